This design comes from an exercise in tuning for small area, a short achievable clock period and few clock cycles per item on the open sky130 flow, not from production work. At most, simulation tests tie the RTL to the original design; equivalence was not proved. Order is by start time. A run may have started before the one above it ended, and the first run may already hold edits. The series may have gaps, and a smaller design here may also do less where the tests do not look. The RTL of runs 5, 6, 9, 10 and 22 to 25 was laid out without a check of its function.

`design/flow/run.sh`:
```
#!/bin/bash
# synth_recipe.tcl (not shown) runs the flow's synth.tcl, then flattens the netlist and writes it again
# the make line also repeats each setting of config.mk as NAME=value (left out here)
make -C /OpenROAD-flow-scripts/flow DESIGN_CONFIG=/design/flow/config.mk WORK_HOME=/design/flow/orfs CLKGATE_MAP_FILE= SYNTH_SCRIPT=/design/flow/synth_recipe.tcl finish
```
`design/flow/config.mk`:
```
export PLATFORM = sky130hd
export DESIGN_NAME = arctan_top
export DESIGN_NICKNAME = arctan_top
export VERILOG_FILES = /design/flow/design.v
export SDC_FILE = /design/flow/constraint.sdc
export NUM_CORES = 4
export LEC_CHECK = 0
export CAP_MARGIN = 20
export CORE_MARGIN = 2
export CORE_UTILIZATION = 40
export SLEW_MARGIN = 20
```
`design/flow/constraint.sdc`:
```
create_clock -name core_clock -period 200.0 [get_ports {clk}]
set_input_delay 40.0000 -clock core_clock [delete_from_list [all_inputs] [get_ports {clk}]]
set_output_delay 40.0000 -clock core_clock [all_outputs]
set_load 0.01 [all_outputs]
```
`design/flow/design.v`:
```
module arctan_step #(parameter K = 0) (
	input  [33:0] x,
	input  [32:0] u,
	input         n,
	output [33:0] xo,
	output [32:0] uo,
	output        no
);
wire [33:0] xs;
wire [33:0] us;
wire [33:0] ua = {1'b0, u};
wire [33:0] xb = ~xs;
wire [34:0] cy;
wire [34:0] cx;
wire [33:0] w;
assign cy[0] = 1'b1;
assign cx[0] = n;
genvar i;
generate for (i = 0; i < 34; i = i + 1) begin : b
	if (i + K < 34) begin : in
		assign xs[i] = x[i+K];
		assign us[i] = ua[i+K];
	end else begin : ext
		assign xs[i] = x[33];
		assign us[i] = 1'b0;
	end
	assign w[i]    = ua[i] ^ xb[i] ^ cy[i];
	assign cy[i+1] = (ua[i] & xb[i]) | (cy[i] & (ua[i] ^ xb[i]));
	assign xo[i]   = x[i] ^ us[i] ^ cx[i];
	assign cx[i+1] = (x[i] & us[i]) | (cx[i] & (x[i] ^ us[i]));
end endgenerate
assign uo = w[32:0] ^ {33{w[33]}};
assign no = n ^ w[33];
endmodule
module arctan(
	input             clk,
	input      [31:0] inx,
	input      [31:0] iny,
	output     [31:0] out
);
wire [33:0] x_0 = {{2{inx[31]}}, inx};
wire        n_0 = iny[31];
wire [32:0] u_0 = {2'b0, iny[30:0] ^ {31{iny[31]}}};
wire [37:0] d_0 = {37'b0, n_0};
wire [33:0] x_1; wire [32:0] u_1; wire n_1;
arctan_step #(.K(0)) s0(.x(x_0), .u(u_0), .n(n_0), .xo(x_1), .uo(u_1), .no(n_1));
wire [33:0] x_2; wire [32:0] u_2; wire n_2;
arctan_step #(.K(1)) s1(.x(x_1), .u(u_1), .n(n_1), .xo(x_2), .uo(u_2), .no(n_2));
wire [33:0] x_3; wire [32:0] u_3; wire n_3;
arctan_step #(.K(2)) s2(.x(x_2), .u(u_2), .n(n_2), .xo(x_3), .uo(u_3), .no(n_3));
wire [37:0] dc_0;
assign dc_0[0:0] = d_0[0:0];
assign dc_0[1] = n_1;
assign dc_0[2] = n_2;
assign dc_0[3] = n_3;
assign dc_0[37:4] = 0;
reg [33:0] rx_0; reg [32:0] ru_0; reg rn_0; reg [3:0] rd_0;
always @(posedge clk) begin rx_0 <= x_3; ru_0 <= u_3; rn_0 <= n_3; rd_0 <= dc_0[3:0]; end
wire [37:0] rdx_0 = {34'b0, rd_0};
wire [33:0] x_4; wire [32:0] u_4; wire n_4;
arctan_step #(.K(3)) s3(.x(rx_0), .u(ru_0), .n(rn_0), .xo(x_4), .uo(u_4), .no(n_4));
wire [33:0] x_5; wire [32:0] u_5; wire n_5;
arctan_step #(.K(4)) s4(.x(x_4), .u(u_4), .n(n_4), .xo(x_5), .uo(u_5), .no(n_5));
wire [33:0] x_6; wire [32:0] u_6; wire n_6;
arctan_step #(.K(5)) s5(.x(x_5), .u(u_5), .n(n_5), .xo(x_6), .uo(u_6), .no(n_6));
wire [37:0] dc_1;
assign dc_1[3:0] = rdx_0[3:0];
assign dc_1[4] = n_4;
assign dc_1[5] = n_5;
assign dc_1[6] = n_6;
assign dc_1[37:7] = 0;
reg [33:0] rx_1; reg [32:0] ru_1; reg rn_1; reg [6:0] rd_1;
always @(posedge clk) begin rx_1 <= x_6; ru_1 <= u_6; rn_1 <= n_6; rd_1 <= dc_1[6:0]; end
wire [37:0] rdx_1 = {31'b0, rd_1};
wire [33:0] x_7; wire [32:0] u_7; wire n_7;
arctan_step #(.K(6)) s6(.x(rx_1), .u(ru_1), .n(rn_1), .xo(x_7), .uo(u_7), .no(n_7));
wire [33:0] x_8; wire [32:0] u_8; wire n_8;
arctan_step #(.K(7)) s7(.x(x_7), .u(u_7), .n(n_7), .xo(x_8), .uo(u_8), .no(n_8));
wire [33:0] x_9; wire [32:0] u_9; wire n_9;
arctan_step #(.K(8)) s8(.x(x_8), .u(u_8), .n(n_8), .xo(x_9), .uo(u_9), .no(n_9));
wire [37:0] dc_2;
assign dc_2[6:0] = rdx_1[6:0];
assign dc_2[7] = n_7;
assign dc_2[8] = n_8;
assign dc_2[9] = n_9;
assign dc_2[37:10] = 0;
reg [33:0] rx_2; reg [32:0] ru_2; reg rn_2; reg [9:0] rd_2;
always @(posedge clk) begin rx_2 <= x_9; ru_2 <= u_9; rn_2 <= n_9; rd_2 <= dc_2[9:0]; end
wire [37:0] rdx_2 = {28'b0, rd_2};
wire [33:0] x_10; wire [32:0] u_10; wire n_10;
arctan_step #(.K(9)) s9(.x(rx_2), .u(ru_2), .n(rn_2), .xo(x_10), .uo(u_10), .no(n_10));
wire [33:0] x_11; wire [32:0] u_11; wire n_11;
arctan_step #(.K(10)) s10(.x(x_10), .u(u_10), .n(n_10), .xo(x_11), .uo(u_11), .no(n_11));
wire [33:0] x_12; wire [32:0] u_12; wire n_12;
arctan_step #(.K(11)) s11(.x(x_11), .u(u_11), .n(n_11), .xo(x_12), .uo(u_12), .no(n_12));
wire [37:0] dc_3;
assign dc_3[9:0] = rdx_2[9:0];
assign dc_3[10] = n_10;
assign dc_3[11] = n_11;
assign dc_3[12] = n_12;
assign dc_3[37:13] = 0;
reg [33:0] rx_3; reg [32:0] ru_3; reg rn_3; reg [12:0] rd_3;
always @(posedge clk) begin rx_3 <= x_12; ru_3 <= u_12; rn_3 <= n_12; rd_3 <= dc_3[12:0]; end
wire [37:0] rdx_3 = {25'b0, rd_3};
wire [33:0] x_13; wire [32:0] u_13; wire n_13;
arctan_step #(.K(12)) s12(.x(rx_3), .u(ru_3), .n(rn_3), .xo(x_13), .uo(u_13), .no(n_13));
wire [33:0] x_14; wire [32:0] u_14; wire n_14;
arctan_step #(.K(13)) s13(.x(x_13), .u(u_13), .n(n_13), .xo(x_14), .uo(u_14), .no(n_14));
wire [33:0] x_15; wire [32:0] u_15; wire n_15;
arctan_step #(.K(14)) s14(.x(x_14), .u(u_14), .n(n_14), .xo(x_15), .uo(u_15), .no(n_15));
wire [37:0] dc_4;
assign dc_4[12:0] = rdx_3[12:0];
assign dc_4[13] = n_13;
assign dc_4[14] = n_14;
assign dc_4[15] = n_15;
assign dc_4[37:16] = 0;
reg [33:0] rx_4; reg [32:0] ru_4; reg rn_4; reg [15:0] rd_4;
always @(posedge clk) begin rx_4 <= x_15; ru_4 <= u_15; rn_4 <= n_15; rd_4 <= dc_4[15:0]; end
wire [37:0] rdx_4 = {22'b0, rd_4};
wire [33:0] x_16; wire [32:0] u_16; wire n_16;
arctan_step #(.K(15)) s15(.x(rx_4), .u(ru_4), .n(rn_4), .xo(x_16), .uo(u_16), .no(n_16));
wire [33:0] x_17; wire [32:0] u_17; wire n_17;
arctan_step #(.K(16)) s16(.x(x_16), .u(u_16), .n(n_16), .xo(x_17), .uo(u_17), .no(n_17));
wire [33:0] x_18; wire [32:0] u_18; wire n_18;
arctan_step #(.K(17)) s17(.x(x_17), .u(u_17), .n(n_17), .xo(x_18), .uo(u_18), .no(n_18));
wire [37:0] dc_5;
assign dc_5[15:0] = rdx_4[15:0];
assign dc_5[16] = n_16;
assign dc_5[17] = n_17;
assign dc_5[18] = n_18;
assign dc_5[37:19] = 0;
reg [33:0] rx_5; reg [32:0] ru_5; reg rn_5; reg [18:0] rd_5;
always @(posedge clk) begin rx_5 <= x_18; ru_5 <= u_18; rn_5 <= n_18; rd_5 <= dc_5[18:0]; end
wire [37:0] rdx_5 = {19'b0, rd_5};
wire [33:0] x_19; wire [32:0] u_19; wire n_19;
arctan_step #(.K(18)) s18(.x(rx_5), .u(ru_5), .n(rn_5), .xo(x_19), .uo(u_19), .no(n_19));
wire [33:0] x_20; wire [32:0] u_20; wire n_20;
arctan_step #(.K(19)) s19(.x(x_19), .u(u_19), .n(n_19), .xo(x_20), .uo(u_20), .no(n_20));
wire [33:0] x_21; wire [32:0] u_21; wire n_21;
arctan_step #(.K(20)) s20(.x(x_20), .u(u_20), .n(n_20), .xo(x_21), .uo(u_21), .no(n_21));
wire [37:0] dc_6;
assign dc_6[18:0] = rdx_5[18:0];
assign dc_6[19] = n_19;
assign dc_6[20] = n_20;
assign dc_6[21] = n_21;
assign dc_6[37:22] = 0;
reg [33:0] rx_6; reg [32:0] ru_6; reg rn_6; reg [21:0] rd_6;
always @(posedge clk) begin rx_6 <= x_21; ru_6 <= u_21; rn_6 <= n_21; rd_6 <= dc_6[21:0]; end
wire [37:0] rdx_6 = {16'b0, rd_6};
wire [33:0] x_22; wire [32:0] u_22; wire n_22;
arctan_step #(.K(21)) s21(.x(rx_6), .u(ru_6), .n(rn_6), .xo(x_22), .uo(u_22), .no(n_22));
wire [33:0] x_23; wire [32:0] u_23; wire n_23;
arctan_step #(.K(22)) s22(.x(x_22), .u(u_22), .n(n_22), .xo(x_23), .uo(u_23), .no(n_23));
wire [33:0] x_24; wire [32:0] u_24; wire n_24;
arctan_step #(.K(23)) s23(.x(x_23), .u(u_23), .n(n_23), .xo(x_24), .uo(u_24), .no(n_24));
wire [37:0] dc_7;
assign dc_7[21:0] = rdx_6[21:0];
assign dc_7[22] = n_22;
assign dc_7[23] = n_23;
assign dc_7[24] = n_24;
assign dc_7[37:25] = 0;
reg [33:0] rx_7; reg [32:0] ru_7; reg rn_7; reg [24:0] rd_7;
always @(posedge clk) begin rx_7 <= x_24; ru_7 <= u_24; rn_7 <= n_24; rd_7 <= dc_7[24:0]; end
wire [37:0] rdx_7 = {13'b0, rd_7};
wire [33:0] x_25; wire [32:0] u_25; wire n_25;
arctan_step #(.K(24)) s24(.x(rx_7), .u(ru_7), .n(rn_7), .xo(x_25), .uo(u_25), .no(n_25));
wire [33:0] x_26; wire [32:0] u_26; wire n_26;
arctan_step #(.K(25)) s25(.x(x_25), .u(u_25), .n(n_25), .xo(x_26), .uo(u_26), .no(n_26));
wire [33:0] x_27; wire [32:0] u_27; wire n_27;
arctan_step #(.K(26)) s26(.x(x_26), .u(u_26), .n(n_26), .xo(x_27), .uo(u_27), .no(n_27));
wire [37:0] dc_8;
assign dc_8[24:0] = rdx_7[24:0];
assign dc_8[25] = n_25;
assign dc_8[26] = n_26;
assign dc_8[27] = n_27;
assign dc_8[37:28] = 0;
reg [33:0] rx_8; reg [32:0] ru_8; reg rn_8; reg [27:0] rd_8;
always @(posedge clk) begin rx_8 <= x_27; ru_8 <= u_27; rn_8 <= n_27; rd_8 <= dc_8[27:0]; end
wire [37:0] rdx_8 = {10'b0, rd_8};
wire [33:0] x_28; wire [32:0] u_28; wire n_28;
arctan_step #(.K(27)) s27(.x(rx_8), .u(ru_8), .n(rn_8), .xo(x_28), .uo(u_28), .no(n_28));
wire [33:0] x_29; wire [32:0] u_29; wire n_29;
arctan_step #(.K(28)) s28(.x(x_28), .u(u_28), .n(n_28), .xo(x_29), .uo(u_29), .no(n_29));
wire [33:0] x_30; wire [32:0] u_30; wire n_30;
arctan_step #(.K(29)) s29(.x(x_29), .u(u_29), .n(n_29), .xo(x_30), .uo(u_30), .no(n_30));
wire [37:0] dc_9;
assign dc_9[27:0] = rdx_8[27:0];
assign dc_9[28] = n_28;
assign dc_9[29] = n_29;
assign dc_9[30] = n_30;
assign dc_9[37:31] = 0;
reg [33:0] rx_9; reg [32:0] ru_9; reg rn_9; reg [30:0] rd_9;
always @(posedge clk) begin rx_9 <= x_30; ru_9 <= u_30; rn_9 <= n_30; rd_9 <= dc_9[30:0]; end
wire [37:0] rdx_9 = {7'b0, rd_9};
wire [33:0] x_31; wire [32:0] u_31; wire n_31;
arctan_step #(.K(30)) s30(.x(rx_9), .u(ru_9), .n(rn_9), .xo(x_31), .uo(u_31), .no(n_31));
wire [33:0] x_32; wire [32:0] u_32; wire n_32;
arctan_step #(.K(31)) s31(.x(x_31), .u(u_31), .n(n_31), .xo(x_32), .uo(u_32), .no(n_32));
wire [33:0] x_33; wire [32:0] u_33; wire n_33;
arctan_step #(.K(32)) s32(.x(x_32), .u(u_32), .n(n_32), .xo(x_33), .uo(u_33), .no(n_33));
wire [37:0] dc_10;
assign dc_10[30:0] = rdx_9[30:0];
assign dc_10[31] = n_31;
assign dc_10[32] = n_32;
assign dc_10[33] = n_33;
assign dc_10[37:34] = 0;
reg [33:0] rx_10; reg [32:0] ru_10; reg rn_10; reg [33:0] rd_10;
always @(posedge clk) begin rx_10 <= x_33; ru_10 <= u_33; rn_10 <= n_33; rd_10 <= dc_10[33:0]; end
wire [37:0] rdx_10 = {4'b0, rd_10};
wire [33:0] x_34; wire [32:0] u_34; wire n_34;
arctan_step #(.K(33)) s33(.x(rx_10), .u(ru_10), .n(rn_10), .xo(x_34), .uo(u_34), .no(n_34));
wire [33:0] x_35; wire [32:0] u_35; wire n_35;
arctan_step #(.K(34)) s34(.x(x_34), .u(u_34), .n(n_34), .xo(x_35), .uo(u_35), .no(n_35));
wire [33:0] x_36; wire [32:0] u_36; wire n_36;
arctan_step #(.K(35)) s35(.x(x_35), .u(u_35), .n(n_35), .xo(x_36), .uo(u_36), .no(n_36));
wire [37:0] dc_11;
assign dc_11[33:0] = rdx_10[33:0];
assign dc_11[34] = n_34;
assign dc_11[35] = n_35;
assign dc_11[36] = n_36;
assign dc_11[37:37] = 0;
reg [33:0] rx_11; reg [32:0] ru_11; reg rn_11; reg [36:0] rd_11;
always @(posedge clk) begin rx_11 <= x_36; ru_11 <= u_36; rn_11 <= n_36; rd_11 <= dc_11[36:0]; end
wire [37:0] rdx_11 = {1'b0, rd_11};
wire [33:0] x_37; wire [32:0] u_37; wire n_37;
arctan_step #(.K(36)) s36(.x(rx_11), .u(ru_11), .n(rn_11), .xo(x_37), .uo(u_37), .no(n_37));
wire [37:0] dc_12;
assign dc_12[36:0] = rdx_11[36:0];
assign dc_12[37] = n_37;
wire [37:0] nfin = dc_12;
wire zt1;
wire zt2;
assign zt1 = ~nfin[2] ^ ~nfin[3] ^ ~nfin[5];
assign zt2 = (~nfin[2] & ~nfin[3]) | (~nfin[5] & (~nfin[2] ^ ~nfin[3]));
wire zt3;
wire zt4;
assign zt3 = ~nfin[6] ^ ~nfin[7] ^ nfin[8];
assign zt4 = (~nfin[6] & ~nfin[7]) | (nfin[8] & (~nfin[6] ^ ~nfin[7]));
wire zt5;
wire zt6;
assign zt5 = nfin[9] ^ ~nfin[11] ^ ~nfin[13];
assign zt6 = (nfin[9] & ~nfin[11]) | (~nfin[13] & (nfin[9] ^ ~nfin[11]));
wire zt7;
wire zt8;
assign zt7 = nfin[19] ^ nfin[20] ^ ~nfin[21];
assign zt8 = (nfin[19] & nfin[20]) | (~nfin[21] & (nfin[19] ^ nfin[20]));
wire zt9;
wire zt10;
assign zt9 = nfin[23] ^ nfin[24] ^ ~nfin[25];
assign zt10 = (nfin[23] & nfin[24]) | (~nfin[25] & (nfin[23] ^ nfin[24]));
wire zt11;
wire zt12;
assign zt11 = ~nfin[27] ^ ~nfin[30] ^ ~nfin[32];
assign zt12 = (~nfin[27] & ~nfin[30]) | (~nfin[32] & (~nfin[27] ^ ~nfin[30]));
wire zt13;
wire zt14;
assign zt13 = nfin[35] ^ nfin[36] ^ ~nfin[37];
assign zt14 = (nfin[35] & nfin[36]) | (~nfin[37] & (nfin[35] ^ nfin[36]));
wire zt15;
wire zt16;
assign zt15 = nfin[1] ^ ~nfin[12] ^ nfin[18];
assign zt16 = (nfin[1] & ~nfin[12]) | (nfin[18] & (nfin[1] ^ ~nfin[12]));
wire zt17;
wire zt18;
assign zt17 = nfin[22] ^ ~nfin[26] ^ ~nfin[29];
assign zt18 = (nfin[22] & ~nfin[26]) | (~nfin[29] & (nfin[22] ^ ~nfin[26]));
wire zt19;
wire zt20;
assign zt19 = nfin[2] ^ nfin[4] ^ ~nfin[5];
assign zt20 = (nfin[2] & nfin[4]) | (~nfin[5] & (nfin[2] ^ nfin[4]));
wire zt21;
wire zt22;
assign zt21 = nfin[8] ^ nfin[11] ^ nfin[17];
assign zt22 = (nfin[8] & nfin[11]) | (nfin[17] & (nfin[8] ^ nfin[11]));
wire zt23;
wire zt24;
assign zt23 = nfin[20] ^ nfin[21] ^ nfin[24];
assign zt24 = (nfin[20] & nfin[21]) | (nfin[24] & (nfin[20] ^ nfin[21]));
wire zt25;
wire zt26;
assign zt25 = ~nfin[25] ^ ~nfin[28] ^ ~nfin[30];
assign zt26 = (~nfin[25] & ~nfin[28]) | (~nfin[30] & (~nfin[25] ^ ~nfin[28]));
wire zt27;
wire zt28;
assign zt27 = ~nfin[1] ^ ~nfin[3] ^ nfin[9];
assign zt28 = (~nfin[1] & ~nfin[3]) | (nfin[9] & (~nfin[1] ^ ~nfin[3]));
wire zt29;
wire zt30;
assign zt29 = nfin[16] ^ nfin[19] ^ nfin[23];
assign zt30 = (nfin[16] & nfin[19]) | (nfin[23] & (nfin[16] ^ nfin[19]));
wire zt31;
wire zt32;
assign zt31 = ~nfin[27] ^ ~nfin[29] ^ nfin[32];
assign zt32 = (~nfin[27] & ~nfin[29]) | (nfin[32] & (~nfin[27] ^ ~nfin[29]));
wire zt33;
wire zt34;
assign zt33 = ~nfin[4] ^ nfin[6] ^ nfin[15];
assign zt34 = (~nfin[4] & nfin[6]) | (nfin[15] & (~nfin[4] ^ nfin[6]));
wire zt35;
wire zt36;
assign zt35 = nfin[18] ^ nfin[22] ^ ~nfin[24];
assign zt36 = (nfin[18] & nfin[22]) | (~nfin[24] & (nfin[18] ^ nfin[22]));
wire zt37;
wire zt38;
assign zt37 = ~nfin[26] ^ ~nfin[28] ^ nfin[31];
assign zt38 = (~nfin[26] & ~nfin[28]) | (nfin[31] & (~nfin[26] ^ ~nfin[28]));
wire zt39;
wire zt40;
assign zt39 = ~nfin[1] ^ nfin[5] ^ ~nfin[7];
assign zt40 = (~nfin[1] & nfin[5]) | (~nfin[7] & (~nfin[1] ^ nfin[5]));
wire zt41;
wire zt42;
assign zt41 = ~nfin[8] ^ nfin[14] ^ nfin[17];
assign zt42 = (~nfin[8] & nfin[14]) | (nfin[17] & (~nfin[8] ^ nfin[14]));
wire zt43;
wire zt44;
assign zt43 = nfin[21] ^ ~nfin[23] ^ ~nfin[25];
assign zt44 = (nfin[21] & ~nfin[23]) | (~nfin[25] & (nfin[21] ^ ~nfin[23]));
wire zt45;
wire zt46;
assign zt45 = ~nfin[27] ^ nfin[30] ^ ~nfin[33];
assign zt46 = (~nfin[27] & nfin[30]) | (~nfin[33] & (~nfin[27] ^ nfin[30]));
wire zt47;
wire zt48;
assign zt47 = ~nfin[3] ^ ~nfin[4] ^ nfin[6];
assign zt48 = (~nfin[3] & ~nfin[4]) | (nfin[6] & (~nfin[3] ^ ~nfin[4]));
wire zt49;
wire zt50;
assign zt49 = nfin[9] ^ nfin[10] ^ nfin[13];
assign zt50 = (nfin[9] & nfin[10]) | (nfin[13] & (nfin[9] ^ nfin[10]));
wire zt51;
wire zt52;
assign zt51 = nfin[16] ^ nfin[20] ^ ~nfin[22];
assign zt52 = (nfin[16] & nfin[20]) | (~nfin[22] & (nfin[16] ^ nfin[20]));
wire zt53;
wire zt54;
assign zt53 = ~nfin[24] ^ ~nfin[26] ^ nfin[29];
assign zt54 = (~nfin[24] & ~nfin[26]) | (nfin[29] & (~nfin[24] ^ ~nfin[26]));
wire zt55;
wire zt56;
assign zt55 = nfin[1] ^ ~nfin[2] ^ nfin[7];
assign zt56 = (nfin[1] & ~nfin[2]) | (nfin[7] & (nfin[1] ^ ~nfin[2]));
wire zt57;
wire zt58;
assign zt57 = nfin[12] ^ nfin[15] ^ nfin[19];
assign zt58 = (nfin[12] & nfin[15]) | (nfin[19] & (nfin[12] ^ nfin[15]));
wire zt59;
wire zt60;
assign zt59 = ~nfin[21] ^ ~nfin[23] ^ ~nfin[25];
assign zt60 = (~nfin[21] & ~nfin[23]) | (~nfin[25] & (~nfin[21] ^ ~nfin[23]));
wire zt61;
wire zt62;
assign zt61 = nfin[28] ^ ~nfin[31] ^ 1'b1;
assign zt62 = (nfin[28] & ~nfin[31]) | (1'b1 & (nfin[28] ^ ~nfin[31]));
wire zt63;
wire zt64;
assign zt63 = ~nfin[5] ^ nfin[6] ^ ~nfin[8];
assign zt64 = (~nfin[5] & nfin[6]) | (~nfin[8] & (~nfin[5] ^ nfin[6]));
wire zt65;
wire zt66;
assign zt65 = nfin[11] ^ nfin[14] ^ nfin[18];
assign zt66 = (nfin[11] & nfin[14]) | (nfin[18] & (nfin[11] ^ nfin[14]));
wire zt67;
wire zt68;
assign zt67 = ~nfin[20] ^ ~nfin[22] ^ ~nfin[24];
assign zt68 = (~nfin[20] & ~nfin[22]) | (~nfin[24] & (~nfin[20] ^ ~nfin[22]));
wire zt69;
wire zt70;
assign zt69 = ~nfin[1] ^ ~nfin[3] ^ nfin[4];
assign zt70 = (~nfin[1] & ~nfin[3]) | (nfin[4] & (~nfin[1] ^ ~nfin[3]));
wire zt71;
wire zt72;
assign zt71 = ~nfin[9] ^ nfin[10] ^ nfin[13];
assign zt72 = (~nfin[9] & nfin[10]) | (nfin[13] & (~nfin[9] ^ nfin[10]));
wire zt73;
wire zt74;
assign zt73 = nfin[17] ^ ~nfin[19] ^ ~nfin[21];
assign zt74 = (nfin[17] & ~nfin[19]) | (~nfin[21] & (nfin[17] ^ ~nfin[19]));
wire zt75;
wire zt76;
assign zt75 = ~nfin[23] ^ nfin[26] ^ ~nfin[29];
assign zt76 = (~nfin[23] & nfin[26]) | (~nfin[29] & (~nfin[23] ^ nfin[26]));
wire zt77;
wire zt78;
assign zt77 = ~nfin[5] ^ nfin[6] ^ ~nfin[8];
assign zt78 = (~nfin[5] & nfin[6]) | (~nfin[8] & (~nfin[5] ^ nfin[6]));
wire zt79;
wire zt80;
assign zt79 = nfin[12] ^ nfin[16] ^ ~nfin[18];
assign zt80 = (nfin[12] & nfin[16]) | (~nfin[18] & (nfin[12] ^ nfin[16]));
wire zt81;
wire zt82;
assign zt81 = ~nfin[20] ^ ~nfin[22] ^ nfin[25];
assign zt82 = (~nfin[20] & ~nfin[22]) | (nfin[25] & (~nfin[20] ^ ~nfin[22]));
wire zt83;
wire zt84;
assign zt83 = ~nfin[4] ^ nfin[7] ^ nfin[9];
assign zt84 = (~nfin[4] & nfin[7]) | (nfin[9] & (~nfin[4] ^ nfin[7]));
wire zt85;
wire zt86;
assign zt85 = nfin[11] ^ nfin[15] ^ ~nfin[17];
assign zt86 = (nfin[11] & nfin[15]) | (~nfin[17] & (nfin[11] ^ nfin[15]));
wire zt87;
wire zt88;
assign zt87 = ~nfin[19] ^ ~nfin[21] ^ nfin[24];
assign zt88 = (~nfin[19] & ~nfin[21]) | (nfin[24] & (~nfin[19] ^ ~nfin[21]));
wire zt89;
wire zt90;
assign zt89 = nfin[1] ^ ~nfin[3] ^ ~nfin[5];
assign zt90 = (nfin[1] & ~nfin[3]) | (~nfin[5] & (nfin[1] ^ ~nfin[3]));
wire zt91;
wire zt92;
assign zt91 = nfin[10] ^ nfin[14] ^ ~nfin[16];
assign zt92 = (nfin[10] & nfin[14]) | (~nfin[16] & (nfin[10] ^ nfin[14]));
wire zt93;
wire zt94;
assign zt93 = ~nfin[18] ^ ~nfin[20] ^ nfin[23];
assign zt94 = (~nfin[18] & ~nfin[20]) | (nfin[23] & (~nfin[18] ^ ~nfin[20]));
wire zt95;
wire zt96;
assign zt95 = ~nfin[4] ^ ~nfin[6] ^ nfin[7];
assign zt96 = (~nfin[4] & ~nfin[6]) | (nfin[7] & (~nfin[4] ^ ~nfin[6]));
wire zt97;
wire zt98;
assign zt97 = ~nfin[8] ^ nfin[9] ^ nfin[13];
assign zt98 = (~nfin[8] & nfin[9]) | (nfin[13] & (~nfin[8] ^ nfin[9]));
wire zt99;
wire zt100;
assign zt99 = ~nfin[15] ^ ~nfin[17] ^ ~nfin[19];
assign zt100 = (~nfin[15] & ~nfin[17]) | (~nfin[19] & (~nfin[15] ^ ~nfin[17]));
wire zt101;
wire zt102;
assign zt101 = nfin[22] ^ ~nfin[25] ^ 1'b1;
assign zt102 = (nfin[22] & ~nfin[25]) | (1'b1 & (nfin[22] ^ ~nfin[25]));
wire zt103;
wire zt104;
assign zt103 = ~nfin[1] ^ ~nfin[2] ^ nfin[12];
assign zt104 = (~nfin[1] & ~nfin[2]) | (nfin[12] & (~nfin[1] ^ ~nfin[2]));
wire zt105;
wire zt106;
assign zt105 = ~nfin[14] ^ ~nfin[16] ^ ~nfin[18];
assign zt106 = (~nfin[14] & ~nfin[16]) | (~nfin[18] & (~nfin[14] ^ ~nfin[16]));
wire zt107;
wire zt108;
assign zt107 = nfin[21] ^ ~nfin[24] ^ 1'b1;
assign zt108 = (nfin[21] & ~nfin[24]) | (1'b1 & (nfin[21] ^ ~nfin[24]));
wire zt109;
wire zt110;
assign zt109 = ~nfin[4] ^ nfin[5] ^ nfin[8];
assign zt110 = (~nfin[4] & nfin[5]) | (nfin[8] & (~nfin[4] ^ nfin[5]));
wire zt111;
wire zt112;
assign zt111 = nfin[11] ^ ~nfin[13] ^ ~nfin[15];
assign zt112 = (nfin[11] & ~nfin[13]) | (~nfin[15] & (nfin[11] ^ ~nfin[13]));
wire zt113;
wire zt114;
assign zt113 = ~nfin[17] ^ nfin[20] ^ ~nfin[23];
assign zt114 = (~nfin[17] & nfin[20]) | (~nfin[23] & (~nfin[17] ^ nfin[20]));
wire zt115;
wire zt116;
assign zt115 = nfin[1] ^ nfin[2] ^ ~nfin[3];
assign zt116 = (nfin[1] & nfin[2]) | (~nfin[3] & (nfin[1] ^ nfin[2]));
wire zt117;
wire zt118;
assign zt117 = nfin[7] ^ nfin[10] ^ ~nfin[12];
assign zt118 = (nfin[7] & nfin[10]) | (~nfin[12] & (nfin[7] ^ nfin[10]));
wire zt119;
wire zt120;
assign zt119 = ~nfin[14] ^ ~nfin[16] ^ nfin[19];
assign zt120 = (~nfin[14] & ~nfin[16]) | (nfin[19] & (~nfin[14] ^ ~nfin[16]));
wire zt121;
wire zt122;
assign zt121 = ~nfin[4] ^ ~nfin[6] ^ nfin[9];
assign zt122 = (~nfin[4] & ~nfin[6]) | (nfin[9] & (~nfin[4] ^ ~nfin[6]));
wire zt123;
wire zt124;
assign zt123 = ~nfin[11] ^ ~nfin[13] ^ ~nfin[15];
assign zt124 = (~nfin[11] & ~nfin[13]) | (~nfin[15] & (~nfin[11] ^ ~nfin[13]));
wire zt125;
wire zt126;
assign zt125 = nfin[18] ^ ~nfin[21] ^ 1'b1;
assign zt126 = (nfin[18] & ~nfin[21]) | (1'b1 & (nfin[18] ^ ~nfin[21]));
wire zt127;
wire zt128;
assign zt127 = nfin[8] ^ ~nfin[10] ^ ~nfin[12];
assign zt128 = (nfin[8] & ~nfin[10]) | (~nfin[12] & (nfin[8] ^ ~nfin[10]));
wire zt129;
wire zt130;
assign zt129 = ~nfin[14] ^ nfin[17] ^ ~nfin[20];
assign zt130 = (~nfin[14] & nfin[17]) | (~nfin[20] & (~nfin[14] ^ nfin[17]));
wire zt131;
wire zt132;
assign zt131 = ~nfin[1] ^ ~nfin[2] ^ ~nfin[4];
assign zt132 = (~nfin[1] & ~nfin[2]) | (~nfin[4] & (~nfin[1] ^ ~nfin[2]));
wire zt133;
wire zt134;
assign zt133 = nfin[5] ^ ~nfin[6] ^ nfin[7];
assign zt134 = (nfin[5] & ~nfin[6]) | (nfin[7] & (nfin[5] ^ ~nfin[6]));
wire zt135;
wire zt136;
assign zt135 = ~nfin[9] ^ ~nfin[11] ^ ~nfin[13];
assign zt136 = (~nfin[9] & ~nfin[11]) | (~nfin[13] & (~nfin[9] ^ ~nfin[11]));
wire zt137;
wire zt138;
assign zt137 = nfin[16] ^ ~nfin[19] ^ 1'b1;
assign zt138 = (nfin[16] & ~nfin[19]) | (1'b1 & (nfin[16] ^ ~nfin[19]));
wire zt139;
wire zt140;
assign zt139 = ~nfin[8] ^ ~nfin[10] ^ ~nfin[12];
assign zt140 = (~nfin[8] & ~nfin[10]) | (~nfin[12] & (~nfin[8] ^ ~nfin[10]));
wire zt141;
wire zt142;
assign zt141 = nfin[15] ^ ~nfin[18] ^ 1'b1;
assign zt142 = (nfin[15] & ~nfin[18]) | (1'b1 & (nfin[15] ^ ~nfin[18]));
wire zt143;
wire zt144;
assign zt143 = ~nfin[1] ^ ~nfin[6] ^ ~nfin[7];
assign zt144 = (~nfin[1] & ~nfin[6]) | (~nfin[7] & (~nfin[1] ^ ~nfin[6]));
wire zt145;
wire zt146;
assign zt145 = ~nfin[9] ^ ~nfin[11] ^ nfin[14];
assign zt146 = (~nfin[9] & ~nfin[11]) | (nfin[14] & (~nfin[9] ^ ~nfin[11]));
wire zt147;
wire zt148;
assign zt147 = ~nfin[2] ^ ~nfin[5] ^ ~nfin[8];
assign zt148 = (~nfin[2] & ~nfin[5]) | (~nfin[8] & (~nfin[2] ^ ~nfin[5]));
wire zt149;
wire zt150;
assign zt149 = ~nfin[10] ^ nfin[13] ^ ~nfin[16];
assign zt150 = (~nfin[10] & nfin[13]) | (~nfin[16] & (~nfin[10] ^ nfin[13]));
wire zt151;
wire zt152;
assign zt151 = ~nfin[1] ^ nfin[4] ^ ~nfin[7];
assign zt152 = (~nfin[1] & nfin[4]) | (~nfin[7] & (~nfin[1] ^ nfin[4]));
wire zt153;
wire zt154;
assign zt153 = ~nfin[9] ^ nfin[12] ^ ~nfin[15];
assign zt154 = (~nfin[9] & nfin[12]) | (~nfin[15] & (~nfin[9] ^ nfin[12]));
wire zt155;
wire zt156;
assign zt155 = ~nfin[2] ^ ~nfin[6] ^ ~nfin[8];
assign zt156 = (~nfin[2] & ~nfin[6]) | (~nfin[8] & (~nfin[2] ^ ~nfin[6]));
wire zt157;
wire zt158;
assign zt157 = ~nfin[5] ^ ~nfin[7] ^ nfin[10];
assign zt158 = (~nfin[5] & ~nfin[7]) | (nfin[10] & (~nfin[5] ^ ~nfin[7]));
wire zt159;
wire zt160;
assign zt159 = ~nfin[4] ^ ~nfin[6] ^ nfin[9];
assign zt160 = (~nfin[4] & ~nfin[6]) | (nfin[9] & (~nfin[4] ^ ~nfin[6]));
wire zt161;
wire zt162;
assign zt161 = ~nfin[2] ^ ~nfin[5] ^ nfin[8];
assign zt162 = (~nfin[2] & ~nfin[5]) | (nfin[8] & (~nfin[2] ^ ~nfin[5]));
wire zt163;
wire zt164;
assign zt163 = ~nfin[1] ^ ~nfin[4] ^ nfin[7];
assign zt164 = (~nfin[1] & ~nfin[4]) | (nfin[7] & (~nfin[1] ^ ~nfin[4]));
wire zt165;
wire zt166;
assign zt165 = ~nfin[3] ^ nfin[6] ^ ~nfin[9];
assign zt166 = (~nfin[3] & nfin[6]) | (~nfin[9] & (~nfin[3] ^ nfin[6]));
wire zt167;
wire zt168;
assign zt167 = ~nfin[1] ^ nfin[4] ^ ~nfin[7];
assign zt168 = (~nfin[1] & nfin[4]) | (~nfin[7] & (~nfin[1] ^ nfin[4]));
wire zt169;
wire zt170;
assign zt169 = ~nfin[0] ^ nfin[3] ^ ~nfin[6];
assign zt170 = (~nfin[0] & nfin[3]) | (~nfin[6] & (~nfin[0] ^ nfin[3]));
wire zt171;
wire zt172;
assign zt171 = ~nfin[1] ^ nfin[2] ^ ~nfin[5];
assign zt172 = (~nfin[1] & nfin[2]) | (~nfin[5] & (~nfin[1] ^ nfin[2]));
wire zt173;
wire zt174;
assign zt173 = nfin[0] ^ ~nfin[4] ^ 1'b1;
assign zt174 = (nfin[0] & ~nfin[4]) | (1'b1 & (nfin[0] ^ ~nfin[4]));
wire zt175;
wire zt176;
assign zt175 = nfin[1] ^ ~nfin[3] ^ 1'b1;
assign zt176 = (nfin[1] & ~nfin[3]) | (1'b1 & (nfin[1] ^ ~nfin[3]));
wire zt177;
wire zt178;
assign zt177 = zt1 ^ zt3 ^ zt5;
assign zt178 = (zt1 & zt3) | (zt5 & (zt1 ^ zt3));
wire zt179;
wire zt180;
assign zt179 = zt7 ^ zt9 ^ zt11;
assign zt180 = (zt7 & zt9) | (zt11 & (zt7 ^ zt9));
wire zt181;
wire zt182;
assign zt181 = zt2 ^ zt4 ^ zt6;
assign zt182 = (zt2 & zt4) | (zt6 & (zt2 ^ zt4));
wire zt183;
wire zt184;
assign zt183 = zt8 ^ zt10 ^ zt12;
assign zt184 = (zt8 & zt10) | (zt12 & (zt8 ^ zt10));
wire zt185;
wire zt186;
assign zt185 = zt14 ^ zt15 ^ zt17;
assign zt186 = (zt14 & zt15) | (zt17 & (zt14 ^ zt15));
wire zt187;
wire zt188;
assign zt187 = zt16 ^ zt18 ^ zt19;
assign zt188 = (zt16 & zt18) | (zt19 & (zt16 ^ zt18));
wire zt189;
wire zt190;
assign zt189 = zt21 ^ zt23 ^ zt25;
assign zt190 = (zt21 & zt23) | (zt25 & (zt21 ^ zt23));
wire zt191;
wire zt192;
assign zt191 = zt20 ^ zt22 ^ zt24;
assign zt192 = (zt20 & zt22) | (zt24 & (zt20 ^ zt22));
wire zt193;
wire zt194;
assign zt193 = zt26 ^ zt27 ^ zt29;
assign zt194 = (zt26 & zt27) | (zt29 & (zt26 ^ zt27));
wire zt195;
wire zt196;
assign zt195 = zt31 ^ ~nfin[35] ^ 1'b1;
assign zt196 = (zt31 & ~nfin[35]) | (1'b1 & (zt31 ^ ~nfin[35]));
wire zt197;
wire zt198;
assign zt197 = zt28 ^ zt30 ^ zt32;
assign zt198 = (zt28 & zt30) | (zt32 & (zt28 ^ zt30));
wire zt199;
wire zt200;
assign zt199 = zt33 ^ zt35 ^ zt37;
assign zt200 = (zt33 & zt35) | (zt37 & (zt33 ^ zt35));
wire zt201;
wire zt202;
assign zt201 = zt34 ^ zt36 ^ zt38;
assign zt202 = (zt34 & zt36) | (zt38 & (zt34 ^ zt36));
wire zt203;
wire zt204;
assign zt203 = zt39 ^ zt41 ^ zt43;
assign zt204 = (zt39 & zt41) | (zt43 & (zt39 ^ zt41));
wire zt205;
wire zt206;
assign zt205 = zt40 ^ zt42 ^ zt44;
assign zt206 = (zt40 & zt42) | (zt44 & (zt40 ^ zt42));
wire zt207;
wire zt208;
assign zt207 = zt46 ^ zt47 ^ zt49;
assign zt208 = (zt46 & zt47) | (zt49 & (zt46 ^ zt47));
wire zt209;
wire zt210;
assign zt209 = zt51 ^ zt53 ^ ~nfin[32];
assign zt210 = (zt51 & zt53) | (~nfin[32] & (zt51 ^ zt53));
wire zt211;
wire zt212;
assign zt211 = zt48 ^ zt50 ^ zt52;
assign zt212 = (zt48 & zt50) | (zt52 & (zt48 ^ zt50));
wire zt213;
wire zt214;
assign zt213 = zt54 ^ zt55 ^ zt57;
assign zt214 = (zt54 & zt55) | (zt57 & (zt54 ^ zt55));
wire zt215;
wire zt216;
assign zt215 = zt56 ^ zt58 ^ zt60;
assign zt216 = (zt56 & zt58) | (zt60 & (zt56 ^ zt58));
wire zt217;
wire zt218;
assign zt217 = zt62 ^ zt63 ^ zt65;
assign zt218 = (zt62 & zt63) | (zt65 & (zt62 ^ zt63));
wire zt219;
wire zt220;
assign zt219 = zt67 ^ nfin[27] ^ ~nfin[30];
assign zt220 = (zt67 & nfin[27]) | (~nfin[30] & (zt67 ^ nfin[27]));
wire zt221;
wire zt222;
assign zt221 = zt64 ^ zt66 ^ zt68;
assign zt222 = (zt64 & zt66) | (zt68 & (zt64 ^ zt66));
wire zt223;
wire zt224;
assign zt223 = zt69 ^ zt71 ^ zt73;
assign zt224 = (zt69 & zt71) | (zt73 & (zt69 ^ zt71));
wire zt225;
wire zt226;
assign zt225 = zt70 ^ zt72 ^ zt74;
assign zt226 = (zt70 & zt72) | (zt74 & (zt70 ^ zt72));
wire zt227;
wire zt228;
assign zt227 = zt76 ^ zt77 ^ zt79;
assign zt228 = (zt76 & zt77) | (zt79 & (zt76 ^ zt77));
wire zt229;
wire zt230;
assign zt229 = zt81 ^ ~nfin[28] ^ 1'b1;
assign zt230 = (zt81 & ~nfin[28]) | (1'b1 & (zt81 ^ ~nfin[28]));
wire zt231;
wire zt232;
assign zt231 = zt78 ^ zt80 ^ zt82;
assign zt232 = (zt78 & zt80) | (zt82 & (zt78 ^ zt80));
wire zt233;
wire zt234;
assign zt233 = zt83 ^ zt85 ^ zt87;
assign zt234 = (zt83 & zt85) | (zt87 & (zt83 ^ zt85));
wire zt235;
wire zt236;
assign zt235 = zt84 ^ zt86 ^ zt88;
assign zt236 = (zt84 & zt86) | (zt88 & (zt84 ^ zt86));
wire zt237;
wire zt238;
assign zt237 = zt89 ^ zt91 ^ zt93;
assign zt238 = (zt89 & zt91) | (zt93 & (zt89 ^ zt91));
wire zt239;
wire zt240;
assign zt239 = zt90 ^ zt92 ^ zt94;
assign zt240 = (zt90 & zt92) | (zt94 & (zt90 ^ zt92));
wire zt241;
wire zt242;
assign zt241 = zt95 ^ zt97 ^ zt99;
assign zt242 = (zt95 & zt97) | (zt99 & (zt95 ^ zt97));
wire zt243;
wire zt244;
assign zt243 = zt96 ^ zt98 ^ zt100;
assign zt244 = (zt96 & zt98) | (zt100 & (zt96 ^ zt98));
wire zt245;
wire zt246;
assign zt245 = zt102 ^ zt103 ^ zt105;
assign zt246 = (zt102 & zt103) | (zt105 & (zt102 ^ zt103));
wire zt247;
wire zt248;
assign zt247 = zt104 ^ zt106 ^ zt108;
assign zt248 = (zt104 & zt106) | (zt108 & (zt104 ^ zt106));
wire zt249;
wire zt250;
assign zt249 = zt109 ^ zt111 ^ zt113;
assign zt250 = (zt109 & zt111) | (zt113 & (zt109 ^ zt111));
wire zt251;
wire zt252;
assign zt251 = zt110 ^ zt112 ^ zt114;
assign zt252 = (zt110 & zt112) | (zt114 & (zt110 ^ zt112));
wire zt253;
wire zt254;
assign zt253 = zt115 ^ zt117 ^ zt119;
assign zt254 = (zt115 & zt117) | (zt119 & (zt115 ^ zt117));
wire zt255;
wire zt256;
assign zt255 = zt116 ^ zt118 ^ zt120;
assign zt256 = (zt116 & zt118) | (zt120 & (zt116 ^ zt118));
wire zt257;
wire zt258;
assign zt257 = zt121 ^ zt123 ^ zt125;
assign zt258 = (zt121 & zt123) | (zt125 & (zt121 ^ zt123));
wire zt259;
wire zt260;
assign zt259 = zt122 ^ zt124 ^ zt126;
assign zt260 = (zt122 & zt124) | (zt126 & (zt122 ^ zt124));
wire zt261;
wire zt262;
assign zt261 = zt127 ^ zt129 ^ 1'b1;
assign zt262 = (zt127 & zt129) | (1'b1 & (zt127 ^ zt129));
wire zt263;
wire zt264;
assign zt263 = zt128 ^ zt130 ^ zt131;
assign zt264 = (zt128 & zt130) | (zt131 & (zt128 ^ zt130));
wire zt265;
wire zt266;
assign zt265 = zt133 ^ zt135 ^ zt137;
assign zt266 = (zt133 & zt135) | (zt137 & (zt133 ^ zt135));
wire zt267;
wire zt268;
assign zt267 = zt132 ^ zt134 ^ zt136;
assign zt268 = (zt132 & zt134) | (zt136 & (zt132 ^ zt134));
wire zt269;
wire zt270;
assign zt269 = zt138 ^ zt139 ^ zt141;
assign zt270 = (zt138 & zt139) | (zt141 & (zt138 ^ zt139));
wire zt271;
wire zt272;
assign zt271 = zt140 ^ zt142 ^ zt143;
assign zt272 = (zt140 & zt142) | (zt143 & (zt140 ^ zt142));
wire zt273;
wire zt274;
assign zt273 = zt144 ^ zt146 ^ zt147;
assign zt274 = (zt144 & zt146) | (zt147 & (zt144 ^ zt146));
wire zt275;
wire zt276;
assign zt275 = zt148 ^ zt150 ^ zt151;
assign zt276 = (zt148 & zt150) | (zt151 & (zt148 ^ zt150));
wire zt277;
wire zt278;
assign zt277 = zt152 ^ zt154 ^ zt155;
assign zt278 = (zt152 & zt154) | (zt155 & (zt152 ^ zt154));
wire zt279;
wire zt280;
assign zt279 = zt156 ^ zt157 ^ ~nfin[13];
assign zt280 = (zt156 & zt157) | (~nfin[13] & (zt156 ^ zt157));
wire zt281;
wire zt282;
assign zt281 = zt158 ^ zt159 ^ ~nfin[12];
assign zt282 = (zt158 & zt159) | (~nfin[12] & (zt158 ^ zt159));
wire zt283;
wire zt284;
assign zt283 = zt160 ^ zt161 ^ ~nfin[11];
assign zt284 = (zt160 & zt161) | (~nfin[11] & (zt160 ^ zt161));
wire zt285;
wire zt286;
assign zt285 = zt162 ^ zt163 ^ ~nfin[10];
assign zt286 = (zt162 & zt163) | (~nfin[10] & (zt162 ^ zt163));
wire zt287;
wire zt288;
assign zt287 = zt166 ^ nfin[5] ^ ~nfin[8];
assign zt288 = (zt166 & nfin[5]) | (~nfin[8] & (zt166 ^ nfin[5]));
wire zt289;
wire zt290;
assign zt289 = zt170 ^ zt171 ^ 1'b1;
assign zt290 = (zt170 & zt171) | (1'b1 & (zt170 ^ zt171));
wire zt291;
wire zt292;
assign zt291 = zt176 ^ nfin[0] ^ ~nfin[2];
assign zt292 = (zt176 & nfin[0]) | (~nfin[2] & (zt176 ^ nfin[0]));
wire zt293;
wire zt294;
assign zt293 = zt177 ^ zt179 ^ zt13;
assign zt294 = (zt177 & zt179) | (zt13 & (zt177 ^ zt179));
wire zt295;
wire zt296;
assign zt295 = zt178 ^ zt180 ^ zt181;
assign zt296 = (zt178 & zt180) | (zt181 & (zt178 ^ zt180));
wire zt297;
wire zt298;
assign zt297 = zt183 ^ zt185 ^ ~nfin[31];
assign zt298 = (zt183 & zt185) | (~nfin[31] & (zt183 ^ zt185));
wire zt299;
wire zt300;
assign zt299 = zt182 ^ zt184 ^ zt186;
assign zt300 = (zt182 & zt184) | (zt186 & (zt182 ^ zt184));
wire zt301;
wire zt302;
assign zt301 = zt187 ^ zt189 ^ nfin[33];
assign zt302 = (zt187 & zt189) | (nfin[33] & (zt187 ^ zt189));
wire zt303;
wire zt304;
assign zt303 = zt188 ^ zt190 ^ zt191;
assign zt304 = (zt188 & zt190) | (zt191 & (zt188 ^ zt190));
wire zt305;
wire zt306;
assign zt305 = zt192 ^ zt194 ^ zt196;
assign zt306 = (zt192 & zt194) | (zt196 & (zt192 ^ zt194));
wire zt307;
wire zt308;
assign zt307 = zt197 ^ zt199 ^ ~nfin[34];
assign zt308 = (zt197 & zt199) | (~nfin[34] & (zt197 ^ zt199));
wire zt309;
wire zt310;
assign zt309 = zt198 ^ zt200 ^ zt201;
assign zt310 = (zt198 & zt200) | (zt201 & (zt198 ^ zt200));
wire zt311;
wire zt312;
assign zt311 = zt203 ^ zt45 ^ 1'b1;
assign zt312 = (zt203 & zt45) | (1'b1 & (zt203 ^ zt45));
wire zt313;
wire zt314;
assign zt313 = zt202 ^ zt204 ^ zt205;
assign zt314 = (zt202 & zt204) | (zt205 & (zt202 ^ zt204));
wire zt315;
wire zt316;
assign zt315 = zt206 ^ zt208 ^ zt210;
assign zt316 = (zt206 & zt208) | (zt210 & (zt206 ^ zt208));
wire zt317;
wire zt318;
assign zt317 = zt211 ^ zt213 ^ zt59;
assign zt318 = (zt211 & zt213) | (zt59 & (zt211 ^ zt213));
wire zt319;
wire zt320;
assign zt319 = zt212 ^ zt214 ^ zt215;
assign zt320 = (zt212 & zt214) | (zt215 & (zt212 ^ zt214));
wire zt321;
wire zt322;
assign zt321 = zt216 ^ zt218 ^ zt220;
assign zt322 = (zt216 & zt218) | (zt220 & (zt216 ^ zt218));
wire zt323;
wire zt324;
assign zt323 = zt221 ^ zt223 ^ zt75;
assign zt324 = (zt221 & zt223) | (zt75 & (zt221 ^ zt223));
wire zt325;
wire zt326;
assign zt325 = zt222 ^ zt224 ^ zt225;
assign zt326 = (zt222 & zt224) | (zt225 & (zt222 ^ zt224));
wire zt327;
wire zt328;
assign zt327 = zt226 ^ zt228 ^ zt230;
assign zt328 = (zt226 & zt228) | (zt230 & (zt226 ^ zt228));
wire zt329;
wire zt330;
assign zt329 = zt231 ^ zt233 ^ ~nfin[27];
assign zt330 = (zt231 & zt233) | (~nfin[27] & (zt231 ^ zt233));
wire zt331;
wire zt332;
assign zt331 = zt232 ^ zt234 ^ zt235;
assign zt332 = (zt232 & zt234) | (zt235 & (zt232 ^ zt234));
wire zt333;
wire zt334;
assign zt333 = zt236 ^ zt238 ^ zt239;
assign zt334 = (zt236 & zt238) | (zt239 & (zt236 ^ zt238));
wire zt335;
wire zt336;
assign zt335 = zt240 ^ zt242 ^ zt243;
assign zt336 = (zt240 & zt242) | (zt243 & (zt240 ^ zt242));
wire zt337;
wire zt338;
assign zt337 = zt244 ^ zt246 ^ zt247;
assign zt338 = (zt244 & zt246) | (zt247 & (zt244 ^ zt246));
wire zt339;
wire zt340;
assign zt339 = zt248 ^ zt250 ^ zt251;
assign zt340 = (zt248 & zt250) | (zt251 & (zt248 ^ zt250));
wire zt341;
wire zt342;
assign zt341 = zt252 ^ zt254 ^ zt255;
assign zt342 = (zt252 & zt254) | (zt255 & (zt252 ^ zt254));
wire zt343;
wire zt344;
assign zt343 = zt256 ^ zt258 ^ zt259;
assign zt344 = (zt256 & zt258) | (zt259 & (zt256 ^ zt258));
wire zt345;
wire zt346;
assign zt345 = zt260 ^ zt262 ^ zt263;
assign zt346 = (zt260 & zt262) | (zt263 & (zt260 ^ zt262));
wire zt347;
wire zt348;
assign zt347 = zt264 ^ zt266 ^ zt267;
assign zt348 = (zt264 & zt266) | (zt267 & (zt264 ^ zt266));
wire zt349;
wire zt350;
assign zt349 = zt268 ^ zt270 ^ zt271;
assign zt350 = (zt268 & zt270) | (zt271 & (zt268 ^ zt270));
wire zt351;
wire zt352;
assign zt351 = zt272 ^ zt273 ^ zt149;
assign zt352 = (zt272 & zt273) | (zt149 & (zt272 ^ zt273));
wire zt353;
wire zt354;
assign zt353 = zt274 ^ zt275 ^ zt153;
assign zt354 = (zt274 & zt275) | (zt153 & (zt274 ^ zt275));
wire zt355;
wire zt356;
assign zt355 = zt276 ^ zt277 ^ nfin[11];
assign zt356 = (zt276 & zt277) | (nfin[11] & (zt276 ^ zt277));
wire zt357;
wire zt358;
assign zt357 = zt278 ^ zt279 ^ 1'b1;
assign zt358 = (zt278 & zt279) | (1'b1 & (zt278 ^ zt279));
wire zt359;
wire zt360;
assign zt359 = zt280 ^ zt281 ^ 1'b1;
assign zt360 = (zt280 & zt281) | (1'b1 & (zt280 ^ zt281));
wire zt361;
wire zt362;
assign zt361 = zt282 ^ zt283 ^ 1'b1;
assign zt362 = (zt282 & zt283) | (1'b1 & (zt282 ^ zt283));
wire zt363;
wire zt364;
assign zt363 = zt286 ^ zt164 ^ zt165;
assign zt364 = (zt286 & zt164) | (zt165 & (zt286 ^ zt164));
wire zt365;
wire zt366;
assign zt365 = zt290 ^ zt172 ^ zt173;
assign zt366 = (zt290 & zt172) | (zt173 & (zt290 ^ zt172));
wire zt367;
wire zt368;
assign zt367 = zt292 ^ ~nfin[1] ^ 1'b1;
assign zt368 = (zt292 & ~nfin[1]) | (1'b1 & (zt292 ^ ~nfin[1]));
wire zt369;
wire zt370;
assign zt369 = zt294 ^ zt295 ^ zt297;
assign zt370 = (zt294 & zt295) | (zt297 & (zt294 ^ zt295));
wire zt371;
wire zt372;
assign zt371 = zt296 ^ zt298 ^ zt299;
assign zt372 = (zt296 & zt298) | (zt299 & (zt296 ^ zt298));
wire zt373;
wire zt374;
assign zt373 = zt300 ^ zt302 ^ zt303;
assign zt374 = (zt300 & zt302) | (zt303 & (zt300 ^ zt302));
wire zt375;
wire zt376;
assign zt375 = zt304 ^ zt305 ^ zt307;
assign zt376 = (zt304 & zt305) | (zt307 & (zt304 ^ zt305));
wire zt377;
wire zt378;
assign zt377 = zt306 ^ zt308 ^ zt309;
assign zt378 = (zt306 & zt308) | (zt309 & (zt306 ^ zt308));
wire zt379;
wire zt380;
assign zt379 = zt310 ^ zt312 ^ zt313;
assign zt380 = (zt310 & zt312) | (zt313 & (zt310 ^ zt312));
wire zt381;
wire zt382;
assign zt381 = zt314 ^ zt315 ^ zt317;
assign zt382 = (zt314 & zt315) | (zt317 & (zt314 ^ zt315));
wire zt383;
wire zt384;
assign zt383 = zt316 ^ zt318 ^ zt319;
assign zt384 = (zt316 & zt318) | (zt319 & (zt316 ^ zt318));
wire zt385;
wire zt386;
assign zt385 = zt320 ^ zt321 ^ zt323;
assign zt386 = (zt320 & zt321) | (zt323 & (zt320 ^ zt321));
wire zt387;
wire zt388;
assign zt387 = zt322 ^ zt324 ^ zt325;
assign zt388 = (zt322 & zt324) | (zt325 & (zt322 ^ zt324));
wire zt389;
wire zt390;
assign zt389 = zt326 ^ zt327 ^ zt329;
assign zt390 = (zt326 & zt327) | (zt329 & (zt326 ^ zt327));
wire zt391;
wire zt392;
assign zt391 = zt328 ^ zt330 ^ zt331;
assign zt392 = (zt328 & zt330) | (zt331 & (zt328 ^ zt330));
wire zt393;
wire zt394;
assign zt393 = zt332 ^ zt333 ^ zt241;
assign zt394 = (zt332 & zt333) | (zt241 & (zt332 ^ zt333));
wire zt395;
wire zt396;
assign zt395 = zt334 ^ zt335 ^ zt245;
assign zt396 = (zt334 & zt335) | (zt245 & (zt334 ^ zt335));
wire zt397;
wire zt398;
assign zt397 = zt336 ^ zt337 ^ zt249;
assign zt398 = (zt336 & zt337) | (zt249 & (zt336 ^ zt337));
wire zt399;
wire zt400;
assign zt399 = zt338 ^ zt339 ^ zt253;
assign zt400 = (zt338 & zt339) | (zt253 & (zt338 ^ zt339));
wire zt401;
wire zt402;
assign zt401 = zt340 ^ zt341 ^ zt257;
assign zt402 = (zt340 & zt341) | (zt257 & (zt340 ^ zt341));
wire zt403;
wire zt404;
assign zt403 = zt342 ^ zt343 ^ zt261;
assign zt404 = (zt342 & zt343) | (zt261 & (zt342 ^ zt343));
wire zt405;
wire zt406;
assign zt405 = zt344 ^ zt345 ^ zt265;
assign zt406 = (zt344 & zt345) | (zt265 & (zt344 ^ zt345));
wire zt407;
wire zt408;
assign zt407 = zt346 ^ zt347 ^ zt269;
assign zt408 = (zt346 & zt347) | (zt269 & (zt346 ^ zt347));
wire zt409;
wire zt410;
assign zt409 = zt348 ^ zt349 ^ zt145;
assign zt410 = (zt348 & zt349) | (zt145 & (zt348 ^ zt349));
wire zt411;
wire zt412;
assign zt411 = zt350 ^ zt351 ^ 1'b1;
assign zt412 = (zt350 & zt351) | (1'b1 & (zt350 ^ zt351));
wire zt413;
wire zt414;
assign zt413 = zt354 ^ zt355 ^ ~nfin[14];
assign zt414 = (zt354 & zt355) | (~nfin[14] & (zt354 ^ zt355));
wire zt415;
wire zt416;
assign zt415 = zt362 ^ zt284 ^ zt285;
assign zt416 = (zt362 & zt284) | (zt285 & (zt362 ^ zt284));
wire zt417;
wire zt418;
assign zt417 = zt366 ^ zt174 ^ zt175;
assign zt418 = (zt366 & zt174) | (zt175 & (zt366 ^ zt174));
wire zt419;
wire zt420;
assign zt419 = zt370 ^ zt371 ^ zt301;
assign zt420 = (zt370 & zt371) | (zt301 & (zt370 ^ zt371));
wire zt421;
wire zt422;
assign zt421 = zt372 ^ zt373 ^ zt193;
assign zt422 = (zt372 & zt373) | (zt193 & (zt372 ^ zt373));
wire zt423;
wire zt424;
assign zt423 = zt374 ^ zt375 ^ 1'b1;
assign zt424 = (zt374 & zt375) | (1'b1 & (zt374 ^ zt375));
wire zt425;
wire zt426;
assign zt425 = zt376 ^ zt377 ^ zt311;
assign zt426 = (zt376 & zt377) | (zt311 & (zt376 ^ zt377));
wire zt427;
wire zt428;
assign zt427 = zt378 ^ zt379 ^ zt207;
assign zt428 = (zt378 & zt379) | (zt207 & (zt378 ^ zt379));
wire zt429;
wire zt430;
assign zt429 = zt380 ^ zt381 ^ zt61;
assign zt430 = (zt380 & zt381) | (zt61 & (zt380 ^ zt381));
wire zt431;
wire zt432;
assign zt431 = zt382 ^ zt383 ^ zt217;
assign zt432 = (zt382 & zt383) | (zt217 & (zt382 ^ zt383));
wire zt433;
wire zt434;
assign zt433 = zt386 ^ zt387 ^ zt227;
assign zt434 = (zt386 & zt387) | (zt227 & (zt386 ^ zt387));
wire zt435;
wire zt436;
assign zt435 = zt388 ^ zt389 ^ 1'b1;
assign zt436 = (zt388 & zt389) | (1'b1 & (zt388 ^ zt389));
wire zt437;
wire zt438;
assign zt437 = zt390 ^ zt391 ^ zt237;
assign zt438 = (zt390 & zt391) | (zt237 & (zt390 ^ zt391));
wire zt439;
wire zt440;
assign zt439 = zt392 ^ zt393 ^ zt101;
assign zt440 = (zt392 & zt393) | (zt101 & (zt392 ^ zt393));
wire zt441;
wire zt442;
assign zt441 = zt394 ^ zt395 ^ zt107;
assign zt442 = (zt394 & zt395) | (zt107 & (zt394 ^ zt395));
wire zt443;
wire zt444;
assign zt443 = zt398 ^ zt399 ^ ~nfin[22];
assign zt444 = (zt398 & zt399) | (~nfin[22] & (zt398 ^ zt399));
wire zt445;
wire zt446;
assign zt445 = zt408 ^ zt409 ^ ~nfin[17];
assign zt446 = (zt408 & zt409) | (~nfin[17] & (zt408 ^ zt409));
wire zt447;
wire zt448;
assign zt447 = zt412 ^ zt352 ^ zt353;
assign zt448 = (zt412 & zt352) | (zt353 & (zt412 ^ zt352));
wire zt449;
wire zt450;
assign zt449 = zt414 ^ zt356 ^ zt357;
assign zt450 = (zt414 & zt356) | (zt357 & (zt414 ^ zt356));
wire zt451;
wire zt452;
assign zt451 = zt420 ^ zt421 ^ zt195;
assign zt452 = (zt420 & zt421) | (zt195 & (zt420 ^ zt421));
wire zt453;
wire zt454;
assign zt453 = zt426 ^ zt427 ^ zt209;
assign zt454 = (zt426 & zt427) | (zt209 & (zt426 ^ zt427));
wire zt455;
wire zt456;
assign zt455 = zt430 ^ zt431 ^ zt219;
assign zt456 = (zt430 & zt431) | (zt219 & (zt430 ^ zt431));
wire zt457;
wire zt458;
assign zt457 = zt432 ^ zt384 ^ zt385;
assign zt458 = (zt432 & zt384) | (zt385 & (zt432 ^ zt384));
wire zt459;
wire zt460;
assign zt459 = zt436 ^ zt437 ^ ~nfin[26];
assign zt460 = (zt436 & zt437) | (~nfin[26] & (zt436 ^ zt437));
wire zt461;
wire zt462;
assign zt461 = zt442 ^ zt396 ^ zt397;
assign zt462 = (zt442 & zt396) | (zt397 & (zt442 ^ zt396));
wire zt463;
wire zt464;
assign zt463 = zt444 ^ zt400 ^ zt401;
assign zt464 = (zt444 & zt400) | (zt401 & (zt444 ^ zt400));
wire zt465;
wire zt466;
assign zt465 = zt446 ^ zt410 ^ zt411;
assign zt466 = (zt446 & zt410) | (zt411 & (zt446 ^ zt410));
wire zt467;
wire zt468;
assign zt467 = zt450 ^ zt358 ^ zt359;
assign zt468 = (zt450 & zt358) | (zt359 & (zt450 ^ zt358));
wire zt469;
wire zt470;
assign zt469 = zt452 ^ zt422 ^ zt423;
assign zt470 = (zt452 & zt422) | (zt423 & (zt452 ^ zt422));
wire zt471;
wire zt472;
assign zt471 = zt454 ^ zt428 ^ zt429;
assign zt472 = (zt454 & zt428) | (zt429 & (zt454 ^ zt428));
wire zt473;
wire zt474;
assign zt473 = zt458 ^ zt433 ^ zt229;
assign zt474 = (zt458 & zt433) | (zt229 & (zt458 ^ zt433));
wire zt475;
wire zt476;
assign zt475 = zt460 ^ zt438 ^ zt439;
assign zt476 = (zt460 & zt438) | (zt439 & (zt460 ^ zt438));
wire zt477;
wire zt478;
assign zt477 = zt464 ^ zt402 ^ zt403;
assign zt478 = (zt464 & zt402) | (zt403 & (zt464 ^ zt402));
wire zt479;
wire zt480;
assign zt479 = zt468 ^ zt360 ^ zt361;
assign zt480 = (zt468 & zt360) | (zt361 & (zt468 ^ zt360));
wire zt481;
wire zt482;
assign zt481 = zt470 ^ zt424 ^ zt425;
assign zt482 = (zt470 & zt424) | (zt425 & (zt470 ^ zt424));
wire zt483;
wire zt484;
assign zt483 = zt474 ^ zt434 ^ zt435;
assign zt484 = (zt474 & zt434) | (zt435 & (zt474 ^ zt434));
wire zt485;
wire zt486;
assign zt485 = zt476 ^ zt440 ^ zt441;
assign zt486 = (zt476 & zt440) | (zt441 & (zt476 ^ zt440));
wire zt487;
wire zt488;
assign zt487 = zt478 ^ zt404 ^ zt405;
assign zt488 = (zt478 & zt404) | (zt405 & (zt478 ^ zt404));
wire zt489;
wire zt490;
assign zt489 = zt488 ^ zt406 ^ zt407;
assign zt490 = (zt488 & zt406) | (zt407 & (zt488 ^ zt406));
wire [39:0] zsum;
assign zsum[0] = 1'b1 ^ 1'b0 ^ 1'b0;
wire zt491;
assign zt491 = (1'b1 & 1'b0) | (1'b0 & (1'b1 ^ 1'b0));
assign zsum[1] = zt293 ^ 1'b1 ^ zt491;
wire zt492;
assign zt492 = (zt293 & 1'b1) | (zt491 & (zt293 ^ 1'b1));
assign zsum[2] = zt369 ^ nfin[34] ^ zt492;
wire zt493;
assign zt493 = (zt369 & nfin[34]) | (zt492 & (zt369 ^ nfin[34]));
assign zsum[3] = zt419 ^ ~nfin[36] ^ zt493;
wire zt494;
assign zt494 = (zt419 & ~nfin[36]) | (zt493 & (zt419 ^ ~nfin[36]));
assign zsum[4] = zt451 ^ 1'b0 ^ zt494;
wire zt495;
assign zt495 = (zt451 & 1'b0) | (zt494 & (zt451 ^ 1'b0));
assign zsum[5] = zt469 ^ 1'b0 ^ zt495;
wire zt496;
assign zt496 = (zt469 & 1'b0) | (zt495 & (zt469 ^ 1'b0));
assign zsum[6] = zt481 ^ 1'b0 ^ zt496;
wire zt497;
assign zt497 = (zt481 & 1'b0) | (zt496 & (zt481 ^ 1'b0));
assign zsum[7] = zt482 ^ zt453 ^ zt497;
wire zt498;
assign zt498 = (zt482 & zt453) | (zt497 & (zt482 ^ zt453));
assign zsum[8] = zt471 ^ 1'b0 ^ zt498;
wire zt499;
assign zt499 = (zt471 & 1'b0) | (zt498 & (zt471 ^ 1'b0));
assign zsum[9] = zt472 ^ zt455 ^ zt499;
wire zt500;
assign zt500 = (zt472 & zt455) | (zt499 & (zt472 ^ zt455));
assign zsum[10] = zt456 ^ zt457 ^ zt500;
wire zt501;
assign zt501 = (zt456 & zt457) | (zt500 & (zt456 ^ zt457));
assign zsum[11] = zt473 ^ 1'b0 ^ zt501;
wire zt502;
assign zt502 = (zt473 & 1'b0) | (zt501 & (zt473 ^ 1'b0));
assign zsum[12] = zt483 ^ 1'b0 ^ zt502;
wire zt503;
assign zt503 = (zt483 & 1'b0) | (zt502 & (zt483 ^ 1'b0));
assign zsum[13] = zt484 ^ zt459 ^ zt503;
wire zt504;
assign zt504 = (zt484 & zt459) | (zt503 & (zt484 ^ zt459));
assign zsum[14] = zt475 ^ 1'b0 ^ zt504;
wire zt505;
assign zt505 = (zt475 & 1'b0) | (zt504 & (zt475 ^ 1'b0));
assign zsum[15] = zt485 ^ 1'b0 ^ zt505;
wire zt506;
assign zt506 = (zt485 & 1'b0) | (zt505 & (zt485 ^ 1'b0));
assign zsum[16] = zt486 ^ zt461 ^ zt506;
wire zt507;
assign zt507 = (zt486 & zt461) | (zt506 & (zt486 ^ zt461));
assign zsum[17] = zt462 ^ zt443 ^ zt507;
wire zt508;
assign zt508 = (zt462 & zt443) | (zt507 & (zt462 ^ zt443));
assign zsum[18] = zt463 ^ 1'b0 ^ zt508;
wire zt509;
assign zt509 = (zt463 & 1'b0) | (zt508 & (zt463 ^ 1'b0));
assign zsum[19] = zt477 ^ 1'b0 ^ zt509;
wire zt510;
assign zt510 = (zt477 & 1'b0) | (zt509 & (zt477 ^ 1'b0));
assign zsum[20] = zt487 ^ 1'b0 ^ zt510;
wire zt511;
assign zt511 = (zt487 & 1'b0) | (zt510 & (zt487 ^ 1'b0));
assign zsum[21] = zt489 ^ 1'b0 ^ zt511;
wire zt512;
assign zt512 = (zt489 & 1'b0) | (zt511 & (zt489 ^ 1'b0));
assign zsum[22] = zt490 ^ zt445 ^ zt512;
wire zt513;
assign zt513 = (zt490 & zt445) | (zt512 & (zt490 ^ zt445));
assign zsum[23] = zt465 ^ 1'b0 ^ zt513;
wire zt514;
assign zt514 = (zt465 & 1'b0) | (zt513 & (zt465 ^ 1'b0));
assign zsum[24] = zt466 ^ zt447 ^ zt514;
wire zt515;
assign zt515 = (zt466 & zt447) | (zt514 & (zt466 ^ zt447));
assign zsum[25] = zt448 ^ zt413 ^ zt515;
wire zt516;
assign zt516 = (zt448 & zt413) | (zt515 & (zt448 ^ zt413));
assign zsum[26] = zt449 ^ 1'b0 ^ zt516;
wire zt517;
assign zt517 = (zt449 & 1'b0) | (zt516 & (zt449 ^ 1'b0));
assign zsum[27] = zt467 ^ 1'b0 ^ zt517;
wire zt518;
assign zt518 = (zt467 & 1'b0) | (zt517 & (zt467 ^ 1'b0));
assign zsum[28] = zt479 ^ 1'b0 ^ zt518;
wire zt519;
assign zt519 = (zt479 & 1'b0) | (zt518 & (zt479 ^ 1'b0));
assign zsum[29] = zt480 ^ zt415 ^ zt519;
wire zt520;
assign zt520 = (zt480 & zt415) | (zt519 & (zt480 ^ zt415));
assign zsum[30] = zt416 ^ zt363 ^ zt520;
wire zt521;
assign zt521 = (zt416 & zt363) | (zt520 & (zt416 ^ zt363));
assign zsum[31] = zt364 ^ zt287 ^ zt521;
wire zt522;
assign zt522 = (zt364 & zt287) | (zt521 & (zt364 ^ zt287));
assign zsum[32] = zt288 ^ zt167 ^ zt522;
wire zt523;
assign zt523 = (zt288 & zt167) | (zt522 & (zt288 ^ zt167));
assign zsum[33] = zt168 ^ zt169 ^ zt523;
wire zt524;
assign zt524 = (zt168 & zt169) | (zt523 & (zt168 ^ zt169));
assign zsum[34] = zt289 ^ 1'b0 ^ zt524;
wire zt525;
assign zt525 = (zt289 & 1'b0) | (zt524 & (zt289 ^ 1'b0));
assign zsum[35] = zt365 ^ 1'b0 ^ zt525;
wire zt526;
assign zt526 = (zt365 & 1'b0) | (zt525 & (zt365 ^ 1'b0));
assign zsum[36] = zt417 ^ 1'b0 ^ zt526;
wire zt527;
assign zt527 = (zt417 & 1'b0) | (zt526 & (zt417 ^ 1'b0));
assign zsum[37] = zt418 ^ zt291 ^ zt527;
wire zt528;
assign zt528 = (zt418 & zt291) | (zt527 & (zt418 ^ zt291));
assign zsum[38] = zt367 ^ 1'b0 ^ zt528;
wire zt529;
assign zt529 = (zt367 & 1'b0) | (zt528 & (zt367 ^ 1'b0));
assign zsum[39] = zt368 ^ ~nfin[0] ^ zt529;
assign out = zsum[39:8];
endmodule
module arctan_top(
	input             clk,
	input             rst,
	input             in_valid,
	output            in_ready,
	input      [31:0] inx,
	input      [31:0] iny,
	output reg        out_valid,
	output reg [31:0] out
);
reg [31:0] x_r, y_r;
reg [12:0] v_r;
wire [31:0] z;
arctan u_arctan(.clk(clk), .inx(x_r), .iny(y_r), .out(z));
assign in_ready = 1'b1;
always @(posedge clk) begin
	if (rst) begin
		v_r       <= 0;
		out_valid <= 1'b0;
	end
	else begin
		v_r       <= {v_r[11:0], in_valid};
		out_valid <= v_r[12];
	end
	x_r <= inx;
	y_r <= iny;
	out <= z;
end
endmodule
```
==> impl_metrics.yaml, run 1 <==
placed_design:
  gp_congestion: 0.800
  port_buffers: 99
  place_ws_ns: 155.26
  hpwl_microns: 131000
yosys:
  synth-seq-area-share_pct: 25.3
  async_reset_ff_share_pct: 0
  synth_edf_count: 0
  avgSynthCellArea_sq_um: 13.2
  synthFlopType: "dfxtp_1"
  synth_seq_cells: 1127
  syn_area_sq_um: 89100
  synth.distinct_cells: 36
  ys_warn_count: 2
  syn_inst: 6729
routing:
  drt_wl_total_microns: 150000
  drtAntennaViolNets: 0
  vias: 42700
  drtIter0Drc: 1002
  firstDrtPassIters: 4
  drc: 0
  wl_per_cell_microns: 15.0
  via_per_inst: 4.27
cells_and_area:
  drive_gt1_share_pct: 4.97
  finalNetCount: 9663
  final_common_cell: "fa_1"
  area_growth_pct: 10.8
  mostFrequentLayoutCells: "1979 x fa_1, 1434 x inv_1, 1126 x dfxtp_1"
global_routing:
  gr-total-overflow: 0
  grt_pass1_wl_microns: 260000
  antenna_found_initial: 5
  track_usage_pct: 14.4
  grt_pass1_vias: 51300
  grt_max_degree: 36
sta:
  max-slew-margin-rel_pct: 30.1
  fin_ws_ns: 155.52
  period_share_pct: 22.2
  setup_viol: 0
  setup_tns_ns: 0
  worst_pin_slew_ns: 1.04
  finClkSkew_ns: 0.0432
  fmax_mhz: 22.5
  rsz0062_at_grt: "no"
  final_hold_viol_count: 0
  post-route-min-period_ns: 44.48
  finalMaxSlewViolations: 0
clock_network:
  clk_pin_slew_worst_paths_ns: 0.07
  hold_buffers: 0
  clock_latency_ns: 0.79
  ctsLongestPathBuffers: 3
  cts-resized-gates: 0
  numCtsBuffers: 133
  cts_num_sinks: 1127
  htreeDepth: 4
  post_cts_buffers: 0
  root_buffer: "clkbuf_16"
  cts_tree: "yes"
worst_setup_path:
  cp_max_fo: 33
  worstSetupPathType: "register to register"
  crit_arrival_ns: 45.12
  cp-start-kind: "register"
  path_common_cell: "fa_1"
  slowest_stage: "dfxtp_1"
  cp_num_buf_inv: 14
  required_ns: 200.64
  slowest_delay_ns: 0.69
  crit_family: "adder cells"
  end_kind: "register"
floorplan:
  ios: 101
  start_util_pct: 40.2
  die_w_microns: 476
  rows: 173
  dieArea_sq_um: 227000
  coreArea_sq_um: 222000
  die_h_microns: 476
run_status:
  outcome: "complete, no violations"
min_path:
  hold_path.class: "register to register"
flow_run:
  cap_violations: 0
==> per-stage QoR <==
step / area (sq um) / hold WS [ns] / std cells / utilization [%]
global placement: 94100 / 0.310 / 9752 / 42.4
detailed placement: 94100 / 0.312 / 9752 / 42.4
global route: 98700 / 0.319 / 9997 / 44.5
finish: 98700 / 0.318 / 9999 / 44.5
CTS: 98700 / 0.319 / 9995 / 44.5
floorplan: 89100 / 0.310 / 6731 / -
==> state kept, by name (all words and copies together), names as in the netlist, 34 cells and up <==
register and cells:
u_arctan.rx_0 34, u_arctan.rx_7 34, u_arctan.rx_1 34, u_arctan.rx_9 34, u_arctan.rx_6 34, u_arctan.rx_3 34
u_arctan.rx_4 34, u_arctan.rx_10 34, u_arctan.rx_5 34, u_arctan.rx_2 34, u_arctan.rx_8 34, u_arctan.rd_11 36
==> synthesized netlist by cell type (9+ instances only) <==
cell	instances	area (sq um)
nand4_1	9	56.3
buf_4	34	255
inv_1	1438	5400
xor2_1	124	1090
xnor2_1	1132	9910
dfxtp_1	1127	22600
clkbuf_1	10	37.5
fa_1	1979	39600
xor2_2	21	342
buf_2	67	335
nor2b_1	14	87.6
xnor2_2	14	228
ha_1	705	8820
==> worst paths after layout <==
kind / start / end / slack (ns) / cells after the start
worst min-delay path: u_arctan.rd_9[4] / u_arctan.rd_10[4] / 0.32 / 0
worst max-delay path: u_arctan.rx_10[33] / u_arctan.ru_11[5] / 155.52 / 118
worst max register to register: u_arctan.rx_10[33] / u_arctan.ru_11[5] / 155.52 / 118
worst min register to register: u_arctan.rd_9[4] / u_arctan.rd_10[4] / 0.32 / 0
==> cell type report <==
class / count / area, sq um
Multi-Input combinational cell: 4052 / 60900
Clock buffer: 169 / 3680
Fill cell: 20200 / 123000
Tap cell: 2975 / 3720
Clock inverter: 74 / 981
Sequential cell: 1127 / 22600
Inverter: 1438 / 5400
Timing Repair Buffer: 160 / 1450
Antenna cell: 4 / 10.0
==> worst register-to-register path: cells and delay by family, from the launching register on <==
kind / cells / cell delay (ns)
xor+xnor: 6 / 0.97
fa+ha+maj: 98 / 40.22
buf+inv: 14 / 2.46
flops: 1 / 0.69
==> logic make-up (layout without fill, tap and decap cells) <==
kind of cell	Yosys count	after routing	share of synthesized area, %
adders and majority gates	2684	2684	54.3
buffers and inverters	1552	1841	6.77
xor gates and xnor gates	1292	1292	13.0
AOI/OAI and AO/OA	35	35	0.286
and+or+nand+nor	35	35	0.230
DFF	1127	1127	25.3
other	2	8	0.00843
muxes	2	2	0.0239
==> per-layer routing <==
layer  GRT usage [%]  wire length, microns  share of wire (%)  up-vias
met2            25.7                 78800                 52      303
li1                -                     -                  -    19900
met1            18.1                 63900                 43    22300
met5               0                     0                  0        -
met3            2.19                  4060                2.7      187
met4            3.64                  3470                2.3        0
Testbench counts, summed over its fixed seeds: cycles 3,312, items 3,200.
Power of run 1 is left out: the tool's default activity adds up to more than one toggle a clock period on the data nets, which glitch-free logic cannot reach.
## Run 2: large edit since run 1, in outline
design/flow/design.v: 1360 -> 1253 lines; modules unchanged: 1
  arctan: edited, 1297 -> 1190 lines, not shown
  arctan_top: edited, 29 -> 29 lines
==> module arctan_top as of run 2 <==
module arctan_top(
	input             clk,
	input             rst,
	input             in_valid,
	output            in_ready,
	input      [31:0] inx,
	input      [31:0] iny,
	output reg        out_valid,
	output reg [31:0] out
);
reg [31:0] x_r, y_r;
reg [11:0] v_r;
wire [31:0] z;
arctan u_arctan(.clk(clk), .inx(x_r), .iny(y_r), .out(z));
assign in_ready = 1'b1;
always @(posedge clk) begin
	if (rst) begin
		v_r       <= 0;
		out_valid <= 1'b0;
	end
	else begin
		v_r       <= {v_r[10:0], in_valid};
		out_valid <= v_r[11];
	end
	x_r <= inx;
	y_r <= iny;
	out <= z;
end
endmodule
==> run 2 against run 1 <==
Against the previous run: clock-buffer cell count down 35; design area down 10%; routed wire length down 5.4%; synthesized cell count down 8.8%; area after synthesis down 10%; highest routed layer unchanged; die area down 9.9%; critical path depth down 3; first-iteration DRC count up 3.2%; flip-flop and latch count down 139; final cell count down 9.6%; hold slack better by 0.0057 ns.
==> impl_metrics.yaml, run 2 <==
sta:
  finalMaxSlewViolations: 0
  worst_pin_slew_ns: 1.05
  setup_tns_ns: 0
  fmax_mhz: 23.6
  post-route-min-period_ns: 42.36
  finClkSkew_ns: 0.0593
  period_share_pct: 21.2
  rsz0062_at_grt: "no"
  final_hold_viol_count: 0
  max-slew-margin-rel_pct: 28.5
  setup_viol: 0
clock_network:
  cts_num_sinks: 988
  numCtsBuffers: 105
  post_cts_buffers: 0
  clock_latency_ns: 0.73
  htreeDepth: 3
  hold_buffers: 0
  cts-resized-gates: 0
  cts_tree: "yes"
  clk_pin_slew_worst_paths_ns: 0.06
  root_buffer: "clkbuf_16"
  ctsLongestPathBuffers: 3
yosys:
  synthTopCellsByCount: "1839 x fa_1, 1405 x inv_1, 1007 x xnor2_1"
  syn_area_sq_um: 80200
  syn_inst: 6137
  avgSynthCellArea_sq_um: 13.1
  yosys.area.top_type: "fa_1"
  synthFlopType: "dfxtp_1"
  synth_area_leaders: "fa_1 46%, dfxtp_1 25%, xnor2_1 11%, ha_1 9.0%, inv_1 6.6%"
  synth_top_area_share_pct: 45.9
  async_reset_ff_share_pct: 0
  synth-seq-area-share_pct: 24.7
  yosysMostFrequentCell: "fa_1"
  ys_warn_count: 2
  synth_seq_cells: 988
  synth_edf_count: 0
  synth.distinct_cells: 39
worst_setup_path:
  slowest_delay_ns: 0.53
  crit_arrival_ns: 42.94
  path_common_cell: "fa_1"
  cp_max_fo: 33
  crit_family: "adder cells"
  cp-start-kind: "register"
  required_ns: 200.58
  cp_num_buf_inv: 10
  r2r-start: "u_arctan.ru_3[0]"
  worstSetupPathType: "register to register"
  slowest_stage: "fa_1"
  end_kind: "register"
  critical_path.startpoint: "u_arctan.ru_3[0]"
cells_and_area:
  final_common_cell: "fa_1"
  area_growth_pct: 10.6
  stdcell_count: 9038
  final_area_sq_um: 88700
  fin_util_pct: 44.5
  n_antenna_cell: 0
  finalNetCount: 8776
  mostFrequentLayoutCells: "1839 x fa_1, 1402 x inv_1, 987 x dfxtp_1"
  drive_gt1_share_pct: 4.37
global_routing:
  antenna_found_initial: 1
  grt_pass1_vias: 46700
  grt_max_degree: 36
  grt_pass1_wl_microns: 244000
  gr-total-overflow: 0
  track_usage_pct: 15.0
placed_design:
  hpwl_microns: 126000
  gp_congestion: 0.865
  place_inst: 8841
  port_buffers: 99
  post_dp_cell_area_sq_um: 84900
routing:
  via_per_inst: 4.25
  firstDrtPassIters: 5
  drt-met1-wl_microns: 59900
  drtAntennaViolNets: 0
  wl_per_cell_microns: 15.7
  top_layer: "met4"
  wl_met2_microns: 75300
  drtIter0Drc: 1034
  vias: 38400
  drt_wl_total_microns: 142000
  wl_met3_microns: 3440
  drc: 0
floorplan:
  dieArea_sq_um: 204000
  ios: 101
  rows: 164
  start_util_pct: 40.2
  coreArea_sq_um: 199000
  die_h_microns: 452
  die_w_microns: 452
min_path:
  min_from: "u_arctan.rd_9[0]"
  hold_path.class: "register to register"
run_status:
  outcome: "complete, no violations"
flow_run:
  cap_violations: 0
run 2: cell families after synthesis:
logic type / after synthesis / share of synthesized area [%]
muxes: 1 / 0.0140
buffers and inverters: 1508 / 7.15
AOI/OAI and AO/OA: 34 / 0.312
adders and majority gates: 2415 / 54.9
other: 2 / 0.00937
xor gates and xnor gates: 1152 / 12.7
and+or+nand+nor: 37 / 0.267
DFF: 988 / 24.7
run 2: final timing paths:
kind,depth (start not counted),end,slack [ns]
max,115,u_arctan.ru_4[4],157.64
min,0,u_arctan.rd_10[0],0.32
max reg2reg,115,u_arctan.ru_4[4],157.64
min reg2reg,0,u_arctan.rd_10[0],0.32
run 2: cell type report:
type	instances	area, sq um
fill	18400	111000
multi-input combinational	3643	55100
sequential	988	19800
inverter	1405	5270
tap	2656	3320
clock buffer	134	2910
timing repair buffer	151	1450
clock inverter	61	852
run 2: per-layer routing:
metal / up-vias / global-route usage, %
li1: 18000 / -
met1: 20000 / 19.2
met2: 287 / 27.1
met3: 172 / 1.87
met4: 0 / 3.38
met5: - / 0
run 2: worst register-to-register path, delay by kind of cell, from the launching register on:
| kind | cells | cell delay (ns) |
|---|---|---|
| XOR/XNOR | 6 | 1.00 |
| adder cells (fa/ha/maj) | 99 | 39.04 |
| buffers and inverters | 10 | 1.88 |
| flip-flops | 1 | 0.30 |
run 2: through the flow:
step | setup slack [ns] | hold WS [ns]
finish | 157.64 | 0.323
global route | 156.10 | 0.326
CTS | 157.54 | 0.323
detailed placement | 157.61 | 0.312
global placement | 157.82 | 0.310
floorplan | 159.54 | 0.310
Testbench counts for the RTL of run 2, summed over its fixed seeds: cycles 3,304, items 3,200.
Power of run 2 is left out for the same reason.
==> inputs of run 3 (changes only) <==
--- a/design/flow/config.mk
+++ b/design/flow/config.mk
@@ -7,5 +7,6 @@
 export LEC_CHECK = 0
 export CAP_MARGIN = 20
 export CORE_MARGIN = 2
-export CORE_UTILIZATION = 40
+export CORE_UTILIZATION = 60
+export CTS_BUF_LIST = sky130_fd_sc_hd__clkbuf_8
 export SLEW_MARGIN = 20
==> run 3 against run 2 <==
Against the previous run: via count rose by 2.1%; largest cell class unchanged; area after synthesis did not move; still clean on timing, DRC and antenna; clock skew rose by 0.0080 ns; critical endpoint is now u_arctan.rd_4[15]; flip-flop and latch count did not move; sequential share of layout area rose by 0.32 points; global-route usage rose by 7.8 points; final cell count fell by 8.5%; routed wire length fell by 1.3%; clock-buffer cell count rose by 74; register-to-register slack improved by 0.12 ns; fmax rose by 0.30%.
==> impl_metrics.yaml, run 3 <==
run_status:
  outcome: "complete, no violations"
sta:
  finClkSkew_ns: 0.0673
  period_share_pct: 21.1
  setup_viol: 0
  post-route-min-period_ns: 42.24
  setup_tns_ns: 0
  final_hold_viol_count: 0
  worst_pin_slew_ns: 1.01
  rsz0062_at_grt: "no"
  finalMaxSlewViolations: 0
  fmax_mhz: 23.7
  max-slew-margin-rel_pct: 32.2
routing:
  via_per_inst: 4.74
  firstDrtPassIters: 5
  drtAntennaViolNets: 0
  drt_wl_total_microns: 140000
  drt-met1-wl_microns: 61600
  top_layer: "met4"
  drtIter0Drc: 1307
  wl_met2_microns: 70200
  vias: 39200
  wl_per_cell_microns: 16.9
  drc: 0
  wl_met3_microns: 5850
yosys:
  synth_seq_cells: 988
  synth_top_area_share_pct: 45.9
  synthFlopType: "dfxtp_1"
  async_reset_ff_share_pct: 0
  avgSynthCellArea_sq_um: 13.1
  yosysMostFrequentCell: "fa_1"
  yosys.area.top_type: "fa_1"
  synthTopCellsByCount: "1839 x fa_1, 1405 x inv_1, 1007 x xnor2_1"
  ys_warn_count: 2
  synth-seq-area-share_pct: 24.7
  synth_edf_count: 0
  synth_area_leaders: "fa_1 46%, dfxtp_1 25%, xnor2_1 11%, ha_1 9.0%, inv_1 6.6%"
  synth.distinct_cells: 39
  syn_inst: 6137
  syn_area_sq_um: 80200
clock_network:
  cts_num_sinks: 988
  cts-resized-gates: 0
  post_cts_buffers: 0
  hold_buffers: 0
  clk_pin_slew_worst_paths_ns: 0.06
  numCtsBuffers: 170
  cts_tree: "yes"
  root_buffer: "clkbuf_8"
  htreeDepth: 4
  ctsLongestPathBuffers: 3
  clock_latency_ns: 0.92
worst_setup_path:
  worstSetupPathType: "register to register"
  r2r_cells: 114
  required_ns: 200.75
  slowest_delay_ns: 0.54
  crit_arrival_ns: 42.99
  end_kind: "register"
  slowest_stage: "fa_1"
  path_common_cell: "fa_1"
  cp_max_fo: 33
  cp-start-kind: "register"
placed_design:
  hpwl_microns: 123000
  port_buffers: 99
  gp_congestion: 0.886
global_routing:
  grt_pass1_wl_microns: 242000
  antenna_found_initial: 2
  track_usage_pct: 22.8
  gr-total-overflow: 0
  grt_max_degree: 36
  grt_pass1_vias: 47000
floorplan:
  coreArea_sq_um: 133000
  rows: 134
  ios: 101
  die_h_microns: 370
  dieArea_sq_um: 137000
  die_w_microns: 370
  start_util_pct: 60.2
cells_and_area:
  drive_gt1_share_pct: 5.60
  final_common_cell: "fa_1"
  mostFrequentLayoutCells: "1839 x fa_1, 1451 x inv_1, 987 x dfxtp_1"
  finalNetCount: 8848
  fillers: 10400
  area_growth_pct: 9.03
min_path:
  min_path_cells: 0
  hold_path.class: "register to register"
flow_run:
  cap_violations: 0
==> run 3: worst max-delay path: cells and delay by family, from the launching register on <==
kind	cells	cell delay (ns)
buffers and inverters	9	1.79
xor gates and xnor gates	6	0.87
DFF	1	0.34
adders and majority gates	99	38.98
==> run 3: per-stage QoR <==
step / hold slack, ns / cell area [sq um] / setup WS, ns / instances / utilization [%]
floorplan: 0.310 / 80200 / 159.54 / 6139 / -
global placement: 0.310 / 83800 / 157.83 / 7962 / 62.9
detailed placement: 0.312 / 83800 / 157.35 / 7962 / 62.9
CTS: 0.300 / 87400 / 157.44 / 8270 / 65.7
global route: 0.310 / 87400 / 155.86 / 8272 / 65.7
finish: 0.293 / 87400 / 157.76 / 8272 / 65.7
==> run 3: final timing paths <==
check               startpoint            endpoint  slack (ns)
max reg2reg  u_arctan.rx_3[12]   u_arctan.rd_4[15]      157.76
min reg2reg  u_arctan.rd_9[20]  u_arctan.rd_10[20]        0.29
max          u_arctan.rx_3[12]   u_arctan.rd_4[15]      157.76
min          u_arctan.rd_9[20]  u_arctan.rd_10[20]        0.29
==> run 3: layout make-up <==
cell class | count | area, sq um | share of cell area (%)
Antenna cell | 2 | 5.00 | 0.00572
Clock buffer | 208 | 2860 | 3.27
Clock inverter | 100 | 762 | 0.872
Inverter | 1405 | 5270 | 6.03
Multi-Input combinational cell | 3643 | 55100 | 63.0
Sequential cell | 988 | 19800 | 22.6
Tap cell | 1768 | 2210 | 2.53
Timing Repair Buffer | 158 | 1430 | 1.64
==> run 3: cells by family after synthesis <==
| logic type | count (synthesis) | synth area share (%) |
|---|---|---|
| XOR/XNOR | 1152 | 12.7 |
| multiplexers | 1 | 0.0140 |
| flip-flops | 988 | 24.7 |
| AND/OR/NAND/NOR | 37 | 0.267 |
| buffers and inverters | 1508 | 7.15 |
| AO/OA/AOI/OAI | 34 | 0.312 |
| adder cells (fa/ha/maj) | 2415 | 54.9 |
| other | 2 | 0.00937 |
==> run 3: routing by layer <==
metal,up-vias,GRT usage [%]
met4,0,5.08
met5,-,0
met2,445,38.1
met3,162,4.24
li1,18100,-
met1,20500,31.4
Power of run 3 is left out for the same reason.
==> inputs of run 4 (changes only) <==
--- a/design/flow/config.mk
+++ b/design/flow/config.mk
@@ -7,6 +7,6 @@
 export LEC_CHECK = 0
 export CAP_MARGIN = 20
 export CORE_MARGIN = 2
-export CORE_UTILIZATION = 60
-export CTS_BUF_LIST = sky130_fd_sc_hd__clkbuf_8
+export CORE_UTILIZATION = 40
+export CTS_BUF_LIST = sky130_fd_sc_hd__clkbuf_4
 export SLEW_MARGIN = 20
==> run 4 against run 3 <==
Against the previous run: final cell count increased by 13%; sequential share of layout area decreased by 0.20 points; synthesized cell count unchanged; clock-buffer cell count increased by 155; area after synthesis unchanged; utilization decreased by 21 points; clock skew increased by 0.039 ns; hold slack got worse by 0.049 ns.
==> impl_metrics.yaml, run 4 <==
global_routing:
  grt_pass1_wl_microns: 247000
  grt_max_degree: 36
  antenna_found_initial: 4
  grt_pass1_vias: 48400
  track_usage_pct: 15.3
  gr-total-overflow: 0
sta:
  rsz0062_at_grt: "no"
  post-route-min-period_ns: 42.40
  worst_pin_slew_ns: 1.06
  max-slew-margin-rel_pct: 27.7
  fmax_mhz: 23.6
  setup_viol: 0
  finalMaxSlewViolations: 0
  fin_ws_ns: 157.60
  final_hold_viol_count: 0
  period_share_pct: 21.2
  finClkSkew_ns: 0.107
  setup_tns_ns: 0
worst_setup_path:
  end_kind: "primary output"
  crit_family: "buffers and inverters"
  worstSetupPathType: "register to primary output"
  required_ns: 160.00
  slowest_delay_ns: 0.61
  slowest_stage: "clkdlybuf4s50_1"
  cp-start-kind: "register"
  crit_arrival_ns: 2.40
  cp_max_fo: 1
  worstPathCellList: "clkdlybuf4s50_1"
  cp_num_buf_inv: 1
clock_network:
  numCtsBuffers: 279
  hold_buffers: 0
  cts-resized-gates: 0
  clock_latency_ns: 1.25
  cts_num_sinks: 988
  root_buffer: "clkbuf_4"
  post_cts_buffers: 0
  cts_tree: "yes"
  clk_pin_slew_worst_paths_ns: 0.06
  ctsLongestPathBuffers: 4
  htreeDepth: 5
cells_and_area:
  finalNetCount: 8950
  mostFrequentLayoutCells: "1839 x fa_1, 1402 x inv_1, 987 x dfxtp_1"
  drive_gt1_share_pct: 7.51
  area_growth_pct: 9.98
  final_common_cell: "fa_1"
routing:
  wl_per_cell_microns: 15.4
  via_per_inst: 4.24
  firstDrtPassIters: 5
  drtIter0Drc: 1057
  drt_wl_total_microns: 144000
  drc: 0
  drtAntennaViolNets: 0
  vias: 39500
floorplan:
  start_util_pct: 40.2
  coreArea_sq_um: 199000
  dieArea_sq_um: 204000
  rows: 164
  die_w_microns: 452
  ios: 101
  die_h_microns: 452
placed_design:
  hpwl_microns: 126000
  place_ws_ns: 157.61
  gp_congestion: 0.865
  port_buffers: 99
flow_run:
  cap_violations: 0
yosys:
  synth_top_area_share_pct: 45.9
  synth-seq-area-share_pct: 24.7
  synth_seq_cells: 988
  avgSynthCellArea_sq_um: 13.1
  syn_area_sq_um: 80200
  async_reset_ff_share_pct: 0
  synthFlopType: "dfxtp_1"
  yosys.area.top_type: "fa_1"
  ys_warn_count: 2
  synth.distinct_cells: 39
  synth_edf_count: 0
  synth_area_leaders: "fa_1 46%, dfxtp_1 25%, xnor2_1 11%, ha_1 9.0%, inv_1 6.6%"
  yosysMostFrequentCell: "fa_1"
  syn_inst: 6137
  synthTopCellsByCount: "1839 x fa_1, 1405 x inv_1, 1007 x xnor2_1"
min_path:
  hold_path.class: "register to register"
run_status:
  outcome: "complete, no violations"
## run 4: cell type report
type	count	area (sq um)
antenna	17	42.5
clock buffer	363	2730
clock inverter	84	509
fill	18600	111000
inverter	1405	5270
multi-input combinational	3643	55100
sequential	988	19800
tap	2656	3320
timing repair buffer	151	1450
## run 4: final timing paths
kind | slack [ns] | to | cells after the start | from
setup / recovery | 157.60 | out[31] | 1 | out[31]
setup reg to reg | 157.64 | u_arctan.ru_4[11] | 115 | u_arctan.ru_3[0]
hold reg to reg | 0.24 | u_arctan.rd_9[19] | 0 | u_arctan.rd_8[19]
hold / removal | 0.24 | u_arctan.rd_9[19] | 0 | u_arctan.rd_8[19]
## run 4: through the flow
step	cells	area [sq um]	util, %	hold slack [ns]
final	9307	88200	44.2	0.244
after global routing	9307	88200	44.2	0.267
after CTS	9288	88100	44.2	0.238
after detailed placement	8841	84900	42.5	0.312
after global placement	8839	84800	42.5	0.310
after floorplan	6139	80200	-	0.310
## run 4: logic make-up after synthesis
family / synth area share [%]
adders and majority gates: 54.9
buffers and inverters: 7.15
xor gates and xnor gates: 12.7
DFF: 24.7
and+or+nand+nor: 0.267
AOI/OAI and AO/OA: 0.312
other: 0.00937
muxes: 0.0140
## run 4: worst reg2reg max path: cells and delay by family (launching register included)
family                     cells  cell delay (ns)
xor gates and xnor gates       6             0.97
buffers and inverters         10             1.88
adders and majority gates     99            39.06
DFF                            1             0.30
## run 4: metal layers
metal  global-route usage (%)  routed length, microns  vias to the layer above
li1                         -                       -                    18500
met1                     19.0                   59900                    20400
met2                     27.2                   76100                      441
met3                     2.40                    4130                      226
met4                     4.60                    3660                        0
met5                        0                       0                        -
Power of run 4 is left out for the same reason.
==> run 5: too many edits to list; what changed since run 4 <==
design/flow/design.v: 1253 -> 4873 lines; modules unchanged: 0
  arctan: edited, 1190 -> 4844 lines, not shown
  arctan_top: edited, 29 -> 29 lines
  removed: arctan_step
==> module arctan_top as of run 5 <==
module arctan_top(
	input             clk,
	input             rst,
	input             in_valid,
	output            in_ready,
	input      [31:0] inx,
	input      [31:0] iny,
	output reg        out_valid,
	output reg [31:0] out
);
reg [31:0] x_r, y_r;
reg [6:0] v_r;
wire [31:0] z;
arctan u_arctan(.clk(clk), .inx(x_r), .iny(y_r), .out(z));
assign in_ready = 1'b1;
always @(posedge clk) begin
	if (rst) begin
		v_r       <= 0;
		out_valid <= 1'b0;
	end
	else begin
		v_r       <= {v_r[5:0], in_valid};
		out_valid <= v_r[6];
	end
	x_r <= inx;
	y_r <= iny;
	out <= z;
end
endmodule
--- a/design/flow/config.mk
+++ b/design/flow/config.mk
@@ -8,5 +8,4 @@
 export CAP_MARGIN = 20
 export CORE_MARGIN = 2
 export CORE_UTILIZATION = 40
-export CTS_BUF_LIST = sky130_fd_sc_hd__clkbuf_4
 export SLEW_MARGIN = 20
==> run 5 against run 4 <==
Against the previous run: fmax is 0.48% higher; hold slack better by 0.075 ns; synthesized cell count is 36% lower; clock skew is 0.060 ns lower; final cell count is 39% lower; routed wire length is 36% lower; design area is 40% lower; critical path type is now register to register; largest cell class unchanged.
==> impl_metrics.yaml, run 5 <==
run_status:
  outcome: "complete, no violations"
yosys:
  syn_area_sq_um: 48200
  yosysMostFrequentCell: "fa_1"
  synth_edf_count: 0
  synth.distinct_cells: 63
  avgSynthCellArea_sq_um: 12.3
  synth-seq-area-share_pct: 20.6
  ys_warn_count: 2
  synth_top_area_share_pct: 45.9
  synthFlopType: "dfxtp_1"
  yosys.area.top_type: "fa_1"
  async_reset_ff_share_pct: 0
  synth_seq_cells: 495
  synthTopCellsByCount: "1105 x fa_1, 987 x inv_1, 495 x dfxtp_1"
  syn_inst: 3925
  synth_area_leaders: "fa_1 46%, dfxtp_1 21%, ha_1 10%, xor2_1 8.4%, inv_1 7.7%"
cells_and_area:
  area_growth_pct: 10.4
  finalNetCount: 5606
  fin_util_pct: 44.5
  mostFrequentLayoutCells: "1105 x fa_1, 987 x inv_1, 494 x dfxtp_1"
  final_common_cell: "fa_1"
  n_antenna_cell: 0
  final_area_sq_um: 53200
  drive_gt1_share_pct: 3.93
clock_network:
  clock_latency_ns: 0.68
  cts_num_sinks: 495
  clk_pin_slew_worst_paths_ns: 0.06
  ctsLongestPathBuffers: 3
  htreeDepth: 2
  hold_buffers: 0
  cts-resized-gates: 0
  cts_tree: "yes"
  numCtsBuffers: 57
  root_buffer: "clkbuf_16"
  post_cts_buffers: 0
sta:
  rsz0062_at_grt: "no"
  setup_viol: 0
  finClkSkew_ns: 0.0471
  final_hold_viol_count: 0
  setup_tns_ns: 0
  fmax_mhz: 23.7
  period_share_pct: 21.1
  post-route-min-period_ns: 42.20
  worst_pin_slew_ns: 1.13
  finalMaxSlewViolations: 0
  max-slew-margin-rel_pct: 24.0
  fin_ws_ns: 157.80
worst_setup_path:
  crit_arrival_ns: 42.69
  slowest_stage: "fa_1"
  required_ns: 200.49
  r2r_cells: 119
  cp_max_fo: 16
  cp-start-kind: "register"
  path_common_cell: "fa_1"
  end_kind: "register"
  critical_path.startpoint: "u_arctan.rl_4[5]"
  r2r-start: "u_arctan.rl_4[5]"
  slowest_delay_ns: 0.46
  worstSetupPathType: "register to register"
routing:
  drtIter0Drc: 734
  vias: 24800
  wl_per_cell_microns: 16.1
  drc: 0
  via_per_inst: 4.35
  firstDrtPassIters: 4
  drt_wl_total_microns: 91700
  drtAntennaViolNets: 0
global_routing:
  gr-total-overflow: 0
  grt_max_degree: 36
  antenna_found_initial: 3
  grt_pass1_vias: 29700
  track_usage_pct: 16.2
  grt_pass1_wl_microns: 155000
floorplan:
  ios: 101
  start_util_pct: 40.3
  die_h_microns: 351
  die_w_microns: 351
  dieArea_sq_um: 123000
  coreArea_sq_um: 120000
  rows: 127
placed_design:
  gp_congestion: 0.867
  port_buffers: 99
  post_dp_cell_area_sq_um: 51100
  hpwl_microns: 82000
  place_ws_ns: 157.35
flow_run:
  cap_violations: 0
min_path:
  hold_path.class: "register to register"
  min_path_cells: 0
  min_from: "u_arctan.rd_2[8]"
## run 5: cell types whose count changed in the layout (fill, tap and decap cells not counted), sizes merged, moves of 14 or more
cell    previous run  this run
nor3               2        16
dfxtp            988       495
nand2              3        29
inv             1407       997
clkinv            75        12
xnor2           1016       209
ha               576       389
buf               52        22
nor2               3        36
fa              1839      1105
diode             17         0
xor2             135       464
clkbuf           363        76
## run 5: worst max-delay path: cells and delay by family, from the launching register on
family	cells	cell delay, ns
flip-flops	1	0.38
AND/OR/NAND/NOR	8	1.09
buffers and inverters	13	1.69
XOR/XNOR	7	1.25
adder cells (fa/ha/maj)	91	37.55
## run 5: layout make-up
class                           instances  area [sq um]
Clock buffer                           76          1600
Clock inverter                         32           499
Fill cell                           11100         66400
Inverter                              991          3720
Multi-Input combinational cell       2379         34300
Sequential cell                       495          9910
Tap cell                             1612          2020
Timing Repair Buffer                  121          1160
## run 5: cells by family after synthesis
family | Yosys count | share of synthesized area (%)
fa+ha+maj | 1494 | 56.0
buf+inv | 1053 | 8.37
xor+xnor | 674 | 12.4
flops | 495 | 20.6
simple gates | 145 | 1.58
compound gates | 49 | 0.779
mux | 13 | 0.278
other cells | 2 | 0.0156
## run 5: layer usage
layer	GRT usage (%)	up-vias	routed length [microns]	share of wire (%)
li1	-	11600	-	-
met1	20.4	12900	39100	43
met2	29.6	258	48100	53
met3	1.95	91	2630	2.9
met4	3.67	0	1850	2.0
met5	0	-	0	0
## run 5: stage by stage
step / std cells / hold slack [ns]
global placement: 5598 / 0.310
floorplan: 3927 / 0.310
detailed placement: 5598 / 0.312
finish: 5706 / 0.319
global route: 5706 / 0.314
CTS: 5706 / 0.308
## run 5: path summary, 6_finish.rpt
check,endpoint,slack [ns]
hold / removal,u_arctan.rd_3[8],0.32
hold reg to reg,u_arctan.rd_3[8],0.32
setup / recovery,u_arctan.ru_5[8],157.80
setup reg to reg,u_arctan.ru_5[8],157.80
Power of run 5 is left out for the same reason.
--- run 6: outline of the changes from run 5 ---
design/flow/design.v: 4873 -> 4881 lines; modules unchanged: 0
  arctan: edited, 4844 -> 4852 lines, shown in part
  arctan_top: edited, 29 -> 29 lines
==> module arctan, changes in run 6, first 11 of 4230 lines <==
@@ -362,77 +362,85 @@
 assign x_2_c[33] = (x_1[32] & 1'b0) | (x_2_c[32] & (x_1[32] ^ 1'b0));
 assign x_2[33] = x_1[33] ^ 1'b0 ^ x_2_c[33];
 assign x_2_c[34] = (x_1[33] & 1'b0) | (x_2_c[33] & (x_1[33] ^ 1'b0));
+reg [2:0] rd_0;
+always @(posedge clk) rd_0 <= {n_2, n_1, iny[31]};
+reg rf_0;
+always @(posedge clk) rf_0 <= f_2;
+reg [31:0] ru_0;
+always @(posedge clk) ru_0 <= {un_1[31], un_1[30], un_1[29], un_1[28], un_1[27], un_1[26], un_1[25], un_1[24], un_1[23], un_1[22], un_1[21], un_1[20], un_1[19], un_1[18], un_1[17], un_1[16], un_1[15], un_1[14], un_1[13], un_1[12], un_1[11], un_1[10], un_1[9], un_1[8], un_1[7], un_1[6], un_1[5], un_1[4], un_1[3], un_1[2], un_1[1], un_1[0]};
+reg [33:0] rx_0;
==> module arctan_top as of run 6 <==
module arctan_top(
	input             clk,
	input             rst,
	input             in_valid,
	output            in_ready,
	input      [31:0] inx,
	input      [31:0] iny,
	output reg        out_valid,
	output reg [31:0] out
);
reg [31:0] x_r, y_r;
reg [7:0] v_r;
wire [31:0] z;
arctan u_arctan(.clk(clk), .inx(x_r), .iny(y_r), .out(z));
assign in_ready = 1'b1;
always @(posedge clk) begin
	if (rst) begin
		v_r       <= 0;
		out_valid <= 1'b0;
	end
	else begin
		v_r       <= {v_r[6:0], in_valid};
		out_valid <= v_r[7];
	end
	x_r <= inx;
	y_r <= iny;
	out <= z;
end
endmodule
==> run 6 against run 5 <==
Against the previous run: fmax grew 0.60%; synthesized cell count rose by 2.0%; critical path depth decreased by 10; non-clock buffer count shrank 1; routed wire length decreased by 1.2%; critical path type unchanged; via count is 0.82% higher; area after synthesis rose by 2.8%; final cell count is 2.1% higher; clock-buffer cell count increased by 18; hold slack better by 0.0060 ns; largest cell class unchanged; flip-flop and latch count grew 67; register-to-register slack gained 0.25 ns.
==> impl_metrics.yaml, run 6 <==
run_status:
  outcome: "complete, no violations"
worst_setup_path:
  end_kind: "register"
  path_common_cell: "fa_1"
  slowest_stage: "fa_1"
  r2r-end: "u_arctan.rx_1[33]"
  worstSetupPathType: "register to register"
  required_ns: 200.52
  cp_max_fo: 33
  r2r-start: "u_arctan.rx_0[2]"
  crit_arrival_ns: 42.47
  slowest_delay_ns: 0.47
  ff2ff_setup_slack_ns: 158.05
  r2r_cells: 109
  cp-start-kind: "register"
min_path:
  min_from: "u_arctan.rd_4[11]"
  min_path_cells: 0
  hold_end: "u_arctan.rd_5[11]"
  hold_path.class: "register to register"
yosys:
  avgSynthCellArea_sq_um: 12.4
  yosys.area.top_type: "fa_1"
  synth_area_leaders: "fa_1 45%, dfxtp_1 23%, ha_1 9.8%, inv_1 7.5%, xor2_1 7.1%"
  synth_top_area_share_pct: 44.7
  synth_edf_count: 0
  async_reset_ff_share_pct: 0
  synthTopCellsByCount: "1106 x fa_1, 993 x inv_1, 562 x dfxtp_1"
  ys_warn_count: 2
  synth-seq-area-share_pct: 22.7
  synth.distinct_cells: 60
  syn_area_sq_um: 49500
  synth_seq_cells: 562
  syn_inst: 4004
  yosysMostFrequentCell: "fa_1"
  synthFlopType: "dfxtp_1"
clock_network:
  post_cts_buffers: 0
  htreeDepth: 3
  clk_pin_slew_worst_paths_ns: 0.06
  ctsLongestPathBuffers: 3
  numCtsBuffers: 69
  clock_latency_ns: 0.65
  hold_buffers: 0
  cts_tree: "yes"
  cts_num_sinks: 562
  root_buffer: "clkbuf_16"
  cts-resized-gates: 0
flow_run:
  cap_violations: 0
cells_and_area:
  finalNetCount: 5696
  fin_util_pct: 44.5
  drive_gt1_share_pct: 4.18
  mostFrequentLayoutCells: "1106 x fa_1, 993 x inv_1, 561 x dfxtp_1"
  final_common_cell: "fa_1"
  area_growth_pct: 10.8
placed_design:
  hpwl_microns: 80600
  place_ws_ns: 157.87
  port_buffers: 99
  gp_congestion: 0.866
sta:
  setup_viol: 0
  rsz0062_at_grt: "no"
  hold_ws_ns: 0.325
  setup_tns_ns: 0
  period_share_pct: 21.0
  fmax_mhz: 23.8
  post-route-min-period_ns: 41.95
  max-slew-margin-rel_pct: 28.1
  worst_pin_slew_ns: 1.08
  finClkSkew_ns: 0.0237
  finalMaxSlewViolations: 0
  final_hold_viol_count: 0
  fin_ws_ns: 158.05
routing:
  wl_per_cell_microns: 15.5
  firstDrtPassIters: 4
  drc: 0
  drt_wl_total_microns: 90600
  drtAntennaViolNets: 0
  drtIter0Drc: 717
  via_per_inst: 4.30
  vias: 25100
global_routing:
  gr-total-overflow: 0
  antenna_found_initial: 0
  grt_pass1_wl_microns: 152000
  track_usage_pct: 15.5
  grt_pass1_vias: 30100
  grt_max_degree: 36
floorplan:
  rows: 129
  dieArea_sq_um: 127000
  die_h_microns: 356
  ios: 101
  start_util_pct: 40.2
  coreArea_sq_um: 123000
  die_w_microns: 356
-- run 6: cells by family after synthesis --
group           after synthesis  synth area share, %
fa+ha+maj                  1495                 54.5
compound gates               50                0.725
buf+inv                    1058                 8.18
simple gates                161                 1.77
xor+xnor                    665                 11.8
other cells                   2               0.0152
flops                       562                 22.7
mux                          11                0.237
-- run 6: worst max-delay path by stage --
stage | depth (start not counted) | startpoint | to
after floorplan | 109 | u_arctan.rx_0[2] | u_arctan.rx_1[33]
after CTS | 109 | u_arctan.rx_0[2] | u_arctan.rx_1[33]
after global placement | 110 | u_arctan.ru_0[0] | u_arctan.rx_1[33]
after detailed placement | 110 | u_arctan.ru_0[0] | u_arctan.rx_1[33]
after global routing | 109 | u_arctan.rx_0[2] | u_arctan.rx_1[33]
final | 109 | u_arctan.rx_0[2] | u_arctan.rx_1[33]
-- run 6: critical path: cells and delay by family (launching register included) --
kind | cells | cell delay, ns
buffers and inverters | 7 | 1.04
XOR/XNOR | 3 | 0.45
adder cells (fa/ha/maj) | 96 | 39.40
AND/OR/NAND/NOR | 3 | 0.55
flip-flops | 1 | 0.33
-- run 6: routing by layer --
metal / global-route usage, % / part of all wire, % / vias up
li1: - / - / 11800
met1: 16.4 / 37 / 12700
met2: 29.9 / 56 / 306
met3: 2.35 / 2.7 / 152
met4: 6.58 / 4.5 / 0
met5: 0 / 0 / -
-- run 6: metrics by stage --
step | instances | instance area, sq um
after floorplan | 4006 | 49500
after global placement | 5700 | 52500
after detailed placement | 5700 | 52500
after CTS | 5824 | 54900
after global routing | 5824 | 54900
final | 5825 | 54900
-- run 6: layout make-up --
type / count / area [sq um]
sequential: 562 / 11300
fill: 11400 / 68400
multi-input combinational: 2386 / 34300
timing repair buffer: 120 / 1150
clock inverter: 30 / 370
antenna: 1 / 2.50
tap: 1637 / 2050
inverter: 995 / 3730
clock buffer: 94 / 2040
Power of run 6 is left out for the same reason.
==> run 7: too many edits to list; what changed since run 6 <==
design/flow/design.v: 4881 -> 4873 lines; modules unchanged: 0
  arctan: edited, 4852 -> 4844 lines, not shown
  arctan_top: edited, 29 -> 29 lines
==> module arctan_top as of run 7 <==
module arctan_top(
	input             clk,
	input             rst,
	input             in_valid,
	output            in_ready,
	input      [31:0] inx,
	input      [31:0] iny,
	output reg        out_valid,
	output reg [31:0] out
);
reg [31:0] x_r, y_r;
reg [6:0] v_r;
wire [31:0] z;
arctan u_arctan(.clk(clk), .inx(x_r), .iny(y_r), .out(z));
assign in_ready = 1'b1;
always @(posedge clk) begin
	if (rst) begin
		v_r       <= 0;
		out_valid <= 1'b0;
	end
	else begin
		v_r       <= {v_r[5:0], in_valid};
		out_valid <= v_r[6];
	end
	x_r <= inx;
	y_r <= iny;
	out <= z;
end
endmodule
--- a/design/flow/config.mk
+++ b/design/flow/config.mk
@@ -8,4 +8,5 @@
 export CAP_MARGIN = 20
 export CORE_MARGIN = 2
 export CORE_UTILIZATION = 40
+export CTS_BUF_LIST = sky130_fd_sc_hd__clkbuf_4
 export SLEW_MARGIN = 20
==> run 7 against run 6 <==
Against the previous run: utilization decreased by 0.059 points; synthesized cell count decreased by 3.1%; area after synthesis decreased by 3.5%; clock skew increased by 0.035 ns; register-to-register slack got worse by 0.52 ns; worst setup slack got worse by 0.52 ns; hold slack got worse by 0.031 ns; design area decreased by 4.1%; non-clock buffer count decreased by 1; fmax decreased by 1.2%.
==> impl_metrics.yaml, run 7 <==
floorplan:
  die_w_microns: 350
  start_util_pct: 40.4
  ios: 101
  dieArea_sq_um: 122000
  coreArea_sq_um: 118000
  rows: 126
  die_h_microns: 350
clock_network:
  cts_num_sinks: 496
  post_cts_buffers: 0
  numCtsBuffers: 135
  clk_pin_slew_worst_paths_ns: 0.07
  ctsLongestPathBuffers: 3
  root_buffer: "clkbuf_4"
  cts_tree: "yes"
  htreeDepth: 4
  clock_latency_ns: 1.07
  cts-resized-gates: 0
  hold_buffers: 0
cells_and_area:
  finalNetCount: 5640
  mostFrequentLayoutCells: "1103 x fa_1, 923 x inv_1, 495 x dfxtp_1"
  fillers: 11100
  ff_latch_area_sq_um: 9930
  multiInputGateArea_sq_um: 34200
  final_common_cell: "fa_1"
  drive_gt1_share_pct: 6.13
  area_growth_pct: 10.1
global_routing:
  gr-total-overflow: 0
  grt_pass1_wl_microns: 151000
  grt_pass1_vias: 30000
  track_usage_pct: 15.9
  grt_max_degree: 36
  antenna_found_initial: 2
flow_run:
  cap_violations: 0
placed_design:
  hpwl_microns: 79000
  gp_congestion: 0.848
  port_buffers: 99
yosys:
  ys_warn_count: 2
  synth-seq-area-share_pct: 20.8
  avgSynthCellArea_sq_um: 12.3
  yosys.area.top_type: "fa_1"
  async_reset_ff_share_pct: 0
  syn_inst: 3880
  syn_area_sq_um: 47800
  synth.distinct_cells: 52
  synth_seq_cells: 496
  yosysMostFrequentCell: "fa_1"
  synth_area_leaders: "fa_1 46%, dfxtp_1 21%, ha_1 10%, inv_1 7.2%, xnor2_1 6.2%"
  synthFlopType: "dfxtp_1"
  synth_top_area_share_pct: 46.2
  synthTopCellsByCount: "1103 x fa_1, 923 x inv_1, 496 x dfxtp_1"
  synth_edf_count: 0
worst_setup_path:
  cp_num_buf_inv: 8
  slowest_stage: "dfxtp_2"
  r2r_cells: 110
  r2r-start: "y_r[31]"
  critPathCapture: "u_arctan.rx_0[33]"
  crit_arrival_ns: 43.42
  crit_family: "adder cells"
  r2r-end: "u_arctan.rx_0[33]"
  slowest_delay_ns: 0.95
  worstSetupPathType: "register to register"
  end_kind: "register"
  ff2ff_setup_slack_ns: 157.54
  cp_max_fo: 35
  critical_path.startpoint: "y_r[31]"
  required_ns: 200.95
  cp.depth: 110
  path_common_cell: "fa_1"
  cp-start-kind: "register"
sta:
  rsz0062_at_grt: "no"
  fmax_mhz: 23.5
  hold_ws_ns: 0.294
  finClkSkew_ns: 0.0582
  setup_viol: 0
  setup_tns_ns: 0
  period_share_pct: 21.2
  finalMaxSlewViolations: 0
  max-slew-margin-rel_pct: 31.0
  final_hold_viol_count: 0
  worst_pin_slew_ns: 1.03
  post-route-min-period_ns: 42.47
routing:
  vias: 25100
  drtAntennaViolNets: 0
  via_per_inst: 4.34
  drt_wl_total_microns: 88700
  drc: 0
  wl_per_cell_microns: 15.3
  drtIter0Drc: 711
  firstDrtPassIters: 6
min_path:
  hold_path.class: "register to register"
run_status:
  outcome: "complete, no violations"
==> run 7: per-stage QoR <==
stage	instances	setup WS (ns)	utilization [%]	area [sq um]
final	5782	157.54	44.4	52600
after floorplan	3882	158.58	-	47800
after detailed placement	5541	157.17	42.9	50800
after CTS	5774	157.16	44.4	52600
after global placement	5541	157.89	42.9	50800
after global routing	5782	155.63	44.4	52600
==> run 7: worst register-to-register path: cells and delay by family, from the launching register on <==
kind                       cells  cell delay, ns
DFF                            1            0.95
and+or+nand+nor                1            0.05
adders and majority gates     96           39.07
xor gates and xnor gates       5            1.02
buffers and inverters          8            1.22
==> run 7: layout make-up <==
class / instances / area share [%]
well taps: 1600 / 3.80
repair buffers: 119 / 2.19
clock buffers: 180 / 2.57
diodes: 7 / 0.0333
flip-flops and latches: 496 / 18.9
multi-input cells: 2403 / 65.1
clock inverters: 53 / 0.875
inverters: 924 / 6.59
==> run 7: worst min path at each step <==
stage	slack, ns	end	cells past startpoint	startpoint
final	0.29	u_arctan.rd_5[16]	0	u_arctan.rd_4[16]
after CTS	0.28	u_arctan.rd_5[16]	0	u_arctan.rd_4[16]
after detailed placement	0.31	u_arctan.rd_2[4]	0	u_arctan.rd_1[4]
after global placement	0.31	u_arctan.rd_2[5]	0	u_arctan.rd_1[5]
after floorplan	0.31	u_arctan.rd_1[0]	0	u_arctan.rd_0[0]
after global routing	0.30	u_arctan.rd_1[0]	0	u_arctan.rd_0[0]
==> run 7: kinds of logic (layout without fill, tap and decap cells) <==
logic type | Yosys count | after routing | share of synthesized area (%)
buffers and inverters | 983 | 1276 | 7.75
flip-flops | 496 | 496 | 20.8
AO/OA/AOI/OAI | 50 | 50 | 0.722
other | 2 | 11 | 0.0157
multiplexers | 5 | 5 | 0.113
XOR/XNOR | 668 | 668 | 12.3
adder cells (fa/ha/maj) | 1494 | 1494 | 56.4
AND/OR/NAND/NOR | 182 | 182 | 1.95
==> run 7: layer usage <==
| metal | part of all wire, % | GRT usage (%) | vias to the layer above |
|---|---|---|---|
| met5 | 0 | 0 | - |
| met4 | 2.3 | 5.52 | 0 |
| met3 | 3.7 | 2.76 | 122 |
| met2 | 53 | 28.7 | 325 |
| met1 | 41 | 19.1 | 12900 |
| li1 | - | - | 11800 |
Testbench counts for the RTL of run 7, summed over its fixed seeds: cycles 3,264, items 3,200.
Power of run 7 is left out for the same reason.
==> inputs of run 8 (changes only) <==
--- a/design/flow/config.mk
+++ b/design/flow/config.mk
@@ -8,5 +8,4 @@
 export CAP_MARGIN = 20
 export CORE_MARGIN = 2
 export CORE_UTILIZATION = 40
-export CTS_BUF_LIST = sky130_fd_sc_hd__clkbuf_4
 export SLEW_MARGIN = 20
==> run 8 against run 7 <==
Against the previous run: still clean on timing, DRC and antenna; via count decreased by 2.3%; synthesized cell count unchanged; non-clock buffer count down 1; design area rose by 0.34%; clock skew down 0.010 ns; utilization is 0.15 points higher; worst setup slack unchanged; clock-buffer cell count fell by 110; flip-flop and latch count is the same; register-to-register slack about the same; critical endpoint unchanged.
==> impl_metrics.yaml, run 8 <==
yosys:
  synth_top_area_share_pct: 46.2
  synth_area_leaders: "fa_1 46%, dfxtp_1 21%, ha_1 10%, inv_1 7.2%, xnor2_1 6.2%"
  synth_edf_count: 0
  ys_warn_count: 2
  synth-seq-area-share_pct: 20.8
  syn_inst: 3880
  avgSynthCellArea_sq_um: 12.3
  yosys.area.top_type: "fa_1"
  yosysMostFrequentCell: "fa_1"
  synth_seq_cells: 496
  synthTopCellsByCount: "1103 x fa_1, 923 x inv_1, 496 x dfxtp_1"
  syn_area_sq_um: 47800
  synth.distinct_cells: 52
  synthFlopType: "dfxtp_1"
  async_reset_ff_share_pct: 0
floorplan:
  die_w_microns: 350
  rows: 126
  coreArea_sq_um: 118000
  dieArea_sq_um: 122000
  ios: 101
  start_util_pct: 40.4
  die_h_microns: 350
sta:
  post-route-min-period_ns: 42.47
  setup_viol: 0
  hold_ws_ns: 0.321
  finalMaxSlewViolations: 0
  period_share_pct: 21.2
  rsz0062_at_grt: "no"
  max-slew-margin-rel_pct: 30.3
  finClkSkew_ns: 0.0480
  worst_pin_slew_ns: 1.04
  final_hold_viol_count: 0
  fmax_mhz: 23.5
  setup_tns_ns: 0
global_routing:
  track_usage_pct: 15.7
  grt_pass1_vias: 29200
  grt_max_degree: 36
  grt_pass1_wl_microns: 150000
  gr-total-overflow: 0
  antenna_found_initial: 1
clock_network:
  clk_pin_slew_worst_paths_ns: 0.06
  post_cts_buffers: 0
  ctsLongestPathBuffers: 3
  cts_tree: "yes"
  clock_latency_ns: 0.67
  root_buffer: "clkbuf_16"
  htreeDepth: 2
  cts_num_sinks: 496
  hold_buffers: 0
  cts-resized-gates: 0
  numCtsBuffers: 56
routing:
  drtIter0Drc: 773
  wl_per_cell_microns: 15.6
  firstDrtPassIters: 7
  via_per_inst: 4.34
  drc: 0
  drtAntennaViolNets: 0
  drt_wl_total_microns: 88100
  vias: 24500
worst_setup_path:
  end_kind: "register"
  slowest_delay_ns: 0.95
  slowest_stage: "dfxtp_2"
  worstSetupPathType: "register to register"
  path_common_cell: "fa_1"
  crit_arrival_ns: 43.02
  required_ns: 200.55
  cp_max_fo: 35
  cp-start-kind: "register"
  ff2ff_setup_slack_ns: 157.54
placed_design:
  port_buffers: 99
  place_inst: 5541
  hpwl_microns: 79000
  gp_congestion: 0.848
cells_and_area:
  fillers: 11000
  drive_gt1_share_pct: 3.76
  stdcell_count: 5648
  final_common_cell: "fa_1"
  area_growth_pct: 10.4
  finalNetCount: 5560
  ff_latch_area_sq_um: 9930
  mostFrequentLayoutCells: "1103 x fa_1, 923 x inv_1, 495 x dfxtp_1"
  multiInputGateArea_sq_um: 34200
run_status:
  outcome: "complete, no violations"
flow_run:
  cap_violations: 0
min_path:
  hold_path.class: "register to register"
==> run 8: changes by cell type in the layout (fill, tap and decap cells not counted), moves of 2 or more <==
cell / previous run / this run
clkbuf_4: 180 / 0
clkbuf_16: 0 / 56
clkinv_1: 28 / 1
clkbuf_8: 0 / 11
diode_2: 7 / 1
clkbuf_1: 0 / 3
clkinvlp_4: 4 / 6
inv_6: 2 / 4
inv_8: 0 / 2
==> run 8: path summary, 6_finish.rpt <==
check,from,to,cells after the start
min reg2reg,u_arctan.rd_0[0],u_arctan.rd_1[0],0
max,y_r[31],u_arctan.rx_0[33],110
min,u_arctan.rd_0[0],u_arctan.rd_1[0],0
max reg2reg,y_r[31],u_arctan.rx_0[33],110
==> run 8: metal layers <==
metal / GRT usage, % / vias to the layer above / share of wire (%)
li1: - / 11500 / -
met1: 19.3 / 12600 / 42
met2: 29.0 / 247 / 53
met3: 2.04 / 93 / 3.1
met4: 3.69 / 0 / 2.1
met5: 0 / - / 0
==> run 8: layout make-up <==
class,instances,area share [%]
multi-input combinational,2403,64.8
sequential,496,18.8
inverter,924,6.57
tap,1600,3.79
clock buffer,70,2.96
timing repair buffer,118,2.15
clock inverter,36,0.879
antenna,1,0.00474
==> run 8: stage by stage <==
stage | area [sq um] | worst slack [ns] | utilization (%)
2_1_floorplan | 47800 | 158.58 | -
3_3_place_gp | 50800 | 157.89 | 42.9
3_5_place_dp | 50800 | 157.17 | 42.9
4_1_cts | 52800 | 157.14 | 44.6
5_1_grt | 52800 | 155.61 | 44.6
6_report | 52800 | 157.54 | 44.6
==> run 8: kinds of logic after synthesis <==
logic type,after synthesis,synth area share (%)
muxes,5,0.113
and+or+nand+nor,182,1.95
DFF,496,20.8
xor gates and xnor gates,668,12.3
adders and majority gates,1494,56.4
AOI/OAI and AO/OA,50,0.722
other,2,0.0157
buffers and inverters,983,7.75
==> run 8: critical path: cells and delay by family, from the launching register on <==
kind                       cells  cell delay, ns
xor gates and xnor gates       5            0.95
adders and majority gates     96           39.05
buffers and inverters          8            1.21
DFF                            1            0.95
and+or+nand+nor                1            0.05
Power of run 8 is left out for the same reason.
==> run 9: too many edits to list; what changed since run 8 <==
design/flow/design.v: 4873 -> 4797 lines; modules unchanged: 1
  arctan: edited, 4844 -> 4768 lines, not shown
==> run 9 against run 8 <==
Against the previous run: first-iteration DRC count rose by 18%; register-to-register slack improved by 2.1 ns; utilization fell by 0.075 points; critical path type is now register to primary output; critical endpoint is now out[20].
==> impl_metrics.yaml, run 9 <==
run_status:
  outcome: "complete, no violations"
yosys:
  synth_seq_cells: 496
  syn_inst: 3972
  syn_area_sq_um: 48900
  yosys.area.top_type: "fa_1"
  ys_warn_count: 2
  synthFlopType: "dfxtp_1"
  yosysMostFrequentCell: "fa_1"
  synth_area_leaders: "fa_1 46%, dfxtp_1 20%, ha_1 10%, xnor2_1 9.7%, inv_1 7.4%"
  synth_edf_count: 0
  async_reset_ff_share_pct: 0
  synth.distinct_cells: 66
  synthTopCellsByCount: "1131 x fa_1, 959 x inv_1, 539 x xnor2_1"
  avgSynthCellArea_sq_um: 12.3
  synth-seq-area-share_pct: 20.3
  synth_top_area_share_pct: 46.3
sta:
  period_share_pct: 20.7
  fmax_mhz: 24.1
  setup_tns_ns: 0
  setup_viol: 0
  finalMaxSlewViolations: 0
  max-slew-margin-rel_pct: 42.9
  rsz0062_at_grt: "no"
  fin_ws_ns: 158.52
  post-route-min-period_ns: 41.48
  finClkSkew_ns: 0.0302
  worst_pin_slew_ns: 0.855
  final_hold_viol_count: 0
worst_setup_path:
  required_ns: 160.00
  cp.depth: 1
  slowest_stage: "clkdlybuf4s50_1"
  r2r-start: "y_r[31]"
  end_kind: "primary output"
  slowest_delay_ns: 0.54
  r2r-end: "u_arctan.rf_0"
  cp_max_fo: 1
  r2r_cells: 114
  ff2ff_setup_slack_ns: 159.62
  crit_family: "buffers and inverters"
  cp_num_buf_inv: 1
  cp-start-kind: "register"
  crit_arrival_ns: 1.48
  worstSetupPathType: "register to primary output"
  worstPathCellList: "clkdlybuf4s50_1"
clock_network:
  ctsLongestPathBuffers: 3
  numCtsBuffers: 55
  cts-resized-gates: 0
  root_buffer: "clkbuf_16"
  clock_latency_ns: 0.63
  cts_tree: "yes"
  hold_buffers: 0
  post_cts_buffers: 0
  cts_num_sinks: 496
  clk_pin_slew_worst_paths_ns: 0.07
  htreeDepth: 2
global_routing:
  antenna_found_initial: 14
  grt_pass1_vias: 29400
  grt_max_degree: 36
  track_usage_pct: 15.5
  grt_pass1_wl_microns: 154000
  gr-total-overflow: 0
cells_and_area:
  finalNetCount: 5685
  fin_util_pct: 44.5
  final_common_cell: "fa_1"
  mostFrequentLayoutCells: "1131 x fa_1, 959 x inv_1, 529 x xnor2_1"
  drive_gt1_share_pct: 4.05
  n_antenna_cell: 0
  area_growth_pct: 10.7
routing:
  drtAntennaViolNets: 0
  drtIter0Drc: 911
  vias: 25100
  drc: 0
  wl_per_cell_microns: 15.8
  firstDrtPassIters: 6
  via_per_inst: 4.36
  drt_wl_total_microns: 91100
floorplan:
  coreArea_sq_um: 122000
  rows: 128
  dieArea_sq_um: 125000
  start_util_pct: 40.2
  ios: 101
  die_w_microns: 354
  die_h_microns: 354
min_path:
  min_from: "u_arctan.rd_3[11]"
  hold_path.class: "register to register"
  min_path_cells: 0
  hold_end: "u_arctan.rd_4[11]"
placed_design:
  place_ws_ns: 159.17
  port_buffers: 99
  gp_congestion: 0.888
  hpwl_microns: 81400
flow_run:
  cap_violations: 0
## run 9: cell count changes after synthesis, sizes merged, moves of 8 or more
cell	before	now
xnor2	339	547
xor2	329	127
inv	923	960
fa	1103	1131
a21oi	9	23
o21ai	15	26
nor2	44	34
nand2	38	30
nor3	22	14
## run 9: how the worst max path moves through the flow
stage	end	start	slack [ns]
floorplan	out[0]	out[0]	159.67
CTS	out[21]	out[21]	158.46
finish	out[20]	out[20]	158.52
global route	u_arctan.rf_0	y_r[31]	157.73
global placement	out[26]	out[26]	159.18
detailed placement	out[9]	out[9]	159.17
## run 9: final cells by class
| type | count | area [sq um] |
|---|---|---|
| repair buffers | 127 | 1220 |
| clock inverters | 39 | 622 |
| multi-input cells | 2458 | 35300 |
| inverters | 960 | 3600 |
| fillers | 11200 | 67400 |
| flip-flops and latches | 496 | 9930 |
| clock buffers | 65 | 1460 |
| well taps | 1625 | 2030 |
## run 9: kinds of logic after synthesis
group	after synthesis	share of synthesized area, %
muxes	6	0.136
AOI/OAI and AO/OA	98	1.34
buffers and inverters	1020	7.92
DFF	496	20.3
adders and majority gates	1520	56.3
and+or+nand+nor	154	1.65
other	2	0.0154
xor gates and xnor gates	676	12.4
## run 9: metrics by stage
stage                     instances  area [sq um]  hold slack (ns)
after floorplan                3974         48900            0.310
after global placement         5665         52000            0.311
after detailed placement       5665         52000            0.312
after CTS                      5769         54100            0.324
after global routing           5770         54100            0.329
final                          5770         54100            0.321
## run 9: worst reg2reg max path: cells and delay by family (launching register included)
kind,cells,cell delay [ns]
DFF,1,0.31
xor gates and xnor gates,6,1.20
adders and majority gates,95,36.44
and+or+nand+nor,2,0.69
AOI/OAI and AO/OA,1,0.18
buffers and inverters,10,1.46
## run 9: layer usage
layer,part of all wire [%],global-route usage [%],wire length (microns)
met5,0,0,0
met4,2.0,3.32,1810
met3,2.9,1.72,2660
met2,52,27.8,46900
met1,44,20.1,39700
Power of run 9 is left out for the same reason.
==> run 10: too many edits to list; what changed since run 9 <==
design/flow/design.v: 4797 -> 4797 lines; modules unchanged: 1
  arctan: edited, 4768 -> 4768 lines, not shown
==> run 10 against run 9 <==
Against the previous run: critical path depth is 109 higher; flip-flop and latch count stayed put; area after synthesis is 0.92% lower; final cell count is 2.4% lower; routed wire length is 0.88% lower; register-to-register slack worse by 2.7 ns; clock skew hardly changed; via count is 3.1% lower; die area is 0.91% lower; clock-buffer cell count is 8 higher; largest cell class unchanged; still clean; fmax is 3.6% lower; non-clock buffer count is 4 higher.
==> impl_metrics.yaml, run 10 <==
routing:
  drtIter0Drc: 741
  drtAntennaViolNets: 0
  vias: 24400
  drt_wl_total_microns: 90300
  wl_met2_microns: 45000
  via_per_inst: 4.32
  drc: 0
  wl_met3_microns: 2910
  top_layer: "met5"
  wl_per_cell_microns: 16.0
  drt-met1-wl_microns: 39500
  firstDrtPassIters: 5
clock_network:
  cts_num_sinks: 496
  clock_latency_ns: 0.64
  root_buffer: "clkbuf_16"
  ctsLongestPathBuffers: 3
  numCtsBuffers: 55
  clk_pin_slew_worst_paths_ns: 0.07
  cts-resized-gates: 0
  hold_buffers: 0
  cts_tree: "yes"
  htreeDepth: 2
  post_cts_buffers: 0
global_routing:
  grt_pass1_wl_microns: 156000
  grt_pass1_vias: 29400
  track_usage_pct: 15.7
  gr-total-overflow: 0
  antenna_found_initial: 2
  grt_max_degree: 34
min_path:
  hold_end: "u_arctan.rd_5[6]"
  min_path_cells: 0
  min_from: "u_arctan.rd_4[6]"
  hold_path.class: "register to register"
worst_setup_path:
  slowest_delay_ns: 0.51
  worstSetupPathType: "register to register"
  cp_max_fo: 33
  ff2ff_setup_slack_ns: 156.96
  slowest_stage: "fa_1"
  r2r-start: "y_r[31]"
  cp-start-kind: "register"
  r2r_cells: 110
  r2r-end: "u_arctan.rf_0"
  crit_arrival_ns: 43.56
  path_common_cell: "fa_1"
  end_kind: "register"
  required_ns: 200.52
sta:
  finClkSkew_ns: 0.0297
  post-route-min-period_ns: 43.04
  setup_viol: 0
  final_hold_viol_count: 0
  period_share_pct: 21.5
  worst_pin_slew_ns: 0.970
  max-slew-margin-rel_pct: 35.3
  fmax_mhz: 23.2
  rsz0062_at_grt: "no"
  finalMaxSlewViolations: 0
  fin_ws_ns: 156.96
  setup_tns_ns: 0
cells_and_area:
  final_common_cell: "fa_1"
  n_antenna_cell: 0
  finalNetCount: 5565
  mostFrequentLayoutCells: "1131 x fa_1, 848 x inv_1, 495 x dfxtp_1"
  drive_gt1_share_pct: 4.25
  area_growth_pct: 10.7
yosys:
  avgSynthCellArea_sq_um: 12.6
  synthTopCellsByCount: "1131 x fa_1, 848 x inv_1, 496 x dfxtp_1"
  yosys.area.top_type: "fa_1"
  yosysMostFrequentCell: "fa_1"
  synth_edf_count: 0
  synth-seq-area-share_pct: 20.5
  synth_seq_cells: 496
  synth_top_area_share_pct: 46.7
  syn_inst: 3845
  synth_area_leaders: "fa_1 47%, dfxtp_1 20%, ha_1 10%, xnor2_1 7.8%, inv_1 6.6%"
  synth.distinct_cells: 67
  ys_warn_count: 2
  synthFlopType: "dfxtp_1"
  syn_area_sq_um: 48400
  async_reset_ff_share_pct: 0
floorplan:
  start_util_pct: 40.4
  die_w_microns: 352
  coreArea_sq_um: 120000
  die_h_microns: 352
  ios: 101
  rows: 127
  dieArea_sq_um: 124000
placed_design:
  place_ws_ns: 156.62
  port_buffers: 99
  hpwl_microns: 79900
  gp_congestion: 0.861
flow_run:
  cap_violations: 0
run_status:
  outcome: "complete, no violations"
[run 10: logic make-up after synthesis]
group | count (synthesis) | share of synthesized area (%)
AOI/OAI and AO/OA | 107 | 1.47
xor gates and xnor gates | 674 | 12.4
buffers and inverters | 908 | 7.09
and+or+nand+nor | 131 | 1.53
adders and majority gates | 1521 | 56.8
muxes | 6 | 0.137
DFF | 496 | 20.5
other | 2 | 0.0155
[run 10: cell type report]
class	count	area [sq um]
fillers	11100	66300
multi-input cells	2443	35300
flip-flops and latches	496	9930
inverters	850	3190
well taps	1612	2020
clock buffers	73	1580
repair buffers	131	1250
clock inverters	29	370
[run 10: worst max path at each step]
stage | startpoint | to | slack (ns) | cells after the start
5_1_grt | y_r[31] | u_arctan.rf_0 | 155.14 | 110
4_1_cts | y_r[31] | u_arctan.rf_0 | 156.62 | 110
3_5_place_dp | y_r[31] | u_arctan.rf_0 | 156.62 | 110
3_3_place_gp | y_r[31] | u_arctan.rf_0 | 156.81 | 110
2_1_floorplan | y_r[31] | u_arctan.ru_0[0] | 156.84 | 111
6_report | y_r[31] | u_arctan.rf_0 | 156.96 | 110
[run 10: worst max-delay path: cells and delay by family (launching register included)]
kind            cells  cell delay (ns)
flops               1             0.34
simple gates        2             0.26
fa+ha+maj          96            39.88
buf+inv             5             1.41
compound gates      1             0.09
xor+xnor            6             0.91
[run 10: routing by layer]
layer / global-route usage, % / vias to the layer above
met3: 2.03 / 136
met1: 20.6 / 12400
met2: 27.2 / 321
li1: - / 11500
met4: 4.52 / 2
met5: 0 / -
[run 10: metrics by stage]
stage               area (sq um)  cells  hold WS, ns  utilization, %
finish                     53600   5634        0.321            44.7
global route               53600   5634        0.327            44.7
CTS                        53600   5633        0.316            44.7
detailed placement         51600   5531        0.312            43.0
global placement           51600   5531        0.310            43.0
floorplan                  48500   3847        0.310               -
Power of run 10 is left out for the same reason.
## Run 11: large edit since run 10, in outline
design/flow/design.v: 4797 -> 3284 lines; modules unchanged: 1
  arctan: edited, 4768 -> 3247 lines, not shown
  arctan_fa: new, 4 lines
  arctan_ha: new, 4 lines
==> module arctan_fa as of run 11 <==
module arctan_fa(input a, input b, input c, output s, output co);
assign s  = a ^ b ^ c;
assign co = (a & b) | (c & (a ^ b));
endmodule
==> module arctan_ha as of run 11 <==
module arctan_ha(input a, input b, output s, output co);
assign s  = a ^ b;
assign co = a & b;
endmodule
--- a/design/flow/config.mk
+++ b/design/flow/config.mk
@@ -8,4 +8,7 @@
 export CAP_MARGIN = 20
 export CORE_MARGIN = 2
 export CORE_UTILIZATION = 40
+export CTS_BUF_LIST = sky130_fd_sc_hd__clkbuf_4
 export SLEW_MARGIN = 20
+export SYNTH_HIERARCHICAL = 1
+export SYNTH_MINIMUM_KEEP_SIZE = 0
==> run 11 against run 10 <==
Against the previous run: still clean; worst setup slack improved by 1.1 ns; clock skew grew 0.049 ns; design area fell by 4.3%; area after synthesis fell by 3.5%; routed wire length is 4.0% lower; flip-flop and latch count did not move; largest cell class unchanged.
==> impl_metrics.yaml, run 11 <==
run_status:
  outcome: "complete, no violations"
global_routing:
  grt_use_met3_pct: 2.78
  grt_max_degree: 36
  use_met1_pct: 20.0
  grt_pass1_vias: 28600
  grt_busiest_layer: "met2"
  grt_pass1_wl_microns: 149000
  antenna_found_initial: 4
  gr-total-overflow: 0
  met2_usage_pct: 27.7
  track_usage_pct: 15.8
cells_and_area:
  finalNetCount: 5183
  area_growth_pct: 9.79
  mostFrequentLayoutCells: "1132 x fa_1, 495 x dfxtp_1, 397 x xnor2_1"
  fillers: 10800
  final_common_cell: "fa_1"
  drive_gt1_share_pct: 7.30
  final_area_sq_um: 51300
  ff_latch_area_sq_um: 9930
  multiInputGateArea_sq_um: 35100
clock_network:
  root_buffer: "clkbuf_4"
  htreeDepth: 4
  clock_latency_ns: 1.07
  cts_num_sinks: 496
  ctsLongestPathBuffers: 3
  hold_buffers: 0
  post_cts_buffers: 0
  cts_tree: "yes"
  numCtsBuffers: 134
  cts-resized-gates: 0
  clk_pin_slew_worst_paths_ns: 0.06
worst_setup_path:
  cp-start-kind: "register"
  required_ns: 160.00
  r2r-end: "u_arctan.rf_0"
  worstPathCellList: "clkdlybuf4s50_1"
  cp_num_buf_inv: 1
  r2r-start: "y_r[31]"
  r2r_cells: 109
  worstSetupPathType: "register to primary output"
  end_kind: "primary output"
  ff2ff_setup_slack_ns: 158.22
  slowest_stage: "clkdlybuf4s50_1"
  crit_family: "buffers and inverters"
  cp_max_fo: 1
  slowest_delay_ns: 0.53
  crit_arrival_ns: 1.92
floorplan:
  die_w_microns: 346
  dieArea_sq_um: 120000
  coreArea_sq_um: 116000
  start_util_pct: 40.3
  ios: 101
  die_h_microns: 346
  rows: 125
placed_design:
  gp_congestion: 0.845
  hpwl_microns: 76900
  port_buffers: 99
  post_dp_cell_area_sq_um: 49600
min_path:
  hold_end: "u_arctan.rd_4[8]"
  min_path_cells: 0
  hold_path.class: "register to register"
  min_from: "u_arctan.rd_3[8]"
sta:
  finalMaxSlewViolations: 0
  setup_tns_ns: 0
  post-route-min-period_ns: 41.92
  fmax_mhz: 23.9
  finClkSkew_ns: 0.0788
  rsz0062_at_grt: "no"
  max-slew-margin-rel_pct: 34.0
  final_hold_viol_count: 0
  setup_viol: 0
  worst_pin_slew_ns: 0.979
  period_share_pct: 21.0
routing:
  drtIter0Drc: 636
  drtAntennaViolNets: 0
  vias: 23600
  drt_wl_total_microns: 86700
  wl_per_cell_microns: 16.6
  via_per_inst: 4.51
  firstDrtPassIters: 4
  drc: 0
yosys:
  async_reset_ff_share_pct: 0
  ys_warn_count: 8
  yosys.area.top_type: "fa_1"
  synthFlopType: "dfxtp_1"
  synth_area_leaders: "fa_1 48%, dfxtp_1 21%, ha_1 10%, xnor2_1 7.8%, xor2_1 4.6%"
  synth.distinct_cells: 63
  yosysMostFrequentCell: "fa_1"
  syn_inst: 3414
  avgSynthCellArea_sq_um: 13.7
  syn_area_sq_um: 46700
  synth_top_area_share_pct: 48.5
  synth-seq-area-share_pct: 21.2
  synth_seq_cells: 496
  synth_edf_count: 0
  synthTopCellsByCount: "1132 x fa_1, 496 x dfxtp_1, 415 x xnor2_1"
flow_run:
  cap_violations: 0
[run 11: cell type report]
cell class              instances  area share [%]
diodes                         15          0.0731
clock buffers                 177            2.59
clock inverters                52           0.714
inverters                     391            2.86
multi-input cells            2454            68.4
flip-flops and latches        496            19.4
well taps                    1524            3.72
repair buffers                127            2.34
[run 11: worst register-to-register path, delay by kind of cell (launching register included)]
family          cells  cell delay, ns
xor+xnor            5            1.06
simple gates        3            0.26
flops               1            0.97
fa+ha+maj          96           37.80
buf+inv             4            1.41
compound gates      1            0.15
[run 11: worst max-delay path by stage]
stage,from,endpoint,slack (ns),depth (start not counted)
finish,out[10],out[10],158.08,1
detailed placement,y_r[31],u_arctan.rf_0,158.06,109
floorplan,u_arctan.ru_3[0],u_arctan.ru_4[0],156.94,112
CTS,out[28],out[28],157.91,1
global placement,y_r[31],u_arctan.rf_0,158.50,109
global route,y_r[31],u_arctan.rf_0,156.36,109
[run 11: cells by family after synthesis]
| group | Yosys count | share of synthesized area (%) |
|---|---|---|
| compound gates | 87 | 1.22 |
| xor+xnor | 671 | 12.8 |
| fa+ha+maj | 1512 | 58.7 |
| buf+inv | 482 | 4.17 |
| flops | 496 | 21.2 |
| mux | 2 | 0.0428 |
| other cells | 3 | 0.0241 |
| simple gates | 161 | 1.84 |
[run 11: through the flow]
stage                     setup slack, ns  hold slack [ns]  util [%]  instances
final                              158.08            0.299      44.2       5236
after global routing               156.36            0.297      44.2       5233
after CTS                          157.91            0.290      44.2       5221
after detailed placement           158.06            0.312      42.7       4992
after global placement             158.50            0.310      42.7       4992
after floorplan                    156.94            0.310         -       3432
[run 11: layer usage]
layer	vias to the layer above	share of wire [%]
met1	12300	43
li1	10900	-
met3	126	3.4
met4	2	2.1
met2	328	52
met5	-	0.015
[run 11: modules after synthesis (local to each module, per instance)]
module      times used  cell area [sq um]  cells inside
arctan_fa         1132               20.0             1
arctan               1              17400          1804
arctan_top           1               2140           114
arctan_ha          364               12.5             1
Testbench counts for the RTL of run 11, summed over its fixed seeds: cycles 3,264, items 3,200.
Power of run 11 is left out for the same reason.
==> run 12: too many edits to list; what changed since run 11 <==
design/flow/design.v: 3284 -> 3245 lines; modules unchanged: 3
  arctan: edited, 3247 -> 3208 lines, not shown
==> run 12 against run 11 <==
Against the previous run: clock skew is 0.0089 ns higher; routed wire length grew 0.13%; sequential share of layout area increased by 0.52 points; global-route usage increased by 0.30 points; critical path depth did not move; still clean on timing, DRC and antenna; largest cell class unchanged; fmax is 0.19% higher; utilization hardly changed; highest routed layer unchanged; final cell count down 1.2%; critical endpoint is now out_valid; clock-buffer cell count up 7.
==> impl_metrics.yaml, run 12 <==
yosys:
  yosys.area.top_type: "fa_1"
  synth_area_leaders: "fa_1 50%, dfxtp_1 22%, xnor2_1 8.0%, ha_1 7.7%, xor2_1 4.6%"
  synthTopCellsByCount: "1132 x fa_1, 500 x dfxtp_1, 416 x xnor2_1"
  synth_seq_cells: 500
  yosysMostFrequentCell: "fa_1"
  synth-seq-area-share_pct: 21.9
  synth.distinct_cells: 58
  syn_area_sq_um: 45800
  synth_top_area_share_pct: 49.5
  avgSynthCellArea_sq_um: 13.6
  synthFlopType: "dfxtp_1"
  synth_edf_count: 0
  syn_inst: 3367
  async_reset_ff_share_pct: 0
  ys_warn_count: 8
routing:
  top_layer: "met5"
  drc: 0
  firstDrtPassIters: 5
  vias: 23200
  wl_met3_microns: 2920
  wl_met2_microns: 45500
  drt_wl_total_microns: 86800
  via_per_inst: 4.48
  drtIter0Drc: 773
  wl_per_cell_microns: 16.8
  drt-met1-wl_microns: 36000
  drtAntennaViolNets: 0
global_routing:
  antenna_found_initial: 6
  gr-total-overflow: 0
  track_usage_pct: 16.1
  grt_max_degree: 36
  grt_pass1_vias: 28000
  grt_pass1_wl_microns: 146000
placed_design:
  gp_congestion: 0.850
  port_buffers: 99
  place_inst: 4929
  post_dp_cell_area_sq_um: 48600
  hpwl_microns: 76500
worst_setup_path:
  worstSetupPathType: "register to primary output"
  worstPathCellList: "clkdlybuf4s50_1"
  cp_max_fo: 1
  slowest_stage: "clkdlybuf4s50_1"
  crit_arrival_ns: 1.84
  end_kind: "primary output"
  crit_family: "buffers and inverters"
  slowest_delay_ns: 0.54
  cp_num_buf_inv: 1
  required_ns: 160.00
  cp-start-kind: "register"
min_path:
  hold_path.class: "register to register"
clock_network:
  cts_num_sinks: 500
  post_cts_buffers: 0
  root_buffer: "clkbuf_4"
  cts-resized-gates: 0
  cts_tree: "yes"
  hold_buffers: 0
  numCtsBuffers: 137
  ctsLongestPathBuffers: 3
  htreeDepth: 4
  clk_pin_slew_worst_paths_ns: 0.06
  clock_latency_ns: 1.01
floorplan:
  rows: 124
  die_h_microns: 342
  die_w_microns: 342
  dieArea_sq_um: 117000
  ios: 101
  start_util_pct: 40.2
  coreArea_sq_um: 114000
cells_and_area:
  drive_gt1_share_pct: 7.58
  final_common_cell: "fa_1"
  final_area_sq_um: 50400
  mostFrequentLayoutCells: "1132 x fa_1, 499 x dfxtp_1, 396 x xnor2_1"
  stdcell_count: 5171
  fillers: 10600
  finalNetCount: 5038
  area_growth_pct: 10.1
sta:
  fmax_mhz: 23.9
  worst_pin_slew_ns: 1.06
  final_hold_viol_count: 0
  max-slew-margin-rel_pct: 28.3
  rsz0062_at_grt: "no"
  setup_tns_ns: 0
  finClkSkew_ns: 0.0877
  setup_viol: 0
  finalMaxSlewViolations: 0
  post-route-min-period_ns: 41.84
  period_share_pct: 20.9
run_status:
  outcome: "complete, no violations"
flow_run:
  cap_violations: 0
run 12: final timing paths:
path                                     endpoint              start  cells past startpoint  slack (ns)
worst min-delay path            u_arctan.rd_5[17]  u_arctan.rd_4[17]                      0        0.30
worst max-delay path                    out_valid          out_valid                      1      158.16
worst min register to register  u_arctan.rd_5[17]  u_arctan.rd_4[17]                      0        0.30
worst max register to register      u_arctan.rf_0            y_r[31]                    108      158.49
run 12: routing by layer:
layer | GRT usage, % | up-vias
li1 | - | 10600
met1 | 19.8 | 12000
met2 | 28.7 | 333
met3 | 2.74 | 157
met4 | 5.48 | 4
met5 | 0 | -
run 12: cell type report:
class	instances	area, sq um	share of cell area (%)
Inverter	392	1470	2.92
Multi-Input combinational cell	2396	34000	67.5
Sequential cell	500	10000	19.9
Tap cell	1512	1890	3.76
Antenna cell	4	10.0	0.0199
Timing Repair Buffer	129	1220	2.42
Clock inverter	54	372	0.738
Clock buffer	184	1380	2.74
run 12: kinds of logic after synthesis:
family,after synthesis,share of synthesized area [%]
AO/OA/AOI/OAI,100,1.43
adder cells (fa/ha/maj),1415,57.2
flip-flops,500,21.9
AND/OR/NAND/NOR,193,2.12
multiplexers,4,0.0929
XOR/XNOR,667,13.0
buffers and inverters,485,4.26
other,3,0.0246
run 12: Yosys stat by module (local to each module, per instance):
module      copies in the design  cell area [sq um]  cells inside
arctan_fa                   1132               20.0             1
arctan_top                     1               2140           114
arctan                         1              17600          1854
arctan_ha                    267               12.5             1
run 12: stage by stage:
| stage | hold WS (ns) | utilization (%) | worst slack (ns) |
|---|---|---|---|
| 4_1_cts | 0.286 | 44.2 | 157.92 |
| 3_5_place_dp | 0.312 | 42.7 | 158.30 |
| 5_1_grt | 0.294 | 44.2 | 156.63 |
| 2_1_floorplan | 0.310 | - | 157.01 |
| 6_report | 0.303 | 44.2 | 158.16 |
| 3_3_place_gp | 0.310 | 42.7 | 158.69 |
Testbench counts for the RTL of run 12, summed over its fixed seeds: cycles 3,264, items 3,200.
Power of run 12 is left out for the same reason.
==> inputs of run 13 (changes only) <==
--- a/design/flow/config.mk
+++ b/design/flow/config.mk
@@ -8,7 +8,7 @@
 export CAP_MARGIN = 20
 export CORE_MARGIN = 2
 export CORE_UTILIZATION = 40
-export CTS_BUF_LIST = sky130_fd_sc_hd__clkbuf_4
+export CTS_BUF_LIST = sky130_fd_sc_hd__clkbuf_8
 export SLEW_MARGIN = 20
 export SYNTH_HIERARCHICAL = 1
 export SYNTH_MINIMUM_KEEP_SIZE = 0
==> run 13 against run 12 <==
Against the previous run: routed wire length rose by 0.11%; synthesized cell count unchanged; highest routed layer unchanged; design area rose by 0.49%; global-route usage is 0.091 points lower; worst setup slack better by 0.25 ns; sequential share of layout area fell by 0.096 points; final cell count fell by 1.5%; critical endpoint unchanged; hold slack improved by 0.017 ns.
==> impl_metrics.yaml, run 13 <==
run_status:
  outcome: "complete, no violations"
clock_network:
  hold_buffers: 0
  clock_latency_ns: 0.73
  clk_pin_slew_worst_paths_ns: 0.06
  cts-resized-gates: 0
  cts_tree: "yes"
  root_buffer: "clkbuf_8"
  numCtsBuffers: 90
  post_cts_buffers: 0
  htreeDepth: 3
  cts_num_sinks: 500
  ctsLongestPathBuffers: 3
worst_setup_path:
  r2r-start: "y_r[31]"
  r2r-end: "u_arctan.rf_0"
  critPathCapture: "out_valid"
  cp-start-kind: "register"
  required_ns: 160.00
  crit_arrival_ns: 1.59
  worstSetupPathType: "register to primary output"
  slowest_stage: "clkdlybuf4s50_1"
  end_kind: "primary output"
  slowest_delay_ns: 0.54
  ff2ff_setup_slack_ns: 158.52
  cp_num_buf_inv: 1
  critical_path.startpoint: "out_valid"
  crit_family: "buffers and inverters"
  cp.depth: 1
  r2r_cells: 108
  worstPathCellList: "clkdlybuf4s50_1"
  cp_max_fo: 1
sta:
  finClkSkew_ns: 0.0437
  rsz0062_at_grt: "no"
  worst_pin_slew_ns: 1.00
  setup_viol: 0
  finalMaxSlewViolations: 0
  setup_tns_ns: 0
  post-route-min-period_ns: 41.59
  final_hold_viol_count: 0
  period_share_pct: 20.8
  max-slew-margin-rel_pct: 32.4
  fmax_mhz: 24.0
yosys:
  avgSynthCellArea_sq_um: 13.6
  synthTopCellsByCount: "1132 x fa_1, 500 x dfxtp_1, 416 x xnor2_1"
  synthFlopType: "dfxtp_1"
  synth.distinct_cells: 58
  yosysMostFrequentCell: "fa_1"
  synth_area_leaders: "fa_1 50%, dfxtp_1 22%, xnor2_1 8.0%, ha_1 7.7%, xor2_1 4.6%"
  synth_seq_cells: 500
  synth_top_area_share_pct: 49.5
  ys_warn_count: 8
  synth-seq-area-share_pct: 21.9
  async_reset_ff_share_pct: 0
  syn_area_sq_um: 45800
  yosys.area.top_type: "fa_1"
  synth_edf_count: 0
  syn_inst: 3367
cells_and_area:
  drive_gt1_share_pct: 5.70
  final_common_cell: "fa_1"
  mostFrequentLayoutCells: "1132 x fa_1, 499 x dfxtp_1, 412 x inv_1"
  fillers: 10500
  area_growth_pct: 10.6
  finalNetCount: 4991
floorplan:
  die_w_microns: 342
  dieArea_sq_um: 117000
  ios: 101
  start_util_pct: 40.2
  coreArea_sq_um: 114000
  die_h_microns: 342
  rows: 124
routing:
  drt-met1-wl_microns: 36300
  top_layer: "met5"
  vias: 22900
  wl_met3_microns: 2740
  wl_per_cell_microns: 17.1
  drt_wl_total_microns: 86900
  drc: 0
  drtAntennaViolNets: 0
  firstDrtPassIters: 5
  drtIter0Drc: 803
  via_per_inst: 4.49
  wl_met2_microns: 45500
min_path:
  hold_path.class: "register to register"
global_routing:
  grt_max_degree: 36
  gr-total-overflow: 0
  track_usage_pct: 16.0
  grt_pass1_wl_microns: 146000
  grt_pass1_vias: 27700
  antenna_found_initial: 4
placed_design:
  port_buffers: 99
  gp_congestion: 0.850
  hpwl_microns: 76500
flow_run:
  cap_violations: 0
-- run 13: changes by cell type in the layout (fill, tap and decap cells not counted), sizes merged --
cell,delta
clkinv,-25
bufinv,+5
clkbuf,-79
inv,+17
diode,-1
clkinvlp,+5
-- run 13: layer usage --
metal / up-vias / track usage (%)
li1: 10500 / -
met1: 11900 / 19.9
met2: 327 / 28.7
met3: 137 / 2.43
met4: 2 / 4.98
met5: - / 0
-- run 13: layout make-up --
| type | instances | area [sq um] | share of cell area [%] |
|---|---|---|---|
| clock inverters | 56 | 556 | 1.10 |
| diodes | 3 | 7.51 | 0.0148 |
| repair buffers | 129 | 1220 | 2.41 |
| flip-flops and latches | 500 | 10000 | 19.8 |
| multi-input cells | 2396 | 34000 | 67.2 |
| clock buffers | 105 | 1450 | 2.85 |
| inverters | 392 | 1470 | 2.91 |
| well taps | 1512 | 1890 | 3.74 |
-- run 13: kinds of logic (layout without fill, tap and decap cells) --
group	count (synthesis)	count (layout)	share of synthesized area, %
adder cells (fa/ha/maj)	1415	1415	57.2
XOR/XNOR	667	667	13.0
flip-flops	500	500	21.9
buffers and inverters	485	682	4.26
AND/OR/NAND/NOR	193	193	2.12
AO/OA/AOI/OAI	100	100	1.43
multiplexers	4	4	0.0929
other	3	20	0.0246
-- run 13: worst min-delay path by stage --
stage | startpoint | slack, ns | cells after the start | endpoint
after floorplan | u_arctan.rd_0[0] | 0.31 | 0 | u_arctan.rd_1[0]
after detailed placement | u_arctan.rd_1[3] | 0.31 | 0 | u_arctan.rd_2[3]
final | u_arctan.rd_4[3] | 0.32 | 0 | u_arctan.rd_5[3]
after CTS | u_arctan.rd_4[3] | 0.32 | 0 | u_arctan.rd_5[3]
after global placement | u_arctan.rd_0[2] | 0.31 | 0 | u_arctan.rd_1[2]
after global routing | u_arctan.rd_2[5] | 0.33 | 0 | u_arctan.rd_3[5]
-- run 13: through the flow --
stage	util (%)	cell area [sq um]	setup slack, ns	hold WS, ns	cells
2_1_floorplan	-	45800	157.01	0.310	3381
3_3_place_gp	42.7	48600	158.69	0.310	4928
3_5_place_dp	42.7	48600	158.30	0.312	4929
4_1_cts	44.4	50600	158.27	0.323	5090
5_1_grt	44.4	50600	156.67	0.326	5091
6_report	44.5	50600	158.41	0.320	5093
-- run 13: modules after synthesis (local to each module, per instance) --
module	area (sq um)	cells	flops+latches	copies in the design
arctan_ha	12.5	1	0	267
arctan_top	2140	114	104	1
arctan	17600	1854	396	1
arctan_fa	20.0	1	0	1132
Power of run 13 is left out for the same reason.
==> inputs of run 14 (changes only) <==
--- a/design/flow/config.mk
+++ b/design/flow/config.mk
@@ -8,7 +8,7 @@
 export CAP_MARGIN = 20
 export CORE_MARGIN = 2
 export CORE_UTILIZATION = 40
-export CTS_BUF_LIST = sky130_fd_sc_hd__clkbuf_8
+export CTS_BUF_LIST = sky130_fd_sc_hd__clkbuf_2
 export SLEW_MARGIN = 20
 export SYNTH_HIERARCHICAL = 1
 export SYNTH_MINIMUM_KEEP_SIZE = 0
==> run 14 against run 13 <==
Against the previous run: fmax down 1.4%; area after synthesis is the same; highest routed layer unchanged; worst setup slack got worse by 0.60 ns; critical path type unchanged; synthesized cell count unchanged; first-iteration DRC count fell by 5.1%.
==> impl_metrics.yaml, run 14 <==
sta:
  final_hold_viol_count: 0
  finClkSkew_ns: 0.142
  period_share_pct: 21.1
  finalMaxSlewViolations: 0
  fmax_mhz: 23.7
  max-slew-margin-rel_pct: 31.1
  rsz0062_at_grt: "no"
  worst_pin_slew_ns: 1.03
  post-route-min-period_ns: 42.20
  setup_tns_ns: 0
  setup_viol: 0
global_routing:
  grt_pass1_wl_microns: 146000
  antenna_found_initial: 6
  track_usage_pct: 16.1
  grt_max_degree: 36
  grt_pass1_vias: 28000
  gr-total-overflow: 0
cells_and_area:
  area_growth_pct: 8.97
  mostFrequentLayoutCells: "1132 x fa_1, 499 x dfxtp_1, 396 x xnor2_1"
  final_common_cell: "fa_1"
  drive_gt1_share_pct: 7.43
  finalNetCount: 5036
worst_setup_path:
  slowest_delay_ns: 0.54
  worstSetupPathType: "register to primary output"
  cp_max_fo: 1
  required_ns: 160.00
  cp-start-kind: "register"
  slowest_stage: "clkdlybuf4s50_1"
  cp_num_buf_inv: 1
  crit_arrival_ns: 2.20
  worstPathCellList: "clkdlybuf4s50_1"
  crit_family: "buffers and inverters"
  end_kind: "primary output"
yosys:
  synthTopCellsByCount: "1132 x fa_1, 500 x dfxtp_1, 416 x xnor2_1"
  syn_inst: 3367
  synth_seq_cells: 500
  synthFlopType: "dfxtp_1"
  syn_area_sq_um: 45800
  avgSynthCellArea_sq_um: 13.6
  synth_edf_count: 0
  synth_area_leaders: "fa_1 50%, dfxtp_1 22%, xnor2_1 8.0%, ha_1 7.7%, xor2_1 4.6%"
  synth_top_area_share_pct: 49.5
  async_reset_ff_share_pct: 0
  synth-seq-area-share_pct: 21.9
  ys_warn_count: 8
  yosysMostFrequentCell: "fa_1"
  synth.distinct_cells: 58
  yosys.area.top_type: "fa_1"
routing:
  drt_wl_total_microns: 87000
  vias: 23100
  firstDrtPassIters: 5
  drc: 0
  via_per_inst: 4.48
  drtIter0Drc: 762
  wl_per_cell_microns: 16.8
  drtAntennaViolNets: 0
clock_network:
  hold_buffers: 0
  ctsLongestPathBuffers: 3
  clock_latency_ns: 1.40
  cts-resized-gates: 0
  cts_num_sinks: 500
  clk_pin_slew_worst_paths_ns: 0.09
  post_cts_buffers: 0
  root_buffer: "clkbuf_2"
  numCtsBuffers: 135
  htreeDepth: 4
  cts_tree: "yes"
floorplan:
  die_h_microns: 342
  coreArea_sq_um: 114000
  die_w_microns: 342
  ios: 101
  dieArea_sq_um: 117000
  rows: 124
  start_util_pct: 40.2
run_status:
  outcome: "complete, no violations"
placed_design:
  port_buffers: 99
  hpwl_microns: 76500
  gp_congestion: 0.850
min_path:
  hold_path.class: "register to register"
flow_run:
  cap_violations: 0
==> run 14: cell counts after synthesis <==
No cell type changed its count.
==> run 14: worst paths after layout <==
check / from / to / slack [ns] / depth (start not counted)
worst max-delay path: out_valid / out_valid / 157.80 / 1
worst max register to register: y_r[31] / u_arctan.rf_0 / 158.53 / 108
worst min-delay path: u_arctan.rd_4[2] / u_arctan.rd_5[2] / 0.27 / 0
worst min register to register: u_arctan.rd_4[2] / u_arctan.rd_5[2] / 0.27 / 0
==> run 14: metrics by stage <==
stage	area, sq um	cells	setup WS (ns)	util (%)	hold slack (ns)
after global placement	48600	4928	158.69	42.7	0.310
after global routing	49900	5160	156.65	43.8	0.259
after detailed placement	48600	4929	158.30	42.7	0.312
final	49900	5161	157.80	43.8	0.273
after CTS	49900	5158	157.49	43.8	0.252
after floorplan	45800	3381	157.01	-	0.310
==> run 14: cell type report <==
| cell class | instances | area (sq um) |
|---|---|---|
| Multi-Input combinational cell | 2396 | 34000 |
| Tap cell | 1512 | 1890 |
| Antenna cell | 3 | 7.51 |
| Fill cell | 10700 | 64000 |
| Inverter | 392 | 1470 |
| Clock buffer | 179 | 896 |
| Timing Repair Buffer | 129 | 1220 |
| Clock inverter | 50 | 360 |
| Sequential cell | 500 | 10000 |
==> run 14: cell families after synthesis <==
group | count (synthesis) | share of synthesized area [%]
AO/OA/AOI/OAI | 100 | 1.43
XOR/XNOR | 667 | 13.0
adder cells (fa/ha/maj) | 1415 | 57.2
buffers and inverters | 485 | 4.26
flip-flops | 500 | 21.9
multiplexers | 4 | 0.0929
other | 3 | 0.0246
AND/OR/NAND/NOR | 193 | 2.12
==> run 14: metal layers <==
metal,global-route usage (%),up-vias,part of all wire (%)
met2,28.7,357,52
li1,-,10600,-
met4,5.64,4,2.7
met1,19.6,12000,41
met5,0,-,0.031
met3,2.96,134,3.6
==> run 14: per-module statistics from Yosys (local to each module, per instance) <==
module	flops+latches	cell area (sq um)	copies in the design
arctan	396	17600	1
arctan_ha	0	12.5	267
arctan_fa	0	20.0	1132
arctan_top	104	2140	1
Power of run 14 is left out for the same reason.
==> inputs of run 15 (changes only) <==
--- a/design/flow/config.mk
+++ b/design/flow/config.mk
@@ -7,8 +7,8 @@
 export LEC_CHECK = 0
 export CAP_MARGIN = 20
 export CORE_MARGIN = 2
-export CORE_UTILIZATION = 40
-export CTS_BUF_LIST = sky130_fd_sc_hd__clkbuf_2
+export CORE_UTILIZATION = 65
+export CTS_BUF_LIST = sky130_fd_sc_hd__clkbuf_4
 export SLEW_MARGIN = 20
 export SYNTH_HIERARCHICAL = 1
 export SYNTH_MINIMUM_KEEP_SIZE = 0
==> run 15 against run 14 <==
Against the previous run: still clean on timing, DRC and antenna; first-iteration DRC count increased by 19%; synthesized cell count did not move; clock skew decreased by 0.056 ns; sequential share of layout area is 0.080 points higher; critical path depth unchanged; non-clock buffer count shrank 1; design area shrank 0.40%; flip-flop and latch count is the same; die area shrank 38%; critical endpoint unchanged.
==> impl_metrics.yaml, run 15 <==
cells_and_area:
  ff_latch_area_sq_um: 10000
  drive_gt1_share_pct: 7.35
  area_growth_pct: 8.53
  finalNetCount: 5034
  mostFrequentLayoutCells: "1132 x fa_1, 499 x dfxtp_1, 397 x xnor2_1"
  multiInputGateArea_sq_um: 34000
  fillers: 4955
  final_common_cell: "fa_1"
  final_area_sq_um: 49700
yosys:
  yosys.area.top_type: "fa_1"
  synthFlopType: "dfxtp_1"
  synth_area_leaders: "fa_1 50%, dfxtp_1 22%, xnor2_1 8.0%, ha_1 7.7%, xor2_1 4.6%"
  synth_top_area_share_pct: 49.5
  synth.distinct_cells: 58
  avgSynthCellArea_sq_um: 13.6
  yosysMostFrequentCell: "fa_1"
  synth_edf_count: 0
  synthTopCellsByCount: "1132 x fa_1, 500 x dfxtp_1, 416 x xnor2_1"
  syn_inst: 3367
  async_reset_ff_share_pct: 0
  synth_seq_cells: 500
  ys_warn_count: 8
  syn_area_sq_um: 45800
  synth-seq-area-share_pct: 21.9
sta:
  worst_pin_slew_ns: 0.997
  fin_ws_ns: 158.19
  finalMaxSlewViolations: 0
  rsz0062_at_grt: "no"
  finClkSkew_ns: 0.0857
  final_hold_viol_count: 0
  setup_tns_ns: 0
  fmax_mhz: 23.9
  max-slew-margin-rel_pct: 33.3
  post-route-min-period_ns: 41.81
  setup_viol: 0
  period_share_pct: 20.9
global_routing:
  track_usage_pct: 26.7
  gr-total-overflow: 0
  grt_pass1_vias: 28700
  antenna_found_initial: 2
  grt_max_degree: 36
  grt_pass1_wl_microns: 150000
routing:
  drtIter0Drc: 903
  drt_wl_total_microns: 87800
  drc: 0
  firstDrtPassIters: 4
  via_per_inst: 5.16
  wl_per_cell_microns: 19.1
  drtAntennaViolNets: 0
  vias: 23700
min_path:
  hold_path.class: "register to register"
  hold_end: "u_arctan.rd_5[17]"
  min_path_cells: 0
  min_from: "u_arctan.rd_4[17]"
placed_design:
  place_ws_ns: 157.98
  hpwl_microns: 76700
  gp_congestion: 0.927
  post_dp_cell_area_sq_um: 47900
  port_buffers: 99
worst_setup_path:
  crit_arrival_ns: 1.81
  ff2ff_setup_slack_ns: 158.24
  cp_num_buf_inv: 1
  r2r_cells: 112
  cp-start-kind: "register"
  slowest_delay_ns: 0.53
  slowest_stage: "clkdlybuf4s50_1"
  end_kind: "primary output"
  r2r-start: "u_arctan.rx_3[13]"
  cp_max_fo: 1
  required_ns: 160.00
  worstSetupPathType: "register to primary output"
  worstPathCellList: "clkdlybuf4s50_1"
  crit_family: "buffers and inverters"
  r2r-end: "u_arctan.rf_4"
clock_network:
  post_cts_buffers: 0
  numCtsBuffers: 134
  htreeDepth: 4
  hold_buffers: 0
  cts_num_sinks: 500
  cts-resized-gates: 0
  ctsLongestPathBuffers: 3
  root_buffer: "clkbuf_4"
  cts_tree: "yes"
  clk_pin_slew_worst_paths_ns: 0.06
  clock_latency_ns: 0.98
floorplan:
  die_h_microns: 269
  start_util_pct: 65.5
  dieArea_sq_um: 72600
  die_w_microns: 269
  coreArea_sq_um: 69900
  rows: 97
  ios: 101
flow_run:
  cap_violations: 0
run_status:
  outcome: "complete, no violations"
[run 15: how the worst max path moves through the flow]
| stage | startpoint | cells past startpoint | slack, ns | end |
|---|---|---|---|---|
| after detailed placement | u_arctan.rx_3[13] | 112 | 157.98 | u_arctan.rf_4 |
| after global routing | u_arctan.rx_3[13] | 112 | 156.59 | u_arctan.rf_4 |
| final | out_valid | 1 | 158.19 | out_valid |
| after CTS | u_arctan.rx_3[13] | 112 | 157.96 | u_arctan.rf_4 |
| after global placement | u_arctan.ru_3[0] | 112 | 158.47 | u_arctan.rf_4 |
| after floorplan | u_arctan.ru_3[0] | 112 | 157.01 | u_arctan.ru_4[0] |
[run 15: through the flow]
step	hold slack, ns	instances	util (%)
3_3_place_gp	0.310	4356	68.5
3_5_place_dp	0.312	4356	68.5
4_1_cts	0.270	4586	71.0
6_report	0.278	4589	71.1
2_1_floorplan	0.310	3381	-
5_1_grt	0.304	4589	71.1
[run 15: cells by family (layout without fill, tap and decap cells)]
logic type	Yosys count	after routing	share of synthesized area (%)
AO/OA/AOI/OAI	100	100	1.43
buffers and inverters	485	750	4.26
multiplexers	4	4	0.0929
XOR/XNOR	667	667	13.0
adder cells (fa/ha/maj)	1415	1415	57.2
AND/OR/NAND/NOR	193	193	2.12
flip-flops	500	500	21.9
other	3	20	0.0246
[run 15: routing by layer]
layer | track usage (%) | share of wire (%) | vias to the layer above
li1 | - | - | 10600
met5 | 0 | 0 | -
met2 | 46.4 | 53 | 412
met1 | 33.7 | 40 | 12500
met4 | 9.40 | 2.8 | 0
met3 | 5.24 | 4.2 | 145
[run 15: final cells by class]
| cell class | count | share of cell area, % |
|---|---|---|
| clock buffer | 181 | 2.74 |
| inverter | 392 | 2.96 |
| antenna | 3 | 0.0151 |
| sequential | 500 | 20.2 |
| clock inverter | 49 | 0.849 |
| tap | 940 | 2.37 |
| timing repair buffer | 128 | 2.43 |
| multi-input combinational | 2396 | 68.5 |
[run 15: modules after synthesis, one instance, submodules excluded]
module      copies in the design  flops+latches  area (sq um)  cells inside
arctan_top                     1            104          2140           114
arctan_ha                    267              0          12.5             1
arctan                         1            396         17600          1854
arctan_fa                   1132              0          20.0             1
Power of run 15 is left out for the same reason.
==> inputs of run 16 (changes only) <==
--- a/design/flow/config.mk
+++ b/design/flow/config.mk
@@ -7,8 +7,8 @@
 export LEC_CHECK = 0
 export CAP_MARGIN = 20
 export CORE_MARGIN = 2
-export CORE_UTILIZATION = 65
-export CTS_BUF_LIST = sky130_fd_sc_hd__clkbuf_4
+export CORE_UTILIZATION = 40
+export CTS_BUF_LIST = sky130_fd_sc_hd__clkbuf_2 sky130_fd_sc_hd__clkbuf_4
 export SLEW_MARGIN = 20
 export SYNTH_HIERARCHICAL = 1
 export SYNTH_MINIMUM_KEEP_SIZE = 0
==> run 16 against run 15 <==
Against the previous run: die area rose by 61%; utilization down 27 points; design area rose by 1.4%; non-clock buffer count grew 1; synthesized cell count stayed put; fmax hardly changed; final cell count rose by 13%; clock skew grew 0.0020 ns; area after synthesis unchanged; flip-flop and latch count is the same; register-to-register slack better by 0.25 ns; critical endpoint unchanged; via count down 2.3%.
==> impl_metrics.yaml, run 16 <==
routing:
  drtIter0Drc: 773
  drt_wl_total_microns: 86800
  wl_per_cell_microns: 16.8
  wl_met2_microns: 45500
  via_per_inst: 4.48
  drt-met1-wl_microns: 36000
  drc: 0
  wl_met3_microns: 2920
  top_layer: "met5"
  drtAntennaViolNets: 0
  firstDrtPassIters: 5
  vias: 23200
yosys:
  synthFlopType: "dfxtp_1"
  yosysMostFrequentCell: "fa_1"
  synth_area_leaders: "fa_1 50%, dfxtp_1 22%, xnor2_1 8.0%, ha_1 7.7%, xor2_1 4.6%"
  synth_seq_cells: 500
  yosys.area.top_type: "fa_1"
  synth_top_area_share_pct: 49.5
  ys_warn_count: 8
  async_reset_ff_share_pct: 0
  avgSynthCellArea_sq_um: 13.6
  synthTopCellsByCount: "1132 x fa_1, 500 x dfxtp_1, 416 x xnor2_1"
  synth_edf_count: 0
  synth-seq-area-share_pct: 21.9
  synth.distinct_cells: 58
  syn_area_sq_um: 45800
  syn_inst: 3367
sta:
  period_share_pct: 20.9
  max-slew-margin-rel_pct: 28.3
  final_hold_viol_count: 0
  rsz0062_at_grt: "no"
  setup_tns_ns: 0
  finalMaxSlewViolations: 0
  post-route-min-period_ns: 41.84
  finClkSkew_ns: 0.0877
  fmax_mhz: 23.9
  worst_pin_slew_ns: 1.06
  setup_viol: 0
worst_setup_path:
  cp_num_buf_inv: 1
  slowest_stage: "clkdlybuf4s50_1"
  required_ns: 160.00
  cp-start-kind: "register"
  r2r_cells: 108
  r2r-start: "y_r[31]"
  worstPathCellList: "clkdlybuf4s50_1"
  end_kind: "primary output"
  crit_arrival_ns: 1.84
  cp_max_fo: 1
  slowest_delay_ns: 0.54
  ff2ff_setup_slack_ns: 158.49
  r2r-end: "u_arctan.rf_0"
  worstSetupPathType: "register to primary output"
  crit_family: "buffers and inverters"
  cp.depth: 1
  critical_path.startpoint: "out_valid"
cells_and_area:
  fin_util_pct: 44.2
  final_common_cell: "fa_1"
  finalNetCount: 5038
  area_growth_pct: 10.1
  mostFrequentLayoutCells: "1132 x fa_1, 499 x dfxtp_1, 396 x xnor2_1"
  fillers: 10600
  drive_gt1_share_pct: 7.58
placed_design:
  port_buffers: 99
  hpwl_microns: 76500
  gp_congestion: 0.850
clock_network:
  post_cts_buffers: 0
  htreeDepth: 4
  cts_num_sinks: 500
  cts-resized-gates: 0
  cts_tree: "yes"
  numCtsBuffers: 137
  clock_latency_ns: 1.01
  ctsLongestPathBuffers: 3
  root_buffer: "clkbuf_4"
  clk_pin_slew_worst_paths_ns: 0.06
  hold_buffers: 0
floorplan:
  start_util_pct: 40.2
  dieArea_sq_um: 117000
  die_h_microns: 342
  die_w_microns: 342
  rows: 124
  coreArea_sq_um: 114000
  ios: 101
run_status:
  outcome: "complete, no violations"
global_routing:
  antenna_found_initial: 6
  grt_pass1_wl_microns: 146000
  grt_max_degree: 36
  gr-total-overflow: 0
  track_usage_pct: 16.1
  grt_pass1_vias: 28000
flow_run:
  cap_violations: 0
min_path:
  hold_path.class: "register to register"
  min_path_cells: 0
  hold_end: "u_arctan.rd_5[17]"
  min_from: "u_arctan.rd_4[17]"
==> run 16: final cells by class <==
cell class	count	area, sq um	share of cell area [%]
repair buffers	129	1220	2.42
well taps	1512	1890	3.76
inverters	392	1470	2.92
flip-flops and latches	500	10000	19.9
multi-input cells	2396	34000	67.5
diodes	4	10.0	0.0199
clock inverters	54	372	0.738
clock buffers	184	1380	2.74
==> run 16: per-stage QoR <==
stage	hold slack [ns]	instances	area, sq um	setup slack, ns
2_1_floorplan	0.310	3381	45800	157.01
3_3_place_gp	0.310	4928	48600	158.69
3_5_place_dp	0.312	4929	48600	158.30
4_1_cts	0.286	5167	50400	157.92
5_1_grt	0.294	5170	50400	156.63
6_report	0.303	5171	50400	158.16
==> run 16: logic make-up after synthesis <==
kind of cell / Yosys count / share of synthesized area, %
other: 3 / 0.0246
XOR/XNOR: 667 / 13.0
buffers and inverters: 485 / 4.26
adder cells (fa/ha/maj): 1415 / 57.2
multiplexers: 4 / 0.0929
AND/OR/NAND/NOR: 193 / 2.12
AO/OA/AOI/OAI: 100 / 1.43
flip-flops: 500 / 21.9
==> run 16: layer usage <==
metal	GRT usage (%)	up-vias
met3	2.74	157
met2	28.7	333
met4	5.48	4
met1	19.8	12000
li1	-	10600
met5	0	-
==> run 16: worst max-delay path by stage <==
stage                        to
2_1_floorplan  u_arctan.ru_4[0]
3_3_place_gp      u_arctan.rf_0
3_5_place_dp      u_arctan.rf_0
4_1_cts               out_valid
5_1_grt           u_arctan.rf_0
6_report              out_valid
==> run 16: per-module statistics from Yosys (local to each module, per instance) <==
module / copies in the design / flip-flops and latches / cell area [sq um]
arctan_top: 1 / 104 / 2140
arctan_fa: 1132 / 0 / 20.0
arctan_ha: 267 / 0 / 12.5
arctan: 1 / 396 / 17600
Power of run 16 is left out for the same reason.
==> inputs of run 17 (changes only) <==
==> design/flow/flow/run.sh (new file) <==
#!/bin/bash
# The standard layout (standard.sh), with plain buf_2 cells as the port
# buffers instead of the delay buffer the resizer picks by default.
# make's full output goes to flow_make.log; ORFS keeps each step's log under orfs/logs/.
set -euo pipefail
BUFFER_PORTS_ARGS="-buffer_cell sky130_fd_sc_hd__buf_2" bash standard.sh finish > flow_make.log 2>&1
==> design/flow/standard.sh (new file) <==
#!/bin/bash
# synth_recipe.tcl (not shown) runs the flow's synth.tcl, then flattens the netlist and writes it again
# the make line also repeats each setting of config.mk as NAME=value (left out here)
make -C /OpenROAD-flow-scripts/flow DESIGN_CONFIG=/design/flow/config.mk WORK_HOME=/design/flow/orfs CLKGATE_MAP_FILE= SYNTH_SCRIPT=/design/flow/synth_recipe.tcl "${@:-finish}"
--- a/design/flow/config.mk
+++ b/design/flow/config.mk
@@ -8,7 +8,7 @@
 export CAP_MARGIN = 20
 export CORE_MARGIN = 2
 export CORE_UTILIZATION = 40
-export CTS_BUF_LIST = sky130_fd_sc_hd__clkbuf_2 sky130_fd_sc_hd__clkbuf_4
+export CTS_BUF_LIST = sky130_fd_sc_hd__clkbuf_4
 export SLEW_MARGIN = 20
 export SYNTH_HIERARCHICAL = 1
 export SYNTH_MINIMUM_KEEP_SIZE = 0
removed: design/flow/run.sh
==> run 17 against run 16 <==
Against the previous run: die area stayed put; first-iteration DRC count is 5.0% lower; hold slack better by 0.0030 ns; global-route usage is 0.17 points lower; highest routed layer unchanged.
==> impl_metrics.yaml, run 17 <==
flow_run:
  cap_violations: 0
yosys:
  async_reset_ff_share_pct: 0
  synthFlopType: "dfxtp_1"
  synth_seq_cells: 500
  syn_inst: 3367
  synth-seq-area-share_pct: 21.9
  yosys.area.top_type: "fa_1"
  synthTopCellsByCount: "1132 x fa_1, 500 x dfxtp_1, 416 x xnor2_1"
  ys_warn_count: 8
  synth.distinct_cells: 58
  yosysMostFrequentCell: "fa_1"
  avgSynthCellArea_sq_um: 13.6
  synth_top_area_share_pct: 49.5
  syn_area_sq_um: 45800
  synth_area_leaders: "fa_1 50%, dfxtp_1 22%, xnor2_1 8.0%, ha_1 7.7%, xor2_1 4.6%"
  synth_edf_count: 0
cells_and_area:
  finalNetCount: 5042
  final_area_sq_um: 49900
  area_growth_pct: 8.95
  drive_gt1_share_pct: 10.3
  mostFrequentLayoutCells: "1132 x fa_1, 499 x dfxtp_1, 396 x xnor2_1"
  final_common_cell: "fa_1"
clock_network:
  cts-resized-gates: 0
  post_cts_buffers: 0
  cts_num_sinks: 500
  clk_pin_slew_worst_paths_ns: 0.06
  hold_buffers: 0
  clock_latency_ns: 1.03
  htreeDepth: 4
  cts_tree: "yes"
  root_buffer: "clkbuf_4"
  numCtsBuffers: 141
  ctsLongestPathBuffers: 3
worst_setup_path:
  r2r-start: "y_r[31]"
  required_ns: 200.82
  cp_max_fo: 35
  crit_arrival_ns: 42.26
  end_kind: "register"
  ff2ff_setup_slack_ns: 158.56
  slowest_stage: "dfxtp_2"
  worstSetupPathType: "register to register"
  path_common_cell: "fa_1"
  cp-start-kind: "register"
  slowest_delay_ns: 0.97
  r2r-end: "u_arctan.rf_0"
  r2r_cells: 108
sta:
  rsz0062_at_grt: "no"
  fmax_mhz: 24.1
  setup_tns_ns: 0
  worst_pin_slew_ns: 1.03
  setup_viol: 0
  period_share_pct: 20.7
  final_hold_viol_count: 0
  post-route-min-period_ns: 41.44
  finClkSkew_ns: 0.0808
  max-slew-margin-rel_pct: 30.7
  finalMaxSlewViolations: 0
floorplan:
  dieArea_sq_um: 117000
  die_w_microns: 342
  start_util_pct: 40.2
  die_h_microns: 342
  ios: 101
  coreArea_sq_um: 114000
  rows: 124
global_routing:
  grt_pass1_vias: 27700
  antenna_found_initial: 7
  grt_pass1_wl_microns: 145000
  met2_usage_pct: 28.4
  grt_max_degree: 36
  grt_use_met3_pct: 2.75
  grt_busiest_layer: "met2"
  gr-total-overflow: 0
  use_met1_pct: 19.7
  track_usage_pct: 16.0
min_path:
  hold_end: "u_arctan.rd_5[15]"
  min_from: "u_arctan.rd_4[15]"
  min_path_cells: 0
  hold_path.class: "register to register"
routing:
  firstDrtPassIters: 4
  drtIter0Drc: 734
  via_per_inst: 4.47
  drc: 0
  drtAntennaViolNets: 0
  wl_per_cell_microns: 16.7
  drt_wl_total_microns: 86300
  vias: 23100
placed_design:
  port_buffers: 99
  hpwl_microns: 76500
  gp_congestion: 0.855
  post_dp_cell_area_sq_um: 48100
run_status:
  outcome: "complete, no violations"
## run 17: cell counts after synthesis
No cell type changed its count.
## run 17: modules after synthesis (local to each module, per instance)
module	cells inside	flip-flops and latches	cell area, sq um	times used
arctan	1854	396	17600	1
arctan_top	114	104	2140	1
arctan_fa	1	0	20.0	1132
arctan_ha	1	0	12.5	267
## run 17: cell families (layout without fill, tap and decap cells)
group	Yosys count	count (layout)	synth area share, %
adders and majority gates	1415	1415	57.2
xor gates and xnor gates	667	667	13.0
DFF	500	500	21.9
buffers and inverters	485	765	4.26
and+or+nand+nor	193	193	2.12
AOI/OAI and AO/OA	100	100	1.43
muxes	4	4	0.0929
other	3	21	0.0246
## run 17: worst max-delay path, delay by kind of cell (launching register included)
family / cells / cell delay (ns)
AO/OA/AOI/OAI: 1 / 0.15
AND/OR/NAND/NOR: 3 / 0.42
buffers and inverters: 3 / 1.00
flip-flops: 1 / 0.97
adder cells (fa/ha/maj): 96 / 37.74
XOR/XNOR: 5 / 0.93
## run 17: routing by layer
metal / vias to the layer above / share of wire, %
met3: 129 / 3.1
li1: 10600 / -
met5: - / 0.031
met4: 4 / 2.1
met1: 12000 / 42
met2: 300 / 53
## run 17: cell type report
| type | instances | area [sq um] |
|---|---|---|
| fill | 10700 | 64000 |
| inverter | 392 | 1470 |
| clock buffer | 189 | 1420 |
| antenna | 4 | 10.0 |
| timing repair buffer | 129 | 724 |
| sequential | 500 | 10000 |
| clock inverter | 55 | 324 |
| tap | 1512 | 1890 |
| multi-input combinational | 2396 | 34000 |
## run 17: through the flow
| stage | util [%] | std cells | hold slack, ns | worst slack [ns] |
|---|---|---|---|---|
| after detailed placement | 42.3 | 4929 | 0.312 | 158.37 |
| after global routing | 43.8 | 5177 | 0.331 | 156.99 |
| after CTS | 43.8 | 5173 | 0.305 | 158.31 |
| final | 43.8 | 5177 | 0.306 | 158.56 |
| after floorplan | - | 3381 | 0.310 | 157.01 |
| after global placement | 42.2 | 4928 | 0.310 | 158.72 |
## run 17: worst max-delay path by stage
stage	startpoint	end	slack (ns)	cells after the start
finish	y_r[31]	u_arctan.rf_0	158.56	108
global route	y_r[31]	u_arctan.rf_0	156.99	108
CTS	y_r[31]	u_arctan.rf_0	158.31	108
detailed placement	y_r[31]	u_arctan.rf_0	158.37	108
global placement	y_r[31]	u_arctan.rf_0	158.72	108
floorplan	u_arctan.ru_3[0]	u_arctan.ru_4[0]	157.01	112
Power of run 17 is left out for the same reason.
==> inputs of run 18 (changes only) <==
==> design/flow/run.sh (new file) <==
#!/bin/bash
# synth_recipe.tcl (not shown) runs the flow's synth.tcl, then flattens the netlist and writes it again
# the make line also repeats each setting of config.mk as NAME=value (left out here)
make -C /OpenROAD-flow-scripts/flow DESIGN_CONFIG=/design/flow/config.mk WORK_HOME=/design/flow/orfs CLKGATE_MAP_FILE= SYNTH_SCRIPT=/design/flow/synth_recipe.tcl finish
--- a/design/flow/config.mk
+++ b/design/flow/config.mk
@@ -8,7 +8,9 @@
 export CAP_MARGIN = 20
 export CORE_MARGIN = 2
 export CORE_UTILIZATION = 40
-export CTS_BUF_LIST = sky130_fd_sc_hd__clkbuf_4
+export CTS_BUF_LIST = sky130_fd_sc_hd__clkbuf_8
+export CTS_CLUSTER_DIAMETER = 84
+export CTS_CLUSTER_SIZE = 14
 export SLEW_MARGIN = 20
 export SYNTH_HIERARCHICAL = 1
 export SYNTH_MINIMUM_KEEP_SIZE = 0
removed: design/flow/flow/run.sh
removed: design/flow/standard.sh
==> run 18 against run 17 <==
Against the previous run: routed wire length is 0.51% lower; fmax fell by 0.23%; largest cell class unchanged; sequential share of layout area increased by 0.19 points; non-clock buffer count stayed put; synthesized cell count did not move; via count down 2.6%; worst setup slack got worse by 0.097 ns; critical path type is now register to primary output.
==> impl_metrics.yaml, run 18 <==
run_status:
  outcome: "complete, no violations"
yosys:
  syn_area_sq_um: 45800
  yosysMostFrequentCell: "fa_1"
  synth-seq-area-share_pct: 21.9
  avgSynthCellArea_sq_um: 13.6
  async_reset_ff_share_pct: 0
  synth.distinct_cells: 58
  yosys.area.top_type: "fa_1"
  synth_edf_count: 0
  synthTopCellsByCount: "1132 x fa_1, 500 x dfxtp_1, 416 x xnor2_1"
  ys_warn_count: 8
  synth_top_area_share_pct: 49.5
  synthFlopType: "dfxtp_1"
  synth_seq_cells: 500
  syn_inst: 3367
  synth_area_leaders: "fa_1 50%, dfxtp_1 22%, xnor2_1 8.0%, ha_1 7.7%, xor2_1 4.6%"
sta:
  rsz0062_at_grt: "no"
  finalMaxSlewViolations: 0
  period_share_pct: 20.8
  setup_viol: 0
  worst_pin_slew_ns: 1.00
  fmax_mhz: 24.1
  hold_ws_ns: 0.321
  final_hold_viol_count: 0
  setup_tns_ns: 0
  finClkSkew_ns: 0.0514
  post-route-min-period_ns: 41.54
  max-slew-margin-rel_pct: 32.3
min_path:
  hold_path.class: "register to register"
placed_design:
  hpwl_microns: 76500
  gp_congestion: 0.850
  port_buffers: 99
global_routing:
  gr-total-overflow: 0
  antenna_found_initial: 5
  track_usage_pct: 15.8
  grt_pass1_vias: 27200
  grt_pass1_wl_microns: 144000
  grt_max_degree: 36
worst_setup_path:
  crit_arrival_ns: 1.54
  worstPathCellList: "clkdlybuf4s50_1"
  end_kind: "primary output"
  slowest_stage: "clkdlybuf4s50_1"
  cp_num_buf_inv: 1
  worstSetupPathType: "register to primary output"
  required_ns: 160.00
  slowest_delay_ns: 0.54
  cp-start-kind: "register"
  cp_max_fo: 1
  crit_family: "buffers and inverters"
clock_network:
  hold_buffers: 0
  cts-resized-gates: 0
  cts_num_sinks: 500
  post_cts_buffers: 0
  cts_tree: "yes"
  ctsLongestPathBuffers: 3
  root_buffer: "clkbuf_8"
  numCtsBuffers: 45
  clock_latency_ns: 0.68
  clk_pin_slew_worst_paths_ns: 0.10
  htreeDepth: 2
flow_run:
  cap_violations: 0
cells_and_area:
  final_common_cell: "fa_1"
  fillers: 10600
  drive_gt1_share_pct: 3.54
  area_growth_pct: 7.92
  mostFrequentLayoutCells: "1132 x fa_1, 499 x dfxtp_1, 396 x xnor2_1"
  finalNetCount: 4946
routing:
  firstDrtPassIters: 5
  wl_per_cell_microns: 17.2
  drtAntennaViolNets: 0
  via_per_inst: 4.51
  vias: 22500
  drtIter0Drc: 785
  drt_wl_total_microns: 85800
  drc: 0
floorplan:
  die_w_microns: 342
  rows: 124
  ios: 101
  start_util_pct: 40.2
  die_h_microns: 342
  coreArea_sq_um: 114000
  dieArea_sq_um: 117000
[run 18: cell count changes in the layout (fill, tap and decap cells not counted), moves of 3 or more]
cell and delta:
clkbuf_8 +48, inv_1 +3, clkinv_2 -8, inv_6 -4, buf_2 -99, clkdlybuf4s50_1 +99, clkbuf_4 -189, clkinv_1 -29
[run 18: area by class of cell]
type	count	area, sq um	share of cell area, %
Tap cell	1512	1890	3.83
Clock inverter	14	111	0.225
Sequential cell	500	10000	20.3
Clock buffer	48	661	1.34
Antenna cell	6	15.0	0.0304
Multi-Input combinational cell	2396	34000	68.9
Timing Repair Buffer	129	1220	2.47
Inverter	392	1470	2.98
[run 18: per-module statistics from Yosys, one instance, submodules excluded]
module,times used,cells inside,cell area (sq um),flip-flops and latches
arctan,1,1854,17600,396
arctan_fa,1132,1,20.0,0
arctan_ha,267,1,12.5,0
arctan_top,1,114,2140,104
[run 18: path summary, 6_finish.rpt]
path / from / to / slack (ns) / depth (start not counted)
max: out_valid / out_valid / 158.46 / 1
min: u_arctan.rd_2[4] / u_arctan.rd_3[4] / 0.32 / 0
max reg2reg: y_r[31] / u_arctan.rf_0 / 158.49 / 108
min reg2reg: u_arctan.rd_2[4] / u_arctan.rd_3[4] / 0.32 / 0
[run 18: kinds of logic after synthesis]
group | after synthesis | share of synthesized area, %
adder cells (fa/ha/maj) | 1415 | 57.2
XOR/XNOR | 667 | 13.0
flip-flops | 500 | 21.9
buffers and inverters | 485 | 4.26
AND/OR/NAND/NOR | 193 | 2.12
AO/OA/AOI/OAI | 100 | 1.43
multiplexers | 4 | 0.0929
other | 3 | 0.0246
[run 18: stage by stage]
stage / utilization (%) / cell area (sq um) / cells / setup slack (ns)
2_1_floorplan: - / 45800 / 3381 / 157.01
3_3_place_gp: 42.7 / 48600 / 4928 / 158.69
3_5_place_dp: 42.7 / 48600 / 4929 / 158.30
4_1_cts: 43.4 / 49400 / 4991 / 158.28
5_1_grt: 43.4 / 49400 / 4996 / 156.66
6_report: 43.4 / 49400 / 4997 / 158.46
[run 18: layer usage]
| layer | part of all wire (%) | GRT usage (%) | up-vias |
|---|---|---|---|
| li1 | - | - | 10300 |
| met1 | 42 | 20.0 | 11800 |
| met2 | 53 | 28.6 | 270 |
| met3 | 2.7 | 1.80 | 107 |
| met4 | 2.4 | 3.89 | 6 |
| met5 | 0.047 | 0 | - |
Power of run 18 is left out for the same reason.
==> inputs of run 19 (changes only) <==
--- a/design/flow/config.mk
+++ b/design/flow/config.mk
@@ -10,7 +10,7 @@
 export CORE_UTILIZATION = 40
 export CTS_BUF_LIST = sky130_fd_sc_hd__clkbuf_8
 export CTS_CLUSTER_DIAMETER = 84
-export CTS_CLUSTER_SIZE = 14
+export CTS_CLUSTER_SIZE = 16
 export SLEW_MARGIN = 20
 export SYNTH_HIERARCHICAL = 1
 export SYNTH_MINIMUM_KEEP_SIZE = 0
==> run 19 against run 18 <==
Against the previous run: sequential share of layout area about the same; highest routed layer unchanged; non-clock buffer count is the same; routed wire length is 0.21% lower; critical endpoint is now out[23]; area after synthesis is the same; synthesized cell count unchanged; die area did not move; largest cell class unchanged.
==> impl_metrics.yaml, run 19 <==
run_status:
  outcome: "complete, no violations"
sta:
  fmax_mhz: 24.1
  finClkSkew_ns: 0.0495
  period_share_pct: 20.8
  worst_pin_slew_ns: 1.02
  post-route-min-period_ns: 41.54
  max-slew-margin-rel_pct: 31.1
  finalMaxSlewViolations: 0
  final_hold_viol_count: 0
  fin_ws_ns: 158.46
  rsz0062_at_grt: "no"
  setup_viol: 0
  setup_tns_ns: 0
yosys:
  yosysMostFrequentCell: "fa_1"
  synth_seq_cells: 500
  synth-seq-area-share_pct: 21.9
  synth_top_area_share_pct: 49.5
  synth.distinct_cells: 58
  yosys.area.top_type: "fa_1"
  synthFlopType: "dfxtp_1"
  syn_area_sq_um: 45800
  syn_inst: 3367
  ys_warn_count: 8
  synthTopCellsByCount: "1132 x fa_1, 500 x dfxtp_1, 416 x xnor2_1"
  synth_edf_count: 0
  async_reset_ff_share_pct: 0
  avgSynthCellArea_sq_um: 13.6
  synth_area_leaders: "fa_1 50%, dfxtp_1 22%, xnor2_1 8.0%, ha_1 7.7%, xor2_1 4.6%"
clock_network:
  clock_latency_ns: 0.68
  numCtsBuffers: 42
  cts_tree: "yes"
  hold_buffers: 0
  ctsLongestPathBuffers: 3
  cts-resized-gates: 0
  cts_num_sinks: 500
  htreeDepth: 2
  post_cts_buffers: 0
  clk_pin_slew_worst_paths_ns: 0.11
  root_buffer: "clkbuf_8"
cells_and_area:
  fin_util_pct: 43.4
  finalNetCount: 4943
  drive_gt1_share_pct: 3.54
  area_growth_pct: 8.07
  mostFrequentLayoutCells: "1132 x fa_1, 499 x dfxtp_1, 396 x xnor2_1"
  fillers: 10600
  final_common_cell: "fa_1"
routing:
  drc: 0
  firstDrtPassIters: 5
  drt_wl_total_microns: 85600
  drtIter0Drc: 749
  vias: 22500
  wl_per_cell_microns: 17.1
  via_per_inst: 4.50
  drtAntennaViolNets: 0
worst_setup_path:
  cp_num_buf_inv: 1
  slowest_delay_ns: 0.55
  worstPathCellList: "clkdlybuf4s50_1"
  r2r_cells: 108
  crit_family: "buffers and inverters"
  required_ns: 160.00
  r2r-end: "u_arctan.rf_0"
  end_kind: "primary output"
  worstSetupPathType: "register to primary output"
  ff2ff_setup_slack_ns: 158.51
  cp.depth: 1
  r2r-start: "y_r[31]"
  cp_max_fo: 1
  cp-start-kind: "register"
  slowest_stage: "clkdlybuf4s50_1"
  crit_arrival_ns: 1.54
floorplan:
  ios: 101
  coreArea_sq_um: 114000
  die_w_microns: 342
  start_util_pct: 40.2
  rows: 124
  die_h_microns: 342
  dieArea_sq_um: 117000
global_routing:
  use_met1_pct: 19.9
  track_usage_pct: 15.7
  grt_pass1_wl_microns: 144000
  grt_busiest_layer: "met2"
  grt_pass1_vias: 27100
  grt_max_degree: 36
  met2_usage_pct: 28.6
  grt_use_met3_pct: 1.80
  gr-total-overflow: 0
  antenna_found_initial: 5
min_path:
  hold_end: "u_arctan.rd_5[9]"
  hold_path.class: "register to register"
  min_path_cells: 0
  min_from: "u_arctan.rd_4[9]"
placed_design:
  gp_congestion: 0.850
  hpwl_microns: 76500
  place_ws_ns: 158.30
  port_buffers: 99
flow_run:
  cap_violations: 0
-- run 19: how the worst max path moves through the flow --
stage / startpoint / endpoint / slack [ns]
2_1_floorplan: u_arctan.ru_3[0] / u_arctan.ru_4[0] / 157.01
6_report: out[23] / out[23] / 158.46
3_3_place_gp: y_r[31] / u_arctan.rf_0 / 158.69
4_1_cts: y_r[31] / u_arctan.rf_0 / 158.26
3_5_place_dp: y_r[31] / u_arctan.rf_0 / 158.30
5_1_grt: y_r[31] / u_arctan.rf_0 / 156.65
-- run 19: area by class of cell --
type / count / area [sq um] / share of cell area [%]
tap: 1512 / 1890 / 3.82
antenna: 6 / 15.0 / 0.0304
inverter: 392 / 1470 / 2.98
timing repair buffer: 129 / 1220 / 2.47
sequential: 500 / 10000 / 20.2
clock inverter: 14 / 205 / 0.415
clock buffer: 46 / 633 / 1.28
multi-input combinational: 2396 / 34000 / 68.8
-- run 19: logic make-up (layout without fill, tap and decap cells) --
logic type                 after synthesis  count (layout)  share of synthesized area (%)
AOI/OAI and AO/OA                      100             100                           1.43
xor gates and xnor gates               667             667                           13.0
and+or+nand+nor                        193             193                           2.12
muxes                                    4               4                         0.0929
adders and majority gates             1415            1415                           57.2
DFF                                    500             500                           21.9
other                                    3              23                         0.0246
buffers and inverters                  485             581                           4.26
-- run 19: stage by stage --
step                      cell area [sq um]  instances  hold slack (ns)
after floorplan                       45800       3381            0.310
after global placement                48600       4928            0.310
after detailed placement              48600       4929            0.312
after CTS                             49500       4989            0.329
after global routing                  49500       4994            0.341
final                                 49500       4995            0.324
-- run 19: per-layer routing --
layer | up-vias | share of wire [%]
li1 | 10300 | -
met1 | 11800 | 42
met2 | 250 | 53
met3 | 98 | 2.6
met4 | 6 | 2.2
met5 | - | 0.047
-- run 19: modules after synthesis, one instance, submodules excluded --
module	times used	flops+latches
arctan	1	396
arctan_fa	1132	0
arctan_ha	267	0
arctan_top	1	104
Power of run 19 is left out for the same reason.
==> run 20: too many edits to list; what changed since run 19 <==
design/flow/design.v: 3245 -> 3241 lines; modules unchanged: 3
  arctan: edited, 3208 -> 3204 lines, not shown
--- a/design/flow/config.mk
+++ b/design/flow/config.mk
@@ -10,7 +10,7 @@
 export CORE_UTILIZATION = 40
 export CTS_BUF_LIST = sky130_fd_sc_hd__clkbuf_8
 export CTS_CLUSTER_DIAMETER = 84
-export CTS_CLUSTER_SIZE = 16
+export CTS_CLUSTER_SIZE = 14
 export SLEW_MARGIN = 20
 export SYNTH_HIERARCHICAL = 1
 export SYNTH_MINIMUM_KEEP_SIZE = 0
==> run 20 against run 19 <==
Against the previous run: non-clock buffer count decreased by 2; via count decreased by 0.20%; area after synthesis about the same; global-route usage about the same.
==> impl_metrics.yaml, run 20 <==
routing:
  drc: 0
  vias: 22400
  firstDrtPassIters: 5
  drtAntennaViolNets: 0
  wl_per_cell_microns: 17.1
  drtIter0Drc: 718
  via_per_inst: 4.49
  drt_wl_total_microns: 85500
cells_and_area:
  final_common_cell: "fa_1"
  finalNetCount: 4943
  mostFrequentLayoutCells: "1130 x fa_1, 499 x dfxtp_1, 396 x xnor2_1"
  drive_gt1_share_pct: 3.51
  multiInputGateArea_sq_um: 34000
  area_growth_pct: 7.98
  ff_latch_area_sq_um: 10000
  fillers: 10500
clock_network:
  cts_tree: "yes"
  htreeDepth: 2
  cts_num_sinks: 500
  root_buffer: "clkbuf_8"
  hold_buffers: 0
  clock_latency_ns: 0.71
  cts-resized-gates: 0
  clk_pin_slew_worst_paths_ns: 0.09
  numCtsBuffers: 45
  ctsLongestPathBuffers: 3
  post_cts_buffers: 0
yosys:
  synth_seq_cells: 500
  syn_area_sq_um: 45800
  synthTopCellsByCount: "1130 x fa_1, 500 x dfxtp_1, 415 x xnor2_1"
  synth_edf_count: 0
  synth_area_leaders: "fa_1 49%, dfxtp_1 22%, xnor2_1 7.9%, ha_1 7.8%, xor2_1 4.7%"
  synth_top_area_share_pct: 49.4
  avgSynthCellArea_sq_um: 13.6
  yosysMostFrequentCell: "fa_1"
  synthFlopType: "dfxtp_1"
  async_reset_ff_share_pct: 0
  synth-seq-area-share_pct: 21.9
  synth.distinct_cells: 60
  syn_inst: 3369
  ys_warn_count: 8
  yosys.area.top_type: "fa_1"
global_routing:
  gr-total-overflow: 0
  grt_pass1_wl_microns: 145000
  track_usage_pct: 15.8
  grt_max_degree: 35
  grt_pass1_vias: 27300
  antenna_found_initial: 5
floorplan:
  die_w_microns: 342
  coreArea_sq_um: 114000
  start_util_pct: 40.2
  rows: 124
  die_h_microns: 342
  dieArea_sq_um: 117000
  ios: 101
sta:
  worst_pin_slew_ns: 1.06
  max-slew-margin-rel_pct: 29.2
  final_hold_viol_count: 0
  rsz0062_at_grt: "no"
  setup_tns_ns: 0
  period_share_pct: 20.8
  setup_viol: 0
  finalMaxSlewViolations: 0
  post-route-min-period_ns: 41.61
  fmax_mhz: 24.0
  finClkSkew_ns: 0.0593
worst_setup_path:
  crit_family: "adder cells"
  crit_arrival_ns: 42.18
  cp-start-kind: "register"
  end_kind: "register"
  path_common_cell: "fa_1"
  slowest_delay_ns: 0.62
  required_ns: 200.57
  slowest_stage: "xnor2_4"
  cp_max_fo: 23
  worstSetupPathType: "register to register"
  cp_num_buf_inv: 4
run_status:
  outcome: "complete, no violations"
placed_design:
  port_buffers: 99
  hpwl_microns: 76000
  gp_congestion: 0.834
flow_run:
  cap_violations: 0
min_path:
  hold_path.class: "register to register"
==> run 20: layout make-up <==
class                      instances  area share [%]
inverter                         393            2.99
clock inverter                    14           0.337
multi-input combinational       2395            68.8
antenna                            2          0.0101
tap                             1512            3.83
sequential                       500            20.3
timing repair buffer             127            2.43
clock buffer                      48            1.34
==> run 20: worst reg2reg max path, delay by kind of cell (launching register included) <==
kind,cells,cell delay (ns)
flops,1,0.32
simple gates,2,0.17
buf+inv,4,1.25
fa+ha+maj,95,37.70
compound gates,1,0.10
xor+xnor,10,2.06
==> run 20: logic make-up after synthesis <==
logic type,synth area share (%)
buf+inv,4.28
mux,0.0683
xor+xnor,13.0
simple gates,2.11
flops,21.9
fa+ha+maj,57.2
other cells,0.0164
compound gates,1.51
==> run 20: per-layer routing <==
metal  up-vias  global-route usage, %  part of all wire [%]
li1      10300                      -                     -
met1     11800                   20.1                    43
met2       237                   28.8                    53
met3       100                   1.59                   2.4
met4         0                   3.55                   2.1
met5         -                      0                     0
==> run 20: per-module statistics from Yosys (local to each module, per instance) <==
module | cells | flip-flops and latches | times used | cell area [sq um]
arctan | 1857 | 396 | 1 | 17700
arctan_fa | 1 | 0 | 1130 | 20.0
arctan_ha | 1 | 0 | 268 | 12.5
arctan_top | 114 | 104 | 1 | 2140
==> run 20: final timing paths <==
check / startpoint / endpoint / slack (ns) / depth (start not counted)
hold reg to reg: u_arctan.rd_4[10] / u_arctan.rd_5[10] / 0.32 / 0
setup reg to reg: u_arctan.ru_3[0] / u_arctan.rf_4 / 158.39 / 112
hold / removal: u_arctan.rd_4[10] / u_arctan.rd_5[10] / 0.32 / 0
setup / recovery: u_arctan.ru_3[0] / u_arctan.rf_4 / 158.39 / 112
==> run 20: per-stage QoR <==
step | hold slack (ns) | setup slack, ns | util [%] | instance area [sq um] | cells
after CTS | 0.326 | 158.35 | 43.4 | 49400 | 4989
after floorplan | 0.310 | 157.01 | - | 45800 | 3382
after detailed placement | 0.312 | 158.39 | 42.7 | 48600 | 4927
after global placement | 0.310 | 158.70 | 42.7 | 48600 | 4927
final | 0.325 | 158.39 | 43.4 | 49400 | 4991
after global routing | 0.336 | 156.83 | 43.4 | 49400 | 4991
Testbench counts for the RTL of run 20, summed over its fixed seeds: cycles 3,264, items 3,200.
Power of run 20 is left out for the same reason.
==> inputs of run 21 (changes only) <==
==> design/flow/flow/run.sh (new file) <==
#!/bin/bash
# The standard layout (standard.sh), with plain buf_2 cells as the port
# buffers instead of the delay buffer the resizer picks by default.
# make's full output goes to flow_make.log; ORFS keeps each step's log under orfs/logs/.
set -euo pipefail
BUFFER_PORTS_ARGS="-buffer_cell sky130_fd_sc_hd__buf_2" bash standard.sh finish > flow_make.log 2>&1
==> design/flow/standard.sh (new file) <==
#!/bin/bash
# synth_recipe.tcl (not shown) runs the flow's synth.tcl, then flattens the netlist and writes it again
# the make line also repeats each setting of config.mk as NAME=value (left out here)
make -C /OpenROAD-flow-scripts/flow DESIGN_CONFIG=/design/flow/config.mk WORK_HOME=/design/flow/orfs CLKGATE_MAP_FILE= SYNTH_SCRIPT=/design/flow/synth_recipe.tcl "${@:-finish}"
removed: design/flow/run.sh
==> run 21 against run 20 <==
Against the previous run: still clean on timing, DRC and antenna; sequential share of layout area rose by 0.21 points; area after synthesis did not move; worst setup slack got worse by 0.19 ns; flip-flop and latch count did not move; clock skew fell by 0.0067 ns; fmax fell by 0.45%; final cell count barely moved; routed wire length fell by 2.0%; critical path type unchanged; critical endpoint unchanged; highest routed layer is now met5.
==> impl_metrics.yaml, run 21 <==
sta:
  setup_viol: 0
  finalMaxSlewViolations: 0
  rsz0062_at_grt: "no"
  final_hold_viol_count: 0
  max-slew-margin-rel_pct: 32.6
  setup_tns_ns: 0
  finClkSkew_ns: 0.0526
  worst_pin_slew_ns: 1.00
  post-route-min-period_ns: 41.80
  fmax_mhz: 23.9
  period_share_pct: 20.9
placed_design:
  port_buffers: 99
  hpwl_microns: 74900
  gp_congestion: 0.837
floorplan:
  coreArea_sq_um: 114000
  die_h_microns: 342
  start_util_pct: 40.2
  die_w_microns: 342
  ios: 101
  rows: 124
  dieArea_sq_um: 117000
yosys:
  yosys.area.top_type: "fa_1"
  synth_seq_cells: 500
  syn_area_sq_um: 45800
  avgSynthCellArea_sq_um: 13.6
  synth_edf_count: 0
  synthFlopType: "dfxtp_1"
  ys_warn_count: 8
  synth_top_area_share_pct: 49.4
  syn_inst: 3369
  async_reset_ff_share_pct: 0
  synthTopCellsByCount: "1130 x fa_1, 500 x dfxtp_1, 415 x xnor2_1"
  synth-seq-area-share_pct: 21.9
  yosysMostFrequentCell: "fa_1"
  synth.distinct_cells: 60
  synth_area_leaders: "fa_1 49%, dfxtp_1 22%, xnor2_1 7.9%, ha_1 7.8%, xor2_1 4.7%"
clock_network:
  root_buffer: "clkbuf_8"
  ctsLongestPathBuffers: 3
  htreeDepth: 2
  clk_pin_slew_worst_paths_ns: 0.10
  cts-resized-gates: 0
  cts_tree: "yes"
  cts_num_sinks: 500
  numCtsBuffers: 45
  clock_latency_ns: 0.69
  hold_buffers: 0
  post_cts_buffers: 0
routing:
  drtAntennaViolNets: 0
  via_per_inst: 4.51
  drtIter0Drc: 715
  wl_per_cell_microns: 16.8
  firstDrtPassIters: 4
  drc: 0
  drt_wl_total_microns: 83800
  vias: 22500
worst_setup_path:
  cp_max_fo: 23
  end_kind: "register"
  slowest_stage: "xnor2_4"
  critPathCapture: "u_arctan.rf_4"
  r2r-start: "u_arctan.ru_3[0]"
  ff2ff_setup_slack_ns: 158.20
  slowest_delay_ns: 0.61
  r2r_cells: 112
  critical_path.startpoint: "u_arctan.ru_3[0]"
  cp-start-kind: "register"
  path_common_cell: "fa_1"
  r2r-end: "u_arctan.rf_4"
  required_ns: 200.55
  worstSetupPathType: "register to register"
  crit_arrival_ns: 42.35
global_routing:
  gr-total-overflow: 0
  use_met1_pct: 19.5
  antenna_found_initial: 3
  grt_pass1_wl_microns: 142000
  grt_max_degree: 35
  grt_use_met3_pct: 2.04
  met2_usage_pct: 28.1
  grt_pass1_vias: 27100
  grt_busiest_layer: "met2"
  track_usage_pct: 15.5
cells_and_area:
  finalNetCount: 4942
  area_growth_pct: 6.88
  final_common_cell: "fa_1"
  mostFrequentLayoutCells: "1130 x fa_1, 499 x dfxtp_1, 396 x xnor2_1"
  drive_gt1_share_pct: 6.33
  fillers: 10700
run_status:
  outcome: "complete, no violations"
min_path:
  hold_path.class: "register to register"
flow_run:
  cap_violations: 0
[run 21: cell counts after synthesis]
No cell type changed its count.
[run 21: layout make-up]
cell class / count / area (sq um) / share of cell area (%)
multi-input combinational: 2395 / 34000 / 69.5
clock buffer: 49 / 674 / 1.38
tap: 1512 / 1890 / 3.87
timing repair buffer: 126 / 702 / 1.43
clock inverter: 11 / 146 / 0.299
inverter: 393 / 1480 / 3.02
sequential: 500 / 10000 / 20.5
antenna: 2 / 5.00 / 0.0102
[run 21: worst min-delay path by stage]
stage                              endpoint         startpoint  cells after the start  slack, ns
after floorplan            u_arctan.rd_1[0]   u_arctan.rd_0[0]                      0       0.31
after detailed placement   u_arctan.rd_4[9]   u_arctan.rd_3[9]                      0       0.31
final                     u_arctan.rd_5[16]  u_arctan.rd_4[16]                      0       0.32
after CTS                 u_arctan.rd_5[14]  u_arctan.rd_4[14]                      0       0.31
after global routing       u_arctan.rd_1[2]   u_arctan.rd_0[2]                      0       0.33
after global placement     u_arctan.rd_5[5]   u_arctan.rd_4[5]                      0       0.31
[run 21: kinds of logic after synthesis]
logic type,share of synthesized area (%)
other,0.0164
AND/OR/NAND/NOR,2.11
multiplexers,0.0683
AO/OA/AOI/OAI,1.51
adder cells (fa/ha/maj),57.2
buffers and inverters,4.28
XOR/XNOR,13.0
flip-flops,21.9
[run 21: per-layer routing]
metal  wire (microns)  share of wire, %  vias to the layer above
li1                 -                 -                    10300
met1            35200                42                    11800
met2            44200                53                      256
met3             2480               3.0                       94
met4             1840               2.2                        2
met5                9             0.011                        -
[run 21: critical path, delay by kind of cell (launching register included)]
| kind | cells | cell delay (ns) |
|---|---|---|
| AOI/OAI and AO/OA | 1 | 0.10 |
| xor gates and xnor gates | 10 | 2.26 |
| and+or+nand+nor | 2 | 0.18 |
| buffers and inverters | 4 | 1.25 |
| adders and majority gates | 95 | 37.57 |
| DFF | 1 | 0.32 |
[run 21: per-stage QoR]
step                area (sq um)  setup slack, ns  instances  util (%)  hold WS (ns)
global route               48900           156.64       4987      43.0         0.328
finish                     48900           158.20       4988      43.0         0.321
CTS                        48900           158.24       4986      42.9         0.313
global placement           48100           158.00       4925      42.2         0.310
detailed placement         48100           158.26       4926      42.2         0.312
floorplan                  45800           157.01       3382         -         0.310
[run 21: per-module statistics from Yosys, one instance, submodules excluded]
module      area (sq um)  flops+latches
arctan_fa           20.0              0
arctan             17700            396
arctan_top          2140            104
arctan_ha           12.5              0
Power of run 21 is left out for the same reason.
==> run 22: too many edits to list; what changed since run 21 <==
design/flow/design.v: 3241 -> 3376 lines; modules unchanged: 3
  arctan: edited, 3204 -> 3336 lines, not shown
  arctan_sgn: new, 3 lines
==> module arctan_sgn as of run 22 <==
module arctan_sgn(input a, input b, output y);
assign y = ~(a ^ b);
endmodule
==> run 22 against run 21 <==
Against the previous run: still clean; flip-flop and latch count is the same; global-route usage grew 0.28 points; utilization grew 0.23 points; synthesized cell count grew 2.4%; routed wire length grew 2.7%; via count grew 0.79%; area after synthesis grew 1.1%; non-clock buffer count grew 9; design area grew 1.1%; clock-buffer cell count is the same; worst setup slack lost 0.73 ns; first-iteration DRC count shrank 2.2%; critical path type unchanged.
==> impl_metrics.yaml, run 22 <==
worst_setup_path:
  crit_arrival_ns: 43.16
  cp_max_fo: 10
  slowest_stage: "xnor2_1"
  end_kind: "register"
  worstSetupPathType: "register to register"
  slowest_delay_ns: 0.88
  cp-start-kind: "register"
  required_ns: 200.63
  path_common_cell: "fa_1"
cells_and_area:
  finalNetCount: 5023
  final_common_cell: "fa_1"
  fin_util_pct: 43.2
  mostFrequentLayoutCells: "1130 x fa_1, 498 x dfxtp_1, 437 x xnor2_1"
  drive_gt1_share_pct: 6.70
  fillers: 10600
  area_growth_pct: 6.87
placed_design:
  port_buffers: 99
  gp_congestion: 0.844
  hpwl_microns: 77100
  place_ws_ns: 156.41
sta:
  fmax_mhz: 23.5
  final_hold_viol_count: 0
  period_share_pct: 21.3
  fin_ws_ns: 157.47
  finClkSkew_ns: 0.0546
  finalMaxSlewViolations: 0
  setup_viol: 0
  max-slew-margin-rel_pct: 28.6
  rsz0062_at_grt: "no"
  post-route-min-period_ns: 42.53
  setup_tns_ns: 0
  worst_pin_slew_ns: 1.06
global_routing:
  antenna_found_initial: 5
  grt_pass1_vias: 27500
  gr-total-overflow: 0
  grt_pass1_wl_microns: 145000
  grt_max_degree: 35
  track_usage_pct: 15.7
routing:
  drtAntennaViolNets: 0
  drt_wl_total_microns: 86000
  firstDrtPassIters: 5
  via_per_inst: 4.47
  wl_per_cell_microns: 17.0
  drc: 0
  vias: 22700
  drtIter0Drc: 699
floorplan:
  ios: 101
  coreArea_sq_um: 115000
  die_w_microns: 344
  start_util_pct: 40.4
  die_h_microns: 344
  rows: 124
  dieArea_sq_um: 118000
run_status:
  outcome: "complete, no violations"
clock_network:
  htreeDepth: 2
  clock_latency_ns: 0.73
  numCtsBuffers: 48
  post_cts_buffers: 0
  cts_num_sinks: 500
  clk_pin_slew_worst_paths_ns: 0.10
  cts-resized-gates: 0
  ctsLongestPathBuffers: 3
  cts_tree: "yes"
  hold_buffers: 0
  root_buffer: "clkbuf_8"
yosys:
  yosysMostFrequentCell: "fa_1"
  synth-seq-area-share_pct: 21.6
  async_reset_ff_share_pct: 0
  synth_top_area_share_pct: 48.9
  synth_area_leaders: "fa_1 49%, dfxtp_1 22%, xnor2_1 8.7%, ha_1 7.9%, xor2_1 4.5%"
  synth.distinct_cells: 56
  syn_inst: 3449
  avgSynthCellArea_sq_um: 13.4
  synth_seq_cells: 500
  synth_edf_count: 0
  synthFlopType: "dfxtp_1"
  ys_warn_count: 8
  synthTopCellsByCount: "1130 x fa_1, 500 x dfxtp_1, 458 x xnor2_1"
  yosys.area.top_type: "fa_1"
  syn_area_sq_um: 46300
min_path:
  hold_path.class: "register to register"
flow_run:
  cap_violations: 0
## run 22: changes by cell type after synthesis, sizes merged, moves of 9 or more
| cell | before | now |
|---|---|---|
| xnor2 | 419 | 459 |
| inv | 392 | 418 |
| nand2b | 19 | 4 |
| buf | 51 | 62 |
| clkbuf | 43 | 52 |
| ha | 284 | 293 |
## run 22: per-module statistics from Yosys (local to each module, per instance)
module | cells inside | cell area [sq um]
arctan | 1872 | 17600
arctan_fa | 1 | 20.0
arctan_ha | 1 | 12.5
arctan_sgn | 1 | 8.76
arctan_top | 114 | 2140
## run 22: path summary, 6_finish.rpt
check / slack (ns) / to / startpoint / cells past startpoint
max: 157.47 / u_arctan.rf_4 / u_arctan.rx_3[13] / 108
min: 0.31 / u_arctan.rd_2[4] / u_arctan.rd_1[4] / 0
max reg2reg: 157.47 / u_arctan.rf_4 / u_arctan.rx_3[13] / 108
min reg2reg: 0.31 / u_arctan.rd_2[4] / u_arctan.rd_1[4] / 0
## run 22: layer usage
layer / share of wire (%) / vias to the layer above / track usage [%]
met3: 2.5 / 87 / 1.71
li1: - / 10500 / -
met4: 2.0 / 0 / 3.54
met1: 42 / 11800 / 19.6
met5: 0 / - / 0
met2: 53 / 226 / 29.2
## run 22: cell families after synthesis
kind of cell | Yosys count | synth area share [%]
XOR/XNOR | 699 | 13.3
other | 2 | 0.0162
AO/OA/AOI/OAI | 108 | 1.47
adder cells (fa/ha/maj) | 1423 | 56.8
multiplexers | 2 | 0.0703
buffers and inverters | 532 | 4.64
flip-flops | 500 | 21.6
AND/OR/NAND/NOR | 183 | 2.01
## run 22: final cells by class
class	count	area (sq um)	share of cell area [%]
Multi-Input combinational cell	2430	34400	69.5
Sequential cell	500	10000	20.2
Tap cell	1512	1890	3.83
Inverter	418	1570	3.17
Timing Repair Buffer	135	766	1.55
Clock buffer	49	674	1.36
Clock inverter	20	174	0.352
Antenna cell	3	7.51	0.0152
## run 22: stage by stage
step	cell area, sq um	cells	hold WS (ns)
after global placement	48500	4995	0.310
after global routing	49400	5066	0.333
after detailed placement	48500	4995	0.312
after CTS	49400	5064	0.318
final	49400	5067	0.315
after floorplan	46300	3462	0.310
## run 22: critical path, delay by kind of cell, from the launching register on
| family | cells | cell delay (ns) |
|---|---|---|
| AND/OR/NAND/NOR | 2 | 0.16 |
| adder cells (fa/ha/maj) | 95 | 37.62 |
| AO/OA/AOI/OAI | 1 | 0.10 |
| XOR/XNOR | 10 | 4.25 |
| flip-flops | 1 | 0.33 |
Power of run 22 is left out for the same reason.
==> run 23: too many edits to list; what changed since run 22 <==
design/flow/design.v: 3376 -> 3244 lines; modules unchanged: 4
  arctan: edited, 3336 -> 3204 lines, not shown
removed: design/flow/flow/run.sh
removed: design/flow/standard.sh
==> design/flow/run.sh (new file) <==
#!/bin/bash
# synth_recipe.tcl (not shown) runs the flow's synth.tcl, then flattens the netlist and writes it again
# the make line also repeats each setting of config.mk as NAME=value (left out here)
make -C /OpenROAD-flow-scripts/flow DESIGN_CONFIG=/design/flow/config.mk WORK_HOME=/design/flow/orfs CLKGATE_MAP_FILE= SYNTH_SCRIPT=/design/flow/synth_recipe.tcl finish
==> design/flow/config.mk (replaced) <==
export PLATFORM = sky130hd
export DESIGN_NAME = arctan_top
export DESIGN_NICKNAME = arctan_top
export VERILOG_FILES = /design/flow/design.v
export SDC_FILE = /design/flow/constraint.sdc
export NUM_CORES = 4
export LEC_CHECK = 0
export CAP_MARGIN = 20
export CORE_MARGIN = 2
export CORE_UTILIZATION = 40
export SLEW_MARGIN = 20
==> run 23 against run 22 <==
Against the previous run: still clean on timing, DRC and antenna; clock-buffer cell count increased by 17; routed wire length increased by 4.8%; via count increased by 7.3%; sequential share of layout area decreased by 1.3 points; fmax decreased by 0.21%; utilization increased by 1.4 points; global-route usage about the same; critical path type unchanged; highest routed layer is now met5.
==> impl_metrics.yaml, run 23 <==
run_status:
  outcome: "complete, no violations"
flow_run:
  cap_violations: 0
clock_network:
  hold_buffers: 0
  cts_tree: "yes"
  ctsLongestPathBuffers: 3
  clk_pin_slew_worst_paths_ns: 0.06
  post_cts_buffers: 0
  cts-resized-gates: 0
  htreeDepth: 2
  numCtsBuffers: 54
  clock_latency_ns: 0.65
  cts_num_sinks: 500
  root_buffer: "clkbuf_16"
worst_setup_path:
  crit_arrival_ns: 43.15
  required_ns: 200.53
  worstSetupPathType: "register to register"
  ff2ff_setup_slack_ns: 157.38
  end_kind: "register"
  slowest_stage: "xor2_4"
  cp_max_fo: 20
  path_common_cell: "fa_1"
  slowest_delay_ns: 0.56
  cp-start-kind: "register"
floorplan:
  die_w_microns: 350
  rows: 126
  start_util_pct: 40.4
  die_h_microns: 350
  coreArea_sq_um: 118000
  dieArea_sq_um: 122000
  ios: 101
yosys:
  synth_seq_cells: 500
  syn_area_sq_um: 47900
  synth_top_area_share_pct: 47.4
  yosys.area_share.simple_pct: 1.72
  ys_warn_count: 2
  synth_top_family_by_area: "adder cells"
  synth_xor_area_share_pct: 12.8
  avgSynthCellArea_sq_um: 12.5
  synthAdderAreaFrac_pct: 55.0
  synth-seq-area-share_pct: 20.9
  synth_compound_area_share_pct: 1.81
  async_reset_ff_share_pct: 0
  yosysMostFrequentCell: "fa_1"
  synthTopCellsByCount: "1132 x fa_1, 892 x inv_1, 517 x xnor2_1"
  synth_mux_area_share_pct: 0.107
  yosys.area.top_type: "fa_1"
  syn_inst: 3838
  synthFlopType: "dfxtp_1"
  synth_area_leaders: "fa_1 47%, dfxtp_1 21%, xnor2_1 9.5%, ha_1 7.6%, inv_1 7.0%"
  synth.distinct_cells: 67
  synth_edf_count: 0
sta:
  fmax_mhz: 23.5
  rsz0062_at_grt: "no"
  worst_pin_slew_ns: 0.916
  setup_tns_ns: 0
  period_share_pct: 21.3
  finClkSkew_ns: 0.0405
  finalMaxSlewViolations: 0
  final_hold_viol_count: 0
  max-slew-margin-rel_pct: 38.5
  post-route-min-period_ns: 42.62
  setup_viol: 0
placed_design:
  hpwl_microns: 79700
  gp_congestion: 0.877
  port_buffers: 99
routing:
  firstDrtPassIters: 5
  via_per_inst: 4.34
  drc: 0
  drtAntennaViolNets: 0
  drt_wl_total_microns: 90100
  wl_per_cell_microns: 16.1
  drtIter0Drc: 887
  vias: 24300
cells_and_area:
  area_growth_pct: 10.2
  mostFrequentLayoutCells: "1132 x fa_1, 892 x inv_1, 513 x xnor2_1"
  drive_gt1_share_pct: 4.40
  final_common_cell: "fa_1"
  finalNetCount: 5450
global_routing:
  grt_pass1_vias: 28400
  grt_pass1_wl_microns: 150000
  met2_usage_pct: 28.2
  track_usage_pct: 15.7
  use_met1_pct: 20.2
  grt_use_met3_pct: 2.01
  grt_max_degree: 34
  grt_busiest_layer: "met2"
  gr-total-overflow: 0
  antenna_found_initial: 11
min_path:
  hold_path.class: "register to register"
-- run 23: cell types whose count changed after synthesis, sizes merged, moves of 12 or more --
cell,change
clkbuf,-24
inv,+476
a21oi,-16
xor2,-88
nor2,-12
xnor2,+65
buf,-25
-- run 23: final timing paths --
kind	startpoint	end	depth (start not counted)
hold / removal	u_arctan.rd_2[0]	u_arctan.rd_3[0]	0
hold reg to reg	u_arctan.rd_2[0]	u_arctan.rd_3[0]	0
setup / recovery	u_arctan.rx_3[13]	u_arctan.rf_4	119
setup reg to reg	u_arctan.rx_3[13]	u_arctan.rf_4	119
-- run 23: cells by family after synthesis --
family / after synthesis
muxes: 5
other: 1
and+or+nand+nor: 157
DFF: 500
AOI/OAI and AO/OA: 117
buffers and inverters: 959
adders and majority gates: 1423
xor gates and xnor gates: 676
-- run 23: cell type report --
cell class                      count  area, sq um
Fill cell                       10900        65700
Antenna cell                        4         10.0
Sequential cell                   500        10000
Inverter                          894         3360
Multi-Input combinational cell   2379        34300
Timing Repair Buffer              131         1230
Clock inverter                     31          289
Tap cell                         1600         2000
Clock buffer                       66         1490
-- run 23: per-stage QoR --
step                      area, sq um  hold slack [ns]  utilization (%)  std cells  worst slack, ns
final                           52700            0.302             44.5       5605           157.38
after detailed placement        50900            0.312             43.0       5504           156.88
after floorplan                 47900            0.310                -       3838           156.89
after global routing            52700            0.321             44.5       5601           155.47
after CTS                       52700            0.312             44.5       5601           156.87
after global placement          50900            0.311             43.0       5504           157.46
-- run 23: metal layers --
layer | vias up | wire length, microns
met3 | 102 | 3210
met5 | - | 13
li1 | 11400 | -
met1 | 12600 | 38000
met2 | 289 | 47000
met4 | 2 | 1840
-- run 23: worst max-delay path: cells and delay by family (launching register included) --
| family | cells | cell delay [ns] |
|---|---|---|
| AOI/OAI and AO/OA | 1 | 0.09 |
| and+or+nand+nor | 1 | 0.30 |
| buffers and inverters | 12 | 1.36 |
| xor gates and xnor gates | 10 | 2.16 |
| adders and majority gates | 95 | 38.17 |
| DFF | 1 | 0.34 |
Power of run 23 is left out for the same reason.
==> inputs of run 24 (changes only) <==
--- a/design/flow/design.v
+++ b/design/flow/design.v
@@ -1378,7 +1378,7 @@
 wire [21:0] v_13;
 wire [22:0] v_13_c;
 assign v_13_c[0] = c_13;
-arctan_fa fa803(.a(v_13_c[0]), .b(rx_3[13]), .c(ru_3[0]), .s(v_13[0]), .co(v_13_c[1]));
+arctan_fa fa803(.a(ru_3[0]), .b(rx_3[13]), .c(v_13_c[0]), .s(v_13[0]), .co(v_13_c[1]));
 arctan_fa fa804(.a(ru_3[1]), .b(rx_3[14]), .c(v_13_c[1]), .s(v_13[1]), .co(v_13_c[2]));
 arctan_fa fa805(.a(ru_3[2]), .b(rx_3[15]), .c(v_13_c[2]), .s(v_13[2]), .co(v_13_c[3]));
 arctan_fa fa806(.a(ru_3[3]), .b(rx_3[16]), .c(v_13_c[3]), .s(v_13[3]), .co(v_13_c[4]));
@@ -1448,7 +1448,7 @@
 wire [20:0] v_14;
 wire [21:0] v_14_c;
 assign v_14_c[0] = c_14;
-arctan_fa fa833(.a(v_14_c[0]), .b(rx_3[14]), .c(tn_13[0]), .s(v_14[0]), .co(v_14_c[1]));
+arctan_fa fa833(.a(tn_13[0]), .b(rx_3[14]), .c(v_14_c[0]), .s(v_14[0]), .co(v_14_c[1]));
 arctan_fa fa834(.a(tn_13[1]), .b(rx_3[15]), .c(v_14_c[1]), .s(v_14[1]), .co(v_14_c[2]));
 arctan_fa fa835(.a(tn_13[2]), .b(rx_3[16]), .c(v_14_c[2]), .s(v_14[2]), .co(v_14_c[3]));
 arctan_fa fa836(.a(tn_13[3]), .b(rx_3[17]), .c(v_14_c[3]), .s(v_14[3]), .co(v_14_c[4]));
@@ -1515,7 +1515,7 @@
 wire [19:0] v_15;
 wire [20:0] v_15_c;
 assign v_15_c[0] = c_15;
-arctan_fa fa863(.a(v_15_c[0]), .b(rx_3[15]), .c(tn_14[0]), .s(v_15[0]), .co(v_15_c[1]));
+arctan_fa fa863(.a(tn_14[0]), .b(rx_3[15]), .c(v_15_c[0]), .s(v_15[0]), .co(v_15_c[1]));
 arctan_fa fa864(.a(tn_14[1]), .b(rx_3[16]), .c(v_15_c[1]), .s(v_15[1]), .co(v_15_c[2]));
 arctan_fa fa865(.a(tn_14[2]), .b(rx_3[17]), .c(v_15_c[2]), .s(v_15[2]), .co(v_15_c[3]));
 arctan_fa fa866(.a(tn_14[3]), .b(rx_3[18]), .c(v_15_c[3]), .s(v_15[3]), .co(v_15_c[4]));
@@ -1580,7 +1580,7 @@
 wire [18:0] v_16;
 wire [19:0] v_16_c;
 assign v_16_c[0] = c_16;
-arctan_fa fa892(.a(v_16_c[0]), .b(rx_3[16]), .c(tn_15[0]), .s(v_16[0]), .co(v_16_c[1]));
+arctan_fa fa892(.a(tn_15[0]), .b(rx_3[16]), .c(v_16_c[0]), .s(v_16[0]), .co(v_16_c[1]));
 arctan_fa fa893(.a(tn_15[1]), .b(rx_3[17]), .c(v_16_c[1]), .s(v_16[1]), .co(v_16_c[2]));
 arctan_fa fa894(.a(tn_15[2]), .b(rx_3[18]), .c(v_16_c[2]), .s(v_16[2]), .co(v_16_c[3]));
 arctan_fa fa895(.a(tn_15[3]), .b(rx_3[19]), .c(v_16_c[3]), .s(v_16[3]), .co(v_16_c[4]));
@@ -1643,7 +1643,7 @@
 wire [17:0] v_17;
 wire [18:0] v_17_c;
 assign v_17_c[0] = c_17;
-arctan_fa fa920(.a(v_17_c[0]), .b(rx_3[17]), .c(tn_16[0]), .s(v_17[0]), .co(v_17_c[1]));
+arctan_fa fa920(.a(tn_16[0]), .b(rx_3[17]), .c(v_17_c[0]), .s(v_17[0]), .co(v_17_c[1]));
 arctan_fa fa921(.a(tn_16[1]), .b(rx_3[18]), .c(v_17_c[1]), .s(v_17[1]), .co(v_17_c[2]));
 arctan_fa fa922(.a(tn_16[2]), .b(rx_3[19]), .c(v_17_c[2]), .s(v_17[2]), .co(v_17_c[3]));
 arctan_fa fa923(.a(tn_16[3]), .b(rx_3[20]), .c(v_17_c[3]), .s(v_17[3]), .co(v_17_c[4]));
@@ -1723,7 +1723,7 @@
 wire [16:0] v_18;
 wire [17:0] v_18_c;
 assign v_18_c[0] = c_18;
-arctan_fa fa942(.a(v_18_c[0]), .b(rxf_4[18]), .c(ru_4[0]), .s(v_18[0]), .co(v_18_c[1]));
+arctan_fa fa942(.a(ru_4[0]), .b(rxf_4[18]), .c(v_18_c[0]), .s(v_18[0]), .co(v_18_c[1]));
 arctan_fa fa943(.a(ru_4[1]), .b(rxf_4[19]), .c(v_18_c[1]), .s(v_18[1]), .co(v_18_c[2]));
 arctan_fa fa944(.a(ru_4[2]), .b(rxf_4[20]), .c(v_18_c[2]), .s(v_18[2]), .co(v_18_c[3]));
 arctan_fa fa945(.a(ru_4[3]), .b(rxf_4[21]), .c(v_18_c[3]), .s(v_18[3]), .co(v_18_c[4]));
@@ -1782,7 +1782,7 @@
 wire [15:0] v_19;
 wire [16:0] v_19_c;
 assign v_19_c[0] = c_19;
-arctan_fa fa964(.a(v_19_c[0]), .b(rxf_4[19]), .c(tn_18[0]), .s(v_19[0]), .co(v_19_c[1]));
+arctan_fa fa964(.a(tn_18[0]), .b(rxf_4[19]), .c(v_19_c[0]), .s(v_19[0]), .co(v_19_c[1]));
 arctan_fa fa965(.a(tn_18[1]), .b(rxf_4[20]), .c(v_19_c[1]), .s(v_19[1]), .co(v_19_c[2]));
 arctan_fa fa966(.a(tn_18[2]), .b(rxf_4[21]), .c(v_19_c[2]), .s(v_19[2]), .co(v_19_c[3]));
 arctan_fa fa967(.a(tn_18[3]), .b(rxf_4[22]), .c(v_19_c[3]), .s(v_19[3]), .co(v_19_c[4]));
@@ -1839,7 +1839,7 @@
 wire [14:0] v_20;
 wire [15:0] v_20_c;
 assign v_20_c[0] = c_20;
-arctan_fa fa985(.a(v_20_c[0]), .b(rxf_4[20]), .c(tn_19[0]), .s(v_20[0]), .co(v_20_c[1]));
+arctan_fa fa985(.a(tn_19[0]), .b(rxf_4[20]), .c(v_20_c[0]), .s(v_20[0]), .co(v_20_c[1]));
 arctan_fa fa986(.a(tn_19[1]), .b(rxf_4[21]), .c(v_20_c[1]), .s(v_20[1]), .co(v_20_c[2]));
 arctan_fa fa987(.a(tn_19[2]), .b(rxf_4[22]), .c(v_20_c[2]), .s(v_20[2]), .co(v_20_c[3]));
 arctan_fa fa988(.a(tn_19[3]), .b(rxf_4[23]), .c(v_20_c[3]), .s(v_20[3]), .co(v_20_c[4]));
@@ -1894,7 +1894,7 @@
 wire [13:0] v_21;
 wire [14:0] v_21_c;
 assign v_21_c[0] = c_21;
-arctan_fa fa1005(.a(v_21_c[0]), .b(rxf_4[21]), .c(tn_20[0]), .s(v_21[0]), .co(v_21_c[1]));
+arctan_fa fa1005(.a(tn_20[0]), .b(rxf_4[21]), .c(v_21_c[0]), .s(v_21[0]), .co(v_21_c[1]));
 arctan_fa fa1006(.a(tn_20[1]), .b(rxf_4[22]), .c(v_21_c[1]), .s(v_21[1]), .co(v_21_c[2]));
 arctan_fa fa1007(.a(tn_20[2]), .b(rxf_4[23]), .c(v_21_c[2]), .s(v_21[2]), .co(v_21_c[3]));
 arctan_fa fa1008(.a(tn_20[3]), .b(rxf_4[24]), .c(v_21_c[3]), .s(v_21[3]), .co(v_21_c[4]));
@@ -1947,7 +1947,7 @@
 wire [12:0] v_22;
 wire [13:0] v_22_c;
 assign v_22_c[0] = c_22;
-arctan_fa fa1024(.a(v_22_c[0]), .b(rxf_4[22]), .c(tn_21[0]), .s(v_22[0]), .co(v_22_c[1]));
+arctan_fa fa1024(.a(tn_21[0]), .b(rxf_4[22]), .c(v_22_c[0]), .s(v_22[0]), .co(v_22_c[1]));
 arctan_fa fa1025(.a(tn_21[1]), .b(rxf_4[23]), .c(v_22_c[1]), .s(v_22[1]), .co(v_22_c[2]));
 arctan_fa fa1026(.a(tn_21[2]), .b(rxf_4[24]), .c(v_22_c[2]), .s(v_22[2]), .co(v_22_c[3]));
 arctan_fa fa1027(.a(tn_21[3]), .b(rxf_4[25]), .c(v_22_c[3]), .s(v_22[3]), .co(v_22_c[4]));
@@ -1998,7 +1998,7 @@
 wire [11:0] v_23;
 wire [12:0] v_23_c;
 assign v_23_c[0] = c_23;
-arctan_fa fa1042(.a(v_23_c[0]), .b(rxf_4[23]), .c(tn_22[0]), .s(v_23[0]), .co(v_23_c[1]));
+arctan_fa fa1042(.a(tn_22[0]), .b(rxf_4[23]), .c(v_23_c[0]), .s(v_23[0]), .co(v_23_c[1]));
 arctan_fa fa1043(.a(tn_22[1]), .b(rxf_4[24]), .c(v_23_c[1]), .s(v_23[1]), .co(v_23_c[2]));
 arctan_fa fa1044(.a(tn_22[2]), .b(rxf_4[25]), .c(v_23_c[2]), .s(v_23[2]), .co(v_23_c[3]));
 arctan_fa fa1045(.a(tn_22[3]), .b(rxf_4[26]), .c(v_23_c[3]), .s(v_23[3]), .co(v_23_c[4]));
@@ -2042,37 +2042,23 @@
 arctan_ha ha1058(.a(lc_23), .b(l_24_c[5]), .s(l_24[5]), .co(l_24_c[6]));
 wire lf_24;
 assign lf_24 = rle_4 | (rlq_4 & lc_24);
-reg [24:0] rd_5;
-always @(posedge clk) rd_5 <= {n_24, n_23, n_22, n_21, n_20, n_19, rd_4[18], rd_4[17], rd_4[16], rd_4[15], rd_4[14], rd_4[13], rd_4[12], rd_4[11], rd_4[10], rd_4[9], rd_4[8], rd_4[7], rd_4[6], rd_4[5], rd_4[4], rd_4[3], rd_4[2], rd_4[1], rd_4[0]};
-reg rf_5;
-always @(posedge clk) rf_5 <= f_24;
-reg [9:0] ru_5;
-always @(posedge clk) ru_5 <= {tn_23[9], tn_23[8], tn_23[7], tn_23[6], tn_23[5], tn_23[4], tn_23[3], tn_23[2], tn_23[1], tn_23[0]};
-reg [33:24] rxf_5;
-always @(posedge clk) rxf_5 <= {rxf_4[33], rxf_4[32], rxf_4[31], rxf_4[30], rxf_4[29], rxf_4[28], rxf_4[27], rxf_4[26], rxf_4[25], rxf_4[24]};
-reg ra_5;
-always @(posedge clk) ra_5 <= ab_24;
-reg [5:0] rl_5;
-always @(posedge clk) rl_5 <= {lc_24, l_24[4], l_24[3], l_24[2], l_24[1], l_24[0]};
-reg rle_5, rlq_5;
-always @(posedge clk) begin rle_5 <= rle_4; rlq_5 <= rlq_4; end
 wire c_24;
-assign c_24 = ra_5 & (rle_5 | (rlq_5 & rl_5[5]));
+assign c_24 = ab_24 & lf_24;
 wire [10:0] v_24;
 wire [11:0] v_24_c;
 assign v_24_c[0] = c_24;
-arctan_fa fa1059(.a(v_24_c[0]), .b(rxf_5[24]), .c(ru_5[0]), .s(v_24[0]), .co(v_24_c[1]));
-arctan_fa fa1060(.a(ru_5[1]), .b(rxf_5[25]), .c(v_24_c[1]), .s(v_24[1]), .co(v_24_c[2]));
-arctan_fa fa1061(.a(ru_5[2]), .b(rxf_5[26]), .c(v_24_c[2]), .s(v_24[2]), .co(v_24_c[3]));
-arctan_fa fa1062(.a(ru_5[3]), .b(rxf_5[27]), .c(v_24_c[3]), .s(v_24[3]), .co(v_24_c[4]));
-arctan_fa fa1063(.a(ru_5[4]), .b(rxf_5[28]), .c(v_24_c[4]), .s(v_24[4]), .co(v_24_c[5]));
-arctan_fa fa1064(.a(ru_5[5]), .b(rxf_5[29]), .c(v_24_c[5]), .s(v_24[5]), .co(v_24_c[6]));
-arctan_fa fa1065(.a(ru_5[6]), .b(rxf_5[30]), .c(v_24_c[6]), .s(v_24[6]), .co(v_24_c[7]));
-arctan_fa fa1066(.a(ru_5[7]), .b(rxf_5[31]), .c(v_24_c[7]), .s(v_24[7]), .co(v_24_c[8]));
-arctan_fa fa1067(.a(ru_5[8]), .b(rxf_5[32]), .c(v_24_c[8]), .s(v_24[8]), .co(v_24_c[9]));
-arctan_fa fa1068(.a(ru_5[9]), .b(rxf_5[33]), .c(v_24_c[9]), .s(v_24[9]), .co(v_24_c[10]));
-assign v_24[10] = ~(rxf_5[33] ^ v_24_c[10]);
-assign v_24_c[11] = rxf_5[33] | v_24_c[10];
+arctan_fa fa1059(.a(tn_23[0]), .b(rxf_4[24]), .c(v_24_c[0]), .s(v_24[0]), .co(v_24_c[1]));
+arctan_fa fa1060(.a(tn_23[1]), .b(rxf_4[25]), .c(v_24_c[1]), .s(v_24[1]), .co(v_24_c[2]));
+arctan_fa fa1061(.a(tn_23[2]), .b(rxf_4[26]), .c(v_24_c[2]), .s(v_24[2]), .co(v_24_c[3]));
+arctan_fa fa1062(.a(tn_23[3]), .b(rxf_4[27]), .c(v_24_c[3]), .s(v_24[3]), .co(v_24_c[4]));
+arctan_fa fa1063(.a(tn_23[4]), .b(rxf_4[28]), .c(v_24_c[4]), .s(v_24[4]), .co(v_24_c[5]));
+arctan_fa fa1064(.a(tn_23[5]), .b(rxf_4[29]), .c(v_24_c[5]), .s(v_24[5]), .co(v_24_c[6]));
+arctan_fa fa1065(.a(tn_23[6]), .b(rxf_4[30]), .c(v_24_c[6]), .s(v_24[6]), .co(v_24_c[7]));
+arctan_fa fa1066(.a(tn_23[7]), .b(rxf_4[31]), .c(v_24_c[7]), .s(v_24[7]), .co(v_24_c[8]));
+arctan_fa fa1067(.a(tn_23[8]), .b(rxf_4[32]), .c(v_24_c[8]), .s(v_24[8]), .co(v_24_c[9]));
+arctan_fa fa1068(.a(tn_23[9]), .b(rxf_4[33]), .c(v_24_c[9]), .s(v_24[9]), .co(v_24_c[10]));
+assign v_24[10] = ~(rxf_4[33] ^ v_24_c[10]);
+assign v_24_c[11] = rxf_4[33] | v_24_c[10];
 wire [9:0] tn_24;
 assign tn_24[0] = ~(v_24[0] ^ v_24[10]);
 assign tn_24[1] = ~(v_24[1] ^ v_24[10]);
@@ -2085,38 +2071,52 @@
 assign tn_24[8] = ~(v_24[8] ^ v_24[10]);
 assign tn_24[9] = ~(v_24[9] ^ v_24[10]);
 wire n_25;
-assign n_25 = rf_5 ? rd_5[24] : ~(rd_5[24] ^ v_24[10]);
+assign n_25 = f_24 ? n_24 : ~(n_24 ^ v_24[10]);
 wire f_25;
-assign f_25 = rf_5 | ((v_24[9] ^ v_24[10]) | ((v_24[8] ^ v_24[10]) & ((v_24[7] ^ v_24[10]) | (v_24[6] ^ v_24[10]))));
+assign f_25 = f_24 | ((v_24[9] ^ v_24[10]) | ((v_24[8] ^ v_24[10]) & ((v_24[7] ^ v_24[10]) | (v_24[6] ^ v_24[10]))));
 wire ab_25;
-assign ab_25 = ra_5 & rxf_5[24];
+assign ab_25 = ab_24 & rxf_4[24];
 wire lc_25;
-assign lc_25 = rl_5[5] | (rd_5[24] & rl_5[0] & rl_5[1] & rl_5[2] & rl_5[3] & rl_5[4]);
+assign lc_25 = lc_24 | (n_24 & l_24[0] & l_24[1] & l_24[2] & l_24[3] & l_24[4]);
 wire [5:0] l_25;
 wire [6:0] l_25_c;
-assign l_25_c[0] = rd_5[24];
-arctan_ha ha1069(.a(rl_5[0]), .b(l_25_c[0]), .s(l_25[0]), .co(l_25_c[1]));
-arctan_ha ha1070(.a(rl_5[1]), .b(l_25_c[1]), .s(l_25[1]), .co(l_25_c[2]));
-arctan_ha ha1071(.a(rl_5[2]), .b(l_25_c[2]), .s(l_25[2]), .co(l_25_c[3]));
-arctan_ha ha1072(.a(rl_5[3]), .b(l_25_c[3]), .s(l_25[3]), .co(l_25_c[4]));
-arctan_ha ha1073(.a(rl_5[4]), .b(l_25_c[4]), .s(l_25[4]), .co(l_25_c[5]));
-arctan_ha ha1074(.a(rl_5[5]), .b(l_25_c[5]), .s(l_25[5]), .co(l_25_c[6]));
+assign l_25_c[0] = n_24;
+arctan_ha ha1069(.a(l_24[0]), .b(l_25_c[0]), .s(l_25[0]), .co(l_25_c[1]));
+arctan_ha ha1070(.a(l_24[1]), .b(l_25_c[1]), .s(l_25[1]), .co(l_25_c[2]));
+arctan_ha ha1071(.a(l_24[2]), .b(l_25_c[2]), .s(l_25[2]), .co(l_25_c[3]));
+arctan_ha ha1072(.a(l_24[3]), .b(l_25_c[3]), .s(l_25[3]), .co(l_25_c[4]));
+arctan_ha ha1073(.a(l_24[4]), .b(l_25_c[4]), .s(l_25[4]), .co(l_25_c[5]));
+arctan_ha ha1074(.a(lc_24), .b(l_25_c[5]), .s(l_25[5]), .co(l_25_c[6]));
 wire lf_25;
-assign lf_25 = rle_5 | (rlq_5 & lc_25);
+assign lf_25 = rle_4 | (rlq_4 & lc_25);
+reg [25:0] rd_5;
+always @(posedge clk) rd_5 <= {n_25, n_24, n_23, n_22, n_21, n_20, n_19, rd_4[18], rd_4[17], rd_4[16], rd_4[15], rd_4[14], rd_4[13], rd_4[12], rd_4[11], rd_4[10], rd_4[9], rd_4[8], rd_4[7], rd_4[6], rd_4[5], rd_4[4], rd_4[3], rd_4[2], rd_4[1], rd_4[0]};
+reg rf_5;
+always @(posedge clk) rf_5 <= f_25;
+reg [8:0] ru_5;
+always @(posedge clk) ru_5 <= {tn_24[8], tn_24[7], tn_24[6], tn_24[5], tn_24[4], tn_24[3], tn_24[2], tn_24[1], tn_24[0]};
+reg [33:25] rxf_5;
+always @(posedge clk) rxf_5 <= {rxf_4[33], rxf_4[32], rxf_4[31], rxf_4[30], rxf_4[29], rxf_4[28], rxf_4[27], rxf_4[26], rxf_4[25]};
+reg ra_5;
+always @(posedge clk) ra_5 <= ab_25;
+reg [5:0] rl_5;
+always @(posedge clk) rl_5 <= {lc_25, l_25[4], l_25[3], l_25[2], l_25[1], l_25[0]};
+reg rle_5, rlq_5;
+always @(posedge clk) begin rle_5 <= rle_4; rlq_5 <= rlq_4; end
 wire c_25;
-assign c_25 = ab_25 & lf_25;
+assign c_25 = ra_5 & (rle_5 | (rlq_5 & rl_5[5]));
 wire [9:0] v_25;
 wire [10:0] v_25_c;
 assign v_25_c[0] = c_25;
-arctan_fa fa1075(.a(v_25_c[0]), .b(rxf_5[25]), .c(tn_24[0]), .s(v_25[0]), .co(v_25_c[1]));
-arctan_fa fa1076(.a(tn_24[1]), .b(rxf_5[26]), .c(v_25_c[1]), .s(v_25[1]), .co(v_25_c[2]));
-arctan_fa fa1077(.a(tn_24[2]), .b(rxf_5[27]), .c(v_25_c[2]), .s(v_25[2]), .co(v_25_c[3]));
-arctan_fa fa1078(.a(tn_24[3]), .b(rxf_5[28]), .c(v_25_c[3]), .s(v_25[3]), .co(v_25_c[4]));
-arctan_fa fa1079(.a(tn_24[4]), .b(rxf_5[29]), .c(v_25_c[4]), .s(v_25[4]), .co(v_25_c[5]));
-arctan_fa fa1080(.a(tn_24[5]), .b(rxf_5[30]), .c(v_25_c[5]), .s(v_25[5]), .co(v_25_c[6]));
-arctan_fa fa1081(.a(tn_24[6]), .b(rxf_5[31]), .c(v_25_c[6]), .s(v_25[6]), .co(v_25_c[7]));
-arctan_fa fa1082(.a(tn_24[7]), .b(rxf_5[32]), .c(v_25_c[7]), .s(v_25[7]), .co(v_25_c[8]));
-arctan_fa fa1083(.a(tn_24[8]), .b(rxf_5[33]), .c(v_25_c[8]), .s(v_25[8]), .co(v_25_c[9]));
+arctan_fa fa1075(.a(ru_5[0]), .b(rxf_5[25]), .c(v_25_c[0]), .s(v_25[0]), .co(v_25_c[1]));
+arctan_fa fa1076(.a(ru_5[1]), .b(rxf_5[26]), .c(v_25_c[1]), .s(v_25[1]), .co(v_25_c[2]));
+arctan_fa fa1077(.a(ru_5[2]), .b(rxf_5[27]), .c(v_25_c[2]), .s(v_25[2]), .co(v_25_c[3]));
+arctan_fa fa1078(.a(ru_5[3]), .b(rxf_5[28]), .c(v_25_c[3]), .s(v_25[3]), .co(v_25_c[4]));
+arctan_fa fa1079(.a(ru_5[4]), .b(rxf_5[29]), .c(v_25_c[4]), .s(v_25[4]), .co(v_25_c[5]));
+arctan_fa fa1080(.a(ru_5[5]), .b(rxf_5[30]), .c(v_25_c[5]), .s(v_25[5]), .co(v_25_c[6]));
+arctan_fa fa1081(.a(ru_5[6]), .b(rxf_5[31]), .c(v_25_c[6]), .s(v_25[6]), .co(v_25_c[7]));
+arctan_fa fa1082(.a(ru_5[7]), .b(rxf_5[32]), .c(v_25_c[7]), .s(v_25[7]), .co(v_25_c[8]));
+arctan_fa fa1083(.a(ru_5[8]), .b(rxf_5[33]), .c(v_25_c[8]), .s(v_25[8]), .co(v_25_c[9]));
 assign v_25[9] = ~(rxf_5[33] ^ v_25_c[9]);
 assign v_25_c[10] = rxf_5[33] | v_25_c[9];
 wire [8:0] tn_25;
@@ -2130,22 +2130,22 @@
 assign tn_25[7] = ~(v_25[7] ^ v_25[9]);
 assign tn_25[8] = ~(v_25[8] ^ v_25[9]);
 wire n_26;
-assign n_26 = f_25 ? n_25 : ~(n_25 ^ v_25[9]);
+assign n_26 = rf_5 ? rd_5[25] : ~(rd_5[25] ^ v_25[9]);
 wire f_26;
-assign f_26 = f_25 | ((v_25[8] ^ v_25[9]) | ((v_25[7] ^ v_25[9]) & ((v_25[6] ^ v_25[9]) | (v_25[5] ^ v_25[9]))));
+assign f_26 = rf_5 | ((v_25[8] ^ v_25[9]) | ((v_25[7] ^ v_25[9]) & ((v_25[6] ^ v_25[9]) | (v_25[5] ^ v_25[9]))));
 wire ab_26;
-assign ab_26 = ab_25 & rxf_5[25];
+assign ab_26 = ra_5 & rxf_5[25];
 wire lc_26;
-assign lc_26 = lc_25 | (n_25 & l_25[0] & l_25[1] & l_25[2] & l_25[3] & l_25[4]);
+assign lc_26 = rl_5[5] | (rd_5[25] & rl_5[0] & rl_5[1] & rl_5[2] & rl_5[3] & rl_5[4]);
 wire [5:0] l_26;
 wire [6:0] l_26_c;
-assign l_26_c[0] = n_25;
-arctan_ha ha1084(.a(l_25[0]), .b(l_26_c[0]), .s(l_26[0]), .co(l_26_c[1]));
-arctan_ha ha1085(.a(l_25[1]), .b(l_26_c[1]), .s(l_26[1]), .co(l_26_c[2]));
-arctan_ha ha1086(.a(l_25[2]), .b(l_26_c[2]), .s(l_26[2]), .co(l_26_c[3]));
-arctan_ha ha1087(.a(l_25[3]), .b(l_26_c[3]), .s(l_26[3]), .co(l_26_c[4]));
-arctan_ha ha1088(.a(l_25[4]), .b(l_26_c[4]), .s(l_26[4]), .co(l_26_c[5]));
-arctan_ha ha1089(.a(lc_25), .b(l_26_c[5]), .s(l_26[5]), .co(l_26_c[6]));
+assign l_26_c[0] = rd_5[25];
+arctan_ha ha1084(.a(rl_5[0]), .b(l_26_c[0]), .s(l_26[0]), .co(l_26_c[1]));
+arctan_ha ha1085(.a(rl_5[1]), .b(l_26_c[1]), .s(l_26[1]), .co(l_26_c[2]));
+arctan_ha ha1086(.a(rl_5[2]), .b(l_26_c[2]), .s(l_26[2]), .co(l_26_c[3]));
+arctan_ha ha1087(.a(rl_5[3]), .b(l_26_c[3]), .s(l_26[3]), .co(l_26_c[4]));
+arctan_ha ha1088(.a(rl_5[4]), .b(l_26_c[4]), .s(l_26[4]), .co(l_26_c[5]));
+arctan_ha ha1089(.a(rl_5[5]), .b(l_26_c[5]), .s(l_26[5]), .co(l_26_c[6]));
 wire lf_26;
 assign lf_26 = rle_5 | (rlq_5 & lc_26);
 wire c_26;
@@ -2153,7 +2153,7 @@
 wire [8:0] v_26;
 wire [9:0] v_26_c;
 assign v_26_c[0] = c_26;
-arctan_fa fa1090(.a(v_26_c[0]), .b(rxf_5[26]), .c(tn_25[0]), .s(v_26[0]), .co(v_26_c[1]));
+arctan_fa fa1090(.a(tn_25[0]), .b(rxf_5[26]), .c(v_26_c[0]), .s(v_26[0]), .co(v_26_c[1]));
 arctan_fa fa1091(.a(tn_25[1]), .b(rxf_5[27]), .c(v_26_c[1]), .s(v_26[1]), .co(v_26_c[2]));
 arctan_fa fa1092(.a(tn_25[2]), .b(rxf_5[28]), .c(v_26_c[2]), .s(v_26[2]), .co(v_26_c[3]));
 arctan_fa fa1093(.a(tn_25[3]), .b(rxf_5[29]), .c(v_26_c[3]), .s(v_26[3]), .co(v_26_c[4]));
@@ -2196,7 +2196,7 @@
 wire [7:0] v_27;
 wire [8:0] v_27_c;
 assign v_27_c[0] = c_27;
-arctan_fa fa1104(.a(v_27_c[0]), .b(rxf_5[27]), .c(tn_26[0]), .s(v_27[0]), .co(v_27_c[1]));
+arctan_fa fa1104(.a(tn_26[0]), .b(rxf_5[27]), .c(v_27_c[0]), .s(v_27[0]), .co(v_27_c[1]));
 arctan_fa fa1105(.a(tn_26[1]), .b(rxf_5[28]), .c(v_27_c[1]), .s(v_27[1]), .co(v_27_c[2]));
 arctan_fa fa1106(.a(tn_26[2]), .b(rxf_5[29]), .c(v_27_c[2]), .s(v_27[2]), .co(v_27_c[3]));
 arctan_fa fa1107(.a(tn_26[3]), .b(rxf_5[30]), .c(v_27_c[3]), .s(v_27[3]), .co(v_27_c[4]));
@@ -2237,7 +2237,7 @@
 wire [7:0] v_28;
 wire [8:0] v_28_c;
 assign v_28_c[0] = c_28;
-arctan_fa fa1117(.a(v_28_c[0]), .b(rxf_5[28]), .c(tn_27[0]), .s(v_28[0]), .co(v_28_c[1]));
+arctan_fa fa1117(.a(tn_27[0]), .b(rxf_5[28]), .c(v_28_c[0]), .s(v_28[0]), .co(v_28_c[1]));
 arctan_fa fa1118(.a(tn_27[1]), .b(rxf_5[29]), .c(v_28_c[1]), .s(v_28[1]), .co(v_28_c[2]));
 arctan_fa fa1119(.a(tn_27[2]), .b(rxf_5[30]), .c(v_28_c[2]), .s(v_28[2]), .co(v_28_c[3]));
 arctan_fa fa1120(.a(tn_27[3]), .b(rxf_5[31]), .c(v_28_c[3]), .s(v_28[3]), .co(v_28_c[4]));
@@ -2279,7 +2279,7 @@
 wire [6:0] v_29;
 wire [7:0] v_29_c;
 assign v_29_c[0] = c_29;
-arctan_fa fa1129(.a(v_29_c[0]), .b(rxf_5[29]), .c(tn_28[0]), .s(v_29[0]), .co(v_29_c[1]));
+arctan_fa fa1129(.a(tn_28[0]), .b(rxf_5[29]), .c(v_29_c[0]), .s(v_29[0]), .co(v_29_c[1]));
 arctan_fa fa1130(.a(tn_28[1]), .b(rxf_5[30]), .c(v_29_c[1]), .s(v_29[1]), .co(v_29_c[2]));
 arctan_fa fa1131(.a(tn_28[2]), .b(rxf_5[31]), .c(v_29_c[2]), .s(v_29[2]), .co(v_29_c[3]));
 arctan_fa fa1132(.a(tn_28[3]), .b(rxf_5[32]), .c(v_29_c[3]), .s(v_29[3]), .co(v_29_c[4]));
@@ -2319,7 +2319,7 @@
 wire [5:0] v_30;
 wire [6:0] v_30_c;
 assign v_30_c[0] = c_30;
-arctan_fa fa1140(.a(v_30_c[0]), .b(rxf_5[30]), .c(tn_29[0]), .s(v_30[0]), .co(v_30_c[1]));
+arctan_fa fa1140(.a(tn_29[0]), .b(rxf_5[30]), .c(v_30_c[0]), .s(v_30[0]), .co(v_30_c[1]));
 arctan_fa fa1141(.a(tn_29[1]), .b(rxf_5[31]), .c(v_30_c[1]), .s(v_30[1]), .co(v_30_c[2]));
 arctan_fa fa1142(.a(tn_29[2]), .b(rxf_5[32]), .c(v_30_c[2]), .s(v_30[2]), .co(v_30_c[3]));
 arctan_fa fa1143(.a(tn_29[3]), .b(rxf_5[33]), .c(v_30_c[3]), .s(v_30[3]), .co(v_30_c[4]));
@@ -2357,7 +2357,7 @@
 wire [4:0] v_31;
 wire [5:0] v_31_c;
 assign v_31_c[0] = c_31;
-arctan_fa fa1150(.a(v_31_c[0]), .b(rxf_5[31]), .c(tn_30[0]), .s(v_31[0]), .co(v_31_c[1]));
+arctan_fa fa1150(.a(tn_30[0]), .b(rxf_5[31]), .c(v_31_c[0]), .s(v_31[0]), .co(v_31_c[1]));
 arctan_fa fa1151(.a(tn_30[1]), .b(rxf_5[32]), .c(v_31_c[1]), .s(v_31[1]), .co(v_31_c[2]));
 arctan_fa fa1152(.a(tn_30[2]), .b(rxf_5[33]), .c(v_31_c[2]), .s(v_31[2]), .co(v_31_c[3]));
 assign v_31[3] = ~(rxf_5[33] ^ v_31_c[3]);
@@ -2393,7 +2393,7 @@
 wire [3:0] v_32;
 wire [4:0] v_32_c;
 assign v_32_c[0] = c_32;
-arctan_fa fa1159(.a(v_32_c[0]), .b(rxf_5[32]), .c(tn_31[0]), .s(v_32[0]), .co(v_32_c[1]));
+arctan_fa fa1159(.a(tn_31[0]), .b(rxf_5[32]), .c(v_32_c[0]), .s(v_32[0]), .co(v_32_c[1]));
 arctan_fa fa1160(.a(tn_31[1]), .b(rxf_5[33]), .c(v_32_c[1]), .s(v_32[1]), .co(v_32_c[2]));
 assign v_32[2] = ~(rxf_5[33] ^ v_32_c[2]);
 assign v_32_c[3] = rxf_5[33] | v_32_c[2];
@@ -2436,7 +2436,7 @@
 arctan_fa fa1178(.a(rd_5[19]), .b(rd_5[20]), .c(~rd_5[21]), .s(zs1176), .co(zc1177));
 wire zs1179;
 wire zc1180;
-arctan_fa fa1181(.a(rd_5[23]), .b(rd_5[24]), .c(~n_25), .s(zs1179), .co(zc1180));
+arctan_fa fa1181(.a(rd_5[23]), .b(rd_5[24]), .c(~rd_5[25]), .s(zs1179), .co(zc1180));
 wire zs1182;
 wire zc1183;
 arctan_fa fa1184(.a(~n_27), .b(~n_30), .c(~n_32), .s(zs1182), .co(zc1183));
@@ -2457,7 +2457,7 @@
 arctan_fa fa1199(.a(rd_5[20]), .b(rd_5[21]), .c(rd_5[24]), .s(zs1197), .co(zc1198));
 wire zs1200;
 wire zc1201;
-arctan_fa fa1202(.a(~n_25), .b(~n_28), .c(~n_30), .s(zs1200), .co(zc1201));
+arctan_fa fa1202(.a(~rd_5[25]), .b(~n_28), .c(~n_30), .s(zs1200), .co(zc1201));
 wire zs1203;
 wire zc1204;
 arctan_fa fa1205(.a(~rd_5[1]), .b(~rd_5[3]), .c(rd_5[9]), .s(zs1203), .co(zc1204));
@@ -2484,7 +2484,7 @@
 arctan_fa fa1226(.a(~rd_5[8]), .b(rd_5[14]), .c(rd_5[17]), .s(zs1224), .co(zc1225));
 wire zs1227;
 wire zc1228;
-arctan_fa fa1229(.a(rd_5[21]), .b(~rd_5[23]), .c(~n_25), .s(zs1227), .co(zc1228));
+arctan_fa fa1229(.a(rd_5[21]), .b(~rd_5[23]), .c(~rd_5[25]), .s(zs1227), .co(zc1228));
 wire zs1230;
 wire zc1231;
 assign zs1230 = ~(~n_27 ^ n_30);
@@ -2509,7 +2509,7 @@
 arctan_fa fa1249(.a(rd_5[12]), .b(rd_5[15]), .c(rd_5[19]), .s(zs1247), .co(zc1248));
 wire zs1250;
 wire zc1251;
-arctan_fa fa1252(.a(~rd_5[21]), .b(~rd_5[23]), .c(~n_25), .s(zs1250), .co(zc1251));
+arctan_fa fa1252(.a(~rd_5[21]), .b(~rd_5[23]), .c(~rd_5[25]), .s(zs1250), .co(zc1251));
 wire zs1253;
 wire zc1254;
 assign zs1253 = ~(n_28 ^ ~n_31);
@@ -2543,7 +2543,7 @@
 arctan_fa fa1281(.a(rd_5[12]), .b(rd_5[16]), .c(~rd_5[18]), .s(zs1279), .co(zc1280));
 wire zs1282;
 wire zc1283;
-arctan_fa fa1284(.a(~rd_5[20]), .b(~rd_5[22]), .c(n_25), .s(zs1282), .co(zc1283));
+arctan_fa fa1284(.a(~rd_5[20]), .b(~rd_5[22]), .c(rd_5[25]), .s(zs1282), .co(zc1283));
 wire zs1285;
 wire zc1286;
 arctan_fa fa1287(.a(~rd_5[4]), .b(rd_5[7]), .c(rd_5[9]), .s(zs1285), .co(zc1286));
@@ -2573,8 +2573,8 @@
 arctan_fa fa1311(.a(~rd_5[15]), .b(~rd_5[17]), .c(~rd_5[19]), .s(zs1309), .co(zc1310));
 wire zs1312;
 wire zc1313;
-assign zs1312 = ~(rd_5[22] ^ ~n_25);
-assign zc1313 = rd_5[22] | ~n_25;
+assign zs1312 = ~(rd_5[22] ^ ~rd_5[25]);
+assign zc1313 = rd_5[22] | ~rd_5[25];
 wire zs1314;
 wire zc1315;
 arctan_fa fa1316(.a(~rd_5[1]), .b(~rd_5[2]), .c(rd_5[12]), .s(zs1314), .co(zc1315));
@@ -3210,9 +3210,6 @@
 assign s  = a ^ b;
 assign co = a & b;
 endmodule
-module arctan_sgn(input a, input b, output y);
-assign y = ~(a ^ b);
-endmodule
 module arctan_top(
 	input             clk,
 	input             rst,
--- a/design/flow/config.mk
+++ b/design/flow/config.mk
@@ -8,4 +8,9 @@
 export CAP_MARGIN = 20
 export CORE_MARGIN = 2
 export CORE_UTILIZATION = 40
+export CTS_BUF_LIST = sky130_fd_sc_hd__clkbuf_8
+export CTS_CLUSTER_DIAMETER = 84
+export CTS_CLUSTER_SIZE = 14
 export SLEW_MARGIN = 20
+export SYNTH_HIERARCHICAL = 1
+export SYNTH_MINIMUM_KEEP_SIZE = 0
==> run 24 against run 23 <==
Against the previous run: area after synthesis decreased by 4.0%; routed wire length fell by 5.7%; clock skew shrank 0.00081 ns; critical endpoint unchanged; sequential share of layout area is 1.2 points higher; final cell count decreased by 10%; design area fell by 6.0%; first-iteration DRC count shrank 20%; clock-buffer cell count shrank 17; fmax is 1.3% higher; non-clock buffer count decreased by 3; register-to-register slack improved by 0.54 ns.
==> impl_metrics.yaml, run 24 <==
yosys:
  synth_compound_area_share_pct: 1.84
  synth-seq-area-share_pct: 21.7
  yosys.area_share.simple_pct: 2.29
  async_reset_ff_share_pct: 0
  synth_top_family_by_area: "adder cells"
  synthAdderAreaFrac_pct: 57.0
  ys_warn_count: 8
  synthFlopType: "dfxtp_1"
  syn_inst: 3414
  synth_top_area_share_pct: 49.2
  synth.distinct_cells: 60
  synth_xor_area_share_pct: 12.7
  syn_area_sq_um: 45900
  yosys.area.top_type: "fa_1"
  synth_area_leaders: "fa_1 49%, dfxtp_1 22%, xnor2_1 8.0%, ha_1 7.7%, xor2_1 4.5%"
  synth_mux_area_share_pct: 0.0953
  synth_seq_cells: 499
  synth_edf_count: 0
  avgSynthCellArea_sq_um: 13.5
  yosysMostFrequentCell: "fa_1"
  synthTopCellsByCount: "1130 x fa_1, 499 x dfxtp_1, 419 x xnor2_1"
floorplan:
  die_w_microns: 343
  coreArea_sq_um: 114000
  dieArea_sq_um: 118000
  die_h_microns: 343
  rows: 124
  ios: 101
  start_util_pct: 40.2
placed_design:
  hpwl_microns: 75100
  port_buffers: 99
  post_dp_cell_area_sq_um: 48700
  gp_congestion: 0.844
sta:
  setup_viol: 0
  max-slew-margin-rel_pct: 32.3
  final_hold_viol_count: 0
  hold_ws_ns: 0.324
  finClkSkew_ns: 0.0397
  finalMaxSlewViolations: 0
  rsz0062_at_grt: "no"
  post-route-min-period_ns: 42.08
  fmax_mhz: 23.8
  period_share_pct: 21.0
  setup_tns_ns: 0
  worst_pin_slew_ns: 1.01
clock_network:
  htreeDepth: 2
  cts-resized-gates: 0
  cts_num_sinks: 499
  ctsLongestPathBuffers: 3
  clock_latency_ns: 0.68
  hold_buffers: 0
  cts_tree: "yes"
  numCtsBuffers: 46
  clk_pin_slew_worst_paths_ns: 0.09
  root_buffer: "clkbuf_8"
  post_cts_buffers: 0
worst_setup_path:
  slowest_delay_ns: 0.60
  crit_family: "adder cells"
  slowest_stage: "xnor2_4"
  worstSetupPathType: "register to register"
  cp_num_buf_inv: 4
  cp_max_fo: 24
  required_ns: 200.54
  end_kind: "register"
  path_common_cell: "fa_1"
  crit_arrival_ns: 42.62
  cp-start-kind: "register"
run_status:
  outcome: "complete, no violations"
cells_and_area:
  final_area_sq_um: 49600
  fillers: 10700
  area_growth_pct: 7.88
  mostFrequentLayoutCells: "1130 x fa_1, 498 x dfxtp_1, 400 x xnor2_1"
  finalNetCount: 4985
  multiInputGateArea_sq_um: 34200
  final_common_cell: "fa_1"
  fin_util_pct: 43.4
  drive_gt1_share_pct: 3.38
  ff_latch_area_sq_um: 9990
routing:
  vias: 22900
  via_per_inst: 4.54
  drtAntennaViolNets: 0
  drt_wl_total_microns: 85000
  drtIter0Drc: 710
  wl_per_cell_microns: 16.9
  firstDrtPassIters: 4
  drc: 0
global_routing:
  grt_pass1_wl_microns: 144000
  track_usage_pct: 15.6
  gr-total-overflow: 0
  grt_max_degree: 35
  antenna_found_initial: 9
  grt_pass1_vias: 27400
flow_run:
  cap_violations: 0
min_path:
  hold_path.class: "register to register"
==> run 24: cell types whose count changed in the layout (fill, tap and decap cells not counted), sizes merged, moves of 10 or more <==
cell    change
clkbuf     -17
nor3       +10
conb       +14
a21oi      +21
xnor2     -103
xor2       +89
nor2       +26
inv       -496
clkinv     -13
==> run 24: cells by family (layout without fill, tap and decap cells) <==
family,Yosys count,after routing
simple gates,209,209
buf+inv,496,587
compound gates,130,130
flops,499,499
xor+xnor,661,661
other cells,2,19
fa+ha+maj,1414,1414
mux,3,3
==> run 24: path summary, 6_finish.rpt <==
path                     from  slack [ns]               end  depth (start not counted)
max          u_arctan.ru_3[0]      157.92     u_arctan.rf_4                        111
min          u_arctan.rd_3[1]        0.32  u_arctan.rd_4[1]                          0
max reg2reg  u_arctan.ru_3[0]      157.92     u_arctan.rf_4                        111
min reg2reg  u_arctan.rd_3[1]        0.32  u_arctan.rd_4[1]                          0
==> run 24: cell type report <==
type / instances / area share [%]
clock buffers: 49 / 1.36
well taps: 1512 / 3.82
multi-input cells: 2432 / 68.9
inverters: 397 / 3.01
flip-flops and latches: 499 / 20.2
diodes: 4 / 0.0202
clock inverters: 13 / 0.247
repair buffers: 128 / 2.45
==> run 24: per-module statistics from Yosys (local to each module, per instance) <==
module      area (sq um)  flops+latches  copies in the design
arctan             17800            395                     1
arctan_top          2140            104                     1
arctan_fa           20.0              0                  1130
arctan_ha           12.5              0                   268
==> run 24: per-layer routing <==
metal / share of wire (%) / GRT usage [%] / up-vias / wire [microns]
li1: - / - / 10500 / -
met2: 54 / 29.0 / 207 / 45900
met1: 42 / 19.6 / 12100 / 35700
met4: 1.6 / 3.00 / 0 / 1370
met3: 2.4 / 1.62 / 78 / 2020
met5: 0 / 0 / - / 0
==> run 24: stage by stage <==
step	setup WS (ns)	cells
global route	156.42	5032
finish	157.92	5034
floorplan	156.56	3427
CTS	157.88	5030
detailed placement	157.93	4968
global placement	157.81	4967
Power of run 24 is left out for the same reason.
==> run 25: too many edits to list; what changed since run 24 <==
design/flow/design.v: 3241 -> 3235 lines; modules unchanged: 3
  arctan: edited, 3204 -> 3198 lines, not shown
==> run 25 against run 24 <==
Against the previous run: global-route usage increased by 0.41 points; clock-buffer cell count decreased by 2; design area decreased by 0.56%; die area decreased by 0.49%; synthesized cell count decreased by 1.2%; flip-flop and latch count increased by 1; non-clock buffer count decreased by 3; critical path depth increased by 2; highest routed layer unchanged.
==> impl_metrics.yaml, run 25 <==
run_status:
  outcome: "complete, no violations"
sta:
  setup_tns_ns: 0
  finalMaxSlewViolations: 0
  finClkSkew_ns: 0.0454
  setup_viol: 0
  post-route-min-period_ns: 41.62
  worst_pin_slew_ns: 0.998
  max-slew-margin-rel_pct: 32.6
  hold_ws_ns: 0.310
  final_hold_viol_count: 0
  rsz0062_at_grt: "no"
  fmax_mhz: 24.0
  period_share_pct: 20.8
cells_and_area:
  final_area_sq_um: 49300
  area_growth_pct: 7.81
  final_common_cell: "fa_1"
  finalNetCount: 4927
  fillers: 10600
  drive_gt1_share_pct: 3.51
  reg_top3: "u_arctan.rx_0 x34, u_arctan.rx_1 x34, u_arctan.rx_2 x34"
  mostFrequentLayoutCells: "1130 x fa_1, 499 x dfxtp_1, 395 x xnor2_1"
global_routing:
  antenna_found_initial: 5
  grt_pass1_vias: 27000
  grt_max_degree: 35
  track_usage_pct: 16.0
  grt_pass1_wl_microns: 146000
  gr-total-overflow: 0
min_path:
  min_from: "u_arctan.rd_1[5]"
  hold_end: "u_arctan.rd_2[5]"
  min_path_cells: 0
  hold_path.class: "register to register"
clock_network:
  clk_pin_slew_worst_paths_ns: 0.10
  cts_tree: "yes"
  numCtsBuffers: 45
  cts-resized-gates: 0
  ctsLongestPathBuffers: 3
  root_buffer: "clkbuf_8"
  htreeDepth: 2
  hold_buffers: 0
  clock_latency_ns: 0.69
  cts_num_sinks: 500
  post_cts_buffers: 0
worst_setup_path:
  critical_path.startpoint: "u_arctan.ra_3"
  worstSetupPathType: "register to register"
  r2r-start: "u_arctan.ra_3"
  slowest_delay_ns: 0.61
  r2r_cells: 113
  crit_arrival_ns: 42.20
  end_kind: "register"
  r2r-end: "u_arctan.rf_4"
  slowest_stage: "xnor2_4"
  path_common_cell: "fa_1"
  cp-start-kind: "register"
  required_ns: 200.57
  ff2ff_setup_slack_ns: 158.38
  cp_max_fo: 23
routing:
  drtAntennaViolNets: 0
  vias: 22600
  firstDrtPassIters: 5
  wl_per_cell_microns: 17.5
  drtIter0Drc: 817
  drc: 0
  via_per_inst: 4.53
  drt_wl_total_microns: 87100
yosys:
  synth_edf_count: 0
  yosys.area.top_type: "fa_1"
  synth_top_area_share_pct: 49.5
  syn_area_sq_um: 45700
  ys_warn_count: 8
  synth_seq_cells: 500
  avgSynthCellArea_sq_um: 13.6
  synth_area_leaders: "fa_1 49%, dfxtp_1 22%, xnor2_1 7.9%, ha_1 7.4%, xor2_1 4.7%"
  synthTopCellsByCount: "1130 x fa_1, 500 x dfxtp_1, 413 x xnor2_1"
  synth-seq-area-share_pct: 21.9
  syn_inst: 3373
  synthFlopType: "dfxtp_1"
  async_reset_ff_share_pct: 0
  yosysMostFrequentCell: "fa_1"
  synth.distinct_cells: 66
floorplan:
  die_h_microns: 342
  ios: 101
  dieArea_sq_um: 117000
  start_util_pct: 40.1
  rows: 124
  coreArea_sq_um: 114000
  die_w_microns: 342
placed_design:
  gp_congestion: 0.887
  hpwl_microns: 77800
  port_buffers: 99
  post_dp_cell_area_sq_um: 48500
flow_run:
  cap_violations: 0
## run 25: changes by cell type after synthesis, moves of 4 or more
cell      delta
xnor2_1      -6
a21oi_1     -11
nor3_1       -4
ha_1        -14
or2_2        +5
a211oi_1     -5
nand3_1      +5
nor2b_1      +4
o22ai_1      -5
inv_1        -5
nor2_1      -21
and3b_1      -5
a41o_1       -5
xor2_1       +7
## run 25: logic make-up after synthesis
group           share of synthesized area [%]
buf+inv                                  4.34
fa+ha+maj                                56.9
compound gates                           1.55
mux                                    0.0684
flops                                    21.9
xor+xnor                                 12.9
simple gates                             2.32
other cells                            0.0164
## run 25: layer usage
| layer | GRT usage (%) | wire length (microns) |
|---|---|---|
| met3 | 1.68 | 2450 |
| met4 | 2.80 | 1280 |
| met1 | 20.8 | 37500 |
| met2 | 29.2 | 45800 |
| met5 | 0 | 0 |
## run 25: cell type report
class,instances,area [sq um],area share [%]
Multi-Input combinational cell,2395,33900,68.8
Sequential cell,500,10000,20.3
Tap cell,1512,1890,3.84
Inverter,393,1480,3.00
Timing Repair Buffer,125,1190,2.41
Clock buffer,47,647,1.31
Clock inverter,12,154,0.312
Antenna cell,1,2.50,0.00508
## run 25: worst max-delay path by stage
| stage | end | cells after the start |
|---|---|---|
| floorplan | u_arctan.ru_4[0] | 113 |
| global placement | u_arctan.rf_4 | 113 |
| detailed placement | u_arctan.rf_4 | 113 |
| CTS | u_arctan.rf_4 | 113 |
| global route | u_arctan.rf_4 | 113 |
| finish | u_arctan.rf_4 | 113 |
## run 25: worst max-delay path: cells and delay by family, from the launching register on
kind	cells	cell delay [ns]
compound gates	1	0.10
xor+xnor	10	1.99
fa+ha+maj	95	37.47
buf+inv	4	1.25
flops	1	0.33
simple gates	3	0.34
## run 25: metrics by stage
step / std cells / utilization, % / worst slack [ns]
2_1_floorplan: 3385 / - / 156.90
3_3_place_gp: 4925 / 42.6 / 158.81
3_5_place_dp: 4925 / 42.6 / 158.34
4_1_cts: 4984 / 43.3 / 158.35
5_1_grt: 4985 / 43.3 / 156.91
6_report: 4985 / 43.3 / 158.38
## run 25: per-module statistics from Yosys, one instance, submodules excluded
| module | copies in the design | flops+latches | area (sq um) | cells inside |
|---|---|---|---|---|
| arctan_ha | 254 | 0 | 12.5 | 1 |
| arctan_fa | 1130 | 0 | 20.0 | 1 |
| arctan_top | 1 | 104 | 2140 | 114 |
| arctan | 1 | 396 | 17800 | 1875 |
Power of run 25 is left out for the same reason.
==> run 26: too many edits to list; what changed since run 25 <==
design/flow/design.v: 3235 -> 3241 lines; modules unchanged: 3
  arctan: edited, 3198 -> 3204 lines, not shown
==> run 26 against run 25 <==
Against the previous run: area after synthesis is 0.31% higher; clock-buffer cell count unchanged; sequential share of layout area is essentially flat; critical endpoint is now out_valid; flip-flop and latch count rose by 2; clock skew increased by 0.0075 ns; routed wire length is 1.2% lower; hold slack better by 0.014 ns; register-to-register slack improved by 0.92 ns; first-iteration DRC count decreased by 12%; fmax increased by 0.23%; still clean on timing, DRC and antenna; critical path type is now register to primary output; synthesized cell count shrank 0.24%; largest cell class unchanged; non-clock buffer count rose by 5.
==> impl_metrics.yaml, run 26 <==
routing:
  firstDrtPassIters: 7
  via_per_inst: 4.51
  drtAntennaViolNets: 0
  wl_per_cell_microns: 17.3
  drtIter0Drc: 719
  drt_wl_total_microns: 86100
  vias: 22400
  drc: 0
worst_setup_path:
  cp-start-kind: "register"
  worstSetupPathType: "register to primary output"
  end_kind: "primary output"
  ff2ff_setup_slack_ns: 159.30
  slowest_delay_ns: 0.53
  slowest_stage: "clkdlybuf4s50_1"
  required_ns: 160.00
  r2r-start: "u_arctan.rx_2[9]"
  crit_arrival_ns: 1.53
  cp_max_fo: 1
  r2r-end: "u_arctan.rf_3"
  r2r_cells: 108
  crit_family: "buffers and inverters"
  cp_num_buf_inv: 1
  worstPathCellList: "clkdlybuf4s50_1"
min_path:
  hold_end: "u_arctan.rd_5[8]"
  min_path_cells: 0
  min_from: "u_arctan.rd_4[8]"
  hold_path.class: "register to register"
yosys:
  synthFlopType: "dfxtp_1"
  synth_area_leaders: "fa_1 49%, dfxtp_1 22%, xnor2_1 7.9%, ha_1 7.7%, xor2_1 4.6%"
  yosysMostFrequentCell: "fa_1"
  ys_warn_count: 8
  synthTopCellsByCount: "1130 x fa_1, 502 x dfxtp_1, 415 x xnor2_1"
  synth-seq-area-share_pct: 21.9
  yosys.area.top_type: "fa_1"
  synth_top_area_share_pct: 49.3
  synth_seq_cells: 502
  avgSynthCellArea_sq_um: 13.6
  async_reset_ff_share_pct: 0
  synth.distinct_cells: 63
  syn_area_sq_um: 45900
  synth_edf_count: 0
  syn_inst: 3365
floorplan:
  ios: 101
  rows: 124
  die_h_microns: 343
  coreArea_sq_um: 114000
  dieArea_sq_um: 117000
  start_util_pct: 40.2
  die_w_microns: 343
placed_design:
  port_buffers: 99
  place_inst: 4923
  gp_congestion: 0.889
  place_ws_ns: 159.16
  hpwl_microns: 77000
clock_network:
  numCtsBuffers: 44
  clk_pin_slew_worst_paths_ns: 0.09
  cts-resized-gates: 0
  cts_num_sinks: 502
  cts_tree: "yes"
  clock_latency_ns: 0.69
  hold_buffers: 0
  root_buffer: "clkbuf_8"
  ctsLongestPathBuffers: 3
  post_cts_buffers: 0
  htreeDepth: 2
flow_run:
  cap_violations: 0
sta:
  setup_tns_ns: 0
  finClkSkew_ns: 0.0529
  worst_pin_slew_ns: 1.02
  fmax_mhz: 24.1
  setup_viol: 0
  fin_ws_ns: 158.47
  rsz0062_at_grt: "no"
  max-slew-margin-rel_pct: 31.6
  finalMaxSlewViolations: 0
  period_share_pct: 20.8
  post-route-min-period_ns: 41.53
  final_hold_viol_count: 0
global_routing:
  use_met1_pct: 20.0
  grt_pass1_wl_microns: 144000
  grt_max_degree: 35
  grt_pass1_vias: 26900
  grt_busiest_layer: "met2"
  met2_usage_pct: 28.8
  antenna_found_initial: 3
  grt_use_met3_pct: 1.94
  track_usage_pct: 15.8
  gr-total-overflow: 0
cells_and_area:
  stdcell_count: 4982
  final_common_cell: "fa_1"
  drive_gt1_share_pct: 3.60
  mostFrequentLayoutCells: "1130 x fa_1, 500 x dfxtp_1, 398 x xnor2_1"
  finalNetCount: 4938
  area_growth_pct: 7.78
run_status:
  outcome: "complete, no violations"
[run 26: cells by family (layout without fill, tap and decap cells)]
family          count (synthesis)  in the layout  share of synthesized area, %
mux                             2              2                        0.0437
fa+ha+maj                    1414           1414                          57.1
flops                         502            502                          21.9
compound gates                104            104                          1.52
xor+xnor                      668            668                          13.1
other cells                     2             16                        0.0164
buf+inv                       488            579                          4.28
simple gates                  185            185                          2.08
[run 26: through the flow]
| stage | instance area [sq um] | hold slack [ns] | util (%) |
|---|---|---|---|
| 2_1_floorplan | 45900 | 0.310 | - |
| 3_3_place_gp | 48700 | 0.310 | 42.7 |
| 3_5_place_dp | 48700 | 0.312 | 42.7 |
| 4_1_cts | 49400 | 0.326 | 43.3 |
| 5_1_grt | 49400 | 0.332 | 43.3 |
| 6_report | 49400 | 0.325 | 43.3 |
[run 26: per-layer routing]
metal / wire length, microns / vias to the layer above / share of wire, %
met3: 2500 / 108 / 2.9
met1: 36300 / 11800 / 42
met5: 12 / - / 0.014
met2: 45400 / 279 / 53
li1: - / 10300 / -
met4: 1850 / 2 / 2.2
[run 26: final cells by class]
cell class / count / area (sq um)
multi-input cells: 2388 / 34000
repair buffers: 130 / 1220
fillers: 10600 / 64600
flip-flops and latches: 502 / 10100
well taps: 1512 / 1890
inverters: 391 / 1470
diodes: 1 / 2.50
clock inverters: 11 / 108
clock buffers: 47 / 647
[run 26: Yosys stat by module (local to each module, per instance)]
module      copies in the design  cells  flip-flops and latches
arctan_fa                   1130      1                       0
arctan_ha                    268      1                       0
arctan                         1   1853                     398
arctan_top                     1    114                     104
[run 26: worst max-delay path by stage]
stage                              endpoint        startpoint  cells after the start  slack [ns]
after floorplan           u_arctan.rv_4[17]  u_arctan.ru_3[0]                    110      158.17
after global placement              out[30]           out[30]                      1      159.18
after detailed placement             out[7]            out[7]                      1      159.16
after CTS                         out_valid         out_valid                      1      158.37
after global routing          u_arctan.rf_3  u_arctan.rx_2[9]                    108      157.84
final                             out_valid         out_valid                      1      158.47
Testbench counts for the RTL of run 26, summed over its fixed seeds: cycles 3,264, items 3,200.
Power of run 26 is left out for the same reason.
==> inputs of run 27 (changes only) <==
==> design/flow/flow/run.sh (new file) <==
#!/bin/bash
# The standard layout (standard.sh), with plain buf_2 cells as the port
# buffers instead of the delay buffer the resizer picks by default.
# make's full output goes to flow_make.log; ORFS keeps each step's log under orfs/logs/.
set -euo pipefail
BUFFER_PORTS_ARGS="-buffer_cell sky130_fd_sc_hd__buf_2" bash standard.sh finish > flow_make.log 2>&1
==> design/flow/standard.sh (new file) <==
#!/bin/bash
# synth_recipe.tcl (not shown) runs the flow's synth.tcl, then flattens the netlist and writes it again
# the make line also repeats each setting of config.mk as NAME=value (left out here)
make -C /OpenROAD-flow-scripts/flow DESIGN_CONFIG=/design/flow/config.mk WORK_HOME=/design/flow/orfs CLKGATE_MAP_FILE= SYNTH_SCRIPT=/design/flow/synth_recipe.tcl "${@:-finish}"
removed: design/flow/run.sh
==> run 27 against run 26 <==
Against the previous run: worst setup slack improved by 0.40 ns; final cell count about the same; hold slack got worse by 0.0017 ns; critical path depth unchanged; design area decreased by 0.90%; still clean on timing, DRC and antenna; via count decreased by 0.11%; routed wire length decreased by 1.3%; global-route usage decreased by 0.19 points; clock skew decreased by 0.016 ns; highest routed layer unchanged.
==> impl_metrics.yaml, run 27 <==
routing:
  drc: 0
  drt_wl_total_microns: 85000
  wl_per_cell_microns: 17.0
  drtIter0Drc: 641
  via_per_inst: 4.50
  firstDrtPassIters: 4
  drtAntennaViolNets: 0
  vias: 22400
yosys:
  ys_warn_count: 8
  synth_seq_cells: 502
  synth_top_family_by_area: "adder cells"
  synth_xor_area_share_pct: 13.1
  synthTopCellsByCount: "1130 x fa_1, 502 x dfxtp_1, 415 x xnor2_1"
  synth_compound_area_share_pct: 1.52
  synth_mux_area_share_pct: 0.0437
  synth.distinct_cells: 63
  synthFlopType: "dfxtp_1"
  async_reset_ff_share_pct: 0
  synth-seq-area-share_pct: 21.9
  avgSynthCellArea_sq_um: 13.6
  yosys.area.top_type: "fa_1"
  synth_area_leaders: "fa_1 49%, dfxtp_1 22%, xnor2_1 7.9%, ha_1 7.7%, xor2_1 4.6%"
  syn_inst: 3365
  synth_edf_count: 0
  yosysMostFrequentCell: "fa_1"
  yosys.area_share.simple_pct: 2.08
  synth_top_area_share_pct: 49.3
  syn_area_sq_um: 45900
  synthAdderAreaFrac_pct: 57.1
floorplan:
  dieArea_sq_um: 117000
  rows: 124
  start_util_pct: 40.2
  ios: 101
  die_h_microns: 343
  die_w_microns: 343
  coreArea_sq_um: 114000
worst_setup_path:
  crit_family: "flip-flops"
  cp-start-kind: "register"
  slowest_delay_ns: 0.33
  worstSetupPathType: "register to primary output"
  cp.depth: 1
  cp_num_buf_inv: 1
  required_ns: 160.00
  crit_arrival_ns: 1.13
  cp_max_fo: 1
  worstPathCellList: "buf_2"
  slowest_stage: "dfxtp_1"
  r2r_cells: 109
  end_kind: "primary output"
clock_network:
  cts_tree: "yes"
  root_buffer: "clkbuf_8"
  post_cts_buffers: 0
  htreeDepth: 2
  cts_num_sinks: 502
  clk_pin_slew_worst_paths_ns: 0.09
  ctsLongestPathBuffers: 3
  numCtsBuffers: 45
  hold_buffers: 0
  cts-resized-gates: 0
  clock_latency_ns: 0.68
sta:
  fmax_mhz: 24.3
  post-route-min-period_ns: 41.13
  worst_pin_slew_ns: 0.993
  final_hold_viol_count: 0
  rsz0062_at_grt: "no"
  period_share_pct: 20.6
  finalMaxSlewViolations: 0
  max-slew-margin-rel_pct: 33.7
  setup_tns_ns: 0
  setup_viol: 0
  finClkSkew_ns: 0.0372
global_routing:
  grt_pass1_wl_microns: 142000
  track_usage_pct: 15.6
  grt_max_degree: 35
  antenna_found_initial: 4
  grt_pass1_vias: 26700
  gr-total-overflow: 0
flow_run:
  cap_violations: 0
placed_design:
  port_buffers: 99
  hpwl_microns: 76400
  place_inst: 4920
  gp_congestion: 0.917
min_path:
  min_path_cells: 0
  hold_path.class: "register to register"
cells_and_area:
  fin_util_pct: 42.9
  mostFrequentLayoutCells: "1130 x fa_1, 500 x dfxtp_1, 399 x xnor2_1"
  drive_gt1_share_pct: 6.42
  final_common_cell: "fa_1"
  finalNetCount: 4936
  area_growth_pct: 6.81
  stdcell_count: 4986
run_status:
  outcome: "complete, no violations"
run 27: logic make-up (layout without fill, tap and decap cells):
kind of cell	count (synthesis)	after routing
other	2	18
buffers and inverters	488	581
AO/OA/AOI/OAI	104	104
AND/OR/NAND/NOR	185	185
XOR/XNOR	668	668
adder cells (fa/ha/maj)	1414	1414
multiplexers	2	2
flip-flops	502	502
run 27: Yosys stat by module, one instance, submodules excluded:
module | copies in the design | area (sq um) | flip-flops and latches | cells inside
arctan_fa | 1130 | 20.0 | 0 | 1
arctan | 1 | 17700 | 398 | 1853
arctan_ha | 268 | 12.5 | 0 | 1
arctan_top | 1 | 2140 | 104 | 114
run 27: final timing paths:
check	end	startpoint	slack [ns]
setup / recovery	out[27]	out[27]	158.87
hold / removal	u_arctan.rd_3[8]	u_arctan.rd_2[8]	0.32
setup reg to reg	u_arctan.rf_3	u_arctan.ru_2[0]	159.12
hold reg to reg	u_arctan.rd_3[8]	u_arctan.rd_2[8]	0.32
run 27: stage by stage:
stage / area (sq um) / hold WS [ns] / worst slack (ns)
2_1_floorplan: 45900 / 0.310 / 158.17
3_3_place_gp: 48100 / 0.310 / 159.60
3_5_place_dp: 48100 / 0.312 / 159.12
4_1_cts: 49000 / 0.323 / 158.77
5_1_grt: 49000 / 0.337 / 157.63
6_report: 49000 / 0.323 / 158.87
run 27: area by class of cell:
class	instances	area (sq um)
Clock buffer	49	674
Clock inverter	14	160
Inverter	391	1470
Timing Repair Buffer	127	703
Fill cell	10700	65100
Antenna cell	3	7.51
Multi-Input combinational cell	2388	34000
Tap cell	1512	1890
Sequential cell	502	10100
run 27: routing by layer:
metal  track usage (%)  wire length [microns]  up-vias
li1                  -                      -    10300
met1              19.5                  35300    11700
met2              28.1                  44600      274
met3              2.32                   3060      101
met4              3.99                   2000        2
met5                 0                     12        -
Power of run 27 is left out for the same reason.
--- run 28: outline of the changes from run 27 ---
design/flow/design.v: 3241 -> 3223 lines; modules unchanged: 3
  arctan: edited, 3204 -> 3186 lines, not shown
removed: design/flow/flow/run.sh
removed: design/flow/standard.sh
==> design/flow/run.sh (new file) <==
#!/bin/bash
# synth_recipe.tcl (not shown) runs the flow's synth.tcl, then flattens the netlist and writes it again
# the make line also repeats each setting of config.mk as NAME=value (left out here)
make -C /OpenROAD-flow-scripts/flow DESIGN_CONFIG=/design/flow/config.mk WORK_HOME=/design/flow/orfs CLKGATE_MAP_FILE= SYNTH_SCRIPT=/design/flow/synth_recipe.tcl finish
==> run 28 against run 27 <==
Against the previous run: register-to-register slack gained 0.12 ns; first-iteration DRC count grew 11%; clock skew grew 0.019 ns; non-clock buffer count grew 2; sequential share of layout area shrank 0.20 points; via count grew 1.0%; flip-flop and latch count is the same.
==> impl_metrics.yaml, run 28 <==
floorplan:
  start_util_pct: 40.4
  rows: 123
  dieArea_sq_um: 117000
  die_h_microns: 342
  coreArea_sq_um: 113000
  ios: 101
  die_w_microns: 342
yosys:
  synth_area_leaders: "fa_1 49%, dfxtp_1 22%, xnor2_1 8.0%, ha_1 7.9%, xor2_1 4.6%"
  synth_edf_count: 0
  synth_xor_area_share_pct: 12.9
  async_reset_ff_share_pct: 0
  syn_area_sq_um: 45600
  synth_seq_cells: 502
  synthTopCellsByCount: "1124 x fa_1, 502 x dfxtp_1, 419 x xnor2_1"
  yosysMostFrequentCell: "fa_1"
  synth_top_family_by_area: "adder cells"
  synth.distinct_cells: 61
  synth_compound_area_share_pct: 1.66
  syn_inst: 3362
  synthFlopType: "dfxtp_1"
  synth_top_area_share_pct: 49.3
  synth-seq-area-share_pct: 22.0
  yosys.area_share.simple_pct: 2.23
  ys_warn_count: 8
  synth_mux_area_share_pct: 0.0768
  avgSynthCellArea_sq_um: 13.6
  synthAdderAreaFrac_pct: 57.2
  yosys.area.top_type: "fa_1"
clock_network:
  root_buffer: "clkbuf_8"
  cts-resized-gates: 0
  numCtsBuffers: 46
  htreeDepth: 2
  clock_latency_ns: 0.70
  clk_pin_slew_worst_paths_ns: 0.09
  cts_num_sinks: 502
  hold_buffers: 0
  ctsLongestPathBuffers: 3
  post_cts_buffers: 0
  cts_tree: "yes"
sta:
  finClkSkew_ns: 0.0560
  max-slew-margin-rel_pct: 34.8
  finalMaxSlewViolations: 0
  setup_viol: 0
  final_hold_viol_count: 0
  rsz0062_at_grt: "no"
  post-route-min-period_ns: 41.55
  worst_pin_slew_ns: 0.971
  period_share_pct: 20.8
  setup_tns_ns: 0
  fmax_mhz: 24.1
worst_setup_path:
  worstSetupPathType: "register to primary output"
  cp_max_fo: 1
  crit_family: "buffers and inverters"
  cp_num_buf_inv: 1
  end_kind: "primary output"
  slowest_stage: "clkdlybuf4s50_1"
  ff2ff_setup_slack_ns: 159.24
  required_ns: 160.00
  worstPathCellList: "clkdlybuf4s50_1"
  crit_arrival_ns: 1.55
  slowest_delay_ns: 0.54
  cp-start-kind: "register"
routing:
  vias: 22600
  drc: 0
  firstDrtPassIters: 5
  via_per_inst: 4.53
  drtAntennaViolNets: 0
  wl_per_cell_microns: 17.2
  drtIter0Drc: 714
  drt_wl_total_microns: 85900
cells_and_area:
  finalNetCount: 4962
  stdcell_count: 4999
  fillers: 10400
  final_common_cell: "fa_1"
  area_growth_pct: 8.42
  mostFrequentLayoutCells: "1124 x fa_1, 500 x dfxtp_1, 402 x xnor2_1"
  drive_gt1_share_pct: 3.77
min_path:
  hold_path.class: "register to register"
global_routing:
  grt_pass1_wl_microns: 144000
  gr-total-overflow: 0
  grt_pass1_vias: 26900
  antenna_found_initial: 2
  grt_use_met3_pct: 2.08
  grt_max_degree: 35
  track_usage_pct: 15.8
  use_met1_pct: 20.5
  met2_usage_pct: 28.2
  grt_busiest_layer: "met2"
placed_design:
  hpwl_microns: 77100
  port_buffers: 99
  place_inst: 4935
  gp_congestion: 0.884
run_status:
  outcome: "complete, no violations"
flow_run:
  cap_violations: 0
==> run 28: cell count changes after synthesis, moves of 5 or more <==
| cell | change |
|---|---|
| nand4_1 | +5 |
| fa_1 | -6 |
| nor3_1 | +5 |
| a21o_1 | +5 |
| nand3_1 | +5 |
| nand2b_1 | -6 |
| o21ai_0 | +10 |
| buf_4 | -32 |
==> run 28: logic make-up after synthesis <==
family	count (synthesis)
other	2
and+or+nand+nor	198
AOI/OAI and AO/OA	117
adders and majority gates	1412
xor gates and xnor gates	665
DFF	502
muxes	3
buffers and inverters	463
==> run 28: final timing paths <==
kind | startpoint | end | cells past startpoint
hold reg to reg | u_arctan.rd_3[9] | u_arctan.rd_4[9] | 0
setup reg to reg | u_arctan.rx_3[13] | u_arctan.rv_4[17] | 108
hold / removal | u_arctan.rd_3[9] | u_arctan.rd_4[9] | 0
setup / recovery | out[27] | out[27] | 1
==> run 28: area by class of cell <==
type	count	area, sq um	area share [%]
clock buffer	50	688	1.39
tap	1500	1880	3.79
antenna	1	2.50	0.00506
timing repair buffer	129	1220	2.46
inverter	394	1480	2.99
clock inverter	13	155	0.314
sequential	502	10100	20.3
multi-input combinational	2410	34000	68.7
==> run 28: Yosys stat by module (local to each module, per instance) <==
module / cell area (sq um) / copies in the design
arctan_top: 2140 / 1
arctan_fa: 20.0 / 1124
arctan: 17700 / 1
arctan_ha: 12.5 / 266
==> run 28: routing by layer <==
layer / vias up / wire (microns) / share of wire [%]
li1: 10400 / - / -
met1: 11900 / 37200 / 43
met2: 278 / 44300 / 52
met3: 84 / 2830 / 3.3
met4: 0 / 1550 / 1.8
met5: - / 0 / 0
==> run 28: metrics by stage <==
stage | cell area [sq um] | setup WS, ns | hold WS, ns | util, %
6_report | 49500 | 158.45 | 0.304 | 43.9
5_1_grt | 49500 | 157.78 | 0.289 | 43.9
4_1_cts | 49500 | 158.36 | 0.282 | 43.8
3_5_place_dp | 48600 | 159.16 | 0.312 | 43.1
3_3_place_gp | 48600 | 159.18 | 0.310 | 43.1
2_1_floorplan | 45700 | 158.17 | 0.310 | -
Testbench counts for the RTL of run 28, summed over its fixed seeds: cycles 3,264, items 3,200.
Power of run 28 is left out for the same reason.
==> inputs of run 29 (changes only) <==
==> design/flow/flow/run.sh (new file) <==
#!/bin/bash
# The standard layout (standard.sh), with plain buf_2 cells as the port
# buffers instead of the delay buffer the resizer picks by default.
# make's full output goes to flow_make.log; ORFS keeps each step's log under orfs/logs/.
set -euo pipefail
BUFFER_PORTS_ARGS="-buffer_cell sky130_fd_sc_hd__buf_2" bash standard.sh finish > flow_make.log 2>&1
==> design/flow/standard.sh (new file) <==
#!/bin/bash
# synth_recipe.tcl (not shown) runs the flow's synth.tcl, then flattens the netlist and writes it again
# the make line also repeats each setting of config.mk as NAME=value (left out here)
make -C /OpenROAD-flow-scripts/flow DESIGN_CONFIG=/design/flow/config.mk WORK_HOME=/design/flow/orfs CLKGATE_MAP_FILE= SYNTH_SCRIPT=/design/flow/synth_recipe.tcl "${@:-finish}"
removed: design/flow/run.sh
==> run 29 against run 28 <==
Against the previous run: die area stayed put; fmax is 1.1% higher; design area is 1.1% lower; via count is 1.1% higher; synthesized cell count stayed put; clock-buffer cell count is 3 lower; sequential share of layout area is 0.23 points higher; utilization is 0.49 points lower; first-iteration DRC count is 33% higher; final cell count hardly changed; critical path type unchanged; largest cell class unchanged; highest routed layer is now met5.
==> impl_metrics.yaml, run 29 <==
yosys:
  ys_warn_count: 8
  synth_edf_count: 0
  synth-seq-area-share_pct: 22.0
  synthFlopType: "dfxtp_1"
  yosysMostFrequentCell: "fa_1"
  synth.distinct_cells: 61
  async_reset_ff_share_pct: 0
  synth_area_leaders: "fa_1 49%, dfxtp_1 22%, xnor2_1 8.0%, ha_1 7.9%, xor2_1 4.6%"
  syn_inst: 3362
  synth_top_area_share_pct: 49.3
  syn_area_sq_um: 45600
  synth_seq_cells: 502
  synthTopCellsByCount: "1124 x fa_1, 502 x dfxtp_1, 419 x xnor2_1"
  avgSynthCellArea_sq_um: 13.6
  yosys.area.top_type: "fa_1"
floorplan:
  coreArea_sq_um: 113000
  start_util_pct: 40.4
  dieArea_sq_um: 117000
  die_w_microns: 342
  rows: 123
  ios: 101
  die_h_microns: 342
worst_setup_path:
  cp_max_fo: 1
  end_kind: "primary output"
  slowest_stage: "dfxtp_1"
  worstPathCellList: "buf_2"
  cp_num_buf_inv: 1
  crit_family: "flip-flops"
  cp-start-kind: "register"
  slowest_delay_ns: 0.32
  r2r-start: "u_arctan.ru_2[0]"
  required_ns: 160.00
  critical_path.startpoint: "out[26]"
  crit_arrival_ns: 1.12
  worstSetupPathType: "register to primary output"
sta:
  setup_tns_ns: 0
  worst_pin_slew_ns: 1.00
  final_hold_viol_count: 0
  rsz0062_at_grt: "no"
  post-route-min-period_ns: 41.12
  setup_viol: 0
  fmax_mhz: 24.3
  period_share_pct: 20.6
  finClkSkew_ns: 0.0604
  max-slew-margin-rel_pct: 32.7
  finalMaxSlewViolations: 0
run_status:
  outcome: "complete, no violations"
clock_network:
  numCtsBuffers: 45
  htreeDepth: 2
  cts-resized-gates: 0
  cts_num_sinks: 502
  hold_buffers: 0
  clock_latency_ns: 0.69
  cts_tree: "yes"
  clk_pin_slew_worst_paths_ns: 0.09
  post_cts_buffers: 0
  root_buffer: "clkbuf_8"
  ctsLongestPathBuffers: 3
global_routing:
  grt_pass1_wl_microns: 146000
  gr-total-overflow: 0
  grt_pass1_vias: 27000
  grt_max_degree: 35
  track_usage_pct: 16.0
  antenna_found_initial: 3
routing:
  drc: 0
  via_per_inst: 4.58
  firstDrtPassIters: 5
  vias: 22900
  drtIter0Drc: 948
  drt_wl_total_microns: 86000
  drtAntennaViolNets: 0
  wl_per_cell_microns: 17.2
cells_and_area:
  fillers: 10400
  drive_gt1_share_pct: 6.55
  final_common_cell: "fa_1"
  area_growth_pct: 7.21
  finalNetCount: 4964
  mostFrequentLayoutCells: "1124 x fa_1, 500 x dfxtp_1, 402 x xnor2_1"
placed_design:
  gp_congestion: 0.890
  port_buffers: 99
  hpwl_microns: 77200
min_path:
  hold_path.class: "register to register"
  min_from: "u_arctan.rd_2[8]"
flow_run:
  cap_violations: 0
==> run 29: path summary, 6_finish.rpt <==
path         cells after the start          endpoint  slack, ns
min                              0  u_arctan.rd_3[8]       0.32
max reg2reg                    109     u_arctan.rf_3     159.00
min reg2reg                      0  u_arctan.rd_3[8]       0.32
max                              1           out[26]     158.88
==> run 29: worst reg2reg max path: cells and delay by family, from the launching register on <==
kind	cells	cell delay, ns
AO/OA/AOI/OAI	1	0.09
XOR/XNOR	8	1.30
adder cells (fa/ha/maj)	94	37.57
buffers and inverters	4	1.48
flip-flops	1	0.33
AND/OR/NAND/NOR	2	0.16
==> run 29: kinds of logic (layout without fill, tap and decap cells) <==
group,after synthesis,in the layout,share of synthesized area (%)
adders and majority gates,1412,1412,57.2
muxes,3,3,0.0768
and+or+nand+nor,198,198,2.23
DFF,502,502,22.0
AOI/OAI and AO/OA,117,117,1.66
buffers and inverters,463,585,3.86
other,2,18,0.0165
xor gates and xnor gates,665,665,12.9
==> run 29: per-layer routing <==
layer / track usage [%] / wire, microns / vias up
met5: 0 / 19 / -
met1: 21.2 / 37600 / 12100
met3: 1.93 / 2690 / 91
met4: 3.07 / 1500 / 2
li1: - / - / 10400
met2: 28.2 / 44200 / 275
==> run 29: per-module statistics from Yosys (local to each module, per instance) <==
module,copies in the design,cells inside,cell area [sq um],flip-flops and latches
arctan_top,1,114,2140,104
arctan,1,1858,17700,398
arctan_ha,266,1,12.5,0
arctan_fa,1124,1,20.0,0
==> run 29: layout make-up <==
cell class                 count  area, sq um  area share, %
timing repair buffer         132          743           1.52
antenna                        3         7.51         0.0153
sequential                   502        10100           20.6
multi-input combinational   2410        34000           69.5
clock inverter                12          111          0.228
inverter                     394         1480           3.02
tap                         1500         1880           3.84
clock buffer                  47          647           1.32
==> run 29: through the flow <==
step	cells	setup slack (ns)	hold slack, ns	instance area, sq um	utilization, %
2_1_floorplan	3375	158.17	0.310	45700	-
3_3_place_gp	4938	159.56	0.310	48100	42.7
3_5_place_dp	4938	159.06	0.312	48100	42.7
5_1_grt	5000	157.52	0.318	48900	43.4
4_1_cts	4997	158.80	0.315	48900	43.4
6_report	5000	158.88	0.316	48900	43.4
Power of run 29 is left out for the same reason.
==> run 30: too many edits to list; what changed since run 29 <==
design/flow/design.v: 3223 -> 3217 lines; modules unchanged: 3
  arctan: edited, 3186 -> 3180 lines, not shown
==> run 30 against run 29 <==
Against the previous run: sequential share of layout area rose by 0.057 points; die area is 0.37% lower; area after synthesis fell by 0.37%; via count shrank 0.87%; largest cell class unchanged.
==> impl_metrics.yaml, run 30 <==
run_status:
  outcome: "complete, no violations"
clock_network:
  clock_latency_ns: 0.68
  ctsLongestPathBuffers: 3
  htreeDepth: 2
  root_buffer: "clkbuf_8"
  post_cts_buffers: 0
  hold_buffers: 0
  cts_num_sinks: 502
  numCtsBuffers: 45
  cts-resized-gates: 0
  cts_tree: "yes"
  clk_pin_slew_worst_paths_ns: 0.10
global_routing:
  use_met1_pct: 21.4
  grt_pass1_vias: 27000
  antenna_found_initial: 2
  gr-total-overflow: 0
  grt_busiest_layer: "met2"
  grt_pass1_wl_microns: 145000
  track_usage_pct: 16.0
  grt_max_degree: 35
  grt_use_met3_pct: 1.80
  met2_usage_pct: 28.0
sta:
  fmax_mhz: 24.3
  post-route-min-period_ns: 41.12
  period_share_pct: 20.6
  worst_pin_slew_ns: 1.01
  finalMaxSlewViolations: 0
  finClkSkew_ns: 0.0448
  setup_tns_ns: 0
  final_hold_viol_count: 0
  setup_viol: 0
  rsz0062_at_grt: "no"
  max-slew-margin-rel_pct: 32.6
placed_design:
  port_buffers: 99
  gp_congestion: 0.902
  hpwl_microns: 77100
routing:
  drtAntennaViolNets: 0
  drt_wl_total_microns: 85900
  via_per_inst: 4.55
  drc: 0
  vias: 22700
  firstDrtPassIters: 5
  drtIter0Drc: 920
  wl_per_cell_microns: 17.2
cells_and_area:
  multiInputGateArea_sq_um: 33800
  area_growth_pct: 7.32
  drive_gt1_share_pct: 6.55
  fillers: 10400
  ff_latch_area_sq_um: 10100
  fin_util_pct: 43.3
  reg_top3: "u_arctan.rx_0 x34, u_arctan.rx_1 x34, u_arctan.rx_2 x34"
  final_common_cell: "fa_1"
  mostFrequentLayoutCells: "1124 x fa_1, 500 x dfxtp_1, 402 x xnor2_1"
  finalNetCount: 4931
worst_setup_path:
  worstSetupPathType: "register to primary output"
  crit_family: "flip-flops"
  cp-start-kind: "register"
  cp_max_fo: 1
  worstPathCellList: "buf_2"
  slowest_delay_ns: 0.33
  crit_arrival_ns: 1.12
  slowest_stage: "dfxtp_1"
  end_kind: "primary output"
  cp_num_buf_inv: 1
  required_ns: 160.00
flow_run:
  cap_violations: 0
yosys:
  avgSynthCellArea_sq_um: 13.6
  synthFlopType: "dfxtp_1"
  yosysMostFrequentCell: "fa_1"
  synth.distinct_cells: 59
  ys_warn_count: 8
  synthTopCellsByCount: "1124 x fa_1, 502 x dfxtp_1, 418 x xnor2_1"
  yosys.area.top_type: "fa_1"
  syn_inst: 3347
  synth_seq_cells: 502
  synth_edf_count: 0
  async_reset_ff_share_pct: 0
  synth_top_area_share_pct: 49.5
  synth_area_leaders: "fa_1 50%, dfxtp_1 22%, xnor2_1 8.1%, ha_1 7.5%, xor2_1 4.6%"
  synth-seq-area-share_pct: 22.1
  syn_area_sq_um: 45500
floorplan:
  dieArea_sq_um: 116000
  die_h_microns: 341
  start_util_pct: 40.3
  die_w_microns: 341
  rows: 123
  coreArea_sq_um: 113000
  ios: 101
min_path:
  hold_path.class: "register to register"
[run 30: cell count changes after synthesis, moves of 3 or more]
cell      change
xor2_1        +3
inv_1         -4
ha_1         -14
clkbuf_1      -6
a211oi_1      +3
nand2_1       +4
a21o_1        -4
buf_1         +6
nand3_1      -10
[run 30: final cells by class]
cell class	instances	share of cell area [%]
Antenna cell	3	0.0154
Clock buffer	45	1.27
Clock inverter	15	0.408
Inverter	390	3.00
Multi-Input combinational cell	2398	69.4
Sequential cell	502	20.6
Tap cell	1500	3.85
Timing Repair Buffer	129	1.48
[run 30: through the flow]
stage / cell area, sq um / cells / hold WS [ns] / setup slack (ns)
6_report: 48800 / 4982 / 0.314 / 158.88
2_1_floorplan: 45500 / 3359 / 0.310 / 158.05
3_5_place_dp: 48000 / 4919 / 0.312 / 159.07
5_1_grt: 48800 / 4981 / 0.320 / 157.53
4_1_cts: 48800 / 4979 / 0.310 / 158.77
3_3_place_gp: 47900 / 4919 / 0.310 / 159.28
[run 30: metal layers]
metal | wire length [microns] | up-vias
met5 | 13 | -
met4 | 1630 | 2
met3 | 2730 | 80
met2 | 43800 | 291
met1 | 37700 | 12000
li1 | - | 10400
[run 30: Yosys stat by module (local to each module, per instance)]
module / flops+latches / area, sq um / copies in the design / cells
arctan_fa: 0 / 20.0 / 1124 / 1
arctan: 398 / 17700 / 1 / 1857
arctan_top: 104 / 2140 / 1 / 114
arctan_ha: 0 / 12.5 / 252 / 1
[run 30: cells by family after synthesis]
group	Yosys count	share of synthesized area, %
other	2	0.0165
multiplexers	4	0.121
buffers and inverters	459	3.85
flip-flops	502	22.1
AO/OA/AOI/OAI	113	1.57
adder cells (fa/ha/maj)	1398	57.0
XOR/XNOR	666	13.0
AND/OR/NAND/NOR	203	2.32
[run 30: worst register-to-register path, delay by kind of cell (launching register included)]
family / cells / cell delay (ns)
DFF: 1 / 0.35
and+or+nand+nor: 2 / 0.19
buffers and inverters: 4 / 1.46
adders and majority gates: 94 / 37.50
xor gates and xnor gates: 8 / 1.30
AOI/OAI and AO/OA: 1 / 0.09
[run 30: path summary, 6_finish.rpt]
path | startpoint | endpoint | slack [ns] | depth (start not counted)
worst max-delay path | out[29] | out[29] | 158.88 | 1
worst min-delay path | u_arctan.rd_3[8] | u_arctan.rd_4[8] | 0.31 | 0
worst max register to register | u_arctan.rx_2[9] | u_arctan.rf_3 | 159.05 | 109
worst min register to register | u_arctan.rd_3[8] | u_arctan.rd_4[8] | 0.31 | 0
Testbench counts for the RTL of run 30, summed over its fixed seeds: cycles 3,264, items 3,200.
Power of run 30 is left out for the same reason.
==> inputs of run 31 (changes only) <==
==> design/flow/flow/run.sh (replaced) <==
#!/bin/bash
# The standard layout (standard.sh), with plain buf_1 cells as the port
# buffers instead of the delay buffer the resizer picks by default.
# make's full output goes to flow_make.log; ORFS keeps each step's log under orfs/logs/.
set -euo pipefail
BUFFER_PORTS_ARGS="-buffer_cell sky130_fd_sc_hd__buf_1" bash standard.sh finish > flow_make.log 2>&1
==> run 31 against run 30 <==
Against the previous run: die area is the same; highest routed layer is now met4; largest cell class unchanged; sequential share of layout area grew 0.054 points; final cell count is essentially flat; flip-flop and latch count is the same; critical path depth is the same; first-iteration DRC count shrank 8.0%; still clean; synthesized cell count is the same.
==> impl_metrics.yaml, run 31 <==
routing:
  wl_per_cell_microns: 17.1
  drtAntennaViolNets: 0
  via_per_inst: 4.57
  vias: 22800
  drtIter0Drc: 846
  drc: 0
  drt_wl_total_microns: 85300
  firstDrtPassIters: 5
cells_and_area:
  fillers: 10500
  reg_top3: "u_arctan.rx_0 x34, u_arctan.rx_1 x34, u_arctan.rx_2 x34"
  final_common_cell: "fa_1"
  mostFrequentLayoutCells: "1124 x fa_1, 500 x dfxtp_1, 402 x xnor2_1"
  drive_gt1_share_pct: 3.85
  finalNetCount: 4933
  area_growth_pct: 7.04
global_routing:
  grt_max_degree: 35
  grt_pass1_vias: 26700
  track_usage_pct: 15.9
  antenna_found_initial: 3
  grt_pass1_wl_microns: 144000
  gr-total-overflow: 0
placed_design:
  hpwl_microns: 76500
  gp_congestion: 0.888
  port_buffers: 99
worst_setup_path:
  worstPathCellList: "buf_1"
  slowest_stage: "dfxtp_1"
  r2r-start: "u_arctan.rx_2[9]"
  r2r-end: "u_arctan.rf_3"
  end_kind: "primary output"
  cp-start-kind: "register"
  slowest_delay_ns: 0.34
  cp_num_buf_inv: 1
  crit_arrival_ns: 1.16
  crit_family: "flip-flops"
  ff2ff_setup_slack_ns: 159.09
  required_ns: 160.00
  critPathCapture: "out[30]"
  worstSetupPathType: "register to primary output"
  cp_max_fo: 1
  r2r_cells: 109
  cp.depth: 1
  critical_path.startpoint: "out[30]"
yosys:
  synth_edf_count: 0
  yosysMostFrequentCell: "fa_1"
  synth_top_area_share_pct: 49.5
  synth_mux_area_share_pct: 0.121
  synth_area_leaders: "fa_1 50%, dfxtp_1 22%, xnor2_1 8.1%, ha_1 7.5%, xor2_1 4.6%"
  synth_compound_area_share_pct: 1.57
  synthFlopType: "dfxtp_1"
  syn_area_sq_um: 45500
  synth.distinct_cells: 59
  avgSynthCellArea_sq_um: 13.6
  synth_xor_area_share_pct: 13.0
  yosys.area_share.simple_pct: 2.32
  synthTopCellsByCount: "1124 x fa_1, 502 x dfxtp_1, 418 x xnor2_1"
  async_reset_ff_share_pct: 0
  syn_inst: 3347
  synthAdderAreaFrac_pct: 57.0
  ys_warn_count: 8
  synth-seq-area-share_pct: 22.1
  yosys.area.top_type: "fa_1"
  synth_seq_cells: 502
  synth_top_family_by_area: "adder cells"
floorplan:
  start_util_pct: 40.3
  die_h_microns: 341
  die_w_microns: 341
  ios: 101
  dieArea_sq_um: 116000
  rows: 123
  coreArea_sq_um: 113000
clock_network:
  clock_latency_ns: 0.70
  hold_buffers: 0
  htreeDepth: 2
  numCtsBuffers: 45
  clk_pin_slew_worst_paths_ns: 0.09
  cts-resized-gates: 0
  root_buffer: "clkbuf_8"
  cts_tree: "yes"
  cts_num_sinks: 502
  ctsLongestPathBuffers: 3
  post_cts_buffers: 0
sta:
  setup_viol: 0
  setup_tns_ns: 0
  worst_pin_slew_ns: 0.994
  finClkSkew_ns: 0.0668
  final_hold_viol_count: 0
  finalMaxSlewViolations: 0
  fmax_mhz: 24.3
  hold_ws_ns: 0.300
  max-slew-margin-rel_pct: 33.8
  period_share_pct: 20.6
  post-route-min-period_ns: 41.16
  rsz0062_at_grt: "no"
run_status:
  outcome: "complete, no violations"
flow_run:
  cap_violations: 0
min_path:
  hold_path.class: "register to register"
run 31: cell counts after synthesis:
No cell type changed its count.
run 31: final cells by class:
| class | count | area (sq um) | share of cell area [%] |
|---|---|---|---|
| Multi-Input combinational cell | 2398 | 33800 | 69.5 |
| Sequential cell | 502 | 10100 | 20.7 |
| Tap cell | 1500 | 1880 | 3.86 |
| Inverter | 390 | 1460 | 3.01 |
| Clock buffer | 48 | 661 | 1.36 |
| Timing Repair Buffer | 131 | 612 | 1.26 |
| Clock inverter | 13 | 150 | 0.309 |
| Antenna cell | 3 | 7.51 | 0.0154 |
run 31: worst min path at each step:
| stage | start | endpoint | cells past startpoint |
|---|---|---|---|
| after global routing | u_arctan.rd_4[9] | u_arctan.rd_5[9] | 0 |
| after floorplan | u_arctan.rd_0[0] | u_arctan.rd_1[0] | 0 |
| after detailed placement | u_arctan.rd_4[1] | u_arctan.rd_5[1] | 0 |
| final | u_arctan.rd_4[9] | u_arctan.rd_5[9] | 0 |
| after CTS | u_arctan.rd_4[9] | u_arctan.rd_5[9] | 0 |
| after global placement | u_arctan.rd_1[4] | u_arctan.rd_2[4] | 0 |
run 31: cell families after synthesis:
group,count (synthesis)
compound gates,113
mux,4
fa+ha+maj,1398
buf+inv,459
other cells,2
simple gates,203
xor+xnor,666
flops,502
run 31: per-stage QoR:
| stage | instances | utilization, % | setup slack [ns] | instance area [sq um] |
|---|---|---|---|---|
| final | 4985 | 43.2 | 158.84 | 48700 |
| after detailed placement | 4921 | 42.5 | 159.12 | 47800 |
| after floorplan | 3359 | - | 158.05 | 45500 |
| after global routing | 4984 | 43.2 | 157.62 | 48600 |
| after CTS | 4982 | 43.2 | 158.77 | 48600 |
| after global placement | 4921 | 42.5 | 159.54 | 47800 |
run 31: Yosys stat by module (local to each module, per instance):
module,flip-flops and latches,times used
arctan,398,1
arctan_fa,0,1124
arctan_ha,0,252
arctan_top,104,1
run 31: worst register-to-register path, delay by kind of cell, from the launching register on:
kind                     cells  cell delay [ns]
XOR/XNOR                     8             1.30
AO/OA/AOI/OAI                1             0.10
flip-flops                   1             0.35
buffers and inverters        4             1.47
adder cells (fa/ha/maj)     94            37.38
AND/OR/NAND/NOR              2             0.15
run 31: per-layer routing:
metal / vias to the layer above / GRT usage (%) / share of wire (%)
met5: - / 0 / 0
met4: 0 / 3.58 / 2.1
met3: 93 / 1.74 / 2.9
met2: 288 / 27.7 / 51
met1: 12000 / 21.4 / 44
li1: 10400 / - / -
Power of run 31 is left out for the same reason.
==> inputs of run 32 (changes only) <==
--- a/design/flow/config.mk
+++ b/design/flow/config.mk
@@ -9,7 +9,7 @@
 export CORE_MARGIN = 2
 export CORE_UTILIZATION = 40
 export CTS_BUF_LIST = sky130_fd_sc_hd__clkbuf_8
-export CTS_CLUSTER_DIAMETER = 84
+export CTS_CLUSTER_DIAMETER = 60
 export CTS_CLUSTER_SIZE = 14
 export SLEW_MARGIN = 20
 export SYNTH_HIERARCHICAL = 1
==> run 32 against run 31 <==
Against the previous run: routed wire length shrank 0.15%; design area grew 0.44%; die area is the same; via count is essentially flat; still clean on timing, DRC and antenna; worst setup slack lost 0.032 ns; critical endpoint unchanged; utilization grew 0.19 points; register-to-register slack is essentially flat; hold slack gained 0.020 ns; area after synthesis is the same; sequential share of layout area shrank 0.090 points.
==> impl_metrics.yaml, run 32 <==
worst_setup_path:
  r2r-start: "u_arctan.rx_2[9]"
  cp.depth: 1
  slowest_stage: "dfxtp_1"
  crit_family: "flip-flops"
  critical_path.startpoint: "out[30]"
  cp-start-kind: "register"
  worstPathCellList: "buf_1"
  slowest_delay_ns: 0.33
  end_kind: "primary output"
  crit_arrival_ns: 1.19
  cp_num_buf_inv: 1
  critPathCapture: "out[30]"
  r2r-end: "u_arctan.rf_3"
  cp_max_fo: 1
  worstSetupPathType: "register to primary output"
  ff2ff_setup_slack_ns: 159.08
  required_ns: 160.00
  r2r_cells: 109
placed_design:
  port_buffers: 99
  hpwl_microns: 76500
  gp_congestion: 0.888
cells_and_area:
  reg_top3: "u_arctan.rx_0 x34, u_arctan.rx_1 x34, u_arctan.rx_2 x34"
  final_common_cell: "fa_1"
  mostFrequentLayoutCells: "1124 x fa_1, 500 x dfxtp_1, 402 x xnor2_1"
  fillers: 10500
  area_growth_pct: 7.51
  drive_gt1_share_pct: 4.37
  multiInputGateArea_sq_um: 33800
  finalNetCount: 4939
  ff_latch_area_sq_um: 10100
yosys:
  synth_seq_cells: 502
  avgSynthCellArea_sq_um: 13.6
  syn_area_sq_um: 45500
  async_reset_ff_share_pct: 0
  synth-seq-area-share_pct: 22.1
  yosysMostFrequentCell: "fa_1"
  synth_top_area_share_pct: 49.5
  synthTopCellsByCount: "1124 x fa_1, 502 x dfxtp_1, 418 x xnor2_1"
  yosys.area.top_type: "fa_1"
  synth_edf_count: 0
  synthFlopType: "dfxtp_1"
  synth.distinct_cells: 59
  syn_inst: 3347
  synth_area_leaders: "fa_1 50%, dfxtp_1 22%, xnor2_1 8.1%, ha_1 7.5%, xor2_1 4.6%"
  ys_warn_count: 8
routing:
  vias: 22800
  firstDrtPassIters: 5
  drtIter0Drc: 803
  drtAntennaViolNets: 0
  via_per_inst: 4.56
  wl_per_cell_microns: 17.0
  drc: 0
  drt_wl_total_microns: 85200
floorplan:
  ios: 101
  rows: 123
  die_w_microns: 341
  start_util_pct: 40.3
  die_h_microns: 341
  coreArea_sq_um: 113000
  dieArea_sq_um: 116000
sta:
  post-route-min-period_ns: 41.19
  period_share_pct: 20.6
  max-slew-margin-rel_pct: 33.2
  setup_viol: 0
  worst_pin_slew_ns: 1.00
  fmax_mhz: 24.3
  setup_tns_ns: 0
  rsz0062_at_grt: "no"
  final_hold_viol_count: 0
  finalMaxSlewViolations: 0
  finClkSkew_ns: 0.0765
global_routing:
  antenna_found_initial: 3
  grt_max_degree: 35
  grt_pass1_wl_microns: 144000
  grt_pass1_vias: 26700
  track_usage_pct: 15.9
  gr-total-overflow: 0
clock_network:
  numCtsBuffers: 51
  cts_tree: "yes"
  clock_latency_ns: 0.72
  cts-resized-gates: 0
  clk_pin_slew_worst_paths_ns: 0.08
  htreeDepth: 2
  ctsLongestPathBuffers: 3
  post_cts_buffers: 0
  root_buffer: "clkbuf_8"
  hold_buffers: 0
  cts_num_sinks: 502
run_status:
  outcome: "complete, no violations"
flow_run:
  cap_violations: 0
min_path:
  hold_path.class: "register to register"
[run 32: cell counts after synthesis]
No cell type changed its count.
[run 32: layout make-up]
cell class | count | share of cell area, %
antenna | 1 | 0.00512
clock buffer | 55 | 1.55
clock inverter | 24 | 0.558
inverter | 390 | 3.00
multi-input combinational | 2398 | 69.2
sequential | 502 | 20.6
tap | 1500 | 3.84
timing repair buffer | 131 | 1.25
[run 32: metrics by stage]
stage	setup WS (ns)	utilization, %	instance area, sq um	std cells	hold WS [ns]
6_report	158.81	43.4	48900	5001	0.320
4_1_cts	158.69	43.4	48900	5000	0.299
3_5_place_dp	159.12	42.5	47800	4921	0.312
2_1_floorplan	158.05	-	45500	3359	0.310
5_1_grt	157.57	43.4	48900	5001	0.327
3_3_place_gp	159.54	42.5	47800	4921	0.310
[run 32: kinds of logic after synthesis]
family                   after synthesis  share of synthesized area, %
other                                  2                        0.0165
AO/OA/AOI/OAI                        113                          1.57
buffers and inverters                459                          3.85
AND/OR/NAND/NOR                      203                          2.32
adder cells (fa/ha/maj)             1398                          57.0
multiplexers                           4                         0.121
flip-flops                           502                          22.1
XOR/XNOR                             666                          13.0
[run 32: how the worst min path moves through the flow]
| stage | from | end | slack, ns | cells past startpoint |
|---|---|---|---|---|
| after floorplan | u_arctan.rd_0[0] | u_arctan.rd_1[0] | 0.31 | 0 |
| after global placement | u_arctan.rd_1[4] | u_arctan.rd_2[4] | 0.31 | 0 |
| after detailed placement | u_arctan.rd_4[1] | u_arctan.rd_5[1] | 0.31 | 0 |
| after CTS | u_arctan.rd_4[9] | u_arctan.rd_5[9] | 0.30 | 0 |
| after global routing | u_arctan.rd_4[9] | u_arctan.rd_5[9] | 0.33 | 0 |
| final | u_arctan.rd_4[9] | u_arctan.rd_5[9] | 0.32 | 0 |
[run 32: Yosys stat by module, one instance, submodules excluded]
| module | copies in the design | cells | flip-flops and latches | area (sq um) |
|---|---|---|---|---|
| arctan | 1 | 1857 | 398 | 17700 |
| arctan_fa | 1124 | 1 | 0 | 20.0 |
| arctan_ha | 252 | 1 | 0 | 12.5 |
| arctan_top | 1 | 114 | 104 | 2140 |
[run 32: per-layer routing]
layer	global-route usage, %	vias up	wire length [microns]	part of all wire, %
met5	0	-	0	0
met4	3.67	0	1830	2.1
met3	1.83	94	2460	2.9
met2	27.6	269	43100	51
met1	21.3	12000	37800	44
li1	-	10400	-	-
Power of run 32 is left out for the same reason.
==> inputs of run 33 (changes only) <==
--- a/design/flow/config.mk
+++ b/design/flow/config.mk
@@ -9,8 +9,8 @@
 export CORE_MARGIN = 2
 export CORE_UTILIZATION = 40
 export CTS_BUF_LIST = sky130_fd_sc_hd__clkbuf_8
-export CTS_CLUSTER_DIAMETER = 60
-export CTS_CLUSTER_SIZE = 14
+export CTS_CLUSTER_DIAMETER = 84
+export CTS_CLUSTER_SIZE = 12
 export SLEW_MARGIN = 20
 export SYNTH_HIERARCHICAL = 1
 export SYNTH_MINIMUM_KEEP_SIZE = 0
==> run 33 against run 32 <==
Against the previous run: sequential share of layout area rose by 0.083 points; register-to-register slack improved by 0.05 ns; global-route usage barely moved; non-clock buffer count did not move; flip-flop and latch count did not move; die area did not move; hold slack got worse by 0.012 ns; clock skew fell by 0.027 ns; fmax barely moved; worst setup slack improved by 0.023 ns; synthesized cell count did not move; area after synthesis did not move; critical path type unchanged; critical endpoint unchanged; largest cell class unchanged.
==> impl_metrics.yaml, run 33 <==
floorplan:
  ios: 101
  start_util_pct: 40.3
  dieArea_sq_um: 116000
  rows: 123
  die_h_microns: 341
  die_w_microns: 341
  coreArea_sq_um: 113000
yosys:
  syn_inst: 3347
  syn_area_sq_um: 45500
  yosys.area.top_type: "fa_1"
  synthTopCellsByCount: "1124 x fa_1, 502 x dfxtp_1, 418 x xnor2_1"
  synth_seq_cells: 502
  synth-seq-area-share_pct: 22.1
  synth.distinct_cells: 59
  synth_area_leaders: "fa_1 50%, dfxtp_1 22%, xnor2_1 8.1%, ha_1 7.5%, xor2_1 4.6%"
  synth_edf_count: 0
  synthFlopType: "dfxtp_1"
  avgSynthCellArea_sq_um: 13.6
  yosysMostFrequentCell: "fa_1"
  ys_warn_count: 8
  async_reset_ff_share_pct: 0
  synth_top_area_share_pct: 49.5
worst_setup_path:
  cp-start-kind: "register"
  worstSetupPathType: "register to primary output"
  slowest_stage: "dfxtp_1"
  crit_family: "flip-flops"
  required_ns: 160.00
  worstPathCellList: "buf_1"
  cp_max_fo: 1
  end_kind: "primary output"
  cp_num_buf_inv: 1
  slowest_delay_ns: 0.34
  crit_arrival_ns: 1.17
routing:
  vias: 22800
  top_layer: "met4"
  wl_per_cell_microns: 17.1
  drt-met1-wl_microns: 37900
  drc: 0
  via_per_inst: 4.57
  drtAntennaViolNets: 0
  wl_met2_microns: 43200
  drt_wl_total_microns: 85300
  drtIter0Drc: 779
  firstDrtPassIters: 4
  wl_met3_microns: 2420
min_path:
  hold_path.class: "register to register"
clock_network:
  cts_tree: "yes"
  clk_pin_slew_worst_paths_ns: 0.08
  root_buffer: "clkbuf_8"
  clock_latency_ns: 0.69
  htreeDepth: 2
  cts_num_sinks: 502
  hold_buffers: 0
  cts-resized-gates: 0
  numCtsBuffers: 50
  ctsLongestPathBuffers: 3
  post_cts_buffers: 0
sta:
  fin_ws_ns: 158.83
  rsz0062_at_grt: "no"
  period_share_pct: 20.6
  final_hold_viol_count: 0
  fmax_mhz: 24.3
  setup_tns_ns: 0
  finClkSkew_ns: 0.0491
  setup_viol: 0
  post-route-min-period_ns: 41.17
  max-slew-margin-rel_pct: 33.2
  worst_pin_slew_ns: 1.00
  finalMaxSlewViolations: 0
placed_design:
  port_buffers: 99
  hpwl_microns: 76500
  place_ws_ns: 159.12
  gp_congestion: 0.888
  place_inst: 4921
cells_and_area:
  fillers: 10500
  final_common_cell: "fa_1"
  ff_latch_area_sq_um: 10100
  reg_top3: "u_arctan.rx_0 x34, u_arctan.rx_1 x34, u_arctan.rx_2 x34"
  finalNetCount: 4938
  mostFrequentLayoutCells: "1124 x fa_1, 500 x dfxtp_1, 402 x xnor2_1"
  drive_gt1_share_pct: 3.90
  multiInputGateArea_sq_um: 33800
  fin_util_pct: 43.2
  area_growth_pct: 7.07
  stdcell_count: 4986
global_routing:
  track_usage_pct: 15.9
  antenna_found_initial: 3
  grt_pass1_vias: 26700
  gr-total-overflow: 0
  grt_max_degree: 35
  grt_pass1_wl_microns: 144000
flow_run:
  cap_violations: 0
run_status:
  outcome: "complete, no violations"
-- run 33: final timing paths --
check / startpoint / to / slack (ns) / cells past startpoint
worst min register to register: u_arctan.rd_3[1] / u_arctan.rd_4[1] / 0.31 / 0
worst max-delay path: out[30] / out[30] / 158.83 / 1
worst min-delay path: u_arctan.rd_3[1] / u_arctan.rd_4[1] / 0.31 / 0
worst max register to register: u_arctan.ru_2[0] / u_arctan.rf_3 / 159.13 / 109
-- run 33: per-module statistics from Yosys (local to each module, per instance) --
module	flops+latches	area, sq um	times used	cells inside
arctan_fa	0	20.0	1124	1
arctan_top	104	2140	1	114
arctan_ha	0	12.5	252	1
arctan	398	17700	1	1857
-- run 33: layout make-up --
cell class,instances,area share [%]
antenna,2,0.0103
clock buffer,53,1.50
clock inverter,10,0.208
inverter,390,3.01
multi-input combinational,2398,69.5
sequential,502,20.7
tap,1500,3.86
timing repair buffer,131,1.26
-- run 33: cells by family (layout without fill, tap and decap cells) --
| kind of cell | Yosys count | after routing | synth area share (%) |
|---|---|---|---|
| compound gates | 113 | 113 | 1.57 |
| xor+xnor | 666 | 666 | 13.0 |
| fa+ha+maj | 1398 | 1398 | 57.0 |
| buf+inv | 459 | 584 | 3.85 |
| flops | 502 | 502 | 22.1 |
| mux | 4 | 4 | 0.121 |
| other cells | 2 | 16 | 0.0165 |
| simple gates | 203 | 203 | 2.32 |
-- run 33: metal layers --
layer | GRT usage (%) | up-vias
met4 | 3.53 | 0
met2 | 27.7 | 267
li1 | - | 10400
met3 | 1.72 | 92
met1 | 21.4 | 12100
met5 | 0 | -
-- run 33: stage by stage --
step	hold slack, ns	instance area, sq um
finish	0.308	48700
floorplan	0.310	45500
global route	0.309	48700
global placement	0.310	47800
CTS	0.295	48700
detailed placement	0.312	47800
Power of run 33 is left out for the same reason.
==> run 34: too many edits to list; what changed since run 33 <==
design/flow/design.v: 3217 -> 3206 lines; modules unchanged: 3
  arctan: edited, 3180 -> 3169 lines, not shown
==> run 34 against run 33 <==
Against the previous run: clock-buffer cell count fell by 2; die area fell by 1.1%; hold slack improved by 0.016 ns; sequential share of layout area rose by 0.12 points; worst setup slack got worse by 0.0010 ns; utilization rose by 0.24 points; global-route usage rose by 0.062 points; routed wire length rose by 0.18%; via count fell by 1.6%; fmax barely moved; non-clock buffer count fell by 1.
==> impl_metrics.yaml, run 34 <==
placed_design:
  port_buffers: 99
  place_ws_ns: 158.99
  post_dp_cell_area_sq_um: 47300
  gp_congestion: 0.874
  hpwl_microns: 76500
floorplan:
  ios: 101
  rows: 122
  die_h_microns: 339
  dieArea_sq_um: 115000
  coreArea_sq_um: 111000
  start_util_pct: 40.5
  die_w_microns: 339
worst_setup_path:
  worstSetupPathType: "register to primary output"
  r2r-start: "u_arctan.rx_2[9]"
  cp-start-kind: "register"
  worstPathCellList: "buf_1"
  ff2ff_setup_slack_ns: 159.02
  slowest_delay_ns: 0.31
  r2r_cells: 109
  slowest_stage: "dfxtp_1"
  required_ns: 160.00
  crit_family: "flip-flops"
  crit_arrival_ns: 1.17
  end_kind: "primary output"
  cp_num_buf_inv: 1
  r2r-end: "u_arctan.rf_3"
  cp_max_fo: 1
sta:
  final_hold_viol_count: 0
  setup_viol: 0
  setup_tns_ns: 0
  period_share_pct: 20.6
  max-slew-margin-rel_pct: 32.9
  post-route-min-period_ns: 41.17
  rsz0062_at_grt: "no"
  fmax_mhz: 24.3
  fin_ws_ns: 158.83
  finClkSkew_ns: 0.0373
  worst_pin_slew_ns: 1.01
  finalMaxSlewViolations: 0
clock_network:
  ctsLongestPathBuffers: 3
  post_cts_buffers: 0
  numCtsBuffers: 50
  clk_pin_slew_worst_paths_ns: 0.08
  cts_num_sinks: 500
  cts_tree: "yes"
  cts-resized-gates: 0
  hold_buffers: 0
  root_buffer: "clkbuf_8"
  htreeDepth: 2
  clock_latency_ns: 0.70
routing:
  drtAntennaViolNets: 0
  drt_wl_total_microns: 85500
  firstDrtPassIters: 5
  via_per_inst: 4.55
  vias: 22400
  drc: 0
  wl_per_cell_microns: 17.3
  drtIter0Drc: 932
global_routing:
  grt_pass1_vias: 26800
  grt_pass1_wl_microns: 144000
  grt_max_degree: 35
  gr-total-overflow: 0
  antenna_found_initial: 5
  track_usage_pct: 16.0
yosys:
  avgSynthCellArea_sq_um: 13.6
  ys_warn_count: 8
  yosys.area.top_type: "fa_1"
  yosysMostFrequentCell: "fa_1"
  synth_seq_cells: 500
  synth-seq-area-share_pct: 22.3
  async_reset_ff_share_pct: 0
  synth_area_leaders: "fa_1 50%, dfxtp_1 22%, xnor2_1 8.2%, ha_1 7.0%, xor2_1 4.7%"
  synth_top_area_share_pct: 50.1
  synth_edf_count: 0
  syn_area_sq_um: 44900
  syn_inst: 3297
  synth.distinct_cells: 57
  synthTopCellsByCount: "1124 x fa_1, 500 x dfxtp_1, 420 x xnor2_1"
  synthFlopType: "dfxtp_1"
cells_and_area:
  mostFrequentLayoutCells: "1124 x fa_1, 498 x dfxtp_1, 402 x xnor2_1"
  final_common_cell: "fa_1"
  finalNetCount: 4869
  area_growth_pct: 7.28
  fin_util_pct: 43.4
  drive_gt1_share_pct: 3.64
  final_area_sq_um: 48200
  reg_top3: "u_arctan.rx_0 x34, u_arctan.rx_1 x34, u_arctan.rx_2 x34"
  fillers: 10300
min_path:
  hold_path.class: "register to register"
  min_path_cells: 0
  hold_end: "u_arctan.rd_4[2]"
  min_from: "u_arctan.rd_3[2]"
run_status:
  outcome: "complete, no violations"
flow_run:
  cap_violations: 0
==> run 34: worst max-delay path by stage <==
| stage | from | end | cells past startpoint |
|---|---|---|---|
| 3_3_place_gp | rst | out_valid | 2 |
| 5_1_grt | u_arctan.ru_2[0] | u_arctan.rf_3 | 109 |
| 4_1_cts | out[30] | out[30] | 1 |
| 6_report | out[30] | out[30] | 1 |
| 2_1_floorplan | u_arctan.ra_3 | u_arctan.rv_4[17] | 111 |
| 3_5_place_dp | u_arctan.rx_2[9] | u_arctan.rf_3 | 109 |
==> run 34: cell type report <==
| class | count | area (sq um) | area share (%) |
|---|---|---|---|
| multi-input combinational | 2348 | 33400 | 69.2 |
| sequential | 500 | 10000 | 20.8 |
| tap | 1488 | 1860 | 3.86 |
| inverter | 396 | 1490 | 3.08 |
| clock buffer | 51 | 702 | 1.46 |
| timing repair buffer | 130 | 604 | 1.25 |
| clock inverter | 12 | 160 | 0.332 |
| antenna | 2 | 5.00 | 0.0104 |
==> run 34: stage by stage <==
| stage | hold slack, ns | instances |
|---|---|---|
| final | 0.324 | 4927 |
| after global routing | 0.333 | 4927 |
| after CTS | 0.325 | 4925 |
| after detailed placement | 0.312 | 4862 |
| after global placement | 0.310 | 4862 |
| after floorplan | 0.310 | 3309 |
==> run 34: cells by family (layout without fill, tap and decap cells) <==
family                   after synthesis  count (layout)  share of synthesized area [%]
adder cells (fa/ha/maj)             1376            1376                           57.1
XOR/XNOR                             665             665                           13.0
flip-flops                           500             500                           22.3
buffers and inverters                461             589                           3.87
AND/OR/NAND/NOR                      175             175                           2.04
AO/OA/AOI/OAI                        118             118                           1.65
other                                  2              16                         0.0167
==> run 34: per-layer routing <==
metal,global-route usage [%],vias to the layer above,part of all wire (%)
met2,28.5,275,52
li1,-,10200,-
met4,3.16,2,1.6
met1,21.0,11900,44
met5,0,-,0.016
met3,1.85,78,3.0
==> run 34: Yosys stat by module, one instance, submodules excluded <==
module | copies in the design | cells | flip-flops and latches
arctan | 1 | 1829 | 396
arctan_top | 1 | 114 | 104
arctan_fa | 1124 | 1 | 0
arctan_ha | 230 | 1 | 0
Testbench counts for the RTL of run 34, summed over its fixed seeds: cycles 3,264, items 3,200.
Power of run 34 is left out for the same reason.
--- run 35: outline of the changes from run 34 ---
design/flow/design.v: 3206 -> 3231 lines; modules unchanged: 3
  arctan: edited, 3169 -> 3194 lines, not shown
==> run 35 against run 34 <==
Against the previous run: still clean on timing, DRC and antenna; worst setup slack worse by 0.031 ns; clock-buffer cell count up 1; global-route usage decreased by 0.33 points; routed wire length shrank 1.9%; hold slack worse by 0.015 ns.
==> impl_metrics.yaml, run 35 <==
routing:
  vias: 22200
  drc: 0
  via_per_inst: 4.49
  drt_wl_total_microns: 83900
  firstDrtPassIters: 5
  drtIter0Drc: 669
  drtAntennaViolNets: 0
  wl_per_cell_microns: 17.0
yosys:
  synth_top_area_share_pct: 50.2
  synth_seq_cells: 500
  yosys.area.top_type: "fa_1"
  ys_warn_count: 8
  synth.distinct_cells: 63
  yosysMostFrequentCell: "fa_1"
  synthTopCellsByCount: "1124 x fa_1, 500 x dfxtp_1, 417 x xnor2_1"
  async_reset_ff_share_pct: 0
  avgSynthCellArea_sq_um: 13.6
  syn_inst: 3299
  syn_area_sq_um: 44800
  synth_area_leaders: "fa_1 50%, dfxtp_1 22%, xnor2_1 8.1%, ha_1 6.4%, xor2_1 4.7%"
  synth-seq-area-share_pct: 22.3
  synthFlopType: "dfxtp_1"
  synth_edf_count: 0
worst_setup_path:
  slowest_stage: "dfxtp_1"
  crit_family: "flip-flops"
  worstSetupPathType: "register to primary output"
  required_ns: 160.00
  cp.depth: 1
  end_kind: "primary output"
  slowest_delay_ns: 0.35
  r2r_cells: 109
  cp_max_fo: 1
  cp-start-kind: "register"
  crit_arrival_ns: 1.20
  cp_num_buf_inv: 1
  worstPathCellList: "buf_1"
sta:
  setup_tns_ns: 0
  max-slew-margin-rel_pct: 33.2
  rsz0062_at_grt: "no"
  finalMaxSlewViolations: 0
  post-route-min-period_ns: 41.20
  fmax_mhz: 24.3
  worst_pin_slew_ns: 1.00
  final_hold_viol_count: 0
  setup_viol: 0
  finClkSkew_ns: 0.0441
  period_share_pct: 20.6
floorplan:
  start_util_pct: 40.4
  rows: 122
  die_h_microns: 339
  ios: 101
  dieArea_sq_um: 115000
  coreArea_sq_um: 111000
  die_w_microns: 339
global_routing:
  grt_max_degree: 35
  grt_pass1_vias: 26800
  gr-total-overflow: 0
  grt_pass1_wl_microns: 142000
  antenna_found_initial: 5
  track_usage_pct: 15.6
placed_design:
  port_buffers: 99
  gp_congestion: 0.856
  place_inst: 4861
  hpwl_microns: 74700
clock_network:
  root_buffer: "clkbuf_8"
  post_cts_buffers: 0
  cts-resized-gates: 0
  clk_pin_slew_worst_paths_ns: 0.07
  htreeDepth: 2
  numCtsBuffers: 51
  clock_latency_ns: 0.72
  hold_buffers: 0
  cts_num_sinks: 500
  cts_tree: "yes"
  ctsLongestPathBuffers: 3
flow_run:
  cap_violations: 0
cells_and_area:
  reg_top3: "u_arctan.rx_0 x34, u_arctan.rx_1 x34, u_arctan.rx_2 x34"
  stdcell_count: 4933
  fillers: 10300
  final_common_cell: "fa_1"
  mostFrequentLayoutCells: "1124 x fa_1, 498 x dfxtp_1, 399 x xnor2_1"
  drive_gt1_share_pct: 3.90
  finalNetCount: 4848
  area_growth_pct: 7.23
  multiInputGateArea_sq_um: 33300
  ff_latch_area_sq_um: 10000
run_status:
  outcome: "complete, no violations"
min_path:
  min_path_cells: 0
  hold_path.class: "register to register"
run 35: worst paths after layout:
path,from,slack (ns),end
worst min-delay path,u_arctan.rd_4[8],0.31,u_arctan.rd_5[8]
worst max-delay path,out_valid,158.80,out_valid
worst max register to register,u_arctan.rl_3[11],159.10,u_arctan.rv_4[17]
worst min register to register,u_arctan.rd_4[8],0.31,u_arctan.rd_5[8]
run 35: logic make-up (layout without fill, tap and decap cells):
family | after synthesis | in the layout | share of synthesized area [%]
muxes | 3 | 3 | 0.0809
and+or+nand+nor | 194 | 194 | 2.25
buffers and inverters | 463 | 591 | 3.93
xor gates and xnor gates | 666 | 666 | 13.2
other | 2 | 20 | 0.0168
DFF | 500 | 500 | 22.3
AOI/OAI and AO/OA | 116 | 116 | 1.58
adders and majority gates | 1355 | 1355 | 56.6
run 35: stage by stage:
stage	area (sq um)	setup WS, ns	hold WS [ns]	utilization [%]
after floorplan	44900	158.05	0.310	-
after global placement	47200	159.47	0.310	42.5
after detailed placement	47200	159.14	0.312	42.5
after CTS	48100	158.67	0.288	43.3
after global routing	48100	157.66	0.292	43.3
final	48100	158.80	0.309	43.3
run 35: area by class of cell:
cell class	count	share of cell area, %
repair buffers	128	1.23
multi-input cells	2348	69.2
clock buffers	52	1.49
flip-flops and latches	500	20.8
well taps	1488	3.87
clock inverters	14	0.291
diodes	6	0.0312
inverters	397	3.10
run 35: metal layers:
layer  GRT usage [%]  vias to the layer above  part of all wire, %
met5               0                        -                    0
met4            3.75                        0                  2.2
met3            1.54                      104                  2.4
met2            28.5                      242                   53
met1            20.0                    11600                   43
li1                -                    10200                    -
run 35: modules after synthesis, one instance, submodules excluded:
module	area [sq um]	cells inside
arctan_ha	12.5	1
arctan_top	2140	114
arctan_fa	20.0	1
arctan	17600	1852
Testbench counts for the RTL of run 35, summed over its fixed seeds: cycles 3,264, items 3,200.
Power of run 35 is left out for the same reason.
==> inputs of run 36 (changes only) <==
--- a/design/flow/config.mk
+++ b/design/flow/config.mk
@@ -9,7 +9,7 @@
 export CORE_MARGIN = 2
 export CORE_UTILIZATION = 40
 export CTS_BUF_LIST = sky130_fd_sc_hd__clkbuf_8
-export CTS_CLUSTER_DIAMETER = 84
+export CTS_CLUSTER_DIAMETER = 100
 export CTS_CLUSTER_SIZE = 12
 export SLEW_MARGIN = 20
 export SYNTH_HIERARCHICAL = 1
==> run 36 against run 35 <==
Against the previous run: still clean; first-iteration DRC count rose by 1.0%; design area shrank 0.11%; utilization barely moved.
==> impl_metrics.yaml, run 36 <==
run_status:
  outcome: "complete, no violations"
floorplan:
  dieArea_sq_um: 115000
  die_h_microns: 339
  ios: 101
  rows: 122
  die_w_microns: 339
  start_util_pct: 40.4
  coreArea_sq_um: 111000
min_path:
  min_path_cells: 0
  min_from: "u_arctan.rd_1[3]"
  hold_path.class: "register to register"
routing:
  via_per_inst: 4.50
  firstDrtPassIters: 4
  drc: 0
  wl_per_cell_microns: 17.0
  drtAntennaViolNets: 0
  drt_wl_total_microns: 83600
  vias: 22200
  drtIter0Drc: 676
global_routing:
  grt_max_degree: 35
  track_usage_pct: 15.6
  grt_pass1_vias: 26800
  antenna_found_initial: 5
  gr-total-overflow: 0
  grt_pass1_wl_microns: 142000
placed_design:
  gp_congestion: 0.856
  port_buffers: 99
  hpwl_microns: 74700
worst_setup_path:
  worstSetupPathType: "register to primary output"
  crit_arrival_ns: 1.18
  cp.depth: 1
  required_ns: 160.00
  crit_family: "flip-flops"
  slowest_delay_ns: 0.35
  r2r_cells: 109
  cp-start-kind: "register"
  worstPathCellList: "buf_1"
  cp_max_fo: 1
  r2r-start: "u_arctan.rl_3[11]"
  end_kind: "primary output"
  slowest_stage: "dfxtp_1"
  critical_path.startpoint: "out_valid"
  cp_num_buf_inv: 1
yosys:
  synth_area_leaders: "fa_1 50%, dfxtp_1 22%, xnor2_1 8.1%, ha_1 6.4%, xor2_1 4.7%"
  synth_seq_cells: 500
  synth.distinct_cells: 63
  syn_inst: 3299
  synth_top_area_share_pct: 50.2
  synthFlopType: "dfxtp_1"
  avgSynthCellArea_sq_um: 13.6
  ys_warn_count: 8
  syn_area_sq_um: 44800
  yosys.area.top_type: "fa_1"
  synthTopCellsByCount: "1124 x fa_1, 500 x dfxtp_1, 417 x xnor2_1"
  synth_edf_count: 0
  yosysMostFrequentCell: "fa_1"
  async_reset_ff_share_pct: 0
  synth-seq-area-share_pct: 22.3
cells_and_area:
  finalNetCount: 4847
  mostFrequentLayoutCells: "1124 x fa_1, 498 x dfxtp_1, 399 x xnor2_1"
  multiInputGateArea_sq_um: 33300
  drive_gt1_share_pct: 3.84
  fillers: 10300
  area_growth_pct: 7.11
  ff_latch_area_sq_um: 10000
  reg_top3: "u_arctan.rx_0 x34, u_arctan.rx_1 x34, u_arctan.rx_2 x34"
  final_common_cell: "fa_1"
sta:
  finalMaxSlewViolations: 0
  final_hold_viol_count: 0
  period_share_pct: 20.6
  setup_tns_ns: 0
  max-slew-margin-rel_pct: 33.0
  fmax_mhz: 24.3
  worst_pin_slew_ns: 1.01
  rsz0062_at_grt: "no"
  setup_viol: 0
  post-route-min-period_ns: 41.18
  finClkSkew_ns: 0.0402
clock_network:
  clk_pin_slew_worst_paths_ns: 0.09
  post_cts_buffers: 0
  cts_num_sinks: 500
  hold_buffers: 0
  numCtsBuffers: 50
  cts-resized-gates: 0
  ctsLongestPathBuffers: 3
  htreeDepth: 2
  cts_tree: "yes"
  clock_latency_ns: 0.70
  root_buffer: "clkbuf_8"
flow_run:
  cap_violations: 0
==> run 36: cell counts after synthesis <==
Identical to the previous run, type by type.
==> run 36: metrics by stage <==
| stage | worst slack (ns) | instance area [sq um] | instances | hold slack, ns | util (%) |
|---|---|---|---|---|---|
| 4_1_cts | 158.68 | 48000 | 4923 | 0.306 | 43.3 |
| 5_1_grt | 157.66 | 48000 | 4924 | 0.321 | 43.3 |
| 6_report | 158.82 | 48000 | 4924 | 0.319 | 43.3 |
| 2_1_floorplan | 158.05 | 44900 | 3311 | 0.310 | - |
| 3_5_place_dp | 159.14 | 47200 | 4861 | 0.312 | 42.5 |
| 3_3_place_gp | 159.47 | 47200 | 4861 | 0.310 | 42.5 |
==> run 36: layout make-up <==
type,instances,area share (%)
diodes,1,0.00521
multi-input cells,2348,69.2
repair buffers,128,1.23
clock buffers,51,1.46
inverters,397,3.10
flip-flops and latches,500,20.8
clock inverters,11,0.232
well taps,1488,3.88
==> run 36: logic make-up (layout without fill, tap and decap cells) <==
family,count (synthesis),in the layout,synth area share [%]
adders and majority gates,1355,1355,56.6
xor gates and xnor gates,666,666,13.2
DFF,500,500,22.3
buffers and inverters,463,587,3.93
and+or+nand+nor,194,194,2.25
AOI/OAI and AO/OA,116,116,1.58
muxes,3,3,0.0809
other,2,15,0.0168
==> run 36: worst reg2reg max path, delay by kind of cell, from the launching register on <==
family                   cells  cell delay [ns]
adder cells (fa/ha/maj)     95            37.66
flip-flops                   1             0.34
buffers and inverters        4             1.30
AND/OR/NAND/NOR              1             0.16
XOR/XNOR                     9             1.32
==> run 36: worst paths after layout <==
kind / end / slack, ns
worst max-delay path: out_valid / 158.82
worst max register to register: u_arctan.rv_4[17] / 159.11
worst min register to register: u_arctan.rd_2[3] / 0.32
worst min-delay path: u_arctan.rd_2[3] / 0.32
==> run 36: per-layer routing <==
layer / vias to the layer above / GRT usage (%) / share of wire, %
met2: 234 / 28.4 / 52
met1: 11600 / 19.9 / 43
met4: 0 / 3.81 / 2.3
met5: - / 0 / 0
met3: 105 / 1.54 / 2.3
li1: 10200 / - / -
==> run 36: modules after synthesis (local to each module, per instance) <==
module	flip-flops and latches	copies in the design	cells
arctan	396	1	1852
arctan_top	104	1	114
arctan_fa	0	1124	1
arctan_ha	0	209	1
Power of run 36 is left out for the same reason.
==> inputs of run 37 (changes only) <==
--- a/design/flow/config.mk
+++ b/design/flow/config.mk
@@ -9,8 +9,8 @@
 export CORE_MARGIN = 2
 export CORE_UTILIZATION = 40
 export CTS_BUF_LIST = sky130_fd_sc_hd__clkbuf_8
-export CTS_CLUSTER_DIAMETER = 100
-export CTS_CLUSTER_SIZE = 12
+export CTS_CLUSTER_DIAMETER = 84
+export CTS_CLUSTER_SIZE = 14
 export SLEW_MARGIN = 20
 export SYNTH_HIERARCHICAL = 1
 export SYNTH_MINIMUM_KEEP_SIZE = 0
==> run 37 against run 36 <==
Against the previous run: critical endpoint unchanged; first-iteration DRC count grew 7.4%; largest cell class unchanged; clock skew is essentially flat; still clean on timing, DRC and antenna; final cell count is essentially flat; critical path depth did not move; via count shrank 0.29%.
==> impl_metrics.yaml, run 37 <==
run_status:
  outcome: "complete, no violations"
sta:
  final_hold_viol_count: 0
  rsz0062_at_grt: "no"
  worst_pin_slew_ns: 1.00
  period_share_pct: 20.6
  setup_viol: 0
  fin_ws_ns: 158.84
  post-route-min-period_ns: 41.16
  setup_tns_ns: 0
  finClkSkew_ns: 0.0398
  finalMaxSlewViolations: 0
  max-slew-margin-rel_pct: 33.2
  fmax_mhz: 24.3
clock_network:
  ctsLongestPathBuffers: 3
  clock_latency_ns: 0.68
  clk_pin_slew_worst_paths_ns: 0.09
  cts-resized-gates: 0
  cts_num_sinks: 500
  cts_tree: "yes"
  post_cts_buffers: 0
  numCtsBuffers: 44
  htreeDepth: 2
  root_buffer: "clkbuf_8"
  hold_buffers: 0
global_routing:
  gr-total-overflow: 0
  grt_pass1_vias: 26800
  grt_pass1_wl_microns: 142000
  track_usage_pct: 15.6
  grt_max_degree: 35
  antenna_found_initial: 5
cells_and_area:
  final_area_sq_um: 47900
  final_common_cell: "fa_1"
  drive_gt1_share_pct: 3.62
  reg_top3: "u_arctan.rx_0 x34, u_arctan.rx_1 x34, u_arctan.rx_2 x34"
  area_growth_pct: 6.92
  fillers: 10300
  mostFrequentLayoutCells: "1124 x fa_1, 498 x dfxtp_1, 399 x inv_1, 399 x xnor2_1, 243 x xor2_1"
  finalNetCount: 4841
yosys:
  yosys.area.top_type: "fa_1"
  synth_top_area_share_pct: 50.2
  synth_area_leaders: "fa_1 50%, dfxtp_1 22%, xnor2_1 8.1%, ha_1 6.4%, xor2_1 4.7%"
  syn_area_sq_um: 44800
  synthTopCellsByCount: "1124 x fa_1, 500 x dfxtp_1, 417 x xnor2_1"
  avgSynthCellArea_sq_um: 13.6
  synthFlopType: "dfxtp_1"
  ys_warn_count: 8
  synth_edf_count: 0
  synth-seq-area-share_pct: 22.3
  yosysMostFrequentCell: "fa_1"
  synth.distinct_cells: 63
  syn_inst: 3299
  async_reset_ff_share_pct: 0
  synth_seq_cells: 500
worst_setup_path:
  cp-start-kind: "register"
  end_kind: "primary output"
  worstPathCellList: "buf_1"
  worstSetupPathType: "register to primary output"
  slowest_delay_ns: 0.35
  slowest_stage: "dfxtp_1"
  cp_max_fo: 1
  cp_num_buf_inv: 1
  crit_family: "flip-flops"
  required_ns: 160.00
  crit_arrival_ns: 1.17
routing:
  drt_wl_total_microns: 83600
  via_per_inst: 4.49
  drtIter0Drc: 726
  vias: 22100
  drc: 0
  firstDrtPassIters: 5
  drtAntennaViolNets: 0
  wl_per_cell_microns: 17.0
floorplan:
  ios: 101
  start_util_pct: 40.4
  die_w_microns: 339
  dieArea_sq_um: 115000
  rows: 122
  die_h_microns: 339
  coreArea_sq_um: 111000
placed_design:
  post_dp_cell_area_sq_um: 47200
  gp_congestion: 0.856
  hpwl_microns: 74700
  place_ws_ns: 159.14
  port_buffers: 99
min_path:
  hold_path.class: "register to register"
flow_run:
  cap_violations: 0
## run 37: modules after synthesis, one instance, submodules excluded
module	times used	flip-flops and latches
arctan	1	396
arctan_fa	1124	0
arctan_ha	209	0
arctan_top	1	104
## run 37: kinds of logic (layout without fill, tap and decap cells)
group | after synthesis | in the layout | share of synthesized area [%]
multiplexers | 3 | 3 | 0.0809
AND/OR/NAND/NOR | 194 | 194 | 2.25
other | 2 | 19 | 0.0168
AO/OA/AOI/OAI | 116 | 116 | 1.58
buffers and inverters | 463 | 582 | 3.93
flip-flops | 500 | 500 | 22.3
XOR/XNOR | 666 | 666 | 13.2
adder cells (fa/ha/maj) | 1355 | 1355 | 56.6
## run 37: area by class of cell
class	count	area [sq um]	area share, %
multi-input combinational	2348	33300	69.4
sequential	500	10000	20.9
tap	1488	1860	3.88
inverter	397	1490	3.11
clock buffer	45	619	1.29
timing repair buffer	128	589	1.23
clock inverter	12	96.3	0.201
antenna	5	12.5	0.0261
## run 37: worst paths after layout
path / slack, ns / end / startpoint / cells past startpoint
worst min register to register: 0.32 / u_arctan.rd_5[7] / u_arctan.rd_4[7] / 0
worst max register to register: 159.10 / u_arctan.rv_4[17] / u_arctan.ra_3 / 109
worst min-delay path: 0.32 / u_arctan.rd_5[7] / u_arctan.rd_4[7] / 0
worst max-delay path: 158.84 / out_valid / out_valid / 1
## run 37: per-layer routing
metal / vias up / wire length (microns) / part of all wire [%] / global-route usage [%]
met1: 11600 / 36200 / 43 / 20.0
met3: 88 / 1670 / 2.0 / 1.49
met2: 207 / 44000 / 53 / 28.4
met4: 0 / 1680 / 2.0 / 3.54
met5: - / 0 / 0 / 0
li1: 10200 / - / - / -
## run 37: stage by stage
| stage | instances | hold WS [ns] | utilization [%] |
|---|---|---|---|
| 6_report | 4923 | 0.320 | 43.2 |
| 3_5_place_dp | 4861 | 0.312 | 42.5 |
| 3_3_place_gp | 4861 | 0.310 | 42.5 |
| 2_1_floorplan | 3311 | 0.310 | - |
| 5_1_grt | 4923 | 0.325 | 43.2 |
| 4_1_cts | 4918 | 0.322 | 43.2 |
Power of run 37 is left out for the same reason.
==> inputs of run 38 (changes only) <==
--- a/design/flow/design.v
+++ b/design/flow/design.v
@@ -7,7 +7,7 @@
 wire [32:0] v_0;
 wire [33:0] v_0_c;
 assign v_0_c[0] = 1'b0;
-arctan_fa fa1(.a(~(iny[0] ^ iny[31])), .b(inx[0]), .c(v_0_c[0]), .s(v_0[0]), .co(v_0_c[1]));
+arctan_ha ha1(.a(~(iny[0] ^ iny[31])), .b(inx[0]), .s(v_0[0]), .co(v_0_c[1]));
 arctan_fa fa2(.a(~(iny[1] ^ iny[31])), .b(inx[1]), .c(v_0_c[1]), .s(v_0[1]), .co(v_0_c[2]));
 arctan_fa fa3(.a(~(iny[2] ^ iny[31])), .b(inx[2]), .c(v_0_c[2]), .s(v_0[2]), .co(v_0_c[3]));
 arctan_fa fa4(.a(~(iny[3] ^ iny[31])), .b(inx[3]), .c(v_0_c[3]), .s(v_0[3]), .co(v_0_c[4]));
@@ -117,7 +117,7 @@
 wire [33:0] v_1;
 wire [34:0] v_1_c;
 assign v_1_c[0] = 1'b0;
-arctan_fa fa66(.a(tn_0[0]), .b(x_1[1]), .c(v_1_c[0]), .s(v_1[0]), .co(v_1_c[1]));
+arctan_ha ha66(.a(tn_0[0]), .b(x_1[1]), .s(v_1[0]), .co(v_1_c[1]));
 arctan_fa fa67(.a(tn_0[1]), .b(x_1[2]), .c(v_1_c[1]), .s(v_1[1]), .co(v_1_c[2]));
 arctan_fa fa68(.a(tn_0[2]), .b(x_1[3]), .c(v_1_c[2]), .s(v_1[2]), .co(v_1_c[3]));
 arctan_fa fa69(.a(tn_0[3]), .b(x_1[4]), .c(v_1_c[3]), .s(v_1[3]), .co(v_1_c[4]));
@@ -231,7 +231,7 @@
 wire [32:0] v_2;
 wire [33:0] v_2_c;
 assign v_2_c[0] = 1'b0;
-arctan_fa fa132(.a(tn_1[0]), .b(x_2[2]), .c(v_2_c[0]), .s(v_2[0]), .co(v_2_c[1]));
+arctan_ha ha132(.a(tn_1[0]), .b(x_2[2]), .s(v_2[0]), .co(v_2_c[1]));
 arctan_fa fa133(.a(tn_1[1]), .b(x_2[3]), .c(v_2_c[1]), .s(v_2[1]), .co(v_2_c[2]));
 arctan_fa fa134(.a(tn_1[2]), .b(x_2[4]), .c(v_2_c[2]), .s(v_2[2]), .co(v_2_c[3]));
 arctan_fa fa135(.a(tn_1[3]), .b(x_2[5]), .c(v_2_c[3]), .s(v_2[3]), .co(v_2_c[4]));
@@ -350,7 +350,7 @@
 wire [31:0] v_3;
 wire [32:0] v_3_c;
 assign v_3_c[0] = 1'b0;
-arctan_fa fa198(.a(tn_2[0]), .b(rx_0[3]), .c(v_3_c[0]), .s(v_3[0]), .co(v_3_c[1]));
+arctan_ha ha198(.a(tn_2[0]), .b(rx_0[3]), .s(v_3[0]), .co(v_3_c[1]));
 arctan_fa fa199(.a(tn_2[1]), .b(rx_0[4]), .c(v_3_c[1]), .s(v_3[1]), .co(v_3_c[2]));
 arctan_fa fa200(.a(tn_2[2]), .b(rx_0[5]), .c(v_3_c[2]), .s(v_3[2]), .co(v_3_c[3]));
 arctan_fa fa201(.a(tn_2[3]), .b(rx_0[6]), .c(v_3_c[3]), .s(v_3[3]), .co(v_3_c[4]));
@@ -459,7 +459,7 @@
 wire [30:0] v_4;
 wire [31:0] v_4_c;
 assign v_4_c[0] = 1'b0;
-arctan_fa fa263(.a(tn_3[0]), .b(x_4[4]), .c(v_4_c[0]), .s(v_4[0]), .co(v_4_c[1]));
+arctan_ha ha263(.a(tn_3[0]), .b(x_4[4]), .s(v_4[0]), .co(v_4_c[1]));
 arctan_fa fa264(.a(tn_3[1]), .b(x_4[5]), .c(v_4_c[1]), .s(v_4[1]), .co(v_4_c[2]));
 arctan_fa fa265(.a(tn_3[2]), .b(x_4[6]), .c(v_4_c[2]), .s(v_4[2]), .co(v_4_c[3]));
 arctan_fa fa266(.a(tn_3[3]), .b(x_4[7]), .c(v_4_c[3]), .s(v_4[3]), .co(v_4_c[4]));
@@ -566,7 +566,7 @@
 wire [29:0] v_5;
 wire [30:0] v_5_c;
 assign v_5_c[0] = 1'b0;
-arctan_fa fa327(.a(tn_4[0]), .b(x_5[5]), .c(v_5_c[0]), .s(v_5[0]), .co(v_5_c[1]));
+arctan_ha ha327(.a(tn_4[0]), .b(x_5[5]), .s(v_5[0]), .co(v_5_c[1]));
 arctan_fa fa328(.a(tn_4[1]), .b(x_5[6]), .c(v_5_c[1]), .s(v_5[1]), .co(v_5_c[2]));
 arctan_fa fa329(.a(tn_4[2]), .b(x_5[7]), .c(v_5_c[2]), .s(v_5[2]), .co(v_5_c[3]));
 arctan_fa fa330(.a(tn_4[3]), .b(x_5[8]), .c(v_5_c[3]), .s(v_5[3]), .co(v_5_c[4]));
@@ -679,7 +679,7 @@
 wire [28:0] v_6;
 wire [29:0] v_6_c;
 assign v_6_c[0] = 1'b0;
-arctan_fa fa390(.a(ru_1[0]), .b(rx_1[6]), .c(v_6_c[0]), .s(v_6[0]), .co(v_6_c[1]));
+arctan_ha ha390(.a(ru_1[0]), .b(rx_1[6]), .s(v_6[0]), .co(v_6_c[1]));
 arctan_fa fa391(.a(ru_1[1]), .b(rx_1[7]), .c(v_6_c[1]), .s(v_6[1]), .co(v_6_c[2]));
 arctan_fa fa392(.a(ru_1[2]), .b(rx_1[8]), .c(v_6_c[2]), .s(v_6[2]), .co(v_6_c[3]));
 arctan_fa fa393(.a(ru_1[3]), .b(rx_1[9]), .c(v_6_c[3]), .s(v_6[3]), .co(v_6_c[4]));
@@ -782,7 +782,7 @@
 wire [27:0] v_7;
 wire [28:0] v_7_c;
 assign v_7_c[0] = 1'b0;
-arctan_fa fa452(.a(tn_6[0]), .b(x_7[7]), .c(v_7_c[0]), .s(v_7[0]), .co(v_7_c[1]));
+arctan_ha ha452(.a(tn_6[0]), .b(x_7[7]), .s(v_7[0]), .co(v_7_c[1]));
 arctan_fa fa453(.a(tn_6[1]), .b(x_7[8]), .c(v_7_c[1]), .s(v_7[1]), .co(v_7_c[2]));
 arctan_fa fa454(.a(tn_6[2]), .b(x_7[9]), .c(v_7_c[2]), .s(v_7[2]), .co(v_7_c[3]));
 arctan_fa fa455(.a(tn_6[3]), .b(x_7[10]), .c(v_7_c[3]), .s(v_7[3]), .co(v_7_c[4]));
@@ -883,7 +883,7 @@
 wire [26:0] v_8;
 wire [27:0] v_8_c;
 assign v_8_c[0] = 1'b0;
-arctan_fa fa513(.a(tn_7[0]), .b(x_8[8]), .c(v_8_c[0]), .s(v_8[0]), .co(v_8_c[1]));
+arctan_ha ha513(.a(tn_7[0]), .b(x_8[8]), .s(v_8[0]), .co(v_8_c[1]));
 arctan_fa fa514(.a(tn_7[1]), .b(x_8[9]), .c(v_8_c[1]), .s(v_8[1]), .co(v_8_c[2]));
 arctan_fa fa515(.a(tn_7[2]), .b(x_8[10]), .c(v_8_c[2]), .s(v_8[2]), .co(v_8_c[3]));
 arctan_fa fa516(.a(tn_7[3]), .b(x_8[11]), .c(v_8_c[3]), .s(v_8[3]), .co(v_8_c[4]));
@@ -990,7 +990,7 @@
 wire [25:0] v_9;
 wire [26:0] v_9_c;
 assign v_9_c[0] = 1'b0;
-arctan_fa fa573(.a(ru_2[0]), .b(rx_2[9]), .c(v_9_c[0]), .s(v_9[0]), .co(v_9_c[1]));
+arctan_ha ha573(.a(ru_2[0]), .b(rx_2[9]), .s(v_9[0]), .co(v_9_c[1]));
 arctan_fa fa574(.a(ru_2[1]), .b(rx_2[10]), .c(v_9_c[1]), .s(v_9[1]), .co(v_9_c[2]));
 arctan_fa fa575(.a(ru_2[2]), .b(rx_2[11]), .c(v_9_c[2]), .s(v_9[2]), .co(v_9_c[3]));
 arctan_fa fa576(.a(ru_2[3]), .b(rx_2[12]), .c(v_9_c[3]), .s(v_9[3]), .co(v_9_c[4]));
@@ -1087,7 +1087,7 @@
 wire [24:0] v_10;
 wire [25:0] v_10_c;
 assign v_10_c[0] = 1'b0;
-arctan_fa fa632(.a(tn_9[0]), .b(x_10[10]), .c(v_10_c[0]), .s(v_10[0]), .co(v_10_c[1]));
+arctan_ha ha632(.a(tn_9[0]), .b(x_10[10]), .s(v_10[0]), .co(v_10_c[1]));
 arctan_fa fa633(.a(tn_9[1]), .b(x_10[11]), .c(v_10_c[1]), .s(v_10[1]), .co(v_10_c[2]));
 arctan_fa fa634(.a(tn_9[2]), .b(x_10[12]), .c(v_10_c[2]), .s(v_10[2]), .co(v_10_c[3]));
 arctan_fa fa635(.a(tn_9[3]), .b(x_10[13]), .c(v_10_c[3]), .s(v_10[3]), .co(v_10_c[4]));
@@ -1182,7 +1182,7 @@
 wire [23:0] v_11;
 wire [24:0] v_11_c;
 assign v_11_c[0] = 1'b0;
-arctan_fa fa690(.a(tn_10[0]), .b(x_11[11]), .c(v_11_c[0]), .s(v_11[0]), .co(v_11_c[1]));
+arctan_ha ha690(.a(tn_10[0]), .b(x_11[11]), .s(v_11[0]), .co(v_11_c[1]));
 arctan_fa fa691(.a(tn_10[1]), .b(x_11[12]), .c(v_11_c[1]), .s(v_11[1]), .co(v_11_c[2]));
 arctan_fa fa692(.a(tn_10[2]), .b(x_11[13]), .c(v_11_c[2]), .s(v_11[2]), .co(v_11_c[3]));
 arctan_fa fa693(.a(tn_10[3]), .b(x_11[14]), .c(v_11_c[3]), .s(v_11[3]), .co(v_11_c[4]));
==> run 38 against run 37 <==
Against the previous run: fmax hardly changed; critical endpoint unchanged; design area fell by 0.20%; critical path type unchanged; synthesized cell count did not move.
==> impl_metrics.yaml, run 38 <==
worst_setup_path:
  cp-start-kind: "register"
  slowest_delay_ns: 0.35
  cp_max_fo: 1
  required_ns: 160.00
  crit_arrival_ns: 1.17
  worstPathCellList: "buf_1"
  cp_num_buf_inv: 1
  worstSetupPathType: "register to primary output"
  crit_family: "flip-flops"
  ff2ff_setup_slack_ns: 159.20
  end_kind: "primary output"
  slowest_stage: "dfxtp_1"
clock_network:
  ctsLongestPathBuffers: 3
  post_cts_buffers: 0
  root_buffer: "clkbuf_8"
  clock_latency_ns: 0.69
  hold_buffers: 0
  cts_tree: "yes"
  clk_pin_slew_worst_paths_ns: 0.08
  htreeDepth: 2
  cts_num_sinks: 500
  numCtsBuffers: 45
  cts-resized-gates: 0
sta:
  finClkSkew_ns: 0.0370
  worst_pin_slew_ns: 1.00
  post-route-min-period_ns: 41.18
  setup_viol: 0
  rsz0062_at_grt: "no"
  finalMaxSlewViolations: 0
  period_share_pct: 20.6
  final_hold_viol_count: 0
  setup_tns_ns: 0
  max-slew-margin-rel_pct: 33.2
  fmax_mhz: 24.3
min_path:
  hold_path.class: "register to register"
yosys:
  synth_top_area_share_pct: 49.8
  synth_area_leaders: "fa_1 50%, dfxtp_1 22%, xnor2_1 8.2%, ha_1 6.8%, xor2_1 4.8%"
  yosys.area.top_type: "fa_1"
  synth_edf_count: 0
  avgSynthCellArea_sq_um: 13.6
  yosysMostFrequentCell: "fa_1"
  ys_warn_count: 8
  async_reset_ff_share_pct: 0
  syn_area_sq_um: 44700
  synthTopCellsByCount: "1112 x fa_1, 500 x dfxtp_1, 417 x xnor2_1"
  synthFlopType: "dfxtp_1"
  synth_seq_cells: 500
  synth-seq-area-share_pct: 22.4
  syn_inst: 3299
  synth.distinct_cells: 63
cells_and_area:
  drive_gt1_share_pct: 3.68
  area_growth_pct: 6.92
  final_common_cell: "fa_1"
  reg_top3: "u_arctan.rx_0 x34, u_arctan.rx_1 x34, u_arctan.rx_2 x34"
  mostFrequentLayoutCells: "1112 x fa_1, 498 x dfxtp_1, 400 x xnor2_1"
  finalNetCount: 4830
floorplan:
  die_w_microns: 338
  coreArea_sq_um: 111000
  die_h_microns: 338
  start_util_pct: 40.4
  dieArea_sq_um: 115000
  rows: 122
  ios: 101
global_routing:
  grt_max_degree: 35
  track_usage_pct: 15.5
  grt_pass1_wl_microns: 141000
  grt_pass1_vias: 26400
  antenna_found_initial: 3
  gr-total-overflow: 0
placed_design:
  gp_congestion: 0.855
  port_buffers: 99
  hpwl_microns: 74200
routing:
  drtIter0Drc: 687
  vias: 21900
  firstDrtPassIters: 5
  drtAntennaViolNets: 0
  wl_per_cell_microns: 16.9
  drc: 0
  drt_wl_total_microns: 83000
  via_per_inst: 4.46
run_status:
  outcome: "complete, no violations"
flow_run:
  cap_violations: 0
## run 38: layout make-up
class | instances | area (sq um)
clock inverter | 13 | 139
sequential | 500 | 10000
timing repair buffer | 128 | 589
inverter | 397 | 1490
multi-input combinational | 2336 | 33100
antenna | 1 | 2.50
clock buffer | 46 | 633
fill | 10400 | 63000
tap | 1488 | 1860
## run 38: final timing paths
path	start	end	depth (start not counted)
setup reg to reg	u_arctan.ra_3	u_arctan.rv_4[17]	109
hold reg to reg	u_arctan.rd_4[0]	u_arctan.rd_5[0]	0
hold / removal	u_arctan.rd_4[0]	u_arctan.rd_5[0]	0
setup / recovery	out_valid	out_valid	1
## run 38: logic make-up after synthesis
kind of cell	synth area share, %
xor+xnor	13.2
mux	0.0811
buf+inv	3.94
flops	22.4
simple gates	2.26
other cells	0.0168
compound gates	1.59
fa+ha+maj	56.5
## run 38: routing by layer
layer	track usage, %	vias to the layer above	routed length (microns)	share of wire [%]
met5	0	-	0	0
met1	19.9	11500	35700	43
met2	28.4	202	44200	53
met3	1.47	79	1690	2.0
li1	-	10200	-	-
met4	3.03	0	1400	1.7
## run 38: worst reg2reg max path, delay by kind of cell, from the launching register on
| family | cells | cell delay [ns] |
|---|---|---|
| buffers and inverters | 4 | 1.28 |
| DFF | 1 | 0.33 |
| adders and majority gates | 95 | 37.53 |
| and+or+nand+nor | 1 | 0.17 |
| xor gates and xnor gates | 9 | 1.31 |
## run 38: modules after synthesis (local to each module, per instance)
module	cells inside	area, sq um
arctan_top	114	2140
arctan_ha	1	12.5
arctan	1852	17600
arctan_fa	1	20.0
## run 38: stage by stage
stage                     hold WS, ns  worst slack (ns)  std cells  util [%]  instance area [sq um]
after floorplan                 0.310            158.05       3299         -                  44700
final                           0.330            158.83       4909      43.2                  47800
after global placement          0.310            159.47       4849      42.5                  47100
after global routing            0.334            157.75       4909      43.2                  47800
after CTS                       0.330            158.69       4908      43.2                  47800
after detailed placement        0.312            159.21       4849      42.5                  47100
Testbench counts for the RTL of run 38, summed over its fixed seeds: cycles 3,264, items 3,200.
Power of run 38 is left out for the same reason.
==> inputs of run 39 (changes only) <==
--- a/design/flow/config.mk
+++ b/design/flow/config.mk
@@ -7,10 +7,11 @@
 export LEC_CHECK = 0
 export CAP_MARGIN = 20
 export CORE_MARGIN = 2
-export CORE_UTILIZATION = 40
+export CORE_UTILIZATION = 55
 export CTS_BUF_LIST = sky130_fd_sc_hd__clkbuf_8
 export CTS_CLUSTER_DIAMETER = 84
 export CTS_CLUSTER_SIZE = 14
+export PLACE_DENSITY = 0.65
 export SLEW_MARGIN = 20
 export SYNTH_HIERARCHICAL = 1
 export SYNTH_MINIMUM_KEEP_SIZE = 0
==> run 39 against run 38 <==
Against the previous run: still clean on timing, DRC and antenna; register-to-register slack got worse by 0.26 ns; final cell count fell by 8.7%; global-route usage rose by 6.6 points; via count rose by 3.1%; area after synthesis did not move; hold slack got worse by 0.0070 ns; non-clock buffer count fell by 1; critical path depth did not move; first-iteration DRC count rose by 11%; design area fell by 1.0%; critical endpoint is now out[1]; highest routed layer unchanged.
==> impl_metrics.yaml, run 39 <==
run_status:
  outcome: "complete, no violations"
yosys:
  synth_edf_count: 0
  avgSynthCellArea_sq_um: 13.6
  yosysMostFrequentCell: "fa_1"
  synth.distinct_cells: 63
  synth_area_leaders: "fa_1 50%, dfxtp_1 22%, xnor2_1 8.2%, ha_1 6.8%, xor2_1 4.8%"
  synth_seq_cells: 500
  synthFlopType: "dfxtp_1"
  ys_warn_count: 8
  synth_top_area_share_pct: 49.8
  yosys.area.top_type: "fa_1"
  synth-seq-area-share_pct: 22.4
  syn_inst: 3299
  synthTopCellsByCount: "1112 x fa_1, 500 x dfxtp_1, 417 x xnor2_1"
  async_reset_ff_share_pct: 0
  syn_area_sq_um: 44700
sta:
  final_hold_viol_count: 0
  setup_tns_ns: 0
  setup_viol: 0
  finClkSkew_ns: 0.0676
  fin_ws_ns: 158.86
  worst_pin_slew_ns: 1.02
  fmax_mhz: 24.3
  max-slew-margin-rel_pct: 32.1
  period_share_pct: 20.6
  rsz0062_at_grt: "no"
  post-route-min-period_ns: 41.14
  finalMaxSlewViolations: 0
routing:
  drt_wl_total_microns: 83700
  wl_per_cell_microns: 18.7
  drtAntennaViolNets: 0
  via_per_inst: 5.04
  vias: 22600
  firstDrtPassIters: 7
  drtIter0Drc: 760
  drc: 0
cells_and_area:
  area_growth_pct: 5.80
  finalNetCount: 4830
  mostFrequentLayoutCells: "1112 x fa_1, 498 x dfxtp_1, 401 x xnor2_1"
  stdcell_count: 4484
  final_common_cell: "fa_1"
  reg_top3: "u_arctan.rx_0 x34, u_arctan.rx_1 x34, u_arctan.rx_2 x34"
  drive_gt1_share_pct: 3.74
  fin_util_pct: 58.8
placed_design:
  place_ws_ns: 158.98
  place_inst: 4420
  port_buffers: 99
  hpwl_microns: 74900
  gp_congestion: 0.907
worst_setup_path:
  required_ns: 160.00
  end_kind: "primary output"
  cp_max_fo: 1
  slowest_delay_ns: 0.33
  cp_num_buf_inv: 1
  worstSetupPathType: "register to primary output"
  worstPathCellList: "buf_1"
  crit_arrival_ns: 1.14
  cp-start-kind: "register"
  slowest_stage: "dfxtp_1"
  crit_family: "flip-flops"
flow_run:
  cap_violations: 0
clock_network:
  root_buffer: "clkbuf_8"
  cts_tree: "yes"
  post_cts_buffers: 0
  numCtsBuffers: 46
  hold_buffers: 0
  clk_pin_slew_worst_paths_ns: 0.09
  clock_latency_ns: 0.70
  cts-resized-gates: 0
  cts_num_sinks: 500
  ctsLongestPathBuffers: 3
  htreeDepth: 2
global_routing:
  track_usage_pct: 22.0
  grt_pass1_vias: 27400
  gr-total-overflow: 0
  antenna_found_initial: 5
  grt_max_degree: 36
  grt_pass1_wl_microns: 143000
floorplan:
  die_w_microns: 289
  coreArea_sq_um: 80500
  start_util_pct: 55.5
  dieArea_sq_um: 83600
  ios: 101
  die_h_microns: 289
  rows: 104
min_path:
  hold_path.class: "register to register"
==> run 39: cell counts after synthesis <==
No cell type changed its count.
==> run 39: cells by family after synthesis <==
logic type | count (synthesis) | share of synthesized area, %
compound gates | 116 | 1.59
xor+xnor | 666 | 13.2
flops | 500 | 22.4
fa+ha+maj | 1355 | 56.5
simple gates | 194 | 2.26
buf+inv | 463 | 3.94
other cells | 2 | 0.0168
mux | 3 | 0.0811
==> run 39: per-module statistics from Yosys, one instance, submodules excluded <==
| module | flops+latches | cell area (sq um) |
|---|---|---|
| arctan_fa | 0 | 20.0 |
| arctan | 396 | 17600 |
| arctan_top | 104 | 2140 |
| arctan_ha | 0 | 12.5 |
==> run 39: final cells by class <==
class | count | area (sq um)
Antenna cell | 1 | 2.50
Clock buffer | 50 | 688
Clock inverter | 13 | 136
Fill cell | 6480 | 33200
Inverter | 397 | 1490
Multi-Input combinational cell | 2336 | 33100
Sequential cell | 500 | 10000
Tap cell | 1060 | 1330
Timing Repair Buffer | 127 | 582
==> run 39: metrics by stage <==
step | hold WS [ns] | instance area (sq um)
finish | 0.323 | 47300
global route | 0.335 | 47300
CTS | 0.327 | 47300
detailed placement | 0.312 | 46500
global placement | 0.310 | 46500
floorplan | 0.310 | 44700
==> run 39: metal layers <==
metal	routed length, microns	track usage (%)
met3	2480	2.41
met1	34500	28.4
met5	0	0
met2	44800	40.1
met4	1870	5.05
==> run 39: path summary, 6_finish.rpt <==
path                    startpoint                 to  slack, ns  cells after the start
setup / recovery            out[1]             out[1]     158.86                      1
hold / removal    u_arctan.rd_4[8]   u_arctan.rd_5[8]       0.32                      0
setup reg to reg     u_arctan.ra_3  u_arctan.rv_4[17]     158.94                    109
hold reg to reg   u_arctan.rd_4[8]   u_arctan.rd_5[8]       0.32                      0
Power of run 39 is left out for the same reason.
==> inputs of run 40 (changes only) <==
--- a/design/flow/config.mk
+++ b/design/flow/config.mk
@@ -7,11 +7,11 @@
 export LEC_CHECK = 0
 export CAP_MARGIN = 20
 export CORE_MARGIN = 2
-export CORE_UTILIZATION = 55
+export CORE_UTILIZATION = 40
 export CTS_BUF_LIST = sky130_fd_sc_hd__clkbuf_8
 export CTS_CLUSTER_DIAMETER = 84
 export CTS_CLUSTER_SIZE = 14
-export PLACE_DENSITY = 0.65
+export PLACE_DENSITY = 0.75
 export SLEW_MARGIN = 20
 export SYNTH_HIERARCHICAL = 1
 export SYNTH_MINIMUM_KEEP_SIZE = 0
==> run 40 against run 39 <==
Against the previous run: final cell count up 9.3%; critical path depth stayed put; first-iteration DRC count grew 13%; highest routed layer is now met5.
==> impl_metrics.yaml, run 40 <==
worst_setup_path:
  r2r-start: "u_arctan.rl_3[11]"
  critical_path.startpoint: "out[19]"
  r2r-end: "u_arctan.rv_4[17]"
  ff2ff_setup_slack_ns: 158.91
  end_kind: "primary output"
  cp_max_fo: 1
  cp.depth: 1
  required_ns: 160.00
  critPathCapture: "out[19]"
  worstPathCellList: "buf_1"
  slowest_stage: "dfxtp_1"
  cp_num_buf_inv: 1
  cp-start-kind: "register"
  crit_family: "flip-flops"
  worstSetupPathType: "register to primary output"
  slowest_delay_ns: 0.33
  crit_arrival_ns: 1.16
  r2r_cells: 108
cells_and_area:
  mostFrequentLayoutCells: "1112 x fa_1, 498 x dfxtp_1, 401 x xnor2_1"
  final_common_cell: "fa_1"
  fin_util_pct: 43.1
  area_growth_pct: 6.70
  finalNetCount: 4827
  ff_latch_area_sq_um: 10000
  fillers: 10100
  multiInputGateArea_sq_um: 33100
  reg_top3: "u_arctan.rx_0 x34, u_arctan.rx_1 x34, u_arctan.rx_2 x34"
  drive_gt1_share_pct: 3.46
routing:
  vias: 22300
  drtAntennaViolNets: 0
  drc: 0
  drtIter0Drc: 861
  drt_wl_total_microns: 79500
  via_per_inst: 4.56
  firstDrtPassIters: 5
  wl_per_cell_microns: 16.2
yosys:
  avgSynthCellArea_sq_um: 13.6
  synth_area_leaders: "fa_1 50%, dfxtp_1 22%, xnor2_1 8.2%, ha_1 6.8%, xor2_1 4.8%"
  ys_warn_count: 8
  yosysMostFrequentCell: "fa_1"
  yosys.area.top_type: "fa_1"
  synth.distinct_cells: 63
  synth-seq-area-share_pct: 22.4
  syn_inst: 3299
  async_reset_ff_share_pct: 0
  synth_edf_count: 0
  synth_top_area_share_pct: 49.8
  synth_seq_cells: 500
  synthTopCellsByCount: "1112 x fa_1, 500 x dfxtp_1, 417 x xnor2_1"
  syn_area_sq_um: 44700
  synthFlopType: "dfxtp_1"
clock_network:
  clk_pin_slew_worst_paths_ns: 0.09
  clock_latency_ns: 0.69
  numCtsBuffers: 43
  cts_tree: "yes"
  post_cts_buffers: 0
  root_buffer: "clkbuf_8"
  ctsLongestPathBuffers: 3
  htreeDepth: 2
  hold_buffers: 0
  cts_num_sinks: 500
  cts-resized-gates: 0
floorplan:
  ios: 101
  die_w_microns: 338
  rows: 122
  dieArea_sq_um: 115000
  die_h_microns: 338
  start_util_pct: 40.4
  coreArea_sq_um: 111000
sta:
  setup_tns_ns: 0
  fmax_mhz: 24.3
  hold_ws_ns: 0.313
  period_share_pct: 20.6
  finalMaxSlewViolations: 0
  finClkSkew_ns: 0.0545
  post-route-min-period_ns: 41.16
  worst_pin_slew_ns: 1.09
  setup_viol: 0
  final_hold_viol_count: 0
  rsz0062_at_grt: "no"
  max-slew-margin-rel_pct: 27.5
global_routing:
  grt_pass1_wl_microns: 137000
  gr-total-overflow: 0
  antenna_found_initial: 7
  grt_max_degree: 35
  grt_pass1_vias: 27000
  track_usage_pct: 14.8
placed_design:
  port_buffers: 99
  gp_congestion: 0.875
  hpwl_microns: 70400
min_path:
  hold_path.class: "register to register"
run_status:
  outcome: "complete, no violations"
flow_run:
  cap_violations: 0
## run 40: layer usage
layer / vias up / part of all wire, % / GRT usage, %
met3: 136 / 3.5 / 2.00
met2: 378 / 52 / 26.7
li1: 10200 / - / -
met4: 2 / 3.5 / 5.04
met5: - / 0.016 / 0
met1: 11700 / 41 / 18.2
## run 40: modules after synthesis (local to each module, per instance)
| module | times used | area [sq um] | flip-flops and latches | cells |
|---|---|---|---|---|
| arctan_fa | 1112 | 20.0 | 0 | 1 |
| arctan | 1 | 17600 | 396 | 1852 |
| arctan_ha | 221 | 12.5 | 0 | 1 |
| arctan_top | 1 | 2140 | 104 | 114 |
## run 40: kinds of logic after synthesis
group                    after synthesis  share of synthesized area (%)
adder cells (fa/ha/maj)             1355                           56.5
XOR/XNOR                             666                           13.2
flip-flops                           500                           22.4
buffers and inverters                463                           3.94
AND/OR/NAND/NOR                      194                           2.26
AO/OA/AOI/OAI                        116                           1.59
multiplexers                           3                         0.0811
other                                  2                         0.0168
## run 40: area by class of cell
type,instances,area share (%)
multi-input cells,2336,69.4
inverters,397,3.12
clock inverters,8,0.176
diodes,2,0.0105
flip-flops and latches,500,21.0
well taps,1488,3.90
clock buffers,43,1.24
repair buffers,127,1.22
## run 40: worst min-delay path by stage
stage / start / end / cells past startpoint
3_5_place_dp: u_arctan.rd_1[1] / u_arctan.rd_2[1] / 0
2_1_floorplan: u_arctan.rd_0[0] / u_arctan.rd_1[0] / 0
4_1_cts: u_arctan.rd_4[12] / u_arctan.rd_5[12] / 0
3_3_place_gp: u_arctan.rd_3[0] / u_arctan.rd_4[0] / 0
6_report: u_arctan.rd_4[12] / u_arctan.rd_5[12] / 0
5_1_grt: u_arctan.rd_4[12] / u_arctan.rd_5[12] / 0
## run 40: through the flow
| stage | cells | cell area (sq um) | setup slack (ns) |
|---|---|---|---|
| 6_report | 4901 | 47700 | 158.84 |
| 5_1_grt | 4901 | 47700 | 157.48 |
| 4_1_cts | 4899 | 47700 | 158.73 |
| 3_5_place_dp | 4848 | 47000 | 158.75 |
| 3_3_place_gp | 4848 | 47000 | 159.24 |
| 2_1_floorplan | 3299 | 44700 | 158.05 |
Power of run 40 is left out for the same reason.

-- static timing again, ports no longer ideal --
In the flow no input, the clock included, has a driving cell. The finished layouts below were timed again as built, in two steps. Step 1: set_driving_cell puts a clkbuf_16 on clk and a buf_2 on each other input, an assumption about the parent block. Step 2 times the ports against the registers' clock, not the clock port: input delays grow and output delays shrink by t, the midpoint of the rising clock arrivals with the driver on. Three values: ideal, step 1, step 2; two values: the first two.
run	t, ns	setup WS [ns]	hold WS [ns]	slew at the worst register clock pin (ns)	worst data-port slew with drivers (ns)
run 1	0.849	155.516 / 155.516 / 155.516	0.318 / 0.318 / 0.318	0.07 / 0.07	0.10
run 2	0.783	157.636 / 157.636 / 157.636	0.323 / 0.323 / 0.323	0.07 / 0.07	0.05
run 3	0.964	157.760 / 157.760 / 157.760	0.293 / 0.293 / 0.293	0.07 / 0.07	0.05
run 4	1.288	157.599 / 157.516 / 157.638	0.244 / 0.244 / 0.244	0.08 / 0.08	0.05
run 5	0.716	157.800 / 157.800 / 157.800	0.319 / 0.319 / 0.319	0.07 / 0.07	0.05
run 6	0.710	158.052 / 158.052 / 158.052	0.325 / 0.325 / 0.325	0.06 / 0.06	0.04
run 7	1.105	157.535 / 157.535 / 157.535	0.294 / 0.294 / 0.294	0.09 / 0.09	0.05
run 8	0.714	157.535 / 157.535 / 157.535	0.321 / 0.321 / 0.321	0.07 / 0.07	0.05
run 9	0.681	158.521 / 158.454 / 159.136	0.321 / 0.321 / 0.321	0.07 / 0.07	0.03
run 10	0.692	156.957 / 156.957 / 156.957	0.321 / 0.321 / 0.321	0.07 / 0.07	0.05
run 11	1.099	158.080 / 158.016 / 158.219	0.299 / 0.299 / 0.299	0.09 / 0.09	0.05
run 12	1.035	158.160 / 158.096 / 158.485	0.303 / 0.303 / 0.303	0.08 / 0.08	0.04
run 13	0.780	158.408 / 158.343 / 158.524	0.320 / 0.320 / 0.320	0.08 / 0.08	0.04
run 14	1.395	157.803 / 157.740 / 158.531	0.273 / 0.273 / 0.273	0.12 / 0.12	0.04
run 15	1.007	158.191 / 158.126 / 158.235	0.278 / 0.278 / 0.278	0.09 / 0.09	0.05
run 16	1.035	158.160 / 158.096 / 158.485	0.303 / 0.303 / 0.303	0.08 / 0.08	0.04
run 17	1.053	158.559 / 158.508 / 158.559	0.306 / 0.306 / 0.306	0.08 / 0.08	0.04
run 18	0.716	158.462 / 158.394 / 158.492	0.321 / 0.321 / 0.321	0.11 / 0.11	0.04
run 19	0.723	158.458 / 158.390 / 158.506	0.324 / 0.324 / 0.324	0.11 / 0.11	0.04
run 20	0.740	158.390 / 158.390 / 158.390	0.325 / 0.325 / 0.325	0.10 / 0.10	0.06
run 21	0.730	158.201 / 158.201 / 158.201	0.321 / 0.321 / 0.321	0.10 / 0.10	0.04
run 22	0.770	157.468 / 157.468 / 157.468	0.315 / 0.315 / 0.315	0.10 / 0.10	0.04
run 23	0.695	157.380 / 157.380 / 157.380	0.302 / 0.302 / 0.302	0.07 / 0.07	0.04
run 24	0.728	157.916 / 157.916 / 157.916	0.324 / 0.324 / 0.324	0.10 / 0.10	0.05
run 25	0.718	158.376 / 158.376 / 158.376	0.310 / 0.310 / 0.310	0.11 / 0.11	0.05
run 26	0.731	158.470 / 158.406 / 159.137	0.325 / 0.325 / 0.325	0.10 / 0.10	0.04
run 27	0.724	158.866 / 158.801 / 159.122	0.323 / 0.323 / 0.323	0.10 / 0.10	0.04
run 28	0.734	158.450 / 158.386 / 159.120	0.304 / 0.304 / 0.304	0.10 / 0.10	0.04
run 29	0.730	158.883 / 158.813 / 158.996	0.316 / 0.316 / 0.316	0.12 / 0.12	0.04
run 30	0.726	158.883 / 158.818 / 159.052	0.314 / 0.314 / 0.314	0.10 / 0.10	0.04
run 31	0.736	158.841 / 158.772 / 159.089	0.300 / 0.300 / 0.300	0.12 / 0.12	0.03
run 32	0.745	158.809 / 158.743 / 159.081	0.320 / 0.320 / 0.320	0.09 / 0.09	0.03
run 33	0.744	158.832 / 158.763 / 159.130	0.308 / 0.308 / 0.308	0.10 / 0.10	0.04
run 34	0.750	158.831 / 158.766 / 159.023	0.324 / 0.324 / 0.324	0.10 / 0.10	0.03
run 35	0.761	158.800 / 158.731 / 159.097	0.309 / 0.309 / 0.309	0.10 / 0.10	0.04
run 36	0.746	158.820 / 158.752 / 159.107	0.319 / 0.319 / 0.319	0.10 / 0.10	0.04
run 37	0.727	158.835 / 158.766 / 159.105	0.320 / 0.320 / 0.320	0.11 / 0.11	0.04
run 38	0.736	158.825 / 158.758 / 159.196	0.330 / 0.330 / 0.330	0.11 / 0.11	0.04
run 39	0.722	158.864 / 158.805 / 158.937	0.323 / 0.323 / 0.323	0.10 / 0.10	0.04
run 40	0.738	158.840 / 158.774 / 158.912	0.313 / 0.313 / 0.313	0.10 / 0.10	0.04
After both steps every run listed still meets setup and hold.
